What follows belongs to an exercise in optimizing a design on an open flow for small area, a short achievable clock period and few clock cycles; a production flow would make more cautious choices.
RTL that was checked went through simulation tests only; none was proved equivalent to the original.
Order is by start time. A run may have started before the one above it ended, and the first run may already hold edits.
Not every run is shown, and edits may drop behaviour that the tests do not exercise.
The RTL of runs 8, 10 to 13, 17 to 19, 21, 25 and 26 was laid out without a check of its function.
The clock port is modelled as an ideal driver; clocking choices that lean on that would not hold on a real chip.

[design/flow/config.mk]
export PLATFORM = sky130hd
export DESIGN_NAME = poly1305
export DESIGN_NICKNAME = poly1305
export VERILOG_FILES = /design/flow/design.v
export SDC_FILE = /design/flow/constraint.sdc
export NUM_CORES = 8
export LEC_CHECK = 0
export CAP_MARGIN = 20
export CORE_MARGIN = 2
export CORE_UTILIZATION = 30
export PLACE_DENSITY = 0.5
export SETUP_SLACK_MARGIN = 0.3
export SLEW_MARGIN = 20
[design/flow/constraint.sdc]
create_clock -name core_clock -period 12.0 [get_ports {clk}]
set_input_delay 2.4000 -clock core_clock [delete_from_list [all_inputs] [get_ports {clk}]]
set_output_delay 2.4000 -clock core_clock [all_outputs]
set_load 0.01 [all_outputs]
[design/flow/design.v]
module accelerator (
    input clk,
    input rst_n,
    input start,
    input [130:0] A,   
    input [127:0] B,   
    output reg [258:0] P,   
    output reg ready
);
    logic [65:0] A_low;
    logic [64:0] A_high;
    logic [63:0] B_low, B_high;
    reg [258:0] partial_sum;   
    reg [258:0] partial_product;   
    reg [1:0] state;  
    reg [1:0] step;   
    wire [129:0] mult_result_Alow_Blow;
    wire [129:0] mult_result_Alow_Bhigh;
    wire [128:0] mult_result_Ahigh_Blow;
    wire [128:0] mult_result_Ahigh_Bhigh;
    assign mult_result_Alow_Blow = A_low * B_low;
    assign mult_result_Alow_Bhigh = A_low * B_high;
    assign mult_result_Ahigh_Blow = A_high * B_low;
    assign mult_result_Ahigh_Bhigh = A_high * B_high;
    always @(posedge clk or negedge rst_n) begin
        if (!rst_n) begin
            A_low <= 0;
            A_high <= 0;
            B_low <= 0;
            B_high <= 0;
        end else if (start) begin
            A_low <= A[65:0];   
            A_high <= A[130:66];   
            B_low <= B[63:0];   
            B_high <= B[127:64];   
        end
    end
    always @(posedge clk or negedge rst_n) begin
        if (!rst_n) begin
            state <= 3;
            step <= 0;
            partial_sum <= 0;
            partial_product <= 0;
            ready <= 0;
            P <= 0;
        end else if (start) begin
            state <= 0;
            step <= 0;
            partial_sum <= 0;
            partial_product <= 0;
            ready <= 0;
        end else begin
            case (state)
                0: begin
                    state <= 1;
                end
                1: begin
                    case(step)
                      2'b00: partial_product <= {129'b0, mult_result_Alow_Blow};
                      2'b01: partial_product <= {129'b0, mult_result_Alow_Bhigh};
                      2'b10: partial_product <= {130'b0, mult_result_Ahigh_Blow};
                      2'b11: partial_product <= {130'b0, mult_result_Ahigh_Bhigh};
                    endcase
                    state <= 2;
                end
                2: begin
                    case (step)
                        2'b00: partial_sum <= partial_sum + partial_product;   
                        2'b01: partial_sum <= partial_sum + (partial_product << 64);   
                        2'b10: partial_sum <= partial_sum + (partial_product << 66);   
                        2'b11: partial_sum <= partial_sum + (partial_product << 130);   
                    endcase
                    step <= step + 1;
                    if (step == 2'b11) begin
                        P <= partial_sum + (partial_product << 130);
                        ready <= 1;
                        state <= 3;  
                    end else begin
                        state <= 0;  
                    end
                end
                3: begin
                  ready <= 0;
                end
            endcase
        end
    end
endmodule
module processblock(
    input reset_n,
    input clk,
    input [127:0] r,
    input [128:0] m,  
    input [129:0] a_in,  
    output [129:0] a_out,
    input start,
    output done
);
    logic [130:0] m1;
    logic [258:0] m2;
    logic [131:0] m3;  
    wire [2:0] five;
    logic rdy;
    logic DUT_start;
    assign five = 5;
    localparam IDLE = 3'd0;
    localparam M1_CALC = 3'd1;
    localparam PAD = 3'd2; 
    localparam M2_CALC = 3'd3;
    localparam ACC_RUNNING = 3'd4;
    localparam M3_CALC = 3'd5;
    localparam A_OUT_CALC = 3'd6;
    localparam DONE = 3'd7;
    logic [2:0] current_state, next_state;
    always_ff@(posedge clk or negedge reset_n) begin
      if(!reset_n) begin
        current_state <= IDLE;
      end
      else begin
        current_state <= next_state;
      end
    end
    always_comb begin
      next_state = current_state;
      case(current_state)
        IDLE: begin
          if(start) begin
            next_state = M1_CALC;
          end
          else begin
            next_state = IDLE;
          end
        end
        M1_CALC: begin
          next_state = PAD;
        end
        PAD: begin
          next_state = M2_CALC;
        end
        M2_CALC: begin
          next_state = ACC_RUNNING;
        end
        ACC_RUNNING: begin
          if(rdy) begin
            next_state = M3_CALC;
          end
          else begin
            next_state = ACC_RUNNING;
          end
        end
        M3_CALC: begin
          next_state = A_OUT_CALC;
        end  
        A_OUT_CALC: begin
          next_state = DONE;
        end
        DONE: begin
          next_state = IDLE;
        end
        default: begin
          next_state = IDLE;
        end
      endcase
    end
    accelerator DUT(
      .clk(clk),
      .rst_n(reset_n),
      .start(DUT_start),
      .A(m1),   
      .B(r),   
      .P(m2),   
       .ready(rdy));
    always_ff@(posedge clk or negedge reset_n) begin
      if(!reset_n) begin
        m1 <= 0;
        DUT_start <= 0;
        m3 <= 0;
      end
      else begin
        case(current_state)
          IDLE: begin
          end
          M1_CALC: begin
            m1 <= {2'b0, m} + {1'b0, a_in};
          end
          PAD: begin
          end
          M2_CALC: begin
            DUT_start <= 1;
          end
          ACC_RUNNING: begin
            DUT_start <= 0;
          end
          M3_CALC: begin
            m3 <= {2'b0, m2[129:0]} + m2[258:130] * five;  
          end
          A_OUT_CALC: begin
          end
          DONE: begin
          end
          default: begin
            m1 <= 0;
            DUT_start <= 0;
            m3 <= 0;
          end
        endcase
      end
    end
    assign a_out = m3[129:0] + m3[131:130] * five;  
    assign done = (current_state == DONE) ? 1 : 0;
endmodule
module poly1305(
  input rst_ni,
  input clk,
  input [127:0] r,
  input [127:0] s,
  input [127:0] m,
  input fb,
  input ld,
  input first,
  output [127:0] p,
  output rdy);
  reg [129:0] acc;
  wire [129:0] acc_out;
  wire [129:0] acc_in;
  wire block_start;
  wire block_done;
  wire [128:0] msep;
  assign msep = fb ? {1'b1, m} : {1'b0, m};
  assign acc_in = first ? 130'b0 : acc;
  wire [127:0] rclamp;
  assign rclamp = r & 128'h0FFF_FFFC_0FFF_FFFC_0FFF_FFFC_0FFF_FFFF;
  processblock single(.reset_n(rst_ni),
  .clk (clk),
  .r (rclamp),
  .m (msep),
  .a_in (acc_in),
  .a_out(acc_out),
  .start(block_start),
  .done (block_done)
  );
  always_ff@(posedge clk or negedge rst_ni) begin
    if (!rst_ni)
      acc <= 130'h0;
    else
      acc <= block_done ? acc_out : acc;
  end
  assign block_start = ld;
  assign p = acc_out[127:0] + s;
  assign rdy = block_done;
endmodule
[design/flow/run.sh]
#!/bin/bash
# synth_recipe.tcl (not shown) runs the flow's synth.tcl, then flattens the netlist and writes it again
# the make line also repeats each setting of config.mk as NAME=value (left out here)
make -C /OpenROAD-flow-scripts/flow DESIGN_CONFIG=/design/flow/config.mk WORK_HOME=/design/flow/orfs CLKGATE_MAP_FILE= SYNTH_SCRIPT=/design/flow/synth_recipe.tcl finish
==> results of run 1 <==
[cells in the mapped netlist (all sizes together) (30+ instances only)]
master   instances  area share
xor2           586      0.0089
o22ai           31     0.00034
a41oi           31     0.00047
clkbuf        4293       0.028
or4             35     0.00046
fa           13047        0.45
a31oi          197      0.0022
mux2i           96      0.0017
o21ai         1717       0.015
a21o           895       0.012
nor4           132      0.0015
a21oi         2281       0.020
and4            77      0.0012
o41ai           44     0.00073
xnor2          924       0.014
nor2          1366      0.0089
dfrtp         1281       0.056
o31a            30     0.00046
and2          5935       0.065
o211ai          97      0.0013
nand3          409      0.0036
nor3           353      0.0032
o31ai          106      0.0014
o221ai          88      0.0013
a2111oi        104      0.0017
mux2           586       0.011
a22o            55     0.00084
nand2b         155      0.0017
a211oi         146      0.0019
a22oi           61     0.00080
or2             77     0.00084
a21boi         105      0.0014
or3            117      0.0013
nand4          700      0.0076
nor2b          258      0.0028
nand2        10169       0.066
o21bai         402      0.0052
o21a           200      0.0026
and3           186      0.0020
a221o           66      0.0011
a221oi         232      0.0035
inv          14513       0.095
ha            3894       0.085
buf             59     0.00042
[per-layer routing]
layer  routed length, um  part of all wire
met2             1110000              0.42
met5                1610           0.00061
met1             1100000              0.42
met3              290000              0.11
met4              150000             0.057
[through the flow]
step	util	instance area [um2]	worst slack, ns	hold WS, ns	cells
after floorplan	-	575000	2.79	0.443	66504
after CTS	0.327	625000	0.236	0.484	90704
final	0.328	627000	0.443	0.480	91120
after global routing	0.327	626000	0.138	0.506	90842
after detailed placement	0.323	618000	0.389	0.470	90345
after global placement	0.323	618000	0.340	0.462	90343
[cells in the final DEF, fill, tap and decap left out, types with 74 or more instances in the layout]
| cell type | n |
|---|---|
| inv_1 | 14506 |
| fa_1 | 13047 |
| nand2_1 | 10160 |
| and2_1 | 5927 |
| ha_1 | 3888 |
| a21oi_1 | 2270 |
| buf_4 | 1874 |
| o21ai_0 | 1643 |
| nor2_1 | 1356 |
| dfrtp_1 | 1038 |
| a21o_1 | 895 |
| xnor2_1 | 872 |
| nand4_1 | 700 |
| mux2_2 | 585 |
| xor2_1 | 559 |
| clkdlybuf4s50_1 | 490 |
| nand3_1 | 409 |
| o21bai_1 | 402 |
| diode_2 | 379 |
| buf_12 | 343 |
| nor3_1 | 339 |
| nor2b_1 | 258 |
| dfrtp_4 | 238 |
| a221oi_1 | 226 |
| o21a_1 | 200 |
| clkbuf_16 | 200 |
| a31oi_1 | 191 |
| and3_1 | 186 |
| nand2b_1 | 154 |
| a211oi_1 | 141 |
| nor4_1 | 125 |
| or3_1 | 114 |
| o31ai_1 | 101 |
| a21boi_0 | 98 |
| o211ai_1 | 96 |
| mux2i_1 | 96 |
| o221ai_1 | 88 |
| a2111oi_0 | 86 |
| and4_1 | 77 |
| or2_2 | 74 |
[critical path, delay by kind of cell, from the launching register on]
kind / cells / cell delay (ns)
fa+ha+maj: 10 / 4.93
compound gates: 8 / 2.17
buf+inv: 10 / 1.89
flops: 1 / 1.12
simple gates: 5 / 0.94
xor+xnor: 1 / 0.20
[cell families (layout without fill, tap and decap cells)]
family,after synthesis,in the layout,synth area share
compound gates,7174,7174,0.0787
flops,1283,1283,0.0558
mux,682,682,0.0131
other cells,0,379,0
xor+xnor,1510,1510,0.0230
fa+ha+maj,16941,16941,0.539
simple gates,20049,20049,0.167
buf+inv,18865,17602,0.123
[final cells by class]
type,instances,area share
Multi-Input combinational cell,46356,0.755
Inverter,14513,0.0869
Sequential cell,1283,0.0527
Clock buffer,244,0.00863
Timing Repair Buffer,2731,0.0419
Antenna cell,379,0.00151
Clock inverter,114,0.00229
Tap cell,25500,0.0509
[what timing repair did]
item / 4_1_cts / 5_1_grt
pin swaps: 1 / 1
hold buffers: 0 / 0
endpoints found under the setup margin: 15 / 38
setup buffers: 1 / 31
gates resized for setup: 13 / 24
cloned: 0 / 0
[final timing paths]
kind,end
min,single.m1[118]
max reg2reg,single.DUT.partial_product[117]
min in group asynchronous,single.DUT.B_low[46]
max,single.DUT.partial_product[117]
min reg2reg,single.m1[118]
max in group asynchronous,single.DUT.B_low[40]
[registers in the layout, indices dropped and copies added (netlist names), 3 cells and up]
register                    flops
acc                           130
single.m3                     132
single.m1                     131
single.DUT.partial_sum        259
single.DUT.A_low               66
single.DUT.partial_product    126
single.DUT.A_high              65
single.DUT.P                  259
single.current_state            3
single.DUT.B_high              52
single.DUT.B_low               54
==> run summary, run 1 <==
PortBufs 495; Final ANT Viol Nets 0; period utilization 0.963; met2 Use GR 0.397; post-synthesis sequential area ratio 0.0558; vias in the first global route 484,501; WP data required 12.97 ns; Die W 1.39 mm; Crit Path Class reg2reg; Total Routing Usage GR 0.271; Die ar. 1,930,000 um2; Worst Setup SP single.DUT.B_low[36]; number of fill cells 202,765; post-DP HPWL 2210 mm; CP peak stage delay 1.12 ns; CP max FO 51; via count 469,254; Post-synth EDFFs 0; layout cells sized above 1 0.0577; Yosys reg bits 1,283; final slew viol count 0; RSZ-0062 raised after global routing true; die span in y 1.39 mm; R2R Setup Slk 0.44 ns; WL final 2650 mm; DRT iter0 DRCs 45,748; critical path arrival 12.53 ns; Rows 508; Final Hold Fails 0; drt wl/cell 29.0 um; largest net degree at the start of global routing 148; clock transition at the registers of the reported paths 0.06 ns; H-tree levels 4; total CTS buffers 200; reg2reg path depth 34; GR Layer Usage met1 0.364; GR peak layer met2; worst-margin pin slew 1.38 ns; CTS root buf clkbuf_16; slew margin rel. 0.0737; latest clock arrival within the worst-skew pair 1.25 ns; Post-Syn Area 575,000 um2; asr flop ratio synth 1.00; WHS Path Cells 2; Yosys cell types 110; hold crit path type reg2reg; Ports 518; Syn. warnings 3; RR Startpoint single.DUT.B_low[36]; Worst setup SP type flip-flop; Vias/cell 5.15; maxcap violations 0; HP Start single.m1[118]; critical path capture point type flip-flop; Starting Density 0.301; endpoints failing setup 0; Area growth, synth to finish 8.99%; CTS tree built; status complete, no violations; area of the multi-input gates 473,000 um2; initial antenna violation count 439; clk buf depth 5; CTS Sinks 1,283; register area 33,000 um2; Top FF cell, synth dfrtp_1; Congestion Overflow GR 0; setup TNS 0 ns; total iterations of the first detailed-routing run 9; Core Footprint 1,910,000 um2; # nets final 82,415; Mapped Cells 66,504; Top cell by count, worst path fa_1; critical path's slowest cell dfrtp_4; first-pass GRT wire length 3740 mm; skew final 0.176 ns; fin crit period 11.56 ns; GPL Wtd Cong 1.04; met3 usage 0.0872; DRC violations left 0; Fmax achieved 86.5 MHz; syn avg cell area 8.65 um2
Testbench counts, summed over its fixed seeds: cycles 10,744.
Power of run 1 is not shown: default switching activity piles up to over one toggle a cycle in this logic, so the estimate is an artifact.
## Run 2: large edit since run 1, in outline
design/flow/design.v: 251 -> 2874 lines; modules unchanged: 0
  poly1305: edited, 40 -> 2874 lines, shown in part
  removed: accelerator, processblock
==> module poly1305, changes in run 2, first 62 of 2894 lines <==
@@ -9,32 +9,2866 @@
   input first,
   output [127:0] p,
   output rdy);
-  reg [129:0] acc;
-  wire [129:0] acc_out;
-  wire [129:0] acc_in;
-  wire block_start;
-  wire block_done;
-  wire [128:0] msep;
-  assign msep = fb ? {1'b1, m} : {1'b0, m};
-  assign acc_in = first ? 130'b0 : acc;
-  wire [127:0] rclamp;
-  assign rclamp = r & 128'h0FFF_FFFC_0FFF_FFFC_0FFF_FFFC_0FFF_FFFF;
-  processblock single(.reset_n(rst_ni),
-  .clk (clk),
-  .r (rclamp),
-  .m (msep),
-  .a_in (acc_in),
-  .a_out(acc_out),
-  .start(block_start),
-  .done (block_done)
-  );
-  always_ff@(posedge clk or negedge rst_ni) begin
-    if (!rst_ni)
-      acc <= 130'h0;
-    else
-      acc <= block_done ? acc_out : acc;
+  localparam W = 22;
+  localparam K = 6;
+  localparam NB = 132;
+  wire [127:0] rc = r & 128'h0FFF_FFFC_0FFF_FFFC_0FFF_FFFC_0FFF_FFFF;
+  reg idle;             
+  reg [K-1:0] it;       
+  reg f1, f2, done;
+  wire load = idle | done;
+  wire iter = |it;
+  always @(posedge clk or negedge rst_ni) begin
+    if (!rst_ni) begin
+      idle <= 1'b1; it <= '0; f1 <= 1'b0; f2 <= 1'b0; done <= 1'b0;
+    end else begin
+      idle <= (idle & ~ld) | done;
+      it <= {it[K-2:0], idle & ld};
+      f1 <= it[K-1];
+      f2 <= f1;
+      done <= f2;
+    end
+  end
+  assign rdy = done;
+  reg [NB-1:0] A;           
+  reg [127:0] M;            
+  reg [105:0] R;         
+  reg [W-1:0] Cr;           
+  reg ca;                   
+  reg first_r;
+  reg [123:0] Hs, Hc;      
+  reg cl;                   
+  assign p = M;
+  wire [W-1:0] opa = load ? m[W-1:0] : M[W-1:0];
+  wire [W-1:0] opb = load ? (first ? {W{1'b0}} : A[W-1:0]) : (first_r ? {W{1'b0}} : A[2*W-1:W]);
+  wire cin = ~load & ca;
+  wire [W:0] chunk = {1'b0, opa} + {1'b0, opb} + {{W{1'b0}}, cin};
==> run 2 against run 1 <==
  * Count of clock-buffer cells in the layout down 133
  * Global-route usage down 1.9 points
  * Register-to-register slack better by 0.10 ns
  * Area after synthesis down 79%
  * Largest cell class unchanged
==> run summary, run 2 <==
status complete, no violations (unchanged); Core Footprint 399,000 um2 (was 1,910,000 um2); H-tree levels 3 (was 4); CTS Sinks 561 (was 1,283); RR Endpoint Hs[27] (was single.DUT.partial_product[117]); layout cells sized above 1 0.0598 (was 0.0577); most frequent cell after synthesis inv_1 (unchanged); CP peak stage delay 0.56 ns (was 1.12 ns); setup ws final 0.543 ns (was 0.443 ns); first-pass GRT wire length 741 mm (was 3740 mm); Final Hold Fails 0 (unchanged); WL final 517 mm (was 2650 mm); worst path buffer plus inverter count 7 (was 10); Area contributors post-synth fa_1 (42%), inv_1 (9.1%), nand2_1 (7.2%) (was fa_1 (45%), inv_1 (9.5%), ha_1 (8.5%)); endpoints failing setup 0 (unchanged); Levels on crit path 32 (was 34); Top reg by flops A; Syn. warnings 1 (was 3); fin crit period 11.46 ns (was 11.56 ns); worst-margin pin slew 1.18 ns (was 1.38 ns); Worst setup SP type flip-flop (unchanged); Crit Path Class reg2reg (unchanged); reg2reg path depth 32 (was 34); synth cell count leaders inv_1 (2,902), fa_1 (2,515), nand2_1 (2,319), and2_1 (787), clkbuf_1 (748) (was inv_1 (14,513), fa_1 (13,047), nand2_1 (10,169), and2_1 (5,927), clkbuf_1 (4,293)); post-synthesis compound-gate area fraction 0.0890 (was 0.0787); Die ar. 406,000 um2 (was 1,930,000 um2); Mapped Cells 13,771 (was 66,504); asr flop ratio synth 0.253 (was 1.00); Final ANT Viol Nets 0 (unchanged); register area 14,300 um2 (was 33,000 um2); crit-path leading delay family adder cells (unchanged); Starting Density 0.301 (about the same); critical path's slowest cell fa_1 (was dfrtp_4); CTS root buf clkbuf_16 (unchanged); slew margin rel. 0.205 (was 0.0737); die span in y 637 um (was 1.39 mm); max FFs per register 132; post-synthesis simple-gate area fraction 0.159 (was 0.167); via count 97,931 (was 469,254); Critical Path End Hs[27] (was single.DUT.partial_product[117]); clock transition at the registers of the reported paths 0.07 ns (was 0.06 ns); area of the multi-input gates 92,400 um2 (was 473,000 um2); Top Registers A (132), M (128), Hs (124) (was single.DUT.P (259), single.DUT.partial_sum (259), single.m3 (132)); post-DP HPWL 425 mm (was 2210 mm); most common cell after layout, fill and taps aside inv_1 (unchanged); DRC violations left 0 (unchanged); clk buf depth 4 (was 5); latest clock arrival within the worst-skew pair 0.88 ns (was 1.25 ns); Rows 232 (was 508); PortBufs 495 (unchanged); most frequent cells in the layout inv_1 (2,889), fa_1 (2,430), nand2_1 (2,318) (was inv_1 (14,506), fa_1 (13,047), nand2_1 (10,160)); vias in the first global route 102,397 (was 484,501); WP data required 12.76 ns (was 12.97 ns); Yosys top cell area share 0.419 (was 0.454); total iterations of the first detailed-routing run 8 (was 9); post-placement cell count 19,291 (was 90,345); Area growth, synth to finish 13.9% (was 8.99%); RSZ-0062 raised after global routing true (unchanged); skew final 0.0500 ns (was 0.176 ns); hold crit path type reg2reg (unchanged); Fmax achieved 87.3 MHz (was 86.5 MHz); largest area contributor in the netlist fa_1 (unchanged); CTS tree built (unchanged); GPL Wtd Cong 0.963 (was 1.04); multiplexer share of the synthesized area 0.00234 (was 0.0131); Yosys cell types 88 (was 110); maxcap violations 0 (unchanged); post-synthesis sequential area ratio 0.119 (was 0.0558); Vias/cell 5.03 (was 5.15); Post-Syn Area 120,000 um2 (was 575,000 um2); syn avg cell area 8.73 um2 (was 8.65 um2); critical path capture point type flip-flop (unchanged); Top cell by count, worst path fa_2 (was fa_1); Post-synth EDFFs 237 (was 0); final slew viol count 0 (unchanged); number of fill cells 41,846 (was 202,765); DRT iter0 DRCs 7,559 (was 45,748); critical path arrival 12.22 ns (was 12.53 ns); drt wl/cell 26.6 um (was 29.0 um); initial antenna violation count 60 (was 439); Congestion Overflow GR 0 (unchanged); Ports 518 (unchanged); WHS Path Cells 0 (was 2); final non-filler cell total 19,472 (was 91,120); Yosys reg bits 561 (was 1,283); R2R Setup Slk 0.54 ns (was 0.44 ns); Total Routing Usage GR 0.253 (was 0.271); Worst Setup SP Cr[3] (was single.DUT.B_low[36]); Top FF cell, synth edfxtp_1 (was dfrtp_1); RR Startpoint Cr[3] (was single.DUT.B_low[36]); largest family of logic cells by synthesized area adder cells (unchanged); CP max FO 5 (was 51); setup TNS 0 ns (unchanged); period utilization 0.955 (was 0.963); largest net degree at the start of global routing 155 (was 148); xor-xnor portion of the synthesized cell area 0.0272 (was 0.0230); adder-cell share of the synthesized area 0.488 (was 0.539); total CTS buffers 88 (was 200); # nets final 17,696 (was 82,415); Die W 637 um (was 1.39 mm); pre-CTS setup slack -0.251 ns (was 0.389 ns)
run 2: worst min-delay path by stage:
stage,from,endpoint
final,it[1],it[2]
after global routing,it[1],it[2]
after CTS,it[1],it[2]
after detailed placement,it[1],it[2]
after global placement,it[1],it[2]
after floorplan,it[5],f1
run 2: cell type report:
cell class,count,share of cell area
clock buffers,111,0.0175
diodes,14,0.000256
well taps,5265,0.0481
flip-flops and latches,561,0.105
clock inverters,48,0.00319
multi-input cells,9525,0.674
inverters,2902,0.0796
repair buffers,1046,0.0726
run 2: layer usage:
metal	share of wire	GRT usage	vias up
li1	-	-	42610
met1	0.42	0.334	50448
met2	0.44	0.394	4020
met3	0.086	0.0579	825
met4	0.053	0.112	28
met5	0.0010	0	-
run 2: through the flow:
| step | instance area [um2] | hold slack, ns | util |
|---|---|---|---|
| floorplan | 120000 | 0.354 | - |
| global placement | 134000 | 0.360 | 0.335 |
| detailed placement | 134000 | 0.363 | 0.335 |
| CTS | 137000 | 0.375 | 0.343 |
| global route | 137000 | 0.388 | 0.343 |
| finish | 137000 | 0.373 | 0.343 |
run 2: what timing repair did:
item,4_1_cts,5_1_grt
gates resized for setup,53,44
endpoints found under the setup margin,16,13
buffers inserted,7,0
gates cloned,1,0
pin swaps,24,25
hold buffers,0,0
run 2: cells by family after synthesis:
family / after synthesis
XOR/XNOR: 373
multiplexers: 28
AND/OR/NAND/NOR: 4179
AO/OA/AOI/OAI: 1762
flip-flops: 561
adder cells (fa/ha/maj): 3183
buffers and inverters: 3685
Testbench counts for the RTL of run 2, summed over its fixed seeds: cycles 5,112.
Power of run 2 is not shown: the default activity estimate is doubtful for this run.
==> run 3: too many edits to list; what changed since run 2 <==
design/flow/design.v: 2874 -> 3045 lines; modules unchanged: 0
  fa: new, 4 lines
  poly1305: edited, 2874 -> 3041 lines, shown in part
==> module fa as of run 3 <==
module fa(input a, input b, input ci, output s, output co);
  assign s = a ^ b ^ ci;
  assign co = (a & b) | (ci & (a | b));
endmodule
==> module poly1305, changes in run 3, first 49 of 5821 lines <==
@@ -13,6 +13,7 @@
   localparam K = 6;
   localparam NB = 132;
   wire [127:0] rc = r & 128'h0FFF_FFFC_0FFF_FFFC_0FFF_FFFC_0FFF_FFFF;
+  wire [129:0] rc3 = {rc, 1'b0} + {2'b00, rc};
   reg idle;             
   reg [K-1:0] it;       
   reg f1, f2, done;
@@ -33,2823 +34,2981 @@
   reg [NB-1:0] A;           
   reg [127:0] M;            
   reg [105:0] R;         
-  reg [W-1:0] Cr;           
+  reg [113:0] R3;        
+  reg [10:0] D1, D2, D3;   
   reg ca;                   
   reg first_r;
-  reg [123:0] Hs, Hc;      
+  reg [123:0] HsN, HcN;    
+  reg [W-1:0] LsN, LcN;     
   reg cl;                   
+  wire clN = ~cl;
+  wire [NB-1:0] AN = ~A;
   assign p = M;
   wire [W-1:0] opa = load ? m[W-1:0] : M[W-1:0];
   wire [W-1:0] opb = load ? (first ? {W{1'b0}} : A[W-1:0]) : (first_r ? {W{1'b0}} : A[2*W-1:W]);
   wire cin = ~load & ca;
   wire [W:0] chunk = {1'b0, opa} + {1'b0, opb} + {{W{1'b0}}, cin};
-  wire [105:0] pp0 = R & {106{Cr[0]}};
-  wire [105:0] pp1 = R & {106{Cr[1]}};
-  wire [105:0] pp2 = R & {106{Cr[2]}};
-  wire [105:0] pp3 = R & {106{Cr[3]}};
-  wire [105:0] pp4 = R & {106{Cr[4]}};
-  wire [105:0] pp5 = R & {106{Cr[5]}};
-  wire [105:0] pp6 = R & {106{Cr[6]}};
-  wire [105:0] pp7 = R & {106{Cr[7]}};
-  wire [105:0] pp8 = R & {106{Cr[8]}};
-  wire [105:0] pp9 = R & {106{Cr[9]}};
-  wire [105:0] pp10 = R & {106{Cr[10]}};
-  wire [105:0] pp11 = R & {106{Cr[11]}};
-  wire [105:0] pp12 = R & {106{Cr[12]}};
-  wire [105:0] pp13 = R & {106{Cr[13]}};
-  wire [105:0] pp14 = R & {106{Cr[14]}};
-  wire [105:0] pp15 = R & {106{Cr[15]}};
-  wire [105:0] pp16 = R & {106{Cr[16]}};
-  wire [105:0] pp17 = R & {106{Cr[17]}};
-  wire [105:0] pp18 = R & {106{Cr[18]}};
-  wire [105:0] pp19 = R & {106{Cr[19]}};
-  wire [105:0] pp20 = R & {106{Cr[20]}};
--- a/design/flow/config.mk
+++ b/design/flow/config.mk
@@ -11,3 +11,4 @@
 export PLACE_DENSITY = 0.5
 export SETUP_SLACK_MARGIN = 0.3
 export SLEW_MARGIN = 20
+export SYNTH_HIERARCHICAL = 1
==> run 3 against run 2 <==
  * Area after synthesis down 12%
  * Routed wire length up 2.1%
  * First-iteration DRC count rose to 2.7 times the previous value
  * Count of clock-buffer cells in the layout up 21
  * Cell count down 24%
  * Die area down 12%
  * Non-clock buffer count down 402
  * Synthesized cell count down 26%
  * Sequential share of layout area up 7.0 points
  * Critical path type unchanged
  * Maximum frequency up 50%
  * Critical path depth down 6
  * Clock skew up 0.0062 ns
==> run summary, run 3 <==
largest area contributor in the netlist fa_1 (unchanged); DRT iter0 DRCs 20,718 (was 7,559); post-DP HPWL 391 mm (was 425 mm); period utilization 0.637 (was 0.955); latest clock arrival within the worst-skew pair 0.90 ns (was 0.88 ns); RSZ-0062 raised after global routing false (was true); GPL Wtd Cong 0.977 (was 0.963); skew final 0.0562 ns (was 0.0500 ns); CP peak stage delay 0.73 ns (was 0.56 ns); DR WL met2 225 mm (was 228 mm); Ports 518 (unchanged); Starting Density 0.302 (was 0.301); slew margin rel. 0.146 (was 0.205); total iterations of the first detailed-routing run 15 (was 8); Final ANT Viol Nets 0 (unchanged); PortBufs 495 (unchanged); total CTS buffers 109 (was 88); max FFs per register 132 (unchanged); met3 wire length 69.6 mm (was 44.7 mm); Crit Path Class reg2reg (unchanged); max layer used met5 (unchanged); Final Hold Fails 0 (unchanged); clk buf depth 4 (unchanged); clock transition at the registers of the reported paths 0.07 ns (about the same); asr flop ratio synth 0.175 (was 0.253); die span in y 597 um (was 637 um); Syn. warnings 7 (was 1); post-synthesis sequential area ratio 0.195 (was 0.119); worst-margin pin slew 1.28 ns (was 1.18 ns); CTS root buf clkbuf_16 (unchanged); setup TNS 0 ns (unchanged); Top reg by flops A (unchanged); DRC violations left 0 (unchanged); via count 96,476 (was 97,931); most frequent cells in the layout fa_1 (1,708), a222oi_1 (1,124), nand2_1 (728) (was inv_1 (2,889), fa_1 (2,430), nand2_1 (2,318)); fin crit period 7.65 ns (was 11.46 ns); Area contributors post-synth fa_1 (32%), a222oi_1 (11%), edfxtp_1 (10%) (was fa_1 (42%), inv_1 (9.1%), nand2_1 (7.2%)); Die ar. 356,000 um2 (was 406,000 um2); largest net degree at the start of global routing 131 (was 155); Yosys cell types 97 (was 88); critical path arrival 8.40 ns (was 12.22 ns); endpoints failing setup 0 (unchanged); Vias/cell 6.54 (was 5.03); Fmax achieved 131 MHz (was 87.3 MHz); drt wl/cell 35.8 um (was 26.6 um); Yosys top cell area share 0.324 (was 0.419); metal1 wirelength 203 mm (was 217 mm); Post-Syn Area 106,000 um2 (was 120,000 um2); WL final 528 mm (was 517 mm); most frequent cell after synthesis fa_1 (was inv_1); critical path capture point type flip-flop (unchanged); Top FF cell, synth edfxtp_1 (unchanged); Yosys reg bits 812 (was 561); syn avg cell area 10.3 um2 (was 8.73 um2); Worst setup SP type flip-flop (unchanged); most common cell after layout, fill and taps aside fa_1 (was inv_1); final slew viol count 0 (unchanged); critical path's slowest cell a21oi_1 (was fa_1); H-tree levels 3 (unchanged); post-cts sizing count 0 (was 53); vias in the first global route 97,823 (was 102,397); CTS Sinks 812 (was 561); Area growth, synth to finish 11.6% (was 13.9%); Rows 217 (was 232); worst path buffer plus inverter count 3 (was 7); hold crit path type reg2reg (unchanged); Core Footprint 350,000 um2 (was 399,000 um2); synth cell count leaders fa_1 (1,708), a222oi_1 (1,124), clkbuf_1 (986), nand2_1 (728), a21oi_1 (600) (was inv_1 (2,902), fa_1 (2,515), nand2_1 (2,319), and2_1 (787), clkbuf_1 (748)); number of hold buffers added after cts 0 (unchanged); Total Routing Usage GR 0.287 (was 0.253); first-pass GRT wire length 742 mm (was 741 mm); layout cells sized above 1 0.0403 (was 0.0598); CP max FO 9 (was 5); CTS tree built (unchanged); maxcap violations 0 (unchanged); initial antenna violation count 40 (was 60); crit-path leading delay family compound AO/OA/AOI/OAI gates (was adder cells); Die W 597 um (was 637 um); status complete, no violations (unchanged); postcts setup bufs 0 (was 7); WP data required 12.75 ns (was 12.76 ns); Post-synth EDFFs 358 (was 237); Congestion Overflow GR 0 (unchanged); # nets final 12,648 (was 17,696); Mapped Cells 10,256 (was 13,771); Top Registers A (132), M (128), HsN (124) (was A (132), M (128), Hs (124))
[run 3: cell types whose count changed in the layout (fill, tap and decap cells not counted), moves of 132 or more]
cell / before / now
inv_1: 2889 / 279
nand2_1: 2318 / 728
or3_1: 58 / 332
and2_1: 786 / 22
dfxtp_1: 180 / 312
ha_1: 668 / 536
fa_1: 2430 / 1708
a222oi_1: 0 / 1124
buf_4: 474 / 134
xnor2_1: 209 / 361
[run 3: path summary, 6_finish.rpt]
check	end	cells past startpoint	slack, ns	startpoint
max	A[130]	26	4.35	LsN[8]
min	f1	0	0.37	it[5]
max reg2reg	A[130]	26	4.35	LsN[8]
min reg2reg	f1	0	0.37	it[5]
max in group asynchronous	A[93]	3	8.63	rst_ni
min in group asynchronous	A[6]	1	1.46	rst_ni
[run 3: cell families (layout without fill, tap and decap cells)]
kind of cell,after synthesis,after routing,share of synthesized area
AO/OA/AOI/OAI,3206,3206,0.229
XOR/XNOR,476,476,0.0396
adder cells (fa/ha/maj),2244,2244,0.388
buffers and inverters,1370,1126,0.0488
flip-flops,812,812,0.195
multiplexers,16,16,0.00153
other,1,145,0.0000355
AND/OR/NAND/NOR,2131,2131,0.0990
[run 3: stage by stage]
step | worst slack (ns) | utilization | cell area [um2] | hold slack [ns] | cells
final | 4.35 | 0.337 | 118000 | 0.369 | 14755
after global routing | 4.03 | 0.337 | 118000 | 0.383 | 14744
after CTS | 4.40 | 0.336 | 118000 | 0.374 | 14702
after detailed placement | 4.44 | 0.326 | 114000 | 0.360 | 14503
after global placement | 4.40 | 0.326 | 114000 | 0.369 | 14503
after floorplan | 2.22 | - | 106000 | 0.352 | 10347
[run 3: final cells by class]
type | instances | area (um2)
fillers | 35443 | 232000
multi-input cells | 8165 | 80200
flip-flops and latches | 812 | 20600
repair buffers | 644 | 6260
well taps | 4599 | 5750
clock buffers | 132 | 2930
inverters | 283 | 1070
clock inverters | 67 | 835
diodes | 53 | 133
[run 3: per-layer routing]
metal | GRT usage | vias to the layer above
li1 | - | 38490
met5 | 0 | -
met2 | 0.433 | 7565
met1 | 0.372 | 48773
met4 | 0.126 | 38
met3 | 0.0957 | 1610
[run 3: modules after synthesis, one instance, submodules excluded]
module / cell area [um2] / flops+latches
fa: 20.0 / 0
poly1305: 71500 / 812
[run 3: worst reg2reg max path: cells and delay by family, from the launching register on]
family	cells	cell delay (ns)
AO/OA/AOI/OAI	16	4.77
adder cells (fa/ha/maj)	3	0.84
buffers and inverters	3	0.77
AND/OR/NAND/NOR	3	0.62
flip-flops	1	0.34
multiplexers	1	0.18
Testbench counts for the RTL of run 3, summed over its fixed seeds: cycles 5,112.
Power of run 3 is not shown: the default activity estimate is doubtful for this run.
==> run 4: too many edits to list; what changed since run 3 <==
design/flow/design.v: 3045 -> 6130 lines; modules unchanged: 1
  addr3_27: new, 223 lines, not shown
  addr3_29: new, 243 lines, not shown
  add131: new, 1047 lines, not shown
  add128: new, 1030 lines, not shown
  addc0: new, 183 lines
  carrycx: new, 40 lines
  carry130: new, 257 lines, not shown
  poly1305: edited, 3041 -> 3103 lines, shown in part
==> module addc0 as of run 4 <==
module addc0(input [22:0] a, input [22:0] b, input ci, output [22:0] s, output co);
  wire [22:0] p = a ^ b;
  wire [22:0] g = a & b;
  wire G0 = g[0] | (p[0] & ci);
  wire G1 = g[1] | (p[1] & g[0]);
  wire P1 = p[1] & p[0];
  wire G2 = g[2] | (p[2] & g[1]);
  wire P2 = p[2] & p[1];
  wire G3 = g[3] | (p[3] & g[2]);
  wire P3 = p[3] & p[2];
  wire G4 = g[4] | (p[4] & g[3]);
  wire P4 = p[4] & p[3];
  wire G5 = g[5] | (p[5] & g[4]);
  wire P5 = p[5] & p[4];
  wire G6 = g[6] | (p[6] & g[5]);
  wire P6 = p[6] & p[5];
  wire G7 = g[7] | (p[7] & g[6]);
  wire P7 = p[7] & p[6];
  wire G8 = g[8] | (p[8] & g[7]);
  wire P8 = p[8] & p[7];
  wire G9 = g[9] | (p[9] & g[8]);
  wire P9 = p[9] & p[8];
  wire G10 = g[10] | (p[10] & g[9]);
  wire P10 = p[10] & p[9];
  wire G11 = g[11] | (p[11] & g[10]);
  wire P11 = p[11] & p[10];
  wire G12 = g[12] | (p[12] & g[11]);
  wire P12 = p[12] & p[11];
  wire G13 = g[13] | (p[13] & g[12]);
  wire P13 = p[13] & p[12];
  wire G14 = g[14] | (p[14] & g[13]);
  wire P14 = p[14] & p[13];
  wire G15 = g[15] | (p[15] & g[14]);
  wire P15 = p[15] & p[14];
  wire G16 = g[16] | (p[16] & g[15]);
  wire P16 = p[16] & p[15];
  wire G17 = g[17] | (p[17] & g[16]);
  wire P17 = p[17] & p[16];
  wire G18 = g[18] | (p[18] & g[17]);
  wire P18 = p[18] & p[17];
  wire G19 = g[19] | (p[19] & g[18]);
  wire P19 = p[19] & p[18];
  wire G20 = g[20] | (p[20] & g[19]);
  wire P20 = p[20] & p[19];
  wire G21 = g[21] | (p[21] & g[20]);
  wire P21 = p[21] & p[20];
  wire G22 = g[22] | (p[22] & g[21]);
  wire P22 = p[22] & p[21];
  wire G23 = G1 | (P1 & ci);
  wire G24 = G2 | (P2 & G0);
  wire G25 = G3 | (P3 & G1);
  wire P25 = P3 & P1;
  wire G26 = G4 | (P4 & G2);
  wire P26 = P4 & P2;
  wire G27 = G5 | (P5 & G3);
  wire P27 = P5 & P3;
  wire G28 = G6 | (P6 & G4);
  wire P28 = P6 & P4;
  wire G29 = G7 | (P7 & G5);
  wire P29 = P7 & P5;
  wire G30 = G8 | (P8 & G6);
  wire P30 = P8 & P6;
  wire G31 = G9 | (P9 & G7);
  wire P31 = P9 & P7;
  wire G32 = G10 | (P10 & G8);
  wire P32 = P10 & P8;
  wire G33 = G11 | (P11 & G9);
  wire P33 = P11 & P9;
  wire G34 = G12 | (P12 & G10);
  wire P34 = P12 & P10;
  wire G35 = G13 | (P13 & G11);
  wire P35 = P13 & P11;
  wire G36 = G14 | (P14 & G12);
  wire P36 = P14 & P12;
  wire G37 = G15 | (P15 & G13);
  wire P37 = P15 & P13;
  wire G38 = G16 | (P16 & G14);
  wire P38 = P16 & P14;
  wire G39 = G17 | (P17 & G15);
  wire P39 = P17 & P15;
  wire G40 = G18 | (P18 & G16);
  wire P40 = P18 & P16;
  wire G41 = G19 | (P19 & G17);
  wire P41 = P19 & P17;
  wire G42 = G20 | (P20 & G18);
  wire P42 = P20 & P18;
  wire G43 = G21 | (P21 & G19);
  wire P43 = P21 & P19;
  wire G44 = G22 | (P22 & G20);
  wire P44 = P22 & P20;
  wire G45 = G25 | (P25 & ci);
  wire G46 = G26 | (P26 & G0);
  wire G47 = G27 | (P27 & G23);
  wire G48 = G28 | (P28 & G24);
  wire G49 = G29 | (P29 & G25);
  wire P49 = P29 & P25;
  wire G50 = G30 | (P30 & G26);
  wire P50 = P30 & P26;
  wire G51 = G31 | (P31 & G27);
  wire P51 = P31 & P27;
  wire G52 = G32 | (P32 & G28);
  wire P52 = P32 & P28;
  wire G53 = G33 | (P33 & G29);
  wire P53 = P33 & P29;
  wire G54 = G34 | (P34 & G30);
  wire P54 = P34 & P30;
  wire G55 = G35 | (P35 & G31);
  wire P55 = P35 & P31;
  wire G56 = G36 | (P36 & G32);
  wire P56 = P36 & P32;
  wire G57 = G37 | (P37 & G33);
  wire P57 = P37 & P33;
  wire G58 = G38 | (P38 & G34);
  wire P58 = P38 & P34;
  wire G59 = G39 | (P39 & G35);
  wire P59 = P39 & P35;
  wire G60 = G40 | (P40 & G36);
  wire P60 = P40 & P36;
  wire G61 = G41 | (P41 & G37);
  wire P61 = P41 & P37;
  wire G62 = G42 | (P42 & G38);
  wire P62 = P42 & P38;
  wire G63 = G43 | (P43 & G39);
  wire P63 = P43 & P39;
  wire G64 = G44 | (P44 & G40);
  wire P64 = P44 & P40;
  wire G65 = G49 | (P49 & ci);
  wire G66 = G50 | (P50 & G0);
  wire G67 = G51 | (P51 & G23);
  wire G68 = G52 | (P52 & G24);
  wire G69 = G53 | (P53 & G45);
  wire G70 = G54 | (P54 & G46);
  wire G71 = G55 | (P55 & G47);
  wire G72 = G56 | (P56 & G48);
  wire G73 = G57 | (P57 & G49);
  wire P73 = P57 & P49;
  wire G74 = G58 | (P58 & G50);
  wire P74 = P58 & P50;
  wire G75 = G59 | (P59 & G51);
  wire P75 = P59 & P51;
  wire G76 = G60 | (P60 & G52);
  wire P76 = P60 & P52;
  wire G77 = G61 | (P61 & G53);
  wire P77 = P61 & P53;
  wire G78 = G62 | (P62 & G54);
  wire P78 = P62 & P54;
  wire G79 = G63 | (P63 & G55);
  wire P79 = P63 & P55;
  wire G80 = G64 | (P64 & G56);
  wire P80 = P64 & P56;
  wire G81 = G73 | (P73 & ci);
  wire G82 = G74 | (P74 & G0);
  wire G83 = G75 | (P75 & G23);
  wire G84 = G76 | (P76 & G24);
  wire G85 = G77 | (P77 & G45);
  wire G86 = G78 | (P78 & G46);
  wire G87 = G79 | (P79 & G47);
  wire G88 = G80 | (P80 & G48);
  assign s[0] = p[0] ^ ci;
  assign s[1] = p[1] ^ G0;
  assign s[2] = p[2] ^ G23;
  assign s[3] = p[3] ^ G24;
  assign s[4] = p[4] ^ G45;
  assign s[5] = p[5] ^ G46;
  assign s[6] = p[6] ^ G47;
  assign s[7] = p[7] ^ G48;
  assign s[8] = p[8] ^ G65;
  assign s[9] = p[9] ^ G66;
  assign s[10] = p[10] ^ G67;
  assign s[11] = p[11] ^ G68;
  assign s[12] = p[12] ^ G69;
  assign s[13] = p[13] ^ G70;
  assign s[14] = p[14] ^ G71;
  assign s[15] = p[15] ^ G72;
  assign s[16] = p[16] ^ G81;
  assign s[17] = p[17] ^ G82;
  assign s[18] = p[18] ^ G83;
  assign s[19] = p[19] ^ G84;
  assign s[20] = p[20] ^ G85;
  assign s[21] = p[21] ^ G86;
  assign s[22] = p[22] ^ G87;
  assign co = G88;
endmodule
==> module carrycx as of run 4 <==
module carrycx(input [19:0] a, input [19:0] b, input ci, output co);
  wire [19:0] p = a ^ b;
  wire [19:0] g = a & b;
  wire G0 = g[0] | (p[0] & ci);
  wire G1 = g[2] | (p[2] & g[1]);
  wire P1 = p[2] & p[1];
  wire G2 = g[4] | (p[4] & g[3]);
  wire P2 = p[4] & p[3];
  wire G3 = g[6] | (p[6] & g[5]);
  wire P3 = p[6] & p[5];
  wire G4 = g[8] | (p[8] & g[7]);
  wire P4 = p[8] & p[7];
  wire G5 = g[10] | (p[10] & g[9]);
  wire P5 = p[10] & p[9];
  wire G6 = g[12] | (p[12] & g[11]);
  wire P6 = p[12] & p[11];
  wire G7 = g[14] | (p[14] & g[13]);
  wire P7 = p[14] & p[13];
  wire G8 = g[16] | (p[16] & g[15]);
  wire P8 = p[16] & p[15];
  wire G9 = g[18] | (p[18] & g[17]);
  wire P9 = p[18] & p[17];
  wire G10 = G1 | (P1 & G0);
  wire G11 = G3 | (P3 & G2);
  wire P11 = P3 & P2;
  wire G12 = G5 | (P5 & G4);
  wire P12 = P5 & P4;
  wire G13 = G7 | (P7 & G6);
  wire P13 = P7 & P6;
  wire G14 = G9 | (P9 & G8);
  wire P14 = P9 & P8;
  wire G15 = G11 | (P11 & G10);
  wire G16 = G13 | (P13 & G12);
  wire P16 = P13 & P12;
  wire G17 = g[19] | (p[19] & G14);
  wire P17 = p[19] & P14;
  wire G18 = G16 | (P16 & G15);
  wire G19 = G17 | (P17 & G18);
  assign co = G19;
endmodule
==> module poly1305, changes in run 4, first 52 of 1476 lines <==
@@ -13,20 +13,53 @@
   localparam K = 6;
   localparam NB = 132;
   wire [127:0] rc = r & 128'h0FFF_FFFC_0FFF_FFFC_0FFF_FFFC_0FFF_FFFF;
-  wire [129:0] rc3 = {rc, 1'b0} + {2'b00, rc};
+  wire [129:0] rc3;
+  wire [28:0] r3s0;
+  wire r3c0;
+  addr3_29 u_r3_0 (.a({rc[27:0], 1'b0}), .b({1'b0, rc[27:0]}), .ci(1'b0), .s(r3s0), .co(r3c0));
+  assign rc3[29:0] = {r3c0, r3s0};
+  wire [26:0] r3s1;
+  wire r3c1;
+  addr3_27 u_r3_1 (.a({rc[59:34], 1'b0}), .b({1'b0, rc[59:34]}), .ci(1'b0), .s(r3s1), .co(r3c1));
+  assign rc3[61:34] = {r3c1, r3s1};
+  wire [26:0] r3s2;
+  wire r3c2;
+  addr3_27 u_r3_2 (.a({rc[91:66], 1'b0}), .b({1'b0, rc[91:66]}), .ci(1'b0), .s(r3s2), .co(r3c2));
+  assign rc3[93:66] = {r3c2, r3s2};
+  wire [26:0] r3s3;
+  wire r3c3;
+  addr3_27 u_r3_3 (.a({rc[123:98], 1'b0}), .b({1'b0, rc[123:98]}), .ci(1'b0), .s(r3s3), .co(r3c3));
+  assign rc3[125:98] = {r3c3, r3s3};
+  assign rc3[30] = 1'b0;
+  assign rc3[31] = 1'b0;
+  assign rc3[32] = 1'b0;
+  assign rc3[33] = 1'b0;
+  assign rc3[62] = 1'b0;
+  assign rc3[63] = 1'b0;
+  assign rc3[64] = 1'b0;
+  assign rc3[65] = 1'b0;
+  assign rc3[94] = 1'b0;
+  assign rc3[95] = 1'b0;
+  assign rc3[96] = 1'b0;
+  assign rc3[97] = 1'b0;
+  assign rc3[126] = 1'b0;
+  assign rc3[127] = 1'b0;
+  assign rc3[128] = 1'b0;
+  assign rc3[129] = 1'b0;
   reg idle;             
   reg [K-1:0] it;       
-  reg f1, f2, done;
+  reg f1, f1b, f2, done;
   wire load = idle | done;
   wire iter = |it;
   always @(posedge clk or negedge rst_ni) begin
     if (!rst_ni) begin
-      idle <= 1'b1; it <= '0; f1 <= 1'b0; f2 <= 1'b0; done <= 1'b0;
+      idle <= 1'b1; it <= '0; f1 <= 1'b0; f1b <= 1'b0; f2 <= 1'b0; done <= 1'b0;
     end else begin
       idle <= (idle & ~ld) | done;
       it <= {it[K-2:0], idle & ld};
       f1 <= it[K-1];
==> design/flow/config.mk (replaced) <==
export PLATFORM = sky130hd
export DESIGN_NAME = poly1305
export DESIGN_NICKNAME = poly1305
export VERILOG_FILES = /design/flow/design.v
export SDC_FILE = /design/flow/constraint.sdc
export NUM_CORES = 8
export LEC_CHECK = 0
export CAP_MARGIN = 50
export CELL_PAD_IN_SITES_DETAIL_PLACEMENT = 1
export CORE_MARGIN = 2
export CORE_UTILIZATION = 40
export PLACE_DENSITY = 0.6
export SETUP_SLACK_MARGIN = 5
export SLEW_MARGIN = 70
export SYNTH_HIERARCHICAL = 1
==> run 4 against run 3 <==
  * Worst hold slack worse by 0.015 ns
  * Count of clock-buffer cells in the layout is 17 higher
  * Routed wire length up 3.3%
  * Register-to-register slack gained 2.1 ns
  * Final area is 5.2% higher
  * Sequential share of layout area is 1.9 points lower
  * Largest cell class unchanged
  * First-iteration DRC count down 3.5%
  * Area after synthesis barely moved
==> run summary, run 4 <==
status complete, no violations (unchanged); fin crit period 5.56 ns (was 7.65 ns); CTS tree built (unchanged); Final Hold Fails 0 (unchanged); postcts setup bufs 0 (unchanged); endpoints failing setup 0 (unchanged); Crit Path Class reg2reg (unchanged); max FFs per register 132 (unchanged); post-DP HPWL 409 mm (was 391 mm); sequence of cells on the critical path ha_1, ha_1, a21oi_2, o21ai_1, a221o_1, buf_4, nor2b_1, or3_4, nor3_4, inv_2, a21o_1, a21o_1, a2111o_1, o2111ai_1, mux2i_1, nor2_1, a21oi_1, nor2_1, a21oi_1, o21ai_0; slew margin rel. 0.640 (was 0.146); RSZ-0062 raised after global routing false (unchanged); CP peak stage delay 0.65 ns (was 0.73 ns); Post-Syn Area 106,000 um2 (about the same); worst-margin pin slew 0.535 ns (was 1.28 ns); total iterations of the first detailed-routing run 27 (was 15); Congestion Overflow GR 0 (unchanged); skew final 0.0687 ns (was 0.0562 ns); Top Registers A (132), M (128), HsN (124) (unchanged); number of hold buffers added after cts 0 (unchanged); Fmax achieved 180 MHz (was 131 MHz); die span in y 518 um (was 597 um); maxcap violations 0 (unchanged); total CTS buffers 116 (was 109); period utilization 0.464 (was 0.637); DRT iter0 DRCs 19,992 (was 20,718); post-cts sizing count 0 (unchanged); H-tree levels 3 (unchanged); CTS root buf clkbuf_16 (unchanged); PortBufs 495 (unchanged); WL final 546 mm (was 528 mm); final slew viol count 0 (unchanged); latest clock arrival within the worst-skew pair 0.87 ns (was 0.90 ns); Mapped Cells 10,328 (was 10,256); first-pass GRT wire length 775 mm (was 742 mm); WP data required 12.71 ns (was 12.75 ns); Ports 518 (unchanged); setup TNS 0 ns (unchanged); largest net degree at the start of global routing 74 (was 131); GPL Wtd Cong 1.07 (was 0.977); layout cells sized above 1 0.114 (was 0.0403); Fin Hold WS 0.354 ns (was 0.369 ns); critical path arrival 6.27 ns (was 8.40 ns); Core Footprint 262,000 um2 (was 350,000 um2); critical path capture point type flip-flop (unchanged); syn avg cell area 10.2 um2 (was 10.3 um2); Total Routing Usage GR 0.396 (was 0.287); via count 100,484 (was 96,476); Vias/cell 7.09 (was 6.54); clock transition at the registers of the reported paths 0.06 ns (was 0.07 ns); most common cell after layout, fill and taps aside fa_1 (unchanged); CTS Sinks 878 (was 812); Rows 188 (was 217); DRC violations left 0 (unchanged); Worst setup SP type flip-flop (unchanged); Top reg by flops A (unchanged); critical path's slowest cell dfrtp_2 (was a21oi_1); drt wl/cell 38.5 um (was 35.8 um); Final ANT Viol Nets 0 (unchanged); Starting Density 0.402 (was 0.302); number of fill cells 28,130 (was 35,443); Die W 518 um (was 597 um); vias in the first global route 106,447 (was 97,823); worst path buffer plus inverter count 2 (was 3); CP max FO 6 (was 9); initial antenna violation count 25 (was 40); crit-path leading delay family compound AO/OA/AOI/OAI gates (unchanged); Area growth, synth to finish 17.5% (was 11.6%); Syn. warnings 7 (unchanged); most frequent cells in the layout fa_1 (1,719), a222oi_1 (1,122), ha_1 (728) (was fa_1 (1,708), a222oi_1 (1,124), nand2_1 (728)); Die ar. 268,000 um2 (was 356,000 um2); clk buf depth 3 (was 4); hold crit path type reg2reg (unchanged); # nets final 13,392 (was 12,648)
-- run 4: final cells by class --
class                           instances  area (um2)  share of cell area
Tap cell                             3515        4400              0.0355
Multi-Input combinational cell       8263       83600               0.675
Sequential cell                       878       19200               0.155
Timing Repair Buffer                  993       11300              0.0914
Clock buffer                          149        3290              0.0266
Inverter                              300        1130             0.00909
Clock inverter                         71         911             0.00735
Antenna cell                           11        27.5            0.000222
-- run 4: through the flow --
stage / instance area (um2) / worst slack, ns / utilization / std cells
global route: 124000 / 6.38 / 0.473 / 14171
finish: 124000 / 6.44 / 0.473 / 14180
detailed placement: 118000 / 6.25 / 0.450 / 13842
floorplan: 106000 / 7.11 / - / 10445
global placement: 113000 / 5.44 / 0.430 / 13617
CTS: 122000 / 6.58 / 0.466 / 14062
-- run 4: path summary, 6_finish.rpt --
kind                          to  slack, ns   start  depth (start not counted)
hold reg to reg             done       0.35      f2                          0
min in group asynchronous    f1b       1.43  rst_ni                          1
hold / removal              done       0.35      f2                          0
max in group asynchronous  A[45]       9.45  rst_ni                          4
setup / recovery           M[70]       6.44   A[40]                         20
setup reg to reg           M[70]       6.44   A[40]                         20
-- run 4: routing by layer --
metal	wire length, um	GRT usage
met4	54600	0.294
met1	187000	0.463
met3	71000	0.145
met2	232000	0.593
met5	604	0.0117
Testbench counts for the RTL of run 4, summed over its fixed seeds: cycles 5,624.
Power of run 4 is not shown: default switching activity piles up to over one toggle a cycle in this logic, so the estimate is an artifact.
==> run 5, diff against run 4 <==
==> design/flow/flow/run.sh (new file) <==
#!/bin/bash
# Standard layout with extra setup-repair passes after placement and after CTS.
# Each tool's full output goes to its own log in this folder.
set -euo pipefail
R=orfs/results/sky130hd/poly1305/base
MARGIN=${REPAIR_MARGIN:-7}
bash standard.sh synth > 1_synth.log 2>&1
bash standard.sh floorplan > 2_floorplan.log 2>&1
bash standard.sh place > 3_place.log 2>&1
STAGE_ODB=$R/3_place.odb STAGE_SDC=$R/3_place.sdc MARGIN=$MARGIN PAD=1 \
  openroad -exit -no_init flow/repair.tcl > 3_extra_repair.log 2>&1
bash standard.sh cts > 4_cts.log 2>&1
STAGE_ODB=$R/4_cts.odb STAGE_SDC=$R/4_cts.sdc MARGIN=$MARGIN PAD=1 PROPAGATED=1 \
  openroad -exit -no_init flow/repair.tcl > 4_extra_repair.log 2>&1
bash standard.sh finish > 5_finish.log 2>&1
==> design/flow/flow/repair.tcl (new file) <==
# Extra setup repair on a placed (or clock-tree) database, then re-legalize.
# env: STAGE_ODB, STAGE_SDC, MARGIN, PAD
read_liberty $::env(FLOW_HOME)/platforms/sky130hd/lib/sky130_fd_sc_hd__tt_025C_1v80.lib
read_db $::env(STAGE_ODB)
read_sdc $::env(STAGE_SDC)
source $::env(FLOW_HOME)/platforms/sky130hd/setRC.tcl
if {[info exists ::env(PROPAGATED)]} { set_propagated_clock [all_clocks] }
set_dont_use [list sky130_fd_sc_hd__probe_p_8 sky130_fd_sc_hd__probec_p_8 sky130_fd_sc_hd__lpflow_*]
estimate_parasitics -placement
report_worst_slack
report_design_area
repair_timing -setup -setup_margin $::env(MARGIN) -verbose
if {[info exists ::env(PROPAGATED)]} { repair_timing -hold -hold_margin 0.05 -verbose }
set_placement_padding -global -left $::env(PAD) -right $::env(PAD)
detailed_placement
check_placement -verbose
estimate_parasitics -placement
report_worst_slack
report_design_area
write_db $::env(STAGE_ODB)
==> design/flow/standard.sh (new file) <==
#!/bin/bash
# synth_recipe.tcl (not shown) runs the flow's synth.tcl, then flattens the netlist and writes it again
# the make line also repeats each setting of config.mk as NAME=value (left out here)
make -C /OpenROAD-flow-scripts/flow DESIGN_CONFIG=/design/flow/config.mk WORK_HOME=/design/flow/orfs CLKGATE_MAP_FILE= SYNTH_SCRIPT=/design/flow/synth_recipe.tcl "${@:-finish}"
removed: design/flow/run.sh
==> run 5 against run 4 <==
  * Global-route usage is 0.13 points higher
  * Utilization is 0.38 points higher
  * Area after synthesis stayed put
  * Register-to-register slack better by 0.29 ns
  * Via count is 0.46% higher
  * Routed wire length is 0.51% higher
  * Cell count is 0.32% higher
  * Worst setup slack better by 0.29 ns
  * Critical endpoint is now M[69]
==> run summary, run 5 <==
status complete, no violations (unchanged); period utilization 0.439 (was 0.464); postcts setup bufs 0 (unchanged); Total Routing Usage GR 0.397 (was 0.396); Vias/cell 7.10 (was 7.09); critical path arrival 5.98 ns (was 6.27 ns); CTS root buf clkbuf_16 (unchanged); total iterations of the first detailed-routing run 23 (was 27); drt wl/cell 38.6 um (was 38.5 um); WL final 548 mm (was 546 mm); slew margin rel. 0.640 (about the same); Die W 518 um (unchanged); most common cell after layout, fill and taps aside fa_1 (unchanged); number of hold buffers added after cts 0 (unchanged); DRT iter0 DRCs 20,497 (was 19,992); fin crit period 5.27 ns (was 5.56 ns); GPL Wtd Cong 1.07 (unchanged); Final ANT Viol Nets 0 (unchanged); CP max FO 6 (unchanged); initial antenna violation count 24 (was 25); Area growth, synth to finish 18.4% (was 17.5%); WP data required 12.71 ns (about the same); worst path buffer plus inverter count 2 (unchanged); first-pass GRT wire length 778 mm (was 775 mm); vias in the first global route 106,711 (was 106,447); Top Registers A (132), M (128), HsN (124) (unchanged); CTS tree built (unchanged); # nets final 13,432 (was 13,392); largest net degree at the start of global routing 74 (unchanged); total CTS buffers 116 (unchanged); DRC violations left 0 (unchanged); hold crit path type reg2reg (unchanged); Mapped Cells 10,328 (unchanged); Die ar. 268,000 um2 (unchanged); crit-path leading delay family compound AO/OA/AOI/OAI gates (unchanged); endpoints failing setup 0 (unchanged); maxcap violations 0 (unchanged); Worst setup SP type flip-flop (unchanged); PortBufs 495 (unchanged); H-tree levels 3 (unchanged); Congestion Overflow GR 0 (unchanged); register area 19,300 um2 (was 19,200 um2); Core Footprint 262,000 um2 (unchanged); area of the multi-input gates 84,000 um2 (was 83,600 um2); latest clock arrival within the worst-skew pair 0.89 ns (was 0.87 ns); CP peak stage delay 0.48 ns (was 0.65 ns); number of fill cells 28,096 (was 28,130); post-DP HPWL 409 mm (unchanged); Fmax achieved 190 MHz (was 180 MHz); syn avg cell area 10.2 um2 (unchanged); most frequent cells in the layout fa_1 (1,719), a222oi_1 (1,122), ha_1 (696) (was fa_1 (1,719), a222oi_1 (1,122), ha_1 (728)); Syn. warnings 7 (unchanged); via count 100,948 (was 100,484); Post-Syn Area 106,000 um2 (unchanged); max FFs per register 132 (unchanged); worst-margin pin slew 0.541 ns (was 0.535 ns); critical path's slowest cell dfrtp_1 (was dfrtp_2); post-cts sizing count 0 (unchanged); Rows 188 (unchanged); die span in y 518 um (unchanged); Starting Density 0.402 (unchanged); clock transition at the registers of the reported paths 0.07 ns (was 0.06 ns); final instance area 125,000 um2 (was 124,000 um2); critical path capture point type flip-flop (unchanged); CTS Sinks 878 (unchanged); setup TNS 0 ns (unchanged); Top reg by flops A (unchanged); final slew viol count 0 (unchanged); layout cells sized above 1 0.124 (was 0.114); placed cell areas 118,000 um2 (unchanged); RSZ-0062 raised after global routing false (unchanged); Ports 518 (unchanged); Final Hold Fails 0 (unchanged); Crit Path Class reg2reg (unchanged); clk buf depth 3 (unchanged); sequence of cells on the critical path ha_1, ha_1, nand3_1, o211ai_1, o21ai_4, o211ai_1, or3_4, nor3_4, inv_4, a21o_1, a21o_1, a21oi_1, xnor2_1, mux2i_1, nor2_4, a21oi_1, nor2_1, a21oi_4, buf_4, o21ai_0 (was ha_1, ha_1, a21oi_2, o21ai_1, a221o_1, buf_4, nor2b_1, or3_4, nor3_4, inv_2, a21o_1, a21o_1, a2111o_1, o2111ai_1, mux2i_1, nor2_1, a21oi_1, nor2_1, a21oi_1, o21ai_0); skew final 0.111 ns (was 0.0687 ns)
run 5: cell count changes in the layout (fill, tap and decap cells not counted), sizes merged:
cell | before | now
clkdlybuf4s50 | 550 | 544
clkinv | 55 | 48
inv | 286 | 298
buf | 385 | 415
clkbuf | 166 | 167
clkinvlp | 15 | 16
clkdlybuf4s15 | 1 | 0
diode | 11 | 15
dlymetal6s2s | 0 | 13
clkdlybuf4s25 | 34 | 32
bufinv | 15 | 16
run 5: final timing paths:
path | slack [ns] | end | depth (start not counted) | start
min in group asynchronous | 1.40 | f1b | 1 | rst_ni
max reg2reg | 6.73 | M[69] | 20 | A[53]
max in group asynchronous | 9.44 | A[45] | 4 | rst_ni
min reg2reg | 0.35 | done | 0 | f2
max | 6.73 | M[69] | 20 | A[53]
min | 0.35 | done | 0 | f2
run 5: final cells by class:
class,instances,area share
Sequential cell,878,0.154
Timing Repair Buffer,1033,0.0940
Clock inverter,78,0.00820
Inverter,300,0.00903
Multi-Input combinational cell,8263,0.673
Antenna cell,15,0.000300
Clock buffer,144,0.0265
Tap cell,3515,0.0352
run 5: per-stage QoR:
step | utilization | hold WS [ns] | cells | setup slack, ns
floorplan | - | 0.331 | 10445 | 7.11
global placement | 0.430 | 0.333 | 13617 | 5.44
detailed placement | 0.450 | 0.344 | 13842 | 6.25
CTS | 0.469 | 0.358 | 14086 | 6.80
global route | 0.476 | 0.365 | 14215 | 6.55
finish | 0.476 | 0.354 | 14226 | 6.73
run 5: routing by layer:
metal	GRT usage	routed length (um)
met5	0.0128	545
met4	0.302	55700
met3	0.143	71400
met2	0.594	233000
met1	0.464	188000
Power of run 5 is left out for the same reason.
==> run 6, diff against run 5 <==
--- a/design/flow/design.v
+++ b/design/flow/design.v
@@ -6,467 +6,335 @@
   wire [26:0] p = a ^ b;
   wire [26:0] g = a & b;
   wire G0 = g[0] | (p[0] & ci);
-  wire G1 = g[1] | (p[1] & g[0]);
-  wire P1 = p[1] & p[0];
-  wire G2 = g[2] | (p[2] & g[1]);
-  wire P2 = p[2] & p[1];
-  wire G3 = g[3] | (p[3] & g[2]);
-  wire P3 = p[3] & p[2];
-  wire G4 = g[4] | (p[4] & g[3]);
-  wire P4 = p[4] & p[3];
-  wire G5 = g[5] | (p[5] & g[4]);
-  wire P5 = p[5] & p[4];
-  wire G6 = g[6] | (p[6] & g[5]);
-  wire P6 = p[6] & p[5];
-  wire G7 = g[7] | (p[7] & g[6]);
-  wire P7 = p[7] & p[6];
-  wire G8 = g[8] | (p[8] & g[7]);
-  wire P8 = p[8] & p[7];
-  wire G9 = g[9] | (p[9] & g[8]);
-  wire P9 = p[9] & p[8];
-  wire G10 = g[10] | (p[10] & g[9]);
-  wire P10 = p[10] & p[9];
-  wire G11 = g[11] | (p[11] & g[10]);
-  wire P11 = p[11] & p[10];
-  wire G12 = g[12] | (p[12] & g[11]);
-  wire P12 = p[12] & p[11];
-  wire G13 = g[13] | (p[13] & g[12]);
-  wire P13 = p[13] & p[12];
-  wire G14 = g[14] | (p[14] & g[13]);
-  wire P14 = p[14] & p[13];
-  wire G15 = g[15] | (p[15] & g[14]);
-  wire P15 = p[15] & p[14];
-  wire G16 = g[16] | (p[16] & g[15]);
-  wire P16 = p[16] & p[15];
-  wire G17 = g[17] | (p[17] & g[16]);
-  wire P17 = p[17] & p[16];
-  wire G18 = g[18] | (p[18] & g[17]);
-  wire P18 = p[18] & p[17];
-  wire G19 = g[19] | (p[19] & g[18]);
-  wire P19 = p[19] & p[18];
-  wire G20 = g[20] | (p[20] & g[19]);
-  wire P20 = p[20] & p[19];
-  wire G21 = g[21] | (p[21] & g[20]);
-  wire P21 = p[21] & p[20];
-  wire G22 = g[22] | (p[22] & g[21]);
-  wire P22 = p[22] & p[21];
-  wire G23 = g[23] | (p[23] & g[22]);
-  wire P23 = p[23] & p[22];
-  wire G24 = g[24] | (p[24] & g[23]);
-  wire P24 = p[24] & p[23];
-  wire G25 = g[25] | (p[25] & g[24]);
-  wire P25 = p[25] & p[24];
-  wire G26 = g[26] | (p[26] & g[25]);
-  wire P26 = p[26] & p[25];
-  wire G27 = G1 | (P1 & ci);
-  wire G28 = G2 | (P2 & G0);
-  wire G29 = G3 | (P3 & G1);
-  wire P29 = P3 & P1;
-  wire G30 = G4 | (P4 & G2);
-  wire P30 = P4 & P2;
-  wire G31 = G5 | (P5 & G3);
-  wire P31 = P5 & P3;
-  wire G32 = G6 | (P6 & G4);
-  wire P32 = P6 & P4;
-  wire G33 = G7 | (P7 & G5);
-  wire P33 = P7 & P5;
-  wire G34 = G8 | (P8 & G6);
-  wire P34 = P8 & P6;
-  wire G35 = G9 | (P9 & G7);
-  wire P35 = P9 & P7;
-  wire G36 = G10 | (P10 & G8);
-  wire P36 = P10 & P8;
-  wire G37 = G11 | (P11 & G9);
-  wire P37 = P11 & P9;
-  wire G38 = G12 | (P12 & G10);
-  wire P38 = P12 & P10;
-  wire G39 = G13 | (P13 & G11);
-  wire P39 = P13 & P11;
-  wire G40 = G14 | (P14 & G12);
-  wire P40 = P14 & P12;
-  wire G41 = G15 | (P15 & G13);
-  wire P41 = P15 & P13;
-  wire G42 = G16 | (P16 & G14);
-  wire P42 = P16 & P14;
-  wire G43 = G17 | (P17 & G15);
-  wire P43 = P17 & P15;
-  wire G44 = G18 | (P18 & G16);
-  wire P44 = P18 & P16;
-  wire G45 = G19 | (P19 & G17);
-  wire P45 = P19 & P17;
-  wire G46 = G20 | (P20 & G18);
-  wire P46 = P20 & P18;
-  wire G47 = G21 | (P21 & G19);
-  wire P47 = P21 & P19;
-  wire G48 = G22 | (P22 & G20);
-  wire P48 = P22 & P20;
-  wire G49 = G23 | (P23 & G21);
-  wire P49 = P23 & P21;
-  wire G50 = G24 | (P24 & G22);
-  wire P50 = P24 & P22;
-  wire G51 = G25 | (P25 & G23);
-  wire P51 = P25 & P23;
-  wire G52 = G26 | (P26 & G24);
-  wire P52 = P26 & P24;
-  wire G53 = G29 | (P29 & ci);
-  wire G54 = G30 | (P30 & G0);
-  wire G55 = G31 | (P31 & G27);
-  wire G56 = G32 | (P32 & G28);
-  wire G57 = G33 | (P33 & G29);
-  wire P57 = P33 & P29;
-  wire G58 = G34 | (P34 & G30);
-  wire P58 = P34 & P30;
-  wire G59 = G35 | (P35 & G31);
-  wire P59 = P35 & P31;
-  wire G60 = G36 | (P36 & G32);
-  wire P60 = P36 & P32;
-  wire G61 = G37 | (P37 & G33);
-  wire P61 = P37 & P33;
-  wire G62 = G38 | (P38 & G34);
-  wire P62 = P38 & P34;
-  wire G63 = G39 | (P39 & G35);
-  wire P63 = P39 & P35;
-  wire G64 = G40 | (P40 & G36);
-  wire P64 = P40 & P36;
-  wire G65 = G41 | (P41 & G37);
-  wire P65 = P41 & P37;
-  wire G66 = G42 | (P42 & G38);
-  wire P66 = P42 & P38;
-  wire G67 = G43 | (P43 & G39);
-  wire P67 = P43 & P39;
-  wire G68 = G44 | (P44 & G40);
-  wire P68 = P44 & P40;
-  wire G69 = G45 | (P45 & G41);
-  wire P69 = P45 & P41;
-  wire G70 = G46 | (P46 & G42);
-  wire P70 = P46 & P42;
-  wire G71 = G47 | (P47 & G43);
-  wire P71 = P47 & P43;
-  wire G72 = G48 | (P48 & G44);
-  wire P72 = P48 & P44;
-  wire G73 = G49 | (P49 & G45);
-  wire P73 = P49 & P45;
-  wire G74 = G50 | (P50 & G46);
-  wire P74 = P50 & P46;
-  wire G75 = G51 | (P51 & G47);
-  wire P75 = P51 & P47;
-  wire G76 = G52 | (P52 & G48);
-  wire P76 = P52 & P48;
-  wire G77 = G57 | (P57 & ci);
-  wire G78 = G58 | (P58 & G0);
-  wire G79 = G59 | (P59 & G27);
-  wire G80 = G60 | (P60 & G28);
-  wire G81 = G61 | (P61 & G53);
-  wire G82 = G62 | (P62 & G54);
-  wire G83 = G63 | (P63 & G55);
-  wire G84 = G64 | (P64 & G56);
-  wire G85 = G65 | (P65 & G57);
-  wire P85 = P65 & P57;
-  wire G86 = G66 | (P66 & G58);
-  wire P86 = P66 & P58;
-  wire G87 = G67 | (P67 & G59);
-  wire P87 = P67 & P59;
-  wire G88 = G68 | (P68 & G60);
-  wire P88 = P68 & P60;
-  wire G89 = G69 | (P69 & G61);
-  wire P89 = P69 & P61;
-  wire G90 = G70 | (P70 & G62);
-  wire P90 = P70 & P62;
-  wire G91 = G71 | (P71 & G63);
-  wire P91 = P71 & P63;
-  wire G92 = G72 | (P72 & G64);
-  wire P92 = P72 & P64;
-  wire G93 = G73 | (P73 & G65);
-  wire P93 = P73 & P65;
-  wire G94 = G74 | (P74 & G66);
-  wire P94 = P74 & P66;
-  wire G95 = G75 | (P75 & G67);
-  wire P95 = P75 & P67;
-  wire G96 = G76 | (P76 & G68);
-  wire P96 = P76 & P68;
-  wire G97 = G85 | (P85 & ci);
-  wire G98 = G86 | (P86 & G0);
-  wire G99 = G87 | (P87 & G27);
-  wire G100 = G88 | (P88 & G28);
-  wire G101 = G89 | (P89 & G53);
-  wire G102 = G90 | (P90 & G54);
-  wire G103 = G91 | (P91 & G55);
-  wire G104 = G92 | (P92 & G56);
-  wire G105 = G93 | (P93 & G77);
-  wire G106 = G94 | (P94 & G78);
-  wire G107 = G95 | (P95 & G79);
-  wire G108 = G96 | (P96 & G80);
+  wire G1 = g[2] | (p[2] & g[1]);
+  wire P1 = p[2] & p[1];
+  wire G2 = g[4] | (p[4] & g[3]);
+  wire P2 = p[4] & p[3];
+  wire G3 = g[6] | (p[6] & g[5]);
+  wire P3 = p[6] & p[5];
+  wire G4 = g[8] | (p[8] & g[7]);
+  wire P4 = p[8] & p[7];
+  wire G5 = g[10] | (p[10] & g[9]);
+  wire P5 = p[10] & p[9];
+  wire G6 = g[12] | (p[12] & g[11]);
+  wire P6 = p[12] & p[11];
+  wire G7 = g[14] | (p[14] & g[13]);
+  wire P7 = p[14] & p[13];
+  wire G8 = g[16] | (p[16] & g[15]);
+  wire P8 = p[16] & p[15];
+  wire G9 = g[18] | (p[18] & g[17]);
+  wire P9 = p[18] & p[17];
+  wire G10 = g[20] | (p[20] & g[19]);
+  wire P10 = p[20] & p[19];
+  wire G11 = g[22] | (p[22] & g[21]);
+  wire P11 = p[22] & p[21];
+  wire G12 = g[24] | (p[24] & g[23]);
+  wire P12 = p[24] & p[23];
+  wire G13 = g[26] | (p[26] & g[25]);
+  wire P13 = p[26] & p[25];
+  wire G14 = g[1] | (p[1] & G0);
+  wire P14 = p[1] & 1'b0;
+  wire G15 = G1 | (P1 & G0);
+  wire P15 = P1 & 1'b0;
+  wire G16 = g[5] | (p[5] & G2);
+  wire P16 = p[5] & P2;
+  wire G17 = G3 | (P3 & G2);
+  wire P17 = P3 & P2;
+  wire G18 = g[9] | (p[9] & G4);
+  wire P18 = p[9] & P4;
+  wire G19 = G5 | (P5 & G4);
+  wire P19 = P5 & P4;
+  wire G20 = g[13] | (p[13] & G6);
+  wire P20 = p[13] & P6;
+  wire G21 = G7 | (P7 & G6);
+  wire P21 = P7 & P6;
+  wire G22 = g[17] | (p[17] & G8);
+  wire P22 = p[17] & P8;
+  wire G23 = G9 | (P9 & G8);
+  wire P23 = P9 & P8;
+  wire G24 = g[21] | (p[21] & G10);
+  wire P24 = p[21] & P10;
+  wire G25 = G11 | (P11 & G10);
+  wire P25 = P11 & P10;
+  wire G26 = g[25] | (p[25] & G12);
+  wire P26 = p[25] & P12;
+  wire G27 = G13 | (P13 & G12);
+  wire P27 = P13 & P12;
+  wire G28 = g[3] | (p[3] & G15);
+  wire P28 = p[3] & P15;
+  wire G29 = G2 | (P2 & G15);
+  wire P29 = P2 & P15;
+  wire G30 = G16 | (P16 & G15);
+  wire P30 = P16 & P15;
+  wire G31 = G17 | (P17 & G15);
+  wire P31 = P17 & P15;
+  wire G32 = g[11] | (p[11] & G19);
+  wire P32 = p[11] & P19;
+  wire G33 = G6 | (P6 & G19);
+  wire P33 = P6 & P19;
+  wire G34 = G20 | (P20 & G19);
+  wire P34 = P20 & P19;
+  wire G35 = G21 | (P21 & G19);
+  wire P35 = P21 & P19;
+  wire G36 = g[19] | (p[19] & G23);
+  wire P36 = p[19] & P23;
+  wire G37 = G10 | (P10 & G23);
+  wire P37 = P10 & P23;
+  wire G38 = G24 | (P24 & G23);
+  wire P38 = P24 & P23;
+  wire G39 = G25 | (P25 & G23);
+  wire P39 = P25 & P23;
+  wire G40 = g[7] | (p[7] & G31);
+  wire P40 = p[7] & P31;
+  wire G41 = G4 | (P4 & G31);
+  wire P41 = P4 & P31;
+  wire G42 = G18 | (P18 & G31);
+  wire P42 = P18 & P31;
+  wire G43 = G19 | (P19 & G31);
+  wire P43 = P19 & P31;
+  wire G44 = G32 | (P32 & G31);
+  wire P44 = P32 & P31;
+  wire G45 = G33 | (P33 & G31);
+  wire P45 = P33 & P31;
+  wire G46 = G34 | (P34 & G31);
+  wire P46 = P34 & P31;
+  wire G47 = G35 | (P35 & G31);
+  wire P47 = P35 & P31;
+  wire G48 = g[23] | (p[23] & G39);
+  wire P48 = p[23] & P39;
+  wire G49 = G12 | (P12 & G39);
+  wire P49 = P12 & P39;
+  wire G50 = G26 | (P26 & G39);
+  wire P50 = P26 & P39;
+  wire G51 = G27 | (P27 & G39);
+  wire P51 = P27 & P39;
+  wire G52 = g[15] | (p[15] & G47);
+  wire P52 = p[15] & P47;
+  wire G53 = G8 | (P8 & G47);
+  wire P53 = P8 & P47;
+  wire G54 = G22 | (P22 & G47);
+  wire P54 = P22 & P47;
+  wire G55 = G23 | (P23 & G47);
+  wire P55 = P23 & P47;
+  wire G56 = G36 | (P36 & G47);
+  wire P56 = P36 & P47;
+  wire G57 = G37 | (P37 & G47);
+  wire P57 = P37 & P47;
+  wire G58 = G38 | (P38 & G47);
+  wire P58 = P38 & P47;
+  wire G59 = G39 | (P39 & G47);
+  wire P59 = P39 & P47;
+  wire G60 = G48 | (P48 & G47);
+  wire P60 = P48 & P47;
+  wire G61 = G49 | (P49 & G47);
+  wire P61 = P49 & P47;
+  wire G62 = G50 | (P50 & G47);
+  wire P62 = P50 & P47;
+  wire G63 = G51 | (P51 & G47);
+  wire P63 = P51 & P47;
   assign s[0] = p[0] ^ ci;
   assign s[1] = p[1] ^ G0;
-  assign s[2] = p[2] ^ G27;
-  assign s[3] = p[3] ^ G28;
-  assign s[4] = p[4] ^ G53;
-  assign s[5] = p[5] ^ G54;
-  assign s[6] = p[6] ^ G55;
-  assign s[7] = p[7] ^ G56;
-  assign s[8] = p[8] ^ G77;
-  assign s[9] = p[9] ^ G78;
-  assign s[10] = p[10] ^ G79;
-  assign s[11] = p[11] ^ G80;
-  assign s[12] = p[12] ^ G81;
-  assign s[13] = p[13] ^ G82;
-  assign s[14] = p[14] ^ G83;
-  assign s[15] = p[15] ^ G84;
-  assign s[16] = p[16] ^ G97;
-  assign s[17] = p[17] ^ G98;
-  assign s[18] = p[18] ^ G99;
-  assign s[19] = p[19] ^ G100;
-  assign s[20] = p[20] ^ G101;
-  assign s[21] = p[21] ^ G102;
-  assign s[22] = p[22] ^ G103;
-  assign s[23] = p[23] ^ G104;
-  assign s[24] = p[24] ^ G105;
-  assign s[25] = p[25] ^ G106;
-  assign s[26] = p[26] ^ G107;
-  assign co = G108;
+  assign s[2] = p[2] ^ G14;
+  assign s[3] = p[3] ^ G15;
+  assign s[4] = p[4] ^ G28;
+  assign s[5] = p[5] ^ G29;
+  assign s[6] = p[6] ^ G30;
+  assign s[7] = p[7] ^ G31;
+  assign s[8] = p[8] ^ G40;
+  assign s[9] = p[9] ^ G41;
+  assign s[10] = p[10] ^ G42;
+  assign s[11] = p[11] ^ G43;
+  assign s[12] = p[12] ^ G44;
+  assign s[13] = p[13] ^ G45;
+  assign s[14] = p[14] ^ G46;
+  assign s[15] = p[15] ^ G47;
+  assign s[16] = p[16] ^ G52;
+  assign s[17] = p[17] ^ G53;
+  assign s[18] = p[18] ^ G54;
+  assign s[19] = p[19] ^ G55;
+  assign s[20] = p[20] ^ G56;
+  assign s[21] = p[21] ^ G57;
+  assign s[22] = p[22] ^ G58;
+  assign s[23] = p[23] ^ G59;
+  assign s[24] = p[24] ^ G60;
+  assign s[25] = p[25] ^ G61;
+  assign s[26] = p[26] ^ G62;
+  assign co = G63;
 endmodule
 module addr3_29(input [28:0] a, input [28:0] b, input ci, output [28:0] s, output co);
   wire [28:0] p = a ^ b;
   wire [28:0] g = a & b;
   wire G0 = g[0] | (p[0] & ci);
-  wire G1 = g[1] | (p[1] & g[0]);
-  wire P1 = p[1] & p[0];
-  wire G2 = g[2] | (p[2] & g[1]);
-  wire P2 = p[2] & p[1];
-  wire G3 = g[3] | (p[3] & g[2]);
-  wire P3 = p[3] & p[2];
-  wire G4 = g[4] | (p[4] & g[3]);
-  wire P4 = p[4] & p[3];
-  wire G5 = g[5] | (p[5] & g[4]);
-  wire P5 = p[5] & p[4];
-  wire G6 = g[6] | (p[6] & g[5]);
-  wire P6 = p[6] & p[5];
-  wire G7 = g[7] | (p[7] & g[6]);
-  wire P7 = p[7] & p[6];
-  wire G8 = g[8] | (p[8] & g[7]);
-  wire P8 = p[8] & p[7];
-  wire G9 = g[9] | (p[9] & g[8]);
-  wire P9 = p[9] & p[8];
-  wire G10 = g[10] | (p[10] & g[9]);
-  wire P10 = p[10] & p[9];
-  wire G11 = g[11] | (p[11] & g[10]);
-  wire P11 = p[11] & p[10];
-  wire G12 = g[12] | (p[12] & g[11]);
-  wire P12 = p[12] & p[11];
-  wire G13 = g[13] | (p[13] & g[12]);
-  wire P13 = p[13] & p[12];
-  wire G14 = g[14] | (p[14] & g[13]);
-  wire P14 = p[14] & p[13];
-  wire G15 = g[15] | (p[15] & g[14]);
-  wire P15 = p[15] & p[14];
-  wire G16 = g[16] | (p[16] & g[15]);
-  wire P16 = p[16] & p[15];
-  wire G17 = g[17] | (p[17] & g[16]);
-  wire P17 = p[17] & p[16];
-  wire G18 = g[18] | (p[18] & g[17]);
-  wire P18 = p[18] & p[17];
-  wire G19 = g[19] | (p[19] & g[18]);
-  wire P19 = p[19] & p[18];
-  wire G20 = g[20] | (p[20] & g[19]);
-  wire P20 = p[20] & p[19];
-  wire G21 = g[21] | (p[21] & g[20]);
-  wire P21 = p[21] & p[20];
-  wire G22 = g[22] | (p[22] & g[21]);
-  wire P22 = p[22] & p[21];
-  wire G23 = g[23] | (p[23] & g[22]);
-  wire P23 = p[23] & p[22];
-  wire G24 = g[24] | (p[24] & g[23]);
-  wire P24 = p[24] & p[23];
-  wire G25 = g[25] | (p[25] & g[24]);
-  wire P25 = p[25] & p[24];
-  wire G26 = g[26] | (p[26] & g[25]);
-  wire P26 = p[26] & p[25];
-  wire G27 = g[27] | (p[27] & g[26]);
-  wire P27 = p[27] & p[26];
-  wire G28 = g[28] | (p[28] & g[27]);
-  wire P28 = p[28] & p[27];
-  wire G29 = G1 | (P1 & ci);
-  wire G30 = G2 | (P2 & G0);
-  wire G31 = G3 | (P3 & G1);
-  wire P31 = P3 & P1;
-  wire G32 = G4 | (P4 & G2);
-  wire P32 = P4 & P2;
-  wire G33 = G5 | (P5 & G3);
-  wire P33 = P5 & P3;
-  wire G34 = G6 | (P6 & G4);
-  wire P34 = P6 & P4;
-  wire G35 = G7 | (P7 & G5);
-  wire P35 = P7 & P5;
-  wire G36 = G8 | (P8 & G6);
-  wire P36 = P8 & P6;
-  wire G37 = G9 | (P9 & G7);
-  wire P37 = P9 & P7;
-  wire G38 = G10 | (P10 & G8);
-  wire P38 = P10 & P8;
-  wire G39 = G11 | (P11 & G9);
-  wire P39 = P11 & P9;
-  wire G40 = G12 | (P12 & G10);
-  wire P40 = P12 & P10;
-  wire G41 = G13 | (P13 & G11);
-  wire P41 = P13 & P11;
-  wire G42 = G14 | (P14 & G12);
-  wire P42 = P14 & P12;
-  wire G43 = G15 | (P15 & G13);
-  wire P43 = P15 & P13;
-  wire G44 = G16 | (P16 & G14);
-  wire P44 = P16 & P14;
-  wire G45 = G17 | (P17 & G15);
-  wire P45 = P17 & P15;
-  wire G46 = G18 | (P18 & G16);
-  wire P46 = P18 & P16;
-  wire G47 = G19 | (P19 & G17);
-  wire P47 = P19 & P17;
-  wire G48 = G20 | (P20 & G18);
-  wire P48 = P20 & P18;
-  wire G49 = G21 | (P21 & G19);
-  wire P49 = P21 & P19;
-  wire G50 = G22 | (P22 & G20);
-  wire P50 = P22 & P20;
-  wire G51 = G23 | (P23 & G21);
-  wire P51 = P23 & P21;
-  wire G52 = G24 | (P24 & G22);
-  wire P52 = P24 & P22;
-  wire G53 = G25 | (P25 & G23);
-  wire P53 = P25 & P23;
-  wire G54 = G26 | (P26 & G24);
-  wire P54 = P26 & P24;
-  wire G55 = G27 | (P27 & G25);
-  wire P55 = P27 & P25;
-  wire G56 = G28 | (P28 & G26);
-  wire P56 = P28 & P26;
-  wire G57 = G31 | (P31 & ci);
-  wire G58 = G32 | (P32 & G0);
-  wire G59 = G33 | (P33 & G29);
-  wire G60 = G34 | (P34 & G30);
-  wire G61 = G35 | (P35 & G31);
-  wire P61 = P35 & P31;
-  wire G62 = G36 | (P36 & G32);
-  wire P62 = P36 & P32;
-  wire G63 = G37 | (P37 & G33);
-  wire P63 = P37 & P33;
-  wire G64 = G38 | (P38 & G34);
-  wire P64 = P38 & P34;
-  wire G65 = G39 | (P39 & G35);
-  wire P65 = P39 & P35;
-  wire G66 = G40 | (P40 & G36);
-  wire P66 = P40 & P36;
-  wire G67 = G41 | (P41 & G37);
-  wire P67 = P41 & P37;
-  wire G68 = G42 | (P42 & G38);
-  wire P68 = P42 & P38;
-  wire G69 = G43 | (P43 & G39);
-  wire P69 = P43 & P39;
-  wire G70 = G44 | (P44 & G40);
-  wire P70 = P44 & P40;
-  wire G71 = G45 | (P45 & G41);
-  wire P71 = P45 & P41;
-  wire G72 = G46 | (P46 & G42);
-  wire P72 = P46 & P42;
-  wire G73 = G47 | (P47 & G43);
-  wire P73 = P47 & P43;
-  wire G74 = G48 | (P48 & G44);
-  wire P74 = P48 & P44;
-  wire G75 = G49 | (P49 & G45);
-  wire P75 = P49 & P45;
-  wire G76 = G50 | (P50 & G46);
-  wire P76 = P50 & P46;
-  wire G77 = G51 | (P51 & G47);
-  wire P77 = P51 & P47;
-  wire G78 = G52 | (P52 & G48);
-  wire P78 = P52 & P48;
-  wire G79 = G53 | (P53 & G49);
-  wire P79 = P53 & P49;
-  wire G80 = G54 | (P54 & G50);
-  wire P80 = P54 & P50;
-  wire G81 = G55 | (P55 & G51);
-  wire P81 = P55 & P51;
-  wire G82 = G56 | (P56 & G52);
-  wire P82 = P56 & P52;
-  wire G83 = G61 | (P61 & ci);
-  wire G84 = G62 | (P62 & G0);
-  wire G85 = G63 | (P63 & G29);
-  wire G86 = G64 | (P64 & G30);
-  wire G87 = G65 | (P65 & G57);
-  wire G88 = G66 | (P66 & G58);
-  wire G89 = G67 | (P67 & G59);
-  wire G90 = G68 | (P68 & G60);
-  wire G91 = G69 | (P69 & G61);
-  wire P91 = P69 & P61;
-  wire G92 = G70 | (P70 & G62);
-  wire P92 = P70 & P62;
-  wire G93 = G71 | (P71 & G63);
-  wire P93 = P71 & P63;
-  wire G94 = G72 | (P72 & G64);
-  wire P94 = P72 & P64;
-  wire G95 = G73 | (P73 & G65);
-  wire P95 = P73 & P65;
-  wire G96 = G74 | (P74 & G66);
-  wire P96 = P74 & P66;
-  wire G97 = G75 | (P75 & G67);
-  wire P97 = P75 & P67;
-  wire G98 = G76 | (P76 & G68);
-  wire P98 = P76 & P68;
-  wire G99 = G77 | (P77 & G69);
-  wire P99 = P77 & P69;
-  wire G100 = G78 | (P78 & G70);
-  wire P100 = P78 & P70;
-  wire G101 = G79 | (P79 & G71);
-  wire P101 = P79 & P71;
-  wire G102 = G80 | (P80 & G72);
-  wire P102 = P80 & P72;
-  wire G103 = G81 | (P81 & G73);
-  wire P103 = P81 & P73;
-  wire G104 = G82 | (P82 & G74);
-  wire P104 = P82 & P74;
-  wire G105 = G91 | (P91 & ci);
-  wire G106 = G92 | (P92 & G0);
-  wire G107 = G93 | (P93 & G29);
-  wire G108 = G94 | (P94 & G30);
-  wire G109 = G95 | (P95 & G57);
-  wire G110 = G96 | (P96 & G58);
-  wire G111 = G97 | (P97 & G59);
-  wire G112 = G98 | (P98 & G60);
-  wire G113 = G99 | (P99 & G83);
-  wire G114 = G100 | (P100 & G84);
-  wire G115 = G101 | (P101 & G85);
-  wire G116 = G102 | (P102 & G86);
-  wire G117 = G103 | (P103 & G87);
-  wire G118 = G104 | (P104 & G88);
+  wire G1 = g[2] | (p[2] & g[1]);
+  wire P1 = p[2] & p[1];
+  wire G2 = g[4] | (p[4] & g[3]);
+  wire P2 = p[4] & p[3];
+  wire G3 = g[6] | (p[6] & g[5]);
+  wire P3 = p[6] & p[5];
+  wire G4 = g[8] | (p[8] & g[7]);
+  wire P4 = p[8] & p[7];
+  wire G5 = g[10] | (p[10] & g[9]);
+  wire P5 = p[10] & p[9];
+  wire G6 = g[12] | (p[12] & g[11]);
+  wire P6 = p[12] & p[11];
+  wire G7 = g[14] | (p[14] & g[13]);
+  wire P7 = p[14] & p[13];
+  wire G8 = g[16] | (p[16] & g[15]);
+  wire P8 = p[16] & p[15];
+  wire G9 = g[18] | (p[18] & g[17]);
+  wire P9 = p[18] & p[17];
+  wire G10 = g[20] | (p[20] & g[19]);
+  wire P10 = p[20] & p[19];
+  wire G11 = g[22] | (p[22] & g[21]);
+  wire P11 = p[22] & p[21];
+  wire G12 = g[24] | (p[24] & g[23]);
+  wire P12 = p[24] & p[23];
+  wire G13 = g[26] | (p[26] & g[25]);
+  wire P13 = p[26] & p[25];
+  wire G14 = g[28] | (p[28] & g[27]);
+  wire P14 = p[28] & p[27];
+  wire G15 = g[1] | (p[1] & G0);
+  wire P15 = p[1] & 1'b0;
+  wire G16 = G1 | (P1 & G0);
+  wire P16 = P1 & 1'b0;
+  wire G17 = g[5] | (p[5] & G2);
+  wire P17 = p[5] & P2;
+  wire G18 = G3 | (P3 & G2);
+  wire P18 = P3 & P2;
+  wire G19 = g[9] | (p[9] & G4);
+  wire P19 = p[9] & P4;
+  wire G20 = G5 | (P5 & G4);
+  wire P20 = P5 & P4;
+  wire G21 = g[13] | (p[13] & G6);
+  wire P21 = p[13] & P6;
+  wire G22 = G7 | (P7 & G6);
+  wire P22 = P7 & P6;
+  wire G23 = g[17] | (p[17] & G8);
+  wire P23 = p[17] & P8;
+  wire G24 = G9 | (P9 & G8);
+  wire P24 = P9 & P8;
+  wire G25 = g[21] | (p[21] & G10);
+  wire P25 = p[21] & P10;
+  wire G26 = G11 | (P11 & G10);
+  wire P26 = P11 & P10;
+  wire G27 = g[25] | (p[25] & G12);
+  wire P27 = p[25] & P12;
+  wire G28 = G13 | (P13 & G12);
+  wire P28 = P13 & P12;
+  wire G29 = g[3] | (p[3] & G16);
+  wire P29 = p[3] & P16;
+  wire G30 = G2 | (P2 & G16);
+  wire P30 = P2 & P16;
+  wire G31 = G17 | (P17 & G16);
+  wire P31 = P17 & P16;
+  wire G32 = G18 | (P18 & G16);
+  wire P32 = P18 & P16;
+  wire G33 = g[11] | (p[11] & G20);
+  wire P33 = p[11] & P20;
+  wire G34 = G6 | (P6 & G20);
+  wire P34 = P6 & P20;
+  wire G35 = G21 | (P21 & G20);
+  wire P35 = P21 & P20;
+  wire G36 = G22 | (P22 & G20);
+  wire P36 = P22 & P20;
+  wire G37 = g[19] | (p[19] & G24);
+  wire P37 = p[19] & P24;
+  wire G38 = G10 | (P10 & G24);
+  wire P38 = P10 & P24;
+  wire G39 = G25 | (P25 & G24);
+  wire P39 = P25 & P24;
+  wire G40 = G26 | (P26 & G24);
+  wire P40 = P26 & P24;
+  wire G41 = g[27] | (p[27] & G28);
+  wire P41 = p[27] & P28;
+  wire G42 = G14 | (P14 & G28);
+  wire P42 = P14 & P28;
+  wire G43 = g[7] | (p[7] & G32);
+  wire P43 = p[7] & P32;
+  wire G44 = G4 | (P4 & G32);
+  wire P44 = P4 & P32;
+  wire G45 = G19 | (P19 & G32);
+  wire P45 = P19 & P32;
+  wire G46 = G20 | (P20 & G32);
+  wire P46 = P20 & P32;
+  wire G47 = G33 | (P33 & G32);
+  wire P47 = P33 & P32;
+  wire G48 = G34 | (P34 & G32);
+  wire P48 = P34 & P32;
+  wire G49 = G35 | (P35 & G32);
+  wire P49 = P35 & P32;
+  wire G50 = G36 | (P36 & G32);
+  wire P50 = P36 & P32;
+  wire G51 = g[23] | (p[23] & G40);
+  wire P51 = p[23] & P40;
+  wire G52 = G12 | (P12 & G40);
+  wire P52 = P12 & P40;
+  wire G53 = G27 | (P27 & G40);
+  wire P53 = P27 & P40;
+  wire G54 = G28 | (P28 & G40);
+  wire P54 = P28 & P40;
+  wire G55 = G41 | (P41 & G40);
+  wire P55 = P41 & P40;
+  wire G56 = G42 | (P42 & G40);
+  wire P56 = P42 & P40;
+  wire G57 = g[15] | (p[15] & G50);
+  wire P57 = p[15] & P50;
+  wire G58 = G8 | (P8 & G50);
+  wire P58 = P8 & P50;
+  wire G59 = G23 | (P23 & G50);
+  wire P59 = P23 & P50;
+  wire G60 = G24 | (P24 & G50);
+  wire P60 = P24 & P50;
+  wire G61 = G37 | (P37 & G50);
+  wire P61 = P37 & P50;
+  wire G62 = G38 | (P38 & G50);
+  wire P62 = P38 & P50;
+  wire G63 = G39 | (P39 & G50);
+  wire P63 = P39 & P50;
+  wire G64 = G40 | (P40 & G50);
+  wire P64 = P40 & P50;
+  wire G65 = G51 | (P51 & G50);
+  wire P65 = P51 & P50;
+  wire G66 = G52 | (P52 & G50);
+  wire P66 = P52 & P50;
+  wire G67 = G53 | (P53 & G50);
+  wire P67 = P53 & P50;
+  wire G68 = G54 | (P54 & G50);
+  wire P68 = P54 & P50;
+  wire G69 = G55 | (P55 & G50);
+  wire P69 = P55 & P50;
+  wire G70 = G56 | (P56 & G50);
+  wire P70 = P56 & P50;
   assign s[0] = p[0] ^ ci;
   assign s[1] = p[1] ^ G0;
-  assign s[2] = p[2] ^ G29;
-  assign s[3] = p[3] ^ G30;
-  assign s[4] = p[4] ^ G57;
-  assign s[5] = p[5] ^ G58;
-  assign s[6] = p[6] ^ G59;
-  assign s[7] = p[7] ^ G60;
-  assign s[8] = p[8] ^ G83;
-  assign s[9] = p[9] ^ G84;
-  assign s[10] = p[10] ^ G85;
-  assign s[11] = p[11] ^ G86;
-  assign s[12] = p[12] ^ G87;
-  assign s[13] = p[13] ^ G88;
-  assign s[14] = p[14] ^ G89;
-  assign s[15] = p[15] ^ G90;
-  assign s[16] = p[16] ^ G105;
-  assign s[17] = p[17] ^ G106;
-  assign s[18] = p[18] ^ G107;
-  assign s[19] = p[19] ^ G108;
-  assign s[20] = p[20] ^ G109;
-  assign s[21] = p[21] ^ G110;
-  assign s[22] = p[22] ^ G111;
-  assign s[23] = p[23] ^ G112;
-  assign s[24] = p[24] ^ G113;
-  assign s[25] = p[25] ^ G114;
-  assign s[26] = p[26] ^ G115;
-  assign s[27] = p[27] ^ G116;
-  assign s[28] = p[28] ^ G117;
-  assign co = G118;
+  assign s[2] = p[2] ^ G15;
+  assign s[3] = p[3] ^ G16;
+  assign s[4] = p[4] ^ G29;
+  assign s[5] = p[5] ^ G30;
+  assign s[6] = p[6] ^ G31;
+  assign s[7] = p[7] ^ G32;
+  assign s[8] = p[8] ^ G43;
+  assign s[9] = p[9] ^ G44;
+  assign s[10] = p[10] ^ G45;
+  assign s[11] = p[11] ^ G46;
+  assign s[12] = p[12] ^ G47;
+  assign s[13] = p[13] ^ G48;
+  assign s[14] = p[14] ^ G49;
+  assign s[15] = p[15] ^ G50;
+  assign s[16] = p[16] ^ G57;
+  assign s[17] = p[17] ^ G58;
+  assign s[18] = p[18] ^ G59;
+  assign s[19] = p[19] ^ G60;
+  assign s[20] = p[20] ^ G61;
+  assign s[21] = p[21] ^ G62;
+  assign s[22] = p[22] ^ G63;
+  assign s[23] = p[23] ^ G64;
+  assign s[24] = p[24] ^ G65;
+  assign s[25] = p[25] ^ G66;
+  assign s[26] = p[26] ^ G67;
+  assign s[27] = p[27] ^ G68;
+  assign s[28] = p[28] ^ G69;
+  assign co = G70;
 endmodule
 module add131(input [130:0] a, input [130:0] b, input ci, output [130:0] s, output co);
   wire [130:0] p = a ^ b;
@@ -2768,263 +2636,6 @@
   wire G19 = G17 | (P17 & G18);
   assign co = G19;
 endmodule
-module carry130(input [129:0] a, input [129:0] b, input ci, output co);
-  wire [129:0] p = a ^ b;
-  wire [129:0] g = a & b;
-  wire G0 = g[0] | (p[0] & ci);
-  wire G1 = g[2] | (p[2] & g[1]);
-  wire P1 = p[2] & p[1];
-  wire G2 = g[4] | (p[4] & g[3]);
-  wire P2 = p[4] & p[3];
-  wire G3 = g[6] | (p[6] & g[5]);
-  wire P3 = p[6] & p[5];
-  wire G4 = g[8] | (p[8] & g[7]);
-  wire P4 = p[8] & p[7];
-  wire G5 = g[10] | (p[10] & g[9]);
-  wire P5 = p[10] & p[9];
-  wire G6 = g[12] | (p[12] & g[11]);
-  wire P6 = p[12] & p[11];
-  wire G7 = g[14] | (p[14] & g[13]);
-  wire P7 = p[14] & p[13];
-  wire G8 = g[16] | (p[16] & g[15]);
-  wire P8 = p[16] & p[15];
-  wire G9 = g[18] | (p[18] & g[17]);
-  wire P9 = p[18] & p[17];
-  wire G10 = g[20] | (p[20] & g[19]);
-  wire P10 = p[20] & p[19];
-  wire G11 = g[22] | (p[22] & g[21]);
-  wire P11 = p[22] & p[21];
-  wire G12 = g[24] | (p[24] & g[23]);
-  wire P12 = p[24] & p[23];
-  wire G13 = g[26] | (p[26] & g[25]);
-  wire P13 = p[26] & p[25];
-  wire G14 = g[28] | (p[28] & g[27]);
-  wire P14 = p[28] & p[27];
-  wire G15 = g[30] | (p[30] & g[29]);
-  wire P15 = p[30] & p[29];
-  wire G16 = g[32] | (p[32] & g[31]);
-  wire P16 = p[32] & p[31];
-  wire G17 = g[34] | (p[34] & g[33]);
-  wire P17 = p[34] & p[33];
-  wire G18 = g[36] | (p[36] & g[35]);
-  wire P18 = p[36] & p[35];
-  wire G19 = g[38] | (p[38] & g[37]);
-  wire P19 = p[38] & p[37];
-  wire G20 = g[40] | (p[40] & g[39]);
-  wire P20 = p[40] & p[39];
-  wire G21 = g[42] | (p[42] & g[41]);
-  wire P21 = p[42] & p[41];
-  wire G22 = g[44] | (p[44] & g[43]);
-  wire P22 = p[44] & p[43];
-  wire G23 = g[46] | (p[46] & g[45]);
-  wire P23 = p[46] & p[45];
-  wire G24 = g[48] | (p[48] & g[47]);
-  wire P24 = p[48] & p[47];
-  wire G25 = g[50] | (p[50] & g[49]);
-  wire P25 = p[50] & p[49];
-  wire G26 = g[52] | (p[52] & g[51]);
-  wire P26 = p[52] & p[51];
-  wire G27 = g[54] | (p[54] & g[53]);
-  wire P27 = p[54] & p[53];
-  wire G28 = g[56] | (p[56] & g[55]);
-  wire P28 = p[56] & p[55];
-  wire G29 = g[58] | (p[58] & g[57]);
-  wire P29 = p[58] & p[57];
-  wire G30 = g[60] | (p[60] & g[59]);
-  wire P30 = p[60] & p[59];
-  wire G31 = g[62] | (p[62] & g[61]);
-  wire P31 = p[62] & p[61];
-  wire G32 = g[64] | (p[64] & g[63]);
-  wire P32 = p[64] & p[63];
-  wire G33 = g[66] | (p[66] & g[65]);
-  wire P33 = p[66] & p[65];
-  wire G34 = g[68] | (p[68] & g[67]);
-  wire P34 = p[68] & p[67];
-  wire G35 = g[70] | (p[70] & g[69]);
-  wire P35 = p[70] & p[69];
-  wire G36 = g[72] | (p[72] & g[71]);
-  wire P36 = p[72] & p[71];
-  wire G37 = g[74] | (p[74] & g[73]);
-  wire P37 = p[74] & p[73];
-  wire G38 = g[76] | (p[76] & g[75]);
-  wire P38 = p[76] & p[75];
-  wire G39 = g[78] | (p[78] & g[77]);
-  wire P39 = p[78] & p[77];
-  wire G40 = g[80] | (p[80] & g[79]);
-  wire P40 = p[80] & p[79];
-  wire G41 = g[82] | (p[82] & g[81]);
-  wire P41 = p[82] & p[81];
-  wire G42 = g[84] | (p[84] & g[83]);
-  wire P42 = p[84] & p[83];
-  wire G43 = g[86] | (p[86] & g[85]);
-  wire P43 = p[86] & p[85];
-  wire G44 = g[88] | (p[88] & g[87]);
-  wire P44 = p[88] & p[87];
-  wire G45 = g[90] | (p[90] & g[89]);
-  wire P45 = p[90] & p[89];
-  wire G46 = g[92] | (p[92] & g[91]);
-  wire P46 = p[92] & p[91];
-  wire G47 = g[94] | (p[94] & g[93]);
-  wire P47 = p[94] & p[93];
-  wire G48 = g[96] | (p[96] & g[95]);
-  wire P48 = p[96] & p[95];
-  wire G49 = g[98] | (p[98] & g[97]);
-  wire P49 = p[98] & p[97];
-  wire G50 = g[100] | (p[100] & g[99]);
-  wire P50 = p[100] & p[99];
-  wire G51 = g[102] | (p[102] & g[101]);
-  wire P51 = p[102] & p[101];
-  wire G52 = g[104] | (p[104] & g[103]);
-  wire P52 = p[104] & p[103];
-  wire G53 = g[106] | (p[106] & g[105]);
-  wire P53 = p[106] & p[105];
-  wire G54 = g[108] | (p[108] & g[107]);
-  wire P54 = p[108] & p[107];
-  wire G55 = g[110] | (p[110] & g[109]);
-  wire P55 = p[110] & p[109];
-  wire G56 = g[112] | (p[112] & g[111]);
-  wire P56 = p[112] & p[111];
-  wire G57 = g[114] | (p[114] & g[113]);
-  wire P57 = p[114] & p[113];
-  wire G58 = g[116] | (p[116] & g[115]);
-  wire P58 = p[116] & p[115];
-  wire G59 = g[118] | (p[118] & g[117]);
-  wire P59 = p[118] & p[117];
-  wire G60 = g[120] | (p[120] & g[119]);
-  wire P60 = p[120] & p[119];
-  wire G61 = g[122] | (p[122] & g[121]);
-  wire P61 = p[122] & p[121];
-  wire G62 = g[124] | (p[124] & g[123]);
-  wire P62 = p[124] & p[123];
-  wire G63 = g[126] | (p[126] & g[125]);
-  wire P63 = p[126] & p[125];
-  wire G64 = g[128] | (p[128] & g[127]);
-  wire P64 = p[128] & p[127];
-  wire G65 = G1 | (P1 & G0);
-  wire G66 = G3 | (P3 & G2);
-  wire P66 = P3 & P2;
-  wire G67 = G5 | (P5 & G4);
-  wire P67 = P5 & P4;
-  wire G68 = G7 | (P7 & G6);
-  wire P68 = P7 & P6;
-  wire G69 = G9 | (P9 & G8);
-  wire P69 = P9 & P8;
-  wire G70 = G11 | (P11 & G10);
-  wire P70 = P11 & P10;
-  wire G71 = G13 | (P13 & G12);
-  wire P71 = P13 & P12;
-  wire G72 = G15 | (P15 & G14);
-  wire P72 = P15 & P14;
-  wire G73 = G17 | (P17 & G16);
-  wire P73 = P17 & P16;
-  wire G74 = G19 | (P19 & G18);
-  wire P74 = P19 & P18;
-  wire G75 = G21 | (P21 & G20);
-  wire P75 = P21 & P20;
-  wire G76 = G23 | (P23 & G22);
-  wire P76 = P23 & P22;
-  wire G77 = G25 | (P25 & G24);
-  wire P77 = P25 & P24;
-  wire G78 = G27 | (P27 & G26);
-  wire P78 = P27 & P26;
-  wire G79 = G29 | (P29 & G28);
-  wire P79 = P29 & P28;
-  wire G80 = G31 | (P31 & G30);
-  wire P80 = P31 & P30;
-  wire G81 = G33 | (P33 & G32);
-  wire P81 = P33 & P32;
-  wire G82 = G35 | (P35 & G34);
-  wire P82 = P35 & P34;
-  wire G83 = G37 | (P37 & G36);
-  wire P83 = P37 & P36;
-  wire G84 = G39 | (P39 & G38);
-  wire P84 = P39 & P38;
-  wire G85 = G41 | (P41 & G40);
-  wire P85 = P41 & P40;
-  wire G86 = G43 | (P43 & G42);
-  wire P86 = P43 & P42;
-  wire G87 = G45 | (P45 & G44);
-  wire P87 = P45 & P44;
-  wire G88 = G47 | (P47 & G46);
-  wire P88 = P47 & P46;
-  wire G89 = G49 | (P49 & G48);
-  wire P89 = P49 & P48;
-  wire G90 = G51 | (P51 & G50);
-  wire P90 = P51 & P50;
-  wire G91 = G53 | (P53 & G52);
-  wire P91 = P53 & P52;
-  wire G92 = G55 | (P55 & G54);
-  wire P92 = P55 & P54;
-  wire G93 = G57 | (P57 & G56);
-  wire P93 = P57 & P56;
-  wire G94 = G59 | (P59 & G58);
-  wire P94 = P59 & P58;
-  wire G95 = G61 | (P61 & G60);
-  wire P95 = P61 & P60;
-  wire G96 = G63 | (P63 & G62);
-  wire P96 = P63 & P62;
-  wire G97 = g[129] | (p[129] & G64);
-  wire P97 = p[129] & P64;
-  wire G98 = G66 | (P66 & G65);
-  wire G99 = G68 | (P68 & G67);
-  wire P99 = P68 & P67;
-  wire G100 = G70 | (P70 & G69);
-  wire P100 = P70 & P69;
-  wire G101 = G72 | (P72 & G71);
-  wire P101 = P72 & P71;
-  wire G102 = G74 | (P74 & G73);
-  wire P102 = P74 & P73;
-  wire G103 = G76 | (P76 & G75);
-  wire P103 = P76 & P75;
-  wire G104 = G78 | (P78 & G77);
-  wire P104 = P78 & P77;
-  wire G105 = G80 | (P80 & G79);
-  wire P105 = P80 & P79;
-  wire G106 = G82 | (P82 & G81);
-  wire P106 = P82 & P81;
-  wire G107 = G84 | (P84 & G83);
-  wire P107 = P84 & P83;
-  wire G108 = G86 | (P86 & G85);
-  wire P108 = P86 & P85;
-  wire G109 = G88 | (P88 & G87);
-  wire P109 = P88 & P87;
-  wire G110 = G90 | (P90 & G89);
-  wire P110 = P90 & P89;
-  wire G111 = G92 | (P92 & G91);
-  wire P111 = P92 & P91;
-  wire G112 = G94 | (P94 & G93);
-  wire P112 = P94 & P93;
-  wire G113 = G96 | (P96 & G95);
-  wire P113 = P96 & P95;
-  wire G114 = G99 | (P99 & G98);
-  wire G115 = G101 | (P101 & G100);
-  wire P115 = P101 & P100;
-  wire G116 = G103 | (P103 & G102);
-  wire P116 = P103 & P102;
-  wire G117 = G105 | (P105 & G104);
-  wire P117 = P105 & P104;
-  wire G118 = G107 | (P107 & G106);
-  wire P118 = P107 & P106;
-  wire G119 = G109 | (P109 & G108);
-  wire P119 = P109 & P108;
-  wire G120 = G111 | (P111 & G110);
-  wire P120 = P111 & P110;
-  wire G121 = G113 | (P113 & G112);
-  wire P121 = P113 & P112;
-  wire G122 = G115 | (P115 & G114);
-  wire G123 = G117 | (P117 & G116);
-  wire P123 = P117 & P116;
-  wire G124 = G119 | (P119 & G118);
-  wire P124 = P119 & P118;
-  wire G125 = G121 | (P121 & G120);
-  wire P125 = P121 & P120;
-  wire G126 = G123 | (P123 & G122);
-  wire G127 = G125 | (P125 & G124);
-  wire P127 = P125 & P124;
-  wire G128 = G127 | (P127 & G126);
-  wire G129 = G97 | (P97 & G128);
-  assign co = G129;
-endmodule
 module poly1305(
   input rst_ni,
   input clk,
@@ -6081,9 +5692,7 @@
   wire xco;
   add131 u_xadd (.a(A[130:0]), .b({XT, M}), .ci(1'b1), .s(xsum), .co(xco));
   wire [130:0] X = ~xsum;   
-  wire c130;
-  carry130 u_c130 (.a(A[129:0]), .b({XT[1:0], M}), .ci(1'b1), .co(c130));
-  wire cX = ~(A[130] ^ XT[2] ^ c130);    
+  wire cX = X[130];
   wire [127:0] pa = {A[127:3] ^ M[127:3], A[2] ^ M[2] ^ c5r, A[1:0]};
   wire [127:0] pb = {A[126:3] & M[126:3], (A[2] & M[2]) | (c5r & (A[2] | M[2])), 1'b0, M[1:0]};
   wire [127:0] pv;
==> design/flow/run.sh (new file) <==
#!/bin/bash
# synth_recipe.tcl (not shown) runs the flow's synth.tcl, then flattens the netlist and writes it again
# the make line also repeats each setting of config.mk as NAME=value (left out here)
make -C /OpenROAD-flow-scripts/flow DESIGN_CONFIG=/design/flow/config.mk WORK_HOME=/design/flow/orfs CLKGATE_MAP_FILE= SYNTH_SCRIPT=/design/flow/synth_recipe.tcl finish
--- a/design/flow/config.mk
+++ b/design/flow/config.mk
@@ -9,6 +9,7 @@
 export CELL_PAD_IN_SITES_DETAIL_PLACEMENT = 1
 export CORE_MARGIN = 2
 export CORE_UTILIZATION = 40
+export MIN_ROUTING_LAYER = met2
 export PLACE_DENSITY = 0.6
 export SETUP_SLACK_MARGIN = 5
 export SLEW_MARGIN = 70
removed: design/flow/flow/run.sh
removed: design/flow/flow/repair.tcl
removed: design/flow/standard.sh
==> run 6 against run 5 <==
  * The run now fails in global routing
  * Synthesized cell count decreased by 4.7%
  * Area after synthesis decreased by 3.8%
==> run summary, run 6 <==
status did not finish (was complete, no violations); Failed at global routing; Error [ERROR GRT-0116] Global routing finished with congestion. Check the congestion regions in the DRC Viewer.; Ports 518 (unchanged); PortBufs 495 (unchanged); CTS Sinks 878 (unchanged); largest net degree at the start of global routing 73; Rows 184 (was 188); Starting Density 0.403 (was 0.402); post-DP HPWL 449 mm (was 409 mm); H-tree levels 3 (unchanged); syn avg cell area 10.3 um2 (was 10.2 um2); number of hold buffers added after cts 0 (unchanged); post-cts sizing count 0 (unchanged); die span in y 508 um (was 518 um); Post-Syn Area 102,000 um2 (was 106,000 um2); Die W 508 um (was 518 um); Syn. warnings 7 (unchanged); GPL Wtd Cong 1.19 (was 1.07); postcts setup bufs 0 (unchanged); CTS root buf clkbuf_16 (unchanged); clk buf depth 3 (unchanged); Mapped Cells 9,841 (was 10,328); total CTS buffers 118 (was 116)
[run 6: worst max path at each step]
stage / end / depth (start not counted) / start / slack (ns)
floorplan: D1[9] / 12 / first / 7.19
global placement: M[105] / 17 / M[90] / 5.13
detailed placement: D1[9] / 14 / first / 5.85
CTS: M[74] / 21 / A[53] / 6.34
[run 6: through the flow]
step | cells | instance area [um2] | hold WS, ns | setup WS [ns] | util
2_1_floorplan | 9949 | 102000 | 0.331 | 7.19 | -
3_3_place_gp | 13025 | 109000 | 0.337 | 5.13 | 0.434
3_5_place_dp | 13260 | 114000 | 0.366 | 5.85 | 0.454
4_1_cts | 13486 | 119000 | 0.372 | 6.34 | 0.471
Testbench counts for the RTL of run 6, summed over its fixed seeds: cycles 5,624.
==> run 7, diff against run 6 <==
--- a/design/flow/config.mk
+++ b/design/flow/config.mk
@@ -7,10 +7,11 @@
 export LEC_CHECK = 0
 export CAP_MARGIN = 50
 export CELL_PAD_IN_SITES_DETAIL_PLACEMENT = 1
+export CELL_PAD_IN_SITES_GLOBAL_PLACEMENT = 1
 export CORE_MARGIN = 2
-export CORE_UTILIZATION = 40
-export MIN_ROUTING_LAYER = met2
-export PLACE_DENSITY = 0.6
+export CORE_UTILIZATION = 30
+export GPL_ROUTABILITY_DRIVEN = 1
+export PLACE_DENSITY = 0.45
 export SETUP_SLACK_MARGIN = 5
 export SLEW_MARGIN = 70
 export SYNTH_HIERARCHICAL = 1
==> run 7 against run 6 <==
  * The run now finishes clean
  * Area after synthesis unchanged
  * Synthesized cell count is the same
==> run summary, run 7 <==
register area 19,200 um2; Hold Path End done; RR Startpoint A[14]; skew final 0.0668 ns; critical path's slowest cell a2111o_1; Final ANT Viol Nets 0; CP max FO 7; WL final 583 mm; area of the multi-input gates 79,300 um2; worst path buffer plus inverter count 2; # nets final 12,881; final slew viol count 0; drt wl/cell 39.4 um; critical path capture point type flip-flop; GPL Wtd Cong 0.977 (was 1.19); slew margin rel. 0.665; via count 91,890; clk buf depth 4 (was 3); critical path arrival 6.36 ns; number of hold buffers added after cts 0 (unchanged); syn avg cell area 10.3 um2 (unchanged); Vias/cell 6.21; post-placement cell count 14,464 (was 13,260); CP peak stage delay 0.56 ns; H-tree levels 4 (was 3); RSZ-0062 raised after global routing false; RR Endpoint M[127]; Starting Density 0.301 (was 0.403); hold crit path type reg2reg; Top Registers A (132), M (128), HsN (124); number of fill cells 36,774; most frequent cells in the layout fa_1 (1,739), a222oi_1 (1,122), a21oi_1 (713); Congestion Overflow GR 0; Post-Syn Area 102,000 um2 (unchanged); maxcap violations 0; crit-path leading delay family compound AO/OA/AOI/OAI gates; CTS Sinks 878 (unchanged); Util after Layout 0.360; Final Hold Fails 0; Die W 586 um (was 508 um); vias in the first global route 97,818; R2R Setup Slk 6.44 ns; sequence of cells on the critical path ha_1, ha_1, nand2_1, nor3_1, o2111ai_2, a21o_1, a211oi_4, o2111ai_1, buf_4, a2111o_1, a21o_1, a21oi_1, a21oi_1, fa_1, inv_1, mux2i_1, nor2_1, a21oi_1, nor2_1; initial antenna violation count 31; die span in y 586 um (was 508 um); fin crit period 5.56 ns; DRC violations left 0; post-cts sizing count 0 (unchanged); Die ar. 343,000 um2; Top reg by flops A; HP Start f2; final non-filler cell total 14,808; Rows 213 (was 184); setup TNS 0 ns; Area growth, synth to finish 19.3%; DRT iter0 DRCs 16,025; post-DP HPWL 451 mm (was 449 mm); period utilization 0.464; total CTS buffers 136 (was 118); WHS Path Cells 0; placed cell areas 116,000 um2 (was 114,000 um2); first-pass GRT wire length 805 mm; Core Footprint 337,000 um2; worst-margin pin slew 0.500 ns; postcts setup bufs 0 (unchanged); CTS tree built; clock transition at the registers of the reported paths 0.06 ns; reg2reg path depth 19; endpoints failing setup 0; Worst setup SP type flip-flop; Syn. warnings 7 (unchanged); PortBufs 495 (unchanged); latest clock arrival within the worst-skew pair 0.92 ns; max FFs per register 132; Mapped Cells 9,841 (unchanged); WP data required 12.79 ns; Total Routing Usage GR 0.334; status complete, no violations (was did not finish); Fmax achieved 180 MHz; Top cell by count, worst path a21oi_1; Crit Path Class reg2reg; Ports 518 (unchanged); largest net degree at the start of global routing 74; final instance area 121,000 um2; CTS root buf clkbuf_16 (unchanged); layout cells sized above 1 0.124; total iterations of the first detailed-routing run 17; most common cell after layout, fill and taps aside fa_1
[run 7: final cells by class]
class                      instances  share of cell area
antenna                           29            0.000599
multi-input combinational       7750               0.655
clock buffer                     174              0.0315
sequential                       878               0.159
inverter                         348              0.0110
tap                             4515              0.0466
timing repair buffer            1044              0.0908
clock inverter                    70             0.00600
[run 7: per-layer routing]
layer	global-route usage	vias to the layer above	part of all wire
met5	0	-	0.00012
met2	0.515	5575	0.44
met4	0.191	10	0.069
met3	0.0859	1154	0.098
met1	0.423	47887	0.39
li1	-	37264	-
[run 7: through the flow]
step | hold slack [ns] | worst slack (ns)
3_3_place_gp | 0.333 | 5.68
2_1_floorplan | 0.331 | 7.19
3_5_place_dp | 0.337 | 5.91
6_report | 0.372 | 6.44
5_1_grt | 0.388 | 6.17
4_1_cts | 0.379 | 6.45
[run 7: worst max path at each step]
stage / start / to / slack [ns] / cells past startpoint
4_1_cts: A[14] / M[127] / 6.45 / 19
3_3_place_gp: first / D3N[6] / 5.68 / 11
6_report: A[14] / M[127] / 6.44 / 19
2_1_floorplan: first / D1[9] / 7.19 / 12
3_5_place_dp: first / D3N[5] / 5.91 / 16
5_1_grt: A[14] / M[127] / 6.17 / 19
Power of run 7 is left out for the same reason.
--- run 8: outline of the changes from run 7 ---
design/flow/design.v: 5739 -> 6828 lines; modules unchanged: 6
  add131: edited, 1047 -> 1607 lines, shown in part
  add128: edited, 1030 -> 1559 lines, not shown
==> module add131 as of run 8, first 55 of 1607 lines <==
module add131(input [130:0] a, input [130:0] b, input ci, output [130:0] s, output co);
  wire [130:0] p = a ^ b;
  wire [130:0] g = a & b;
  wire G0 = g[0] | (p[0] & ci);
  wire G1 = g[1] | (p[1] & g[0]);
  wire P1 = p[1] & p[0];
  wire G2 = g[2] | (p[2] & g[1]);
  wire P2 = p[2] & p[1];
  wire G3 = g[3] | (p[3] & g[2]);
  wire P3 = p[3] & p[2];
  wire G4 = g[4] | (p[4] & g[3]);
  wire P4 = p[4] & p[3];
  wire G5 = g[5] | (p[5] & g[4]);
  wire P5 = p[5] & p[4];
  wire G6 = g[6] | (p[6] & g[5]);
  wire P6 = p[6] & p[5];
  wire G7 = g[7] | (p[7] & g[6]);
  wire P7 = p[7] & p[6];
  wire G8 = g[8] | (p[8] & g[7]);
  wire P8 = p[8] & p[7];
  wire G9 = g[9] | (p[9] & g[8]);
  wire P9 = p[9] & p[8];
  wire G10 = g[10] | (p[10] & g[9]);
  wire P10 = p[10] & p[9];
  wire G11 = g[11] | (p[11] & g[10]);
  wire P11 = p[11] & p[10];
  wire G12 = g[12] | (p[12] & g[11]);
  wire P12 = p[12] & p[11];
  wire G13 = g[13] | (p[13] & g[12]);
  wire P13 = p[13] & p[12];
  wire G14 = g[14] | (p[14] & g[13]);
  wire P14 = p[14] & p[13];
  wire G15 = g[15] | (p[15] & g[14]);
  wire P15 = p[15] & p[14];
  wire G16 = g[16] | (p[16] & g[15]);
  wire P16 = p[16] & p[15];
  wire G17 = g[17] | (p[17] & g[16]);
  wire P17 = p[17] & p[16];
  wire G18 = g[18] | (p[18] & g[17]);
  wire P18 = p[18] & p[17];
  wire G19 = g[19] | (p[19] & g[18]);
  wire P19 = p[19] & p[18];
  wire G20 = g[20] | (p[20] & g[19]);
  wire P20 = p[20] & p[19];
  wire G21 = g[21] | (p[21] & g[20]);
  wire P21 = p[21] & p[20];
  wire G22 = g[22] | (p[22] & g[21]);
  wire P22 = p[22] & p[21];
  wire G23 = g[23] | (p[23] & g[22]);
  wire P23 = p[23] & p[22];
  wire G24 = g[24] | (p[24] & g[23]);
  wire P24 = p[24] & p[23];
  wire G25 = g[25] | (p[25] & g[24]);
  wire P25 = p[25] & p[24];
  wire G26 = g[26] | (p[26] & g[25]);
==> run 8 against run 7 <==
  * Worst setup slack lost 0.14 ns
  * Routed wire length increased by 14%
  * Via count increased by 9.7%
  * Maximum frequency is 2.4% lower
  * Synthesized cell count grew 10%
  * Utilization is essentially flat
  * Worst hold slack worse by 0.024 ns
  * Non-clock buffer count is 7 higher
  * Clock skew up 0.018 ns
  * Flip-flop and latch count is the same
  * Register-to-register slack got worse by 0.14 ns
  * Sequential share of layout area shrank 0.64 points
==> run summary, run 8 <==
CTS Sinks 878 (unchanged); Congestion Overflow GR 0 (unchanged); initial antenna violation count 69 (was 31); GPL Wtd Cong 1.01 (was 0.977); PortBufs 495 (unchanged); vias in the first global route 106,460 (was 97,818); RR Endpoint M[124] (was M[127]); CTS tree built (unchanged); clock transition at the registers of the reported paths 0.06 ns (about the same); Area growth, synth to finish 19.1% (was 19.3%); critical path capture point type flip-flop (unchanged); worst-margin pin slew 0.531 ns (was 0.500 ns); Syn. warnings 7 (unchanged); Mapped Cells 10,832 (was 9,841); status complete, no violations (unchanged); post-cts sizing count 0 (unchanged); Fmax achieved 175 MHz (was 180 MHz); post-DP HPWL 521 mm (was 451 mm); CTS root buf clkbuf_16 (unchanged); hold crit path type reg2reg (unchanged); Crit Path Class reg2reg (unchanged); Ports 518 (unchanged); Worst setup SP type flip-flop (unchanged); GR Layer Usage met1 0.454 (was 0.423); clk buf depth 4 (unchanged); RSZ-0062 raised after global routing false (unchanged); GR peak layer met2 (unchanged); Total Routing Usage GR 0.362 (was 0.334); R2R Setup Slk 6.30 ns (was 6.44 ns); met2 Use GR 0.580 (was 0.515); DRC violations left 0 (unchanged); Starting Density 0.302 (was 0.301); first-pass GRT wire length 907 mm (was 805 mm); critical path's slowest cell dfxtp_1 (was a2111o_1); drt wl/cell 41.7 um (was 39.4 um); Top Registers A (132), M (128), HsN (124) (unchanged); Core Footprint 353,000 um2 (was 337,000 um2); Vias/cell 6.32 (was 6.21); period utilization 0.475 (was 0.464); Fin Hold WS 0.348 ns (was 0.372 ns); final slew viol count 0 (unchanged); Die W 600 um (was 586 um); total iterations of the first detailed-routing run 14 (was 17); Rows 218 (was 213); RR Startpoint M[24] (was A[14]); critical path arrival 6.46 ns (was 6.36 ns); final non-filler cell total 15,957 (was 14,808); syn avg cell area 9.83 um2 (was 10.3 um2); maxcap violations 0 (unchanged); Top reg by flops A (unchanged); layout cells sized above 1 0.133 (was 0.124); Post-Syn Area 107,000 um2 (was 102,000 um2); Hold Path End done (unchanged); CP max FO 6 (was 7); most common cell after layout, fill and taps aside fa_1 (unchanged); slew margin rel. 0.645 (was 0.665); Die ar. 360,000 um2 (was 343,000 um2); endpoints failing setup 0 (unchanged); die span in y 600 um (was 586 um); H-tree levels 4 (unchanged); reg2reg path depth 20 (was 19); latest clock arrival within the worst-skew pair 0.90 ns (was 0.92 ns); CP peak stage delay 0.50 ns (was 0.56 ns); sequence of cells on the critical path buf_4, ha_1, ha_1, nand4_1, nor3_2, nand3_1, a211o_1, a211oi_4, buf_2, o211ai_1, a21oi_2, o2111ai_2, a21oi_2, nand3_1, o31a_1, xnor2_1, mux2i_1, nor2_1, a21oi_1, nor2_1 (was ha_1, ha_1, nand2_1, nor3_1, o2111ai_2, a21o_1, a211oi_4, o2111ai_1, buf_4, a2111o_1, a21o_1, a21oi_1, a21oi_1, fa_1, inv_1, mux2i_1, nor2_1, a21oi_1, nor2_1); HP Start f2 (unchanged); via count 100,809 (was 91,890); setup TNS 0 ns (unchanged); number of hold buffers added after cts 0 (unchanged); # nets final 13,753 (was 12,881); skew final 0.0849 ns (was 0.0668 ns); DRT iter0 DRCs 17,255 (was 16,025); met3 usage 0.0689 (was 0.0859); most frequent cells in the layout fa_1 (1,682), a222oi_1 (1,122), a21oi_1 (917) (was fa_1 (1,739), a222oi_1 (1,122), a21oi_1 (713)); postcts setup bufs 0 (unchanged); largest net degree at the start of global routing 85 (was 74); max FFs per register 132 (unchanged); Final Hold Fails 0 (unchanged); WHS Path Cells 0 (unchanged); fin crit period 5.70 ns (was 5.56 ns); Final ANT Viol Nets 0 (unchanged); post-placement cell count 15,565 (was 14,464); total CTS buffers 136 (unchanged); WL final 666 mm (was 583 mm); WP data required 12.76 ns (was 12.79 ns)
run 8: worst max path at each step:
stage          cells after the start     end  slack (ns)   from
3_3_place_gp                      18  M[124]        5.03  M[23]
5_1_grt                           22  M[104]        6.04  M[24]
6_report                          20  M[124]        6.30  M[24]
2_1_floorplan                     12  D3N[5]        7.25  first
3_5_place_dp                      20  M[125]        6.22  A[48]
4_1_cts                           20  M[124]        6.17  M[24]
run 8: worst max-delay path: cells and delay by family, from the launching register on:
family          cells  cell delay, ns
buf+inv             2            0.49
compound gates      8            2.31
fa+ha+maj           2            0.69
xor+xnor            1            0.13
simple gates        6            1.29
mux                 1            0.14
flops               1            0.50
run 8: area by class of cell:
| type | instances | area (um2) |
|---|---|---|
| fillers | 39028 | 226000 |
| multi-input cells | 8649 | 84300 |
| flip-flops and latches | 878 | 19300 |
| repair buffers | 1051 | 11300 |
| well taps | 4730 | 5920 |
| clock buffers | 179 | 3820 |
| inverters | 325 | 1260 |
| clock inverters | 64 | 771 |
| diodes | 81 | 203 |
run 8: routing by layer:
layer | wire [um] | up-vias | part of all wire
li1 | - | 40823 | -
met1 | 259000 | 52684 | 0.39
met2 | 303000 | 5989 | 0.45
met3 | 56000 | 1289 | 0.084
met4 | 48400 | 24 | 0.073
met5 | 174 | - | 0.00026
run 8: through the flow:
step / area (um2) / setup WS [ns] / utilization
after floorplan: 107000 / 7.25 / -
after global placement: 116000 / 5.03 / 0.328
after detailed placement: 121000 / 6.22 / 0.343
after CTS: 126000 / 6.17 / 0.356
after global routing: 127000 / 6.04 / 0.359
final: 127000 / 6.30 / 0.360
Power of run 8 is left out for the same reason.
==> run 9, diff against run 8 <==
==> design/flow/design.v: back to that of run 6 <==
==> design/flow/flow/run.sh (new file) <==
#!/bin/bash
# Standard layout (standard.sh), with two changes to how it is made:
#  - the port buffers are sky130_fd_sc_hd__buf_2 cells (every port is still buffered);
#  - extra setup repair passes (repair_timing) after placement and after CTS.
# Each tool's full output goes to its own log in this folder.
set -euo pipefail
R=orfs/results/sky130hd/poly1305/base
MARGIN=${REPAIR_MARGIN:-7}
export BUFFER_PORTS_ARGS="-buffer_cell sky130_fd_sc_hd__buf_2"
bash standard.sh synth > 1_synth.log 2>&1
bash standard.sh floorplan > 2_floorplan.log 2>&1
bash standard.sh place > 3_place.log 2>&1
STAGE_ODB=$R/3_place.odb STAGE_SDC=$R/3_place.sdc MARGIN=$MARGIN PAD=1 \
  openroad -exit -no_init flow/repair.tcl > 3_extra_repair.log 2>&1
bash standard.sh cts > 4_cts.log 2>&1
STAGE_ODB=$R/4_cts.odb STAGE_SDC=$R/4_cts.sdc MARGIN=$MARGIN PAD=1 PROPAGATED=1 \
  openroad -exit -no_init flow/repair.tcl > 4_extra_repair.log 2>&1
bash standard.sh finish > 5_finish.log 2>&1
==> design/flow/flow/repair.tcl (new file) <==
# Extra setup repair on a placed (or clock-tree) database, then re-legalize.
# env: STAGE_ODB, STAGE_SDC, MARGIN, PAD
read_liberty $::env(FLOW_HOME)/platforms/sky130hd/lib/sky130_fd_sc_hd__tt_025C_1v80.lib
read_db $::env(STAGE_ODB)
read_sdc $::env(STAGE_SDC)
source $::env(FLOW_HOME)/platforms/sky130hd/setRC.tcl
if {[info exists ::env(PROPAGATED)]} { set_propagated_clock [all_clocks] }
set_dont_use [list sky130_fd_sc_hd__probe_p_8 sky130_fd_sc_hd__probec_p_8 sky130_fd_sc_hd__lpflow_*]
estimate_parasitics -placement
report_worst_slack
report_design_area
repair_timing -setup -setup_margin $::env(MARGIN) -verbose
if {[info exists ::env(PROPAGATED)]} { repair_timing -hold -hold_margin 0.05 -verbose }
set_placement_padding -global -left $::env(PAD) -right $::env(PAD)
detailed_placement
check_placement -verbose
estimate_parasitics -placement
report_worst_slack
report_design_area
write_db $::env(STAGE_ODB)
==> design/flow/standard.sh (new file) <==
#!/bin/bash
# synth_recipe.tcl (not shown) runs the flow's synth.tcl, then flattens the netlist and writes it again
# the make line also repeats each setting of config.mk as NAME=value (left out here)
make -C /OpenROAD-flow-scripts/flow DESIGN_CONFIG=/design/flow/config.mk WORK_HOME=/design/flow/orfs CLKGATE_MAP_FILE= SYNTH_SCRIPT=/design/flow/synth_recipe.tcl "${@:-finish}"
removed: design/flow/run.sh
==> run 9 against run 8 <==
  * Area after synthesis down 4.7%
  * Maximum frequency up 11%
  * Cell count down 7.3%
  * Clock skew down 0.026 ns
  * Die area down 4.6%
  * Worst hold slack better by 0.011 ns
  * First-iteration DRC count down 9.9%
==> run summary, run 9 <==
Ports 518 (unchanged); DRT iter0 DRCs 15,545 (was 17,255); maxcap violations 0 (unchanged); most frequent cells in the layout fa_1 (1,738), a222oi_1 (1,122), a21oi_1 (710) (was fa_1 (1,682), a222oi_1 (1,122), a21oi_1 (917)); fin crit period 5.14 ns (was 5.70 ns); total CTS buffers 137 (was 136); Final ANT Viol Nets 0 (unchanged); Top reg by flops A (unchanged); GPL Wtd Cong 0.953 (was 1.01); number of fill cells 37,074 (was 39,028); Syn. warnings 7 (unchanged); Mapped Cells 9,841 (was 10,832); first-pass GRT wire length 800 mm (was 907 mm); syn avg cell area 10.3 um2 (was 9.83 um2); Worst Setup SP M[57] (was M[24]); final non-filler cell total 14,793 (was 15,957); initial antenna violation count 33 (was 69); Critical Path End M[94] (was M[124]); WP data required 12.81 ns (was 12.76 ns); RR Endpoint M[94] (was M[124]); CP max FO 8 (was 6); drt wl/cell 39.0 um (was 41.7 um); placed cell areas 113,000 um2 (was 121,000 um2); Starting Density 0.301 (was 0.302); final slew viol count 0 (unchanged); PortBufs 495 (unchanged); largest net degree at the start of global routing 75 (was 85); # nets final 12,883 (was 13,753); via count 91,519 (was 100,809); Fmax achieved 195 MHz (was 175 MHz); worst-margin pin slew 0.557 ns (was 0.531 ns); Rows 213 (was 218); CTS root buf clkbuf_16 (unchanged); clock transition at the registers of the reported paths 0.06 ns (about the same); Area growth, synth to finish 17.6% (was 19.1%); skew final 0.0585 ns (was 0.0849 ns); clk buf depth 4 (unchanged); Top Registers A (132), M (128), HsN (124) (unchanged); layout cells sized above 1 0.176 (was 0.133); Total Routing Usage GR 0.331 (was 0.362); Worst setup SP type flip-flop (unchanged); H-tree levels 4 (unchanged); R2R Setup Slk 6.86 ns (was 6.30 ns); max FFs per register 132 (unchanged); period utilization 0.428 (was 0.475); post-DP HPWL 447 mm (was 521 mm); Post-Syn Area 102,000 um2 (was 107,000 um2); register area 19,100 um2 (was 19,300 um2); latest clock arrival within the worst-skew pair 0.90 ns (about the same); Core Footprint 337,000 um2 (was 353,000 um2); RSZ-0062 raised after global routing false (unchanged); Die W 586 um (was 600 um); most common cell after layout, fill and taps aside fa_1 (unchanged); critical path capture point type flip-flop (unchanged); slew margin rel. 0.627 (was 0.645); status complete, no violations (unchanged); Congestion Overflow GR 0 (unchanged); Crit Path Class reg2reg (unchanged); RR Startpoint M[57] (was M[24]); postcts setup bufs 0 (unchanged); critical path arrival 5.95 ns (was 6.46 ns); hold crit path type reg2reg (unchanged); DRC violations left 0 (unchanged); number of hold buffers added after cts 0 (unchanged); Vias/cell 6.19 (was 6.32); CTS tree built (unchanged); setup TNS 0 ns (unchanged); die span in y 586 um (was 600 um); area of the multi-input gates 79,700 um2 (was 84,300 um2); Die ar. 343,000 um2 (was 360,000 um2); vias in the first global route 97,761 (was 106,460); CTS Sinks 878 (unchanged); reg2reg path depth 19 (was 20); post-placement cell count 14,455 (was 15,565); post-cts sizing count 0 (unchanged); final instance area 119,000 um2 (was 127,000 um2); WL final 578 mm (was 666 mm); endpoints failing setup 0 (unchanged); Final Hold Fails 0 (unchanged); total iterations of the first detailed-routing run 15 (was 14)
[run 9: worst min path at each step]
stage          slack (ns)  endpoint  depth (start not counted)  startpoint
2_1_floorplan        0.33      done                          0          f2
3_3_place_gp         0.34      done                          0          f2
3_5_place_dp         0.36      done                          0          f2
4_1_cts              0.36      done                          0          f2
5_1_grt              0.37      done                          0          f2
6_report             0.36      done                          0          f2
[run 9: final cells by class]
| cell class | instances | share of cell area |
|---|---|---|
| multi-input cells | 7750 | 0.667 |
| flip-flops and latches | 878 | 0.160 |
| repair buffers | 1045 | 0.0753 |
| well taps | 4515 | 0.0473 |
| clock buffers | 175 | 0.0328 |
| inverters | 348 | 0.0111 |
| clock inverters | 72 | 0.00585 |
| diodes | 10 | 0.000210 |
[run 9: metal layers]
layer  global-route usage  vias up  part of all wire
met4                0.179        4             0.066
met3               0.0707     1068             0.089
met1                0.427    47845              0.40
li1                     -    37239                 -
met5                    0        -          0.000047
met2                0.517     5363              0.45
[run 9: worst max-delay path, cell delays in order, from the launching register on]
cell and delay, ns:
dfxtp_2 0.58, ha_1 0.31, ha_1 0.38, and4_1 0.37, and2_1 0.23, nand3_2 0.22, or4_1 0.58, a21oi_4 0.28
nor3_4 0.07, clkbuf_4 0.20, o31ai_2 0.41, a21oi_4 0.19, o31ai_1 0.28, xor2_1 0.36, mux2i_1 0.12, nor2_1 0.10
a21oi_1 0.05, nor2_1 0.10, a21oi_1 0.07, o21ai_0 0.18
[run 9: metrics by stage]
step | worst slack [ns] | hold WS (ns) | utilization
2_1_floorplan | 7.19 | 0.331 | -
3_3_place_gp | 5.63 | 0.336 | 0.321
3_5_place_dp | 6.29 | 0.355 | 0.337
4_1_cts | 6.96 | 0.358 | 0.352
5_1_grt | 6.56 | 0.367 | 0.354
6_report | 6.86 | 0.359 | 0.354
Testbench counts for the RTL of run 9, summed over its fixed seeds: cycles 5,624.
Power of run 9 is left out for the same reason.
==> run 10, diff against run 9 <==
--- a/design/flow/design.v
+++ b/design/flow/design.v
@@ -2716,6 +2716,8 @@
   reg [123:0] HsN, HcN;    
   reg [W-1:0] LsN, LcN;     
   reg cl;                   
+  wire [123:0] HsI = HsN | {124{it[0]}};
+  wire [123:0] HcI = HcN | {124{it[0]}};
   wire clN = ~cl;
   wire [NB-1:0] AN = ~A;
   assign p = M;
@@ -3985,365 +3987,365 @@
   wire pp10_124 = ~((E2[10] & R[105]) | (E3[10] & R3[112]));
   wire pp10_125 = ~((E3[10] & R3[113]));
   wire [1297:0] its, itc;
-  fa it0 (.a(HsN[14]), .b(HcN[14]), .ci(pp0_14), .s(its[0]), .co(itc[0]));
-  fa it1 (.a(HsN[15]), .b(HcN[15]), .ci(pp0_15), .s(its[1]), .co(itc[1]));
-  fa it2 (.a(HsN[16]), .b(HcN[16]), .ci(pp0_16), .s(its[2]), .co(itc[2]));
+  fa it0 (.a(HsI[14]), .b(HcI[14]), .ci(pp0_14), .s(its[0]), .co(itc[0]));
+  fa it1 (.a(HsI[15]), .b(HcI[15]), .ci(pp0_15), .s(its[1]), .co(itc[1]));
+  fa it2 (.a(HsI[16]), .b(HcI[16]), .ci(pp0_16), .s(its[2]), .co(itc[2]));
   fa it3 (.a(pp1_14), .b(pp2_12), .ci(pp3_10), .s(its[3]), .co(itc[3]));
-  fa it4 (.a(HsN[17]), .b(HcN[17]), .ci(pp0_17), .s(its[4]), .co(itc[4]));
+  fa it4 (.a(HsI[17]), .b(HcI[17]), .ci(pp0_17), .s(its[4]), .co(itc[4]));
   fa it5 (.a(pp1_15), .b(pp2_13), .ci(pp3_11), .s(its[5]), .co(itc[5]));
-  fa it6 (.a(HsN[18]), .b(HcN[18]), .ci(pp0_18), .s(its[6]), .co(itc[6]));
+  fa it6 (.a(HsI[18]), .b(HcI[18]), .ci(pp0_18), .s(its[6]), .co(itc[6]));
   fa it7 (.a(pp1_16), .b(pp2_14), .ci(pp3_12), .s(its[7]), .co(itc[7]));
   fa it8 (.a(pp4_10), .b(pp5_8), .ci(pp6_6), .s(its[8]), .co(itc[8]));
-  fa it9 (.a(HsN[19]), .b(HcN[19]), .ci(pp0_19), .s(its[9]), .co(itc[9]));
+  fa it9 (.a(HsI[19]), .b(HcI[19]), .ci(pp0_19), .s(its[9]), .co(itc[9]));
   fa it10 (.a(pp1_17), .b(pp2_15), .ci(pp3_13), .s(its[10]), .co(itc[10]));
   fa it11 (.a(pp4_11), .b(pp5_9), .ci(pp6_7), .s(its[11]), .co(itc[11]));
-  fa it12 (.a(HsN[20]), .b(HcN[20]), .ci(pp0_20), .s(its[12]), .co(itc[12]));
+  fa it12 (.a(HsI[20]), .b(HcI[20]), .ci(pp0_20), .s(its[12]), .co(itc[12]));
   fa it13 (.a(pp1_18), .b(pp2_16), .ci(pp3_14), .s(its[13]), .co(itc[13]));
   fa it14 (.a(pp4_12), .b(pp5_10), .ci(pp6_8), .s(its[14]), .co(itc[14]));
   fa it15 (.a(pp7_6), .b(pp8_4), .ci(pp9_2), .s(its[15]), .co(itc[15]));
-  fa it16 (.a(HsN[21]), .b(HcN[21]), .ci(pp0_21), .s(its[16]), .co(itc[16]));
+  fa it16 (.a(HsI[21]), .b(HcI[21]), .ci(pp0_21), .s(its[16]), .co(itc[16]));
   fa it17 (.a(pp1_19), .b(pp2_17), .ci(pp3_15), .s(its[17]), .co(itc[17]));
   fa it18 (.a(pp4_13), .b(pp5_11), .ci(pp6_9), .s(its[18]), .co(itc[18]));
   fa it19 (.a(pp7_7), .b(pp8_5), .ci(pp9_3), .s(its[19]), .co(itc[19]));
-  fa it20 (.a(HsN[22]), .b(HcN[22]), .ci(pp0_22), .s(its[20]), .co(itc[20]));
+  fa it20 (.a(HsI[22]), .b(HcI[22]), .ci(pp0_22), .s(its[20]), .co(itc[20]));
   fa it21 (.a(pp1_20), .b(pp2_18), .ci(pp3_16), .s(its[21]), .co(itc[21]));
   fa it22 (.a(pp4_14), .b(pp5_12), .ci(pp6_10), .s(its[22]), .co(itc[22]));
   fa it23 (.a(pp7_8), .b(pp8_6), .ci(pp9_4), .s(its[23]), .co(itc[23]));
-  fa it24 (.a(HsN[23]), .b(HcN[23]), .ci(pp0_23), .s(its[24]), .co(itc[24]));
+  fa it24 (.a(HsI[23]), .b(HcI[23]), .ci(pp0_23), .s(its[24]), .co(itc[24]));
   fa it25 (.a(pp1_21), .b(pp2_19), .ci(pp3_17), .s(its[25]), .co(itc[25]));
   fa it26 (.a(pp4_15), .b(pp5_13), .ci(pp6_11), .s(its[26]), .co(itc[26]));
   fa it27 (.a(pp7_9), .b(pp8_7), .ci(pp9_5), .s(its[27]), .co(itc[27]));
-  fa it28 (.a(HsN[24]), .b(HcN[24]), .ci(pp0_24), .s(its[28]), .co(itc[28]));
+  fa it28 (.a(HsI[24]), .b(HcI[24]), .ci(pp0_24), .s(its[28]), .co(itc[28]));
   fa it29 (.a(pp1_22), .b(pp2_20), .ci(pp3_18), .s(its[29]), .co(itc[29]));
   fa it30 (.a(pp4_16), .b(pp5_14), .ci(pp6_12), .s(its[30]), .co(itc[30]));
   fa it31 (.a(pp7_10), .b(pp8_8), .ci(pp9_6), .s(its[31]), .co(itc[31]));
-  fa it32 (.a(HsN[25]), .b(HcN[25]), .ci(pp0_25), .s(its[32]), .co(itc[32]));
+  fa it32 (.a(HsI[25]), .b(HcI[25]), .ci(pp0_25), .s(its[32]), .co(itc[32]));
   fa it33 (.a(pp1_23), .b(pp2_21), .ci(pp3_19), .s(its[33]), .co(itc[33]));
   fa it34 (.a(pp4_17), .b(pp5_15), .ci(pp6_13), .s(its[34]), .co(itc[34]));
   fa it35 (.a(pp7_11), .b(pp8_9), .ci(pp9_7), .s(its[35]), .co(itc[35]));
-  fa it36 (.a(HsN[26]), .b(HcN[26]), .ci(pp0_26), .s(its[36]), .co(itc[36]));
+  fa it36 (.a(HsI[26]), .b(HcI[26]), .ci(pp0_26), .s(its[36]), .co(itc[36]));
   fa it37 (.a(pp1_24), .b(pp2_22), .ci(pp3_20), .s(its[37]), .co(itc[37]));
   fa it38 (.a(pp4_18), .b(pp5_16), .ci(pp6_14), .s(its[38]), .co(itc[38]));
   fa it39 (.a(pp7_12), .b(pp8_10), .ci(pp9_8), .s(its[39]), .co(itc[39]));
-  fa it40 (.a(HsN[27]), .b(HcN[27]), .ci(pp0_27), .s(its[40]), .co(itc[40]));
+  fa it40 (.a(HsI[27]), .b(HcI[27]), .ci(pp0_27), .s(its[40]), .co(itc[40]));
   fa it41 (.a(pp1_25), .b(pp2_23), .ci(pp3_21), .s(its[41]), .co(itc[41]));
   fa it42 (.a(pp4_19), .b(pp5_17), .ci(pp6_15), .s(its[42]), .co(itc[42]));
   fa it43 (.a(pp7_13), .b(pp8_11), .ci(pp9_9), .s(its[43]), .co(itc[43]));
-  fa it44 (.a(HsN[28]), .b(HcN[28]), .ci(pp0_28), .s(its[44]), .co(itc[44]));
+  fa it44 (.a(HsI[28]), .b(HcI[28]), .ci(pp0_28), .s(its[44]), .co(itc[44]));
   fa it45 (.a(pp1_26), .b(pp2_24), .ci(pp3_22), .s(its[45]), .co(itc[45]));
   fa it46 (.a(pp4_20), .b(pp5_18), .ci(pp6_16), .s(its[46]), .co(itc[46]));
   fa it47 (.a(pp7_14), .b(pp8_12), .ci(pp9_10), .s(its[47]), .co(itc[47]));
-  fa it48 (.a(HsN[29]), .b(HcN[29]), .ci(pp0_29), .s(its[48]), .co(itc[48]));
+  fa it48 (.a(HsI[29]), .b(HcI[29]), .ci(pp0_29), .s(its[48]), .co(itc[48]));
   fa it49 (.a(pp1_27), .b(pp2_25), .ci(pp3_23), .s(its[49]), .co(itc[49]));
   fa it50 (.a(pp4_21), .b(pp5_19), .ci(pp6_17), .s(its[50]), .co(itc[50]));
   fa it51 (.a(pp7_15), .b(pp8_13), .ci(pp9_11), .s(its[51]), .co(itc[51]));
-  fa it52 (.a(HsN[30]), .b(HcN[30]), .ci(pp1_28), .s(its[52]), .co(itc[52]));
+  fa it52 (.a(HsI[30]), .b(HcI[30]), .ci(pp1_28), .s(its[52]), .co(itc[52]));
   fa it53 (.a(pp2_26), .b(pp3_24), .ci(pp4_22), .s(its[53]), .co(itc[53]));
   fa it54 (.a(pp5_20), .b(pp6_18), .ci(pp7_16), .s(its[54]), .co(itc[54]));
   fa it55 (.a(pp8_14), .b(pp9_12), .ci(pp10_10), .s(its[55]), .co(itc[55]));
-  fa it56 (.a(HsN[31]), .b(HcN[31]), .ci(pp1_29), .s(its[56]), .co(itc[56]));
+  fa it56 (.a(HsI[31]), .b(HcI[31]), .ci(pp1_29), .s(its[56]), .co(itc[56]));
   fa it57 (.a(pp2_27), .b(pp3_25), .ci(pp4_23), .s(its[57]), .co(itc[57]));
   fa it58 (.a(pp5_21), .b(pp6_19), .ci(pp7_17), .s(its[58]), .co(itc[58]));
   fa it59 (.a(pp8_15), .b(pp9_13), .ci(pp10_11), .s(its[59]), .co(itc[59]));
-  fa it60 (.a(HsN[32]), .b(HcN[32]), .ci(pp2_28), .s(its[60]), .co(itc[60]));
+  fa it60 (.a(HsI[32]), .b(HcI[32]), .ci(pp2_28), .s(its[60]), .co(itc[60]));
   fa it61 (.a(pp3_26), .b(pp4_24), .ci(pp5_22), .s(its[61]), .co(itc[61]));
   fa it62 (.a(pp6_20), .b(pp7_18), .ci(pp8_16), .s(its[62]), .co(itc[62]));
-  fa it63 (.a(HsN[33]), .b(HcN[33]), .ci(pp2_29), .s(its[63]), .co(itc[63]));
+  fa it63 (.a(HsI[33]), .b(HcI[33]), .ci(pp2_29), .s(its[63]), .co(itc[63]));
   fa it64 (.a(pp3_27), .b(pp4_25), .ci(pp5_23), .s(its[64]), .co(itc[64]));
   fa it65 (.a(pp6_21), .b(pp7_19), .ci(pp8_17), .s(its[65]), .co(itc[65]));
-  fa it66 (.a(HsN[34]), .b(HcN[34]), .ci(pp0_34), .s(its[66]), .co(itc[66]));
+  fa it66 (.a(HsI[34]), .b(HcI[34]), .ci(pp0_34), .s(its[66]), .co(itc[66]));
   fa it67 (.a(pp3_28), .b(pp4_26), .ci(pp5_24), .s(its[67]), .co(itc[67]));
   fa it68 (.a(pp6_22), .b(pp7_20), .ci(pp8_18), .s(its[68]), .co(itc[68]));
-  fa it69 (.a(HsN[35]), .b(HcN[35]), .ci(pp0_35), .s(its[69]), .co(itc[69]));
+  fa it69 (.a(HsI[35]), .b(HcI[35]), .ci(pp0_35), .s(its[69]), .co(itc[69]));
   fa it70 (.a(pp3_29), .b(pp4_27), .ci(pp5_25), .s(its[70]), .co(itc[70]));
   fa it71 (.a(pp6_23), .b(pp7_21), .ci(pp8_19), .s(its[71]), .co(itc[71]));
-  fa it72 (.a(HsN[36]), .b(HcN[36]), .ci(pp0_36), .s(its[72]), .co(itc[72]));
+  fa it72 (.a(HsI[36]), .b(HcI[36]), .ci(pp0_36), .s(its[72]), .co(itc[72]));
   fa it73 (.a(pp1_34), .b(pp4_28), .ci(pp5_26), .s(its[73]), .co(itc[73]));
   fa it74 (.a(pp6_24), .b(pp7_22), .ci(pp8_20), .s(its[74]), .co(itc[74]));
-  fa it75 (.a(HsN[37]), .b(HcN[37]), .ci(pp0_37), .s(its[75]), .co(itc[75]));
+  fa it75 (.a(HsI[37]), .b(HcI[37]), .ci(pp0_37), .s(its[75]), .co(itc[75]));
   fa it76 (.a(pp1_35), .b(pp4_29), .ci(pp5_27), .s(its[76]), .co(itc[76]));
   fa it77 (.a(pp6_25), .b(pp7_23), .ci(pp8_21), .s(its[77]), .co(itc[77]));
-  fa it78 (.a(HsN[38]), .b(HcN[38]), .ci(pp0_38), .s(its[78]), .co(itc[78]));
+  fa it78 (.a(HsI[38]), .b(HcI[38]), .ci(pp0_38), .s(its[78]), .co(itc[78]));
   fa it79 (.a(pp1_36), .b(pp2_34), .ci(pp5_28), .s(its[79]), .co(itc[79]));
   fa it80 (.a(pp6_26), .b(pp7_24), .ci(pp8_22), .s(its[80]), .co(itc[80]));
-  fa it81 (.a(HsN[39]), .b(HcN[39]), .ci(pp0_39), .s(its[81]), .co(itc[81]));
+  fa it81 (.a(HsI[39]), .b(HcI[39]), .ci(pp0_39), .s(its[81]), .co(itc[81]));
   fa it82 (.a(pp1_37), .b(pp2_35), .ci(pp5_29), .s(its[82]), .co(itc[82]));
   fa it83 (.a(pp6_27), .b(pp7_25), .ci(pp8_23), .s(its[83]), .co(itc[83]));
-  fa it84 (.a(HsN[40]), .b(HcN[40]), .ci(pp0_40), .s(its[84]), .co(itc[84]));
+  fa it84 (.a(HsI[40]), .b(HcI[40]), .ci(pp0_40), .s(its[84]), .co(itc[84]));
   fa it85 (.a(pp1_38), .b(pp2_36), .ci(pp3_34), .s(its[85]), .co(itc[85]));
   fa it86 (.a(pp6_28), .b(pp7_26), .ci(pp8_24), .s(its[86]), .co(itc[86]));
-  fa it87 (.a(HsN[41]), .b(HcN[41]), .ci(pp0_41), .s(its[87]), .co(itc[87]));
+  fa it87 (.a(HsI[41]), .b(HcI[41]), .ci(pp0_41), .s(its[87]), .co(itc[87]));
   fa it88 (.a(pp1_39), .b(pp2_37), .ci(pp3_35), .s(its[88]), .co(itc[88]));
   fa it89 (.a(pp6_29), .b(pp7_27), .ci(pp8_25), .s(its[89]), .co(itc[89]));
-  fa it90 (.a(HsN[42]), .b(HcN[42]), .ci(pp0_42), .s(its[90]), .co(itc[90]));
+  fa it90 (.a(HsI[42]), .b(HcI[42]), .ci(pp0_42), .s(its[90]), .co(itc[90]));
   fa it91 (.a(pp1_40), .b(pp2_38), .ci(pp3_36), .s(its[91]), .co(itc[91]));
   fa it92 (.a(pp4_34), .b(pp7_28), .ci(pp8_26), .s(its[92]), .co(itc[92]));
-  fa it93 (.a(HsN[43]), .b(HcN[43]), .ci(pp0_43), .s(its[93]), .co(itc[93]));
+  fa it93 (.a(HsI[43]), .b(HcI[43]), .ci(pp0_43), .s(its[93]), .co(itc[93]));
   fa it94 (.a(pp1_41), .b(pp2_39), .ci(pp3_37), .s(its[94]), .co(itc[94]));
   fa it95 (.a(pp4_35), .b(pp7_29), .ci(pp8_27), .s(its[95]), .co(itc[95]));
-  fa it96 (.a(HsN[44]), .b(HcN[44]), .ci(pp0_44), .s(its[96]), .co(itc[96]));
+  fa it96 (.a(HsI[44]), .b(HcI[44]), .ci(pp0_44), .s(its[96]), .co(itc[96]));
   fa it97 (.a(pp1_42), .b(pp2_40), .ci(pp3_38), .s(its[97]), .co(itc[97]));
   fa it98 (.a(pp4_36), .b(pp5_34), .ci(pp8_28), .s(its[98]), .co(itc[98]));
-  fa it99 (.a(HsN[45]), .b(HcN[45]), .ci(pp0_45), .s(its[99]), .co(itc[99]));
+  fa it99 (.a(HsI[45]), .b(HcI[45]), .ci(pp0_45), .s(its[99]), .co(itc[99]));
   fa it100 (.a(pp1_43), .b(pp2_41), .ci(pp3_39), .s(its[100]), .co(itc[100]));
   fa it101 (.a(pp4_37), .b(pp5_35), .ci(pp8_29), .s(its[101]), .co(itc[101]));
-  fa it102 (.a(HsN[46]), .b(HcN[46]), .ci(pp0_46), .s(its[102]), .co(itc[102]));
+  fa it102 (.a(HsI[46]), .b(HcI[46]), .ci(pp0_46), .s(its[102]), .co(itc[102]));
   fa it103 (.a(pp1_44), .b(pp2_42), .ci(pp3_40), .s(its[103]), .co(itc[103]));
   fa it104 (.a(pp4_38), .b(pp5_36), .ci(pp6_34), .s(its[104]), .co(itc[104]));
-  fa it105 (.a(HsN[47]), .b(HcN[47]), .ci(pp0_47), .s(its[105]), .co(itc[105]));
+  fa it105 (.a(HsI[47]), .b(HcI[47]), .ci(pp0_47), .s(its[105]), .co(itc[105]));
   fa it106 (.a(pp1_45), .b(pp2_43), .ci(pp3_41), .s(its[106]), .co(itc[106]));
   fa it107 (.a(pp4_39), .b(pp5_37), .ci(pp6_35), .s(its[107]), .co(itc[107]));
-  fa it108 (.a(HsN[48]), .b(HcN[48]), .ci(pp0_48), .s(its[108]), .co(itc[108]));
+  fa it108 (.a(HsI[48]), .b(HcI[48]), .ci(pp0_48), .s(its[108]), .co(itc[108]));
   fa it109 (.a(pp1_46), .b(pp2_44), .ci(pp3_42), .s(its[109]), .co(itc[109]));
   fa it110 (.a(pp4_40), .b(pp5_38), .ci(pp6_36), .s(its[110]), .co(itc[110]));
-  fa it111 (.a(HsN[49]), .b(HcN[49]), .ci(pp0_49), .s(its[111]), .co(itc[111]));
+  fa it111 (.a(HsI[49]), .b(HcI[49]), .ci(pp0_49), .s(its[111]), .co(itc[111]));
   fa it112 (.a(pp1_47), .b(pp2_45), .ci(pp3_43), .s(its[112]), .co(itc[112]));
   fa it113 (.a(pp4_41), .b(pp5_39), .ci(pp6_37), .s(its[113]), .co(itc[113]));
-  fa it114 (.a(HsN[50]), .b(HcN[50]), .ci(pp0_50), .s(its[114]), .co(itc[114]));
+  fa it114 (.a(HsI[50]), .b(HcI[50]), .ci(pp0_50), .s(its[114]), .co(itc[114]));
   fa it115 (.a(pp1_48), .b(pp2_46), .ci(pp3_44), .s(its[115]), .co(itc[115]));
   fa it116 (.a(pp4_42), .b(pp5_40), .ci(pp6_38), .s(its[116]), .co(itc[116]));
-  fa it117 (.a(HsN[51]), .b(HcN[51]), .ci(pp0_51), .s(its[117]), .co(itc[117]));
+  fa it117 (.a(HsI[51]), .b(HcI[51]), .ci(pp0_51), .s(its[117]), .co(itc[117]));
   fa it118 (.a(pp1_49), .b(pp2_47), .ci(pp3_45), .s(its[118]), .co(itc[118]));
   fa it119 (.a(pp4_43), .b(pp5_41), .ci(pp6_39), .s(its[119]), .co(itc[119]));
-  fa it120 (.a(HsN[52]), .b(HcN[52]), .ci(pp0_52), .s(its[120]), .co(itc[120]));
+  fa it120 (.a(HsI[52]), .b(HcI[52]), .ci(pp0_52), .s(its[120]), .co(itc[120]));
   fa it121 (.a(pp1_50), .b(pp2_48), .ci(pp3_46), .s(its[121]), .co(itc[121]));
   fa it122 (.a(pp4_44), .b(pp5_42), .ci(pp6_40), .s(its[122]), .co(itc[122]));
-  fa it123 (.a(HsN[53]), .b(HcN[53]), .ci(pp0_53), .s(its[123]), .co(itc[123]));
+  fa it123 (.a(HsI[53]), .b(HcI[53]), .ci(pp0_53), .s(its[123]), .co(itc[123]));
   fa it124 (.a(pp1_51), .b(pp2_49), .ci(pp3_47), .s(its[124]), .co(itc[124]));
   fa it125 (.a(pp4_45), .b(pp5_43), .ci(pp6_41), .s(its[125]), .co(itc[125]));
-  fa it126 (.a(HsN[54]), .b(HcN[54]), .ci(pp0_54), .s(its[126]), .co(itc[126]));
+  fa it126 (.a(HsI[54]), .b(HcI[54]), .ci(pp0_54), .s(its[126]), .co(itc[126]));
   fa it127 (.a(pp1_52), .b(pp2_50), .ci(pp3_48), .s(its[127]), .co(itc[127]));
   fa it128 (.a(pp4_46), .b(pp5_44), .ci(pp6_42), .s(its[128]), .co(itc[128]));
   fa it129 (.a(pp7_40), .b(pp8_38), .ci(pp9_36), .s(its[129]), .co(itc[129]));
-  fa it130 (.a(HsN[55]), .b(HcN[55]), .ci(pp0_55), .s(its[130]), .co(itc[130]));
+  fa it130 (.a(HsI[55]), .b(HcI[55]), .ci(pp0_55), .s(its[130]), .co(itc[130]));
   fa it131 (.a(pp1_53), .b(pp2_51), .ci(pp3_49), .s(its[131]), .co(itc[131]));
   fa it132 (.a(pp4_47), .b(pp5_45), .ci(pp6_43), .s(its[132]), .co(itc[132]));
   fa it133 (.a(pp7_41), .b(pp8_39), .ci(pp9_37), .s(its[133]), .co(itc[133]));
-  fa it134 (.a(HsN[56]), .b(HcN[56]), .ci(pp0_56), .s(its[134]), .co(itc[134]));
+  fa it134 (.a(HsI[56]), .b(HcI[56]), .ci(pp0_56), .s(its[134]), .co(itc[134]));
   fa it135 (.a(pp1_54), .b(pp2_52), .ci(pp3_50), .s(its[135]), .co(itc[135]));
   fa it136 (.a(pp4_48), .b(pp5_46), .ci(pp6_44), .s(its[136]), .co(itc[136]));
   fa it137 (.a(pp7_42), .b(pp8_40), .ci(pp9_38), .s(its[137]), .co(itc[137]));
-  fa it138 (.a(HsN[57]), .b(HcN[57]), .ci(pp0_57), .s(its[138]), .co(itc[138]));
+  fa it138 (.a(HsI[57]), .b(HcI[57]), .ci(pp0_57), .s(its[138]), .co(itc[138]));
   fa it139 (.a(pp1_55), .b(pp2_53), .ci(pp3_51), .s(its[139]), .co(itc[139]));
   fa it140 (.a(pp4_49), .b(pp5_47), .ci(pp6_45), .s(its[140]), .co(itc[140]));
   fa it141 (.a(pp7_43), .b(pp8_41), .ci(pp9_39), .s(its[141]), .co(itc[141]));
-  fa it142 (.a(HsN[58]), .b(HcN[58]), .ci(pp0_58), .s(its[142]), .co(itc[142]));
+  fa it142 (.a(HsI[58]), .b(HcI[58]), .ci(pp0_58), .s(its[142]), .co(itc[142]));
   fa it143 (.a(pp1_56), .b(pp2_54), .ci(pp3_52), .s(its[143]), .co(itc[143]));
   fa it144 (.a(pp4_50), .b(pp5_48), .ci(pp6_46), .s(its[144]), .co(itc[144]));
   fa it145 (.a(pp7_44), .b(pp8_42), .ci(pp9_40), .s(its[145]), .co(itc[145]));
-  fa it146 (.a(HsN[59]), .b(HcN[59]), .ci(pp0_59), .s(its[146]), .co(itc[146]));
+  fa it146 (.a(HsI[59]), .b(HcI[59]), .ci(pp0_59), .s(its[146]), .co(itc[146]));
   fa it147 (.a(pp1_57), .b(pp2_55), .ci(pp3_53), .s(its[147]), .co(itc[147]));
   fa it148 (.a(pp4_51), .b(pp5_49), .ci(pp6_47), .s(its[148]), .co(itc[148]));
   fa it149 (.a(pp7_45), .b(pp8_43), .ci(pp9_41), .s(its[149]), .co(itc[149]));
-  fa it150 (.a(HsN[60]), .b(HcN[60]), .ci(pp0_60), .s(its[150]), .co(itc[150]));
+  fa it150 (.a(HsI[60]), .b(HcI[60]), .ci(pp0_60), .s(its[150]), .co(itc[150]));
   fa it151 (.a(pp1_58), .b(pp2_56), .ci(pp3_54), .s(its[151]), .co(itc[151]));
   fa it152 (.a(pp4_52), .b(pp5_50), .ci(pp6_48), .s(its[152]), .co(itc[152]));
   fa it153 (.a(pp7_46), .b(pp8_44), .ci(pp9_42), .s(its[153]), .co(itc[153]));
-  fa it154 (.a(HsN[61]), .b(HcN[61]), .ci(pp0_61), .s(its[154]), .co(itc[154]));
+  fa it154 (.a(HsI[61]), .b(HcI[61]), .ci(pp0_61), .s(its[154]), .co(itc[154]));
   fa it155 (.a(pp1_59), .b(pp2_57), .ci(pp3_55), .s(its[155]), .co(itc[155]));
   fa it156 (.a(pp4_53), .b(pp5_51), .ci(pp6_49), .s(its[156]), .co(itc[156]));
   fa it157 (.a(pp7_47), .b(pp8_45), .ci(pp9_43), .s(its[157]), .co(itc[157]));
-  fa it158 (.a(HsN[62]), .b(HcN[62]), .ci(pp1_60), .s(its[158]), .co(itc[158]));
+  fa it158 (.a(HsI[62]), .b(HcI[62]), .ci(pp1_60), .s(its[158]), .co(itc[158]));
   fa it159 (.a(pp2_58), .b(pp3_56), .ci(pp4_54), .s(its[159]), .co(itc[159]));
   fa it160 (.a(pp5_52), .b(pp6_50), .ci(pp7_48), .s(its[160]), .co(itc[160]));
   fa it161 (.a(pp8_46), .b(pp9_44), .ci(pp10_42), .s(its[161]), .co(itc[161]));
-  fa it162 (.a(HsN[63]), .b(HcN[63]), .ci(pp1_61), .s(its[162]), .co(itc[162]));
+  fa it162 (.a(HsI[63]), .b(HcI[63]), .ci(pp1_61), .s(its[162]), .co(itc[162]));
   fa it163 (.a(pp2_59), .b(pp3_57), .ci(pp4_55), .s(its[163]), .co(itc[163]));
   fa it164 (.a(pp5_53), .b(pp6_51), .ci(pp7_49), .s(its[164]), .co(itc[164]));
   fa it165 (.a(pp8_47), .b(pp9_45), .ci(pp10_43), .s(its[165]), .co(itc[165]));
-  fa it166 (.a(HsN[64]), .b(HcN[64]), .ci(pp2_60), .s(its[166]), .co(itc[166]));
+  fa it166 (.a(HsI[64]), .b(HcI[64]), .ci(pp2_60), .s(its[166]), .co(itc[166]));
   fa it167 (.a(pp3_58), .b(pp4_56), .ci(pp5_54), .s(its[167]), .co(itc[167]));
   fa it168 (.a(pp6_52), .b(pp7_50), .ci(pp8_48), .s(its[168]), .co(itc[168]));
-  fa it169 (.a(HsN[65]), .b(HcN[65]), .ci(pp2_61), .s(its[169]), .co(itc[169]));
+  fa it169 (.a(HsI[65]), .b(HcI[65]), .ci(pp2_61), .s(its[169]), .co(itc[169]));
   fa it170 (.a(pp3_59), .b(pp4_57), .ci(pp5_55), .s(its[170]), .co(itc[170]));
   fa it171 (.a(pp6_53), .b(pp7_51), .ci(pp8_49), .s(its[171]), .co(itc[171]));
-  fa it172 (.a(HsN[66]), .b(HcN[66]), .ci(pp0_66), .s(its[172]), .co(itc[172]));
+  fa it172 (.a(HsI[66]), .b(HcI[66]), .ci(pp0_66), .s(its[172]), .co(itc[172]));
   fa it173 (.a(pp3_60), .b(pp4_58), .ci(pp5_56), .s(its[173]), .co(itc[173]));
   fa it174 (.a(pp6_54), .b(pp7_52), .ci(pp8_50), .s(its[174]), .co(itc[174]));
-  fa it175 (.a(HsN[67]), .b(HcN[67]), .ci(pp0_67), .s(its[175]), .co(itc[175]));
+  fa it175 (.a(HsI[67]), .b(HcI[67]), .ci(pp0_67), .s(its[175]), .co(itc[175]));
   fa it176 (.a(pp3_61), .b(pp4_59), .ci(pp5_57), .s(its[176]), .co(itc[176]));
   fa it177 (.a(pp6_55), .b(pp7_53), .ci(pp8_51), .s(its[177]), .co(itc[177]));
-  fa it178 (.a(HsN[68]), .b(HcN[68]), .ci(pp0_68), .s(its[178]), .co(itc[178]));
+  fa it178 (.a(HsI[68]), .b(HcI[68]), .ci(pp0_68), .s(its[178]), .co(itc[178]));
   fa it179 (.a(pp1_66), .b(pp4_60), .ci(pp5_58), .s(its[179]), .co(itc[179]));
   fa it180 (.a(pp6_56), .b(pp7_54), .ci(pp8_52), .s(its[180]), .co(itc[180]));
-  fa it181 (.a(HsN[69]), .b(HcN[69]), .ci(pp0_69), .s(its[181]), .co(itc[181]));
+  fa it181 (.a(HsI[69]), .b(HcI[69]), .ci(pp0_69), .s(its[181]), .co(itc[181]));
   fa it182 (.a(pp1_67), .b(pp4_61), .ci(pp5_59), .s(its[182]), .co(itc[182]));
   fa it183 (.a(pp6_57), .b(pp7_55), .ci(pp8_53), .s(its[183]), .co(itc[183]));
-  fa it184 (.a(HsN[70]), .b(HcN[70]), .ci(pp0_70), .s(its[184]), .co(itc[184]));
+  fa it184 (.a(HsI[70]), .b(HcI[70]), .ci(pp0_70), .s(its[184]), .co(itc[184]));
   fa it185 (.a(pp1_68), .b(pp2_66), .ci(pp5_60), .s(its[185]), .co(itc[185]));
   fa it186 (.a(pp6_58), .b(pp7_56), .ci(pp8_54), .s(its[186]), .co(itc[186]));
-  fa it187 (.a(HsN[71]), .b(HcN[71]), .ci(pp0_71), .s(its[187]), .co(itc[187]));
+  fa it187 (.a(HsI[71]), .b(HcI[71]), .ci(pp0_71), .s(its[187]), .co(itc[187]));
   fa it188 (.a(pp1_69), .b(pp2_67), .ci(pp5_61), .s(its[188]), .co(itc[188]));
   fa it189 (.a(pp6_59), .b(pp7_57), .ci(pp8_55), .s(its[189]), .co(itc[189]));
-  fa it190 (.a(HsN[72]), .b(HcN[72]), .ci(pp0_72), .s(its[190]), .co(itc[190]));
+  fa it190 (.a(HsI[72]), .b(HcI[72]), .ci(pp0_72), .s(its[190]), .co(itc[190]));
   fa it191 (.a(pp1_70), .b(pp2_68), .ci(pp3_66), .s(its[191]), .co(itc[191]));
   fa it192 (.a(pp6_60), .b(pp7_58), .ci(pp8_56), .s(its[192]), .co(itc[192]));
-  fa it193 (.a(HsN[73]), .b(HcN[73]), .ci(pp0_73), .s(its[193]), .co(itc[193]));
+  fa it193 (.a(HsI[73]), .b(HcI[73]), .ci(pp0_73), .s(its[193]), .co(itc[193]));
   fa it194 (.a(pp1_71), .b(pp2_69), .ci(pp3_67), .s(its[194]), .co(itc[194]));
   fa it195 (.a(pp6_61), .b(pp7_59), .ci(pp8_57), .s(its[195]), .co(itc[195]));
-  fa it196 (.a(HsN[74]), .b(HcN[74]), .ci(pp0_74), .s(its[196]), .co(itc[196]));
+  fa it196 (.a(HsI[74]), .b(HcI[74]), .ci(pp0_74), .s(its[196]), .co(itc[196]));
   fa it197 (.a(pp1_72), .b(pp2_70), .ci(pp3_68), .s(its[197]), .co(itc[197]));
   fa it198 (.a(pp4_66), .b(pp7_60), .ci(pp8_58), .s(its[198]), .co(itc[198]));
-  fa it199 (.a(HsN[75]), .b(HcN[75]), .ci(pp0_75), .s(its[199]), .co(itc[199]));
+  fa it199 (.a(HsI[75]), .b(HcI[75]), .ci(pp0_75), .s(its[199]), .co(itc[199]));
   fa it200 (.a(pp1_73), .b(pp2_71), .ci(pp3_69), .s(its[200]), .co(itc[200]));
   fa it201 (.a(pp4_67), .b(pp7_61), .ci(pp8_59), .s(its[201]), .co(itc[201]));
-  fa it202 (.a(HsN[76]), .b(HcN[76]), .ci(pp0_76), .s(its[202]), .co(itc[202]));
+  fa it202 (.a(HsI[76]), .b(HcI[76]), .ci(pp0_76), .s(its[202]), .co(itc[202]));
   fa it203 (.a(pp1_74), .b(pp2_72), .ci(pp3_70), .s(its[203]), .co(itc[203]));
   fa it204 (.a(pp4_68), .b(pp5_66), .ci(pp8_60), .s(its[204]), .co(itc[204]));
-  fa it205 (.a(HsN[77]), .b(HcN[77]), .ci(pp0_77), .s(its[205]), .co(itc[205]));
+  fa it205 (.a(HsI[77]), .b(HcI[77]), .ci(pp0_77), .s(its[205]), .co(itc[205]));
   fa it206 (.a(pp1_75), .b(pp2_73), .ci(pp3_71), .s(its[206]), .co(itc[206]));
   fa it207 (.a(pp4_69), .b(pp5_67), .ci(pp8_61), .s(its[207]), .co(itc[207]));
-  fa it208 (.a(HsN[78]), .b(HcN[78]), .ci(pp0_78), .s(its[208]), .co(itc[208]));
+  fa it208 (.a(HsI[78]), .b(HcI[78]), .ci(pp0_78), .s(its[208]), .co(itc[208]));
   fa it209 (.a(pp1_76), .b(pp2_74), .ci(pp3_72), .s(its[209]), .co(itc[209]));
   fa it210 (.a(pp4_70), .b(pp5_68), .ci(pp6_66), .s(its[210]), .co(itc[210]));
-  fa it211 (.a(HsN[79]), .b(HcN[79]), .ci(pp0_79), .s(its[211]), .co(itc[211]));
+  fa it211 (.a(HsI[79]), .b(HcI[79]), .ci(pp0_79), .s(its[211]), .co(itc[211]));
   fa it212 (.a(pp1_77), .b(pp2_75), .ci(pp3_73), .s(its[212]), .co(itc[212]));
   fa it213 (.a(pp4_71), .b(pp5_69), .ci(pp6_67), .s(its[213]), .co(itc[213]));
-  fa it214 (.a(HsN[80]), .b(HcN[80]), .ci(pp0_80), .s(its[214]), .co(itc[214]));
+  fa it214 (.a(HsI[80]), .b(HcI[80]), .ci(pp0_80), .s(its[214]), .co(itc[214]));
   fa it215 (.a(pp1_78), .b(pp2_76), .ci(pp3_74), .s(its[215]), .co(itc[215]));
   fa it216 (.a(pp4_72), .b(pp5_70), .ci(pp6_68), .s(its[216]), .co(itc[216]));
-  fa it217 (.a(HsN[81]), .b(HcN[81]), .ci(pp0_81), .s(its[217]), .co(itc[217]));
+  fa it217 (.a(HsI[81]), .b(HcI[81]), .ci(pp0_81), .s(its[217]), .co(itc[217]));
   fa it218 (.a(pp1_79), .b(pp2_77), .ci(pp3_75), .s(its[218]), .co(itc[218]));
   fa it219 (.a(pp4_73), .b(pp5_71), .ci(pp6_69), .s(its[219]), .co(itc[219]));
-  fa it220 (.a(HsN[82]), .b(HcN[82]), .ci(pp0_82), .s(its[220]), .co(itc[220]));
+  fa it220 (.a(HsI[82]), .b(HcI[82]), .ci(pp0_82), .s(its[220]), .co(itc[220]));
   fa it221 (.a(pp1_80), .b(pp2_78), .ci(pp3_76), .s(its[221]), .co(itc[221]));
   fa it222 (.a(pp4_74), .b(pp5_72), .ci(pp6_70), .s(its[222]), .co(itc[222]));
-  fa it223 (.a(HsN[83]), .b(HcN[83]), .ci(pp0_83), .s(its[223]), .co(itc[223]));
+  fa it223 (.a(HsI[83]), .b(HcI[83]), .ci(pp0_83), .s(its[223]), .co(itc[223]));
   fa it224 (.a(pp1_81), .b(pp2_79), .ci(pp3_77), .s(its[224]), .co(itc[224]));
   fa it225 (.a(pp4_75), .b(pp5_73), .ci(pp6_71), .s(its[225]), .co(itc[225]));
-  fa it226 (.a(HsN[84]), .b(HcN[84]), .ci(pp0_84), .s(its[226]), .co(itc[226]));
+  fa it226 (.a(HsI[84]), .b(HcI[84]), .ci(pp0_84), .s(its[226]), .co(itc[226]));
   fa it227 (.a(pp1_82), .b(pp2_80), .ci(pp3_78), .s(its[227]), .co(itc[227]));
   fa it228 (.a(pp4_76), .b(pp5_74), .ci(pp6_72), .s(its[228]), .co(itc[228]));
-  fa it229 (.a(HsN[85]), .b(HcN[85]), .ci(pp0_85), .s(its[229]), .co(itc[229]));
+  fa it229 (.a(HsI[85]), .b(HcI[85]), .ci(pp0_85), .s(its[229]), .co(itc[229]));
   fa it230 (.a(pp1_83), .b(pp2_81), .ci(pp3_79), .s(its[230]), .co(itc[230]));
   fa it231 (.a(pp4_77), .b(pp5_75), .ci(pp6_73), .s(its[231]), .co(itc[231]));
-  fa it232 (.a(HsN[86]), .b(HcN[86]), .ci(pp0_86), .s(its[232]), .co(itc[232]));
+  fa it232 (.a(HsI[86]), .b(HcI[86]), .ci(pp0_86), .s(its[232]), .co(itc[232]));
   fa it233 (.a(pp1_84), .b(pp2_82), .ci(pp3_80), .s(its[233]), .co(itc[233]));
   fa it234 (.a(pp4_78), .b(pp5_76), .ci(pp6_74), .s(its[234]), .co(itc[234]));
   fa it235 (.a(pp7_72), .b(pp8_70), .ci(pp9_68), .s(its[235]), .co(itc[235]));
-  fa it236 (.a(HsN[87]), .b(HcN[87]), .ci(pp0_87), .s(its[236]), .co(itc[236]));
+  fa it236 (.a(HsI[87]), .b(HcI[87]), .ci(pp0_87), .s(its[236]), .co(itc[236]));
   fa it237 (.a(pp1_85), .b(pp2_83), .ci(pp3_81), .s(its[237]), .co(itc[237]));
   fa it238 (.a(pp4_79), .b(pp5_77), .ci(pp6_75), .s(its[238]), .co(itc[238]));
   fa it239 (.a(pp7_73), .b(pp8_71), .ci(pp9_69), .s(its[239]), .co(itc[239]));
-  fa it240 (.a(HsN[88]), .b(HcN[88]), .ci(pp0_88), .s(its[240]), .co(itc[240]));
+  fa it240 (.a(HsI[88]), .b(HcI[88]), .ci(pp0_88), .s(its[240]), .co(itc[240]));
   fa it241 (.a(pp1_86), .b(pp2_84), .ci(pp3_82), .s(its[241]), .co(itc[241]));
   fa it242 (.a(pp4_80), .b(pp5_78), .ci(pp6_76), .s(its[242]), .co(itc[242]));
   fa it243 (.a(pp7_74), .b(pp8_72), .ci(pp9_70), .s(its[243]), .co(itc[243]));
-  fa it244 (.a(HsN[89]), .b(HcN[89]), .ci(pp0_89), .s(its[244]), .co(itc[244]));
+  fa it244 (.a(HsI[89]), .b(HcI[89]), .ci(pp0_89), .s(its[244]), .co(itc[244]));
   fa it245 (.a(pp1_87), .b(pp2_85), .ci(pp3_83), .s(its[245]), .co(itc[245]));
   fa it246 (.a(pp4_81), .b(pp5_79), .ci(pp6_77), .s(its[246]), .co(itc[246]));
   fa it247 (.a(pp7_75), .b(pp8_73), .ci(pp9_71), .s(its[247]), .co(itc[247]));
-  fa it248 (.a(HsN[90]), .b(HcN[90]), .ci(pp0_90), .s(its[248]), .co(itc[248]));
+  fa it248 (.a(HsI[90]), .b(HcI[90]), .ci(pp0_90), .s(its[248]), .co(itc[248]));
   fa it249 (.a(pp1_88), .b(pp2_86), .ci(pp3_84), .s(its[249]), .co(itc[249]));
   fa it250 (.a(pp4_82), .b(pp5_80), .ci(pp6_78), .s(its[250]), .co(itc[250]));
   fa it251 (.a(pp7_76), .b(pp8_74), .ci(pp9_72), .s(its[251]), .co(itc[251]));
-  fa it252 (.a(HsN[91]), .b(HcN[91]), .ci(pp0_91), .s(its[252]), .co(itc[252]));
+  fa it252 (.a(HsI[91]), .b(HcI[91]), .ci(pp0_91), .s(its[252]), .co(itc[252]));
   fa it253 (.a(pp1_89), .b(pp2_87), .ci(pp3_85), .s(its[253]), .co(itc[253]));
   fa it254 (.a(pp4_83), .b(pp5_81), .ci(pp6_79), .s(its[254]), .co(itc[254]));
   fa it255 (.a(pp7_77), .b(pp8_75), .ci(pp9_73), .s(its[255]), .co(itc[255]));
-  fa it256 (.a(HsN[92]), .b(HcN[92]), .ci(pp0_92), .s(its[256]), .co(itc[256]));
+  fa it256 (.a(HsI[92]), .b(HcI[92]), .ci(pp0_92), .s(its[256]), .co(itc[256]));
   fa it257 (.a(pp1_90), .b(pp2_88), .ci(pp3_86), .s(its[257]), .co(itc[257]));
   fa it258 (.a(pp4_84), .b(pp5_82), .ci(pp6_80), .s(its[258]), .co(itc[258]));
   fa it259 (.a(pp7_78), .b(pp8_76), .ci(pp9_74), .s(its[259]), .co(itc[259]));
-  fa it260 (.a(HsN[93]), .b(HcN[93]), .ci(pp0_93), .s(its[260]), .co(itc[260]));
+  fa it260 (.a(HsI[93]), .b(HcI[93]), .ci(pp0_93), .s(its[260]), .co(itc[260]));
   fa it261 (.a(pp1_91), .b(pp2_89), .ci(pp3_87), .s(its[261]), .co(itc[261]));
   fa it262 (.a(pp4_85), .b(pp5_83), .ci(pp6_81), .s(its[262]), .co(itc[262]));
   fa it263 (.a(pp7_79), .b(pp8_77), .ci(pp9_75), .s(its[263]), .co(itc[263]));
-  fa it264 (.a(HsN[94]), .b(HcN[94]), .ci(pp1_92), .s(its[264]), .co(itc[264]));
+  fa it264 (.a(HsI[94]), .b(HcI[94]), .ci(pp1_92), .s(its[264]), .co(itc[264]));
   fa it265 (.a(pp2_90), .b(pp3_88), .ci(pp4_86), .s(its[265]), .co(itc[265]));
   fa it266 (.a(pp5_84), .b(pp6_82), .ci(pp7_80), .s(its[266]), .co(itc[266]));
   fa it267 (.a(pp8_78), .b(pp9_76), .ci(pp10_74), .s(its[267]), .co(itc[267]));
-  fa it268 (.a(HsN[95]), .b(HcN[95]), .ci(pp1_93), .s(its[268]), .co(itc[268]));
+  fa it268 (.a(HsI[95]), .b(HcI[95]), .ci(pp1_93), .s(its[268]), .co(itc[268]));
   fa it269 (.a(pp2_91), .b(pp3_89), .ci(pp4_87), .s(its[269]), .co(itc[269]));
   fa it270 (.a(pp5_85), .b(pp6_83), .ci(pp7_81), .s(its[270]), .co(itc[270]));
   fa it271 (.a(pp8_79), .b(pp9_77), .ci(pp10_75), .s(its[271]), .co(itc[271]));
-  fa it272 (.a(HsN[96]), .b(HcN[96]), .ci(pp2_92), .s(its[272]), .co(itc[272]));
+  fa it272 (.a(HsI[96]), .b(HcI[96]), .ci(pp2_92), .s(its[272]), .co(itc[272]));
   fa it273 (.a(pp3_90), .b(pp4_88), .ci(pp5_86), .s(its[273]), .co(itc[273]));
   fa it274 (.a(pp6_84), .b(pp7_82), .ci(pp8_80), .s(its[274]), .co(itc[274]));
-  fa it275 (.a(HsN[97]), .b(HcN[97]), .ci(pp2_93), .s(its[275]), .co(itc[275]));
+  fa it275 (.a(HsI[97]), .b(HcI[97]), .ci(pp2_93), .s(its[275]), .co(itc[275]));
   fa it276 (.a(pp3_91), .b(pp4_89), .ci(pp5_87), .s(its[276]), .co(itc[276]));
   fa it277 (.a(pp6_85), .b(pp7_83), .ci(pp8_81), .s(its[277]), .co(itc[277]));
-  fa it278 (.a(HsN[98]), .b(HcN[98]), .ci(pp0_98), .s(its[278]), .co(itc[278]));
+  fa it278 (.a(HsI[98]), .b(HcI[98]), .ci(pp0_98), .s(its[278]), .co(itc[278]));
   fa it279 (.a(pp3_92), .b(pp4_90), .ci(pp5_88), .s(its[279]), .co(itc[279]));
   fa it280 (.a(pp6_86), .b(pp7_84), .ci(pp8_82), .s(its[280]), .co(itc[280]));
-  fa it281 (.a(HsN[99]), .b(HcN[99]), .ci(pp0_99), .s(its[281]), .co(itc[281]));
+  fa it281 (.a(HsI[99]), .b(HcI[99]), .ci(pp0_99), .s(its[281]), .co(itc[281]));
   fa it282 (.a(pp3_93), .b(pp4_91), .ci(pp5_89), .s(its[282]), .co(itc[282]));
   fa it283 (.a(pp6_87), .b(pp7_85), .ci(pp8_83), .s(its[283]), .co(itc[283]));
-  fa it284 (.a(HsN[100]), .b(HcN[100]), .ci(pp0_100), .s(its[284]), .co(itc[284]));
+  fa it284 (.a(HsI[100]), .b(HcI[100]), .ci(pp0_100), .s(its[284]), .co(itc[284]));
   fa it285 (.a(pp1_98), .b(pp4_92), .ci(pp5_90), .s(its[285]), .co(itc[285]));
   fa it286 (.a(pp6_88), .b(pp7_86), .ci(pp8_84), .s(its[286]), .co(itc[286]));
-  fa it287 (.a(HsN[101]), .b(HcN[101]), .ci(pp0_101), .s(its[287]), .co(itc[287]));
+  fa it287 (.a(HsI[101]), .b(HcI[101]), .ci(pp0_101), .s(its[287]), .co(itc[287]));
   fa it288 (.a(pp1_99), .b(pp4_93), .ci(pp5_91), .s(its[288]), .co(itc[288]));
   fa it289 (.a(pp6_89), .b(pp7_87), .ci(pp8_85), .s(its[289]), .co(itc[289]));
-  fa it290 (.a(HsN[102]), .b(HcN[102]), .ci(pp0_102), .s(its[290]), .co(itc[290]));
+  fa it290 (.a(HsI[102]), .b(HcI[102]), .ci(pp0_102), .s(its[290]), .co(itc[290]));
   fa it291 (.a(pp1_100), .b(pp2_98), .ci(pp5_92), .s(its[291]), .co(itc[291]));
   fa it292 (.a(pp6_90), .b(pp7_88), .ci(pp8_86), .s(its[292]), .co(itc[292]));
-  fa it293 (.a(HsN[103]), .b(HcN[103]), .ci(pp0_103), .s(its[293]), .co(itc[293]));
+  fa it293 (.a(HsI[103]), .b(HcI[103]), .ci(pp0_103), .s(its[293]), .co(itc[293]));
   fa it294 (.a(pp1_101), .b(pp2_99), .ci(pp5_93), .s(its[294]), .co(itc[294]));
   fa it295 (.a(pp6_91), .b(pp7_89), .ci(pp8_87), .s(its[295]), .co(itc[295]));
-  fa it296 (.a(HsN[104]), .b(HcN[104]), .ci(pp0_104), .s(its[296]), .co(itc[296]));
+  fa it296 (.a(HsI[104]), .b(HcI[104]), .ci(pp0_104), .s(its[296]), .co(itc[296]));
   fa it297 (.a(pp1_102), .b(pp2_100), .ci(pp3_98), .s(its[297]), .co(itc[297]));
   fa it298 (.a(pp6_92), .b(pp7_90), .ci(pp8_88), .s(its[298]), .co(itc[298]));
-  fa it299 (.a(HsN[105]), .b(HcN[105]), .ci(pp0_105), .s(its[299]), .co(itc[299]));
+  fa it299 (.a(HsI[105]), .b(HcI[105]), .ci(pp0_105), .s(its[299]), .co(itc[299]));
   fa it300 (.a(pp1_103), .b(pp2_101), .ci(pp3_99), .s(its[300]), .co(itc[300]));
   fa it301 (.a(pp6_93), .b(pp7_91), .ci(pp8_89), .s(its[301]), .co(itc[301]));
-  fa it302 (.a(HsN[106]), .b(HcN[106]), .ci(pp0_106), .s(its[302]), .co(itc[302]));
+  fa it302 (.a(HsI[106]), .b(HcI[106]), .ci(pp0_106), .s(its[302]), .co(itc[302]));
   fa it303 (.a(pp1_104), .b(pp2_102), .ci(pp3_100), .s(its[303]), .co(itc[303]));
   fa it304 (.a(pp4_98), .b(pp7_92), .ci(pp8_90), .s(its[304]), .co(itc[304]));
-  fa it305 (.a(HsN[107]), .b(HcN[107]), .ci(pp0_107), .s(its[305]), .co(itc[305]));
+  fa it305 (.a(HsI[107]), .b(HcI[107]), .ci(pp0_107), .s(its[305]), .co(itc[305]));
   fa it306 (.a(pp1_105), .b(pp2_103), .ci(pp3_101), .s(its[306]), .co(itc[306]));
   fa it307 (.a(pp4_99), .b(pp7_93), .ci(pp8_91), .s(its[307]), .co(itc[307]));
-  fa it308 (.a(HsN[108]), .b(HcN[108]), .ci(pp0_108), .s(its[308]), .co(itc[308]));
+  fa it308 (.a(HsI[108]), .b(HcI[108]), .ci(pp0_108), .s(its[308]), .co(itc[308]));
   fa it309 (.a(pp1_106), .b(pp2_104), .ci(pp3_102), .s(its[309]), .co(itc[309]));
   fa it310 (.a(pp4_100), .b(pp5_98), .ci(pp8_92), .s(its[310]), .co(itc[310]));
-  fa it311 (.a(HsN[109]), .b(HcN[109]), .ci(pp0_109), .s(its[311]), .co(itc[311]));
+  fa it311 (.a(HsI[109]), .b(HcI[109]), .ci(pp0_109), .s(its[311]), .co(itc[311]));
   fa it312 (.a(pp1_107), .b(pp2_105), .ci(pp3_103), .s(its[312]), .co(itc[312]));
   fa it313 (.a(pp4_101), .b(pp5_99), .ci(pp8_93), .s(its[313]), .co(itc[313]));
-  fa it314 (.a(HsN[110]), .b(HcN[110]), .ci(pp0_110), .s(its[314]), .co(itc[314]));
+  fa it314 (.a(HsI[110]), .b(HcI[110]), .ci(pp0_110), .s(its[314]), .co(itc[314]));
   fa it315 (.a(pp1_108), .b(pp2_106), .ci(pp3_104), .s(its[315]), .co(itc[315]));
   fa it316 (.a(pp4_102), .b(pp5_100), .ci(pp6_98), .s(its[316]), .co(itc[316]));
-  fa it317 (.a(HsN[111]), .b(HcN[111]), .ci(pp0_111), .s(its[317]), .co(itc[317]));
+  fa it317 (.a(HsI[111]), .b(HcI[111]), .ci(pp0_111), .s(its[317]), .co(itc[317]));
   fa it318 (.a(pp1_109), .b(pp2_107), .ci(pp3_105), .s(its[318]), .co(itc[318]));
   fa it319 (.a(pp4_103), .b(pp5_101), .ci(pp6_99), .s(its[319]), .co(itc[319]));
-  fa it320 (.a(HsN[112]), .b(HcN[112]), .ci(pp0_112), .s(its[320]), .co(itc[320]));
+  fa it320 (.a(HsI[112]), .b(HcI[112]), .ci(pp0_112), .s(its[320]), .co(itc[320]));
   fa it321 (.a(pp1_110), .b(pp2_108), .ci(pp3_106), .s(its[321]), .co(itc[321]));
   fa it322 (.a(pp4_104), .b(pp5_102), .ci(pp6_100), .s(its[322]), .co(itc[322]));
-  fa it323 (.a(HsN[113]), .b(HcN[113]), .ci(pp0_113), .s(its[323]), .co(itc[323]));
+  fa it323 (.a(HsI[113]), .b(HcI[113]), .ci(pp0_113), .s(its[323]), .co(itc[323]));
   fa it324 (.a(pp1_111), .b(pp2_109), .ci(pp3_107), .s(its[324]), .co(itc[324]));
   fa it325 (.a(pp4_105), .b(pp5_103), .ci(pp6_101), .s(its[325]), .co(itc[325]));
-  fa it326 (.a(HsN[114]), .b(HcN[114]), .ci(pp0_114), .s(its[326]), .co(itc[326]));
+  fa it326 (.a(HsI[114]), .b(HcI[114]), .ci(pp0_114), .s(its[326]), .co(itc[326]));
   fa it327 (.a(pp1_112), .b(pp2_110), .ci(pp3_108), .s(its[327]), .co(itc[327]));
   fa it328 (.a(pp4_106), .b(pp5_104), .ci(pp6_102), .s(its[328]), .co(itc[328]));
-  fa it329 (.a(HsN[115]), .b(HcN[115]), .ci(pp0_115), .s(its[329]), .co(itc[329]));
+  fa it329 (.a(HsI[115]), .b(HcI[115]), .ci(pp0_115), .s(its[329]), .co(itc[329]));
   fa it330 (.a(pp1_113), .b(pp2_111), .ci(pp3_109), .s(its[330]), .co(itc[330]));
   fa it331 (.a(pp4_107), .b(pp5_105), .ci(pp6_103), .s(its[331]), .co(itc[331]));
-  fa it332 (.a(HsN[116]), .b(HcN[116]), .ci(pp0_116), .s(its[332]), .co(itc[332]));
+  fa it332 (.a(HsI[116]), .b(HcI[116]), .ci(pp0_116), .s(its[332]), .co(itc[332]));
   fa it333 (.a(pp1_114), .b(pp2_112), .ci(pp3_110), .s(its[333]), .co(itc[333]));
   fa it334 (.a(pp4_108), .b(pp5_106), .ci(pp6_104), .s(its[334]), .co(itc[334]));
-  fa it335 (.a(HsN[117]), .b(HcN[117]), .ci(pp0_117), .s(its[335]), .co(itc[335]));
+  fa it335 (.a(HsI[117]), .b(HcI[117]), .ci(pp0_117), .s(its[335]), .co(itc[335]));
   fa it336 (.a(pp1_115), .b(pp2_113), .ci(pp3_111), .s(its[336]), .co(itc[336]));
   fa it337 (.a(pp4_109), .b(pp5_107), .ci(pp6_105), .s(its[337]), .co(itc[337]));
-  fa it338 (.a(HsN[118]), .b(HcN[118]), .ci(pp0_118), .s(its[338]), .co(itc[338]));
+  fa it338 (.a(HsI[118]), .b(HcI[118]), .ci(pp0_118), .s(its[338]), .co(itc[338]));
   fa it339 (.a(pp1_116), .b(pp2_114), .ci(pp3_112), .s(its[339]), .co(itc[339]));
   fa it340 (.a(pp4_110), .b(pp5_108), .ci(pp6_106), .s(its[340]), .co(itc[340]));
   fa it341 (.a(pp7_104), .b(pp8_102), .ci(pp9_100), .s(its[341]), .co(itc[341]));
-  fa it342 (.a(HsN[119]), .b(HcN[119]), .ci(pp0_119), .s(its[342]), .co(itc[342]));
+  fa it342 (.a(HsI[119]), .b(HcI[119]), .ci(pp0_119), .s(its[342]), .co(itc[342]));
   fa it343 (.a(pp1_117), .b(pp2_115), .ci(pp3_113), .s(its[343]), .co(itc[343]));
   fa it344 (.a(pp4_111), .b(pp5_109), .ci(pp6_107), .s(its[344]), .co(itc[344]));
   fa it345 (.a(pp7_105), .b(pp8_103), .ci(pp9_101), .s(its[345]), .co(itc[345]));
-  fa it346 (.a(HsN[120]), .b(HcN[120]), .ci(pp0_120), .s(its[346]), .co(itc[346]));
+  fa it346 (.a(HsI[120]), .b(HcI[120]), .ci(pp0_120), .s(its[346]), .co(itc[346]));
   fa it347 (.a(pp1_118), .b(pp2_116), .ci(pp3_114), .s(its[347]), .co(itc[347]));
   fa it348 (.a(pp4_112), .b(pp5_110), .ci(pp6_108), .s(its[348]), .co(itc[348]));
   fa it349 (.a(pp7_106), .b(pp8_104), .ci(pp9_102), .s(its[349]), .co(itc[349]));
-  fa it350 (.a(HsN[121]), .b(HcN[121]), .ci(pp0_121), .s(its[350]), .co(itc[350]));
+  fa it350 (.a(HsI[121]), .b(HcI[121]), .ci(pp0_121), .s(its[350]), .co(itc[350]));
   fa it351 (.a(pp1_119), .b(pp2_117), .ci(pp3_115), .s(its[351]), .co(itc[351]));
   fa it352 (.a(pp4_113), .b(pp5_111), .ci(pp6_109), .s(its[352]), .co(itc[352]));
   fa it353 (.a(pp7_107), .b(pp8_105), .ci(pp9_103), .s(its[353]), .co(itc[353]));
-  fa it354 (.a(HsN[122]), .b(HcN[122]), .ci(pp0_122), .s(its[354]), .co(itc[354]));
+  fa it354 (.a(HsI[122]), .b(HcI[122]), .ci(pp0_122), .s(its[354]), .co(itc[354]));
   fa it355 (.a(pp1_120), .b(pp2_118), .ci(pp3_116), .s(its[355]), .co(itc[355]));
   fa it356 (.a(pp4_114), .b(pp5_112), .ci(pp6_110), .s(its[356]), .co(itc[356]));
   fa it357 (.a(pp7_108), .b(pp8_106), .ci(pp9_104), .s(its[357]), .co(itc[357]));
-  fa it358 (.a(HsN[123]), .b(HcN[123]), .ci(pp0_123), .s(its[358]), .co(itc[358]));
+  fa it358 (.a(HsI[123]), .b(HcI[123]), .ci(pp0_123), .s(its[358]), .co(itc[358]));
   fa it359 (.a(pp1_121), .b(pp2_119), .ci(pp3_117), .s(its[359]), .co(itc[359]));
   fa it360 (.a(pp4_115), .b(pp5_113), .ci(pp6_111), .s(its[360]), .co(itc[360]));
   fa it361 (.a(pp7_109), .b(pp8_107), .ci(pp9_105), .s(its[361]), .co(itc[361]));
@@ -4359,16 +4361,16 @@
   fa it371 (.a(pp4_119), .b(pp5_117), .ci(pp6_115), .s(its[371]), .co(itc[371]));
   fa it372 (.a(pp2_124), .b(pp3_122), .ci(pp4_120), .s(its[372]), .co(itc[372]));
   fa it373 (.a(pp2_125), .b(pp3_123), .ci(pp4_121), .s(its[373]), .co(itc[373]));
-  fa it374 (.a(HsN[8]), .b(HcN[8]), .ci(pp0_8), .s(its[374]), .co(itc[374]));
-  fa it375 (.a(HsN[9]), .b(HcN[9]), .ci(pp0_9), .s(its[375]), .co(itc[375]));
-  fa it376 (.a(HsN[10]), .b(HcN[10]), .ci(pp0_10), .s(its[376]), .co(itc[376]));
+  fa it374 (.a(HsI[8]), .b(HcI[8]), .ci(pp0_8), .s(its[374]), .co(itc[374]));
+  fa it375 (.a(HsI[9]), .b(HcI[9]), .ci(pp0_9), .s(its[375]), .co(itc[375]));
+  fa it376 (.a(HsI[10]), .b(HcI[10]), .ci(pp0_10), .s(its[376]), .co(itc[376]));
   fa it377 (.a(pp1_8), .b(pp2_6), .ci(pp3_4), .s(its[377]), .co(itc[377]));
-  fa it378 (.a(HsN[11]), .b(HcN[11]), .ci(pp0_11), .s(its[378]), .co(itc[378]));
+  fa it378 (.a(HsI[11]), .b(HcI[11]), .ci(pp0_11), .s(its[378]), .co(itc[378]));
   fa it379 (.a(pp1_9), .b(pp2_7), .ci(pp3_5), .s(its[379]), .co(itc[379]));
-  fa it380 (.a(HsN[12]), .b(HcN[12]), .ci(pp0_12), .s(its[380]), .co(itc[380]));
+  fa it380 (.a(HsI[12]), .b(HcI[12]), .ci(pp0_12), .s(its[380]), .co(itc[380]));
   fa it381 (.a(pp1_10), .b(pp2_8), .ci(pp3_6), .s(its[381]), .co(itc[381]));
   fa it382 (.a(pp4_4), .b(pp5_2), .ci(pp6_0), .s(its[382]), .co(itc[382]));
-  fa it383 (.a(HsN[13]), .b(HcN[13]), .ci(pp0_13), .s(its[383]), .co(itc[383]));
+  fa it383 (.a(HsI[13]), .b(HcI[13]), .ci(pp0_13), .s(its[383]), .co(itc[383]));
   fa it384 (.a(pp1_11), .b(pp2_9), .ci(pp3_7), .s(its[384]), .co(itc[384]));
   fa it385 (.a(pp4_5), .b(pp5_3), .ci(pp6_1), .s(its[385]), .co(itc[385]));
   fa it386 (.a(pp1_12), .b(pp2_10), .ci(pp3_8), .s(its[386]), .co(itc[386]));
@@ -4731,11 +4733,11 @@
   fa it743 (.a(pp7_119), .b(pp8_117), .ci(pp9_115), .s(its[743]), .co(itc[743]));
   fa it744 (.a(pp5_124), .b(pp6_122), .ci(pp7_120), .s(its[744]), .co(itc[744]));
   fa it745 (.a(pp5_125), .b(pp6_123), .ci(pp7_121), .s(its[745]), .co(itc[745]));
-  fa it746 (.a(HsN[4]), .b(HcN[4]), .ci(pp0_4), .s(its[746]), .co(itc[746]));
-  fa it747 (.a(HsN[5]), .b(HcN[5]), .ci(pp0_5), .s(its[747]), .co(itc[747]));
-  fa it748 (.a(HsN[6]), .b(HcN[6]), .ci(pp0_6), .s(its[748]), .co(itc[748]));
+  fa it746 (.a(HsI[4]), .b(HcI[4]), .ci(pp0_4), .s(its[746]), .co(itc[746]));
+  fa it747 (.a(HsI[5]), .b(HcI[5]), .ci(pp0_5), .s(its[747]), .co(itc[747]));
+  fa it748 (.a(HsI[6]), .b(HcI[6]), .ci(pp0_6), .s(its[748]), .co(itc[748]));
   fa it749 (.a(pp1_4), .b(pp2_2), .ci(pp3_0), .s(its[749]), .co(itc[749]));
-  fa it750 (.a(HsN[7]), .b(HcN[7]), .ci(pp0_7), .s(its[750]), .co(itc[750]));
+  fa it750 (.a(HsI[7]), .b(HcI[7]), .ci(pp0_7), .s(its[750]), .co(itc[750]));
   fa it751 (.a(pp1_5), .b(pp2_3), .ci(pp3_1), .s(its[751]), .co(itc[751]));
   fa it752 (.a(pp1_6), .b(pp2_4), .ci(pp3_2), .s(its[752]), .co(itc[752]));
   fa it753 (.a(pp4_0), .b(its[374]), .ci(1'b1), .s(its[753]), .co(itc[753]));
@@ -4999,8 +5001,8 @@
   fa it1011 (.a(pp9_119), .b(pp10_117), .ci(1'b1), .s(its[1011]), .co(itc[1011]));
   fa it1012 (.a(pp7_124), .b(pp8_122), .ci(pp9_120), .s(its[1012]), .co(itc[1012]));
   fa it1013 (.a(pp7_125), .b(pp8_123), .ci(pp9_121), .s(its[1013]), .co(itc[1013]));
-  fa it1014 (.a(HsN[2]), .b(HcN[2]), .ci(pp0_2), .s(its[1014]), .co(itc[1014]));
-  fa it1015 (.a(HsN[3]), .b(HcN[3]), .ci(pp0_3), .s(its[1015]), .co(itc[1015]));
+  fa it1014 (.a(HsI[2]), .b(HcI[2]), .ci(pp0_2), .s(its[1014]), .co(itc[1014]));
+  fa it1015 (.a(HsI[3]), .b(HcI[3]), .ci(pp0_3), .s(its[1015]), .co(itc[1015]));
   fa it1016 (.a(pp1_2), .b(pp2_0), .ci(its[746]), .s(its[1016]), .co(itc[1016]));
   fa it1017 (.a(pp1_3), .b(pp2_1), .ci(itc[746]), .s(its[1017]), .co(itc[1017]));
   fa it1018 (.a(itc[747]), .b(its[748]), .ci(its[749]), .s(its[1018]), .co(itc[1018]));
@@ -5139,8 +5141,8 @@
   fa it1151 (.a(pp10_119), .b(itc[1012]), .ci(its[1013]), .s(its[1151]), .co(itc[1151]));
   fa it1152 (.a(pp8_124), .b(pp9_122), .ci(pp10_120), .s(its[1152]), .co(itc[1152]));
   fa it1153 (.a(pp8_125), .b(pp9_123), .ci(pp10_121), .s(its[1153]), .co(itc[1153]));
-  fa it1154 (.a(HsN[0]), .b(HcN[0]), .ci(pp0_0), .s(its[1154]), .co(itc[1154]));
-  fa it1155 (.a(HsN[1]), .b(HcN[1]), .ci(pp0_1), .s(its[1155]), .co(itc[1155]));
+  fa it1154 (.a(HsI[0]), .b(HcI[0]), .ci(pp0_0), .s(its[1154]), .co(itc[1154]));
+  fa it1155 (.a(HsI[1]), .b(HcI[1]), .ci(pp0_1), .s(its[1155]), .co(itc[1155]));
   fa it1156 (.a(pp1_0), .b(its[1014]), .ci(1'b1), .s(its[1156]), .co(itc[1156]));
   fa it1157 (.a(pp1_1), .b(itc[1014]), .ci(its[1015]), .s(its[1157]), .co(itc[1157]));
   fa it1158 (.a(itc[1015]), .b(its[1016]), .ci(1'b1), .s(its[1158]), .co(itc[1158]));
@@ -5730,8 +5732,8 @@
     D1N <= ~{~chunk[21] & chunk[20], ~chunk[19] & chunk[18], ~chunk[17] & chunk[16], ~chunk[15] & chunk[14], ~chunk[13] & chunk[12], ~chunk[11] & chunk[10], ~chunk[9] & chunk[8], ~chunk[7] & chunk[6], ~chunk[5] & chunk[4], ~chunk[3] & chunk[2], ~chunk[1] & chunk[0]};
     D2N <= ~{chunk[21] & ~chunk[20], chunk[19] & ~chunk[18], chunk[17] & ~chunk[16], chunk[15] & ~chunk[14], chunk[13] & ~chunk[12], chunk[11] & ~chunk[10], chunk[9] & ~chunk[8], chunk[7] & ~chunk[6], chunk[5] & ~chunk[4], chunk[3] & ~chunk[2], chunk[1] & ~chunk[0]};
     D3N <= ~{chunk[21] & chunk[20], chunk[19] & chunk[18], chunk[17] & chunk[16], chunk[15] & chunk[14], chunk[13] & chunk[12], chunk[11] & chunk[10], chunk[9] & chunk[8], chunk[7] & chunk[6], chunk[5] & chunk[4], chunk[3] & chunk[2], chunk[1] & chunk[0]};
-    HsN <= load ? '1 : tsN[145:W];
-    HcN <= load ? '1 : tcN[145:W];
+    HsN <= tsN[145:W];
+    HcN <= tcN[145:W];
     LsN <= load ? '1 : tsN[W-1:0];
     LcN <= load ? '1 : tcN[W-1:0];
     cl <= load ? 1'b0 : plow[W];
==> run 10 against run 9 <==
  * Die area decreased by 0.25%
  * Maximum frequency grew 2.1%
  * Global-route usage is 0.18 points lower
  * Count of clock-buffer cells in the layout is 16 higher
  * Clock skew decreased by 0.0012 ns
  * Worst hold slack better by 0.00066 ns
  * Via count decreased by 1.3%
  * Area after synthesis fell by 0.25%
  * Synthesized cell count down 1.8%
  * Sequential share of layout area is 0.067 points higher
  * Cell count fell by 0.94%
==> run summary, run 10 <==
status complete, no violations (unchanged); vias in the first global route 95,738 (was 97,761); Top cell by count, worst path a21oi_1; Core Footprint 336,000 um2 (was 337,000 um2); DRC violations left 0 (unchanged); Vias/cell 6.16 (was 6.19); critical path's slowest cell a311o_1 (was dfxtp_2); GR Layer Usage met1 0.425 (was 0.427); hold crit path type reg2reg (unchanged); worst path buffer plus inverter count 1 (unchanged); maxcap violations 0 (unchanged); CTS tree built (unchanged); period utilization 0.420 (was 0.428); Die W 585 um (was 586 um); most common cell after layout, fill and taps aside fa_1 (unchanged); initial antenna violation count 34 (was 33); Util after Layout 0.354 (about the same); Fmax achieved 199 MHz (was 195 MHz); H-tree levels 4 (unchanged); post-placement cell count 14,303 (was 14,455); critical path capture point type flip-flop (unchanged); die span in y 585 um (was 586 um); final slew viol count 0 (unchanged); Die ar. 342,000 um2 (was 343,000 um2); syn avg cell area 10.5 um2 (was 10.3 um2); number of fill cells 36,864 (was 37,074); number of hold buffers added after cts 0 (unchanged); fin crit period 5.04 ns (was 5.14 ns); Top reg by flops A (unchanged); first-pass GRT wire length 791 mm (was 800 mm); sequence of cells on the critical path buf_4, ha_1, ha_1, a21o_1, a21o_1, a21oi_1, o21a_1, o21ai_0, or2_4, a311o_1, a221o_1, a21oi_1, xnor2_2, mux2i_1, nor2_1, a21oi_1, nor2_1, a21oi_1, o21ai_0 (was ha_1, ha_1, and4_1, and2_1, nand3_2, or4_1, a21oi_4, nor3_4, clkbuf_4, o31ai_2, a21oi_4, o31ai_1, xor2_1, mux2i_1, nor2_1, a21oi_1, nor2_1, a21oi_1, o21ai_0); CTS root buf clkbuf_16 (unchanged); clock transition at the registers of the reported paths 0.06 ns (about the same); Syn. warnings 7 (unchanged); Rows 213 (unchanged); met3 usage 0.0614 (was 0.0707); CP max FO 5 (was 8); Ports 518 (unchanged); GR peak layer met2 (unchanged); Final Hold Fails 0 (unchanged); post-cts sizing count 0 (unchanged); total iterations of the first detailed-routing run 15 (unchanged); Area growth, synth to finish 17.4% (was 17.6%); largest net degree at the start of global routing 90 (was 75); Starting Density 0.301 (about the same); slew margin rel. 0.646 (was 0.627); skew final 0.0573 ns (was 0.0585 ns); CTS Sinks 878 (unchanged); drt wl/cell 39.3 um (was 39.0 um); GPL Wtd Cong 0.973 (was 0.953); Total Routing Usage GR 0.329 (was 0.331); crit-path leading delay family compound AO/OA/AOI/OAI gates (was simple AND/OR/NAND/NOR gates); total CTS buffers 136 (was 137); Congestion Overflow GR 0 (unchanged); WP data required 12.79 ns (was 12.81 ns); Crit Path Class reg2reg (unchanged); latest clock arrival within the worst-skew pair 0.89 ns (was 0.90 ns); layout cells sized above 1 0.196 (was 0.176); setup TNS 0 ns (unchanged); Mapped Cells 9,667 (was 9,841); max FFs per register 132 (unchanged); Top Registers A (132), M (128), HsN (124) (unchanged); WL final 575 mm (was 578 mm); post-DP HPWL 443 mm (was 447 mm); DRT iter0 DRCs 15,606 (was 15,545); RSZ-0062 raised after global routing false (unchanged); Worst setup SP type flip-flop (unchanged); endpoints failing setup 0 (unchanged); worst-margin pin slew 0.530 ns (was 0.557 ns); most frequent cells in the layout fa_1 (1,737), a222oi_1 (1,122), ha_1 (591) (was fa_1 (1,738), a222oi_1 (1,122), a21oi_1 (710)); met2 Use GR 0.521 (was 0.517); # nets final 12,735 (was 12,883); clk buf depth 4 (unchanged); final non-filler cell total 14,654 (was 14,793); Final ANT Viol Nets 0 (unchanged); via count 90,324 (was 91,519); postcts setup bufs 0 (unchanged); PortBufs 495 (unchanged); critical path arrival 5.83 ns (was 5.95 ns); Post-Syn Area 101,000 um2 (was 102,000 um2); CP peak stage delay 0.46 ns (was 0.58 ns); R2R Setup Slk 6.97 ns (was 6.86 ns)
==> run 10: metrics by stage <==
stage	hold slack, ns	setup WS, ns	instance area [um2]
2_1_floorplan	0.331	7.17	102000
3_3_place_gp	0.333	5.74	108000
3_5_place_dp	0.342	6.44	113000
4_1_cts	0.363	6.82	118000
5_1_grt	0.373	6.73	119000
6_report	0.360	6.97	119000
==> run 10: worst reg2reg max path, stage by stage, from the launching register on <==
cell,delay (ns)
dfrtp_1,0.36
buf_4,0.18
ha_1,0.32
ha_1,0.35
a21o_1,0.19
a21o_1,0.19
a21oi_1,0.30
o21a_1,0.36
o21ai_0,0.19
or2_4,0.31
a311o_1,0.46
a221o_1,0.39
a21oi_1,0.25
xnor2_2,0.22
mux2i_1,0.13
nor2_1,0.13
a21oi_1,0.06
nor2_1,0.33
a21oi_1,0.09
o21ai_0,0.15
==> run 10: final cells by class <==
type | count | area (um2) | share of cell area
antenna | 22 | 55.1 | 0.000463
clock buffer | 191 | 3930 | 0.0330
clock inverter | 52 | 632 | 0.00531
inverter | 343 | 1290 | 0.0108
multi-input combinational | 7614 | 79400 | 0.668
sequential | 878 | 19100 | 0.161
tap | 4515 | 5650 | 0.0475
timing repair buffer | 1039 | 8810 | 0.0741
==> run 10: final timing paths <==
path | start | end | cells past startpoint
max in group asynchronous | rst_ni | A[63] | 5
min in group asynchronous | rst_ni | A[1] | 1
worst min register to register | f2 | done | 0
worst max-delay path | A[24] | M[53] | 19
worst max register to register | A[24] | M[53] | 19
worst min-delay path | f2 | done | 0
==> run 10: metal layers <==
metal  part of all wire  wire length [um]  vias to the layer above
li1                   -                 -                    36637
met1               0.40            229000                    47370
met2               0.45            258000                     5222
met3              0.085             49100                     1087
met4              0.068             39200                        8
met5            0.00011                62                        -
Power of run 10 is left out for the same reason.
==> run 11, diff against run 10 <==
--- a/design/flow/flow/run.sh
+++ b/design/flow/flow/run.sh
@@ -1,12 +1,14 @@
 #!/bin/bash
 # Standard layout (standard.sh), with two changes to how it is made:
 #  - the port buffers are sky130_fd_sc_hd__buf_2 cells (every port is still buffered);
-#  - extra setup repair passes (repair_timing) after placement and after CTS.
+#  - extra setup repair passes (repair_timing) after placement and after CTS;
+#  - delay cells (clkdlybuf4s*, dlygate*, dlymetal*) are not used for buffering.
 # Each tool's full output goes to its own log in this folder.
 set -euo pipefail
 R=orfs/results/sky130hd/poly1305/base
 MARGIN=${REPAIR_MARGIN:-7}
 export BUFFER_PORTS_ARGS="-buffer_cell sky130_fd_sc_hd__buf_2"
+export DONT_USE_CELLS="sky130_fd_sc_hd__clkdlybuf4s15_1 sky130_fd_sc_hd__clkdlybuf4s15_2 sky130_fd_sc_hd__clkdlybuf4s18_1 sky130_fd_sc_hd__clkdlybuf4s18_2 sky130_fd_sc_hd__clkdlybuf4s25_1 sky130_fd_sc_hd__clkdlybuf4s25_2 sky130_fd_sc_hd__clkdlybuf4s50_1 sky130_fd_sc_hd__clkdlybuf4s50_2 sky130_fd_sc_hd__dlygate4sd1_1 sky130_fd_sc_hd__dlygate4sd2_1 sky130_fd_sc_hd__dlygate4sd3_1 sky130_fd_sc_hd__dlymetal6s2s_1 sky130_fd_sc_hd__dlymetal6s4s_1 sky130_fd_sc_hd__dlymetal6s6s_1"
 bash standard.sh synth > 1_synth.log 2>&1
 bash standard.sh floorplan > 2_floorplan.log 2>&1
 bash standard.sh place > 3_place.log 2>&1
--- a/design/flow/flow/repair.tcl
+++ b/design/flow/flow/repair.tcl
@@ -5,7 +5,7 @@
 read_sdc $::env(STAGE_SDC)
 source $::env(FLOW_HOME)/platforms/sky130hd/setRC.tcl
 if {[info exists ::env(PROPAGATED)]} { set_propagated_clock [all_clocks] }
-set_dont_use [list sky130_fd_sc_hd__probe_p_8 sky130_fd_sc_hd__probec_p_8 sky130_fd_sc_hd__lpflow_*]
+set_dont_use [list sky130_fd_sc_hd__probe_p_8 sky130_fd_sc_hd__probec_p_8 sky130_fd_sc_hd__lpflow_* sky130_fd_sc_hd__clkdlybuf4s* sky130_fd_sc_hd__dlygate* sky130_fd_sc_hd__dlymetal*]
 estimate_parasitics -placement
 report_worst_slack
 report_design_area
==> run 11 against run 10 <==
  * Still clean
  * Worst setup slack improved by 0.011 ns
  * Critical path depth unchanged
  * Die area unchanged
  * Sequential share of layout area about the same
  * Final area about the same
  * Synthesized cell count unchanged
  * Global-route usage about the same
  * Utilization about the same
  * Worst hold slack improved by 0.00059 ns
==> run summary, run 11 <==
GPL Wtd Cong 0.973 (unchanged); CTS tree built (unchanged); Syn. warnings 7 (unchanged); skew final 0.0642 ns (was 0.0573 ns); vias in the first global route 95,779 (was 95,738); Die W 585 um (unchanged); post-DP HPWL 443 mm (unchanged); Top reg by flops A (unchanged); Top Registers A (132), M (128), HsN (124) (unchanged); clk buf depth 4 (unchanged); hold crit path type reg2reg (unchanged); Final Hold Fails 0 (unchanged); die span in y 585 um (unchanged); fin crit period 5.02 ns (was 5.04 ns); most frequent cells in the layout fa_1 (1,737), a222oi_1 (1,122), ha_1 (588) (was fa_1 (1,737), a222oi_1 (1,122), ha_1 (591)); period utilization 0.419 (was 0.420); register area 19,100 um2 (about the same); Core Footprint 336,000 um2 (unchanged); Congestion Overflow GR 0 (unchanged); DRT iter0 DRCs 15,169 (was 15,606); total iterations of the first detailed-routing run 15 (unchanged); Fmax achieved 199 MHz (about the same); post-placement cell count 14,303 (unchanged); layout cells sized above 1 0.196 (about the same); via count 90,159 (was 90,324); Starting Density 0.301 (unchanged); Top cell by count, worst path a21oi_1 (unchanged); critical path's slowest cell a311o_1 (unchanged); clock transition at the registers of the reported paths 0.06 ns (about the same); # nets final 12,746 (was 12,735); WL final 576 mm (was 575 mm); post-cts sizing count 0 (unchanged); Total Routing Usage GR 0.330 (was 0.329); final non-filler cell total 14,666 (was 14,654); first-pass GRT wire length 791 mm (about the same); RSZ-0062 raised after global routing false (unchanged); Vias/cell 6.15 (was 6.16); Die ar. 342,000 um2 (unchanged); Mapped Cells 9,667 (unchanged); Post-Syn Area 101,000 um2 (unchanged); DRC violations left 0 (unchanged); drt wl/cell 39.3 um (about the same); max FFs per register 132 (unchanged); final slew viol count 0 (unchanged); CP max FO 5 (unchanged); H-tree levels 4 (unchanged); number of fill cells 36,880 (was 36,864); Rows 213 (unchanged); setup TNS 0 ns (unchanged); latest clock arrival within the worst-skew pair 0.90 ns (was 0.89 ns); Crit Path Class reg2reg (unchanged); Final ANT Viol Nets 0 (unchanged); critical path arrival 5.82 ns (was 5.83 ns); postcts setup bufs 0 (unchanged); slew margin rel. 0.657 (was 0.646); maxcap violations 0 (unchanged); syn avg cell area 10.5 um2 (unchanged); Ports 518 (unchanged); initial antenna violation count 32 (was 34); status complete, no violations (unchanged); CTS root buf clkbuf_16 (unchanged); critical path capture point type flip-flop (unchanged); final instance area 119,000 um2 (about the same); number of hold buffers added after cts 0 (unchanged); WP data required 12.79 ns (about the same); worst-margin pin slew 0.509 ns (was 0.530 ns); sequence of cells on the critical path buf_4, ha_1, ha_1, a21o_1, a21o_1, a21oi_1, o21a_1, o21ai_0, or2_4, a311o_1, a221o_1, a21oi_1, xnor2_2, mux2i_1, nor2_1, a21oi_1, nor2_1, a21oi_1, o21ai_0 (unchanged); total CTS buffers 136 (unchanged); placed cell areas 113,000 um2 (unchanged); PortBufs 495 (unchanged); largest net degree at the start of global routing 90 (unchanged); Area growth, synth to finish 17.5% (was 17.4%); CP peak stage delay 0.46 ns (about the same); endpoints failing setup 0 (unchanged); most common cell after layout, fill and taps aside fa_1 (unchanged); CTS Sinks 878 (unchanged); Worst setup SP type flip-flop (unchanged); area of the multi-input gates 79,400 um2 (about the same)
run 11: critical path: cells and delay by family (launching register included):
| family | cells | cell delay [ns] |
|---|---|---|
| XOR/XNOR | 1 | 0.21 |
| flip-flops | 1 | 0.36 |
| buffers and inverters | 1 | 0.18 |
| multiplexers | 1 | 0.12 |
| AO/OA/AOI/OAI | 11 | 2.64 |
| adder cells (fa/ha/maj) | 2 | 0.67 |
| AND/OR/NAND/NOR | 3 | 0.76 |
run 11: final cells by class:
class,count,share of cell area
clock inverter,52,0.00531
clock buffer,191,0.0330
antenna,23,0.000484
multi-input combinational,7614,0.668
timing repair buffer,1050,0.0742
inverter,343,0.0108
tap,4515,0.0475
sequential,878,0.161
run 11: worst paths after layout:
kind                       startpoint  endpoint  slack [ns]  cells after the start
setup / recovery                A[24]     M[53]        6.98                     19
hold / removal                     f2      done        0.36                      0
setup reg to reg                A[24]     M[53]        6.98                     19
hold reg to reg                    f2      done        0.36                      0
max in group asynchronous      rst_ni     A[63]        9.33                      5
min in group asynchronous      rst_ni      A[1]        1.44                      1
run 11: routing by layer:
metal	GRT usage	vias up	routed length [um]
met4	0.180	10	39000
met3	0.0615	1058	49400
li1	-	36650	-
met5	0.000560	-	78
met1	0.425	47214	229000
met2	0.522	5227	259000
run 11: through the flow:
step                      hold WS (ns)  utilization  setup WS (ns)
final                            0.361        0.354           6.98
after global placement           0.333        0.321           5.74
after CTS                        0.363        0.350           6.93
after floorplan                  0.331            -           7.17
after detailed placement         0.342        0.336           6.44
after global routing             0.373        0.354           6.73
Power of run 11 is left out for the same reason.
==> run 12, diff against run 11 <==
--- a/design/flow/flow/run.sh
+++ b/design/flow/flow/run.sh
@@ -6,7 +6,7 @@
 # Each tool's full output goes to its own log in this folder.
 set -euo pipefail
 R=orfs/results/sky130hd/poly1305/base
-MARGIN=${REPAIR_MARGIN:-7}
+MARGIN=${REPAIR_MARGIN:-8}
 export BUFFER_PORTS_ARGS="-buffer_cell sky130_fd_sc_hd__buf_2"
 export DONT_USE_CELLS="sky130_fd_sc_hd__clkdlybuf4s15_1 sky130_fd_sc_hd__clkdlybuf4s15_2 sky130_fd_sc_hd__clkdlybuf4s18_1 sky130_fd_sc_hd__clkdlybuf4s18_2 sky130_fd_sc_hd__clkdlybuf4s25_1 sky130_fd_sc_hd__clkdlybuf4s25_2 sky130_fd_sc_hd__clkdlybuf4s50_1 sky130_fd_sc_hd__clkdlybuf4s50_2 sky130_fd_sc_hd__dlygate4sd1_1 sky130_fd_sc_hd__dlygate4sd2_1 sky130_fd_sc_hd__dlygate4sd3_1 sky130_fd_sc_hd__dlymetal6s2s_1 sky130_fd_sc_hd__dlymetal6s4s_1 sky130_fd_sc_hd__dlymetal6s6s_1"
 bash standard.sh synth > 1_synth.log 2>&1
==> run 12 against run 11 <==
  * Largest cell class unchanged
  * Count of clock-buffer cells in the layout unchanged
  * Highest routed layer unchanged
  * Register-to-register slack improved by 0.21 ns
  * Clock skew fell by 0.023 ns
  * Routed wire length increased by 6.4%
  * Utilization increased by 4.1 points
  * Die area unchanged
==> run summary, run 12 <==
total iterations of the first detailed-routing run 17 (was 15); Levels on crit path 36 (was 19); DRT iter0 DRCs 15,780 (was 15,169); post-DP HPWL 443 mm (unchanged); Die ar. 342,000 um2 (unchanged); reg2reg path depth 36 (was 19); maxcap violations 0 (unchanged); WP data required 12.77 ns (was 12.79 ns); initial antenna violation count 39 (was 32); Total Routing Usage GR 0.351 (was 0.330); CTS tree built (unchanged); skew final 0.0409 ns (was 0.0642 ns); H-tree levels 4 (unchanged); postcts setup bufs 0 (unchanged); critical path arrival 5.58 ns (was 5.82 ns); number of fill cells 36,170 (was 36,880); Vias/cell 6.16 (was 6.15); WL final 613 mm (was 576 mm); CTS root buf clkbuf_16 (unchanged); Worst Setup SP M[60] (was A[24]); most frequent cells in the layout a222oi_1 (1,122), fa_1 (1,098), fa_2 (641) (was fa_1 (1,737), a222oi_1 (1,122), ha_1 (588)); Starting Density 0.301 (unchanged); register area 19,500 um2 (was 19,100 um2); HP Start f2 (unchanged); Final Hold Fails 0 (unchanged); worst path buffer plus inverter count 24 (was 1); first-pass GRT wire length 839 mm (was 791 mm); critical path capture point type flip-flop (unchanged); Syn. warnings 7 (unchanged); DRC violations left 0 (unchanged); Fmax achieved 208 MHz (was 199 MHz); Core Footprint 336,000 um2 (unchanged); drt wl/cell 39.7 um (was 39.3 um); Crit Path Class reg2reg (unchanged); endpoints failing setup 0 (unchanged); Congestion Overflow GR 0 (unchanged); CP peak stage delay 0.43 ns (was 0.46 ns); vias in the first global route 101,806 (was 95,779); via count 95,030 (was 90,159); die span in y 585 um (unchanged); largest net degree at the start of global routing 70 (was 90); Mapped Cells 9,667 (unchanged); Post-Syn Area 101,000 um2 (unchanged); # nets final 13,520 (was 12,746); RSZ-0062 raised after global routing false (unchanged); Area growth, synth to finish 31.1% (was 17.5%); status complete, no violations (unchanged); PortBufs 495 (unchanged); Top Registers A (132), M (128), HsN (124) (unchanged); layout cells sized above 1 0.340 (was 0.196); Die W 585 um (unchanged); Rows 213 (unchanged); area of the multi-input gates 86,400 um2 (was 79,400 um2); max FFs per register 132 (unchanged); critical path's slowest cell dfxtp_4 (was a311o_1); most common cell after layout, fill and taps aside a222oi_1 (was fa_1); crit-path leading delay family buffers and inverters (was compound AO/OA/AOI/OAI gates); total CTS buffers 134 (was 136); Worst setup SP type flip-flop (unchanged); WHS Path Cells 0 (unchanged); period utilization 0.401 (was 0.419); CTS Sinks 878 (unchanged); RR Startpoint M[60] (was A[24]); GPL Wtd Cong 0.973 (unchanged); fin crit period 4.82 ns (was 5.02 ns); syn avg cell area 10.5 um2 (unchanged); slew margin rel. 0.655 (was 0.657); number of hold buffers added after cts 0 (unchanged); post-cts sizing count 0 (unchanged); final slew viol count 0 (unchanged); Top reg by flops A (unchanged); setup TNS 0 ns (unchanged); Top cell by count, worst path buf_1 (was a21oi_1); latest clock arrival within the worst-skew pair 0.86 ns (was 0.90 ns); Ports 518 (unchanged); clk buf depth 4 (unchanged); clock transition at the registers of the reported paths 0.06 ns (about the same); Final ANT Viol Nets 0 (unchanged); worst-margin pin slew 0.518 ns (was 0.509 ns); hold crit path type reg2reg (unchanged); CP max FO 5 (unchanged)
[run 12: stage by stage]
step	utilization	setup WS (ns)	instances	instance area, um2	hold slack, ns
floorplan	-	7.17	9776	102000	0.331
global placement	0.321	5.74	14057	108000	0.333
detailed placement	0.336	6.44	14303	113000	0.342
CTS	0.383	7.30	15112	129000	0.358
global route	0.395	6.83	15428	133000	0.370
finish	0.395	7.18	15437	133000	0.357
[run 12: path summary, 6_finish.rpt]
check,to,slack (ns)
min in group asynchronous,apre[22],1.46
max,M[62],7.18
max reg2reg,M[62],7.18
min,done,0.36
max in group asynchronous,A[59],9.29
min reg2reg,done,0.36
[run 12: area by class of cell]
type                       count  area share
antenna                       21    0.000396
clock buffer                 191      0.0292
clock inverter                49     0.00468
inverter                     343      0.0101
multi-input combinational   7614       0.651
sequential                   878       0.147
tap                         4515      0.0426
timing repair buffer        1826       0.116
[run 12: layer usage]
layer / vias to the layer above / share of wire / GRT usage
met1: 49880 / 0.39 / 0.439
met5: - / 0.00010 / 0.000560
met3: 1306 / 0.092 / 0.0764
met2: 5604 / 0.44 / 0.545
met4: 10 / 0.079 / 0.227
li1: 38230 / - / -
Power of run 12 is left out for the same reason.
==> run 13, diff against run 12 <==
--- a/design/flow/design.v
+++ b/design/flow/design.v
@@ -2728,7 +2728,10 @@
   wire [W:0] chunk1a = {1'b0, M[W-1:0]} + {1'b0, first_r ? {W{1'b0}} : A[2*W-1:W]} + {{W{1'b0}}, ca[0]};
   wire [W+1:0] chunk1 = {1'b0, chunk1a} + {{W{1'b0}}, ca[1], 1'b0};
   wire [W+1:0] chunk = load ? chunk0 : chunk1;
-  wire [W:0] plow = ~({1'b0, LsN} + {1'b0, LcN} + {{W{1'b0}}, clN});    
+  wire [W-1:0] LsI = LsN | {W{it[0]}};
+  wire [W-1:0] LcI = LcN | {W{it[0]}};
+  wire clI = clN | it[0];
+  wire [W:0] plow = ~({1'b0, LsI} + {1'b0, LcI} + {{W{1'b0}}, clI});    
   wire cxco;    
   carrycx u_cx (.a(LsN[19:0]), .b(LcN[19:0]), .ci(clN), .co(cxco));
   wire cxN = cxco;
@@ -5734,8 +5737,8 @@
     D3N <= ~{chunk[21] & chunk[20], chunk[19] & chunk[18], chunk[17] & chunk[16], chunk[15] & chunk[14], chunk[13] & chunk[12], chunk[11] & chunk[10], chunk[9] & chunk[8], chunk[7] & chunk[6], chunk[5] & chunk[4], chunk[3] & chunk[2], chunk[1] & chunk[0]};
     HsN <= tsN[145:W];
     HcN <= tcN[145:W];
-    LsN <= load ? '1 : tsN[W-1:0];
-    LcN <= load ? '1 : tcN[W-1:0];
-    cl <= load ? 1'b0 : plow[W];
+    LsN <= tsN[W-1:0];
+    LcN <= tcN[W-1:0];
+    cl <= plow[W];
   end
 endmodule
--- a/design/flow/flow/run.sh
+++ b/design/flow/flow/run.sh
@@ -6,7 +6,7 @@
 # Each tool's full output goes to its own log in this folder.
 set -euo pipefail
 R=orfs/results/sky130hd/poly1305/base
-MARGIN=${REPAIR_MARGIN:-8}
+MARGIN=${REPAIR_MARGIN:-7}
 export BUFFER_PORTS_ARGS="-buffer_cell sky130_fd_sc_hd__buf_2"
 export DONT_USE_CELLS="sky130_fd_sc_hd__clkdlybuf4s15_1 sky130_fd_sc_hd__clkdlybuf4s15_2 sky130_fd_sc_hd__clkdlybuf4s18_1 sky130_fd_sc_hd__clkdlybuf4s18_2 sky130_fd_sc_hd__clkdlybuf4s25_1 sky130_fd_sc_hd__clkdlybuf4s25_2 sky130_fd_sc_hd__clkdlybuf4s50_1 sky130_fd_sc_hd__clkdlybuf4s50_2 sky130_fd_sc_hd__dlygate4sd1_1 sky130_fd_sc_hd__dlygate4sd2_1 sky130_fd_sc_hd__dlygate4sd3_1 sky130_fd_sc_hd__dlymetal6s2s_1 sky130_fd_sc_hd__dlymetal6s4s_1 sky130_fd_sc_hd__dlymetal6s6s_1"
 bash standard.sh synth > 1_synth.log 2>&1
==> run 13 against run 12 <==
  * Worst hold slack worse by 0.0048 ns
  * Worst setup slack worse by 0.56 ns
  * Count of clock-buffer cells in the layout is 3 lower
  * Cell count is 4.8% lower
  * Final area is 10% lower
  * Critical path type unchanged
  * Register-to-register slack worse by 0.56 ns
  * Via count is 5.0% lower
  * Utilization is 3.9 points lower
  * Synthesized cell count hardly changed
  * Highest routed layer unchanged
  * Area after synthesis hardly changed
==> run summary, run 13 <==
status complete, no violations (unchanged); max FFs per register 132 (unchanged); most frequent cells in the layout fa_1 (1,736), a222oi_1 (1,122), ha_1 (583) (was a222oi_1 (1,122), fa_1 (1,098), fa_2 (641)); CTS tree built (unchanged); final slew viol count 0 (unchanged); critical path arrival 6.11 ns (was 5.58 ns); DRT iter0 DRCs 15,694 (was 15,780); most common cell after layout, fill and taps aside fa_1 (was a222oi_1); slew margin rel. 0.654 (was 0.655); Fmax achieved 186 MHz (was 208 MHz); post-DP HPWL 439 mm (was 443 mm); H-tree levels 4 (unchanged); largest net degree at the start of global routing 84 (was 70); sequence of cells on the critical path ha_1, ha_1, a21oi_1, nand2_1, a221oi_1, clkdlybuf4s50_1, nor2_1, or3_4, nor3_4, inv_2, a21oi_1, o21bai_1, a21oi_1, xnor2_1, mux2i_1, nor2_1, a21oi_1, nor2_2, a21oi_1, o21ai_0; RSZ-0062 raised after global routing false (unchanged); Post-Syn Area 101,000 um2 (about the same); postcts setup bufs 0 (unchanged); CP max FO 8 (was 5); vias in the first global route 96,049 (was 101,806); worst-margin pin slew 0.520 ns (was 0.518 ns); WP data required 12.74 ns (was 12.77 ns); HP Start f2 (unchanged); DRC violations left 0 (unchanged); Top Registers A (132), M (128), HsN (124) (unchanged); Die W 585 um (about the same); Starting Density 0.301 (about the same); setup TNS 0 ns (unchanged); skew final 0.0567 ns (was 0.0409 ns); initial antenna violation count 31 (was 39); CTS root buf clkbuf_16 (unchanged); number of hold buffers added after cts 0 (unchanged); clock transition at the registers of the reported paths 0.06 ns (about the same); Worst setup SP type flip-flop (unchanged); worst path buffer plus inverter count 2 (was 24); Final ANT Viol Nets 0 (unchanged); clk buf depth 4 (unchanged); post-cts sizing count 0 (unchanged); CP peak stage delay 0.61 ns (was 0.43 ns); Die ar. 342,000 um2 (about the same); Area growth, synth to finish 18.0% (was 31.1%); critical path capture point type flip-flop (unchanged); total CTS buffers 136 (was 134); Final Hold Fails 0 (unchanged); PortBufs 495 (unchanged); latest clock arrival within the worst-skew pair 0.87 ns (was 0.86 ns); GPL Wtd Cong 0.986 (was 0.973); syn avg cell area 10.5 um2 (about the same); Syn. warnings 7 (unchanged); Top cell by count, worst path a21oi_1 (was buf_1); endpoints failing setup 0 (unchanged); first-pass GRT wire length 786 mm (was 839 mm); Core Footprint 336,000 um2 (about the same); crit-path leading delay family compound AO/OA/AOI/OAI gates (was buffers and inverters); Worst Setup SP A[37] (was M[60]); critical path's slowest cell dfrtp_1 (was dfxtp_4); period utilization 0.448 (was 0.401); die span in y 585 um (about the same); fin crit period 5.38 ns (was 4.82 ns); hold crit path type reg2reg (unchanged); layout cells sized above 1 0.202 (was 0.340); drt wl/cell 38.7 um (was 39.7 um); maxcap violations 0 (unchanged); Vias/cell 6.15 (was 6.16); Congestion Overflow GR 0 (unchanged); total iterations of the first detailed-routing run 17 (unchanged); Top reg by flops A (unchanged); Mapped Cells 9,664 (was 9,667); # nets final 12,772 (was 13,520); Rows 213 (unchanged); WL final 569 mm (was 613 mm); Crit Path Class reg2reg (unchanged); Ports 518 (unchanged); CTS Sinks 878 (unchanged); RR Startpoint A[37] (was M[60]); via count 90,285 (was 95,030); Total Routing Usage GR 0.327 (was 0.351)
run 13: cell count changes in the layout (fill, tap and decap cells not counted), sizes merged, moves of 6 or more:
cell / delta
nand2: -10
xor2: +8
buf: -649
o21ai: +8
o21a: +10
nor2: +6
or2: +37
clkinv: +7
or3: -37
clkbuf: -101
clkdlybuf4s50: -6
xnor2: -10
run 13: per-stage QoR:
step	utilization	area [um2]	cells	setup slack [ns]	hold WS (ns)
2_1_floorplan	-	102000	9773	7.18	0.331
3_3_place_gp	0.321	108000	14054	5.76	0.335
3_5_place_dp	0.336	113000	14318	6.44	0.341
4_1_cts	0.352	118000	14595	6.97	0.354
5_1_grt	0.355	119000	14681	6.28	0.356
6_report	0.355	119000	14689	6.62	0.352
run 13: final cells by class:
class,count,area (um2)
Timing Repair Buffer,1073,9010
Tap cell,4515,5650
Fill cell,36832,217000
Clock inverter,57,662
Sequential cell,878,19100
Inverter,341,1280
Antenna cell,18,45.0
Multi-Input combinational cell,7619,79600
Clock buffer,188,4010
run 13: routing by layer:
metal  GRT usage  wire (um)
met1       0.420     224000
met2       0.511     254000
met3      0.0612      50000
met4       0.193      41300
met5           0        102
run 13: worst register-to-register path: stages, from the launching register on:
cell             delay [ns]
dfrtp_1                0.61
ha_1                   0.32
ha_1                   0.39
a21oi_1                0.18
nand2_1                0.09
a221oi_1               0.33
clkdlybuf4s50_1        0.59
nor2_1                 0.06
or3_4                  0.37
nor3_4                 0.42
inv_2                  0.21
a21oi_1                0.36
o21bai_1               0.16
a21oi_1                0.20
xnor2_1                0.09
mux2i_1                0.12
nor2_1                 0.05
a21oi_1                0.33
nor2_2                 0.15
a21oi_1                0.15
o21ai_0                0.08
run 13: worst paths after layout:
path                            endpoint  slack [ns]  depth (start not counted)
worst min-delay path                done        0.35                          0
worst min register to register      done        0.35                          0
min in group asynchronous       apre[22]        1.41                          1
max in group asynchronous          A[69]        9.48                          4
worst max register to register     M[85]        6.62                         20
worst max-delay path               M[85]        6.62                         20
Power of run 13 is left out for the same reason.
==> run 14, diff against run 13 <==
--- a/design/flow/design.v
+++ b/design/flow/design.v
@@ -5710,20 +5710,20 @@
       apre <= '0;
     end else begin
       apre <= {1'b0, A[W-1:0]} + {{(W-2){1'b0}}, c5r, 1'b0, c5r};
-      if (iter) A <= {plow[W-1:0], A[NB-1:W]};
-      else if (f1) A <= {{(NB-131){1'b0}}, xsN};
-      else if (f1b) begin
+      if (f1b) begin
         A <= {{(NB-130){1'b0}}, X[129:0]};
         c5r <= cX;
       end
+      else if (iter) A <= {plow[W-1:0], A[NB-1:W]};
+      else if (f1) A <= {{(NB-131){1'b0}}, xsN};
     end
   end
   always @(posedge clk) begin
-    if (load) M <= {{(W-1){1'b0}}, fb, m[127:W]};
+    if (f2) M <= pv;
+    else if (load) M <= {{(W-1){1'b0}}, fb, m[127:W]};
     else if (iter) M <= M >> W;
     else if (f1) M <= xcN[127:0];
-    else if (f1b) M <= s;
-    else M <= pv;
+    else M <= s;
     XT <= xcN[130:128];
     R <= {rc[123], rc[122], rc[121], rc[120], rc[119], rc[118], rc[117], rc[116], rc[115], rc[114], rc[113], rc[112], rc[111], rc[110], rc[109], rc[108], rc[107], rc[106], rc[105], rc[104], rc[103], rc[102], rc[101], rc[100], rc[99], rc[98], rc[91], rc[90], rc[89], rc[88], rc[87], rc[86], rc[85], rc[84], rc[83], rc[82], rc[81], rc[80], rc[79], rc[78], rc[77], rc[76], rc[75], rc[74], rc[73], rc[72], rc[71], rc[70], rc[69], rc[68], rc[67], rc[66], rc[59], rc[58], rc[57], rc[56], rc[55], rc[54], rc[53], rc[52], rc[51], rc[50], rc[49], rc[48], rc[47], rc[46], rc[45], rc[44], rc[43], rc[42], rc[41], rc[40], rc[39], rc[38], rc[37], rc[36], rc[35], rc[34], rc[27], rc[26], rc[25], rc[24], rc[23], rc[22], rc[21], rc[20], rc[19], rc[18], rc[17], rc[16], rc[15], rc[14], rc[13], rc[12], rc[11], rc[10], rc[9], rc[8], rc[7], rc[6], rc[5], rc[4], rc[3], rc[2], rc[1], rc[0]};
     R3 <= {rc3[125], rc3[124], rc3[123], rc3[122], rc3[121], rc3[120], rc3[119], rc3[118], rc3[117], rc3[116], rc3[115], rc3[114], rc3[113], rc3[112], rc3[111], rc3[110], rc3[109], rc3[108], rc3[107], rc3[106], rc3[105], rc3[104], rc3[103], rc3[102], rc3[101], rc3[100], rc3[99], rc3[98], rc3[93], rc3[92], rc3[91], rc3[90], rc3[89], rc3[88], rc3[87], rc3[86], rc3[85], rc3[84], rc3[83], rc3[82], rc3[81], rc3[80], rc3[79], rc3[78], rc3[77], rc3[76], rc3[75], rc3[74], rc3[73], rc3[72], rc3[71], rc3[70], rc3[69], rc3[68], rc3[67], rc3[66], rc3[61], rc3[60], rc3[59], rc3[58], rc3[57], rc3[56], rc3[55], rc3[54], rc3[53], rc3[52], rc3[51], rc3[50], rc3[49], rc3[48], rc3[47], rc3[46], rc3[45], rc3[44], rc3[43], rc3[42], rc3[41], rc3[40], rc3[39], rc3[38], rc3[37], rc3[36], rc3[35], rc3[34], rc3[29], rc3[28], rc3[27], rc3[26], rc3[25], rc3[24], rc3[23], rc3[22], rc3[21], rc3[20], rc3[19], rc3[18], rc3[17], rc3[16], rc3[15], rc3[14], rc3[13], rc3[12], rc3[11], rc3[10], rc3[9], rc3[8], rc3[7], rc3[6], rc3[5], rc3[4], rc3[3], rc3[2], rc3[1], rc3[0]};
==> run 14 against run 13 <==
  * Area after synthesis is 0.33% lower
  * Cell count is 1.3% lower
  * Global-route usage is 0.31 points lower
  * Sequential share of layout area hardly changed
  * Worst setup slack better by 0.45 ns
  * Via count is 0.15% lower
  * Highest routed layer unchanged
==> run summary, run 14 <==
setup TNS 0 ns (unchanged); period utilization 0.411 (was 0.448); CTS root buf clkbuf_16 (unchanged); CTS tree built (unchanged); Total Routing Usage GR 0.323 (was 0.327); Worst setup SP type flip-flop (unchanged); Die ar. 341,000 um2 (was 342,000 um2); most common cell after layout, fill and taps aside fa_1 (unchanged); die span in y 584 um (was 585 um); Syn. warnings 7 (unchanged); Die W 584 um (was 585 um); DRC violations left 0 (unchanged); first-pass GRT wire length 780 mm (was 786 mm); crit-path leading delay family simple AND/OR/NAND/NOR gates (was compound AO/OA/AOI/OAI gates); post-DP HPWL 431 mm (was 439 mm); Mapped Cells 9,643 (was 9,664); Fmax achieved 203 MHz (was 186 MHz); Post-Syn Area 101,000 um2 (about the same); Starting Density 0.302 (was 0.301); WL final 561 mm (was 569 mm); PortBufs 495 (unchanged); WP data required 12.74 ns (about the same); largest net degree at the start of global routing 76 (was 84); total iterations of the first detailed-routing run 17 (unchanged); WHS Path Cells 0 (unchanged); CP max FO 6 (was 8); Congestion Overflow GR 0 (unchanged); Final Hold Fails 0 (unchanged); worst path buffer plus inverter count 4 (was 2); Ports 518 (unchanged); max FFs per register 132 (unchanged); slew margin rel. 0.675 (was 0.654); CTS Sinks 878 (unchanged); initial antenna violation count 51 (was 31); latest clock arrival within the worst-skew pair 0.94 ns (was 0.87 ns); skew final 0.0879 ns (was 0.0567 ns); fin crit period 4.93 ns (was 5.38 ns); Top Registers A (132), M (128), HsN (124) (unchanged); most frequent cells in the layout fa_1 (1,737), a222oi_1 (1,122), nand2_1 (709) (was fa_1 (1,736), a222oi_1 (1,122), ha_1 (583)); endpoints failing setup 0 (unchanged); critical path's slowest cell a2111o_1 (was dfrtp_1); syn avg cell area 10.5 um2 (about the same); vias in the first global route 96,043 (was 96,049); RSZ-0062 raised after global routing false (unchanged); status complete, no violations (unchanged); Crit Path Class reg2reg (unchanged); reg2reg path depth 19 (was 20); number of hold buffers added after cts 0 (unchanged); Core Footprint 334,000 um2 (was 336,000 um2); DRT iter0 DRCs 15,491 (was 15,694); sequence of cells on the critical path ha_1, ha_1, and4_1, nand2_2, nor4_4, buf_4, nand2_1, nor2_4, buf_12, o2111ai_2, buf_4, a2111o_1, a21o_1, a21oi_2, a21oi_1, fa_1, inv_1, nand2_1, o21ai_0 (was ha_1, ha_1, a21oi_1, nand2_1, a221oi_1, clkdlybuf4s50_1, nor2_1, or3_4, nor3_4, inv_2, a21oi_1, o21bai_1, a21oi_1, xnor2_1, mux2i_1, nor2_1, a21oi_1, nor2_2, a21oi_1, o21ai_0); critical path capture point type flip-flop (unchanged); layout cells sized above 1 0.197 (was 0.202); Top reg by flops A (unchanged); number of fill cells 36,423 (was 36,832); final slew viol count 0 (unchanged); drt wl/cell 38.7 um (about the same); GPL Wtd Cong 0.945 (was 0.986); Levels on crit path 19 (was 20); via count 90,149 (was 90,285); Area growth, synth to finish 17.9% (was 18.0%); clk buf depth 4 (unchanged); post-cts sizing count 0 (unchanged); hold crit path type reg2reg (unchanged); H-tree levels 3 (was 4); worst-margin pin slew 0.474 ns (was 0.520 ns); CP peak stage delay 0.49 ns (was 0.61 ns); Vias/cell 6.22 (was 6.15); total CTS buffers 125 (was 136); Rows 212 (was 213); clock transition at the registers of the reported paths 0.06 ns (about the same); critical path arrival 5.68 ns (was 6.11 ns); # nets final 12,702 (was 12,772); Final ANT Viol Nets 0 (unchanged); maxcap violations 0 (unchanged); postcts setup bufs 0 (unchanged)
## run 14: final timing paths
| kind | start | endpoint | slack (ns) |
|---|---|---|---|
| max in group asynchronous | rst_ni | A[72] | 9.46 |
| worst min register to register | it[2] | it[3] | 0.37 |
| worst min-delay path | it[2] | it[3] | 0.37 |
| worst max-delay path | A[77] | M[127] | 7.07 |
| worst max register to register | A[77] | M[127] | 7.07 |
| min in group asynchronous | rst_ni | apre[13] | 1.40 |
## run 14: cell type report
type / count / area [um2] / area share
antenna: 21 / 52.6 / 0.000442
clock buffer: 167 / 3610 / 0.0304
clock inverter: 65 / 753 / 0.00633
inverter: 350 / 1330 / 0.0112
multi-input combinational: 7595 / 79800 / 0.671
sequential: 878 / 19000 / 0.160
tap: 4387 / 5490 / 0.0462
timing repair buffer: 1029 / 8860 / 0.0745
## run 14: metal layers
layer	wire length, um	vias up	GRT usage	part of all wire
met2	254000	5343	0.513	0.45
met3	54500	1057	0.0745	0.097
met1	220000	47234	0.413	0.39
met5	68	-	0.000567	0.00012
li1	-	36505	-	-
met4	32800	10	0.160	0.058
## run 14: metrics by stage
| stage | worst slack, ns | instance area (um2) | instances | utilization | hold slack [ns] |
|---|---|---|---|---|---|
| 2_1_floorplan | 7.16 | 101000 | 9752 | - | 0.352 |
| 3_3_place_gp | 5.41 | 107000 | 13905 | 0.322 | 0.360 |
| 3_5_place_dp | 6.32 | 113000 | 14146 | 0.338 | 0.364 |
| 4_1_cts | 6.94 | 118000 | 14402 | 0.353 | 0.374 |
| 5_1_grt | 6.84 | 119000 | 14479 | 0.356 | 0.381 |
| 6_report | 7.07 | 119000 | 14492 | 0.356 | 0.374 |
Testbench counts for the RTL of run 14, summed over its fixed seeds: cycles 5,624.
Power of run 14 is left out for the same reason.
==> run 15, diff against run 14 <==
==> design/flow/flow/run.sh (replaced) <==
#!/bin/bash
# Standard layout (standard.sh), with two changes to how it is made:
#  - the port buffers are sky130_fd_sc_hd__buf_2 cells (every port is still buffered);
#  - extra setup repair passes (repair_timing) after placement and after CTS;
#  - in those passes, delay cells (clkdlybuf4s*, dlygate*, dlymetal*) left as buffers by
#    earlier repair steps are swapped for sky130_fd_sc_hd__buf_2.
# Each tool's full output goes to its own log in this folder.
set -euo pipefail
R=orfs/results/sky130hd/poly1305/base
MARGIN=${REPAIR_MARGIN:-7}
export BUFFER_PORTS_ARGS="-buffer_cell sky130_fd_sc_hd__buf_2"
bash standard.sh synth > 1_synth.log 2>&1
bash standard.sh floorplan > 2_floorplan.log 2>&1
bash standard.sh place > 3_place.log 2>&1
STAGE_ODB=$R/3_place.odb STAGE_SDC=$R/3_place.sdc MARGIN=$MARGIN PAD=1 \
  openroad -exit -no_init flow/repair.tcl > 3_extra_repair.log 2>&1
bash standard.sh cts > 4_cts.log 2>&1
STAGE_ODB=$R/4_cts.odb STAGE_SDC=$R/4_cts.sdc MARGIN=$MARGIN PAD=1 PROPAGATED=1 \
  openroad -exit -no_init flow/repair.tcl > 4_extra_repair.log 2>&1
bash standard.sh finish > 5_finish.log 2>&1
--- a/design/flow/flow/repair.tcl
+++ b/design/flow/flow/repair.tcl
@@ -6,6 +6,16 @@
 source $::env(FLOW_HOME)/platforms/sky130hd/setRC.tcl
 if {[info exists ::env(PROPAGATED)]} { set_propagated_clock [all_clocks] }
 set_dont_use [list sky130_fd_sc_hd__probe_p_8 sky130_fd_sc_hd__probec_p_8 sky130_fd_sc_hd__lpflow_* sky130_fd_sc_hd__clkdlybuf4s* sky130_fd_sc_hd__dlygate* sky130_fd_sc_hd__dlymetal*]
+# swap delay-cell buffers left by earlier repair steps for plain buffers
+set nswap 0
+foreach inst [[ord::get_db_block] getInsts] {
+  set m [[$inst getMaster] getName]
+  if {[string match "sky130_fd_sc_hd__clkdlybuf4s*" $m] || [string match "sky130_fd_sc_hd__dlygate*" $m] || [string match "sky130_fd_sc_hd__dlymetal*" $m]} {
+    replace_cell [get_cells [$inst getName]] sky130_fd_sc_hd__buf_2
+    incr nswap
+  }
+}
+puts "swapped $nswap delay cells"
 estimate_parasitics -placement
 report_worst_slack
 report_design_area
==> run 15 against run 14 <==
  * Still clean on timing, DRC and antenna
  * Worst hold slack gained 0.0012 ns
  * Synthesized cell count is the same
  * Critical path depth is the same
  * Critical endpoint unchanged
==> run summary, run 15 <==
status complete, no violations (unchanged); skew final 0.0898 ns (was 0.0879 ns); CTS tree built (unchanged); clk buf depth 4 (unchanged); HP Start it[2] (unchanged); clock transition at the registers of the reported paths 0.06 ns (about the same); Rows 212 (unchanged); Area growth, synth to finish 17.6% (was 17.9%); crit-path leading delay family simple AND/OR/NAND/NOR gates (unchanged); layout cells sized above 1 0.203 (was 0.197); CTS Sinks 878 (unchanged); number of hold buffers added after cts 0 (unchanged); Hold Path End it[3] (unchanged); critical path arrival 5.66 ns (was 5.68 ns); critical path capture point type flip-flop (unchanged); period utilization 0.410 (was 0.411); H-tree levels 3 (unchanged); Levels on crit path 19 (unchanged); largest net degree at the start of global routing 76 (unchanged); Core Footprint 334,000 um2 (unchanged); most common cell after layout, fill and taps aside fa_1 (unchanged); Total Routing Usage GR 0.323 (about the same); syn avg cell area 10.5 um2 (unchanged); Fmax achieved 203 MHz (about the same); final instance area 119,000 um2 (about the same); setup TNS 0 ns (unchanged); Die W 584 um (unchanged); RR Endpoint M[127] (unchanged); GPL Wtd Cong 0.945 (unchanged); final slew viol count 0 (unchanged); via count 90,135 (was 90,149); hold crit path type reg2reg (unchanged); first-pass GRT wire length 780 mm (about the same); R2R Setup Slk 7.08 ns (was 7.07 ns); initial antenna violation count 53 (was 51); total CTS buffers 125 (unchanged); RSZ-0062 raised after global routing false (unchanged); post-cts sizing count 0 (unchanged); Syn. warnings 7 (unchanged); Vias/cell 6.22 (about the same); slew margin rel. 0.669 (was 0.675); Final Hold Fails 0 (unchanged); most frequent cells in the layout fa_1 (1,737), a222oi_1 (1,122), nand2_1 (709) (unchanged); post-DP HPWL 431 mm (unchanged); Top reg by flops A (unchanged); Die ar. 341,000 um2 (unchanged); sequence of cells on the critical path ha_1, ha_1, and4_1, nand2_2, nor4_4, buf_4, nand2_1, nor2_4, buf_12, o2111ai_2, buf_4, a2111o_1, a21o_1, a21oi_2, a21oi_1, fa_1, inv_1, nand2_1, o21ai_0 (unchanged); DRT iter0 DRCs 15,785 (was 15,491); RR Startpoint A[77] (unchanged); vias in the first global route 96,084 (was 96,043); DRC violations left 0 (unchanged); Mapped Cells 9,643 (unchanged); drt wl/cell 38.8 um (was 38.7 um); Final ANT Viol Nets 0 (unchanged); PortBufs 495 (unchanged); critical path's slowest cell a2111o_1 (unchanged); WL final 562 mm (was 561 mm); Congestion Overflow GR 0 (unchanged); WHS Path Cells 0 (unchanged); fin crit period 4.92 ns (was 4.93 ns); endpoints failing setup 0 (unchanged); Post-Syn Area 101,000 um2 (unchanged); worst-margin pin slew 0.483 ns (was 0.474 ns); Worst setup SP type flip-flop (unchanged); CP peak stage delay 0.48 ns (was 0.49 ns); Top Registers A (132), M (128), HsN (124) (unchanged); WP data required 12.75 ns (was 12.74 ns); # nets final 12,701 (was 12,702); postcts setup bufs 0 (unchanged); placed cell areas 113,000 um2 (unchanged); max FFs per register 132 (unchanged); Starting Density 0.302 (unchanged); Crit Path Class reg2reg (unchanged); reg2reg path depth 19 (unchanged); total iterations of the first detailed-routing run 15 (was 17); CTS root buf clkbuf_16 (unchanged); latest clock arrival within the worst-skew pair 0.95 ns (was 0.94 ns); die span in y 584 um (unchanged); maxcap violations 0 (unchanged); worst path buffer plus inverter count 4 (unchanged); Ports 518 (unchanged); CP max FO 6 (unchanged)
==> run 15: layout make-up <==
class,count,area (um2)
flip-flops and latches,878,19000
clock buffers,167,3610
fillers,36456,215000
repair buffers,1028,8580
multi-input cells,7595,79800
inverters,350,1330
diodes,18,45.0
well taps,4387,5490
clock inverters,65,753
==> run 15: worst max path at each step <==
stage          start      to  slack, ns
2_1_floorplan  first  D3[10]       7.16
3_3_place_gp   first  D3N[8]       5.41
3_5_place_dp   first   D2[9]       6.32
4_1_cts        M[74]  M[127]       6.94
5_1_grt        A[77]  M[127]       6.84
6_report       A[77]  M[127]       7.08
==> run 15: metrics by stage <==
stage	util	setup slack, ns	hold slack (ns)	cells
global route	0.355	6.84	0.381	14478
CTS	0.352	6.94	0.374	14402
global placement	0.322	5.41	0.360	13905
floorplan	-	7.16	0.352	9752
finish	0.355	7.08	0.375	14488
detailed placement	0.338	6.32	0.364	14146
==> run 15: metal layers <==
metal	vias to the layer above	wire length [um]	track usage
met5	-	88	0.000567
met4	12	33300	0.161
met3	1064	53800	0.0747
met2	5445	254000	0.513
met1	47118	220000	0.412
li1	36496	-	-
Power of run 15 is left out for the same reason.
==> run 16, diff against run 15 <==
--- a/design/flow/flow/run.sh
+++ b/design/flow/flow/run.sh
@@ -1,5 +1,5 @@
 #!/bin/bash
-# Standard layout (standard.sh), with two changes to how it is made:
+# Standard layout (standard.sh), with these changes to how it is made:
 #  - the port buffers are sky130_fd_sc_hd__buf_2 cells (every port is still buffered);
 #  - extra setup repair passes (repair_timing) after placement and after CTS;
 #  - in those passes, delay cells (clkdlybuf4s*, dlygate*, dlymetal*) left as buffers by
==> run 16 against run 15 <==
  * Still clean
  * Critical path depth stayed put
  * Non-clock buffer count is the same
  * Area after synthesis did not move
  * Global-route usage unchanged
  * Critical path type unchanged
==> run summary, run 16 <==
fin crit period 4.92 ns (unchanged); skew final 0.0898 ns (unchanged); Final ANT Viol Nets 0 (unchanged); worst-margin pin slew 0.483 ns (unchanged); Syn. warnings 7 (unchanged); post-cts sizing count 0 (unchanged); Mapped Cells 9,643 (unchanged); slew margin rel. 0.669 (unchanged); maxcap violations 0 (unchanged); Starting Density 0.302 (unchanged); clock transition at the registers of the reported paths 0.06 ns (about the same); RR Startpoint A[77] (unchanged); Worst Setup SP A[77] (unchanged); Final Hold Fails 0 (unchanged); R2R Setup Slk 7.08 ns (about the same); WL final 562 mm (unchanged); Rows 212 (unchanged); Total Routing Usage GR 0.323 (unchanged); setup TNS 0 ns (unchanged); DRT iter0 DRCs 15,785 (unchanged); Top Registers A (132), M (128), HsN (124) (unchanged); CTS tree built (unchanged); PortBufs 495 (unchanged); status complete, no violations (unchanged); via count 90,135 (unchanged); first-pass GRT wire length 780 mm (unchanged); CTS root buf clkbuf_16 (unchanged); final non-filler cell total 14,488 (unchanged); total iterations of the first detailed-routing run 15 (unchanged); DRC violations left 0 (unchanged); total CTS buffers 125 (unchanged); Crit Path Class reg2reg (unchanged); Ports 518 (unchanged); max FFs per register 132 (unchanged); setup ws final 7.08 ns (unchanged); Top reg by flops A (unchanged); hold crit path type reg2reg (unchanged); largest net degree at the start of global routing 76 (unchanged); Die W 584 um (unchanged); Fmax achieved 203 MHz (unchanged); # nets final 12,701 (unchanged); CTS Sinks 878 (unchanged); H-tree levels 3 (unchanged); most frequent cells in the layout fa_1 (1,737), a222oi_1 (1,122), nand2_1 (709) (unchanged); Area growth, synth to finish 17.6% (unchanged); clk buf depth 4 (unchanged); number of fill cells 36,456 (unchanged); period utilization 0.410 (unchanged); HP Start it[2] (unchanged); layout cells sized above 1 0.203 (unchanged); GPL Wtd Cong 0.945 (unchanged); vias in the first global route 96,084 (unchanged); final slew viol count 0 (unchanged); Congestion Overflow GR 0 (unchanged); syn avg cell area 10.5 um2 (unchanged); RSZ-0062 raised after global routing false (unchanged); post-DP HPWL 431 mm (unchanged); Vias/cell 6.22 (unchanged); critical path arrival 5.66 ns (about the same); endpoints failing setup 0 (unchanged); initial antenna violation count 53 (unchanged); WP data required 12.75 ns (about the same); CP max FO 6 (unchanged); pre-CTS setup slack 6.32 ns (unchanged); most common cell after layout, fill and taps aside fa_1 (unchanged); Post-Syn Area 101,000 um2 (unchanged); postcts setup bufs 0 (unchanged); number of hold buffers added after cts 0 (unchanged); drt wl/cell 38.8 um (unchanged); latest clock arrival within the worst-skew pair 0.95 ns (about the same); post-placement cell count 14,146 (unchanged); Core Footprint 334,000 um2 (unchanged); Worst setup SP type flip-flop (unchanged); critical path capture point type flip-flop (unchanged); die span in y 584 um (unchanged); Die ar. 341,000 um2 (unchanged)
## run 16: worst max-delay path: stages, from the launching register on
cell and delay [ns]:
dfrtp_1 0.43, ha_1 0.32, ha_1 0.38, and4_1 0.31, nand2_2 0.21, nor4_4 0.45
buf_4 0.22, nand2_1 0.11, nor2_4 0.15, buf_12 0.16, o2111ai_2 0.09, buf_4 0.23
a2111o_1 0.48, a21o_1 0.24, a21oi_2 0.18, a21oi_1 0.11, fa_1 0.48, inv_1 0.04
nand2_1 0.05, o21ai_0 0.07
## run 16: layer usage
| metal | global-route usage | up-vias | routed length (um) |
|---|---|---|---|
| li1 | - | 36496 | - |
| met1 | 0.412 | 47118 | 220000 |
| met2 | 0.513 | 5445 | 254000 |
| met3 | 0.0747 | 1064 | 53800 |
| met4 | 0.161 | 12 | 33300 |
| met5 | 0.000567 | - | 88 |
## run 16: final timing paths
path                       cells after the start        to
max                                           19    M[127]
max reg2reg                                   19    M[127]
max in group asynchronous                      4     A[72]
min in group asynchronous                      1  apre[13]
min reg2reg                                    0     it[3]
min                                            0     it[3]
## run 16: final cells by class
cell class	instances	area, um2	share of cell area
multi-input cells	7595	79800	0.673
flip-flops and latches	878	19000	0.160
repair buffers	1028	8580	0.0723
well taps	4387	5490	0.0463
clock buffers	167	3610	0.0304
inverters	350	1330	0.0112
clock inverters	65	753	0.00635
diodes	18	45.0	0.000380
## run 16: per-stage QoR
step	utilization	area, um2	hold WS (ns)
3_5_place_dp	0.338	113000	0.364
5_1_grt	0.355	119000	0.381
3_3_place_gp	0.322	107000	0.360
2_1_floorplan	-	101000	0.352
6_report	0.355	119000	0.375
4_1_cts	0.352	118000	0.374
Power of run 16 is left out for the same reason.
==> run 17, diff against run 16 <==
--- a/design/flow/design.v
+++ b/design/flow/design.v
@@ -2687,14 +2687,16 @@
   reg idle;             
   reg [K-1:0] it;       
   reg f1, f1b, f2, done;
+  reg it0n;             
   wire load = idle | done;
   wire iter = |it;
   always @(posedge clk or negedge rst_ni) begin
     if (!rst_ni) begin
-      idle <= 1'b1; it <= '0; f1 <= 1'b0; f1b <= 1'b0; f2 <= 1'b0; done <= 1'b0;
+      idle <= 1'b1; it0n <= 1'b1; it <= '0; f1 <= 1'b0; f1b <= 1'b0; f2 <= 1'b0; done <= 1'b0;
     end else begin
       idle <= (idle & ~ld) | done;
       it <= {it[K-2:0], idle & ld};
+      it0n <= ~(idle & ld);
       f1 <= it[K-1];
       f1b <= f1;
       f2 <= f1b;
@@ -2717,7 +2719,7 @@
   reg [W-1:0] LsN, LcN;     
   reg cl;                   
   wire [123:0] HsI = HsN | {124{it[0]}};
-  wire [123:0] HcI = HcN | {124{it[0]}};
+  wire [123:0] HcI = HcN | {124{~it0n}};    
   wire clN = ~cl;
   wire [NB-1:0] AN = ~A;
   assign p = M;
--- a/design/flow/config.mk
+++ b/design/flow/config.mk
@@ -5,7 +5,7 @@
 export SDC_FILE = /design/flow/constraint.sdc
 export NUM_CORES = 8
 export LEC_CHECK = 0
-export CAP_MARGIN = 50
+export CAP_MARGIN = 20
 export CELL_PAD_IN_SITES_DETAIL_PLACEMENT = 1
 export CELL_PAD_IN_SITES_GLOBAL_PLACEMENT = 1
 export CORE_MARGIN = 2
@@ -13,5 +13,5 @@
 export GPL_ROUTABILITY_DRIVEN = 1
 export PLACE_DENSITY = 0.45
 export SETUP_SLACK_MARGIN = 5
-export SLEW_MARGIN = 70
+export SLEW_MARGIN = 20
 export SYNTH_HIERARCHICAL = 1
==> run 17 against run 16 <==
  * Final area decreased by 4.9%
  * Area after synthesis hardly changed
  * Critical endpoint is now HcN[68]
  * Largest cell class unchanged
  * Worst setup slack worse by 0.15 ns
  * Sequential share of layout area increased by 0.44 points
  * Maximum frequency decreased by 2.9%
  * Non-clock buffer count decreased by 273
==> run summary, run 17 <==
H-tree levels 4 (was 3); Area growth, synth to finish 11.9% (was 17.6%); Hold Path End it[5] (was it[3]); RR Startpoint D1N[1] (was A[77]); Vias/cell 6.22 (about the same); total CTS buffers 135 (was 125); Util after Layout 0.338 (was 0.355); PortBufs 495 (unchanged); Mapped Cells 9,647 (was 9,643); # nets final 12,447 (was 12,701); Rows 212 (unchanged); latest clock arrival within the worst-skew pair 0.88 ns (was 0.95 ns); GPL Wtd Cong 0.948 (was 0.945); Fin Hold WS 0.378 ns (was 0.375 ns); Core Footprint 334,000 um2 (unchanged); met2 Use GR 0.506 (was 0.513); Congestion Overflow GR 0 (unchanged); sequence of cells on the critical path clkinv_1, buf_4, a222oi_1, fa_1, fa_1, fa_1, fa_1, fa_1 (was ha_1, ha_1, and4_1, nand2_2, nor4_4, buf_4, nand2_1, nor2_4, buf_12, o2111ai_2, buf_4, a2111o_1, a21o_1, a21oi_2, a21oi_1, fa_1, inv_1, nand2_1, o21ai_0); Die ar. 341,000 um2 (about the same); largest net degree at the start of global routing 92 (was 76); area of the multi-input gates 78,300 um2 (was 79,800 um2); max FFs per register 132 (unchanged); met3 usage 0.0660 (was 0.0747); WL final 557 mm (was 562 mm); Fmax achieved 197 MHz (was 203 MHz); GR Layer Usage met1 0.416 (was 0.412); postcts setup bufs 0 (unchanged); WHS Path Cells 0 (unchanged); final slew viol count 0 (unchanged); Top reg by flops A (unchanged); Post-Syn Area 101,000 um2 (about the same); Ports 518 (unchanged); hold crit path type reg2reg (unchanged); CTS tree built (unchanged); CTS root buf clkbuf_16 (unchanged); DRT iter0 DRCs 15,514 (was 15,785); Top Registers A (132), M (128), HsN (124) (unchanged); Die W 584 um (about the same); period utilization 0.422 (was 0.410); clock transition at the registers of the reported paths 0.06 ns (about the same); RR Endpoint HcN[68] (was M[127]); die span in y 584 um (about the same); RSZ-0062 raised after global routing false (unchanged); critical path capture point type flip-flop (unchanged); R2R Setup Slk 6.94 ns (was 7.08 ns); vias in the first global route 94,609 (was 96,084); status complete, no violations (unchanged); Total Routing Usage GR 0.321 (was 0.323); fin crit period 5.06 ns (was 4.92 ns); critical path's slowest cell clkinv_1 (was a2111o_1); initial antenna violation count 57 (was 53); Final ANT Viol Nets 0 (unchanged); Top cell by count, worst path fa_1; total iterations of the first detailed-routing run 17 (was 15); HP Start it[4] (was it[2]); post-DP HPWL 421 mm (was 431 mm); WP data required 12.69 ns (was 12.75 ns); final instance area 113,000 um2 (was 119,000 um2); maxcap violations 0 (unchanged); CTS Sinks 879 (was 878); CP peak stage delay 0.68 ns (was 0.48 ns); number of hold buffers added after cts 0 (unchanged); Crit Path Class reg2reg (unchanged); placed cell areas 108,000 um2 (was 113,000 um2); syn avg cell area 10.5 um2 (about the same); Syn. warnings 7 (unchanged); Worst setup SP type flip-flop (unchanged); layout cells sized above 1 0.136 (was 0.203); post-cts sizing count 0 (unchanged); skew final 0.0808 ns (was 0.0898 ns); drt wl/cell 39.2 um (was 38.8 um); slew margin rel. 0.105 (was 0.669); Final Hold Fails 0 (unchanged); most common cell after layout, fill and taps aside fa_1 (unchanged); CP max FO 41 (was 6); first-pass GRT wire length 774 mm (was 780 mm); GR peak layer met2 (unchanged); most frequent cells in the layout fa_1 (1,738), a222oi_1 (1,122), nand2_1 (743) (was fa_1 (1,737), a222oi_1 (1,122), nand2_1 (709)); number of fill cells 36,850 (was 36,456); DRC violations left 0 (unchanged); worst-margin pin slew 1.34 ns (was 0.483 ns); via count 88,437 (was 90,135); reg2reg path depth 8 (was 19); register area 18,600 um2 (was 19,000 um2); clk buf depth 4 (unchanged); Starting Density 0.302 (about the same); setup TNS 0 ns (unchanged); endpoints failing setup 0 (unchanged); critical path arrival 5.75 ns (was 5.66 ns)
run 17: worst max path at each step:
stage	cells past startpoint	slack (ns)	from	to
6_report	8	6.94	D1N[1]	HcN[68]
5_1_grt	17	6.77	A[51]	M[127]
4_1_cts	18	6.78	M[77]	M[127]
3_5_place_dp	17	5.37	M[77]	M[127]
3_3_place_gp	17	5.45	M[77]	M[127]
2_1_floorplan	13	6.85	first	D1N[10]
run 17: per-stage QoR:
step	std cells	setup WS, ns
2_1_floorplan	9756	6.85
3_3_place_gp	13935	5.45
3_5_place_dp	13939	5.37
4_1_cts	14206	6.78
5_1_grt	14215	6.77
6_report	14225	6.94
run 17: critical path: cells and delay by family (launching register included):
kind,cells,cell delay (ns)
fa+ha+maj,5,2.58
buf+inv,2,1.30
compound gates,1,0.67
flops,1,0.32
run 17: metal layers:
layer  part of all wire  vias to the layer above
met5            0.00014                        -
met4              0.060                       12
met3              0.091                     1023
met2               0.45                     5219
met1               0.40                    46272
li1                   -                    35911
run 17: area by class of cell:
class                      instances  area share
inverter                         356      0.0119
clock inverter                    54     0.00677
multi-input combinational       7597       0.694
timing repair buffer             755      0.0394
clock buffer                     182      0.0344
tap                             4387      0.0486
antenna                           15    0.000333
sequential                       879       0.165
Power of run 17 is left out for the same reason.
==> run 18, diff against run 17 <==
--- a/design/flow/config.mk
+++ b/design/flow/config.mk
@@ -5,6 +5,7 @@
 export SDC_FILE = /design/flow/constraint.sdc
 export NUM_CORES = 8
 export LEC_CHECK = 0
+export ABC_AREA = 1
 export CAP_MARGIN = 20
 export CELL_PAD_IN_SITES_DETAIL_PLACEMENT = 1
 export CELL_PAD_IN_SITES_GLOBAL_PLACEMENT = 1
==> run 18 against run 17 <==
  * Still clean
  * Register-to-register slack got worse by 0.05 ns
  * Die area increased by 9.8%
  * Cell count increased by 29%
  * Synthesized cell count increased by 40%
  * Via count increased by 18%
  * Worst hold slack improved by 0.0012 ns
  * Worst setup slack got worse by 0.051 ns
  * Critical endpoint is now A[34]
  * Largest cell class unchanged
==> run summary, run 18 <==
clock transition at the registers of the reported paths 0.06 ns (about the same); Total Routing Usage GR 0.340 (was 0.321); WHS Path Cells 0 (unchanged); endpoints failing setup 0 (unchanged); drt wl/cell 35.2 um (was 39.2 um); PortBufs 495 (unchanged); Mapped Cells 13,487 (was 9,647); hold crit path type reg2reg (unchanged); RR Endpoint A[34] (was HcN[68]); initial antenna violation count 52 (was 57); worst-margin pin slew 1.33 ns (was 1.34 ns); Syn. warnings 7 (unchanged); CTS tree built (unchanged); placed cell areas 117,000 um2 (was 108,000 um2); reg2reg path depth 9 (was 8); Core Footprint 368,000 um2 (was 334,000 um2); R2R Setup Slk 6.89 ns (was 6.94 ns); H-tree levels 4 (unchanged); layout cells sized above 1 0.0999 (was 0.136); Die W 612 um (was 584 um); critical path capture point type flip-flop (unchanged); latest clock arrival within the worst-skew pair 0.93 ns (was 0.88 ns); RR Startpoint it[0] (was D1N[1]); fin crit period 5.11 ns (was 5.06 ns); final slew viol count 0 (unchanged); Rows 223 (was 212); DRT iter0 DRCs 9,788 (was 15,514); total CTS buffers 140 (was 135); Crit Path Class reg2reg (unchanged); first-pass GRT wire length 892 mm (was 774 mm); syn avg cell area 8.21 um2 (was 10.5 um2); final instance area 122,000 um2 (was 113,000 um2); max FFs per register 132 (unchanged); via count 104,477 (was 88,437); CP max FO 122 (was 41); total iterations of the first detailed-routing run 5 (was 17); DRC violations left 0 (unchanged); status complete, no violations (unchanged); CTS root buf clkbuf_16 (unchanged); Worst setup SP type flip-flop (unchanged); GPL Wtd Cong 0.945 (was 0.948); post-DP HPWL 498 mm (was 421 mm); Hold Path End it[3] (was it[5]); critical path arrival 5.84 ns (was 5.75 ns); Ports 518 (unchanged); Top Registers A (132), M (128), HsN (124) (unchanged); vias in the first global route 109,338 (was 94,609); Top reg by flops A (unchanged); clk buf depth 4 (unchanged); most frequent cells in the layout nand2_1 (2,433), a21oi_1 (1,852), fa_1 (1,739) (was fa_1 (1,738), a222oi_1 (1,122), nand2_1 (743)); RSZ-0062 raised after global routing false (unchanged); WL final 648 mm (was 557 mm); post-cts sizing count 0 (unchanged); register area 18,600 um2 (about the same); Area growth, synth to finish 10.5% (was 11.9%); Starting Density 0.301 (was 0.302); largest net degree at the start of global routing 141 (was 92); Fmax achieved 196 MHz (was 197 MHz); slew margin rel. 0.102 (was 0.105); # nets final 16,164 (was 12,447); setup TNS 0 ns (unchanged); period utilization 0.426 (was 0.422); WP data required 12.72 ns (was 12.69 ns); CTS Sinks 879 (unchanged); die span in y 612 um (was 584 um); maxcap violations 0 (unchanged); most common cell after layout, fill and taps aside nand2_1 (was fa_1); skew final 0.103 ns (was 0.0808 ns); number of fill cells 43,371 (was 36,850); HP Start it[2] (was it[4]); number of hold buffers added after cts 0 (unchanged); Congestion Overflow GR 0 (unchanged); Final ANT Viol Nets 0 (unchanged); Final Hold Fails 0 (unchanged); Die ar. 374,000 um2 (was 341,000 um2); postcts setup bufs 0 (unchanged); Vias/cell 5.68 (was 6.22); area of the multi-input gates 83,700 um2 (was 78,300 um2); Post-Syn Area 111,000 um2 (was 101,000 um2)
run 18: final cells by class:
type / instances / area share
Timing Repair Buffer: 681 / 0.0319
Tap cell: 4837 / 0.0494
Multi-Input combinational cell: 10384 / 0.684
Clock inverter: 65 / 0.00681
Antenna cell: 17 / 0.000348
Sequential cell: 879 / 0.152
Inverter: 1353 / 0.0418
Timing Repair inverter: 2 / 0.000102
Clock buffer: 184 / 0.0333
run 18: worst max-delay path by stage:
stage                     startpoint       end  slack [ns]  cells after the start
after floorplan                first    D2N[8]        7.66                     14
after global placement        D3N[3]  HcN[101]        6.25                      8
after detailed placement      D3N[3]  HcN[101]        6.20                      8
after CTS                       it0n   HcN[37]        7.03                      7
after global routing           it[0]     A[33]        6.65                      9
final                          it[0]     A[34]        6.89                      9
run 18: metal layers:
metal,part of all wire,wire length (um),global-route usage
met5,0.00016,104,0
met4,0.036,23400,0.105
met3,0.083,53800,0.0787
met2,0.44,286000,0.530
met1,0.44,284000,0.464
run 18: stage by stage:
step,instances,hold WS (ns),util,setup WS (ns)
4_1_cts,18385,0.381,0.332,7.03
5_1_grt,18386,0.388,0.332,6.65
3_5_place_dp,18129,0.370,0.319,6.20
2_1_floorplan,13596,0.349,-,7.66
3_3_place_gp,18129,0.359,0.319,6.25
6_report,18402,0.380,0.332,6.89
run 18: worst max-delay path: stages, from the launching register on:
cell,delay (ns)
dfrtp_4,0.74
nor2_2,0.21
nand3_2,0.58
buf_4,0.50
inv_12,0.36
buf_4,0.66
buf_4,0.68
o21ai_0,0.60
o21ai_0,0.30
o21ai_0,0.12
Power of run 18 is left out for the same reason.
## Run 19: large edit since run 18, in outline
design/flow/design.v: 5746 -> 7207 lines; modules unchanged: 5
  addc0: edited, 183 -> 311 lines
  carrycx: edited, 40 -> 56 lines
  poly1305: edited, 3108 -> 4425 lines, shown in part
==> module addc0 as of run 19 <==
module addc0(input [34:0] a, input [34:0] b, input ci, output [34:0] s, output co);
  wire [34:0] p = a ^ b;
  wire [34:0] g = a & b;
  wire G0 = g[0] | (p[0] & ci);
  wire G1 = g[1] | (p[1] & g[0]);
  wire P1 = p[1] & p[0];
  wire G2 = g[2] | (p[2] & g[1]);
  wire P2 = p[2] & p[1];
  wire G3 = g[3] | (p[3] & g[2]);
  wire P3 = p[3] & p[2];
  wire G4 = g[4] | (p[4] & g[3]);
  wire P4 = p[4] & p[3];
  wire G5 = g[5] | (p[5] & g[4]);
  wire P5 = p[5] & p[4];
  wire G6 = g[6] | (p[6] & g[5]);
  wire P6 = p[6] & p[5];
  wire G7 = g[7] | (p[7] & g[6]);
  wire P7 = p[7] & p[6];
  wire G8 = g[8] | (p[8] & g[7]);
  wire P8 = p[8] & p[7];
  wire G9 = g[9] | (p[9] & g[8]);
  wire P9 = p[9] & p[8];
  wire G10 = g[10] | (p[10] & g[9]);
  wire P10 = p[10] & p[9];
  wire G11 = g[11] | (p[11] & g[10]);
  wire P11 = p[11] & p[10];
  wire G12 = g[12] | (p[12] & g[11]);
  wire P12 = p[12] & p[11];
  wire G13 = g[13] | (p[13] & g[12]);
  wire P13 = p[13] & p[12];
  wire G14 = g[14] | (p[14] & g[13]);
  wire P14 = p[14] & p[13];
  wire G15 = g[15] | (p[15] & g[14]);
  wire P15 = p[15] & p[14];
  wire G16 = g[16] | (p[16] & g[15]);
  wire P16 = p[16] & p[15];
  wire G17 = g[17] | (p[17] & g[16]);
  wire P17 = p[17] & p[16];
  wire G18 = g[18] | (p[18] & g[17]);
  wire P18 = p[18] & p[17];
  wire G19 = g[19] | (p[19] & g[18]);
  wire P19 = p[19] & p[18];
  wire G20 = g[20] | (p[20] & g[19]);
  wire P20 = p[20] & p[19];
  wire G21 = g[21] | (p[21] & g[20]);
  wire P21 = p[21] & p[20];
  wire G22 = g[22] | (p[22] & g[21]);
  wire P22 = p[22] & p[21];
  wire G23 = g[23] | (p[23] & g[22]);
  wire P23 = p[23] & p[22];
  wire G24 = g[24] | (p[24] & g[23]);
  wire P24 = p[24] & p[23];
  wire G25 = g[25] | (p[25] & g[24]);
  wire P25 = p[25] & p[24];
  wire G26 = g[26] | (p[26] & g[25]);
  wire P26 = p[26] & p[25];
  wire G27 = g[27] | (p[27] & g[26]);
  wire P27 = p[27] & p[26];
  wire G28 = g[28] | (p[28] & g[27]);
  wire P28 = p[28] & p[27];
  wire G29 = g[29] | (p[29] & g[28]);
  wire P29 = p[29] & p[28];
  wire G30 = g[30] | (p[30] & g[29]);
  wire P30 = p[30] & p[29];
  wire G31 = g[31] | (p[31] & g[30]);
  wire P31 = p[31] & p[30];
  wire G32 = g[32] | (p[32] & g[31]);
  wire P32 = p[32] & p[31];
  wire G33 = g[33] | (p[33] & g[32]);
  wire P33 = p[33] & p[32];
  wire G34 = g[34] | (p[34] & g[33]);
  wire P34 = p[34] & p[33];
  wire G35 = G1 | (P1 & ci);
  wire G36 = G2 | (P2 & G0);
  wire G37 = G3 | (P3 & G1);
  wire P37 = P3 & P1;
  wire G38 = G4 | (P4 & G2);
  wire P38 = P4 & P2;
  wire G39 = G5 | (P5 & G3);
  wire P39 = P5 & P3;
  wire G40 = G6 | (P6 & G4);
  wire P40 = P6 & P4;
  wire G41 = G7 | (P7 & G5);
  wire P41 = P7 & P5;
  wire G42 = G8 | (P8 & G6);
  wire P42 = P8 & P6;
  wire G43 = G9 | (P9 & G7);
  wire P43 = P9 & P7;
  wire G44 = G10 | (P10 & G8);
  wire P44 = P10 & P8;
  wire G45 = G11 | (P11 & G9);
  wire P45 = P11 & P9;
  wire G46 = G12 | (P12 & G10);
  wire P46 = P12 & P10;
  wire G47 = G13 | (P13 & G11);
  wire P47 = P13 & P11;
  wire G48 = G14 | (P14 & G12);
  wire P48 = P14 & P12;
  wire G49 = G15 | (P15 & G13);
  wire P49 = P15 & P13;
  wire G50 = G16 | (P16 & G14);
  wire P50 = P16 & P14;
  wire G51 = G17 | (P17 & G15);
  wire P51 = P17 & P15;
  wire G52 = G18 | (P18 & G16);
  wire P52 = P18 & P16;
  wire G53 = G19 | (P19 & G17);
  wire P53 = P19 & P17;
  wire G54 = G20 | (P20 & G18);
  wire P54 = P20 & P18;
  wire G55 = G21 | (P21 & G19);
  wire P55 = P21 & P19;
  wire G56 = G22 | (P22 & G20);
  wire P56 = P22 & P20;
  wire G57 = G23 | (P23 & G21);
  wire P57 = P23 & P21;
  wire G58 = G24 | (P24 & G22);
  wire P58 = P24 & P22;
  wire G59 = G25 | (P25 & G23);
  wire P59 = P25 & P23;
  wire G60 = G26 | (P26 & G24);
  wire P60 = P26 & P24;
  wire G61 = G27 | (P27 & G25);
  wire P61 = P27 & P25;
  wire G62 = G28 | (P28 & G26);
  wire P62 = P28 & P26;
  wire G63 = G29 | (P29 & G27);
  wire P63 = P29 & P27;
  wire G64 = G30 | (P30 & G28);
  wire P64 = P30 & P28;
  wire G65 = G31 | (P31 & G29);
  wire P65 = P31 & P29;
  wire G66 = G32 | (P32 & G30);
  wire P66 = P32 & P30;
  wire G67 = G33 | (P33 & G31);
  wire P67 = P33 & P31;
  wire G68 = G34 | (P34 & G32);
  wire P68 = P34 & P32;
  wire G69 = G37 | (P37 & ci);
  wire G70 = G38 | (P38 & G0);
  wire G71 = G39 | (P39 & G35);
  wire G72 = G40 | (P40 & G36);
  wire G73 = G41 | (P41 & G37);
  wire P73 = P41 & P37;
  wire G74 = G42 | (P42 & G38);
  wire P74 = P42 & P38;
  wire G75 = G43 | (P43 & G39);
  wire P75 = P43 & P39;
  wire G76 = G44 | (P44 & G40);
  wire P76 = P44 & P40;
  wire G77 = G45 | (P45 & G41);
  wire P77 = P45 & P41;
  wire G78 = G46 | (P46 & G42);
  wire P78 = P46 & P42;
  wire G79 = G47 | (P47 & G43);
  wire P79 = P47 & P43;
  wire G80 = G48 | (P48 & G44);
  wire P80 = P48 & P44;
  wire G81 = G49 | (P49 & G45);
  wire P81 = P49 & P45;
  wire G82 = G50 | (P50 & G46);
  wire P82 = P50 & P46;
  wire G83 = G51 | (P51 & G47);
  wire P83 = P51 & P47;
  wire G84 = G52 | (P52 & G48);
  wire P84 = P52 & P48;
  wire G85 = G53 | (P53 & G49);
  wire P85 = P53 & P49;
  wire G86 = G54 | (P54 & G50);
  wire P86 = P54 & P50;
  wire G87 = G55 | (P55 & G51);
  wire P87 = P55 & P51;
  wire G88 = G56 | (P56 & G52);
  wire P88 = P56 & P52;
  wire G89 = G57 | (P57 & G53);
  wire P89 = P57 & P53;
  wire G90 = G58 | (P58 & G54);
  wire P90 = P58 & P54;
  wire G91 = G59 | (P59 & G55);
  wire P91 = P59 & P55;
  wire G92 = G60 | (P60 & G56);
  wire P92 = P60 & P56;
  wire G93 = G61 | (P61 & G57);
  wire P93 = P61 & P57;
  wire G94 = G62 | (P62 & G58);
  wire P94 = P62 & P58;
  wire G95 = G63 | (P63 & G59);
  wire P95 = P63 & P59;
  wire G96 = G64 | (P64 & G60);
  wire P96 = P64 & P60;
  wire G97 = G65 | (P65 & G61);
  wire P97 = P65 & P61;
  wire G98 = G66 | (P66 & G62);
  wire P98 = P66 & P62;
  wire G99 = G67 | (P67 & G63);
  wire P99 = P67 & P63;
  wire G100 = G68 | (P68 & G64);
  wire P100 = P68 & P64;
  wire G101 = G73 | (P73 & ci);
  wire G102 = G74 | (P74 & G0);
  wire G103 = G75 | (P75 & G35);
  wire G104 = G76 | (P76 & G36);
  wire G105 = G77 | (P77 & G69);
  wire G106 = G78 | (P78 & G70);
  wire G107 = G79 | (P79 & G71);
  wire G108 = G80 | (P80 & G72);
  wire G109 = G81 | (P81 & G73);
  wire P109 = P81 & P73;
  wire G110 = G82 | (P82 & G74);
  wire P110 = P82 & P74;
  wire G111 = G83 | (P83 & G75);
  wire P111 = P83 & P75;
  wire G112 = G84 | (P84 & G76);
  wire P112 = P84 & P76;
  wire G113 = G85 | (P85 & G77);
  wire P113 = P85 & P77;
  wire G114 = G86 | (P86 & G78);
  wire P114 = P86 & P78;
  wire G115 = G87 | (P87 & G79);
  wire P115 = P87 & P79;
  wire G116 = G88 | (P88 & G80);
  wire P116 = P88 & P80;
  wire G117 = G89 | (P89 & G81);
  wire P117 = P89 & P81;
  wire G118 = G90 | (P90 & G82);
  wire P118 = P90 & P82;
  wire G119 = G91 | (P91 & G83);
  wire P119 = P91 & P83;
  wire G120 = G92 | (P92 & G84);
  wire P120 = P92 & P84;
  wire G121 = G93 | (P93 & G85);
  wire P121 = P93 & P85;
  wire G122 = G94 | (P94 & G86);
  wire P122 = P94 & P86;
  wire G123 = G95 | (P95 & G87);
  wire P123 = P95 & P87;
  wire G124 = G96 | (P96 & G88);
  wire P124 = P96 & P88;
  wire G125 = G97 | (P97 & G89);
  wire P125 = P97 & P89;
  wire G126 = G98 | (P98 & G90);
  wire P126 = P98 & P90;
  wire G127 = G99 | (P99 & G91);
  wire P127 = P99 & P91;
  wire G128 = G100 | (P100 & G92);
  wire P128 = P100 & P92;
  wire G129 = G109 | (P109 & ci);
  wire G130 = G110 | (P110 & G0);
  wire G131 = G111 | (P111 & G35);
  wire G132 = G112 | (P112 & G36);
  wire G133 = G113 | (P113 & G69);
  wire G134 = G114 | (P114 & G70);
  wire G135 = G115 | (P115 & G71);
  wire G136 = G116 | (P116 & G72);
  wire G137 = G117 | (P117 & G101);
  wire G138 = G118 | (P118 & G102);
  wire G139 = G119 | (P119 & G103);
  wire G140 = G120 | (P120 & G104);
  wire G141 = G121 | (P121 & G105);
  wire G142 = G122 | (P122 & G106);
  wire G143 = G123 | (P123 & G107);
  wire G144 = G124 | (P124 & G108);
  wire G145 = G125 | (P125 & G109);
  wire P145 = P125 & P109;
  wire G146 = G126 | (P126 & G110);
  wire P146 = P126 & P110;
  wire G147 = G127 | (P127 & G111);
  wire P147 = P127 & P111;
  wire G148 = G128 | (P128 & G112);
  wire P148 = P128 & P112;
  wire G149 = G145 | (P145 & ci);
  wire G150 = G146 | (P146 & G0);
  wire G151 = G147 | (P147 & G35);
  wire G152 = G148 | (P148 & G36);
  assign s[0] = p[0] ^ ci;
  assign s[1] = p[1] ^ G0;
  assign s[2] = p[2] ^ G35;
  assign s[3] = p[3] ^ G36;
  assign s[4] = p[4] ^ G69;
  assign s[5] = p[5] ^ G70;
  assign s[6] = p[6] ^ G71;
  assign s[7] = p[7] ^ G72;
  assign s[8] = p[8] ^ G101;
  assign s[9] = p[9] ^ G102;
  assign s[10] = p[10] ^ G103;
  assign s[11] = p[11] ^ G104;
  assign s[12] = p[12] ^ G105;
  assign s[13] = p[13] ^ G106;
  assign s[14] = p[14] ^ G107;
  assign s[15] = p[15] ^ G108;
  assign s[16] = p[16] ^ G129;
  assign s[17] = p[17] ^ G130;
  assign s[18] = p[18] ^ G131;
  assign s[19] = p[19] ^ G132;
  assign s[20] = p[20] ^ G133;
  assign s[21] = p[21] ^ G134;
  assign s[22] = p[22] ^ G135;
  assign s[23] = p[23] ^ G136;
  assign s[24] = p[24] ^ G137;
  assign s[25] = p[25] ^ G138;
  assign s[26] = p[26] ^ G139;
  assign s[27] = p[27] ^ G140;
  assign s[28] = p[28] ^ G141;
  assign s[29] = p[29] ^ G142;
  assign s[30] = p[30] ^ G143;
  assign s[31] = p[31] ^ G144;
  assign s[32] = p[32] ^ G149;
  assign s[33] = p[33] ^ G150;
  assign s[34] = p[34] ^ G151;
  assign co = G152;
endmodule
==> module carrycx as of run 19 <==
module carrycx(input [27:0] a, input [27:0] b, input ci, output co);
  wire [27:0] p = a ^ b;
  wire [27:0] g = a & b;
  wire G0 = g[0] | (p[0] & ci);
  wire G1 = g[2] | (p[2] & g[1]);
  wire P1 = p[2] & p[1];
  wire G2 = g[4] | (p[4] & g[3]);
  wire P2 = p[4] & p[3];
  wire G3 = g[6] | (p[6] & g[5]);
  wire P3 = p[6] & p[5];
  wire G4 = g[8] | (p[8] & g[7]);
  wire P4 = p[8] & p[7];
  wire G5 = g[10] | (p[10] & g[9]);
  wire P5 = p[10] & p[9];
  wire G6 = g[12] | (p[12] & g[11]);
  wire P6 = p[12] & p[11];
  wire G7 = g[14] | (p[14] & g[13]);
  wire P7 = p[14] & p[13];
  wire G8 = g[16] | (p[16] & g[15]);
  wire P8 = p[16] & p[15];
  wire G9 = g[18] | (p[18] & g[17]);
  wire P9 = p[18] & p[17];
  wire G10 = g[20] | (p[20] & g[19]);
  wire P10 = p[20] & p[19];
  wire G11 = g[22] | (p[22] & g[21]);
  wire P11 = p[22] & p[21];
  wire G12 = g[24] | (p[24] & g[23]);
  wire P12 = p[24] & p[23];
  wire G13 = g[26] | (p[26] & g[25]);
  wire P13 = p[26] & p[25];
  wire G14 = G1 | (P1 & G0);
  wire G15 = G3 | (P3 & G2);
  wire P15 = P3 & P2;
  wire G16 = G5 | (P5 & G4);
  wire P16 = P5 & P4;
  wire G17 = G7 | (P7 & G6);
  wire P17 = P7 & P6;
  wire G18 = G9 | (P9 & G8);
  wire P18 = P9 & P8;
  wire G19 = G11 | (P11 & G10);
  wire P19 = P11 & P10;
  wire G20 = G13 | (P13 & G12);
  wire P20 = P13 & P12;
  wire G21 = G15 | (P15 & G14);
  wire G22 = G17 | (P17 & G16);
  wire P22 = P17 & P16;
  wire G23 = G19 | (P19 & G18);
  wire P23 = P19 & P18;
  wire G24 = g[27] | (p[27] & G20);
  wire P24 = p[27] & P20;
  wire G25 = G22 | (P22 & G21);
  wire G26 = G24 | (P24 & G23);
  wire P26 = P24 & P23;
  wire G27 = G26 | (P26 & G25);
  assign co = G27;
endmodule
==> module poly1305, changes in run 19, first 45 of 4784 lines <==
@@ -9,9 +9,9 @@
   input first,
   output [127:0] p,
   output rdy);
-  localparam W = 22;
-  localparam K = 6;
-  localparam NB = 132;
+  localparam W = 34;
+  localparam K = 4;
+  localparam NB = 136;
   wire [127:0] rc = r & 128'h0FFF_FFFC_0FFF_FFFC_0FFF_FFFC_0FFF_FFFF;
   wire [129:0] rc3;
   wire [28:0] r3s0;
@@ -70,9 +70,9 @@
   reg [127:0] M;            
   reg [105:0] R;         
   reg [113:0] R3;        
-  reg [10:0] D1, D2, D3;   
-  reg [10:0] D1N, D2N, D3N;   
-  wire [10:0] E1 = ~D1N, E2 = ~D2N, E3 = ~D3N;
+  reg [16:0] D1, D2, D3;   
+  reg [16:0] D1N, D2N, D3N;   
+  wire [16:0] E1 = ~D1N, E2 = ~D2N, E3 = ~D3N;
   reg [1:0] ca;             
   reg first_r;              
   reg [W:0] apre;           
@@ -97,7 +97,7 @@
   wire clI = clN | it[0];
   wire [W:0] plow = ~({1'b0, LsI} + {1'b0, LcI} + {{W{1'b0}}, clI});    
   wire cxco;    
-  carrycx u_cx (.a(LsN[19:0]), .b(LcN[19:0]), .ci(clN), .co(cxco));
+  carrycx u_cx (.a(LsN[27:0]), .b(LcN[27:0]), .ci(clN), .co(cxco));
   wire cxN = cxco;
   wire pp0_0 = ~((D1[0] & R[0]) | (D3[0] & R3[0]));
   wire pp0_1 = ~((D1[0] & R[1]) | (D2[0] & R[0]) | (D3[0] & R3[1]));
@@ -1353,1709 +1353,3026 @@
   wire pp10_123 = ~((E1[10] & R[105]) | (E2[10] & R[104]) | (E3[10] & R3[111]));
   wire pp10_124 = ~((E2[10] & R[105]) | (E3[10] & R3[112]));
   wire pp10_125 = ~((E3[10] & R3[113]));
-  wire [1297:0] its, itc;
-  fa it0 (.a(HsI[14]), .b(HcI[14]), .ci(pp0_14), .s(its[0]), .co(itc[0]));
-  fa it1 (.a(HsI[15]), .b(HcI[15]), .ci(pp0_15), .s(its[1]), .co(itc[1]));
-  fa it2 (.a(HsI[16]), .b(HcI[16]), .ci(pp0_16), .s(its[2]), .co(itc[2]));
-  fa it3 (.a(pp1_14), .b(pp2_12), .ci(pp3_10), .s(its[3]), .co(itc[3]));
-  fa it4 (.a(HsI[17]), .b(HcI[17]), .ci(pp0_17), .s(its[4]), .co(itc[4]));
--- a/design/flow/config.mk
+++ b/design/flow/config.mk
@@ -5,7 +5,6 @@
 export SDC_FILE = /design/flow/constraint.sdc
 export NUM_CORES = 8
 export LEC_CHECK = 0
-export ABC_AREA = 1
 export CAP_MARGIN = 20
 export CELL_PAD_IN_SITES_DETAIL_PLACEMENT = 1
 export CELL_PAD_IN_SITES_GLOBAL_PLACEMENT = 1
==> run 19 against run 18 <==
  * Still clean
  * Sequential share of layout area down 0.76 points
  * Utilization hardly changed
  * Worst hold slack gained 0.042 ns
  * Critical path type unchanged
  * Largest cell class unchanged
==> run summary, run 19 <==
Fmax achieved 193 MHz (was 196 MHz); DRC violations left 0 (unchanged); maxcap violations 0 (unchanged); CTS root buf clkbuf_16 (unchanged); Die W 654 um (was 612 um); Worst setup SP type flip-flop (unchanged); Area growth, synth to finish 10.4% (was 10.5%); max FFs per register 136 (was 132); WHS Path Cells 0 (unchanged); period utilization 0.433 (was 0.426); Post-Syn Area 127,000 um2 (was 111,000 um2); Total Routing Usage GR 0.357 (was 0.340); syn avg cell area 10.7 um2 (was 8.21 um2); WP data required 12.77 ns (was 12.72 ns); Rows 238 (was 223); Syn. warnings 7 (unchanged); first-pass GRT wire length 1060 mm (was 892 mm); worst-margin pin slew 1.29 ns (was 1.33 ns); most common cell after layout, fill and taps aside fa_1 (was nand2_1); final non-filler cell total 17,292 (was 18,402); largest net degree at the start of global routing 149 (was 141); CP max FO 37 (was 122); total iterations of the first detailed-routing run 17 (was 5); Final ANT Viol Nets 0 (unchanged); Top Registers A (136), M (128), HsN (124) (was A (132), M (128), HsN (124)); skew final 0.0703 ns (was 0.103 ns); initial antenna violation count 75 (was 52); fin crit period 5.19 ns (was 5.11 ns); status complete, no violations (unchanged); Top cell by count, worst path fa_1; crit-path leading delay family adder cells (was buffers and inverters); hold crit path type reg2reg (unchanged); Crit Path Class reg2reg (unchanged); GPL Wtd Cong 0.974 (was 0.945); PortBufs 495 (unchanged); setup TNS 0 ns (unchanged); RSZ-0062 raised after global routing false (unchanged); Ports 518 (unchanged); Congestion Overflow GR 0 (unchanged); postcts setup bufs 0 (unchanged); final slew viol count 0 (unchanged); WL final 786 mm (was 648 mm); Top reg by flops A (unchanged); most frequent cells in the layout fa_1 (2,369), a222oi_1 (1,734), dfxtp_1 (699) (was nand2_1 (2,433), a21oi_1 (1,852), fa_1 (1,739)); layout cells sized above 1 0.141 (was 0.0999); number of hold buffers added after cts 0 (unchanged); latest clock arrival within the worst-skew pair 0.95 ns (was 0.93 ns); critical path's slowest cell fa_1 (was dfrtp_4); slew margin rel. 0.141 (was 0.102); post-DP HPWL 572 mm (was 498 mm); # nets final 14,898 (was 16,164); Mapped Cells 11,838 (was 13,487); worst path buffer plus inverter count 2 (was 4); die span in y 654 um (was 612 um); endpoints failing setup 0 (unchanged); drt wl/cell 45.4 um (was 35.2 um); Core Footprint 420,000 um2 (was 368,000 um2); via count 116,040 (was 104,477); CTS tree built (unchanged); CP peak stage delay 0.79 ns (was 0.74 ns); sequence of cells on the critical path clkinv_2, buf_4, a222oi_1, fa_1, fa_1, fa_1, fa_1, fa_1, fa_1 (was nor2_2, nand3_2, buf_4, inv_12, buf_4, buf_4, o21ai_0, o21ai_0, o21ai_0); critical path capture point type flip-flop (unchanged); total CTS buffers 144 (was 140); H-tree levels 4 (unchanged); Starting Density 0.301 (about the same); Vias/cell 6.71 (was 5.68); DRT iter0 DRCs 26,699 (was 9,788); reg2reg path depth 9 (unchanged); vias in the first global route 122,626 (was 109,338); clock transition at the registers of the reported paths 0.06 ns (about the same); post-placement cell count 16,922 (was 18,129); critical path arrival 5.97 ns (was 5.84 ns); CTS Sinks 953 (was 879); post-cts sizing count 0 (unchanged); Die ar. 428,000 um2 (was 374,000 um2); Final Hold Fails 0 (unchanged); Levels on crit path 9 (unchanged); clk buf depth 4 (unchanged)
[run 19: worst paths after layout]
| check | slack, ns | startpoint | end |
|---|---|---|---|
| max | 6.81 | D3N[0] | HcN[37] |
| min | 0.42 | it[1] | it[2] |
| max reg2reg | 6.81 | D3N[0] | HcN[37] |
| min reg2reg | 0.42 | it[1] | it[2] |
| max in group asynchronous | 9.05 | rst_ni | it[0] |
| min in group asynchronous | 1.49 | rst_ni | A[88] |
[run 19: worst reg2reg max path, delay by kind of cell, from the launching register on]
family | cells | cell delay, ns
flops | 1 | 0.33
buf+inv | 2 | 0.84
fa+ha+maj | 6 | 3.33
compound gates | 1 | 0.54
[run 19: final cells by class]
cell class | count | area, um2
diodes | 50 | 125
clock buffers | 180 | 3950
clock inverters | 81 | 853
fillers | 46035 | 281000
inverters | 380 | 1490
multi-input cells | 9090 | 100000
flip-flops and latches | 953 | 20200
well taps | 5640 | 7060
repair buffers | 918 | 5700
[run 19: per-stage QoR]
step / utilization / hold slack, ns / area [um2] / worst slack [ns]
3_3_place_gp: 0.319 / 0.395 / 134000 / 5.66
3_5_place_dp: 0.319 / 0.407 / 134000 / 5.60
5_1_grt: 0.333 / 0.440 / 140000 / 6.85
6_report: 0.333 / 0.422 / 140000 / 6.81
2_1_floorplan: - / 0.352 / 127000 / 6.89
4_1_cts: 0.332 / 0.420 / 140000 / 6.94
[run 19: metal layers]
layer | track usage | up-vias | wire length, um
met5 | 0.0122 | - | 928
met4 | 0.200 | 36 | 54300
met3 | 0.135 | 2010 | 101000
met2 | 0.532 | 8946 | 333000
met1 | 0.442 | 60716 | 297000
li1 | - | 44332 | -
Power of run 19 is left out for the same reason.
==> run 20, diff against run 19 <==
==> design/flow/design.v: back to that of run 14 <==
--- a/design/flow/config.mk
+++ b/design/flow/config.mk
@@ -13,5 +13,5 @@
 export GPL_ROUTABILITY_DRIVEN = 1
 export PLACE_DENSITY = 0.45
 export SETUP_SLACK_MARGIN = 5
-export SLEW_MARGIN = 20
+export SLEW_MARGIN = 30
 export SYNTH_HIERARCHICAL = 1
==> run 20 against run 19 <==
  * Largest cell class unchanged
  * Critical path type unchanged
  * Critical path depth down 1
  * Routed wire length down 29%
  * Utilization up 0.53 points
  * Worst setup slack better by 0.23 ns
==> run summary, run 20 <==
Levels on crit path 8 (was 9); slew margin rel. 0.213 (was 0.141); RR Startpoint it[0] (was D3N[0]); critical path arrival 5.65 ns (was 5.97 ns); Die ar. 341,000 um2 (was 428,000 um2); setup TNS 0 ns (unchanged); RR Endpoint HcN[70] (was HcN[37]); number of hold buffers added after cts 0 (unchanged); status complete, no violations (unchanged); Mapped Cells 9,643 (was 11,838); final slew viol count 0 (unchanged); DRT iter0 DRCs 15,348 (was 26,699); Top cell by count, worst path fa_1 (unchanged); Starting Density 0.302 (was 0.301); Syn. warnings 7 (unchanged); via count 88,804 (was 116,040); total CTS buffers 137 (was 144); post-placement cell count 13,905 (was 16,922); WL final 559 mm (was 786 mm); # nets final 12,413 (was 14,898); period utilization 0.414 (was 0.433); Post-Syn Area 101,000 um2 (was 127,000 um2); PortBufs 495 (unchanged); Critical Path End HcN[70] (was HcN[37]); Final Hold Fails 0 (unchanged); reg2reg path depth 8 (was 9); drt wl/cell 39.3 um (was 45.4 um); postcts setup bufs 0 (unchanged); largest net degree at the start of global routing 138 (was 149); sequence of cells on the critical path buf_6, buf_8, or2_2, fa_1, fa_1, fa_1, fa_1, fa_1 (was clkinv_2, buf_4, a222oi_1, fa_1, fa_1, fa_1, fa_1, fa_1, fa_1); first-pass GRT wire length 775 mm (was 1060 mm); hold crit path type reg2reg (unchanged); register area 18,600 um2 (was 20,200 um2); CTS tree built (unchanged); Ports 518 (unchanged); max FFs per register 132 (was 136); vias in the first global route 94,949 (was 122,626); RSZ-0062 raised after global routing false (unchanged); initial antenna violation count 64 (was 75); Congestion Overflow GR 0 (unchanged); worst-margin pin slew 1.18 ns (was 1.29 ns); layout cells sized above 1 0.151 (was 0.141); GPL Wtd Cong 0.945 (was 0.974); R2R Setup Slk 7.04 ns (was 6.81 ns); Area growth, synth to finish 11.9% (was 10.4%); critical path's slowest cell dfrtp_4 (was fa_1); clk buf depth 4 (unchanged); CTS root buf clkbuf_16 (unchanged); most frequent cells in the layout fa_1 (1,738), a222oi_1 (1,122), nand2_1 (711) (was fa_1 (2,369), a222oi_1 (1,734), dfxtp_1 (699)); clock transition at the registers of the reported paths 0.06 ns (about the same); Total Routing Usage GR 0.322 (was 0.357); latest clock arrival within the worst-skew pair 0.88 ns (was 0.95 ns); crit-path leading delay family adder cells (unchanged); Vias/cell 6.25 (was 6.71); number of fill cells 36,876 (was 46,035); CTS Sinks 878 (was 953); worst path buffer plus inverter count 2 (unchanged); most common cell after layout, fill and taps aside fa_1 (unchanged); DRC violations left 0 (unchanged); post-cts sizing count 0 (unchanged); critical path capture point type flip-flop (unchanged); Final ANT Viol Nets 0 (unchanged); CP max FO 100 (was 37); fin crit period 4.96 ns (was 5.19 ns); final non-filler cell total 14,203 (was 17,292); H-tree levels 4 (unchanged); maxcap violations 0 (unchanged); WP data required 12.69 ns (was 12.77 ns); Worst Setup SP it[0] (was D3N[0]); CP peak stage delay 0.82 ns (was 0.79 ns); Worst setup SP type flip-flop (unchanged); Die W 584 um (was 654 um); Core Footprint 334,000 um2 (was 420,000 um2); Fmax achieved 201 MHz (was 193 MHz); Top Registers A (132), M (128), HsN (124) (was A (136), M (128), HsN (124)); Rows 212 (was 238); endpoints failing setup 0 (unchanged); area of the multi-input gates 78,500 um2 (was 100,000 um2); skew final 0.0677 ns (was 0.0703 ns); syn avg cell area 10.5 um2 (was 10.7 um2); Top reg by flops A (unchanged); Crit Path Class reg2reg (unchanged); die span in y 584 um (was 654 um); total iterations of the first detailed-routing run 19 (was 17); post-DP HPWL 418 mm (was 572 mm)
run 20: changes by cell type in the layout (fill, tap and decap cells not counted), moves of 47 or more:
cell      before   now
a22oi_1      137    90
conb_1        62   111
buf_4        355   193
nand2b_1     180    57
nand2_1      590   711
a21oi_1      435   373
ha_1         637   590
or2_2        200   295
fa_1        2369  1738
o211ai_1     218    23
a222oi_1    1734  1122
o21ai_0      350   552
dfxtp_1      699   644
mux2i_1      189   139
run 20: cell type report:
cell class,instances,share of cell area
multi-input combinational,7595,0.696
clock buffer,192,0.0361
inverter,350,0.0117
antenna,26,0.000576
sequential,878,0.165
tap,4387,0.0486
timing repair buffer,728,0.0389
clock inverter,47,0.00384
run 20: worst reg2reg max path, cell delays in order, from the launching register on:
cell     delay (ns)
dfrtp_4        0.82
buf_6          0.49
buf_8          0.61
or2_2          0.32
fa_1           0.58
fa_1           0.52
fa_1           0.43
fa_1           0.53
fa_1           0.52
run 20: worst min path at each step:
stage	startpoint	endpoint	depth (start not counted)
after floorplan	f1	f1b	0
after global placement	it[2]	it[3]	0
after detailed placement	it[4]	it[5]	0
after CTS	it[1]	it[2]	0
after global routing	it[3]	it[4]	0
final	it[1]	it[2]	0
run 20: routing by layer:
metal | wire, um | GRT usage
met1 | 221000 | 0.409
met2 | 251000 | 0.507
met3 | 54300 | 0.0799
met4 | 32700 | 0.159
met5 | 85 | 0.00128
run 20: per-stage QoR:
stage	cell area (um2)	utilization	hold slack [ns]	setup slack, ns
2_1_floorplan	101000	-	0.352	7.16
3_3_place_gp	107000	0.322	0.360	5.41
3_5_place_dp	108000	0.322	0.363	5.82
4_1_cts	113000	0.337	0.380	6.96
5_1_grt	113000	0.338	0.389	6.72
6_report	113000	0.338	0.379	7.04
Testbench counts for the RTL of run 20, summed over its fixed seeds: cycles 5,624.
Power of run 20 is left out for the same reason.
==> run 21, diff against run 20 <==
--- a/design/flow/design.v
+++ b/design/flow/design.v
@@ -2687,14 +2687,16 @@
   reg idle;             
   reg [K-1:0] it;       
   reg f1, f1b, f2, done;
+  reg it0n;             
   wire load = idle | done;
   wire iter = |it;
   always @(posedge clk or negedge rst_ni) begin
     if (!rst_ni) begin
-      idle <= 1'b1; it <= '0; f1 <= 1'b0; f1b <= 1'b0; f2 <= 1'b0; done <= 1'b0;
+      idle <= 1'b1; it0n <= 1'b1; it <= '0; f1 <= 1'b0; f1b <= 1'b0; f2 <= 1'b0; done <= 1'b0;
     end else begin
       idle <= (idle & ~ld) | done;
       it <= {it[K-2:0], idle & ld};
+      it0n <= ~(idle & ld);
       f1 <= it[K-1];
       f1b <= f1;
       f2 <= f1b;
@@ -2717,7 +2719,7 @@
   reg [W-1:0] LsN, LcN;     
   reg cl;                   
   wire [123:0] HsI = HsN | {124{it[0]}};
-  wire [123:0] HcI = HcN | {124{it[0]}};
+  wire [123:0] HcI = HcN | {124{~it0n}};    
   wire clN = ~cl;
   wire [NB-1:0] AN = ~A;
   assign p = M;
==> run 21 against run 20 <==
  * Still clean
  * Sequential share of layout area is 0.052 points higher
  * First-iteration DRC count is 1.4% higher
  * Via count is 0.49% lower
  * Critical path type unchanged
  * Worst hold slack worse by 0.0065 ns
  * Global-route usage is 0.051 points lower
  * Clock skew is 0.020 ns higher
==> run summary, run 21 <==
initial antenna violation count 57 (was 64); CTS Sinks 879 (was 878); critical path capture point type flip-flop (unchanged); WHS Path Cells 0 (unchanged); # nets final 12,444 (was 12,413); latest clock arrival within the worst-skew pair 0.88 ns (about the same); fin crit period 5.05 ns (was 4.96 ns); period utilization 0.420 (was 0.414); critical path's slowest cell a2111o_1 (was dfrtp_4); postcts setup bufs 0 (unchanged); Die W 584 um (about the same); RR Startpoint M[74] (was it[0]); clk buf depth 4 (unchanged); register area 18,600 um2 (about the same); R2R Setup Slk 6.95 ns (was 7.04 ns); Core Footprint 334,000 um2 (unchanged); PortBufs 495 (unchanged); number of fill cells 36,858 (was 36,876); reg2reg path depth 14 (was 8); max layer used met5 (unchanged); CTS root buf clkbuf_16 (unchanged); drt wl/cell 39.1 um (was 39.3 um); Starting Density 0.302 (about the same); sequence of cells on the critical path ha_1, nand2_1, a211oi_1, o22ai_1, a21boi_2, a2111o_1, a211o_1, o21a_2, a22o_4, a31o_2, a21o_1, fa_1, xor2_1, a221oi_1 (was buf_6, buf_8, or2_2, fa_1, fa_1, fa_1, fa_1, fa_1); largest net degree at the start of global routing 92 (was 138); layout cells sized above 1 0.139 (was 0.151); Worst setup SP type flip-flop (unchanged); post-DP HPWL 421 mm (was 418 mm); met3 wire length 51.9 mm (was 54.3 mm); Total Routing Usage GR 0.321 (was 0.322); max FFs per register 132 (unchanged); first-pass GRT wire length 774 mm (was 775 mm); CTS tree built (unchanged); Die ar. 341,000 um2 (about the same); WL final 557 mm (was 559 mm); DRT iter0 DRCs 15,559 (was 15,348); CP max FO 6 (was 100); number of hold buffers added after cts 0 (unchanged); area of the multi-input gates 78,300 um2 (was 78,500 um2); post-cts sizing count 0 (unchanged); Vias/cell 6.21 (was 6.25); GPL Wtd Cong 0.948 (was 0.945); Fmax achieved 198 MHz (was 201 MHz); Mapped Cells 9,647 (was 9,643); Syn. warnings 7 (unchanged); total iterations of the first detailed-routing run 13 (was 19); total CTS buffers 135 (was 137); HP Start it[2] (was it[1]); WP data required 12.70 ns (was 12.69 ns); endpoints failing setup 0 (unchanged); DR WL met2 248 mm (was 251 mm); RR Endpoint A[128] (was HcN[70]); Area growth, synth to finish 11.9% (about the same); Post-Syn Area 101,000 um2 (about the same); H-tree levels 4 (unchanged); most frequent cells in the layout fa_1 (1,738), a222oi_1 (1,122), nand2_1 (743) (was fa_1 (1,738), a222oi_1 (1,122), nand2_1 (711)); RSZ-0062 raised after global routing false (unchanged); Final ANT Viol Nets 0 (unchanged); vias in the first global route 94,650 (was 94,949); Top Registers A (132), M (128), HsN (124) (unchanged); DRC violations left 0 (unchanged); Congestion Overflow GR 0 (unchanged); status complete, no violations (unchanged); via count 88,365 (was 88,804); die span in y 584 um (about the same); final slew viol count 0 (unchanged); most common cell after layout, fill and taps aside fa_1 (unchanged); Final Hold Fails 0 (unchanged); setup TNS 0 ns (unchanged); Crit Path Class reg2reg (unchanged); CP peak stage delay 0.58 ns (was 0.82 ns); critical path arrival 5.75 ns (was 5.65 ns); worst-margin pin slew 1.17 ns (was 1.18 ns); metal1 wirelength 222 mm (was 221 mm); Ports 518 (unchanged); slew margin rel. 0.217 (was 0.213); maxcap violations 0 (unchanged); Hold Path End it[3] (was it[2]); hold crit path type reg2reg (unchanged); syn avg cell area 10.5 um2 (about the same); Top reg by flops A (unchanged); Rows 212 (unchanged); skew final 0.0875 ns (was 0.0677 ns); clock transition at the registers of the reported paths 0.06 ns (about the same)
## run 21: worst max path at each step
stage | slack (ns) | cells past startpoint | endpoint | from
6_report | 6.95 | 14 | A[128] | M[74]
5_1_grt | 6.80 | 16 | M[117] | A[16]
4_1_cts | 6.76 | 17 | M[127] | M[53]
3_5_place_dp | 5.44 | 17 | M[127] | M[77]
3_3_place_gp | 5.45 | 17 | M[127] | M[77]
2_1_floorplan | 6.85 | 13 | D1N[10] | first
## run 21: layout make-up
cell class,count,area share
Tap cell,4387,0.0487
Sequential cell,879,0.165
Clock inverter,60,0.00555
Inverter,356,0.0119
Multi-Input combinational cell,7597,0.694
Timing Repair Buffer,752,0.0397
Clock buffer,182,0.0345
Antenna cell,15,0.000333
## run 21: through the flow
step           cells   util  setup WS (ns)  instance area (um2)  hold WS (ns)
5_1_grt        14219  0.338           6.80               113000         0.390
3_5_place_dp   13935  0.322           5.44               108000         0.365
3_3_place_gp   13935  0.322           5.45               108000         0.364
4_1_cts        14209  0.337           6.76               113000         0.371
6_report       14228  0.338           6.95               113000         0.372
2_1_floorplan   9756      -           6.85               101000         0.352
## run 21: metal layers
| layer | global-route usage | up-vias |
|---|---|---|
| li1 | - | 35933 |
| met1 | 0.414 | 46131 |
| met2 | 0.503 | 5236 |
| met3 | 0.0695 | 1053 |
| met4 | 0.169 | 12 |
| met5 | 0 | - |
## run 21: worst max-delay path: cells and delay by family, from the launching register on
family	cells	cell delay [ns]
adders and majority gates	2	0.72
DFF	1	0.53
AOI/OAI and AO/OA	10	3.23
xor gates and xnor gates	1	0.16
and+or+nand+nor	1	0.22
Power of run 21 is left out for the same reason.
==> run 22, diff against run 21 <==
--- a/design/flow/design.v
+++ b/design/flow/design.v
@@ -2687,16 +2687,14 @@
   reg idle;             
   reg [K-1:0] it;       
   reg f1, f1b, f2, done;
-  reg it0n;             
   wire load = idle | done;
   wire iter = |it;
   always @(posedge clk or negedge rst_ni) begin
     if (!rst_ni) begin
-      idle <= 1'b1; it0n <= 1'b1; it <= '0; f1 <= 1'b0; f1b <= 1'b0; f2 <= 1'b0; done <= 1'b0;
+      idle <= 1'b1; it <= '0; f1 <= 1'b0; f1b <= 1'b0; f2 <= 1'b0; done <= 1'b0;
     end else begin
       idle <= (idle & ~ld) | done;
       it <= {it[K-2:0], idle & ld};
-      it0n <= ~(idle & ld);
       f1 <= it[K-1];
       f1b <= f1;
       f2 <= f1b;
@@ -2719,7 +2717,7 @@
   reg [W-1:0] LsN, LcN;     
   reg cl;                   
   wire [123:0] HsI = HsN | {124{it[0]}};
-  wire [123:0] HcI = HcN | {124{~it0n}};    
+  wire [123:0] HcI = HcN | {124{it[0]}};
   wire clN = ~cl;
   wire [NB-1:0] AN = ~A;
   assign p = M;
--- a/design/flow/flow/run.sh
+++ b/design/flow/flow/run.sh
@@ -7,7 +7,7 @@
 # Each tool's full output goes to its own log in this folder.
 set -euo pipefail
 R=orfs/results/sky130hd/poly1305/base
-MARGIN=${REPAIR_MARGIN:-7}
+MARGIN=${REPAIR_MARGIN:-6.5}
 export BUFFER_PORTS_ARGS="-buffer_cell sky130_fd_sc_hd__buf_2"
 bash standard.sh synth > 1_synth.log 2>&1
 bash standard.sh floorplan > 2_floorplan.log 2>&1
==> run 22 against run 21 <==
  * First-iteration DRC count grew 1.0%
  * Utilization shrank 0.11 points
  * Area after synthesis is essentially flat
  * Worst hold slack gained 0.0066 ns
  * Register-to-register slack lost 0.34 ns
  * Clock skew shrank 0.016 ns
  * Maximum frequency shrank 6.3%
  * Final area shrank 0.34%
  * Worst setup slack lost 0.34 ns
  * Count of clock-buffer cells in the layout grew 10
  * Sequential share of layout area is essentially flat
  * Critical path type unchanged
  * Critical endpoint is now HcN[70]
  * Highest routed layer unchanged
==> run summary, run 22 <==
setup TNS 0 ns (unchanged); # nets final 12,388 (was 12,444); RSZ-0062 raised after global routing false (unchanged); critical path arrival 6.08 ns (was 5.75 ns); largest net degree at the start of global routing 138 (was 92); clk buf depth 4 (unchanged); met3 usage 0.0794 (was 0.0695); worst-margin pin slew 1.15 ns (was 1.17 ns); latest clock arrival within the worst-skew pair 0.89 ns (was 0.88 ns); CTS root buf clkbuf_16 (unchanged); Core Footprint 334,000 um2 (unchanged); skew final 0.0715 ns (was 0.0875 ns); Post-Syn Area 101,000 um2 (about the same); CTS tree built (unchanged); PortBufs 495 (unchanged); Worst setup SP type flip-flop (unchanged); layout cells sized above 1 0.145 (was 0.139); Syn. warnings 7 (unchanged); Area growth, synth to finish 11.4% (was 11.9%); fin crit period 5.38 ns (was 5.05 ns); crit-path leading delay family adder cells (was compound AO/OA/AOI/OAI gates); Mapped Cells 9,643 (was 9,647); Rows 212 (unchanged); Crit Path Class reg2reg (unchanged); most frequent cells in the layout fa_1 (1,739), a222oi_1 (1,122), nand2_1 (715) (was fa_1 (1,738), a222oi_1 (1,122), nand2_1 (743)); worst path buffer plus inverter count 2 (was 0); postcts setup bufs 0 (unchanged); post-cts sizing count 0 (unchanged); Fmax achieved 186 MHz (was 198 MHz); Levels on crit path 8 (was 14); DRT iter0 DRCs 15,722 (was 15,559); critical path capture point type flip-flop (unchanged); Top Registers A (132), M (128), HsN (124) (unchanged); status complete, no violations (unchanged); CP peak stage delay 0.86 ns (was 0.58 ns); Total Routing Usage GR 0.321 (about the same); total iterations of the first detailed-routing run 15 (was 13); Ports 518 (unchanged); first-pass GRT wire length 773 mm (was 774 mm); Vias/cell 6.25 (was 6.21); die span in y 584 um (about the same); syn avg cell area 10.5 um2 (about the same); Top reg by flops A (unchanged); Top cell by count, worst path fa_1; hold crit path type reg2reg (unchanged); WP data required 12.69 ns (was 12.70 ns); most common cell after layout, fill and taps aside fa_1 (unchanged); Congestion Overflow GR 0 (unchanged); CTS Sinks 878 (was 879); Final Hold Fails 0 (unchanged); drt wl/cell 39.3 um (was 39.1 um); met2 Use GR 0.504 (was 0.503); DRC violations left 0 (unchanged); post-DP HPWL 418 mm (was 421 mm); initial antenna violation count 71 (was 57); WHS Path Cells 0 (unchanged); vias in the first global route 94,550 (was 94,650); maxcap violations 0 (unchanged); Starting Density 0.302 (about the same); Die ar. 341,000 um2 (about the same); GR Layer Usage met1 0.409 (was 0.414); H-tree levels 4 (unchanged); slew margin rel. 0.233 (was 0.217); GPL Wtd Cong 0.945 (was 0.948); total CTS buffers 137 (was 135); GR peak layer met2 (unchanged); number of hold buffers added after cts 0 (unchanged); reg2reg path depth 8 (was 14); Die W 584 um (about the same); period utilization 0.449 (was 0.420); Fin Hold WS 0.379 ns (was 0.372 ns); clock transition at the registers of the reported paths 0.06 ns (about the same); WL final 557 mm (about the same); critical path's slowest cell dfrtp_4 (was a2111o_1); via count 88,580 (was 88,365); Util after Layout 0.337 (was 0.338); sequence of cells on the critical path buf_4, buf_6, or2_2, fa_1, fa_1, fa_1, fa_1, fa_1 (was ha_1, nand2_1, a211oi_1, o22ai_1, a21boi_2, a2111o_1, a211o_1, o21a_2, a22o_4, a31o_2, a21o_1, fa_1, xor2_1, a221oi_1); endpoints failing setup 0 (unchanged); final slew viol count 0 (unchanged); CP max FO 100 (was 6); Final ANT Viol Nets 0 (unchanged); max FFs per register 132 (unchanged)
## run 22: stage by stage
step,setup WS [ns],area (um2),std cells
after global placement,5.41,107000,13905
after global routing,6.42,112000,14158
final,6.62,112000,14179
after detailed placement,5.82,108000,13905
after CTS,6.46,112000,14146
after floorplan,7.16,101000,9752
## run 22: layer usage
layer,wire length (um),vias to the layer above
met2,250000,5303
met1,219000,46333
met4,33200,16
met5,100,-
met3,55000,1065
li1,-,35863
## run 22: final cells by class
cell class                 count  area [um2]
clock buffer                 192        4070
timing repair buffer         703        4180
antenna                       27        67.6
inverter                     350        1320
tap                         4387        5490
clock inverter                47         433
fill                       36916      222000
multi-input combinational   7595       78300
sequential                   878       18600
## run 22: worst paths after layout
check	from	to	slack, ns
max	it[0]	HcN[70]	6.62
min	it[1]	it[2]	0.38
max reg2reg	it[0]	HcN[70]	6.62
min reg2reg	it[1]	it[2]	0.38
max in group asynchronous	rst_ni	A[76]	8.72
min in group asynchronous	rst_ni	apre[13]	1.54
Testbench counts for the RTL of run 22, summed over its fixed seeds: cycles 5,624.
Power of run 22 is left out for the same reason.
==> run 23, diff against run 22 <==
--- a/design/flow/flow/run.sh
+++ b/design/flow/flow/run.sh
@@ -7,7 +7,7 @@
 # Each tool's full output goes to its own log in this folder.
 set -euo pipefail
 R=orfs/results/sky130hd/poly1305/base
-MARGIN=${REPAIR_MARGIN:-6.5}
+MARGIN=${REPAIR_MARGIN:-7}
 export BUFFER_PORTS_ARGS="-buffer_cell sky130_fd_sc_hd__buf_2"
 bash standard.sh synth > 1_synth.log 2>&1
 bash standard.sh floorplan > 2_floorplan.log 2>&1
--- a/design/flow/config.mk
+++ b/design/flow/config.mk
@@ -10,6 +10,7 @@
 export CELL_PAD_IN_SITES_GLOBAL_PLACEMENT = 1
 export CORE_MARGIN = 2
 export CORE_UTILIZATION = 30
+export CTS_BUF_LIST = sky130_fd_sc_hd__clkbuf_4 sky130_fd_sc_hd__clkbuf_8
 export GPL_ROUTABILITY_DRIVEN = 1
 export PLACE_DENSITY = 0.45
 export SETUP_SLACK_MARGIN = 5
==> run 23 against run 22 <==
  * Global-route usage is 0.11 points higher
  * Worst hold slack worse by 0.020 ns
  * Utilization is 0.12 points higher
  * Critical path type unchanged
  * Critical endpoint is now HcN[73]
  * Highest routed layer unchanged
==> run summary, run 23 <==
most common cell after layout, fill and taps aside fa_1 (unchanged); Final Hold Fails 0 (unchanged); post-DP HPWL 418 mm (unchanged); CP max FO 46 (was 100); Mapped Cells 9,643 (unchanged); total CTS buffers 195 (was 137); Vias/cell 6.23 (was 6.25); critical path arrival 5.91 ns (was 6.08 ns); via count 89,117 (was 88,580); RR Startpoint D3N[10] (was it[0]); Critical Path End HcN[73] (was HcN[70]); reg2reg path depth 8 (unchanged); Top reg by flops A (unchanged); Syn. warnings 7 (unchanged); setup TNS 0 ns (unchanged); latest clock arrival within the worst-skew pair 1.07 ns (was 0.89 ns); number of fill cells 36,965 (was 36,916); Fmax achieved 199 MHz (was 186 MHz); drt wl/cell 39.1 um (was 39.3 um); clk buf depth 4 (unchanged); Fin Hold WS 0.359 ns (was 0.379 ns); Final ANT Viol Nets 0 (unchanged); DRT iter0 DRCs 15,060 (was 15,722); largest net degree at the start of global routing 138 (unchanged); most frequent cells in the layout fa_1 (1,738), a222oi_1 (1,122), nand2_1 (711) (was fa_1 (1,739), a222oi_1 (1,122), nand2_1 (715)); RSZ-0062 raised after global routing false (unchanged); Worst setup SP type flip-flop (unchanged); Rows 212 (unchanged); pre-CTS setup slack 5.82 ns (unchanged); fin crit period 5.02 ns (was 5.38 ns); Worst Setup SP D3N[10] (was it[0]); Area growth, synth to finish 11.9% (was 11.4%); Ports 518 (unchanged); maxcap violations 0 (unchanged); CTS root buf clkbuf_8 (was clkbuf_16); post-cts sizing count 0 (unchanged); # nets final 12,471 (was 12,388); Crit Path Class reg2reg (unchanged); RR Endpoint HcN[73] (was HcN[70]); endpoints failing setup 0 (unchanged); skew final 0.111 ns (was 0.0715 ns); CTS Sinks 878 (unchanged); Top Registers A (132), M (128), HsN (124) (unchanged); placed cell areas 108,000 um2 (unchanged); Die W 584 um (unchanged); die span in y 584 um (unchanged); GPL Wtd Cong 0.945 (unchanged); Total Routing Usage GR 0.322 (was 0.321); critical path capture point type flip-flop (unchanged); CTS tree built (unchanged); max FFs per register 132 (unchanged); vias in the first global route 95,380 (was 94,550); syn avg cell area 10.5 um2 (unchanged); number of hold buffers added after cts 0 (unchanged); slew margin rel. 0.155 (was 0.233); DRC violations left 0 (unchanged); first-pass GRT wire length 776 mm (was 773 mm); WP data required 12.89 ns (was 12.69 ns); Core Footprint 334,000 um2 (unchanged); clock transition at the registers of the reported paths 0.06 ns (about the same); H-tree levels 4 (unchanged); R2R Setup Slk 6.98 ns (was 6.62 ns); total iterations of the first detailed-routing run 15 (unchanged); hold crit path type reg2reg (unchanged); postcts setup bufs 0 (unchanged); HP Start it[2] (was it[1]); setup ws final 6.98 ns (was 6.62 ns); final instance area 113,000 um2 (was 112,000 um2); WL final 559 mm (was 557 mm); initial antenna violation count 62 (was 71); status complete, no violations (unchanged); final slew viol count 0 (unchanged); PortBufs 495 (unchanged); Post-Syn Area 101,000 um2 (unchanged); worst-margin pin slew 1.25 ns (was 1.15 ns); Die ar. 341,000 um2 (unchanged); period utilization 0.418 (was 0.449); layout cells sized above 1 0.163 (was 0.145); Congestion Overflow GR 0 (unchanged); Starting Density 0.302 (unchanged)
-- run 23: area by class of cell --
cell class / count / area (um2) / area share
diodes: 21 / 52.6 / 0.000466
multi-input cells: 7595 / 78500 / 0.696
inverters: 350 / 1320 / 0.0117
well taps: 4387 / 5490 / 0.0487
clock buffers: 287 / 3670 / 0.0325
flip-flops and latches: 878 / 18600 / 0.165
repair buffers: 728 / 4380 / 0.0389
clock inverters: 66 / 796 / 0.00705
-- run 23: worst min-delay path by stage --
stage,slack (ns),depth (start not counted),end
2_1_floorplan,0.35,0,f1b
3_3_place_gp,0.36,0,it[3]
3_5_place_dp,0.36,0,it[5]
4_1_cts,0.35,0,it[3]
5_1_grt,0.35,0,it[3]
6_report,0.36,0,it[3]
-- run 23: critical path, cell delays in order (launching register included) --
cell and delay [ns]:
dfxtp_1 0.54, clkinv_1 0.71, buf_4 0.60, a222oi_1 0.49, fa_1 0.52, fa_1 0.50
fa_1 0.41, fa_1 0.60, fa_1 0.43
-- run 23: per-layer routing --
| layer | part of all wire | global-route usage |
|---|---|---|
| met4 | 0.059 | 0.158 |
| met3 | 0.096 | 0.0779 |
| met5 | 0.00022 | 0.000567 |
| met1 | 0.39 | 0.410 |
| met2 | 0.45 | 0.509 |
-- run 23: through the flow --
stage,cells,utilization
3_5_place_dp,13905,0.322
6_report,14312,0.338
3_3_place_gp,13905,0.322
4_1_cts,14288,0.337
2_1_floorplan,9752,-
5_1_grt,14300,0.338
Power of run 23 is left out for the same reason.
==> run 24, diff against run 23 <==
==> design/flow/run.sh (new file) <==
#!/bin/bash
# synth_recipe.tcl (not shown) runs the flow's synth.tcl, then flattens the netlist and writes it again
# the make line also repeats each setting of config.mk as NAME=value (left out here)
make -C /OpenROAD-flow-scripts/flow DESIGN_CONFIG=/design/flow/config.mk WORK_HOME=/design/flow/orfs CLKGATE_MAP_FILE= SYNTH_SCRIPT=/design/flow/synth_recipe.tcl finish
==> design/flow/config.mk (replaced) <==
export PLATFORM = sky130hd
export DESIGN_NAME = poly1305
export DESIGN_NICKNAME = poly1305
export VERILOG_FILES = /design/flow/design.v
export SDC_FILE = /design/flow/constraint.sdc
export NUM_CORES = 8
export LEC_CHECK = 0
export CAP_MARGIN = 50
export CELL_PAD_IN_SITES_DETAIL_PLACEMENT = 1
export CELL_PAD_IN_SITES_GLOBAL_PLACEMENT = 1
export CORE_MARGIN = 2
export CORE_UTILIZATION = 30
export GPL_ROUTABILITY_DRIVEN = 1
export PLACE_DENSITY = 0.45
export SETUP_SLACK_MARGIN = 5
export SLEW_MARGIN = 70
export SYNTH_HIERARCHICAL = 1
removed: design/flow/flow/run.sh
removed: design/flow/flow/repair.tcl
removed: design/flow/standard.sh
==> run 24 against run 23 <==
  * Still clean on timing, DRC and antenna
  * Die area is the same
  * Area after synthesis is the same
  * Final area grew 6.9%
  * Flip-flop and latch count is the same
==> run summary, run 24 <==
# nets final 12,660 (was 12,471); fin crit period 5.28 ns (was 5.02 ns); initial antenna violation count 49 (was 62); number of hold buffers added after cts 0 (unchanged); post-placement cell count 14,114 (was 13,905); Final ANT Viol Nets 0 (unchanged); latest clock arrival within the worst-skew pair 0.87 ns (was 1.07 ns); Worst Setup SP A[77] (was D3N[10]); Core Footprint 334,000 um2 (unchanged); drt wl/cell 38.9 um (was 39.1 um); post-cts sizing count 0 (unchanged); Top cell by count, worst path nand2_1 (was fa_1); CP max FO 6 (was 46); Top Registers A (132), M (128), HsN (124) (unchanged); CTS tree built (unchanged); Area growth, synth to finish 19.6% (was 11.9%); placed cell areas 115,000 um2 (was 108,000 um2); DRC violations left 0 (unchanged); Die ar. 341,000 um2 (unchanged); critical path's slowest cell a2111o_1 (was clkinv_1); Worst setup SP type flip-flop (unchanged); maxcap violations 0 (unchanged); RSZ-0062 raised after global routing false (unchanged); Die W 584 um (unchanged); final non-filler cell total 14,458 (was 14,312); skew final 0.0647 ns (was 0.111 ns); DRT iter0 DRCs 15,575 (was 15,060); first-pass GRT wire length 781 mm (was 776 mm); area of the multi-input gates 79,600 um2 (was 78,500 um2); WHS Path Cells 0 (unchanged); register area 19,000 um2 (was 18,600 um2); largest net degree at the start of global routing 70 (was 138); Mapped Cells 9,643 (unchanged); Starting Density 0.302 (unchanged); worst path buffer plus inverter count 3 (was 2); postcts setup bufs 0 (unchanged); die span in y 584 um (unchanged); Congestion Overflow GR 0 (unchanged); reg2reg path depth 18 (was 8); Ports 518 (unchanged); RR Endpoint M[127] (was HcN[73]); Syn. warnings 7 (unchanged); vias in the first global route 95,549 (was 95,380); Final Hold Fails 0 (unchanged); CTS Sinks 878 (unchanged); max FFs per register 132 (unchanged); Rows 212 (unchanged); total CTS buffers 136 (was 195); total iterations of the first detailed-routing run 17 (was 15); Post-Syn Area 101,000 um2 (unchanged); R2R Setup Slk 6.72 ns (was 6.98 ns); HP Start it[2] (unchanged); number of fill cells 36,166 (was 36,965); syn avg cell area 10.5 um2 (unchanged); crit-path leading delay family compound AO/OA/AOI/OAI gates (was adder cells); hold crit path type reg2reg (unchanged); clock transition at the registers of the reported paths 0.06 ns (about the same); H-tree levels 4 (unchanged); setup TNS 0 ns (unchanged); most common cell after layout, fill and taps aside fa_1 (unchanged); CTS root buf clkbuf_16 (was clkbuf_8); RR Startpoint A[77] (was D3N[10]); Hold Path End it[3] (unchanged); clk buf depth 4 (unchanged); PortBufs 495 (unchanged); worst-margin pin slew 0.524 ns (was 1.25 ns); slew margin rel. 0.651 (was 0.155); via count 89,717 (was 89,117); CP peak stage delay 0.58 ns (was 0.71 ns); critical path arrival 6.01 ns (was 5.91 ns); status complete, no violations (unchanged); period utilization 0.440 (was 0.418); sequence of cells on the critical path ha_1, ha_1, and4_1, nand2_1, nor4_4, buf_2, nand2_1, nor2_4, o2111ai_1, buf_4, a2111o_1, a21o_1, a21oi_1, a21oi_1, fa_1, inv_1, nand2_1, o21ai_0 (was clkinv_1, buf_4, a222oi_1, fa_1, fa_1, fa_1, fa_1, fa_1); critical path capture point type flip-flop (unchanged); Vias/cell 6.21 (was 6.23); final slew viol count 0 (unchanged); Fmax achieved 189 MHz (was 199 MHz); Crit Path Class reg2reg (unchanged); Top reg by flops A (unchanged); endpoints failing setup 0 (unchanged); layout cells sized above 1 0.148 (was 0.163); post-DP HPWL 433 mm (was 418 mm); WL final 562 mm (was 559 mm); GPL Wtd Cong 0.958 (was 0.945); final instance area 121,000 um2 (was 113,000 um2); most frequent cells in the layout fa_1 (1,737), a222oi_1 (1,122), nand2_1 (715) (was fa_1 (1,738), a222oi_1 (1,122), nand2_1 (711)); Total Routing Usage GR 0.324 (was 0.322); WP data required 12.73 ns (was 12.89 ns); Fin Hold WS 0.376 ns (was 0.359 ns)
run 24: worst max-delay path by stage:
stage	endpoint	slack, ns	cells after the start
finish	M[127]	6.72	18
global route	D2[9]	6.51	13
CTS	M[127]	6.68	18
detailed placement	D2[9]	5.83	13
global placement	D3N[8]	4.95	12
floorplan	D3[10]	7.16	12
run 24: cell type report:
type / instances / share of cell area
antenna: 27 / 0.000560
multi-input combinational: 7595 / 0.659
timing repair buffer: 976 / 0.0873
sequential: 878 / 0.158
clock buffer: 171 / 0.0314
inverter: 350 / 0.0110
clock inverter: 74 / 0.00696
tap: 4387 / 0.0455
run 24: worst reg2reg max path, stage by stage, from the launching register on:
cell and delay [ns]:
dfrtp_1 0.45, ha_1 0.33, ha_1 0.39, and4_1 0.29
nand2_1 0.27, nor4_4 0.37, buf_2 0.24, nand2_1 0.13
nor2_4 0.34, o2111ai_1 0.22, buf_4 0.29, a2111o_1 0.60
a21o_1 0.25, a21oi_1 0.25, a21oi_1 0.13, fa_1 0.49
inv_1 0.04, nand2_1 0.05, o21ai_0 0.07
run 24: per-layer routing:
layer | global-route usage | vias up | routed length [um]
li1 | - | 36400 | -
met1 | 0.412 | 46947 | 220000
met2 | 0.519 | 5299 | 257000
met3 | 0.0788 | 1059 | 55200
met4 | 0.144 | 12 | 30300
met5 | 0.00142 | - | 75
run 24: per-stage QoR:
stage	setup slack, ns	util
finish	6.72	0.361
global route	6.51	0.361
detailed placement	5.83	0.344
floorplan	7.16	-
global placement	4.95	0.329
CTS	6.68	0.358
Power of run 24 is left out for the same reason.
==> run 25, diff against run 24 <==
--- a/design/flow/design.v
+++ b/design/flow/design.v
@@ -2,6 +2,373 @@
   assign s = a ^ b ^ ci;
   assign co = (a & b) | (ci & (a | b));
 endmodule
+module inc5(input [127:0] a, output [127:0] s);
+  wire [3:0] lo = {1'b0, a[2:0]} + 4'd5;
+  assign s[2:0] = lo[2:0];
+  wire c3 = lo[3];
+  wire all0 = &a[6:3];
+  wire all1 = &a[10:7];
+  wire all2 = &a[14:11];
+  wire all3 = &a[18:15];
+  wire all4 = &a[22:19];
+  wire all5 = &a[26:23];
+  wire all6 = &a[30:27];
+  wire all7 = &a[34:31];
+  wire all8 = &a[38:35];
+  wire all9 = &a[42:39];
+  wire all10 = &a[46:43];
+  wire all11 = &a[50:47];
+  wire all12 = &a[54:51];
+  wire all13 = &a[58:55];
+  wire all14 = &a[62:59];
+  wire all15 = &a[66:63];
+  wire all16 = &a[70:67];
+  wire all17 = &a[74:71];
+  wire all18 = &a[78:75];
+  wire all19 = &a[82:79];
+  wire all20 = &a[86:83];
+  wire all21 = &a[90:87];
+  wire all22 = &a[94:91];
+  wire all23 = &a[98:95];
+  wire all24 = &a[102:99];
+  wire all25 = &a[106:103];
+  wire all26 = &a[110:107];
+  wire all27 = &a[114:111];
+  wire all28 = &a[118:115];
+  wire all29 = &a[122:119];
+  wire all30 = &a[126:123];
+  wire all31 = &a[127:127];
+  wire pa0 = all1 & all0;
+  wire pa1 = all3 & all2;
+  wire pa2 = all5 & all4;
+  wire pa3 = all7 & all6;
+  wire pa4 = all9 & all8;
+  wire pa5 = all11 & all10;
+  wire pa6 = all13 & all12;
+  wire pa7 = all15 & all14;
+  wire pa8 = all17 & all16;
+  wire pa9 = all19 & all18;
+  wire pa10 = all21 & all20;
+  wire pa11 = all23 & all22;
+  wire pa12 = all25 & all24;
+  wire pa13 = all27 & all26;
+  wire pa14 = all29 & all28;
+  wire pa15 = all31 & all30;
+  wire pa16 = all2 & pa0;
+  wire pa17 = pa1 & pa0;
+  wire pa18 = all6 & pa2;
+  wire pa19 = pa3 & pa2;
+  wire pa20 = all10 & pa4;
+  wire pa21 = pa5 & pa4;
+  wire pa22 = all14 & pa6;
+  wire pa23 = pa7 & pa6;
+  wire pa24 = all18 & pa8;
+  wire pa25 = pa9 & pa8;
+  wire pa26 = all22 & pa10;
+  wire pa27 = pa11 & pa10;
+  wire pa28 = all26 & pa12;
+  wire pa29 = pa13 & pa12;
+  wire pa30 = all30 & pa14;
+  wire pa31 = pa15 & pa14;
+  wire pa32 = all4 & pa17;
+  wire pa33 = pa2 & pa17;
+  wire pa34 = pa18 & pa17;
+  wire pa35 = pa19 & pa17;
+  wire pa36 = all12 & pa21;
+  wire pa37 = pa6 & pa21;
+  wire pa38 = pa22 & pa21;
+  wire pa39 = pa23 & pa21;
+  wire pa40 = all20 & pa25;
+  wire pa41 = pa10 & pa25;
+  wire pa42 = pa26 & pa25;
+  wire pa43 = pa27 & pa25;
+  wire pa44 = all28 & pa29;
+  wire pa45 = pa14 & pa29;
+  wire pa46 = pa30 & pa29;
+  wire pa47 = pa31 & pa29;
+  wire pa48 = all8 & pa35;
+  wire pa49 = pa4 & pa35;
+  wire pa50 = pa20 & pa35;
+  wire pa51 = pa21 & pa35;
+  wire pa52 = pa36 & pa35;
+  wire pa53 = pa37 & pa35;
+  wire pa54 = pa38 & pa35;
+  wire pa55 = pa39 & pa35;
+  wire pa56 = all24 & pa43;
+  wire pa57 = pa12 & pa43;
+  wire pa58 = pa28 & pa43;
+  wire pa59 = pa29 & pa43;
+  wire pa60 = pa44 & pa43;
+  wire pa61 = pa45 & pa43;
+  wire pa62 = pa46 & pa43;
+  wire pa63 = pa47 & pa43;
+  wire pa64 = all16 & pa55;
+  wire pa65 = pa8 & pa55;
+  wire pa66 = pa24 & pa55;
+  wire pa67 = pa25 & pa55;
+  wire pa68 = pa40 & pa55;
+  wire pa69 = pa41 & pa55;
+  wire pa70 = pa42 & pa55;
+  wire pa71 = pa43 & pa55;
+  wire pa72 = pa56 & pa55;
+  wire pa73 = pa57 & pa55;
+  wire pa74 = pa58 & pa55;
+  wire pa75 = pa59 & pa55;
+  wire pa76 = pa60 & pa55;
+  wire pa77 = pa61 & pa55;
+  wire pa78 = pa62 & pa55;
+  wire pa79 = pa63 & pa55;
+  wire bc0 = c3;
+  assign s[3] = a[3] ^ bc0;
+  wire t4 = a[3];
+  assign s[4] = a[4] ^ (bc0 & t4);
+  wire t5 = a[3] & a[4];
+  assign s[5] = a[5] ^ (bc0 & t5);
+  wire t6 = a[3] & a[4] & a[5];
+  assign s[6] = a[6] ^ (bc0 & t6);
+  wire bc1 = (c3 & all0);
+  assign s[7] = a[7] ^ bc1;
+  wire t8 = a[7];
+  assign s[8] = a[8] ^ (bc1 & t8);
+  wire t9 = a[7] & a[8];
+  assign s[9] = a[9] ^ (bc1 & t9);
+  wire t10 = a[7] & a[8] & a[9];
+  assign s[10] = a[10] ^ (bc1 & t10);
+  wire bc2 = (c3 & pa0);
+  assign s[11] = a[11] ^ bc2;
+  wire t12 = a[11];
+  assign s[12] = a[12] ^ (bc2 & t12);
+  wire t13 = a[11] & a[12];
+  assign s[13] = a[13] ^ (bc2 & t13);
+  wire t14 = a[11] & a[12] & a[13];
+  assign s[14] = a[14] ^ (bc2 & t14);
+  wire bc3 = (c3 & pa16);
+  assign s[15] = a[15] ^ bc3;
+  wire t16 = a[15];
+  assign s[16] = a[16] ^ (bc3 & t16);
+  wire t17 = a[15] & a[16];
+  assign s[17] = a[17] ^ (bc3 & t17);
+  wire t18 = a[15] & a[16] & a[17];
+  assign s[18] = a[18] ^ (bc3 & t18);
+  wire bc4 = (c3 & pa17);
+  assign s[19] = a[19] ^ bc4;
+  wire t20 = a[19];
+  assign s[20] = a[20] ^ (bc4 & t20);
+  wire t21 = a[19] & a[20];
+  assign s[21] = a[21] ^ (bc4 & t21);
+  wire t22 = a[19] & a[20] & a[21];
+  assign s[22] = a[22] ^ (bc4 & t22);
+  wire bc5 = (c3 & pa32);
+  assign s[23] = a[23] ^ bc5;
+  wire t24 = a[23];
+  assign s[24] = a[24] ^ (bc5 & t24);
+  wire t25 = a[23] & a[24];
+  assign s[25] = a[25] ^ (bc5 & t25);
+  wire t26 = a[23] & a[24] & a[25];
+  assign s[26] = a[26] ^ (bc5 & t26);
+  wire bc6 = (c3 & pa33);
+  assign s[27] = a[27] ^ bc6;
+  wire t28 = a[27];
+  assign s[28] = a[28] ^ (bc6 & t28);
+  wire t29 = a[27] & a[28];
+  assign s[29] = a[29] ^ (bc6 & t29);
+  wire t30 = a[27] & a[28] & a[29];
+  assign s[30] = a[30] ^ (bc6 & t30);
+  wire bc7 = (c3 & pa34);
+  assign s[31] = a[31] ^ bc7;
+  wire t32 = a[31];
+  assign s[32] = a[32] ^ (bc7 & t32);
+  wire t33 = a[31] & a[32];
+  assign s[33] = a[33] ^ (bc7 & t33);
+  wire t34 = a[31] & a[32] & a[33];
+  assign s[34] = a[34] ^ (bc7 & t34);
+  wire bc8 = (c3 & pa35);
+  assign s[35] = a[35] ^ bc8;
+  wire t36 = a[35];
+  assign s[36] = a[36] ^ (bc8 & t36);
+  wire t37 = a[35] & a[36];
+  assign s[37] = a[37] ^ (bc8 & t37);
+  wire t38 = a[35] & a[36] & a[37];
+  assign s[38] = a[38] ^ (bc8 & t38);
+  wire bc9 = (c3 & pa48);
+  assign s[39] = a[39] ^ bc9;
+  wire t40 = a[39];
+  assign s[40] = a[40] ^ (bc9 & t40);
+  wire t41 = a[39] & a[40];
+  assign s[41] = a[41] ^ (bc9 & t41);
+  wire t42 = a[39] & a[40] & a[41];
+  assign s[42] = a[42] ^ (bc9 & t42);
+  wire bc10 = (c3 & pa49);
+  assign s[43] = a[43] ^ bc10;
+  wire t44 = a[43];
+  assign s[44] = a[44] ^ (bc10 & t44);
+  wire t45 = a[43] & a[44];
+  assign s[45] = a[45] ^ (bc10 & t45);
+  wire t46 = a[43] & a[44] & a[45];
+  assign s[46] = a[46] ^ (bc10 & t46);
+  wire bc11 = (c3 & pa50);
+  assign s[47] = a[47] ^ bc11;
+  wire t48 = a[47];
+  assign s[48] = a[48] ^ (bc11 & t48);
+  wire t49 = a[47] & a[48];
+  assign s[49] = a[49] ^ (bc11 & t49);
+  wire t50 = a[47] & a[48] & a[49];
+  assign s[50] = a[50] ^ (bc11 & t50);
+  wire bc12 = (c3 & pa51);
+  assign s[51] = a[51] ^ bc12;
+  wire t52 = a[51];
+  assign s[52] = a[52] ^ (bc12 & t52);
+  wire t53 = a[51] & a[52];
+  assign s[53] = a[53] ^ (bc12 & t53);
+  wire t54 = a[51] & a[52] & a[53];
+  assign s[54] = a[54] ^ (bc12 & t54);
+  wire bc13 = (c3 & pa52);
+  assign s[55] = a[55] ^ bc13;
+  wire t56 = a[55];
+  assign s[56] = a[56] ^ (bc13 & t56);
+  wire t57 = a[55] & a[56];
+  assign s[57] = a[57] ^ (bc13 & t57);
+  wire t58 = a[55] & a[56] & a[57];
+  assign s[58] = a[58] ^ (bc13 & t58);
+  wire bc14 = (c3 & pa53);
+  assign s[59] = a[59] ^ bc14;
+  wire t60 = a[59];
+  assign s[60] = a[60] ^ (bc14 & t60);
+  wire t61 = a[59] & a[60];
+  assign s[61] = a[61] ^ (bc14 & t61);
+  wire t62 = a[59] & a[60] & a[61];
+  assign s[62] = a[62] ^ (bc14 & t62);
+  wire bc15 = (c3 & pa54);
+  assign s[63] = a[63] ^ bc15;
+  wire t64 = a[63];
+  assign s[64] = a[64] ^ (bc15 & t64);
+  wire t65 = a[63] & a[64];
+  assign s[65] = a[65] ^ (bc15 & t65);
+  wire t66 = a[63] & a[64] & a[65];
+  assign s[66] = a[66] ^ (bc15 & t66);
+  wire bc16 = (c3 & pa55);
+  assign s[67] = a[67] ^ bc16;
+  wire t68 = a[67];
+  assign s[68] = a[68] ^ (bc16 & t68);
+  wire t69 = a[67] & a[68];
+  assign s[69] = a[69] ^ (bc16 & t69);
+  wire t70 = a[67] & a[68] & a[69];
+  assign s[70] = a[70] ^ (bc16 & t70);
+  wire bc17 = (c3 & pa64);
+  assign s[71] = a[71] ^ bc17;
+  wire t72 = a[71];
+  assign s[72] = a[72] ^ (bc17 & t72);
+  wire t73 = a[71] & a[72];
+  assign s[73] = a[73] ^ (bc17 & t73);
+  wire t74 = a[71] & a[72] & a[73];
+  assign s[74] = a[74] ^ (bc17 & t74);
+  wire bc18 = (c3 & pa65);
+  assign s[75] = a[75] ^ bc18;
+  wire t76 = a[75];
+  assign s[76] = a[76] ^ (bc18 & t76);
+  wire t77 = a[75] & a[76];
+  assign s[77] = a[77] ^ (bc18 & t77);
+  wire t78 = a[75] & a[76] & a[77];
+  assign s[78] = a[78] ^ (bc18 & t78);
+  wire bc19 = (c3 & pa66);
+  assign s[79] = a[79] ^ bc19;
+  wire t80 = a[79];
+  assign s[80] = a[80] ^ (bc19 & t80);
+  wire t81 = a[79] & a[80];
+  assign s[81] = a[81] ^ (bc19 & t81);
+  wire t82 = a[79] & a[80] & a[81];
+  assign s[82] = a[82] ^ (bc19 & t82);
+  wire bc20 = (c3 & pa67);
+  assign s[83] = a[83] ^ bc20;
+  wire t84 = a[83];
+  assign s[84] = a[84] ^ (bc20 & t84);
+  wire t85 = a[83] & a[84];
+  assign s[85] = a[85] ^ (bc20 & t85);
+  wire t86 = a[83] & a[84] & a[85];
+  assign s[86] = a[86] ^ (bc20 & t86);
+  wire bc21 = (c3 & pa68);
+  assign s[87] = a[87] ^ bc21;
+  wire t88 = a[87];
+  assign s[88] = a[88] ^ (bc21 & t88);
+  wire t89 = a[87] & a[88];
+  assign s[89] = a[89] ^ (bc21 & t89);
+  wire t90 = a[87] & a[88] & a[89];
+  assign s[90] = a[90] ^ (bc21 & t90);
+  wire bc22 = (c3 & pa69);
+  assign s[91] = a[91] ^ bc22;
+  wire t92 = a[91];
+  assign s[92] = a[92] ^ (bc22 & t92);
+  wire t93 = a[91] & a[92];
+  assign s[93] = a[93] ^ (bc22 & t93);
+  wire t94 = a[91] & a[92] & a[93];
+  assign s[94] = a[94] ^ (bc22 & t94);
+  wire bc23 = (c3 & pa70);
+  assign s[95] = a[95] ^ bc23;
+  wire t96 = a[95];
+  assign s[96] = a[96] ^ (bc23 & t96);
+  wire t97 = a[95] & a[96];
+  assign s[97] = a[97] ^ (bc23 & t97);
+  wire t98 = a[95] & a[96] & a[97];
+  assign s[98] = a[98] ^ (bc23 & t98);
+  wire bc24 = (c3 & pa71);
+  assign s[99] = a[99] ^ bc24;
+  wire t100 = a[99];
+  assign s[100] = a[100] ^ (bc24 & t100);
+  wire t101 = a[99] & a[100];
+  assign s[101] = a[101] ^ (bc24 & t101);
+  wire t102 = a[99] & a[100] & a[101];
+  assign s[102] = a[102] ^ (bc24 & t102);
+  wire bc25 = (c3 & pa72);
+  assign s[103] = a[103] ^ bc25;
+  wire t104 = a[103];
+  assign s[104] = a[104] ^ (bc25 & t104);
+  wire t105 = a[103] & a[104];
+  assign s[105] = a[105] ^ (bc25 & t105);
+  wire t106 = a[103] & a[104] & a[105];
+  assign s[106] = a[106] ^ (bc25 & t106);
+  wire bc26 = (c3 & pa73);
+  assign s[107] = a[107] ^ bc26;
+  wire t108 = a[107];
+  assign s[108] = a[108] ^ (bc26 & t108);
+  wire t109 = a[107] & a[108];
+  assign s[109] = a[109] ^ (bc26 & t109);
+  wire t110 = a[107] & a[108] & a[109];
+  assign s[110] = a[110] ^ (bc26 & t110);
+  wire bc27 = (c3 & pa74);
+  assign s[111] = a[111] ^ bc27;
+  wire t112 = a[111];
+  assign s[112] = a[112] ^ (bc27 & t112);
+  wire t113 = a[111] & a[112];
+  assign s[113] = a[113] ^ (bc27 & t113);
+  wire t114 = a[111] & a[112] & a[113];
+  assign s[114] = a[114] ^ (bc27 & t114);
+  wire bc28 = (c3 & pa75);
+  assign s[115] = a[115] ^ bc28;
+  wire t116 = a[115];
+  assign s[116] = a[116] ^ (bc28 & t116);
+  wire t117 = a[115] & a[116];
+  assign s[117] = a[117] ^ (bc28 & t117);
+  wire t118 = a[115] & a[116] & a[117];
+  assign s[118] = a[118] ^ (bc28 & t118);
+  wire bc29 = (c3 & pa76);
+  assign s[119] = a[119] ^ bc29;
+  wire t120 = a[119];
+  assign s[120] = a[120] ^ (bc29 & t120);
+  wire t121 = a[119] & a[120];
+  assign s[121] = a[121] ^ (bc29 & t121);
+  wire t122 = a[119] & a[120] & a[121];
+  assign s[122] = a[122] ^ (bc29 & t122);
+  wire bc30 = (c3 & pa77);
+  assign s[123] = a[123] ^ bc30;
+  wire t124 = a[123];
+  assign s[124] = a[124] ^ (bc30 & t124);
+  wire t125 = a[123] & a[124];
+  assign s[125] = a[125] ^ (bc30 & t125);
+  wire t126 = a[123] & a[124] & a[125];
+  assign s[126] = a[126] ^ (bc30 & t126);
+  wire bc31 = (c3 & pa78);
+  assign s[127] = a[127] ^ bc31;
+endmodule
 module addr3_27(input [26:0] a, input [26:0] b, input ci, output [26:0] s, output co);
   wire [26:0] p = a ^ b;
   wire [26:0] g = a & b;
@@ -2697,8 +3064,8 @@
       it <= {it[K-2:0], idle & ld};
       f1 <= it[K-1];
       f1b <= f1;
-      f2 <= f1b;
-      done <= f2;
+      f2 <= f1b & cX;
+      done <= f2 | (f1b & ~cX);
     end
   end
   assign rdy = done;
@@ -5698,11 +6065,21 @@
   add131 u_xadd (.a(A[130:0]), .b({XT, M}), .ci(1'b1), .s(xsum), .co(xco));
   wire [130:0] X = ~xsum;   
   wire cX = X[130];
-  wire [127:0] pa = {A[127:3] ^ M[127:3], A[2] ^ M[2] ^ c5r, A[1:0]};
-  wire [127:0] pb = {A[126:3] & M[126:3], (A[2] & M[2]) | (c5r & (A[2] | M[2])), 1'b0, M[1:0]};
-  wire [127:0] pv;
-  wire pvco;
-  add128 u_pv (.a(pa), .b(pb), .ci(c5r), .s(pv), .co(pvco));
+  wire [127:0] sN = {R3[21:0], R};
+  wire [127:0] qsN, qcN;
+  assign qcN[0] = 1'b1;
+  genvar gq;
+  generate for (gq = 0; gq < 128; gq = gq + 1) begin : g_q
+    wire co;
+    fa u (.a(A[gq]), .b(M[gq]), .ci(sN[gq]), .s(qsN[gq]), .co(co));
+    if (gq < 127) assign qcN[gq + 1] = co;
+  end endgenerate
+  wire [127:0] qsum;
+  wire qco;
+  add128 u_q (.a(qsN), .b(qcN), .ci(1'b1), .s(qsum), .co(qco));
+  wire [127:0] q = ~qsum;
+  wire [127:0] q5;
+  inc5 u_q5 (.a(M), .s(q5));
   always @(posedge clk or negedge rst_ni) begin
     if (!rst_ni) begin
       A <= '0;
@@ -5719,14 +6096,17 @@
     end
   end
   always @(posedge clk) begin
-    if (f2) M <= pv;
+    if (f1b) M <= q;
+    else if (f2) M <= q5;
     else if (load) M <= {{(W-1){1'b0}}, fb, m[127:W]};
     else if (iter) M <= M >> W;
-    else if (f1) M <= xcN[127:0];
-    else M <= s;
+    else M <= xcN[127:0];    
     XT <= xcN[130:128];
-    R <= {rc[123], rc[122], rc[121], rc[120], rc[119], rc[118], rc[117], rc[116], rc[115], rc[114], rc[113], rc[112], rc[111], rc[110], rc[109], rc[108], rc[107], rc[106], rc[105], rc[104], rc[103], rc[102], rc[101], rc[100], rc[99], rc[98], rc[91], rc[90], rc[89], rc[88], rc[87], rc[86], rc[85], rc[84], rc[83], rc[82], rc[81], rc[80], rc[79], rc[78], rc[77], rc[76], rc[75], rc[74], rc[73], rc[72], rc[71], rc[70], rc[69], rc[68], rc[67], rc[66], rc[59], rc[58], rc[57], rc[56], rc[55], rc[54], rc[53], rc[52], rc[51], rc[50], rc[49], rc[48], rc[47], rc[46], rc[45], rc[44], rc[43], rc[42], rc[41], rc[40], rc[39], rc[38], rc[37], rc[36], rc[35], rc[34], rc[27], rc[26], rc[25], rc[24], rc[23], rc[22], rc[21], rc[20], rc[19], rc[18], rc[17], rc[16], rc[15], rc[14], rc[13], rc[12], rc[11], rc[10], rc[9], rc[8], rc[7], rc[6], rc[5], rc[4], rc[3], rc[2], rc[1], rc[0]};
-    R3 <= {rc3[125], rc3[124], rc3[123], rc3[122], rc3[121], rc3[120], rc3[119], rc3[118], rc3[117], rc3[116], rc3[115], rc3[114], rc3[113], rc3[112], rc3[111], rc3[110], rc3[109], rc3[108], rc3[107], rc3[106], rc3[105], rc3[104], rc3[103], rc3[102], rc3[101], rc3[100], rc3[99], rc3[98], rc3[93], rc3[92], rc3[91], rc3[90], rc3[89], rc3[88], rc3[87], rc3[86], rc3[85], rc3[84], rc3[83], rc3[82], rc3[81], rc3[80], rc3[79], rc3[78], rc3[77], rc3[76], rc3[75], rc3[74], rc3[73], rc3[72], rc3[71], rc3[70], rc3[69], rc3[68], rc3[67], rc3[66], rc3[61], rc3[60], rc3[59], rc3[58], rc3[57], rc3[56], rc3[55], rc3[54], rc3[53], rc3[52], rc3[51], rc3[50], rc3[49], rc3[48], rc3[47], rc3[46], rc3[45], rc3[44], rc3[43], rc3[42], rc3[41], rc3[40], rc3[39], rc3[38], rc3[37], rc3[36], rc3[35], rc3[34], rc3[29], rc3[28], rc3[27], rc3[26], rc3[25], rc3[24], rc3[23], rc3[22], rc3[21], rc3[20], rc3[19], rc3[18], rc3[17], rc3[16], rc3[15], rc3[14], rc3[13], rc3[12], rc3[11], rc3[10], rc3[9], rc3[8], rc3[7], rc3[6], rc3[5], rc3[4], rc3[3], rc3[2], rc3[1], rc3[0]};
+    if (f1) {R3[21:0], R} <= ~s;
+    else begin
+      R <= {rc[123], rc[122], rc[121], rc[120], rc[119], rc[118], rc[117], rc[116], rc[115], rc[114], rc[113], rc[112], rc[111], rc[110], rc[109], rc[108], rc[107], rc[106], rc[105], rc[104], rc[103], rc[102], rc[101], rc[100], rc[99], rc[98], rc[91], rc[90], rc[89], rc[88], rc[87], rc[86], rc[85], rc[84], rc[83], rc[82], rc[81], rc[80], rc[79], rc[78], rc[77], rc[76], rc[75], rc[74], rc[73], rc[72], rc[71], rc[70], rc[69], rc[68], rc[67], rc[66], rc[59], rc[58], rc[57], rc[56], rc[55], rc[54], rc[53], rc[52], rc[51], rc[50], rc[49], rc[48], rc[47], rc[46], rc[45], rc[44], rc[43], rc[42], rc[41], rc[40], rc[39], rc[38], rc[37], rc[36], rc[35], rc[34], rc[27], rc[26], rc[25], rc[24], rc[23], rc[22], rc[21], rc[20], rc[19], rc[18], rc[17], rc[16], rc[15], rc[14], rc[13], rc[12], rc[11], rc[10], rc[9], rc[8], rc[7], rc[6], rc[5], rc[4], rc[3], rc[2], rc[1], rc[0]};
+      R3 <= {rc3[125], rc3[124], rc3[123], rc3[122], rc3[121], rc3[120], rc3[119], rc3[118], rc3[117], rc3[116], rc3[115], rc3[114], rc3[113], rc3[112], rc3[111], rc3[110], rc3[109], rc3[108], rc3[107], rc3[106], rc3[105], rc3[104], rc3[103], rc3[102], rc3[101], rc3[100], rc3[99], rc3[98], rc3[93], rc3[92], rc3[91], rc3[90], rc3[89], rc3[88], rc3[87], rc3[86], rc3[85], rc3[84], rc3[83], rc3[82], rc3[81], rc3[80], rc3[79], rc3[78], rc3[77], rc3[76], rc3[75], rc3[74], rc3[73], rc3[72], rc3[71], rc3[70], rc3[69], rc3[68], rc3[67], rc3[66], rc3[61], rc3[60], rc3[59], rc3[58], rc3[57], rc3[56], rc3[55], rc3[54], rc3[53], rc3[52], rc3[51], rc3[50], rc3[49], rc3[48], rc3[47], rc3[46], rc3[45], rc3[44], rc3[43], rc3[42], rc3[41], rc3[40], rc3[39], rc3[38], rc3[37], rc3[36], rc3[35], rc3[34], rc3[29], rc3[28], rc3[27], rc3[26], rc3[25], rc3[24], rc3[23], rc3[22], rc3[21], rc3[20], rc3[19], rc3[18], rc3[17], rc3[16], rc3[15], rc3[14], rc3[13], rc3[12], rc3[11], rc3[10], rc3[9], rc3[8], rc3[7], rc3[6], rc3[5], rc3[4], rc3[3], rc3[2], rc3[1], rc3[0]};
+    end
     ca <= chunk[W+1:W];
     first_r <= first;
     D1 <= {~chunk[21] & chunk[20], ~chunk[19] & chunk[18], ~chunk[17] & chunk[16], ~chunk[15] & chunk[14], ~chunk[13] & chunk[12], ~chunk[11] & chunk[10], ~chunk[9] & chunk[8], ~chunk[7] & chunk[6], ~chunk[5] & chunk[4], ~chunk[3] & chunk[2], ~chunk[1] & chunk[0]};
==> design/flow/flow/run.sh (new file) <==
#!/bin/bash
# Standard layout (standard.sh), with these changes to how it is made:
#  - the port buffers are sky130_fd_sc_hd__buf_2 cells (every port is still buffered);
#  - extra setup repair passes (repair_timing) after placement and after CTS;
#  - in those passes, delay cells (clkdlybuf4s*, dlygate*, dlymetal*) left as buffers by
#    earlier repair steps are swapped for sky130_fd_sc_hd__buf_2.
# Each tool's full output goes to its own log in this folder.
set -euo pipefail
R=orfs/results/sky130hd/poly1305/base
MARGIN=${REPAIR_MARGIN:-7}
export BUFFER_PORTS_ARGS="-buffer_cell sky130_fd_sc_hd__buf_2"
bash standard.sh synth > 1_synth.log 2>&1
bash standard.sh floorplan > 2_floorplan.log 2>&1
bash standard.sh place > 3_place.log 2>&1
STAGE_ODB=$R/3_place.odb STAGE_SDC=$R/3_place.sdc MARGIN=$MARGIN PAD=1 \
  openroad -exit -no_init flow/repair.tcl > 3_extra_repair.log 2>&1
bash standard.sh cts > 4_cts.log 2>&1
STAGE_ODB=$R/4_cts.odb STAGE_SDC=$R/4_cts.sdc MARGIN=$MARGIN PAD=1 PROPAGATED=1 \
  openroad -exit -no_init flow/repair.tcl > 4_extra_repair.log 2>&1
bash standard.sh finish > 5_finish.log 2>&1
==> design/flow/flow/repair.tcl (new file) <==
# Extra setup repair on a placed (or clock-tree) database, then re-legalize.
# env: STAGE_ODB, STAGE_SDC, MARGIN, PAD
read_liberty $::env(FLOW_HOME)/platforms/sky130hd/lib/sky130_fd_sc_hd__tt_025C_1v80.lib
read_db $::env(STAGE_ODB)
read_sdc $::env(STAGE_SDC)
source $::env(FLOW_HOME)/platforms/sky130hd/setRC.tcl
if {[info exists ::env(PROPAGATED)]} { set_propagated_clock [all_clocks] }
set_dont_use [list sky130_fd_sc_hd__probe_p_8 sky130_fd_sc_hd__probec_p_8 sky130_fd_sc_hd__lpflow_* sky130_fd_sc_hd__clkdlybuf4s* sky130_fd_sc_hd__dlygate* sky130_fd_sc_hd__dlymetal*]
# swap delay-cell buffers left by earlier repair steps for plain buffers
set nswap 0
foreach inst [[ord::get_db_block] getInsts] {
  set m [[$inst getMaster] getName]
  if {[string match "sky130_fd_sc_hd__clkdlybuf4s*" $m] || [string match "sky130_fd_sc_hd__dlygate*" $m] || [string match "sky130_fd_sc_hd__dlymetal*" $m]} {
    replace_cell [get_cells [$inst getName]] sky130_fd_sc_hd__buf_2
    incr nswap
  }
}
puts "swapped $nswap delay cells"
estimate_parasitics -placement
report_worst_slack
report_design_area
repair_timing -setup -setup_margin $::env(MARGIN) -verbose
if {[info exists ::env(PROPAGATED)]} { repair_timing -hold -hold_margin 0.05 -verbose }
set_placement_padding -global -left $::env(PAD) -right $::env(PAD)
detailed_placement
check_placement -verbose
estimate_parasitics -placement
report_worst_slack
report_design_area
write_db $::env(STAGE_ODB)
==> design/flow/standard.sh (new file) <==
#!/bin/bash
# synth_recipe.tcl (not shown) runs the flow's synth.tcl, then flattens the netlist and writes it again
# the make line also repeats each setting of config.mk as NAME=value (left out here)
make -C /OpenROAD-flow-scripts/flow DESIGN_CONFIG=/design/flow/config.mk WORK_HOME=/design/flow/orfs CLKGATE_MAP_FILE= SYNTH_SCRIPT=/design/flow/synth_recipe.tcl "${@:-finish}"
--- a/design/flow/config.mk
+++ b/design/flow/config.mk
@@ -5,7 +5,7 @@
 export SDC_FILE = /design/flow/constraint.sdc
 export NUM_CORES = 8
 export LEC_CHECK = 0
-export CAP_MARGIN = 50
+export CAP_MARGIN = 20
 export CELL_PAD_IN_SITES_DETAIL_PLACEMENT = 1
 export CELL_PAD_IN_SITES_GLOBAL_PLACEMENT = 1
 export CORE_MARGIN = 2
@@ -13,5 +13,5 @@
 export GPL_ROUTABILITY_DRIVEN = 1
 export PLACE_DENSITY = 0.45
 export SETUP_SLACK_MARGIN = 5
-export SLEW_MARGIN = 70
+export SLEW_MARGIN = 30
 export SYNTH_HIERARCHICAL = 1
removed: design/flow/run.sh
==> run 25 against run 24 <==
  * Largest cell class unchanged
  * Register-to-register slack gained 0.09 ns
  * Area after synthesis grew 5.2%
  * Critical path type unchanged
  * Critical path depth shrank 10
  * Highest routed layer is now met4
==> run summary, run 25 <==
WP data required 12.75 ns (was 12.73 ns); Worst Setup SP D2N[2] (was A[77]); post-cts sizing count 0 (unchanged); maxcap violations 0 (unchanged); Mapped Cells 10,199 (was 9,643); Vias/cell 6.29 (was 6.21); slew margin rel. 0.186 (was 0.651); Starting Density 0.301 (was 0.302); clock transition at the registers of the reported paths 0.06 ns (about the same); sequence of cells on the critical path clkinv_1, buf_4, a222oi_1, fa_1, fa_1, fa_1, fa_1, fa_1 (was ha_1, ha_1, and4_1, nand2_1, nor4_4, buf_2, nand2_1, nor2_4, o2111ai_1, buf_4, a2111o_1, a21o_1, a21oi_1, a21oi_1, fa_1, inv_1, nand2_1, o21ai_0); largest net degree at the start of global routing 138 (was 70); Final Hold Fails 0 (unchanged); final slew viol count 0 (unchanged); GR peak layer met2 (unchanged); Syn. warnings 7 (unchanged); latest clock arrival within the worst-skew pair 0.90 ns (was 0.87 ns); postcts setup bufs 0 (unchanged); met3 usage 0.0688 (was 0.0788); DRT iter0 DRCs 16,703 (was 15,575); Area growth, synth to finish 12.2% (was 19.6%); most frequent cells in the layout fa_1 (1,866), a222oi_1 (1,122), nand2_1 (858) (was fa_1 (1,737), a222oi_1 (1,122), nand2_1 (715)); placed cell areas 114,000 um2 (was 115,000 um2); WL final 591 mm (was 562 mm); DRC violations left 0 (unchanged); clk buf depth 4 (unchanged); setup TNS 0 ns (unchanged); CTS tree built (unchanged); most common cell after layout, fill and taps aside fa_1 (unchanged); final non-filler cell total 15,105 (was 14,458); Top cell by count, worst path fa_1 (was nand2_1); CP max FO 40 (was 6); worst path buffer plus inverter count 2 (was 3); H-tree levels 4 (unchanged); Ports 518 (unchanged); layout cells sized above 1 0.148 (about the same); Core Footprint 352,000 um2 (was 334,000 um2); syn avg cell area 10.4 um2 (was 10.5 um2); CP peak stage delay 0.72 ns (was 0.58 ns); Die ar. 359,000 um2 (was 341,000 um2); Final ANT Viol Nets 0 (unchanged); Total Routing Usage GR 0.323 (was 0.324); final instance area 119,000 um2 (was 121,000 um2); Fmax achieved 193 MHz (was 189 MHz); GR Layer Usage met1 0.422 (was 0.412); critical path's slowest cell a222oi_1 (was a2111o_1); crit-path leading delay family adder cells (was compound AO/OA/AOI/OAI gates); HP Start it[3] (was it[2]); status complete, no violations (unchanged); via count 95,027 (was 89,717); setup ws final 6.81 ns (was 6.72 ns); PortBufs 495 (unchanged); die span in y 599 um (was 584 um); # nets final 13,018 (was 12,660); max FFs per register 132 (unchanged); pre-CTS setup slack 5.04 ns (was 5.83 ns); initial antenna violation count 35 (was 49); total CTS buffers 139 (was 136); CTS root buf clkbuf_16 (unchanged); total iterations of the first detailed-routing run 14 (was 17); post-DP HPWL 438 mm (was 433 mm); Top reg by flops A (unchanged); met2 Use GR 0.503 (was 0.519); worst-margin pin slew 1.21 ns (was 0.524 ns); Crit Path Class reg2reg (unchanged); critical path capture point type flip-flop (unchanged); Worst setup SP type flip-flop (unchanged); Rows 218 (was 212); post-placement cell count 14,823 (was 14,114); vias in the first global route 101,440 (was 95,549); skew final 0.0558 ns (was 0.0647 ns); endpoints failing setup 0 (unchanged); Die W 599 um (was 584 um); period utilization 0.432 (was 0.440); Congestion Overflow GR 0 (unchanged); RR Startpoint D2N[2] (was A[77]); hold crit path type reg2reg (unchanged); first-pass GRT wire length 817 mm (was 781 mm); RSZ-0062 raised after global routing false (unchanged); number of hold buffers added after cts 0 (unchanged); Post-Syn Area 106,000 um2 (was 101,000 um2); GPL Wtd Cong 0.954 (was 0.958); drt wl/cell 39.1 um (was 38.9 um); CTS Sinks 878 (unchanged); fin crit period 5.19 ns (was 5.28 ns); critical path arrival 5.94 ns (was 6.01 ns); Top Registers A (132), M (128), HsN (124) (unchanged)
## run 25: cell types whose count changed in the layout (fill, tap and decap cells not counted), moves of 92 or more
cell	before	now
dfxtp_2	189	33
nand2_1	715	858
buf_2	30	498
buf_4	115	234
fa_1	1737	1866
dfxtp_1	426	551
o21ai_0	521	388
nand3_1	94	210
a311oi_1	7	107
ha_1	595	501
clkdlybuf4s50_1	524	0
edfxtp_1	0	92
mux2i_1	123	15
## run 25: area by class of cell
type,count,area [um2]
Inverter,369,1410
Sequential cell,878,19500
Clock buffer,182,3950
Fill cell,39121,233000
Clock inverter,68,792
Timing Repair Buffer,789,4960
Tap cell,4730,5920
Antenna cell,6,15.0
Multi-Input combinational cell,8083,82500
## run 25: per-stage QoR
step	util	hold slack (ns)
2_1_floorplan	-	0.354
3_3_place_gp	0.322	0.360
3_5_place_dp	0.322	0.363
4_1_cts	0.337	0.381
5_1_grt	0.338	0.389
6_report	0.338	0.377
## run 25: worst reg2reg max path, cell delays in order (launching register included)
cell	delay, ns
dfxtp_1	0.35
clkinv_1	0.69
buf_4	0.62
a222oi_1	0.89
fa_1	0.58
fa_1	0.47
fa_1	0.48
fa_1	0.55
fa_1	0.42
## run 25: path summary, 6_finish.rpt
check | endpoint | slack [ns] | cells past startpoint
worst max-delay path | HcN[51] | 6.81 | 8
worst min-delay path | it[4] | 0.38 | 0
worst max register to register | HcN[51] | 6.81 | 8
worst min register to register | it[4] | 0.38 | 0
max in group asynchronous | A[47] | 8.63 | 3
min in group asynchronous | f1b | 1.43 | 1
## run 25: layer usage
layer	share of wire	vias to the layer above
met1	0.40	49897
met4	0.062	0
met2	0.44	5823
met3	0.095	1201
li1	-	38106
met5	0	-
Power of run 25 is left out for the same reason.
==> run 26, diff against run 25 <==
==> design/flow/run.sh (new file) <==
#!/bin/bash
# synth_recipe.tcl (not shown) runs the flow's synth.tcl, then flattens the netlist and writes it again
# the make line also repeats each setting of config.mk as NAME=value (left out here)
make -C /OpenROAD-flow-scripts/flow DESIGN_CONFIG=/design/flow/config.mk WORK_HOME=/design/flow/orfs CLKGATE_MAP_FILE= SYNTH_SCRIPT=/design/flow/synth_recipe.tcl finish
--- a/design/flow/config.mk
+++ b/design/flow/config.mk
@@ -5,7 +5,7 @@
 export SDC_FILE = /design/flow/constraint.sdc
 export NUM_CORES = 8
 export LEC_CHECK = 0
-export CAP_MARGIN = 20
+export CAP_MARGIN = 50
 export CELL_PAD_IN_SITES_DETAIL_PLACEMENT = 1
 export CELL_PAD_IN_SITES_GLOBAL_PLACEMENT = 1
 export CORE_MARGIN = 2
@@ -13,5 +13,5 @@
 export GPL_ROUTABILITY_DRIVEN = 1
 export PLACE_DENSITY = 0.45
 export SETUP_SLACK_MARGIN = 5
-export SLEW_MARGIN = 30
+export SLEW_MARGIN = 70
 export SYNTH_HIERARCHICAL = 1
removed: design/flow/flow/run.sh
removed: design/flow/flow/repair.tcl
removed: design/flow/standard.sh
==> run 26 against run 25 <==
  * Non-clock buffer count grew 498
  * Die area is the same
  * Routed wire length grew 1.3%
  * Still clean on timing, DRC and antenna
  * Register-to-register slack got worse by 0.64 ns
  * Global-route usage grew 0.41 points
==> run summary, run 26 <==
PortBufs 495 (unchanged); clock transition at the registers of the reported paths 0.06 ns (about the same); RR Endpoint M[127] (was HcN[51]); Syn. warnings 7 (unchanged); WHS Path Cells 0 (unchanged); WP data required 12.81 ns (was 12.75 ns); endpoints failing setup 0 (unchanged); post-DP HPWL 467 mm (was 438 mm); postcts setup bufs 0 (unchanged); CP max FO 23 (was 40); critical path's slowest cell a2111o_2 (was a222oi_1); Area growth, synth to finish 21.4% (was 12.2%); via count 96,575 (was 95,027); sequence of cells on the critical path buf_4, fa_1, ha_1, and4_1, nand2_1, nor4_4, buf_4, nand2_1, nor2_4, o2111ai_4, buf_6, a2111o_2, a21o_1, a21oi_1, a21oi_1, fa_1, inv_1, a21oi_1 (was clkinv_1, buf_4, a222oi_1, fa_1, fa_1, fa_1, fa_1, fa_1); Fmax achieved 172 MHz (was 193 MHz); DRC violations left 0 (unchanged); max FFs per register 132 (unchanged); WL final 598 mm (was 591 mm); Rows 218 (unchanged); Starting Density 0.301 (unchanged); post-placement cell count 15,273 (was 14,823); syn avg cell area 10.4 um2 (unchanged); Levels on crit path 18 (was 8); Mapped Cells 10,199 (unchanged); Top cell by count, worst path a21oi_1 (was fa_1); largest net degree at the start of global routing 79 (was 138); Die W 599 um (unchanged); critical path capture point type flip-flop (unchanged); # nets final 13,515 (was 13,018); initial antenna violation count 37 (was 35); drt wl/cell 38.3 um (was 39.1 um); Ports 518 (unchanged); final slew viol count 0 (unchanged); slew margin rel. 0.649 (was 0.186); fin crit period 5.83 ns (was 5.19 ns); latest clock arrival within the worst-skew pair 0.90 ns (about the same); R2R Setup Slk 6.17 ns (was 6.81 ns); Top reg by flops A (unchanged); Final Hold Fails 0 (unchanged); Core Footprint 352,000 um2 (unchanged); Fin Hold WS 0.378 ns (was 0.377 ns); Die ar. 359,000 um2 (unchanged); total iterations of the first detailed-routing run 14 (unchanged); GPL Wtd Cong 0.941 (was 0.954); status complete, no violations (unchanged); Vias/cell 6.19 (was 6.29); period utilization 0.486 (was 0.432); first-pass GRT wire length 828 mm (was 817 mm); layout cells sized above 1 0.156 (was 0.148); most common cell after layout, fill and taps aside fa_1 (unchanged); H-tree levels 4 (unchanged); skew final 0.0520 ns (was 0.0558 ns); final non-filler cell total 15,610 (was 15,105); Worst setup SP type flip-flop (unchanged); RSZ-0062 raised after global routing false (unchanged); reg2reg path depth 18 (was 8); Post-Syn Area 106,000 um2 (unchanged); HP Start it[5] (was it[3]); Hold Path End f1 (was it[4]); number of hold buffers added after cts 0 (unchanged); CTS Sinks 878 (unchanged); worst-margin pin slew 0.527 ns (was 1.21 ns); CTS root buf clkbuf_16 (unchanged); worst path buffer plus inverter count 4 (was 2); Crit Path Class reg2reg (unchanged); total CTS buffers 138 (was 139); DRT iter0 DRCs 16,835 (was 16,703); maxcap violations 0 (unchanged); hold crit path type reg2reg (unchanged); Total Routing Usage GR 0.327 (was 0.323); CTS tree built (unchanged); critical path arrival 6.63 ns (was 5.94 ns); Final ANT Viol Nets 0 (unchanged); vias in the first global route 102,687 (was 101,440); post-cts sizing count 0 (unchanged); die span in y 599 um (unchanged); crit-path leading delay family compound AO/OA/AOI/OAI gates (was adder cells); most frequent cells in the layout fa_1 (1,864), a222oi_1 (1,122), nand2_1 (854) (was fa_1 (1,866), a222oi_1 (1,122), nand2_1 (858)); CP peak stage delay 0.61 ns (was 0.72 ns); Top Registers A (132), M (128), HsN (124) (unchanged); placed cell areas 123,000 um2 (was 114,000 um2); clk buf depth 4 (unchanged); setup TNS 0 ns (unchanged); final instance area 129,000 um2 (was 119,000 um2); RR Startpoint R[77] (was D2N[2]); Congestion Overflow GR 0 (unchanged)
==> run 26: final cells by class <==
cell class,count,area (um2)
antenna,17,42.5
clock buffer,202,4090
clock inverter,44,407
fill,38321,224000
inverter,369,1420
multi-input combinational,8083,83500
sequential,878,19700
tap,4730,5920
timing repair buffer,1287,13800
==> run 26: metal layers <==
layer	global-route usage	vias up	part of all wire
li1	-	39154	-
met3	0.0638	1225	0.090
met4	0.165	4	0.061
met5	0.00134	-	0.00014
met2	0.513	5916	0.45
met1	0.430	50276	0.40
==> run 26: worst max path at each step <==
stage | end | start | slack (ns)
5_1_grt | A[127] | M[0] | 5.94
3_3_place_gp | M[127] | M[77] | 5.02
6_report | M[127] | R[77] | 6.17
2_1_floorplan | D2[10] | first | 7.11
3_5_place_dp | D1[9] | first | 6.19
4_1_cts | A[127] | M[0] | 6.19
==> run 26: stage by stage <==
stage / setup slack [ns] / util
after floorplan: 7.11 / -
after global placement: 5.02 / 0.329
after detailed placement: 6.19 / 0.350
after CTS: 6.19 / 0.362
after global routing: 5.94 / 0.366
final: 6.17 / 0.366
Power of run 26 is left out for the same reason.
==> run 27, diff against run 26 <==
--- a/design/flow/design.v
+++ b/design/flow/design.v
@@ -3054,14 +3054,16 @@
   reg idle;             
   reg [K-1:0] it;       
   reg f1, f1b, f2, done;
+  reg it0n;             
   wire load = idle | done;
   wire iter = |it;
   always @(posedge clk or negedge rst_ni) begin
     if (!rst_ni) begin
-      idle <= 1'b1; it <= '0; f1 <= 1'b0; f1b <= 1'b0; f2 <= 1'b0; done <= 1'b0;
+      idle <= 1'b1; it0n <= 1'b1; it <= '0; f1 <= 1'b0; f1b <= 1'b0; f2 <= 1'b0; done <= 1'b0;
     end else begin
       idle <= (idle & ~ld) | done;
       it <= {it[K-2:0], idle & ld};
+      it0n <= ~(idle & ld);
       f1 <= it[K-1];
       f1b <= f1;
       f2 <= f1b & cX;
@@ -3084,7 +3086,7 @@
   reg [W-1:0] LsN, LcN;     
   reg cl;                   
   wire [123:0] HsI = HsN | {124{it[0]}};
-  wire [123:0] HcI = HcN | {124{it[0]}};
+  wire [123:0] HcI = HcN | {124{~it0n}};    
   wire clN = ~cl;
   wire [NB-1:0] AN = ~A;
   assign p = M;
==> design/flow/flow/run.sh (new file) <==
#!/bin/bash
# Standard layout (standard.sh), with these changes to how it is made:
#  - the port buffers are sky130_fd_sc_hd__buf_2 cells (every port is still buffered);
#  - extra setup repair passes (repair_timing) after placement and after CTS;
#  - in those passes, delay cells (clkdlybuf4s*, dlygate*, dlymetal*) left as buffers by
#    earlier repair steps are swapped for sky130_fd_sc_hd__buf_2.
# Each tool's full output goes to its own log in this folder.
set -euo pipefail
R=orfs/results/sky130hd/poly1305/base
MARGIN=${REPAIR_MARGIN:-7}
export BUFFER_PORTS_ARGS="-buffer_cell sky130_fd_sc_hd__buf_2"
bash standard.sh synth > 1_synth.log 2>&1
bash standard.sh floorplan > 2_floorplan.log 2>&1
bash standard.sh place > 3_place.log 2>&1
STAGE_ODB=$R/3_place.odb STAGE_SDC=$R/3_place.sdc MARGIN=$MARGIN PAD=1 \
  openroad -exit -no_init flow/repair.tcl > 3_extra_repair.log 2>&1
bash standard.sh cts > 4_cts.log 2>&1
STAGE_ODB=$R/4_cts.odb STAGE_SDC=$R/4_cts.sdc MARGIN=$MARGIN PAD=1 PROPAGATED=1 \
  openroad -exit -no_init flow/repair.tcl > 4_extra_repair.log 2>&1
bash standard.sh finish > 5_finish.log 2>&1
==> design/flow/flow/repair.tcl (new file) <==
# Extra setup repair on a placed (or clock-tree) database, then re-legalize.
# env: STAGE_ODB, STAGE_SDC, MARGIN, PAD
read_liberty $::env(FLOW_HOME)/platforms/sky130hd/lib/sky130_fd_sc_hd__tt_025C_1v80.lib
read_db $::env(STAGE_ODB)
read_sdc $::env(STAGE_SDC)
source $::env(FLOW_HOME)/platforms/sky130hd/setRC.tcl
if {[info exists ::env(PROPAGATED)]} { set_propagated_clock [all_clocks] }
set_dont_use [list sky130_fd_sc_hd__probe_p_8 sky130_fd_sc_hd__probec_p_8 sky130_fd_sc_hd__lpflow_* sky130_fd_sc_hd__clkdlybuf4s* sky130_fd_sc_hd__dlygate* sky130_fd_sc_hd__dlymetal*]
# swap delay-cell buffers left by earlier repair steps for plain buffers
set nswap 0
foreach inst [[ord::get_db_block] getInsts] {
  set m [[$inst getMaster] getName]
  if {[string match "sky130_fd_sc_hd__clkdlybuf4s*" $m] || [string match "sky130_fd_sc_hd__dlygate*" $m] || [string match "sky130_fd_sc_hd__dlymetal*" $m]} {
    replace_cell [get_cells [$inst getName]] sky130_fd_sc_hd__buf_2
    incr nswap
  }
}
puts "swapped $nswap delay cells"
estimate_parasitics -placement
report_worst_slack
report_design_area
repair_timing -setup -setup_margin $::env(MARGIN) -verbose
if {[info exists ::env(PROPAGATED)]} { repair_timing -hold -hold_margin 0.05 -verbose }
set_placement_padding -global -left $::env(PAD) -right $::env(PAD)
detailed_placement
check_placement -verbose
estimate_parasitics -placement
report_worst_slack
report_design_area
write_db $::env(STAGE_ODB)
==> design/flow/standard.sh (new file) <==
#!/bin/bash
# synth_recipe.tcl (not shown) runs the flow's synth.tcl, then flattens the netlist and writes it again
# the make line also repeats each setting of config.mk as NAME=value (left out here)
make -C /OpenROAD-flow-scripts/flow DESIGN_CONFIG=/design/flow/config.mk WORK_HOME=/design/flow/orfs CLKGATE_MAP_FILE= SYNTH_SCRIPT=/design/flow/synth_recipe.tcl "${@:-finish}"
--- a/design/flow/config.mk
+++ b/design/flow/config.mk
@@ -5,7 +5,7 @@
 export SDC_FILE = /design/flow/constraint.sdc
 export NUM_CORES = 8
 export LEC_CHECK = 0
-export CAP_MARGIN = 50
+export CAP_MARGIN = 20
 export CELL_PAD_IN_SITES_DETAIL_PLACEMENT = 1
 export CELL_PAD_IN_SITES_GLOBAL_PLACEMENT = 1
 export CORE_MARGIN = 2
@@ -13,5 +13,5 @@
 export GPL_ROUTABILITY_DRIVEN = 1
 export PLACE_DENSITY = 0.45
 export SETUP_SLACK_MARGIN = 5
-export SLEW_MARGIN = 70
+export SLEW_MARGIN = 30
 export SYNTH_HIERARCHICAL = 1
removed: design/flow/run.sh
==> run 27 against run 26 <==
  * Final area shrank 7.5%
  * Flip-flop and latch count grew 1
  * Routed wire length shrank 0.87%
  * Clock skew grew 0.00053 ns
  * Area after synthesis shrank 0.11%
  * Utilization shrank 2.7 points
  * Synthesized cell count is essentially flat
  * Global-route usage shrank 0.22 points
  * Worst hold slack lost 0.0035 ns
  * Sequential share of layout area grew 1.1 points
  * Register-to-register slack gained 0.78 ns
  * Maximum frequency grew 15%
==> run summary, run 27 <==
Top reg by flops A (unchanged); hold crit path type reg2reg (unchanged); syn avg cell area 10.4 um2 (about the same); GPL Wtd Cong 0.945 (was 0.941); Die ar. 358,000 um2 (was 359,000 um2); layout cells sized above 1 0.138 (was 0.156); total iterations of the first detailed-routing run 14 (unchanged); clk buf depth 4 (unchanged); endpoints failing setup 0 (unchanged); Core Footprint 352,000 um2 (about the same); PortBufs 495 (unchanged); number of hold buffers added after cts 0 (unchanged); DRT iter0 DRCs 17,777 (was 16,835); via count 94,851 (was 96,575); total CTS buffers 139 (was 138); max FFs per register 132 (unchanged); largest net degree at the start of global routing 144 (was 79); period utilization 0.421 (was 0.486); slew margin rel. 0.246 (was 0.649); first-pass GRT wire length 822 mm (was 828 mm); Final Hold Fails 0 (unchanged); critical path capture point type flip-flop (unchanged); Syn. warnings 7 (unchanged); Final ANT Viol Nets 0 (unchanged); worst-margin pin slew 1.13 ns (was 0.527 ns); H-tree levels 4 (unchanged); Top Registers A (132), M (128), HsN (124) (unchanged); RR Endpoint M[78] (was M[127]); fin crit period 5.05 ns (was 5.83 ns); Congestion Overflow GR 0 (unchanged); clock transition at the registers of the reported paths 0.05 ns (was 0.06 ns); CTS Sinks 879 (was 878); reg2reg path depth 17 (was 18); Ports 518 (unchanged); initial antenna violation count 23 (was 37); die span in y 598 um (was 599 um); # nets final 13,042 (was 13,515); WHS Path Cells 0 (unchanged); drt wl/cell 39.2 um (was 38.3 um); R2R Setup Slk 6.95 ns (was 6.17 ns); Starting Density 0.301 (about the same); setup TNS 0 ns (unchanged); Die W 598 um (was 599 um); DRC violations left 0 (unchanged); Area growth, synth to finish 12.4% (was 21.4%); skew final 0.0525 ns (was 0.0520 ns); CTS tree built (unchanged); CTS root buf clkbuf_16 (unchanged); CP max FO 23 (unchanged); WL final 593 mm (was 598 mm); Worst setup SP type flip-flop (unchanged); status complete, no violations (unchanged); post-DP HPWL 438 mm (was 467 mm); RSZ-0062 raised after global routing false (unchanged); vias in the first global route 102,041 (was 102,687); WP data required 12.69 ns (was 12.81 ns); most frequent cells in the layout fa_1 (1,865), a222oi_1 (1,122), nand2_1 (866) (was fa_1 (1,864), a222oi_1 (1,122), nand2_1 (854)); maxcap violations 0 (unchanged); Crit Path Class reg2reg (unchanged); final slew viol count 0 (unchanged); HP Start it[4] (was it[5]); Vias/cell 6.27 (was 6.19); latest clock arrival within the worst-skew pair 0.89 ns (was 0.90 ns); RR Startpoint R[56] (was R[77]); most common cell after layout, fill and taps aside fa_1 (unchanged); Rows 218 (unchanged); post-cts sizing count 0 (unchanged); Hold Path End it[5] (was f1); postcts setup bufs 0 (unchanged); Total Routing Usage GR 0.325 (was 0.327); Post-Syn Area 106,000 um2 (about the same); Fmax achieved 198 MHz (was 172 MHz); critical path arrival 5.74 ns (was 6.63 ns); Mapped Cells 10,194 (was 10,199)
run 27: cell type report:
type                       instances  area [um2]
clock inverter                    61         662
timing repair buffer             812        5090
antenna                           11        27.5
tap                             4730        5920
sequential                       879       19500
fill                           38981      233000
multi-input combinational       8085       82500
inverter                         367        1400
clock buffer                     187        4020
run 27: worst max-delay path by stage:
stage	start	endpoint	slack, ns	cells after the start
4_1_cts	R[76]	M[127]	6.77	19
2_1_floorplan	first	D1[10]	6.99	13
6_report	R[56]	M[78]	6.95	17
3_5_place_dp	M[78]	M[127]	5.08	15
3_3_place_gp	R[77]	M[127]	5.13	16
5_1_grt	M[0]	A[90]	6.78	17
run 27: worst max-delay path, cell delays in order, from the launching register on:
cell,delay [ns]
dfxtp_1,0.32
buf_6,0.32
fa_1,0.50
ha_1,0.39
and4_1,0.29
and2_1,0.23
nand3_2,0.22
or4_1,0.53
a21oi_1,0.24
nor3_4,0.08
buf_8,0.15
buf_2,0.17
buf_2,0.17
o21ai_2,0.24
a21oi_1,0.18
or4b_1,0.49
o2111ai_1,0.13
a21oi_1,0.11
run 27: metrics by stage:
stage	cells	hold WS [ns]	cell area, um2	setup WS (ns)	utilization
after floorplan	10304	0.354	106000	6.99	-
after global placement	14817	0.360	113000	5.13	0.322
after detailed placement	14819	0.364	113000	5.08	0.322
after CTS	15117	0.377	119000	6.77	0.338
after global routing	15122	0.389	119000	6.78	0.338
final	15132	0.374	119000	6.95	0.338
run 27: routing by layer:
| layer | up-vias | share of wire | track usage |
|---|---|---|---|
| met5 | - | 0.000078 | 0.000535 |
| met4 | 6 | 0.060 | 0.164 |
| met3 | 1251 | 0.095 | 0.0740 |
| met2 | 5766 | 0.45 | 0.510 |
| met1 | 49720 | 0.40 | 0.420 |
| li1 | 38108 | - | - |
Testbench counts for the RTL of run 27, summed over its fixed seeds: cycles 5,124.
Power of run 27 is left out for the same reason.
==> run 28, diff against run 27 <==
--- a/design/flow/flow/run.sh
+++ b/design/flow/flow/run.sh
@@ -7,7 +7,7 @@
 # Each tool's full output goes to its own log in this folder.
 set -euo pipefail
 R=orfs/results/sky130hd/poly1305/base
-MARGIN=${REPAIR_MARGIN:-7}
+MARGIN=${REPAIR_MARGIN:-7.3}
 export BUFFER_PORTS_ARGS="-buffer_cell sky130_fd_sc_hd__buf_2"
 bash standard.sh synth > 1_synth.log 2>&1
 bash standard.sh floorplan > 2_floorplan.log 2>&1
==> run 28 against run 27 <==
  * Still clean
  * Count of clock-buffer cells in the layout is 1 higher
  * Non-clock buffer count grew 93
  * Global-route usage grew 0.39 points
  * Critical path depth shrank 9
  * Die area unchanged
  * Final area up 1.6%
  * Via count rose by 0.82%
  * Maximum frequency is 3.1% higher
  * Worst hold slack about the same
  * Flip-flop and latch count is the same
  * Sequential share of layout area is 0.17 points lower
  * Largest cell class unchanged
  * Highest routed layer unchanged
==> run summary, run 28 <==
pre-CTS setup slack 5.08 ns (unchanged); post-DP HPWL 438 mm (unchanged); DRT iter0 DRCs 17,660 (was 17,777); die span in y 598 um (unchanged); total CTS buffers 139 (unchanged); Total Routing Usage GR 0.329 (was 0.325); maxcap violations 0 (unchanged); post-cts sizing count 0 (unchanged); Final Hold Fails 0 (unchanged); RR Startpoint D1N[3] (was R[56]); post-placement cell count 14,819 (unchanged); CTS Sinks 879 (unchanged); WL final 600 mm (was 593 mm); Final ANT Viol Nets 0 (unchanged); final non-filler cell total 15,226 (was 15,132); R2R Setup Slk 7.10 ns (was 6.95 ns); Congestion Overflow GR 0 (unchanged); RSZ-0062 raised after global routing false (unchanged); sequence of cells on the critical path clkinv_1, buf_4, a222oi_1, fa_1, fa_1, fa_1, fa_1, fa_1 (was buf_6, fa_1, ha_1, and4_1, and2_1, nand3_2, or4_1, a21oi_1, nor3_4, buf_8, buf_2, buf_2, o21ai_2, a21oi_1, or4b_1, o2111ai_1, a21oi_1); H-tree levels 4 (unchanged); Crit Path Class reg2reg (unchanged); syn avg cell area 10.4 um2 (unchanged); max FFs per register 132 (unchanged); Top cell by count, worst path fa_1 (was a21oi_1); WHS Path Cells 0 (unchanged); Die W 598 um (unchanged); Mapped Cells 10,194 (unchanged); initial antenna violation count 26 (was 23); status complete, no violations (unchanged); setup ws final 7.10 ns (was 6.95 ns); drt wl/cell 39.4 um (was 39.2 um); GPL Wtd Cong 0.945 (unchanged); most frequent cells in the layout fa_1 (1,863), a222oi_1 (1,122), nand2_1 (864) (was fa_1 (1,865), a222oi_1 (1,122), nand2_1 (866)); vias in the first global route 102,786 (was 102,041); critical path capture point type flip-flop (unchanged); fin crit period 4.90 ns (was 5.05 ns); final slew viol count 0 (unchanged); Area growth, synth to finish 14.2% (was 12.4%); Post-Syn Area 106,000 um2 (unchanged); Core Footprint 352,000 um2 (unchanged); period utilization 0.408 (was 0.421); largest net degree at the start of global routing 144 (unchanged); slew margin rel. 0.238 (was 0.246); most common cell after layout, fill and taps aside fa_1 (unchanged); setup TNS 0 ns (unchanged); number of fill cells 38,889 (was 38,981); hold crit path type reg2reg (unchanged); Die ar. 358,000 um2 (unchanged); CP max FO 42 (was 23); worst-margin pin slew 1.13 ns (about the same); endpoints failing setup 0 (unchanged); Hold Path End it[5] (unchanged); clk buf depth 4 (unchanged); postcts setup bufs 0 (unchanged); WP data required 12.73 ns (was 12.69 ns); Starting Density 0.301 (unchanged); reg2reg path depth 8 (was 17); CTS tree built (unchanged); critical path arrival 5.63 ns (was 5.74 ns); total iterations of the first detailed-routing run 15 (was 14); Syn. warnings 7 (unchanged); HP Start it[4] (unchanged); # nets final 13,135 (was 13,042); Top reg by flops A (unchanged); Ports 518 (unchanged); clock transition at the registers of the reported paths 0.05 ns (about the same); Rows 218 (unchanged); Worst setup SP type flip-flop (unchanged); via count 95,629 (was 94,851); layout cells sized above 1 0.153 (was 0.138); RR Endpoint HcN[53] (was M[78]); CP peak stage delay 0.67 ns (was 0.53 ns); number of hold buffers added after cts 0 (unchanged); latest clock arrival within the worst-skew pair 0.89 ns (about the same); first-pass GRT wire length 831 mm (was 822 mm); CTS root buf clkbuf_16 (unchanged); DRC violations left 0 (unchanged); Vias/cell 6.28 (was 6.27); critical path's slowest cell a222oi_1 (was or4_1); skew final 0.0492 ns (was 0.0525 ns); Fmax achieved 204 MHz (was 198 MHz); Top Registers A (132), M (128), HsN (124) (unchanged); PortBufs 495 (unchanged)
-- run 28: worst max path at each step --
stage | endpoint | from | cells after the start
floorplan | D1[10] | first | 13
global placement | M[127] | R[77] | 16
detailed placement | M[127] | M[78] | 15
CTS | A[14] | A[0] | 34
global route | A[14] | A[5] | 33
finish | HcN[53] | D1N[3] | 8
-- run 28: critical path, delay by kind of cell (launching register included) --
family / cells / cell delay [ns]
buf+inv: 2 / 1.12
fa+ha+maj: 5 / 2.44
compound gates: 1 / 0.67
flops: 1 / 0.32
-- run 28: per-layer routing --
metal,global-route usage,wire [um],vias to the layer above
li1,-,-,38315
met1,0.422,236000,50102
met2,0.514,269000,5925
met3,0.0799,58900,1283
met4,0.170,36500,4
met5,0.000535,27,-
-- run 28: final cells by class --
cell class / instances / area (um2) / area share
Sequential cell: 879 / 19600 / 0.162
Clock buffer: 188 / 4020 / 0.0332
Inverter: 367 / 1410 / 0.0117
Multi-Input combinational cell: 8085 / 83100 / 0.686
Tap cell: 4730 / 5920 / 0.0489
Antenna cell: 11 / 27.5 / 0.000227
Clock inverter: 61 / 662 / 0.00547
Timing Repair Buffer: 905 / 6310 / 0.0521
-- run 28: stage by stage --
stage	util	hold slack (ns)	cell area, um2
after floorplan	-	0.354	106000
after global placement	0.322	0.360	113000
after detailed placement	0.322	0.364	113000
after CTS	0.341	0.377	120000
after global routing	0.344	0.389	121000
final	0.344	0.374	121000
Power of run 28 is left out for the same reason.

-- afterwards: timing with drivers on the ports --
Ports are ideal in the flow. The routed layouts listed here were re-timed in OpenROAD.
Step 1 sets driving cells, clkbuf_16 on the clock port and buf_2 on the other inputs (assumed; they add their load-dependent delay and slew).
Step 2 moves the port delays by t, midway between the first and last clock arrival at a register: inputs arrive t later, outputs are due t later. That takes back most of the time a late clock gives input paths.
a / b / c = ideal ports / drivers / drivers and shift; a / b = the first two.
run	t, ns	setup slack, ns	hold WS [ns]	worst setup path at the end	clock arrival spread, ns
run 1	1.381	0.443 / 0.275 / 0.443	0.480 / 0.480 / 0.480	register to register	0.176 / 0.176
run 2	0.960	0.543 / 0.543 / 0.543	0.373 / 0.373 / 0.373	register to register	0.054 / 0.054
run 3	0.976	4.353 / 4.353 / 4.353	0.369 / 0.369 / 0.369	register to register	0.065 / 0.065
run 4	0.944	6.438 / 6.438 / 6.144	0.354 / 0.354 / 0.354	input to register	0.072 / 0.072
run 5	0.932	6.729 / 6.729 / 6.729	0.354 / 0.354 / 0.354	register to register	0.112 / 0.112
run 7	0.980	6.435 / 6.435 / 5.951	0.372 / 0.372 / 0.372	input to register	0.073 / 0.073
run 8	0.985	6.297 / 6.297 / 6.297	0.348 / 0.348 / 0.348	register to register	0.086 / 0.086
run 9	0.981	6.862 / 6.862 / 6.700	0.359 / 0.359 / 0.359	input to register	0.060 / 0.060
run 10	0.963	6.965 / 6.965 / 6.789	0.360 / 0.360 / 0.360	input to register	0.060 / 0.060
run 11	0.965	6.976 / 6.976 / 6.849	0.361 / 0.361 / 0.361	input to register	0.067 / 0.067
run 12	0.945	7.185 / 7.185 / 6.613	0.357 / 0.357 / 0.357	input to register	0.041 / 0.041
run 13	0.945	6.622 / 6.622 / 6.622	0.352 / 0.352 / 0.352	register to register	0.060 / 0.060
run 14	1.008	7.067 / 7.067 / 6.527	0.374 / 0.374 / 0.374	input to register	0.088 / 0.089
run 15	1.012	7.082 / 7.082 / 6.531	0.375 / 0.375 / 0.375	input to register	0.091 / 0.091
run 16	1.012	7.082 / 7.082 / 6.531	0.375 / 0.375 / 0.375	input to register	0.091 / 0.091
run 17	0.934	6.936 / 6.936 / 6.722	0.378 / 0.378 / 0.378	input to register	0.081 / 0.081
run 18	0.986	6.885 / 6.885 / 6.885	0.380 / 0.380 / 0.380	register to register	0.105 / 0.104
run 19	1.043	6.807 / 6.807 / 6.558	0.422 / 0.422 / 0.422	input to register	0.077 / 0.078
run 20	0.952	7.036 / 7.036 / 6.677	0.379 / 0.379 / 0.379	input to register	0.074 / 0.075
run 21	0.939	6.954 / 6.954 / 6.612	0.372 / 0.372 / 0.372	input to register	0.088 / 0.087
run 22	0.949	6.615 / 6.615 / 6.449	0.379 / 0.379 / 0.379	input to register	0.078 / 0.078
run 23	1.122	6.982 / 6.982 / 6.640	0.359 / 0.359 / 0.359	input to register	0.111 / 0.112
run 24	0.942	6.718 / 6.718 / 5.897	0.376 / 0.376 / 0.376	input to register	0.072 / 0.072
run 25	0.977	6.812 / 6.812 / 6.812	0.377 / 0.377 / 0.377	register to register	0.056 / 0.055
run 26	0.981	6.171 / 6.171 / 6.058	0.378 / 0.378 / 0.378	input to register	0.052 / 0.052
run 27	0.964	6.950 / 6.950 / 6.647	0.374 / 0.374 / 0.374	input to register	0.053 / 0.053
run 28	0.970	7.100 / 7.100 / 6.602	0.374 / 0.374 / 0.374	input to register	0.050 / 0.050
After both steps setup and hold are still met in every run listed. The setup slack of run 24, which loses most, moves by 0.000 ns with the drivers and by -0.821 ns with both steps.
